From an optimization exercise on the open Yosys and OpenROAD flow, aimed at small area, a short achievable clock period and few clock cycles; shortcuts taken in it are not production practice. Where RTL was checked, it was by simulation tests only, not by an equivalence proof against the original. Order is by start time. A run may have started before the one above it ended, and the first run may already hold edits. Some runs may be left out. An edit can pass the tests and still lose a function that they never use. Only the layout flow was run in run 2; the RTL was not checked for function there. The clock port is modelled as an ideal driver; clocking choices that lean on that would not hold on a real chip. No activity file was given, so power comes from the tool's default toggle rates.

[run.sh]
#!/bin/bash
# synth_recipe.tcl (not shown) runs the flow's synth.tcl, then flattens the netlist and writes it again
# the make line also repeats each setting of config.mk as NAME=value (left out here)
make -C /OpenROAD-flow-scripts/flow DESIGN_CONFIG=/design/flow/config.mk WORK_HOME=/design/flow/orfs CLKGATE_MAP_FILE= SYNTH_SCRIPT=/design/flow/synth_recipe.tcl finish
[config.mk]
export PLATFORM = sky130hd
export DESIGN_NAME = mnist_conv
export DESIGN_NICKNAME = mnist_conv
export VERILOG_FILES = /design/flow/design.v
export SDC_FILE = /design/flow/constraint.sdc
export NUM_CORES = 4
export LEC_CHECK = 0
export CAP_MARGIN = 20
export CORE_MARGIN = 2
export CORE_UTILIZATION = 40
export SLEW_MARGIN = 20
[constraint.sdc]
create_clock -name core_clock -period 8.0 [get_ports {clk}]
set_input_delay 1.6000 -clock core_clock [delete_from_list [all_inputs] [get_ports {clk}]]
set_output_delay 1.6000 -clock core_clock [all_outputs]
set_load 0.01 [all_outputs]
[design.v]
module signed_mult (clk, a, b, out);
	input      signed  clk;
	output 	signed  [15:0]	out; 
	input 	signed	[15:0] 	a; 
	input 	signed	[15:0] 	b; 
	wire 	signed	[31:0]	mult_out;
	assign out = a * b;
endmodule
module element_process(clk, reset, a, b, out);
    parameter DATA_WIDTH = 16;
    input      signed  clk;
    input      signed  reset;
    input      signed  [DATA_WIDTH-1:0] a;
    input      signed  [DATA_WIDTH-1:0] b;
    output reg signed  [DATA_WIDTH-1:0] out;
    wire signed [DATA_WIDTH-1:0] mulResult;
    signed_mult multiplication (clk, a, b, mulResult);
    always @(posedge clk) begin
        if (reset) begin
            out <= 0;
        end
        else begin
            out <= out + mulResult;
        end
    end
endmodule
module conv_unit(
    input clk,
    input reset,
    input start,
    output reg done,
    input  wire [11:0] sram1_start_address,
    input  wire [11:0] sram2_start_address,
    output reg [11:0] sram_address_1,
    input  wire [15:0] sram_readdata_1,
    output reg [15:0] sram_writedata_1,
    output reg        sram_write_1,
    output reg [11:0] sram_address_2,
    input  wire [15:0] sram_readdata_2,
    output reg [15:0] sram_writedata_2,
    output reg        sram_write_2,
    input  wire [5:0]  src1_row_size,
    input  wire [5:0]  src1_col_size,
    input  wire [5:0]  src2_row_size,
    input  wire [5:0]  src2_col_size,
    input  wire [11:0] dest_start_address,
    output reg [11:0] dest_address,
    output reg [15:0] dest_writedata,
    input  wire [15:0] dest_readdata,
    output reg        dest_write
);
    reg  [2:0]  state;
    reg  [2:0]  internal_state;
    reg [15:0]  imag_data, weight1, weight2, weight3;
    wire [15:0]  operand_output[2:0];
    reg [15:0]  kernel_output[2:0];
    reg  [3:0]  conv_counter;
    reg  [4:0]  kernel_counter;
    reg  [1:0]  store_counter;
    reg  [9:0]  imag_counter;
    reg [15:0]  kernel1 [8:0];
    reg [15:0]  kernel2 [8:0];
    reg [15:0]  kernel3 [8:0];
    reg         internal_reset1, internal_reset2, internal_reset3;
    element_process processUnit1 (clk, internal_reset1, imag_data, weight1, operand_output[0]);
    element_process processUnit2 (clk, internal_reset2, imag_data, weight2, operand_output[1]);
    element_process processUnit3 (clk, internal_reset3, imag_data, weight3, operand_output[2]);
    always @(posedge clk) begin
        if (reset) begin
            internal_state <= 0;
        end
        else if (internal_state == 0 && ( (state == 1 && kernel_counter == (src1_row_size-2)) || (state == 2 || state == 3) ) )begin
            internal_state <= 1;
        end
        else if (internal_state == 1 && conv_counter == 7) begin
            internal_state <= 3;
        end
        else if ( (conv_counter+2) % 3 == 0 && internal_state == 1 ) begin
            internal_state <= 2;
        end
        else if (internal_state == 2 && conv_counter != 7) begin
            internal_state <= 1;
        end
        else if (internal_state == 3) begin
            internal_state <= 4;
        end
        else if (internal_state == 4) begin
            internal_state <= 5;
        end
        else if (internal_state == 5 && store_counter == 2) begin
            internal_state <= 0;
        end
        else begin
            internal_state <= internal_state;
        end
    end
    always @(posedge clk) begin
        if (reset) begin
            state <= 0;
        end
        else if (start) begin
            if (state == 0) begin
                state <= 1;
            end 
        end
        else if (state == 1 && kernel_counter == (src1_row_size-2)) begin
            state <= 2;
        end
        else if (state == 2 && internal_state == 5 && store_counter == 2) begin
            state <= 3;
        end
        else if (state == 3 && imag_counter == (src1_row_size-2)*(src1_row_size-2)-1 && internal_state == 0 && store_counter == 3) begin
            state <= 4;
        end
        else begin
            state <= state;
        end
    end 
    always @(posedge clk) begin
        if (reset) begin
            conv_counter <= 0;
            imag_counter <= 0;
            sram_address_1 <= 0;
            internal_reset1 <= 1;
            internal_reset2 <= 1;
            internal_reset3 <= 1;
            dest_write <= 0;
            store_counter <= 0;
        end
        else begin
            if (internal_state == 0 && state == 1 && kernel_counter == 26) begin
                conv_counter <= conv_counter + 1;
            end
            if ((state == 1 && kernel_counter == 25)) begin
                sram_address_1 <= sram1_start_address;
                internal_reset1 <= 0;
                internal_reset2 <= 0;
                internal_reset3 <= 0;
                dest_write <= 0;
                store_counter <= 0;
            end
            else if ((state == 1 && kernel_counter == 24)) begin
                sram_address_1 <= sram1_start_address;
            end
            else if ((state == 1 && kernel_counter == (src1_row_size-2))) begin
                sram_address_1 <= sram_address_1 + 1;
            end
            else if (state == 2 || state == 3) begin
                case (internal_state)
                    0: begin  
                        dest_write <= 0;
                        store_counter <= 0;
                        sram_address_1 <= sram_address_1 + 1;
                        if (store_counter == 3) begin
                            imag_counter <= imag_counter + 1;
                        end
                        conv_counter <= conv_counter + 1;
                    end
                    1: begin  
                        sram_address_1 <= sram_address_1 + 1;
                        conv_counter <= conv_counter + 1;
                    end
                    2: begin  
                        sram_address_1 <= sram_address_1 + src1_col_size - 2;
                        conv_counter <= conv_counter + 1;
                    end
                    3: begin  
                        if ((imag_counter + 1) % 26 == 0 && imag_counter > 0) begin
                            sram_address_1 <= sram_address_1 - (src1_col_size*2) + 1; 
                        end
                        else begin
                            sram_address_1 <= sram_address_1 - (src1_col_size*2) - 1; 
                        end
                        conv_counter <= conv_counter + 1;
                        internal_reset1 <= 1;
                        internal_reset2 <= 1;
                        internal_reset3 <= 1;
                    end
                    4: begin 
                        conv_counter <= 0;
                        dest_writedata <= operand_output[store_counter];
                        dest_write <= 1;
                        if (state == 2) begin
                            dest_address <= dest_start_address;
                        end
                        else if (state == 3) begin
                            dest_address <= dest_address - 2*(src1_row_size-2)*(src1_row_size-2)+1;
                        end
                        kernel_output[0] <= operand_output[0];
                        kernel_output[1] <= operand_output[1];
                        kernel_output[2] <= operand_output[2];
                        store_counter <= store_counter + 1;
                    end
                    5: begin   
                        dest_writedata <= kernel_output[store_counter];
                        dest_address <= dest_address + (src1_row_size-2)*(src1_row_size-2);
                        store_counter <= store_counter + 1;
                        if (store_counter == 2) begin
                            internal_reset1 <= 0;
                            internal_reset2 <= 0;
                            internal_reset3 <= 0;
                        end
                    end
                endcase
            end
        end
    end
    always @(posedge clk) begin
        if (reset) begin
            kernel_counter <= 0;
				done <= 0;
        end
        case(state)
            0: begin
                sram_address_2 <= sram2_start_address;
            end
            1: begin
                sram_address_2 <= sram_address_2 + 1;
                kernel_counter <= kernel_counter + 1;
                if (kernel_counter < 9) begin 
                    kernel1[kernel_counter] <= sram_readdata_2;
                end
                else if (kernel_counter < 18) begin
                    kernel2[kernel_counter-9] <= sram_readdata_2;
                end
                else begin
                    kernel3[kernel_counter-18] <= sram_readdata_2;
                end
            end
             4: begin
                 done <= 1'd1;
            end
        endcase
    end
    always @(*) begin
        imag_data = sram_readdata_1;
        weight1 = kernel1[conv_counter];
        weight2 = kernel2[conv_counter];
        weight3 = kernel3[conv_counter];
    end
endmodule
module mnist_conv (
    input  wire        clk,
    input  wire        reset,
    input  wire        start,
    output wire        done,
    input  wire [11:0] img_base,
    input  wire [11:0] krn_base,
    input  wire [11:0] dst_base,
    output wire [11:0] img_addr,
    input  wire [15:0] img_rdata,
    output wire [11:0] krn_addr,
    input  wire [15:0] krn_rdata,
    output wire [11:0] dst_addr,
    output wire [15:0] dst_wdata,
    output wire        dst_we
);
    wire [15:0] unused_wd1, unused_wd2;
    wire        unused_w1, unused_w2;
    conv_unit conv_layer (
        .clk(clk),
        .reset(reset),
        .start(start),
        .done(done),
        .sram1_start_address(img_base),
        .sram2_start_address(krn_base),
        .sram_address_1(img_addr),
        .sram_readdata_1(img_rdata),
        .sram_writedata_1(unused_wd1),
        .sram_write_1(unused_w1),
        .sram_address_2(krn_addr),
        .sram_readdata_2(krn_rdata),
        .sram_writedata_2(unused_wd2),
        .sram_write_2(unused_w2),
        .src1_row_size(6'd28),
        .src1_col_size(6'd28),
        .src2_row_size(6'd3),
        .src2_col_size(6'd3),
        .dest_start_address(dst_base),
        .dest_address(dst_addr),
        .dest_writedata(dst_wdata),
        .dest_readdata(16'd0),
        .dest_write(dst_we)
    );
endmodule
==> run summary, run 1 <==
* CP Class: register to register
* DP Worst Slack at 0.596 ns
* Async SR Flop Fraction at 0%
* Final Non-Filler Cells at 5012
* Hold EP: conv_layer.kernel_output[1][2]
* HPWL after DPL at 69.4 mm
* Drt wl/cell at 19.8 µm
* Row cnt at 116
* #FFs+latches synth at 610
* Vias in the first global route at 27200
* Largest vdd supply drop at 197 µV
* Gr usage total at 19.7%
* Total die area at 104000 µm²
* H-tree depth at 3
* Final ANT Viol Nets at 0
* Core area at 100000 µm²
* Effective utilization at floorplan at 40.4%
* Nets at 4241
* Util after Layout at 45.7%
* Critical Path Start Type: register
* Ant. Diodes at 0
* Part of the power in registers at 36.1%
* First-pass GRT wire length at 157 mm
* Internal at 6.70 mW
* Reg2reg start: conv_layer.conv_counter[1]
* Max-Cap Viols at 0
* Path depth of the worst reg2reg path at 25
* Sequential area share after synthesis at 43.2%
* Number of buffers created by CTS at 73
* Fillers at 9233
* Hold buffers post-CTS at 0
* Placed cell count at 4879
* Fin crit share at 88.8%
* Number of warnings issued by yosys at 4
* Status: timing/DRC/antenna clean
* Least-Margin Pin Slew at 1.15 ns
* Combinational power share at 30.0%
* Post-synth cell types at 94
* Final Hold Fails at 0
* RSZ-0062 raised after global routing: no
* CP endpoint kind: register
* PD cells at 213 nW/µm²
* Hold WC Path Type: register to register
* Die Wd at 322 µm
* DR iter-0 viols at 1982
* Top area cells in the synthesized netlist: edfxtp_1 39%, fa_1 14%, ha_1 7.3%
* Min-delay src: conv_layer.processUnit2.out[2]
* R2r setup slk at 0.90 ns
* Gr ovfl total at 0
* Hold slack at 0.466 ns
* Post-CTS setup buffers at 0
* Crit path DAT at 7.61 ns
* P&R area growth vs syn at 13.2%
* Synth Flop Type: edfxtp_1
* Rel. slew slack at 22.9%
* Chip Height at 322 µm
* Commonest non-fill, non-tap cells in the layout: 525 x edfxtp_1, 511 x nand2_1, 423 x inv_1, 279 x fa_1, 235 x ha_1
* Clk root buf: clkbuf_16
* Avg Synthesized Cell Area at 11.4 µm²
* Post-synth EDFFs at 525
* FF-to-FF End: conv_layer.processUnit2.out[15]
* Fin crit period at 7.10 ns
* Clock network power share at 33.9%
* Hold Path Cell Cnt at 0
* Clock-pin slew on the worst setup and hold paths at 0.07 ns
* Synth Cell Area at 40400 µm²
* Via density at 5.25
* Initial antenna violation count at 3
* Pin count of the biggest net entering global routing at 83
* Sw Ratio at 31.2%
* CTS tree: built
* Wire length after detailed routing at 99.5 mm
* Yosys top cell area share at 39.0%
* I/O pin cnt at 125
* Clk latency of the worst-skew pair at 0.68 ns
* Placed Area at 43400 µm²
* Detailed-route DRC error count at 0
* Fraction of final layout cells sized beyond drive strength 1 at 9.72%
* Setup TNS at 0 ns
* PortBufs at 124
* 1st-pass router iterations at 5
* Dominant cell type by area after synthesis: edfxtp_1
* Net Count, Synth at 4120
* Finished Cell Area at 45800 µm²
* Slew Limit Fails at 0
* Via count at 26300
* FMAX at 0.141 GHz
* Clk_skew at 0.0713 ns
* Clk sinks at 610
* WP data required at 8.51 ns
* Setup Viol. Count Final at 0
* Pleak at 18.3 nW
* Clock Path Buffers at 3
* GP Congestion at 0.861
* Power, Total at 9.73 mW
* Post-synthesis cell count at 3535
* Commonest non-fill, non-tap cell in the layout: edfxtp_1
* Final worst slack at 0.898 ns
* Psw at 3.03 mW
* # resized after CTS at 0
* Crit Path Max Fanout at 38
[cell type report]
class                   count  area [µm²]  area share [%]
well taps                1298        1620            3.55
inverters                 425        1600            3.48
clock buffers              85        1880            4.11
clock inverters            48         517            1.13
repair buffers            215        1950            4.25
flip-flops and latches    610       17500            38.2
multi-input cells        2331       20700            45.3
[layer usage]
metal,wire [µm],vias up,GRT usage (%)
met5,33,-,0
met4,2240,6,5.29
met2,47800,678,33.0
li1,-,12300,-
met1,43700,13200,26.4
met3,5680,136,3.40
[state kept, by name (all words and copies together), names as in the netlist, 3 cells and up]
signal                       cells
conv_layer.dest_address         12
conv_layer.conv_counter          4
conv_layer.dest_writedata       16
conv_layer.kernel_counter        5
conv_layer.sram_address_2       12
conv_layer.kernel_output        48
conv_layer.sram_address_1       12
conv_layer.kernel2             144
conv_layer.processUnit1.out     16
conv_layer.imag_counter         10
conv_layer.kernel1             144
conv_layer.processUnit3.out     16
conv_layer.processUnit2.out     16
conv_layer.internal_state        3
conv_layer.state                 3
conv_layer.kernel3             144
[Yosys cell counts, types with 6 or more instances]
cell type and count:
edfxtp_1 525, nand2_1 512, inv_1 423, fa_1 279
ha_1 235, xnor2_1 152, nor2_1 141, clkbuf_1 134
and2_1 122, nor2b_1 103, a21oi_1 99, mux4_2 98
dfxtp_1 85, o21ai_0 70, mux2i_1 45, xor2_1 41
nor3_1 38, a31oi_1 36, nand3_1 35, nand2b_1 31
a221oi_1 23, buf_1 23, and3_1 22, o21bai_1 19
a21o_1 17, o21ai_1 16, o211ai_1 12, o22ai_1 12
a211oi_1 11, nand4_1 11, or3_1 10, nor3b_1 8
o221ai_1 8, buf_2 7, nor4_1 7, o32ai_1 7
or2_2 7, a21boi_0 6, a221o_1 6, a22oi_1 6
o31ai_1 6
[worst max-delay path by stage]
stage,slack (ns),start,cells after the start,endpoint
after global routing,0.50,conv_layer.conv_counter[1],25,conv_layer.processUnit2.out[15]
after global placement,0.64,img_rdata[7],23,conv_layer.processUnit1.out[15]
after CTS,0.90,conv_layer.conv_counter[1],25,conv_layer.processUnit2.out[15]
after detailed placement,0.60,img_rdata[7],23,conv_layer.processUnit3.out[15]
final,0.90,conv_layer.conv_counter[1],25,conv_layer.processUnit2.out[15]
after floorplan,0.08,conv_layer.conv_counter[0],31,conv_layer.processUnit1.out[15]
[power by group through the flow]
stage / clock (mW) / sequential, mW / combinational, mW
floorplan: 0 / 3.57 / 2.34
global placement: 0 / 3.58 / 2.90
detailed placement: 0 / 3.58 / 2.96
CTS: 3.37 / 3.52 / 2.98
global route: 3.49 / 3.52 / 3.40
finish: 3.30 / 3.52 / 2.91
[cells by family (layout without fill, tap and decap cells)]
| family | after synthesis | after routing | share of synthesized area, % |
|---|---|---|---|
| muxes | 147 | 147 | 6.72 |
| DFF | 610 | 610 | 43.2 |
| AOI/OAI and AO/OA | 409 | 409 | 6.73 |
| buffers and inverters | 594 | 773 | 5.59 |
| xor gates and xnor gates | 193 | 193 | 4.18 |
| and+or+nand+nor | 1066 | 1066 | 12.4 |
| adders and majority gates | 516 | 516 | 21.1 |
[worst max-delay path, stage by stage (launching register included)]
cell      delay [ns]
dfxtp_4         0.58
buf_12          0.31
mux4_2          0.23
mux2i_1         0.15
o21ai_1         0.85
nand2_1         0.20
fa_1            0.57
inv_1           0.05
fa_1            0.47
ha_1            0.23
fa_1            0.53
inv_1           0.05
fa_1            0.46
fa_1            0.55
inv_1           0.04
ha_1            0.27
inv_1           0.10
o21bai_1        0.11
a21oi_1         0.16
o21bai_1        0.11
a21oi_1         0.18
o21bai_1        0.12
a21o_1          0.19
a21oi_1         0.20
xnor2_1         0.14
nor2_1          0.05
Testbench counts, summed over its fixed seeds: cycles 195,384.
--- run 2: outline of the changes from run 1 ---
design.v: 285 -> 4063 lines; modules unchanged: 0
  element_process: edited, 18 -> 3888 lines, shown in part
  mnist_conv: edited, 44 -> 175 lines
  removed: signed_mult, conv_unit
==> module element_process, changes in run 2, first 74 of 3906 lines <==
@@ -1,18 +1,3888 @@
-module element_process(clk, reset, a, b, out);
-    parameter DATA_WIDTH = 16;
-    input      signed  clk;
-    input      signed  reset;
-    input      signed  [DATA_WIDTH-1:0] a;
-    input      signed  [DATA_WIDTH-1:0] b;
-    output reg signed  [DATA_WIDTH-1:0] out;
-    wire signed [DATA_WIDTH-1:0] mulResult;
-    signed_mult multiplication (clk, a, b, mulResult);
-    always @(posedge clk) begin
-        if (reset) begin
-            out <= 0;
-        end
-        else begin
-            out <= out + mulResult;
-        end
-    end
+module element_process (
+    input  wire        clk,
+    input  wire [15:0] t0,
+    input  wire [15:0] t1,
+    input  wire [15:0] t2,
+    input  wire [15:0] t3,
+    input  wire [15:0] t4,
+    input  wire [15:0] t5,
+    input  wire [15:0] t6,
+    input  wire [15:0] t7,
+    input  wire [15:0] w0,
+    input  wire [15:0] w1,
+    input  wire [15:0] w2,
+    input  wire [15:0] w3,
+    input  wire [15:0] w4,
+    input  wire [15:0] w5,
+    input  wire [15:0] w6,
+    input  wire [15:0] w7,
+    output reg  [15:0] y
+);
+    reg [170:0] st1_q;
+    reg [39:0] st2_q;
+    wire [15:0] fa_x, fa_y;
+    wire b0_0_one;
+    wire b0_0_two;
+    wire b0_0_neg;
+    wire p0_0_0;
+    wire p0_0_1;
+    wire p0_0_2;
+    wire p0_0_3;
+    wire p0_0_4;
+    wire p0_0_5;
+    wire p0_0_6;
+    wire p0_0_7;
+    wire p0_0_8;
+    wire p0_0_9;
+    wire p0_0_10;
+    wire p0_0_11;
+    wire p0_0_12;
+    wire p0_0_13;
+    wire p0_0_14;
+    wire p0_0_15;
+    wire b0_1_one;
+    wire b0_1_two;
+    wire b0_1_neg;
+    wire p0_1_0;
+    wire p0_1_1;
+    wire p0_1_2;
+    wire p0_1_3;
+    wire p0_1_4;
+    wire p0_1_5;
+    wire p0_1_6;
+    wire p0_1_7;
+    wire p0_1_8;
+    wire p0_1_9;
+    wire p0_1_10;
==> module mnist_conv as of run 2 <==
module mnist_conv (
    input  wire        clk,
    input  wire        reset,
    input  wire        start,
    output wire        done,
    input  wire [11:0] img_base,
    input  wire [11:0] krn_base,
    input  wire [11:0] dst_base,
    output wire [11:0] img_addr,
    input  wire [15:0] img_rdata,
    output wire [11:0] krn_addr,
    input  wire [15:0] krn_rdata,
    output wire [11:0] dst_addr,
    output wire [15:0] dst_wdata,
    output wire        dst_we
);
    localparam PIPE = 3;             
    localparam [11:0] WE_ON  = 12'd26 + PIPE;
    localparam [11:0] WE_OFF = 12'd2054 + PIPE;
    localparam [1:0] MV_R = 2'd0, MV_L = 2'd1, MV_D = 2'd2;
    reg         run, done_r, we_r;
    reg  [11:0] cnt;                 
    reg  [2:0]  ph;                  
    reg  [11:0] ka, ia, da;          
    reg  [15:0] krd_q;               
    reg  [15:0] pix_q, pix_s0, pix_s1;   
    reg         rd_on;               
    assign done     = done_r;
    assign dst_we   = we_r;
    assign krn_addr = ka;
    assign img_addr = ia;
    assign dst_addr = da;
    wire go = start & ~run & ~done_r;    
    always @(posedge clk) begin
        if (reset) begin
            run    <= 1'b0;
            done_r <= 1'b0;
            we_r   <= 1'b0;
            cnt    <= 12'd0;
            ph     <= 3'b001;
            rd_on  <= 1'b0;
        end else begin
            if (go) run <= 1'b1;
            if (go | run) begin
                cnt <= cnt + 12'd1;
                ph  <= {ph[1:0], ph[2]};
            end
            if (run && cnt == 12'd15) rd_on <= 1'b1;
            if (run && cnt == WE_ON) we_r <= 1'b1;
            if (run && cnt == WE_OFF) begin
                we_r   <= 1'b0;
                done_r <= 1'b1;
                run    <= 1'b0;
                rd_on  <= 1'b0;
            end
        end
    end
    always @(posedge clk) begin
        if (!run) ka <= go ? ka + 12'd8 : krn_base;
        else      ka <= ka + (ph[2] ? 12'hfef : 12'd9);    
    end
    always @(posedge clk) krd_q <= krn_rdata;
    reg [15:0] ring0 [0:7], ring1 [0:7], ring2 [0:7];
    wire ld0_direct = run && (cnt == 12'd2 || cnt == 12'd3 || cnt == 12'd4);
    wire ld0_add    = run && (cnt == 12'd5 || cnt == 12'd6 || cnt == 12'd7);
    wire [15:0] ring0_sum = ring2[0] + krd_q;
    genvar j;
    generate
        for (j = 0; j < 8; j = j + 1) begin : g_ring
            always @(posedge clk) begin
                ring1[j] <= ring0[j];
                ring2[j] <= ring1[j];
            end
            if (j == 0) begin : g_r0
                always @(posedge clk)
                    ring0[0] <= ld0_add ? ring0_sum : (ld0_direct ? krd_q : ring2[0]);
            end else begin : g_rj
                wire ld = run && (cnt == 3*j+5 || cnt == 3*j+6 || cnt == 3*j+7);
                always @(posedge clk)
                    ring0[j] <= ld ? krd_q : ring2[j];
            end
        end
    endgenerate
    reg  [4:0] rrow, rpos;
    wire       row0    = (rrow == 5'd0);
    wire       row_end = (rpos == (row0 ? 5'd27 : 5'd25));
    wire [1:0] mv_cur  = row0 ? MV_R : (rpos == 5'd0 ? MV_D : (rrow[0] ? MV_L : MV_R));
    reg [11:0] ia_step;
    always @(*) begin
        if (!ph[0])
            ia_step = (mv_cur == MV_D) ? 12'd1 : 12'd28;
        else if (row_end)
            ia_step = rrow[0] ? 12'd28 : 12'd26;             
        else if (rrow[0])                                    
            ia_step = (mv_cur == MV_D) ? 12'hfc5 : 12'hfc7;  
        else
            ia_step = 12'hfc9;                               
    end
    always @(posedge clk) begin
        if (!rd_on) begin
            ia   <= img_base;
            rrow <= 5'd0;
            rpos <= 5'd0;
        end else begin
            ia <= ia + ia_step;
            if (ph[0]) begin
                if (row_end) begin
                    rrow <= rrow + 5'd1;
                    rpos <= 5'd0;
                end else begin
                    rpos <= rpos + 5'd1;
                end
            end
        end
    end
    always @(posedge clk) begin
        pix_q  <= img_rdata;
        pix_s0 <= pix_q;
        pix_s1 <= pix_s0;
    end
    reg [1:0] mv_d [0:PIPE];
    integer i;
    always @(posedge clk) begin
        mv_d[0] <= (ph[0] & rd_on) ? mv_cur : mv_d[0];
        for (i = 1; i <= PIPE; i = i + 1) mv_d[i] <= mv_d[i-1];
    end
    reg [15:0] win [0:8];
    wire [15:0] nw0 = pix_s1, nw1 = pix_s0, nw2 = pix_q;
    wire [1:0] mv_w = mv_d[0];
    always @(posedge clk) begin
        if (ph[2]) begin
            case (mv_w)
                MV_R: begin
                    win[0] <= win[1]; win[1] <= win[2]; win[2] <= nw0;
                    win[3] <= win[4]; win[4] <= win[5]; win[5] <= nw1;
                    win[6] <= win[7]; win[7] <= win[8]; win[8] <= nw2;
                end
                MV_L: begin
                    win[2] <= win[1]; win[1] <= win[0]; win[0] <= nw0;
                    win[5] <= win[4]; win[4] <= win[3]; win[3] <= nw1;
                    win[8] <= win[7]; win[7] <= win[6]; win[6] <= nw2;
                end
                default: begin
                    win[0] <= win[3]; win[1] <= win[4]; win[2] <= win[5];
                    win[3] <= win[6]; win[4] <= win[7]; win[5] <= win[8];
                    win[6] <= nw0;    win[7] <= nw1;    win[8] <= nw2;
                end
            endcase
        end
    end
    element_process mac (
        .clk(clk),
        .t0(ring0[0]), .t1(ring0[1]), .t2(ring0[2]), .t3(ring0[3]),
        .t4(ring0[4]), .t5(ring0[5]), .t6(ring0[6]), .t7(ring0[7]),
        .w0(win[0]), .w1(win[1]), .w2(win[2]), .w3(win[3]),
        .w4(win[4]), .w5(win[5]), .w6(win[6]), .w7(win[7]),
        .y(dst_wdata)
    );
    wire [1:0] mv_o = mv_d[PIPE];
    reg [11:0] da_step;
    always @(*) begin
        case (mv_o)
            MV_R:    da_step = 12'd2745;    
            MV_L:    da_step = 12'd2743;    
            default: da_step = 12'd2770;    
        endcase
    end
    wire last_ch = (PIPE % 3 == 0) ? ph[2] : ((PIPE % 3 == 1) ? ph[0] : ph[1]);
    always @(posedge clk) begin
        if (!run || cnt <= WE_ON)
            da <= run ? da : dst_base;
        else
            da <= da + (last_ch ? da_step : 12'd676);
    end
endmodule
==> run summary, run 2 <==
* CP endpoint kind: register
* Synth Cell Area at 60000 µm²
* PortBufs at 124
* Avg Synthesized Cell Area at 8.83 µm²
* Net Count, Synth at 7425
* RSZ-0062 raised after global routing: no
* Final Hold Fails at 0
* Detailed-route DRC error count at 0
* Post-synthesis compound-gate area fraction at 16.6%
* Crit path DAT at 5.03 ns
* Adder-cell share of the synthesized area at 19.4%
* Wire length after detailed routing at 215 mm
* Commonest non-fill, non-tap cells in the layout: 888 x nand2_1, 701 x dfxtp_1, 630 x o21ai_0, 493 x fa_1, 487 x a21oi_1
* DP Worst Slack at 3.67 ns
* Total die area at 153000 µm²
* Hold buffers post-CTS at 0
* Status: timing/DRC/antenna clean
* Clk sinks at 892
* Pleak at 25.6 nW
* Clk latency of the worst-skew pair at 0.79 ns
* Count leader, synth: nand2_1
* 1st-pass router iterations at 9
* Placed cell count at 8436
* Fin crit share at 54.4%
* #FFs+latches synth at 892
* Util after Layout at 44.3%
* Via density at 5.66
* Initial antenna violation count at 15
* Via count at 48900
* HPWL after DPL at 160 mm
* Slowest-stage cell, CP: nor4b_1
* Final Non-Filler Cells at 8632
* Post-synth cell types at 70
* Gr ovfl total at 0
* Main combinational cell family by area after synthesis: adder cells
* Clock Path Buffers at 3
* Placed Area at 62300 µm²
* Dominant cell type by area after synthesis: dfxtp_1
* Top Metal Used: met5
* Number of buffers created by CTS at 101
* Number of warnings issued by yosys at 12
* Synth Flop Type: dfxtp_1
* CP peak stage delay at 0.66 ns
* Setup TNS at 0 ns
* Hold WC Path Type: register to register
* Fin crit period at 4.36 ns
* Biggest register: mac.st1_q
* Critical Path Start Type: register
* Fraction of final layout cells sized beyond drive strength 1 at 7.26%
* Xor and xnor fraction of the mapped netlist area at 7.24%
* WP data required at 8.67 ns
* Vias in the first global route at 45100
* Post-synth EDFFs at 161
* H-tree depth at 3
* Routed wl met3 at 22.0 mm
* Row cnt at 142
* Setup Viol. Count Final at 0
* CP Buf/Inv Count at 3
* Flip-flop count of the largest register after layout at 171
* Sequential area share after synthesis at 32.5%
* Pin count of the biggest net entering global routing at 259
* GP Congestion at 1.02
* Crit Path Max Fanout at 8
* Rel. slew slack at 21.9%
* I/O pin cnt at 125
* Clk_skew at 0.130 ns
* Power, Total at 15.0 mW
* CP Class: register to register
* Top area cells in the synthesized netlist: dfxtp_1 24%, fa_1 16%, edfxtp_1 8.1%
* Fillers at 14400
* P&R area growth vs syn at 10.3%
* Least-Margin Pin Slew at 1.17 ns
* # resized after CTS at 0
* Gr usage total at 27.7%
* M1 wire length at 90.4 mm
* Largest vdd supply drop at 221 µV
* FMAX at 0.230 GHz
* First-pass GRT wire length at 310 mm
* WL met2 at 90.5 mm
* Final ANT Viol Nets at 0
* Nets at 7157
* Crit-path leading delay family: simple AND/OR/NAND/NOR gates
* Hold slack at 0.269 ns
* Clock-pin slew on the worst setup and hold paths at 0.06 ns
* Max-Cap Viols at 0
* Regs by FF count: mac.st1_q (171), win (144)
* Proportion of synthesized area in mux cells at 4.81%
* Slew Limit Fails at 0
* Die Wd at 391 µm
* Final worst slack at 3.64 ns
* CTS tree: built
* Worst-path cell chain: inv_1, ha_1, nor4b_1, xnor2_1, nand4_1, or2_2, o21ai_0, inv_1, ha_1, inv_1, fa_1, nor2b_1, o21a_1, o21ai_0, a21oi_1, o21ai_0, a21boi_0, o21ai_0, nand4b_1, o311ai_0
* Most Frequent Cell on Critical Path: o21ai_0
* Drt wl/cell at 24.9 µm
* Core area at 149000 µm²
* Post-synthesis simple-gate area fraction at 12.5%
* Post-synth top cells: 889 x nand2_1, 731 x dfxtp_1, 631 x o21ai_0, 493 x fa_1, 487 x a21oi_1
* Post-CTS setup buffers at 0
* Effective utilization at floorplan at 40.1%
* Clk root buf: clkbuf_16
* Commonest non-fill, non-tap cell in the layout: nand2_1
* DR iter-0 viols at 6503
* Finished Cell Area at 66100 µm²
* Yosys top cell area share at 24.4%
* Chip Height at 391 µm
* Post-synthesis cell count at 6793
* Async SR Flop Fraction at 0%
* PD cells at 227 nW/µm²
## run 2: power breakdown
part | switching [mW] | internal [mW]
Clock | 2.10 | 3.06
Combinational | 2.64 | 1.74
Sequential | 0.449 | 5.03
## run 2: final cells by class
| class | count | area, µm² | share of cell area (%) |
|---|---|---|---|
| Multi-Input combinational cell | 4809 | 36300 | 54.9 |
| Sequential cell | 892 | 19500 | 29.5 |
| Clock buffer | 129 | 2870 | 4.34 |
| Tap cell | 2016 | 2520 | 3.81 |
| Timing Repair Buffer | 248 | 2200 | 3.33 |
| Inverter | 473 | 1780 | 2.68 |
| Clock inverter | 62 | 906 | 1.37 |
| Antenna cell | 3 | 7.51 | 0.0114 |
## run 2: worst paths after layout
kind	start	endpoint	slack, ns	cells past startpoint
max	rrow[0]	ia[10]	3.64	20
min	ring1[3][14]	ring2[3][14]	0.27	0
max reg2reg	rrow[0]	ia[10]	3.64	20
min reg2reg	ring1[3][14]	ring2[3][14]	0.27	0
## run 2: routing by layer
layer  track usage [%]  up-vias
met3              5.90      419
met2              40.8     2442
met5                 0        -
met1              38.4    23800
li1                  -    22200
met4              13.4        4
## run 2: kinds of logic (layout without fill, tap and decap cells)
family | Yosys count | after routing
adders and majority gates | 651 | 651
buffers and inverters | 1092 | 912
xor gates and xnor gates | 496 | 496
and+or+nand+nor | 1705 | 1705
DFF | 892 | 892
muxes | 269 | 269
other | 0 | 3
AOI/OAI and AO/OA | 1688 | 1688
--- run 3: outline of the changes from run 2 ---
design.v: 4063 -> 6171 lines; modules unchanged: 0
  element_process: edited, 3888 -> 5990 lines, shown in part
  mnist_conv: edited, 175 -> 181 lines
==> module element_process, changes in run 3, first 94 of 7652 lines <==
@@ -18,12 +18,9 @@
     input  wire [15:0] w7,
     output reg  [15:0] y
 );
-    reg [170:0] st1_q;
-    reg [39:0] st2_q;
+    reg [179:0] st1_q;
+    reg [40:0] st2_q;
     wire [15:0] fa_x, fa_y;
-    wire b0_0_one;
-    wire b0_0_two;
-    wire b0_0_neg;
     wire p0_0_0;
     wire p0_0_1;
     wire p0_0_2;
@@ -40,9 +37,6 @@
     wire p0_0_13;
     wire p0_0_14;
     wire p0_0_15;
-    wire b0_1_one;
-    wire b0_1_two;
-    wire b0_1_neg;
     wire p0_1_0;
     wire p0_1_1;
     wire p0_1_2;
@@ -57,9 +51,7 @@
     wire p0_1_11;
     wire p0_1_12;
     wire p0_1_13;
-    wire b0_2_one;
-    wire b0_2_two;
-    wire b0_2_neg;
+    wire p0_1_14;
     wire p0_2_0;
     wire p0_2_1;
     wire p0_2_2;
@@ -72,9 +64,8 @@
     wire p0_2_9;
     wire p0_2_10;
     wire p0_2_11;
-    wire b0_3_one;
-    wire b0_3_two;
-    wire b0_3_neg;
+    wire p0_2_12;
+    wire p0_2_13;
     wire p0_3_0;
     wire p0_3_1;
     wire p0_3_2;
@@ -85,9 +76,9 @@
     wire p0_3_7;
     wire p0_3_8;
     wire p0_3_9;
-    wire b0_4_one;
-    wire b0_4_two;
-    wire b0_4_neg;
+    wire p0_3_10;
+    wire p0_3_11;
+    wire p0_3_12;
     wire p0_4_0;
     wire p0_4_1;
     wire p0_4_2;
@@ -96,30 +87,76 @@
     wire p0_4_5;
     wire p0_4_6;
     wire p0_4_7;
-    wire b0_5_one;
-    wire b0_5_two;
-    wire b0_5_neg;
+    wire p0_4_8;
+    wire p0_4_9;
+    wire p0_4_10;
+    wire p0_4_11;
     wire p0_5_0;
     wire p0_5_1;
     wire p0_5_2;
     wire p0_5_3;
     wire p0_5_4;
     wire p0_5_5;
-    wire b0_6_one;
-    wire b0_6_two;
-    wire b0_6_neg;
+    wire p0_5_6;
+    wire p0_5_7;
+    wire p0_5_8;
+    wire p0_5_9;
+    wire p0_5_10;
     wire p0_6_0;
     wire p0_6_1;
     wire p0_6_2;
     wire p0_6_3;
-    wire b0_7_one;
-    wire b0_7_two;
-    wire b0_7_neg;
+    wire p0_6_4;
==> module mnist_conv, changes in run 3 <==
@@ -81,35 +81,41 @@
             end
         end
     endgenerate
-    reg  [4:0] rrow, rpos;
-    wire       row0    = (rrow == 5'd0);
-    wire       row_end = (rpos == (row0 ? 5'd27 : 5'd25));
-    wire [1:0] mv_cur  = row0 ? MV_R : (rpos == 5'd0 ? MV_D : (rrow[0] ? MV_L : MV_R));
-    reg [11:0] ia_step;
+    reg  [4:0]  rrow, rpos;
+    reg  [1:0]  mv_q;
+    reg  [11:0] jmp_q;
+    wire        row0     = (rrow == 5'd0);
+    wire        row_end  = (rpos == (row0 ? 5'd27 : 5'd25));
+    wire [4:0]  n1_row   = row_end ? rrow + 5'd1 : rrow;
+    wire        n1_odd   = row_end ? ~rrow[0] : rrow[0];
+    wire        n1_first = row_end;                        
+    wire        n1_end   = ~row_end & (rpos == (row0 ? 5'd26 : 5'd24));
+    wire [1:0]  n1_mv    = n1_first ? MV_D : (n1_odd ? MV_L : MV_R);
+    reg  [11:0] n1_jmp;
     always @(*) begin
-        if (!ph[0])
-            ia_step = (mv_cur == MV_D) ? 12'd1 : 12'd28;
-        else if (row_end)
-            ia_step = rrow[0] ? 12'd28 : 12'd26;             
-        else if (rrow[0])                                    
-            ia_step = (mv_cur == MV_D) ? 12'hfc5 : 12'hfc7;  
+        if (n1_end)
+            n1_jmp = n1_odd ? 12'd28 : 12'd26;                
+        else if (n1_odd)                                      
+            n1_jmp = n1_first ? 12'hfc5 : 12'hfc7;            
         else
-            ia_step = 12'hfc9;                               
+            n1_jmp = 12'hfc9;                                 
     end
+    wire [1:0]  mv_cur  = mv_q;
+    wire [11:0] ia_step = ph[0] ? jmp_q : (mv_q == MV_D ? 12'd1 : 12'd28);
     always @(posedge clk) begin
         if (!rd_on) begin
-            ia   <= img_base;
-            rrow <= 5'd0;
-            rpos <= 5'd0;
+            ia    <= img_base;
+            rrow  <= 5'd0;
+            rpos  <= 5'd0;
+            mv_q  <= MV_R;
+            jmp_q <= 12'hfc9;
         end else begin
             ia <= ia + ia_step;
             if (ph[0]) begin
-                if (row_end) begin
-                    rrow <= rrow + 5'd1;
-                    rpos <= 5'd0;
-                end else begin
-                    rpos <= rpos + 5'd1;
-                end
+                rrow  <= n1_row;
+                rpos  <= row_end ? 5'd0 : rpos + 5'd1;
+                mv_q  <= n1_mv;
+                jmp_q <= n1_jmp;
             end
         end
     end
==> run summary, run 3 <==
* Core area at 136000 µm²
* Regs by FF count: mac.st1_q (180), win (144)
* Clk root buf: clkbuf_16
* Via count at 38000
* Clock-pin slew on the worst setup and hold paths at 0.07 ns
* Flip-flop count of the largest register after layout at 180
* WP data required at 8.63 ns
* Rel. slew slack at 16.7%
* I/O pin cnt at 125
* Post-synthesis cell count at 5208
* Avg Synthesized Cell Area at 10.5 µm²
* Drt wl/cell at 28.8 µm
* Via density at 5.32
* Pin count of the biggest net entering global routing at 106
* Psw at 4.44 mW
* DR iter-0 viols at 4411
* Top area cells in the synthesized netlist: fa_1 30%, dfxtp_1 27%, edfxtp_1 8.8%
* Net Count, Synth at 6174
* First-pass GRT wire length at 289 mm
* Combinational power share at 24.1%
* Gr ovfl total at 0
* Async SR Flop Fraction at 0%
* Commonest non-fill, non-tap cell in the layout: nand2_1
* Synth Cell Area at 54900 µm²
* Fraction of final layout cells sized beyond drive strength 1 at 8.19%
* Min-delay src: ring1[7][2]
* H-tree depth at 3
* Fin crit period at 3.96 ns
* Worst Setup SP: win[5][6]
* Biggest register: mac.st1_q
* Hold buffers post-CTS at 0
* Clock Path Buffers at 3
* Internal at 9.26 mW
* Initial antenna violation count at 13
* PD cells at 222 nW/µm²
* Pleak at 24.3 nW
* Util after Layout at 45.5%
* Clk_skew at 0.0617 ns
* Row cnt at 135
* HPWL after DPL at 154 mm
* Crit path DAT at 4.59 ns
* Sequential area share after synthesis at 36.1%
* Max-Cap Viols at 0
* Post-CTS setup buffers at 0
* Part of the power in registers at 40.4%
* Number of buffers created by CTS at 97
* Dominant cell type by area after synthesis: fa_1
* Fin crit share at 49.5%
* Status: timing/DRC/antenna clean
* Wire length after detailed routing at 206 mm
* Clock network power share at 35.4%
* Post-synth cell types at 60
* Gr usage total at 29.6%
* Sw Ratio at 32.4%
* RSZ-0062 raised after global routing: no
* Least-Margin Pin Slew at 1.25 ns
* Die Wd at 374 µm
* Final Hold Fails at 0
* Synth Flop Type: dfxtp_1
* Largest vdd supply drop at 180 µV
* Setup TNS at 0 ns
* Post-synth EDFFs at 161
* Critical Path Start Type: register
* Path depth of the worst reg2reg path at 10
* CP Class: register to register
* Hold Path Cell Cnt at 0
* Number of warnings issued by yosys at 12
* FMAX at 0.253 GHz
* Yosys top cell area share at 30.3%
* Clk sinks at 909
* Clk latency of the worst-skew pair at 0.75 ns
* Hold WC Path Type: register to register
* PortBufs at 124
* Commonest non-fill, non-tap cells in the layout: 1141 x nand2_1, 831 x fa_1, 783 x inv_1, 743 x dfxtp_1, 230 x xnor2_1
* Crit Path Max Fanout at 12
* Effective utilization at floorplan at 40.4%
* Slew Limit Fails at 0
* CP endpoint kind: register
* Total die area at 140000 µm²
* Post-synth top cells: 1141 x nand2_1, 831 x fa_1, 783 x inv_1, 748 x dfxtp_1, 230 x xnor2_1
* #FFs+latches synth at 909
* Final ANT Viol Nets at 0
* Setup Viol. Count Final at 0
* Chip Height at 374 µm
* Nets at 6258
* CTS tree: built
* Vias in the first global route at 38900
* P&R area growth vs syn at 12.5%
* # resized after CTS at 0
* Count leader, synth: nand2_1
* Detailed-route DRC error count at 0
* GP Congestion at 1.04
* Reg2reg start: win[5][6]
* 1st-pass router iterations at 6
-- run 3: path summary, 6_finish.rpt --
path / endpoint / slack [ns]
max: mac.st1_q[178] / 4.04
min: ring2[7][2] / 0.32
max reg2reg: mac.st1_q[178] / 4.04
min reg2reg: ring2[7][2] / 0.32
-- run 3: final cells by class --
class	count	area, µm²
fillers	12900	74100
multi-input cells	3265	31100
flip-flops and latches	909	19800
inverters	783	2940
clock buffers	128	2820
well taps	1781	2230
repair buffers	236	2080
clock inverters	54	701
diodes	2	5.00
-- run 3: per-stage QoR --
step	std cells	hold WS (ns)	cell area, µm²	total power, mW	worst slack, ns
global route	7156	0.327	61700	14.4	4.00
detailed placement	6974	0.312	58200	8.91	4.20
global placement	6974	0.310	58200	8.87	3.94
finish	7158	0.320	61700	13.7	4.04
CTS	7156	0.322	61700	13.8	4.20
floorplan	5208	0.310	54900	7.50	1.79
-- run 3: logic make-up after synthesis --
family,Yosys count,synth area share [%]
buffers and inverters,1034,7.17
and+or+nand+nor,1470,11.4
muxes,279,5.46
DFF,909,36.1
adders and majority gates,895,31.8
xor gates and xnor gates,304,4.85
AOI/OAI and AO/OA,317,3.25
-- run 3: power by group through the flow --
stage	clock network [mW]	registers [mW]	logic (mW)
global route	5.14	5.56	3.71
global placement	0	5.62	3.26
detailed placement	0	5.62	3.28
finish	4.86	5.54	3.31
floorplan	0	5.41	2.09
CTS	4.95	5.52	3.30
-- run 3: layer usage --
layer | global-route usage, % | share of wire (%) | vias up
li1 | - | - | 15900
met1 | 39.8 | 40 | 19100
met2 | 42.5 | 41 | 2432
met3 | 9.81 | 12 | 609
met4 | 15.3 | 6.3 | 6
met5 | 0 | 0.052 | -
-- run 3: worst max-delay path, stage by stage, from the launching register on --
cell and delay (ns):
edfxtp_1 1.12, nand2_1 0.18, fa_1 0.57, fa_1 0.55, inv_1 0.05, fa_1 0.46, xnor2_1 0.32, xnor2_1 0.13
xnor2_1 0.20, xnor2_1 0.10, xnor2_1 0.15
Testbench counts for the RTL of run 3, summed over its fixed seeds: cycles 49,392.
==> run 4, diff against run 3 <==
--- a/config.mk
+++ b/config.mk
@@ -8,4 +8,5 @@
 export CAP_MARGIN = 20
 export CORE_MARGIN = 2
 export CORE_UTILIZATION = 40
+export SETUP_SLACK_MARGIN = 5.0
 export SLEW_MARGIN = 20
==> run summary, run 4 <==
* R2r setup slk at 4.69 ns
* GP Congestion at 1.07
* Clock Path Buffers at 3
* Least-Margin Pin Slew at 1.07 ns
* Nets at 6679
* Reg2reg start: win[4][14]
* Finished Cell Area at 67800 µm²
* Largest vdd supply drop at 170 µV
* HPWL after DPL at 153 mm
* Yosys top cell area share at 30.3%
* Fraction of final layout cells sized beyond drive strength 1 at 24.9%
* Clk latency of the worst-skew pair at 0.77 ns
* Power, Total at 13.7 mW
* PD cells at 202 nW/µm²
* Min-delay src: ring1[5][5]
* Pleak at 27.0 nW
* Commonest non-fill, non-tap cells in the layout: 1078 x nand2_1, 673 x inv_1, 651 x dfxtp_1, 580 x fa_1, 328 x buf_4
* Fin crit period at 3.31 ns
* Setup TNS at 0 ns
* Commonest non-fill, non-tap cell in the layout: nand2_1
* Wire length after detailed routing at 213 mm
* Hold Path Cell Cnt at 0
* Top area cells in the synthesized netlist: fa_1 30%, dfxtp_1 27%, edfxtp_1 8.8%
* CTS tree: built
* Clk sinks at 909
* Final ANT Viol Nets at 0
* DP Worst Slack at 3.84 ns
* FF-to-FF End: mac.st1_q[178]
* Synth Flop Type: dfxtp_1
* CP endpoint kind: register
* First-pass GRT wire length at 299 mm
* Clk root buf: clkbuf_16
* Status: timing/DRC/antenna clean
* Total die area at 140000 µm²
* Rel. slew slack at 28.5%
* Vias in the first global route at 41700
* Crit path DAT at 3.98 ns
* Row cnt at 135
* Biggest register: mac.st1_q
* Avg Synthesized Cell Area at 10.5 µm²
* RSZ-0062 raised after global routing: yes
* P&R area growth vs syn at 23.5%
* Hold WC Path Type: register to register
* Initial antenna violation count at 11
* WP data required at 8.67 ns
* Final Hold Fails at 0
* Max-Cap Viols at 0
* Path depth of the worst reg2reg path at 9
* Drt wl/cell at 28.1 µm
* Final worst slack at 4.69 ns
* Gr ovfl total at 0
* Synth Cell Area at 54900 µm²
* PortBufs at 124
* Regs by FF count: mac.st1_q (180), win (144)
* Sequential area share after synthesis at 36.1%
* Detailed-route DRC error count at 0
* Fillers at 12200
* CP Class: register to register
* Dominant cell type by area after synthesis: fa_1
* Async SR Flop Fraction at 0%
* Clk_skew at 0.0777 ns
* Gr usage total at 30.4%
* Via count at 40500
* Setup Viol. Count Final at 0
* I/O pin cnt at 125
* Chip Height at 374 µm
* Core area at 136000 µm²
* Pin count of the biggest net entering global routing at 187
* Post-synth cell types at 60
* DR iter-0 viols at 4708
* Number of warnings issued by yosys at 12
* Crit Path Max Fanout at 5
* H-tree depth at 3
* Number of buffers created by CTS at 95
* Critical Path Start Type: register
* Slew Limit Fails at 0
* Flip-flop count of the largest register after layout at 180
* FMAX at 0.302 GHz
* Placed Area at 58000 µm²
* Hold EP: ring2[5][5]
* #FFs+latches synth at 909
* Post-synthesis cell count at 5208
* Count leader, synth: nand2_1
* Net Count, Synth at 6174
* Via density at 5.35
* Post-synth EDFFs at 161
* Clock-pin slew on the worst setup and hold paths at 0.07 ns
* Post-synth top cells: 1141 x nand2_1, 831 x fa_1, 783 x inv_1, 748 x dfxtp_1, 230 x xnor2_1
* Effective utilization at floorplan at 40.4%
* Fin crit share at 41.4%
* Die Wd at 374 µm
* 1st-pass router iterations at 7
==> run 4: logic make-up after synthesis <==
logic type | after synthesis | share of synthesized area [%]
adder cells (fa/ha/maj) | 895 | 31.8
multiplexers | 279 | 5.46
buffers and inverters | 1034 | 7.17
AO/OA/AOI/OAI | 317 | 3.25
flip-flops | 909 | 36.1
AND/OR/NAND/NOR | 1470 | 11.4
XOR/XNOR | 304 | 4.85
==> run 4: worst max-delay path by stage <==
| stage | startpoint | to | slack (ns) | cells past startpoint |
|---|---|---|---|---|
| floorplan | ph[2] | da[6] | 4.44 | 13 |
| global placement | ring0[7][0] | mac.st1_q[178] | 3.88 | 10 |
| detailed placement | ring0[7][0] | mac.st1_q[178] | 3.84 | 10 |
| CTS | win[5][10] | mac.st1_q[178] | 4.74 | 10 |
| global route | win[5][1] | mac.st1_q[8] | 4.69 | 10 |
| finish | win[4][14] | mac.st1_q[178] | 4.69 | 9 |
==> run 4: metrics by stage <==
| stage | utilization (%) | hold WS, ns | std cells |
|---|---|---|---|
| 2_1_floorplan | - | 0.310 | 5208 |
| 3_3_place_gp | 42.7 | 0.310 | 6938 |
| 3_5_place_dp | 42.7 | 0.312 | 6939 |
| 4_1_cts | 48.6 | 0.315 | 7478 |
| 5_1_grt | 49.9 | 0.325 | 7575 |
| 6_report | 49.9 | 0.309 | 7581 |
==> run 4: worst max-delay path, cell delays in order (launching register included) <==
cell and delay (ns):
edfxtp_1 0.60, nand2_1 0.17, fa_1 0.53, fa_1 0.55
fa_2 0.41, xnor2_4 0.33, xnor2_2 0.16, xnor2_1 0.16
xnor2_1 0.16, xnor2_1 0.16
==> run 4: cell type report <==
cell class,count,area (µm²),share of cell area (%)
multi-input cells,3265,32300,47.6
flip-flops and latches,909,20100,29.6
diodes,10,25.0,0.0369
clock buffers,137,2800,4.13
repair buffers,659,6880,10.2
well taps,1781,2230,3.29
clock inverters,37,504,0.744
inverters,783,2980,4.39
==> run 4: layer usage <==
metal | up-vias | track usage, % | wire [µm]
met4 | 10 | 19.3 | 17900
met5 | - | 1.23 | 323
met2 | 2800 | 41.6 | 83300
met1 | 20000 | 37.3 | 77200
met3 | 904 | 15.7 | 34100
li1 | 16800 | - | -
==> run 4: power by group <==
group	internal, mW	switching (mW)	total (mW)
Combinational	1.56	2.02	3.58
Sequential	5.10	0.382	5.48
Clock	2.66	1.99	4.65
Total	9.32	4.40	13.7
==> run 4: what timing repair did <==
action / 4_1_cts / 5_1_grt
setup endpoints to repair: 263 / 130
cloned: 3 / 6
buffers inserted: 362 / 87
pin swaps: 114 / 211
hold buffers: 0 / 0
resized for setup: 643 / 377
==> run 5, diff against run 4 <==
--- a/design.v
+++ b/design.v
@@ -18,7 +18,7 @@
     input  wire [15:0] w7,
     output reg  [15:0] y
 );
-    reg [179:0] st1_q;
+    reg [279:0] st1_q;
     reg [40:0] st2_q;
     wire [15:0] fa_x, fa_y;
     wire p0_0_0;
@@ -5335,520 +5335,620 @@
     assign s1353 = s1082 ^ s1083 ^ s1084;
     assign s1354 = s1085 ^ s1086 ^ s1087;
     assign s1355 = s1088 ^ s1089 ^ s1090;
-    assign s1356 = s675 ^ s677 ^ s1093;
-    assign c1357 = (s675 & s677) | (s1093 & (s675 ^ s677));
-    assign s1358 = s685 ^ c1094 ^ s1095;
-    assign c1359 = (s685 & c1094) | (s1095 & (s685 ^ c1094));
-    assign s1360 = c1096 ^ s1099 ^ s1101;
-    assign c1361 = (c1096 & s1099) | (s1101 & (c1096 ^ s1099));
-    assign s1362 = s1103 ^ c1098 ^ s1105;
-    assign c1363 = (s1103 & c1098) | (s1105 & (s1103 ^ c1098));
-    assign s1364 = s711 ^ s713 ^ c1100;
-    assign c1365 = (s711 & s713) | (c1100 & (s711 ^ s713));
-    assign s1366 = c1102 ^ c1104 ^ s1107;
-    assign c1367 = (c1102 & c1104) | (s1107 & (c1102 ^ c1104));
-    assign s1368 = s1109 ^ s1111 ^ c1106;
-    assign c1369 = (s1109 & s1111) | (c1106 & (s1109 ^ s1111));
-    assign s1370 = s731 ^ c1108 ^ c1110;
-    assign c1371 = (s731 & c1108) | (c1110 & (s731 ^ c1108));
-    assign s1372 = c1112 ^ s1115 ^ s1117;
-    assign c1373 = (c1112 & s1115) | (s1117 & (c1112 ^ s1115));
-    assign s1374 = s1119 ^ s1121 ^ c1114;
-    assign c1375 = (s1119 & s1121) | (c1114 & (s1119 ^ s1121));
-    assign s1376 = c1116 ^ c1118 ^ c1120;
-    assign c1377 = (c1116 & c1118) | (c1120 & (c1116 ^ c1118));
-    assign s1378 = c1122 ^ s1127 ^ s1129;
-    assign c1379 = (c1122 & s1127) | (s1129 & (c1122 ^ s1127));
-    assign s1380 = s1131 ^ s1133 ^ s1135;
-    assign c1381 = (s1131 & s1133) | (s1135 & (s1131 ^ s1133));
-    assign s1382 = c1124 ^ c1126 ^ s1137;
-    assign c1383 = (c1124 & c1126) | (s1137 & (c1124 ^ c1126));
-    assign s1384 = s779 ^ s781 ^ c1128;
-    assign c1385 = (s779 & s781) | (c1128 & (s779 ^ s781));
-    assign s1386 = c1130 ^ c1132 ^ c1134;
-    assign c1387 = (c1130 & c1132) | (c1134 & (c1130 ^ c1132));
-    assign s1388 = c1136 ^ s1141 ^ s1143;
-    assign c1389 = (c1136 & s1141) | (s1143 & (c1136 ^ s1141));
-    assign s1390 = s1145 ^ s1147 ^ s1149;
-    assign c1391 = (s1145 & s1147) | (s1149 & (s1145 ^ s1147));
-    assign s1392 = s1151 ^ c1138 ^ c1140;
-    assign c1393 = (s1151 & c1138) | (c1140 & (s1151 ^ c1138));
-    assign s1394 = s811 ^ c1142 ^ c1144;
-    assign c1395 = (s811 & c1142) | (c1144 & (s811 ^ c1142));
-    assign s1396 = c1146 ^ c1148 ^ c1150;
-    assign c1397 = (c1146 & c1148) | (c1150 & (c1146 ^ c1148));
-    assign s1398 = c1152 ^ s1157 ^ s1159;
-    assign c1399 = (c1152 & s1157) | (s1159 & (c1152 ^ s1157));
-    assign s1400 = s1161 ^ s1163 ^ s1165;
-    assign c1401 = (s1161 & s1163) | (s1165 & (s1161 ^ s1163));
-    assign s1402 = s1167 ^ c1154 ^ c1156;
-    assign c1403 = (s1167 & c1154) | (c1156 & (s1167 ^ c1154));
-    assign s1404 = s1169 ^ s1171 ^ s1173;
-    assign c1405 = (s1169 & s1171) | (s1173 & (s1169 ^ s1171));
-    assign s1406 = c1158 ^ c1160 ^ c1162;
-    assign c1407 = (c1158 & c1160) | (c1162 & (c1158 ^ c1160));
-    assign s1408 = c1164 ^ c1166 ^ c1168;
-    assign c1409 = (c1164 & c1166) | (c1168 & (c1164 ^ c1166));
-    assign s1410 = s1175 ^ s1177 ^ s1179;
-    assign c1411 = (s1175 & s1177) | (s1179 & (s1175 ^ s1177));
-    assign s1412 = s1181 ^ s1183 ^ s1185;
-    assign c1413 = (s1181 & s1183) | (s1185 & (s1181 ^ s1183));
-    assign s1414 = s1187 ^ s1189 ^ c1170;
-    assign c1415 = (s1187 & s1189) | (c1170 & (s1187 ^ s1189));
-    assign s1416 = c1172 ^ c1174 ^ s1191;
-    assign c1417 = (c1172 & c1174) | (s1191 & (c1172 ^ c1174));
-    assign s1418 = s881 ^ c1176 ^ c1178;
-    assign c1419 = (s881 & c1176) | (c1178 & (s881 ^ c1176));
-    assign s1420 = c1180 ^ c1182 ^ c1184;
-    assign c1421 = (c1180 & c1182) | (c1184 & (c1180 ^ c1182));
-    assign s1422 = c1186 ^ c1188 ^ c1190;
-    assign c1423 = (c1186 & c1188) | (c1190 & (c1186 ^ c1188));
-    assign s1424 = s1197 ^ s1199 ^ s1201;
-    assign c1425 = (s1197 & s1199) | (s1201 & (s1197 ^ s1199));
-    assign s1426 = s1203 ^ s1205 ^ s1207;
-    assign c1427 = (s1203 & s1205) | (s1207 & (s1203 ^ s1205));
-    assign s1428 = s1209 ^ s1211 ^ s1213;
-    assign c1429 = (s1209 & s1211) | (s1213 & (s1209 ^ s1211));
-    assign s1430 = c1192 ^ c1194 ^ c1196;
-    assign c1431 = (c1192 & c1194) | (c1196 & (c1192 ^ c1194));
-    assign s1432 = s1215 ^ s1217 ^ s1219;
-    assign c1433 = (s1215 & s1217) | (s1219 & (s1215 ^ s1217));
-    assign s1434 = c1198 ^ c1200 ^ c1202;
-    assign c1435 = (c1198 & c1200) | (c1202 & (c1198 ^ c1200));
-    assign s1436 = c1204 ^ c1206 ^ c1208;
-    assign c1437 = (c1204 & c1206) | (c1208 & (c1204 ^ c1206));
-    assign s1438 = c1210 ^ c1212 ^ c1214;
-    assign c1439 = (c1210 & c1212) | (c1214 & (c1210 ^ c1212));
-    assign s1440 = s1221 ^ s1223 ^ s1225;
-    assign c1441 = (s1221 & s1223) | (s1225 & (s1221 ^ s1223));
-    assign s1442 = s1227 ^ s1229 ^ s1231;
-    assign c1443 = (s1227 & s1229) | (s1231 & (s1227 ^ s1229));
-    assign s1444 = s1233 ^ s1235 ^ s1237;
-    assign c1445 = (s1233 & s1235) | (s1237 & (s1233 ^ s1235));
-    assign s1446 = c1216 ^ c1218 ^ c1220;
-    assign c1447 = (c1216 & c1218) | (c1220 & (c1216 ^ c1218));
-    assign s1448 = s1239 ^ s1241 ^ s1243;
-    assign c1449 = (s1239 & s1241) | (s1243 & (s1239 ^ s1241));
-    assign s1450 = s963 ^ s965 ^ c1222;
-    assign c1451 = (s963 & s965) | (c1222 & (s963 ^ s965));
-    assign s1452 = c1224 ^ c1226 ^ c1228;
-    assign c1453 = (c1224 & c1226) | (c1228 & (c1224 ^ c1226));
-    assign s1454 = c1230 ^ c1232 ^ c1234;
-    assign c1455 = (c1230 & c1232) | (c1234 & (c1230 ^ c1232));
-    assign s1456 = c1236 ^ c1238 ^ s1247;
-    assign c1457 = (c1236 & c1238) | (s1247 & (c1236 ^ c1238));
-    assign s1458 = s1249 ^ s1251 ^ s1253;
-    assign c1459 = (s1249 & s1251) | (s1253 & (s1249 ^ s1251));
-    assign s1460 = s1255 ^ s1257 ^ s1259;
-    assign c1461 = (s1255 & s1257) | (s1259 & (s1255 ^ s1257));
-    assign s1462 = s1261 ^ s1263 ^ s1265;
-    assign c1463 = (s1261 & s1263) | (s1265 & (s1261 ^ s1263));
-    assign s1464 = s1267 ^ c1240 ^ c1242;
-    assign c1465 = (s1267 & c1240) | (c1242 & (s1267 ^ c1240));
-    assign s1466 = c1244 ^ c1246 ^ s1269;
-    assign c1467 = (c1244 & c1246) | (s1269 & (c1244 ^ c1246));
-    assign s1468 = s999 ^ c1248 ^ c1250;
-    assign c1469 = (s999 & c1248) | (c1250 & (s999 ^ c1248));
-    assign s1470 = c1252 ^ c1254 ^ c1256;
-    assign c1471 = (c1252 & c1254) | (c1256 & (c1252 ^ c1254));
-    assign s1472 = c1258 ^ c1260 ^ c1262;
-    assign c1473 = (c1258 & c1260) | (c1262 & (c1258 ^ c1260));
-    assign s1474 = c1264 ^ c1266 ^ c1268;
-    assign c1475 = (c1264 & c1266) | (c1268 & (c1264 ^ c1266));
-    assign s1476 = s1275 ^ s1277 ^ s1279;
-    assign c1477 = (s1275 & s1277) | (s1279 & (s1275 ^ s1277));
-    assign s1478 = s1281 ^ s1283 ^ s1285;
-    assign c1479 = (s1281 & s1283) | (s1285 & (s1281 ^ s1283));
-    assign s1480 = s1287 ^ s1289 ^ s1291;
-    assign c1481 = (s1287 & s1289) | (s1291 & (s1287 ^ s1289));
-    assign s1482 = s1293 ^ s1295 ^ c1270;
-    assign c1483 = (s1293 & s1295) | (c1270 & (s1293 ^ s1295));
-    assign s1484 = c1272 ^ c1274 ^ s1297;
-    assign c1485 = (c1272 & c1274) | (s1297 & (c1272 ^ c1274));
-    assign s1486 = s1299 ^ s1301 ^ s1303;
-    assign c1487 = (s1299 & s1301) | (s1303 & (s1299 ^ s1301));
-    assign s1488 = c1276 ^ c1278 ^ c1280;
-    assign c1489 = (c1276 & c1278) | (c1280 & (c1276 ^ c1278));
-    assign s1490 = c1282 ^ c1284 ^ c1286;
-    assign c1491 = (c1282 & c1284) | (c1286 & (c1282 ^ c1284));
-    assign s1492 = c1288 ^ c1290 ^ c1292;
-    assign c1493 = (c1288 & c1290) | (c1292 & (c1288 ^ c1290));
-    assign s1494 = c1294 ^ c1296 ^ s1305;
-    assign c1495 = (c1294 & c1296) | (s1305 & (c1294 ^ c1296));
-    assign s1496 = s1307 ^ s1309 ^ s1311;
-    assign c1497 = (s1307 & s1309) | (s1311 & (s1307 ^ s1309));
-    assign s1498 = s1313 ^ s1315 ^ s1317;
-    assign c1499 = (s1313 & s1315) | (s1317 & (s1313 ^ s1315));
-    assign s1500 = s1319 ^ s1321 ^ s1323;
-    assign c1501 = (s1319 & s1321) | (s1323 & (s1319 ^ s1321));
-    assign s1502 = s1325 ^ s1327 ^ c1298;
-    assign c1503 = (s1325 & s1327) | (c1298 & (s1325 ^ s1327));
-    assign s1504 = c1300 ^ c1302 ^ c1304;
-    assign c1505 = (c1300 & c1302) | (c1304 & (c1300 ^ c1302));
-    assign s1506 = s1329 ^ s1331 ^ s1333;
-    assign c1507 = (s1329 & s1331) | (s1333 & (s1329 ^ s1331));
-    assign s1508 = s1091 ^ s1092 ^ c1306;
-    assign s1509 = c1308 ^ c1310 ^ c1312;
-    assign s1510 = c1314 ^ c1316 ^ c1318;
-    assign s1511 = c1320 ^ c1322 ^ c1324;
-    assign s1512 = c1326 ^ c1328 ^ s1339;
-    assign s1513 = s1340 ^ s1341 ^ s1342;
-    assign s1514 = s1343 ^ s1344 ^ s1345;
-    assign s1515 = s1346 ^ s1347 ^ s1348;
-    assign s1516 = s1349 ^ s1350 ^ s1351;
-    assign s1517 = c1330 ^ c1332 ^ c1334;
-    assign s1518 = c1336 ^ c1338 ^ s1352;
-    assign s1519 = s1353 ^ s1354 ^ s1355;
     always @(posedge clk) st1_q[0] <= s3;
     always @(posedge clk) st1_q[1] <= s673;
-    always @(posedge clk) st1_q[2] <= s1356;
-    always @(posedge clk) st1_q[3] <= c1357;
-    always @(posedge clk) st1_q[4] <= s1358;
-    always @(posedge clk) st1_q[5] <= s1097;
-    always @(posedge clk) st1_q[6] <= c1359;
-    always @(posedge clk) st1_q[7] <= s1360;
-    always @(posedge clk) st1_q[8] <= s1362;
-    always @(posedge clk) st1_q[9] <= c1361;
-    always @(posedge clk) st1_q[10] <= c1363;
-    always @(posedge clk) st1_q[11] <= s1364;
-    always @(posedge clk) st1_q[12] <= s1366;
-    always @(posedge clk) st1_q[13] <= s1368;
-    always @(posedge clk) st1_q[14] <= s1113;
-    always @(posedge clk) st1_q[15] <= c1365;
-    always @(posedge clk) st1_q[16] <= c1367;
-    always @(posedge clk) st1_q[17] <= c1369;
-    always @(posedge clk) st1_q[18] <= s1370;
-    always @(posedge clk) st1_q[19] <= s1372;
-    always @(posedge clk) st1_q[20] <= s1374;
-    always @(posedge clk) st1_q[21] <= s1123;
-    always @(posedge clk) st1_q[22] <= s1125;
-    always @(posedge clk) st1_q[23] <= c1371;
-    always @(posedge clk) st1_q[24] <= c1373;
-    always @(posedge clk) st1_q[25] <= c1375;
-    always @(posedge clk) st1_q[26] <= s1376;
-    always @(posedge clk) st1_q[27] <= s1378;
-    always @(posedge clk) st1_q[28] <= s1380;
-    always @(posedge clk) st1_q[29] <= s1382;
-    always @(posedge clk) st1_q[30] <= s1139;
-    always @(posedge clk) st1_q[31] <= c1377;
-    always @(posedge clk) st1_q[32] <= c1379;
-    always @(posedge clk) st1_q[33] <= c1381;
-    always @(posedge clk) st1_q[34] <= c1383;
-    always @(posedge clk) st1_q[35] <= s1384;
-    always @(posedge clk) st1_q[36] <= s1386;
-    always @(posedge clk) st1_q[37] <= s1388;
-    always @(posedge clk) st1_q[38] <= s1390;
-    always @(posedge clk) st1_q[39] <= s1392;
-    always @(posedge clk) st1_q[40] <= s1153;
-    always @(posedge clk) st1_q[41] <= s1155;
-    always @(posedge clk) st1_q[42] <= c1385;
-    always @(posedge clk) st1_q[43] <= c1387;
-    always @(posedge clk) st1_q[44] <= c1389;
-    always @(posedge clk) st1_q[45] <= c1391;
-    always @(posedge clk) st1_q[46] <= c1393;
-    always @(posedge clk) st1_q[47] <= s1394;
-    always @(posedge clk) st1_q[48] <= s1396;
-    always @(posedge clk) st1_q[49] <= s1398;
-    always @(posedge clk) st1_q[50] <= s1400;
-    always @(posedge clk) st1_q[51] <= s1402;
-    always @(posedge clk) st1_q[52] <= s1404;
-    always @(posedge clk) st1_q[53] <= c1395;
-    always @(posedge clk) st1_q[54] <= c1397;
-    always @(posedge clk) st1_q[55] <= c1399;
-    always @(posedge clk) st1_q[56] <= c1401;
-    always @(posedge clk) st1_q[57] <= c1403;
-    always @(posedge clk) st1_q[58] <= c1405;
-    always @(posedge clk) st1_q[59] <= s1406;
-    always @(posedge clk) st1_q[60] <= s1408;
-    always @(posedge clk) st1_q[61] <= s1410;
-    always @(posedge clk) st1_q[62] <= s1412;
-    always @(posedge clk) st1_q[63] <= s1414;
-    always @(posedge clk) st1_q[64] <= s1416;
-    always @(posedge clk) st1_q[65] <= s1193;
-    always @(posedge clk) st1_q[66] <= s1195;
-    always @(posedge clk) st1_q[67] <= c1407;
-    always @(posedge clk) st1_q[68] <= c1409;
-    always @(posedge clk) st1_q[69] <= c1411;
-    always @(posedge clk) st1_q[70] <= c1413;
-    always @(posedge clk) st1_q[71] <= c1415;
-    always @(posedge clk) st1_q[72] <= c1417;
-    always @(posedge clk) st1_q[73] <= s1418;
-    always @(posedge clk) st1_q[74] <= s1420;
-    always @(posedge clk) st1_q[75] <= s1422;
-    always @(posedge clk) st1_q[76] <= s1424;
-    always @(posedge clk) st1_q[77] <= s1426;
-    always @(posedge clk) st1_q[78] <= s1428;
-    always @(posedge clk) st1_q[79] <= s1430;
-    always @(posedge clk) st1_q[80] <= s1432;
-    always @(posedge clk) st1_q[81] <= c1419;
-    always @(posedge clk) st1_q[82] <= c1421;
-    always @(posedge clk) st1_q[83] <= c1423;
-    always @(posedge clk) st1_q[84] <= c1425;
-    always @(posedge clk) st1_q[85] <= c1427;
-    always @(posedge clk) st1_q[86] <= c1429;
-    always @(posedge clk) st1_q[87] <= c1431;
-    always @(posedge clk) st1_q[88] <= c1433;
-    always @(posedge clk) st1_q[89] <= s1434;
-    always @(posedge clk) st1_q[90] <= s1436;
-    always @(posedge clk) st1_q[91] <= s1438;
-    always @(posedge clk) st1_q[92] <= s1440;
-    always @(posedge clk) st1_q[93] <= s1442;
-    always @(posedge clk) st1_q[94] <= s1444;
-    always @(posedge clk) st1_q[95] <= s1446;
-    always @(posedge clk) st1_q[96] <= s1448;
-    always @(posedge clk) st1_q[97] <= s1245;
-    always @(posedge clk) st1_q[98] <= c1435;
-    always @(posedge clk) st1_q[99] <= c1437;
-    always @(posedge clk) st1_q[100] <= c1439;
-    always @(posedge clk) st1_q[101] <= c1441;
-    always @(posedge clk) st1_q[102] <= c1443;
-    always @(posedge clk) st1_q[103] <= c1445;
-    always @(posedge clk) st1_q[104] <= c1447;
-    always @(posedge clk) st1_q[105] <= c1449;
-    always @(posedge clk) st1_q[106] <= s1450;
-    always @(posedge clk) st1_q[107] <= s1452;
-    always @(posedge clk) st1_q[108] <= s1454;
-    always @(posedge clk) st1_q[109] <= s1456;
-    always @(posedge clk) st1_q[110] <= s1458;
-    always @(posedge clk) st1_q[111] <= s1460;
-    always @(posedge clk) st1_q[112] <= s1462;
-    always @(posedge clk) st1_q[113] <= s1464;
-    always @(posedge clk) st1_q[114] <= s1466;
-    always @(posedge clk) st1_q[115] <= s1271;
-    always @(posedge clk) st1_q[116] <= s1273;
-    always @(posedge clk) st1_q[117] <= c1451;
-    always @(posedge clk) st1_q[118] <= c1453;
-    always @(posedge clk) st1_q[119] <= c1455;
-    always @(posedge clk) st1_q[120] <= c1457;
-    always @(posedge clk) st1_q[121] <= c1459;
-    always @(posedge clk) st1_q[122] <= c1461;
-    always @(posedge clk) st1_q[123] <= c1463;
-    always @(posedge clk) st1_q[124] <= c1465;
-    always @(posedge clk) st1_q[125] <= c1467;
-    always @(posedge clk) st1_q[126] <= s1468;
-    always @(posedge clk) st1_q[127] <= s1470;
-    always @(posedge clk) st1_q[128] <= s1472;
-    always @(posedge clk) st1_q[129] <= s1474;
-    always @(posedge clk) st1_q[130] <= s1476;
-    always @(posedge clk) st1_q[131] <= s1478;
-    always @(posedge clk) st1_q[132] <= s1480;
-    always @(posedge clk) st1_q[133] <= s1482;
-    always @(posedge clk) st1_q[134] <= s1484;
-    always @(posedge clk) st1_q[135] <= s1486;
-    always @(posedge clk) st1_q[136] <= c1469;
-    always @(posedge clk) st1_q[137] <= c1471;
-    always @(posedge clk) st1_q[138] <= c1473;
-    always @(posedge clk) st1_q[139] <= c1475;
-    always @(posedge clk) st1_q[140] <= c1477;
-    always @(posedge clk) st1_q[141] <= c1479;
-    always @(posedge clk) st1_q[142] <= c1481;
-    always @(posedge clk) st1_q[143] <= c1483;
-    always @(posedge clk) st1_q[144] <= c1485;
-    always @(posedge clk) st1_q[145] <= c1487;
-    always @(posedge clk) st1_q[146] <= s1488;
-    always @(posedge clk) st1_q[147] <= s1490;
-    always @(posedge clk) st1_q[148] <= s1492;
-    always @(posedge clk) st1_q[149] <= s1494;
-    always @(posedge clk) st1_q[150] <= s1496;
-    always @(posedge clk) st1_q[151] <= s1498;
-    always @(posedge clk) st1_q[152] <= s1500;
-    always @(posedge clk) st1_q[153] <= s1502;
-    always @(posedge clk) st1_q[154] <= s1504;
-    always @(posedge clk) st1_q[155] <= s1506;
-    always @(posedge clk) st1_q[156] <= s1335;
-    always @(posedge clk) st1_q[157] <= s1337;
-    always @(posedge clk) st1_q[158] <= c1489;
-    always @(posedge clk) st1_q[159] <= c1491;
-    always @(posedge clk) st1_q[160] <= c1493;
-    always @(posedge clk) st1_q[161] <= c1495;
-    always @(posedge clk) st1_q[162] <= c1497;
-    always @(posedge clk) st1_q[163] <= c1499;
-    always @(posedge clk) st1_q[164] <= c1501;
-    always @(posedge clk) st1_q[165] <= c1503;
-    always @(posedge clk) st1_q[166] <= c1505;
-    always @(posedge clk) st1_q[167] <= c1507;
-    always @(posedge clk) st1_q[168] <= s1508;
-    always @(posedge clk) st1_q[169] <= s1509;
-    always @(posedge clk) st1_q[170] <= s1510;
-    always @(posedge clk) st1_q[171] <= s1511;
-    always @(posedge clk) st1_q[172] <= s1512;
-    always @(posedge clk) st1_q[173] <= s1513;
-    always @(posedge clk) st1_q[174] <= s1514;
-    always @(posedge clk) st1_q[175] <= s1515;
-    always @(posedge clk) st1_q[176] <= s1516;
-    always @(posedge clk) st1_q[177] <= s1517;
-    always @(posedge clk) st1_q[178] <= s1518;
-    always @(posedge clk) st1_q[179] <= s1519;
-    assign s1520 = st1_q[3] ^ st1_q[4] ^ st1_q[5];
-    assign c1521 = (st1_q[3] & st1_q[4]) | (st1_q[5] & (st1_q[3] ^ st1_q[4]));
-    assign s1522 = st1_q[6] ^ st1_q[7] ^ st1_q[8];
-    assign c1523 = (st1_q[6] & st1_q[7]) | (st1_q[8] & (st1_q[6] ^ st1_q[7]));
-    assign s1524 = st1_q[10] ^ st1_q[11] ^ st1_q[12];
-    assign c1525 = (st1_q[10] & st1_q[11]) | (st1_q[12] & (st1_q[10] ^ st1_q[11]));
-    assign s1526 = st1_q[13] ^ st1_q[14] ^ st1_q[9];
-    assign c1527 = (st1_q[13] & st1_q[14]) | (st1_q[9] & (st1_q[13] ^ st1_q[14]));
-    assign s1528 = st1_q[15] ^ st1_q[16] ^ st1_q[17];
-    assign c1529 = (st1_q[15] & st1_q[16]) | (st1_q[17] & (st1_q[15] ^ st1_q[16]));
-    assign s1530 = st1_q[18] ^ st1_q[19] ^ st1_q[20];
-    assign c1531 = (st1_q[18] & st1_q[19]) | (st1_q[20] & (st1_q[18] ^ st1_q[19]));
-    assign s1532 = st1_q[23] ^ st1_q[24] ^ st1_q[25];
-    assign c1533 = (st1_q[23] & st1_q[24]) | (st1_q[25] & (st1_q[23] ^ st1_q[24]));
-    assign s1534 = st1_q[26] ^ st1_q[27] ^ st1_q[28];
-    assign c1535 = (st1_q[26] & st1_q[27]) | (st1_q[28] & (st1_q[26] ^ st1_q[27]));
-    assign s1536 = st1_q[31] ^ st1_q[32] ^ st1_q[33];
-    assign c1537 = (st1_q[31] & st1_q[32]) | (st1_q[33] & (st1_q[31] ^ st1_q[32]));
-    assign s1538 = st1_q[34] ^ st1_q[35] ^ st1_q[36];
-    assign c1539 = (st1_q[34] & st1_q[35]) | (st1_q[36] & (st1_q[34] ^ st1_q[35]));
-    assign s1540 = st1_q[37] ^ st1_q[38] ^ st1_q[39];
-    assign c1541 = (st1_q[37] & st1_q[38]) | (st1_q[39] & (st1_q[37] ^ st1_q[38]));
-    assign s1542 = st1_q[42] ^ st1_q[43] ^ st1_q[44];
-    assign c1543 = (st1_q[42] & st1_q[43]) | (st1_q[44] & (st1_q[42] ^ st1_q[43]));
-    assign s1544 = st1_q[45] ^ st1_q[46] ^ st1_q[47];
-    assign c1545 = (st1_q[45] & st1_q[46]) | (st1_q[47] & (st1_q[45] ^ st1_q[46]));
-    assign s1546 = st1_q[48] ^ st1_q[49] ^ st1_q[50];
-    assign c1547 = (st1_q[48] & st1_q[49]) | (st1_q[50] & (st1_q[48] ^ st1_q[49]));
-    assign s1548 = st1_q[53] ^ st1_q[54] ^ st1_q[55];
-    assign c1549 = (st1_q[53] & st1_q[54]) | (st1_q[55] & (st1_q[53] ^ st1_q[54]));
-    assign s1550 = st1_q[56] ^ st1_q[57] ^ st1_q[58];
-    assign c1551 = (st1_q[56] & st1_q[57]) | (st1_q[58] & (st1_q[56] ^ st1_q[57]));
-    assign s1552 = st1_q[59] ^ st1_q[60] ^ st1_q[61];
-    assign c1553 = (st1_q[59] & st1_q[60]) | (st1_q[61] & (st1_q[59] ^ st1_q[60]));
-    assign s1554 = st1_q[62] ^ st1_q[63] ^ st1_q[64];
-    assign c1555 = (st1_q[62] & st1_q[63]) | (st1_q[64] & (st1_q[62] ^ st1_q[63]));
-    assign s1556 = st1_q[67] ^ st1_q[68] ^ st1_q[69];
-    assign c1557 = (st1_q[67] & st1_q[68]) | (st1_q[69] & (st1_q[67] ^ st1_q[68]));
-    assign s1558 = st1_q[70] ^ st1_q[71] ^ st1_q[72];
-    assign c1559 = (st1_q[70] & st1_q[71]) | (st1_q[72] & (st1_q[70] ^ st1_q[71]));
-    assign s1560 = st1_q[73] ^ st1_q[74] ^ st1_q[75];
-    assign c1561 = (st1_q[73] & st1_q[74]) | (st1_q[75] & (st1_q[73] ^ st1_q[74]));
-    assign s1562 = st1_q[76] ^ st1_q[77] ^ st1_q[78];
-    assign c1563 = (st1_q[76] & st1_q[77]) | (st1_q[78] & (st1_q[76] ^ st1_q[77]));
-    assign s1564 = st1_q[81] ^ st1_q[82] ^ st1_q[83];
-    assign c1565 = (st1_q[81] & st1_q[82]) | (st1_q[83] & (st1_q[81] ^ st1_q[82]));
-    assign s1566 = st1_q[84] ^ st1_q[85] ^ st1_q[86];
-    assign c1567 = (st1_q[84] & st1_q[85]) | (st1_q[86] & (st1_q[84] ^ st1_q[85]));
-    assign s1568 = st1_q[87] ^ st1_q[88] ^ st1_q[89];
-    assign c1569 = (st1_q[87] & st1_q[88]) | (st1_q[89] & (st1_q[87] ^ st1_q[88]));
-    assign s1570 = st1_q[90] ^ st1_q[91] ^ st1_q[92];
-    assign c1571 = (st1_q[90] & st1_q[91]) | (st1_q[92] & (st1_q[90] ^ st1_q[91]));
-    assign s1572 = st1_q[93] ^ st1_q[94] ^ st1_q[95];
-    assign c1573 = (st1_q[93] & st1_q[94]) | (st1_q[95] & (st1_q[93] ^ st1_q[94]));
-    assign s1574 = st1_q[100] ^ st1_q[101] ^ st1_q[102];
-    assign c1575 = (st1_q[100] & st1_q[101]) | (st1_q[102] & (st1_q[100] ^ st1_q[101]));
-    assign s1576 = st1_q[103] ^ st1_q[104] ^ st1_q[105];
-    assign c1577 = (st1_q[103] & st1_q[104]) | (st1_q[105] & (st1_q[103] ^ st1_q[104]));
-    assign s1578 = st1_q[106] ^ st1_q[107] ^ st1_q[108];
-    assign c1579 = (st1_q[106] & st1_q[107]) | (st1_q[108] & (st1_q[106] ^ st1_q[107]));
-    assign s1580 = st1_q[109] ^ st1_q[110] ^ st1_q[111];
-    assign c1581 = (st1_q[109] & st1_q[110]) | (st1_q[111] & (st1_q[109] ^ st1_q[110]));
-    assign s1582 = st1_q[112] ^ st1_q[113] ^ st1_q[114];
-    assign c1583 = (st1_q[112] & st1_q[113]) | (st1_q[114] & (st1_q[112] ^ st1_q[113]));
-    assign s1584 = st1_q[115] ^ st1_q[116] ^ st1_q[98];
-    assign c1585 = (st1_q[115] & st1_q[116]) | (st1_q[98] & (st1_q[115] ^ st1_q[116]));
-    assign s1586 = st1_q[117] ^ st1_q[118] ^ st1_q[119];
-    assign c1587 = (st1_q[117] & st1_q[118]) | (st1_q[119] & (st1_q[117] ^ st1_q[118]));
-    assign s1588 = st1_q[120] ^ st1_q[121] ^ st1_q[122];
-    assign c1589 = (st1_q[120] & st1_q[121]) | (st1_q[122] & (st1_q[120] ^ st1_q[121]));
-    assign s1590 = st1_q[123] ^ st1_q[124] ^ st1_q[125];
-    assign c1591 = (st1_q[123] & st1_q[124]) | (st1_q[125] & (st1_q[123] ^ st1_q[124]));
-    assign s1592 = st1_q[126] ^ st1_q[127] ^ st1_q[128];
-    assign c1593 = (st1_q[126] & st1_q[127]) | (st1_q[128] & (st1_q[126] ^ st1_q[127]));
-    assign s1594 = st1_q[129] ^ st1_q[130] ^ st1_q[131];
-    assign c1595 = (st1_q[129] & st1_q[130]) | (st1_q[131] & (st1_q[129] ^ st1_q[130]));
-    assign s1596 = st1_q[132] ^ st1_q[133] ^ st1_q[134];
-    assign c1597 = (st1_q[132] & st1_q[133]) | (st1_q[134] & (st1_q[132] ^ st1_q[133]));
-    assign s1598 = st1_q[136] ^ st1_q[137] ^ st1_q[138];
-    assign c1599 = (st1_q[136] & st1_q[137]) | (st1_q[138] & (st1_q[136] ^ st1_q[137]));
-    assign s1600 = st1_q[139] ^ st1_q[140] ^ st1_q[141];
-    assign c1601 = (st1_q[139] & st1_q[140]) | (st1_q[141] & (st1_q[139] ^ st1_q[140]));
-    assign s1602 = st1_q[142] ^ st1_q[143] ^ st1_q[144];
-    assign c1603 = (st1_q[142] & st1_q[143]) | (st1_q[144] & (st1_q[142] ^ st1_q[143]));
-    assign s1604 = st1_q[145] ^ st1_q[146] ^ st1_q[147];
-    assign c1605 = (st1_q[145] & st1_q[146]) | (st1_q[147] & (st1_q[145] ^ st1_q[146]));
-    assign s1606 = st1_q[148] ^ st1_q[149] ^ st1_q[150];
-    assign c1607 = (st1_q[148] & st1_q[149]) | (st1_q[150] & (st1_q[148] ^ st1_q[149]));
-    assign s1608 = st1_q[151] ^ st1_q[152] ^ st1_q[153];
-    assign c1609 = (st1_q[151] & st1_q[152]) | (st1_q[153] & (st1_q[151] ^ st1_q[152]));
-    assign s1610 = st1_q[154] ^ st1_q[155] ^ st1_q[156];
-    assign c1611 = (st1_q[154] & st1_q[155]) | (st1_q[156] & (st1_q[154] ^ st1_q[155]));
-    assign s1612 = st1_q[158] ^ st1_q[159] ^ st1_q[160];
-    assign s1613 = st1_q[161] ^ st1_q[162] ^ st1_q[163];
-    assign s1614 = st1_q[164] ^ st1_q[165] ^ st1_q[166];
-    assign s1615 = st1_q[167] ^ st1_q[168] ^ st1_q[169];
-    assign s1616 = st1_q[170] ^ st1_q[171] ^ st1_q[172];
-    assign s1617 = st1_q[173] ^ st1_q[174] ^ st1_q[175];
-    assign s1618 = st1_q[176] ^ st1_q[177] ^ st1_q[178];
+    always @(posedge clk) st1_q[2] <= s1093;
+    always @(posedge clk) st1_q[3] <= s675;
+    always @(posedge clk) st1_q[4] <= s677;
+    always @(posedge clk) st1_q[5] <= c1094;
+    always @(posedge clk) st1_q[6] <= s1095;
+    always @(posedge clk) st1_q[7] <= s1097;
+    always @(posedge clk) st1_q[8] <= s685;
+    always @(posedge clk) st1_q[9] <= c1096;
+    always @(posedge clk) st1_q[10] <= c1098;
+    always @(posedge clk) st1_q[11] <= s1099;
+    always @(posedge clk) st1_q[12] <= s1101;
+    always @(posedge clk) st1_q[13] <= s1103;
+    always @(posedge clk) st1_q[14] <= s1105;
+    always @(posedge clk) st1_q[15] <= c1100;
+    always @(posedge clk) st1_q[16] <= c1102;
+    always @(posedge clk) st1_q[17] <= c1104;
+    always @(posedge clk) st1_q[18] <= c1106;
+    always @(posedge clk) st1_q[19] <= s1107;
+    always @(posedge clk) st1_q[20] <= s1109;
+    always @(posedge clk) st1_q[21] <= s1111;
+    always @(posedge clk) st1_q[22] <= s1113;
+    always @(posedge clk) st1_q[23] <= s711;
+    always @(posedge clk) st1_q[24] <= s713;
+    always @(posedge clk) st1_q[25] <= c1108;
+    always @(posedge clk) st1_q[26] <= c1110;
+    always @(posedge clk) st1_q[27] <= c1112;
+    always @(posedge clk) st1_q[28] <= c1114;
+    always @(posedge clk) st1_q[29] <= s1115;
+    always @(posedge clk) st1_q[30] <= s1117;
+    always @(posedge clk) st1_q[31] <= s1119;
+    always @(posedge clk) st1_q[32] <= s1121;
+    always @(posedge clk) st1_q[33] <= s1123;
+    always @(posedge clk) st1_q[34] <= s1125;
+    always @(posedge clk) st1_q[35] <= s731;
+    always @(posedge clk) st1_q[36] <= c1116;
+    always @(posedge clk) st1_q[37] <= c1118;
+    always @(posedge clk) st1_q[38] <= c1120;
+    always @(posedge clk) st1_q[39] <= c1122;
+    always @(posedge clk) st1_q[40] <= c1124;
+    always @(posedge clk) st1_q[41] <= c1126;
+    always @(posedge clk) st1_q[42] <= s1127;
+    always @(posedge clk) st1_q[43] <= s1129;
+    always @(posedge clk) st1_q[44] <= s1131;
+    always @(posedge clk) st1_q[45] <= s1133;
+    always @(posedge clk) st1_q[46] <= s1135;
+    always @(posedge clk) st1_q[47] <= s1137;
+    always @(posedge clk) st1_q[48] <= s1139;
+    always @(posedge clk) st1_q[49] <= c1128;
+    always @(posedge clk) st1_q[50] <= c1130;
+    always @(posedge clk) st1_q[51] <= c1132;
+    always @(posedge clk) st1_q[52] <= c1134;
+    always @(posedge clk) st1_q[53] <= c1136;
+    always @(posedge clk) st1_q[54] <= c1138;
+    always @(posedge clk) st1_q[55] <= c1140;
+    always @(posedge clk) st1_q[56] <= s1141;
+    always @(posedge clk) st1_q[57] <= s1143;
+    always @(posedge clk) st1_q[58] <= s1145;
+    always @(posedge clk) st1_q[59] <= s1147;
+    always @(posedge clk) st1_q[60] <= s1149;
+    always @(posedge clk) st1_q[61] <= s1151;
+    always @(posedge clk) st1_q[62] <= s1153;
+    always @(posedge clk) st1_q[63] <= s1155;
+    always @(posedge clk) st1_q[64] <= s779;
+    always @(posedge clk) st1_q[65] <= s781;
+    always @(posedge clk) st1_q[66] <= c1142;
+    always @(posedge clk) st1_q[67] <= c1144;
+    always @(posedge clk) st1_q[68] <= c1146;
+    always @(posedge clk) st1_q[69] <= c1148;
+    always @(posedge clk) st1_q[70] <= c1150;
+    always @(posedge clk) st1_q[71] <= c1152;
+    always @(posedge clk) st1_q[72] <= c1154;
+    always @(posedge clk) st1_q[73] <= c1156;
+    always @(posedge clk) st1_q[74] <= s1157;
+    always @(posedge clk) st1_q[75] <= s1159;
+    always @(posedge clk) st1_q[76] <= s1161;
+    always @(posedge clk) st1_q[77] <= s1163;
+    always @(posedge clk) st1_q[78] <= s1165;
+    always @(posedge clk) st1_q[79] <= s1167;
+    always @(posedge clk) st1_q[80] <= s1169;
+    always @(posedge clk) st1_q[81] <= s1171;
+    always @(posedge clk) st1_q[82] <= s1173;
+    always @(posedge clk) st1_q[83] <= s811;
+    always @(posedge clk) st1_q[84] <= c1158;
+    always @(posedge clk) st1_q[85] <= c1160;
+    always @(posedge clk) st1_q[86] <= c1162;
+    always @(posedge clk) st1_q[87] <= c1164;
+    always @(posedge clk) st1_q[88] <= c1166;
+    always @(posedge clk) st1_q[89] <= c1168;
+    always @(posedge clk) st1_q[90] <= c1170;
+    always @(posedge clk) st1_q[91] <= c1172;
+    always @(posedge clk) st1_q[92] <= c1174;
+    always @(posedge clk) st1_q[93] <= s1175;
+    always @(posedge clk) st1_q[94] <= s1177;
+    always @(posedge clk) st1_q[95] <= s1179;
+    always @(posedge clk) st1_q[96] <= s1181;
+    always @(posedge clk) st1_q[97] <= s1183;
+    always @(posedge clk) st1_q[98] <= s1185;
+    always @(posedge clk) st1_q[99] <= s1187;
+    always @(posedge clk) st1_q[100] <= s1189;
+    always @(posedge clk) st1_q[101] <= s1191;
+    always @(posedge clk) st1_q[102] <= s1193;
+    always @(posedge clk) st1_q[103] <= s1195;
+    always @(posedge clk) st1_q[104] <= c1176;
+    always @(posedge clk) st1_q[105] <= c1178;
+    always @(posedge clk) st1_q[106] <= c1180;
+    always @(posedge clk) st1_q[107] <= c1182;
+    always @(posedge clk) st1_q[108] <= c1184;
+    always @(posedge clk) st1_q[109] <= c1186;
+    always @(posedge clk) st1_q[110] <= c1188;
+    always @(posedge clk) st1_q[111] <= c1190;
+    always @(posedge clk) st1_q[112] <= c1192;
+    always @(posedge clk) st1_q[113] <= c1194;
+    always @(posedge clk) st1_q[114] <= c1196;
+    always @(posedge clk) st1_q[115] <= s1197;
+    always @(posedge clk) st1_q[116] <= s1199;
+    always @(posedge clk) st1_q[117] <= s1201;
+    always @(posedge clk) st1_q[118] <= s1203;
+    always @(posedge clk) st1_q[119] <= s1205;
+    always @(posedge clk) st1_q[120] <= s1207;
+    always @(posedge clk) st1_q[121] <= s1209;
+    always @(posedge clk) st1_q[122] <= s1211;
+    always @(posedge clk) st1_q[123] <= s1213;
+    always @(posedge clk) st1_q[124] <= s1215;
+    always @(posedge clk) st1_q[125] <= s1217;
+    always @(posedge clk) st1_q[126] <= s1219;
+    always @(posedge clk) st1_q[127] <= s881;
+    always @(posedge clk) st1_q[128] <= c1198;
+    always @(posedge clk) st1_q[129] <= c1200;
+    always @(posedge clk) st1_q[130] <= c1202;
+    always @(posedge clk) st1_q[131] <= c1204;
+    always @(posedge clk) st1_q[132] <= c1206;
+    always @(posedge clk) st1_q[133] <= c1208;
+    always @(posedge clk) st1_q[134] <= c1210;
+    always @(posedge clk) st1_q[135] <= c1212;
+    always @(posedge clk) st1_q[136] <= c1214;
+    always @(posedge clk) st1_q[137] <= c1216;
+    always @(posedge clk) st1_q[138] <= c1218;
+    always @(posedge clk) st1_q[139] <= c1220;
+    always @(posedge clk) st1_q[140] <= s1221;
+    always @(posedge clk) st1_q[141] <= s1223;
+    always @(posedge clk) st1_q[142] <= s1225;
+    always @(posedge clk) st1_q[143] <= s1227;
+    always @(posedge clk) st1_q[144] <= s1229;
+    always @(posedge clk) st1_q[145] <= s1231;
+    always @(posedge clk) st1_q[146] <= s1233;
+    always @(posedge clk) st1_q[147] <= s1235;
+    always @(posedge clk) st1_q[148] <= s1237;
+    always @(posedge clk) st1_q[149] <= s1239;
+    always @(posedge clk) st1_q[150] <= s1241;
+    always @(posedge clk) st1_q[151] <= s1243;
+    always @(posedge clk) st1_q[152] <= s1245;
+    always @(posedge clk) st1_q[153] <= c1222;
+    always @(posedge clk) st1_q[154] <= c1224;
+    always @(posedge clk) st1_q[155] <= c1226;
+    always @(posedge clk) st1_q[156] <= c1228;
+    always @(posedge clk) st1_q[157] <= c1230;
+    always @(posedge clk) st1_q[158] <= c1232;
+    always @(posedge clk) st1_q[159] <= c1234;
+    always @(posedge clk) st1_q[160] <= c1236;
+    always @(posedge clk) st1_q[161] <= c1238;
+    always @(posedge clk) st1_q[162] <= c1240;
+    always @(posedge clk) st1_q[163] <= c1242;
+    always @(posedge clk) st1_q[164] <= c1244;
+    always @(posedge clk) st1_q[165] <= c1246;
+    always @(posedge clk) st1_q[166] <= s1247;
+    always @(posedge clk) st1_q[167] <= s1249;
+    always @(posedge clk) st1_q[168] <= s1251;
+    always @(posedge clk) st1_q[169] <= s1253;
+    always @(posedge clk) st1_q[170] <= s1255;
+    always @(posedge clk) st1_q[171] <= s1257;
+    always @(posedge clk) st1_q[172] <= s1259;
+    always @(posedge clk) st1_q[173] <= s1261;
+    always @(posedge clk) st1_q[174] <= s1263;
+    always @(posedge clk) st1_q[175] <= s1265;
+    always @(posedge clk) st1_q[176] <= s1267;
+    always @(posedge clk) st1_q[177] <= s1269;
+    always @(posedge clk) st1_q[178] <= s1271;
+    always @(posedge clk) st1_q[179] <= s1273;
+    always @(posedge clk) st1_q[180] <= s963;
+    always @(posedge clk) st1_q[181] <= s965;
+    always @(posedge clk) st1_q[182] <= c1248;
+    always @(posedge clk) st1_q[183] <= c1250;
+    always @(posedge clk) st1_q[184] <= c1252;
+    always @(posedge clk) st1_q[185] <= c1254;
+    always @(posedge clk) st1_q[186] <= c1256;
+    always @(posedge clk) st1_q[187] <= c1258;
+    always @(posedge clk) st1_q[188] <= c1260;
+    always @(posedge clk) st1_q[189] <= c1262;
+    always @(posedge clk) st1_q[190] <= c1264;
+    always @(posedge clk) st1_q[191] <= c1266;
+    always @(posedge clk) st1_q[192] <= c1268;
+    always @(posedge clk) st1_q[193] <= c1270;
+    always @(posedge clk) st1_q[194] <= c1272;
+    always @(posedge clk) st1_q[195] <= c1274;
+    always @(posedge clk) st1_q[196] <= s1275;
+    always @(posedge clk) st1_q[197] <= s1277;
+    always @(posedge clk) st1_q[198] <= s1279;
+    always @(posedge clk) st1_q[199] <= s1281;
+    always @(posedge clk) st1_q[200] <= s1283;
+    always @(posedge clk) st1_q[201] <= s1285;
+    always @(posedge clk) st1_q[202] <= s1287;
+    always @(posedge clk) st1_q[203] <= s1289;
+    always @(posedge clk) st1_q[204] <= s1291;
+    always @(posedge clk) st1_q[205] <= s1293;
+    always @(posedge clk) st1_q[206] <= s1295;
+    always @(posedge clk) st1_q[207] <= s1297;
+    always @(posedge clk) st1_q[208] <= s1299;
+    always @(posedge clk) st1_q[209] <= s1301;
+    always @(posedge clk) st1_q[210] <= s1303;
+    always @(posedge clk) st1_q[211] <= s999;
+    always @(posedge clk) st1_q[212] <= c1276;
+    always @(posedge clk) st1_q[213] <= c1278;
+    always @(posedge clk) st1_q[214] <= c1280;
+    always @(posedge clk) st1_q[215] <= c1282;
+    always @(posedge clk) st1_q[216] <= c1284;
+    always @(posedge clk) st1_q[217] <= c1286;
+    always @(posedge clk) st1_q[218] <= c1288;
+    always @(posedge clk) st1_q[219] <= c1290;
+    always @(posedge clk) st1_q[220] <= c1292;
+    always @(posedge clk) st1_q[221] <= c1294;
+    always @(posedge clk) st1_q[222] <= c1296;
+    always @(posedge clk) st1_q[223] <= c1298;
+    always @(posedge clk) st1_q[224] <= c1300;
+    always @(posedge clk) st1_q[225] <= c1302;
+    always @(posedge clk) st1_q[226] <= c1304;
+    always @(posedge clk) st1_q[227] <= s1305;
+    always @(posedge clk) st1_q[228] <= s1307;
+    always @(posedge clk) st1_q[229] <= s1309;
+    always @(posedge clk) st1_q[230] <= s1311;
+    always @(posedge clk) st1_q[231] <= s1313;
+    always @(posedge clk) st1_q[232] <= s1315;
+    always @(posedge clk) st1_q[233] <= s1317;
+    always @(posedge clk) st1_q[234] <= s1319;
+    always @(posedge clk) st1_q[235] <= s1321;
+    always @(posedge clk) st1_q[236] <= s1323;
+    always @(posedge clk) st1_q[237] <= s1325;
+    always @(posedge clk) st1_q[238] <= s1327;
+    always @(posedge clk) st1_q[239] <= s1329;
+    always @(posedge clk) st1_q[240] <= s1331;
+    always @(posedge clk) st1_q[241] <= s1333;
+    always @(posedge clk) st1_q[242] <= s1335;
+    always @(posedge clk) st1_q[243] <= s1337;
+    always @(posedge clk) st1_q[244] <= c1306;
+    always @(posedge clk) st1_q[245] <= c1308;
+    always @(posedge clk) st1_q[246] <= c1310;
+    always @(posedge clk) st1_q[247] <= c1312;
+    always @(posedge clk) st1_q[248] <= c1314;
+    always @(posedge clk) st1_q[249] <= c1316;
+    always @(posedge clk) st1_q[250] <= c1318;
+    always @(posedge clk) st1_q[251] <= c1320;
+    always @(posedge clk) st1_q[252] <= c1322;
+    always @(posedge clk) st1_q[253] <= c1324;
+    always @(posedge clk) st1_q[254] <= c1326;
+    always @(posedge clk) st1_q[255] <= c1328;
+    always @(posedge clk) st1_q[256] <= c1330;
+    always @(posedge clk) st1_q[257] <= c1332;
+    always @(posedge clk) st1_q[258] <= c1334;
+    always @(posedge clk) st1_q[259] <= c1336;
+    always @(posedge clk) st1_q[260] <= c1338;
+    always @(posedge clk) st1_q[261] <= s1339;
+    always @(posedge clk) st1_q[262] <= s1340;
+    always @(posedge clk) st1_q[263] <= s1341;
+    always @(posedge clk) st1_q[264] <= s1342;
+    always @(posedge clk) st1_q[265] <= s1343;
+    always @(posedge clk) st1_q[266] <= s1344;
+    always @(posedge clk) st1_q[267] <= s1345;
+    always @(posedge clk) st1_q[268] <= s1346;
+    always @(posedge clk) st1_q[269] <= s1347;
+    always @(posedge clk) st1_q[270] <= s1348;
+    always @(posedge clk) st1_q[271] <= s1349;
+    always @(posedge clk) st1_q[272] <= s1350;
+    always @(posedge clk) st1_q[273] <= s1351;
+    always @(posedge clk) st1_q[274] <= s1352;
+    always @(posedge clk) st1_q[275] <= s1353;
+    always @(posedge clk) st1_q[276] <= s1354;
+    always @(posedge clk) st1_q[277] <= s1355;
+    always @(posedge clk) st1_q[278] <= s1091;
+    always @(posedge clk) st1_q[279] <= s1092;
+    assign s1356 = st1_q[2] ^ st1_q[3] ^ st1_q[4];
+    assign c1357 = (st1_q[2] & st1_q[3]) | (st1_q[4] & (st1_q[2] ^ st1_q[3]));
+    assign s1358 = st1_q[5] ^ st1_q[6] ^ st1_q[7];
+    assign c1359 = (st1_q[5] & st1_q[6]) | (st1_q[7] & (st1_q[5] ^ st1_q[6]));
+    assign s1360 = st1_q[10] ^ st1_q[11] ^ st1_q[12];
+    assign c1361 = (st1_q[10] & st1_q[11]) | (st1_q[12] & (st1_q[10] ^ st1_q[11]));
+    assign s1362 = st1_q[13] ^ st1_q[14] ^ st1_q[9];
+    assign c1363 = (st1_q[13] & st1_q[14]) | (st1_q[9] & (st1_q[13] ^ st1_q[14]));
+    assign s1364 = st1_q[15] ^ st1_q[16] ^ st1_q[17];
+    assign c1365 = (st1_q[15] & st1_q[16]) | (st1_q[17] & (st1_q[15] ^ st1_q[16]));
+    assign s1366 = st1_q[18] ^ st1_q[19] ^ st1_q[20];
+    assign c1367 = (st1_q[18] & st1_q[19]) | (st1_q[20] & (st1_q[18] ^ st1_q[19]));
+    assign s1368 = st1_q[21] ^ st1_q[22] ^ st1_q[23];
+    assign c1369 = (st1_q[21] & st1_q[22]) | (st1_q[23] & (st1_q[21] ^ st1_q[22]));
+    assign s1370 = st1_q[25] ^ st1_q[26] ^ st1_q[27];
+    assign c1371 = (st1_q[25] & st1_q[26]) | (st1_q[27] & (st1_q[25] ^ st1_q[26]));
+    assign s1372 = st1_q[28] ^ st1_q[29] ^ st1_q[30];
+    assign c1373 = (st1_q[28] & st1_q[29]) | (st1_q[30] & (st1_q[28] ^ st1_q[29]));
+    assign s1374 = st1_q[31] ^ st1_q[32] ^ st1_q[33];
+    assign c1375 = (st1_q[31] & st1_q[32]) | (st1_q[33] & (st1_q[31] ^ st1_q[32]));
+    assign s1376 = st1_q[36] ^ st1_q[37] ^ st1_q[38];
+    assign c1377 = (st1_q[36] & st1_q[37]) | (st1_q[38] & (st1_q[36] ^ st1_q[37]));
+    assign s1378 = st1_q[39] ^ st1_q[40] ^ st1_q[41];
+    assign c1379 = (st1_q[39] & st1_q[40]) | (st1_q[41] & (st1_q[39] ^ st1_q[40]));
+    assign s1380 = st1_q[42] ^ st1_q[43] ^ st1_q[44];
+    assign c1381 = (st1_q[42] & st1_q[43]) | (st1_q[44] & (st1_q[42] ^ st1_q[43]));
+    assign s1382 = st1_q[45] ^ st1_q[46] ^ st1_q[47];
+    assign c1383 = (st1_q[45] & st1_q[46]) | (st1_q[47] & (st1_q[45] ^ st1_q[46]));
+    assign s1384 = st1_q[49] ^ st1_q[50] ^ st1_q[51];
+    assign c1385 = (st1_q[49] & st1_q[50]) | (st1_q[51] & (st1_q[49] ^ st1_q[50]));
+    assign s1386 = st1_q[52] ^ st1_q[53] ^ st1_q[54];
+    assign c1387 = (st1_q[52] & st1_q[53]) | (st1_q[54] & (st1_q[52] ^ st1_q[53]));
+    assign s1388 = st1_q[55] ^ st1_q[56] ^ st1_q[57];
+    assign c1389 = (st1_q[55] & st1_q[56]) | (st1_q[57] & (st1_q[55] ^ st1_q[56]));
+    assign s1390 = st1_q[58] ^ st1_q[59] ^ st1_q[60];
+    assign c1391 = (st1_q[58] & st1_q[59]) | (st1_q[60] & (st1_q[58] ^ st1_q[59]));
+    assign s1392 = st1_q[61] ^ st1_q[62] ^ st1_q[63];
+    assign c1393 = (st1_q[61] & st1_q[62]) | (st1_q[63] & (st1_q[61] ^ st1_q[62]));
+    assign s1394 = st1_q[66] ^ st1_q[67] ^ st1_q[68];
+    assign c1395 = (st1_q[66] & st1_q[67]) | (st1_q[68] & (st1_q[66] ^ st1_q[67]));
+    assign s1396 = st1_q[69] ^ st1_q[70] ^ st1_q[71];
+    assign c1397 = (st1_q[69] & st1_q[70]) | (st1_q[71] & (st1_q[69] ^ st1_q[70]));
+    assign s1398 = st1_q[72] ^ st1_q[73] ^ st1_q[74];
+    assign c1399 = (st1_q[72] & st1_q[73]) | (st1_q[74] & (st1_q[72] ^ st1_q[73]));
+    assign s1400 = st1_q[75] ^ st1_q[76] ^ st1_q[77];
+    assign c1401 = (st1_q[75] & st1_q[76]) | (st1_q[77] & (st1_q[75] ^ st1_q[76]));
+    assign s1402 = st1_q[78] ^ st1_q[79] ^ st1_q[80];
+    assign c1403 = (st1_q[78] & st1_q[79]) | (st1_q[80] & (st1_q[78] ^ st1_q[79]));
+    assign s1404 = st1_q[81] ^ st1_q[82] ^ st1_q[83];
+    assign c1405 = (st1_q[81] & st1_q[82]) | (st1_q[83] & (st1_q[81] ^ st1_q[82]));
+    assign s1406 = st1_q[100] ^ st1_q[101] ^ st1_q[102];
+    assign c1407 = (st1_q[100] & st1_q[101]) | (st1_q[102] & (st1_q[100] ^ st1_q[101]));
+    assign s1408 = st1_q[103] ^ st1_q[84] ^ st1_q[85];
+    assign c1409 = (st1_q[103] & st1_q[84]) | (st1_q[85] & (st1_q[103] ^ st1_q[84]));
+    assign s1410 = st1_q[86] ^ st1_q[87] ^ st1_q[88];
+    assign c1411 = (st1_q[86] & st1_q[87]) | (st1_q[88] & (st1_q[86] ^ st1_q[87]));
+    assign s1412 = st1_q[89] ^ st1_q[90] ^ st1_q[91];
+    assign c1413 = (st1_q[89] & st1_q[90]) | (st1_q[91] & (st1_q[89] ^ st1_q[90]));
+    assign s1414 = st1_q[92] ^ st1_q[93] ^ st1_q[94];
+    assign c1415 = (st1_q[92] & st1_q[93]) | (st1_q[94] & (st1_q[92] ^ st1_q[93]));
+    assign s1416 = st1_q[95] ^ st1_q[96] ^ st1_q[97];
+    assign c1417 = (st1_q[95] & st1_q[96]) | (st1_q[97] & (st1_q[95] ^ st1_q[96]));
+    assign s1418 = st1_q[104] ^ st1_q[105] ^ st1_q[106];
+    assign c1419 = (st1_q[104] & st1_q[105]) | (st1_q[106] & (st1_q[104] ^ st1_q[105]));
+    assign s1420 = st1_q[107] ^ st1_q[108] ^ st1_q[109];
+    assign c1421 = (st1_q[107] & st1_q[108]) | (st1_q[109] & (st1_q[107] ^ st1_q[108]));
+    assign s1422 = st1_q[110] ^ st1_q[111] ^ st1_q[112];
+    assign c1423 = (st1_q[110] & st1_q[111]) | (st1_q[112] & (st1_q[110] ^ st1_q[111]));
+    assign s1424 = st1_q[113] ^ st1_q[114] ^ st1_q[115];
+    assign c1425 = (st1_q[113] & st1_q[114]) | (st1_q[115] & (st1_q[113] ^ st1_q[114]));
+    assign s1426 = st1_q[116] ^ st1_q[117] ^ st1_q[118];
+    assign c1427 = (st1_q[116] & st1_q[117]) | (st1_q[118] & (st1_q[116] ^ st1_q[117]));
+    assign s1428 = st1_q[119] ^ st1_q[120] ^ st1_q[121];
+    assign c1429 = (st1_q[119] & st1_q[120]) | (st1_q[121] & (st1_q[119] ^ st1_q[120]));
+    assign s1430 = st1_q[122] ^ st1_q[123] ^ st1_q[124];
+    assign c1431 = (st1_q[122] & st1_q[123]) | (st1_q[124] & (st1_q[122] ^ st1_q[123]));
+    assign s1432 = st1_q[125] ^ st1_q[126] ^ st1_q[127];
+    assign c1433 = (st1_q[125] & st1_q[126]) | (st1_q[127] & (st1_q[125] ^ st1_q[126]));
+    assign s1434 = st1_q[128] ^ st1_q[129] ^ st1_q[130];
+    assign c1435 = (st1_q[128] & st1_q[129]) | (st1_q[130] & (st1_q[128] ^ st1_q[129]));
+    assign s1436 = st1_q[131] ^ st1_q[132] ^ st1_q[133];
+    assign c1437 = (st1_q[131] & st1_q[132]) | (st1_q[133] & (st1_q[131] ^ st1_q[132]));
+    assign s1438 = st1_q[134] ^ st1_q[135] ^ st1_q[136];
+    assign c1439 = (st1_q[134] & st1_q[135]) | (st1_q[136] & (st1_q[134] ^ st1_q[135]));
+    assign s1440 = st1_q[137] ^ st1_q[138] ^ st1_q[139];
+    assign c1441 = (st1_q[137] & st1_q[138]) | (st1_q[139] & (st1_q[137] ^ st1_q[138]));
+    assign s1442 = st1_q[140] ^ st1_q[141] ^ st1_q[142];
+    assign c1443 = (st1_q[140] & st1_q[141]) | (st1_q[142] & (st1_q[140] ^ st1_q[141]));
+    assign s1444 = st1_q[143] ^ st1_q[144] ^ st1_q[145];
+    assign c1445 = (st1_q[143] & st1_q[144]) | (st1_q[145] & (st1_q[143] ^ st1_q[144]));
+    assign s1446 = st1_q[146] ^ st1_q[147] ^ st1_q[148];
+    assign c1447 = (st1_q[146] & st1_q[147]) | (st1_q[148] & (st1_q[146] ^ st1_q[147]));
+    assign s1448 = st1_q[149] ^ st1_q[150] ^ st1_q[151];
+    assign c1449 = (st1_q[149] & st1_q[150]) | (st1_q[151] & (st1_q[149] ^ st1_q[150]));
+    assign s1450 = st1_q[153] ^ st1_q[154] ^ st1_q[155];
+    assign c1451 = (st1_q[153] & st1_q[154]) | (st1_q[155] & (st1_q[153] ^ st1_q[154]));
+    assign s1452 = st1_q[156] ^ st1_q[157] ^ st1_q[158];
+    assign c1453 = (st1_q[156] & st1_q[157]) | (st1_q[158] & (st1_q[156] ^ st1_q[157]));
+    assign s1454 = st1_q[159] ^ st1_q[160] ^ st1_q[161];
+    assign c1455 = (st1_q[159] & st1_q[160]) | (st1_q[161] & (st1_q[159] ^ st1_q[160]));
+    assign s1456 = st1_q[162] ^ st1_q[163] ^ st1_q[164];
+    assign c1457 = (st1_q[162] & st1_q[163]) | (st1_q[164] & (st1_q[162] ^ st1_q[163]));
+    assign s1458 = st1_q[165] ^ st1_q[166] ^ st1_q[167];
+    assign c1459 = (st1_q[165] & st1_q[166]) | (st1_q[167] & (st1_q[165] ^ st1_q[166]));
+    assign s1460 = st1_q[168] ^ st1_q[169] ^ st1_q[170];
+    assign c1461 = (st1_q[168] & st1_q[169]) | (st1_q[170] & (st1_q[168] ^ st1_q[169]));
+    assign s1462 = st1_q[171] ^ st1_q[172] ^ st1_q[173];
+    assign c1463 = (st1_q[171] & st1_q[172]) | (st1_q[173] & (st1_q[171] ^ st1_q[172]));
+    assign s1464 = st1_q[174] ^ st1_q[175] ^ st1_q[176];
+    assign c1465 = (st1_q[174] & st1_q[175]) | (st1_q[176] & (st1_q[174] ^ st1_q[175]));
+    assign s1466 = st1_q[177] ^ st1_q[178] ^ st1_q[179];
+    assign c1467 = (st1_q[177] & st1_q[178]) | (st1_q[179] & (st1_q[177] ^ st1_q[178]));
+    assign s1468 = st1_q[182] ^ st1_q[183] ^ st1_q[184];
+    assign c1469 = (st1_q[182] & st1_q[183]) | (st1_q[184] & (st1_q[182] ^ st1_q[183]));
+    assign s1470 = st1_q[185] ^ st1_q[186] ^ st1_q[187];
+    assign c1471 = (st1_q[185] & st1_q[186]) | (st1_q[187] & (st1_q[185] ^ st1_q[186]));
+    assign s1472 = st1_q[188] ^ st1_q[189] ^ st1_q[190];
+    assign c1473 = (st1_q[188] & st1_q[189]) | (st1_q[190] & (st1_q[188] ^ st1_q[189]));
+    assign s1474 = st1_q[191] ^ st1_q[192] ^ st1_q[193];
+    assign c1475 = (st1_q[191] & st1_q[192]) | (st1_q[193] & (st1_q[191] ^ st1_q[192]));
+    assign s1476 = st1_q[194] ^ st1_q[195] ^ st1_q[196];
+    assign c1477 = (st1_q[194] & st1_q[195]) | (st1_q[196] & (st1_q[194] ^ st1_q[195]));
+    assign s1478 = st1_q[197] ^ st1_q[198] ^ st1_q[199];
+    assign c1479 = (st1_q[197] & st1_q[198]) | (st1_q[199] & (st1_q[197] ^ st1_q[198]));
+    assign s1480 = st1_q[200] ^ st1_q[201] ^ st1_q[202];
+    assign c1481 = (st1_q[200] & st1_q[201]) | (st1_q[202] & (st1_q[200] ^ st1_q[201]));
+    assign s1482 = st1_q[203] ^ st1_q[204] ^ st1_q[205];
+    assign c1483 = (st1_q[203] & st1_q[204]) | (st1_q[205] & (st1_q[203] ^ st1_q[204]));
+    assign s1484 = st1_q[206] ^ st1_q[207] ^ st1_q[208];
+    assign c1485 = (st1_q[206] & st1_q[207]) | (st1_q[208] & (st1_q[206] ^ st1_q[207]));
+    assign s1486 = st1_q[209] ^ st1_q[210] ^ st1_q[211];
+    assign c1487 = (st1_q[209] & st1_q[210]) | (st1_q[211] & (st1_q[209] ^ st1_q[210]));
+    assign s1488 = st1_q[212] ^ st1_q[213] ^ st1_q[214];
+    assign c1489 = (st1_q[212] & st1_q[213]) | (st1_q[214] & (st1_q[212] ^ st1_q[213]));
+    assign s1490 = st1_q[215] ^ st1_q[216] ^ st1_q[217];
+    assign c1491 = (st1_q[215] & st1_q[216]) | (st1_q[217] & (st1_q[215] ^ st1_q[216]));
+    assign s1492 = st1_q[218] ^ st1_q[219] ^ st1_q[220];
+    assign c1493 = (st1_q[218] & st1_q[219]) | (st1_q[220] & (st1_q[218] ^ st1_q[219]));
+    assign s1494 = st1_q[221] ^ st1_q[222] ^ st1_q[223];
+    assign c1495 = (st1_q[221] & st1_q[222]) | (st1_q[223] & (st1_q[221] ^ st1_q[222]));
+    assign s1496 = st1_q[224] ^ st1_q[225] ^ st1_q[226];
+    assign c1497 = (st1_q[224] & st1_q[225]) | (st1_q[226] & (st1_q[224] ^ st1_q[225]));
+    assign s1498 = st1_q[227] ^ st1_q[228] ^ st1_q[229];
+    assign c1499 = (st1_q[227] & st1_q[228]) | (st1_q[229] & (st1_q[227] ^ st1_q[228]));
+    assign s1500 = st1_q[230] ^ st1_q[231] ^ st1_q[232];
+    assign c1501 = (st1_q[230] & st1_q[231]) | (st1_q[232] & (st1_q[230] ^ st1_q[231]));
+    assign s1502 = st1_q[233] ^ st1_q[234] ^ st1_q[235];
+    assign c1503 = (st1_q[233] & st1_q[234]) | (st1_q[235] & (st1_q[233] ^ st1_q[234]));
+    assign s1504 = st1_q[236] ^ st1_q[237] ^ st1_q[238];
+    assign c1505 = (st1_q[236] & st1_q[237]) | (st1_q[238] & (st1_q[236] ^ st1_q[237]));
+    assign s1506 = st1_q[239] ^ st1_q[240] ^ st1_q[241];
+    assign c1507 = (st1_q[239] & st1_q[240]) | (st1_q[241] & (st1_q[239] ^ st1_q[240]));
+    assign s1508 = st1_q[244] ^ st1_q[245] ^ st1_q[246];
+    assign s1509 = st1_q[247] ^ st1_q[248] ^ st1_q[249];
+    assign s1510 = st1_q[250] ^ st1_q[251] ^ st1_q[252];
+    assign s1511 = st1_q[253] ^ st1_q[254] ^ st1_q[255];
+    assign s1512 = st1_q[256] ^ st1_q[257] ^ st1_q[258];
+    assign s1513 = st1_q[259] ^ st1_q[260] ^ st1_q[261];
+    assign s1514 = st1_q[262] ^ st1_q[263] ^ st1_q[264];
+    assign s1515 = st1_q[265] ^ st1_q[266] ^ st1_q[267];
+    assign s1516 = st1_q[268] ^ st1_q[269] ^ st1_q[270];
+    assign s1517 = st1_q[271] ^ st1_q[272] ^ st1_q[273];
+    assign s1518 = st1_q[274] ^ st1_q[275] ^ st1_q[276];
+    assign s1519 = st1_q[277] ^ st1_q[278] ^ st1_q[279];
+    assign s1520 = st1_q[8] ^ c1357 ^ s1358;
+    assign c1521 = (st1_q[8] & c1357) | (s1358 & (st1_q[8] ^ c1357));
+    assign s1522 = c1359 ^ s1360 ^ s1362;
+    assign c1523 = (c1359 & s1360) | (s1362 & (c1359 ^ s1360));
+    assign s1524 = st1_q[24] ^ c1361 ^ c1363;
+    assign c1525 = (st1_q[24] & c1361) | (c1363 & (st1_q[24] ^ c1361));
+    assign s1526 = s1364 ^ s1366 ^ s1368;
+    assign c1527 = (s1364 & s1366) | (s1368 & (s1364 ^ s1366));
+    assign s1528 = st1_q[34] ^ st1_q[35] ^ c1365;
+    assign c1529 = (st1_q[34] & st1_q[35]) | (c1365 & (st1_q[34] ^ st1_q[35]));
+    assign s1530 = c1367 ^ c1369 ^ s1370;
+    assign c1531 = (c1367 & c1369) | (s1370 & (c1367 ^ c1369));
+    assign s1532 = st1_q[48] ^ c1371 ^ c1373;
+    assign c1533 = (st1_q[48] & c1371) | (c1373 & (st1_q[48] ^ c1371));
+    assign s1534 = c1375 ^ s1376 ^ s1378;
+    assign c1535 = (c1375 & s1376) | (s1378 & (c1375 ^ s1376));
+    assign s1536 = st1_q[64] ^ st1_q[65] ^ c1377;
+    assign c1537 = (st1_q[64] & st1_q[65]) | (c1377 & (st1_q[64] ^ st1_q[65]));
+    assign s1538 = c1379 ^ c1381 ^ c1383;
+    assign c1539 = (c1379 & c1381) | (c1383 & (c1379 ^ c1381));
+    assign s1540 = s1384 ^ s1386 ^ s1388;
+    assign c1541 = (s1384 & s1386) | (s1388 & (s1384 ^ s1386));
+    assign s1542 = c1385 ^ c1387 ^ c1389;
+    assign c1543 = (c1385 & c1387) | (c1389 & (c1385 ^ c1387));
+    assign s1544 = c1391 ^ c1393 ^ s1394;
+    assign c1545 = (c1391 & c1393) | (s1394 & (c1391 ^ c1393));
+    assign s1546 = s1396 ^ s1398 ^ s1400;
+    assign c1547 = (s1396 & s1398) | (s1400 & (s1396 ^ s1398));
+    assign s1548 = st1_q[98] ^ st1_q[99] ^ c1395;
+    assign c1549 = (st1_q[98] & st1_q[99]) | (c1395 & (st1_q[98] ^ st1_q[99]));
+    assign s1550 = c1397 ^ c1399 ^ c1401;
+    assign c1551 = (c1397 & c1399) | (c1401 & (c1397 ^ c1399));
+    assign s1552 = c1403 ^ c1405 ^ s1406;
+    assign c1553 = (c1403 & c1405) | (s1406 & (c1403 ^ c1405));
+    assign s1554 = s1408 ^ s1410 ^ s1412;
+    assign c1555 = (s1408 & s1410) | (s1412 & (s1408 ^ s1410));
+    assign s1556 = c1407 ^ c1409 ^ c1411;
+    assign c1557 = (c1407 & c1409) | (c1411 & (c1407 ^ c1409));
+    assign s1558 = c1413 ^ c1415 ^ c1417;
+    assign c1559 = (c1413 & c1415) | (c1417 & (c1413 ^ c1415));
+    assign s1560 = s1418 ^ s1420 ^ s1422;
+    assign c1561 = (s1418 & s1420) | (s1422 & (s1418 ^ s1420));
+    assign s1562 = s1424 ^ s1426 ^ s1428;
+    assign c1563 = (s1424 & s1426) | (s1428 & (s1424 ^ s1426));
+    assign s1564 = st1_q[152] ^ c1419 ^ c1421;
+    assign c1565 = (st1_q[152] & c1419) | (c1421 & (st1_q[152] ^ c1419));
+    assign s1566 = c1423 ^ c1425 ^ c1427;
+    assign c1567 = (c1423 & c1425) | (c1427 & (c1423 ^ c1425));
+    assign s1568 = c1429 ^ c1431 ^ c1433;
+    assign c1569 = (c1429 & c1431) | (c1433 & (c1429 ^ c1431));
+    assign s1570 = s1434 ^ s1436 ^ s1438;
+    assign c1571 = (s1434 & s1436) | (s1438 & (s1434 ^ s1436));
+    assign s1572 = s1440 ^ s1442 ^ s1444;
+    assign c1573 = (s1440 & s1442) | (s1444 & (s1440 ^ s1442));
+    assign s1574 = st1_q[180] ^ st1_q[181] ^ c1435;
+    assign c1575 = (st1_q[180] & st1_q[181]) | (c1435 & (st1_q[180] ^ st1_q[181]));
+    assign s1576 = c1437 ^ c1439 ^ c1441;
+    assign c1577 = (c1437 & c1439) | (c1441 & (c1437 ^ c1439));
+    assign s1578 = c1443 ^ c1445 ^ c1447;
+    assign c1579 = (c1443 & c1445) | (c1447 & (c1443 ^ c1445));
+    assign s1580 = c1449 ^ s1450 ^ s1452;
+    assign c1581 = (c1449 & s1450) | (s1452 & (c1449 ^ s1450));
+    assign s1582 = s1454 ^ s1456 ^ s1458;
+    assign c1583 = (s1454 & s1456) | (s1458 & (s1454 ^ s1456));
+    assign s1584 = s1460 ^ s1462 ^ s1464;
+    assign c1585 = (s1460 & s1462) | (s1464 & (s1460 ^ s1462));
+    assign s1586 = c1451 ^ c1453 ^ c1455;
+    assign c1587 = (c1451 & c1453) | (c1455 & (c1451 ^ c1453));
+    assign s1588 = c1457 ^ c1459 ^ c1461;
+    assign c1589 = (c1457 & c1459) | (c1461 & (c1457 ^ c1459));
+    assign s1590 = c1463 ^ c1465 ^ c1467;
+    assign c1591 = (c1463 & c1465) | (c1467 & (c1463 ^ c1465));
+    assign s1592 = s1468 ^ s1470 ^ s1472;
+    assign c1593 = (s1468 & s1470) | (s1472 & (s1468 ^ s1470));
+    assign s1594 = s1474 ^ s1476 ^ s1478;
+    assign c1595 = (s1474 & s1476) | (s1478 & (s1474 ^ s1476));
+    assign s1596 = s1480 ^ s1482 ^ s1484;
+    assign c1597 = (s1480 & s1482) | (s1484 & (s1480 ^ s1482));
+    assign s1598 = st1_q[242] ^ st1_q[243] ^ c1469;
+    assign c1599 = (st1_q[242] & st1_q[243]) | (c1469 & (st1_q[242] ^ st1_q[243]));
+    assign s1600 = c1471 ^ c1473 ^ c1475;
+    assign c1601 = (c1471 & c1473) | (c1475 & (c1471 ^ c1473));
+    assign s1602 = c1477 ^ c1479 ^ c1481;
+    assign c1603 = (c1477 & c1479) | (c1481 & (c1477 ^ c1479));
+    assign s1604 = c1483 ^ c1485 ^ c1487;
+    assign c1605 = (c1483 & c1485) | (c1487 & (c1483 ^ c1485));
+    assign s1606 = s1488 ^ s1490 ^ s1492;
+    assign c1607 = (s1488 & s1490) | (s1492 & (s1488 ^ s1490));
+    assign s1608 = s1494 ^ s1496 ^ s1498;
+    assign c1609 = (s1494 & s1496) | (s1498 & (s1494 ^ s1496));
+    assign s1610 = s1500 ^ s1502 ^ s1504;
+    assign c1611 = (s1500 & s1502) | (s1504 & (s1500 ^ s1502));
+    assign s1612 = c1489 ^ c1491 ^ c1493;
+    assign s1613 = c1495 ^ c1497 ^ c1499;
+    assign s1614 = c1501 ^ c1503 ^ c1505;
+    assign s1615 = c1507 ^ s1508 ^ s1509;
+    assign s1616 = s1510 ^ s1511 ^ s1512;
+    assign s1617 = s1513 ^ s1514 ^ s1515;
+    assign s1618 = s1516 ^ s1517 ^ s1518;
     assign s1619 = c1523 ^ s1524 ^ s1526;
     assign c1620 = (c1523 & s1524) | (s1526 & (c1523 ^ s1524));
-    assign s1621 = st1_q[21] ^ st1_q[22] ^ c1525;
-    assign c1622 = (st1_q[21] & st1_q[22]) | (c1525 & (st1_q[21] ^ st1_q[22]));
+    assign s1621 = s1372 ^ s1374 ^ c1525;
+    assign c1622 = (s1372 & s1374) | (c1525 & (s1372 ^ s1374));
     assign s1623 = c1527 ^ s1528 ^ s1530;
     assign c1624 = (c1527 & s1528) | (s1530 & (c1527 ^ s1528));
-    assign s1625 = st1_q[29] ^ st1_q[30] ^ c1529;
-    assign c1626 = (st1_q[29] & st1_q[30]) | (c1529 & (st1_q[29] ^ st1_q[30]));
+    assign s1625 = s1380 ^ s1382 ^ c1529;
+    assign c1626 = (s1380 & s1382) | (c1529 & (s1380 ^ s1382));
     assign s1627 = c1531 ^ s1532 ^ s1534;
     assign c1628 = (c1531 & s1532) | (s1534 & (c1531 ^ s1532));
-    assign s1629 = st1_q[40] ^ st1_q[41] ^ c1533;
-    assign c1630 = (st1_q[40] & st1_q[41]) | (c1533 & (st1_q[40] ^ st1_q[41]));
+    assign s1629 = s1390 ^ s1392 ^ c1533;
+    assign c1630 = (s1390 & s1392) | (c1533 & (s1390 ^ s1392));
     assign s1631 = c1535 ^ s1536 ^ s1538;
     assign c1632 = (c1535 & s1536) | (s1538 & (c1535 ^ s1536));
-    assign s1633 = st1_q[51] ^ st1_q[52] ^ c1537;
-    assign c1634 = (st1_q[51] & st1_q[52]) | (c1537 & (st1_q[51] ^ st1_q[52]));
+    assign s1633 = s1402 ^ s1404 ^ c1537;
+    assign c1634 = (s1402 & s1404) | (c1537 & (s1402 ^ s1404));
     assign s1635 = c1539 ^ c1541 ^ s1542;
     assign c1636 = (c1539 & c1541) | (s1542 & (c1539 ^ c1541));
-    assign s1637 = st1_q[65] ^ st1_q[66] ^ c1543;
-    assign c1638 = (st1_q[65] & st1_q[66]) | (c1543 & (st1_q[65] ^ st1_q[66]));
+    assign s1637 = s1414 ^ s1416 ^ c1543;
+    assign c1638 = (s1414 & s1416) | (c1543 & (s1414 ^ s1416));
     assign s1639 = c1545 ^ c1547 ^ s1548;
     assign c1640 = (c1545 & c1547) | (s1548 & (c1545 ^ c1547));
     assign s1641 = s1550 ^ s1552 ^ s1554;
     assign c1642 = (s1550 & s1552) | (s1554 & (s1550 ^ s1552));
-    assign s1643 = st1_q[79] ^ st1_q[80] ^ c1549;
-    assign c1644 = (st1_q[79] & st1_q[80]) | (c1549 & (st1_q[79] ^ st1_q[80]));
+    assign s1643 = s1430 ^ s1432 ^ c1549;
+    assign c1644 = (s1430 & s1432) | (c1549 & (s1430 ^ s1432));
     assign s1645 = c1551 ^ c1553 ^ c1555;
     assign c1646 = (c1551 & c1553) | (c1555 & (c1551 ^ c1553));
     assign s1647 = s1556 ^ s1558 ^ s1560;
     assign c1648 = (s1556 & s1558) | (s1560 & (s1556 ^ s1558));
-    assign s1649 = st1_q[96] ^ st1_q[97] ^ c1557;
-    assign c1650 = (st1_q[96] & st1_q[97]) | (c1557 & (st1_q[96] ^ st1_q[97]));
+    assign s1649 = s1446 ^ s1448 ^ c1557;
+    assign c1650 = (s1446 & s1448) | (c1557 & (s1446 ^ s1448));
     assign s1651 = c1559 ^ c1561 ^ c1563;
     assign c1652 = (c1559 & c1561) | (c1563 & (c1559 ^ c1561));
     assign s1653 = s1564 ^ s1566 ^ s1568;
     assign c1654 = (s1564 & s1566) | (s1568 & (s1564 ^ s1566));
-    assign s1655 = st1_q[99] ^ c1565 ^ c1567;
-    assign c1656 = (st1_q[99] & c1565) | (c1567 & (st1_q[99] ^ c1565));
+    assign s1655 = s1466 ^ c1565 ^ c1567;
+    assign c1656 = (s1466 & c1565) | (c1567 & (s1466 ^ c1565));
     assign s1657 = c1569 ^ c1571 ^ c1573;
     assign c1658 = (c1569 & c1571) | (c1573 & (c1569 ^ c1571));
     assign s1659 = s1574 ^ s1576 ^ s1578;
     assign c1660 = (s1574 & s1576) | (s1578 & (s1574 ^ s1576));
     assign s1661 = s1580 ^ s1582 ^ s1584;
     assign c1662 = (s1580 & s1582) | (s1584 & (s1580 ^ s1582));
-    assign s1663 = st1_q[135] ^ c1575 ^ c1577;
-    assign c1664 = (st1_q[135] & c1575) | (c1577 & (st1_q[135] ^ c1575));
+    assign s1663 = s1486 ^ c1575 ^ c1577;
+    assign c1664 = (s1486 & c1575) | (c1577 & (s1486 ^ c1575));
     assign s1665 = c1579 ^ c1581 ^ c1583;
     assign c1666 = (c1579 & c1581) | (c1583 & (c1579 ^ c1581));
     assign s1667 = c1585 ^ s1586 ^ s1588;
     assign c1668 = (c1585 & s1586) | (s1588 & (c1585 ^ s1586));
     assign s1669 = s1590 ^ s1592 ^ s1594;
     assign c1670 = (s1590 & s1592) | (s1594 & (s1590 ^ s1592));
-    assign s1671 = st1_q[157] ^ c1587 ^ c1589;
-    assign c1672 = (st1_q[157] & c1587) | (c1589 & (st1_q[157] ^ c1587));
+    assign s1671 = s1506 ^ c1587 ^ c1589;
+    assign c1672 = (s1506 & c1587) | (c1589 & (s1506 ^ c1587));
     assign s1673 = c1591 ^ c1593 ^ c1595;
     assign c1674 = (c1591 & c1593) | (c1595 & (c1591 ^ c1593));
     assign s1675 = c1597 ^ s1598 ^ s1600;
     assign c1676 = (c1597 & s1598) | (s1600 & (c1597 ^ s1598));
     assign s1677 = s1602 ^ s1604 ^ s1606;
     assign c1678 = (s1602 & s1604) | (s1606 & (s1602 ^ s1604));
-    assign s1679 = st1_q[179] ^ c1599 ^ c1601;
+    assign s1679 = s1519 ^ c1599 ^ c1601;
     assign s1680 = c1603 ^ c1605 ^ c1607;
     assign s1681 = c1609 ^ c1611 ^ s1612;
     assign s1682 = s1613 ^ s1614 ^ s1615;
     assign s1683 = s1616 ^ s1617 ^ s1618;
-    assign s1684 = c1620 ^ s1621 ^ s1623;
-    assign c1685 = (c1620 & s1621) | (s1623 & (c1620 ^ s1621));
-    assign s1686 = c1622 ^ c1624 ^ s1625;
-    assign c1687 = (c1622 & c1624) | (s1625 & (c1622 ^ c1624));
-    assign s1688 = s1540 ^ c1626 ^ c1628;
-    assign c1689 = (s1540 & c1626) | (c1628 & (s1540 ^ c1626));
+    assign s1684 = s1621 ^ c1620 ^ s1623;
+    assign c1685 = (s1621 & c1620) | (s1623 & (s1621 ^ c1620));
+    assign s1686 = c1622 ^ s1625 ^ c1624;
+    assign c1687 = (c1622 & s1625) | (c1624 & (c1622 ^ s1625));
+    assign s1688 = s1540 ^ c1626 ^ s1629;
+    assign c1689 = (s1540 & c1626) | (s1629 & (s1540 ^ c1626));
     assign s1690 = s1544 ^ s1546 ^ c1630;
     assign c1691 = (s1544 & s1546) | (c1630 & (s1544 ^ s1546));
     assign s1692 = c1632 ^ s1633 ^ s1635;
@@ -5857,35 +5957,35 @@
     assign c1695 = (c1634 & c1636) | (s1637 & (c1634 ^ c1636));
     assign s1696 = s1562 ^ c1638 ^ c1640;
     assign c1697 = (s1562 & c1638) | (c1640 & (s1562 ^ c1638));
-    assign s1698 = c1642 ^ s1643 ^ s1645;
-    assign c1699 = (c1642 & s1643) | (s1645 & (c1642 ^ s1643));
+    assign s1698 = s1643 ^ c1642 ^ s1645;
+    assign c1699 = (s1643 & c1642) | (s1645 & (s1643 ^ c1642));
     assign s1700 = s1570 ^ s1572 ^ c1644;
     assign c1701 = (s1570 & s1572) | (c1644 & (s1570 ^ s1572));
-    assign s1702 = c1646 ^ c1648 ^ s1649;
-    assign c1703 = (c1646 & c1648) | (s1649 & (c1646 ^ c1648));
+    assign s1702 = c1646 ^ s1649 ^ c1648;
+    assign c1703 = (c1646 & s1649) | (c1648 & (c1646 ^ s1649));
     assign s1704 = c1650 ^ c1652 ^ c1654;
     assign c1705 = (c1650 & c1652) | (c1654 & (c1650 ^ c1652));
     assign s1706 = s1655 ^ s1657 ^ s1659;
     assign c1707 = (s1655 & s1657) | (s1659 & (s1655 ^ s1657));
     assign s1708 = s1596 ^ c1656 ^ c1658;
     assign c1709 = (s1596 & c1656) | (c1658 & (s1596 ^ c1656));
-    assign s1710 = c1660 ^ c1662 ^ s1663;
-    assign c1711 = (c1660 & c1662) | (s1663 & (c1660 ^ c1662));
+    assign s1710 = c1660 ^ s1663 ^ c1662;
+    assign c1711 = (c1660 & s1663) | (c1662 & (c1660 ^ s1663));
     assign s1712 = s1665 ^ s1667 ^ s1669;
     assign c1713 = (s1665 & s1667) | (s1669 & (s1665 ^ s1667));
     assign s1714 = s1608 ^ s1610 ^ c1664;
     assign c1715 = (s1608 & s1610) | (c1664 & (s1608 ^ s1610));
-    assign s1716 = c1666 ^ c1668 ^ c1670;
-    assign c1717 = (c1666 & c1668) | (c1670 & (c1666 ^ c1668));
-    assign s1718 = s1671 ^ s1673 ^ s1675;
-    assign c1719 = (s1671 & s1673) | (s1675 & (s1671 ^ s1673));
+    assign s1716 = c1666 ^ c1668 ^ s1671;
+    assign c1717 = (c1666 & c1668) | (s1671 & (c1666 ^ c1668));
+    assign s1718 = c1670 ^ s1673 ^ s1675;
+    assign c1719 = (c1670 & s1673) | (s1675 & (c1670 ^ s1673));
     assign s1720 = c1672 ^ c1674 ^ c1676;
-    assign s1721 = c1678 ^ s1679 ^ s1680;
+    assign s1721 = s1679 ^ c1678 ^ s1680;
     assign s1722 = s1681 ^ s1682 ^ s1683;
     assign s1723 = s1627 ^ c1685 ^ s1686;
     assign c1724 = (s1627 & c1685) | (s1686 & (s1627 ^ c1685));
-    assign s1725 = s1629 ^ s1631 ^ c1687;
-    assign c1726 = (s1629 & s1631) | (c1687 & (s1629 ^ s1631));
+    assign s1725 = c1628 ^ s1631 ^ c1687;
+    assign c1726 = (c1628 & s1631) | (c1687 & (c1628 ^ s1631));
     assign s1727 = c1689 ^ s1690 ^ s1692;
     assign c1728 = (c1689 & s1690) | (s1692 & (c1689 ^ s1690));
     assign s1729 = s1639 ^ s1641 ^ c1691;
@@ -5894,21 +5994,21 @@
     assign c1732 = (s1647 & c1695) | (s1696 & (s1647 ^ c1695));
     assign s1733 = s1651 ^ s1653 ^ c1697;
     assign c1734 = (s1651 & s1653) | (c1697 & (s1651 ^ s1653));
-    assign s1735 = c1699 ^ s1700 ^ s1702;
-    assign c1736 = (c1699 & s1700) | (s1702 & (c1699 ^ s1700));
+    assign s1735 = s1700 ^ c1699 ^ s1702;
+    assign c1736 = (s1700 & c1699) | (s1702 & (s1700 ^ c1699));
     assign s1737 = s1661 ^ c1701 ^ c1703;
     assign c1738 = (s1661 & c1701) | (c1703 & (s1661 ^ c1701));
-    assign s1739 = c1705 ^ s1708 ^ c1707;
-    assign c1740 = (c1705 & s1708) | (c1707 & (c1705 ^ s1708));
-    assign s1741 = s1677 ^ c1709 ^ c1711;
-    assign c1742 = (s1677 & c1709) | (c1711 & (s1677 ^ c1709));
-    assign s1743 = s1714 ^ c1713 ^ s1716;
-    assign c1744 = (s1714 & c1713) | (s1716 & (s1714 ^ c1713));
+    assign s1739 = c1705 ^ c1707 ^ s1708;
+    assign c1740 = (c1705 & c1707) | (s1708 & (c1705 ^ c1707));
+    assign s1741 = s1677 ^ c1709 ^ s1714;
+    assign c1742 = (s1677 & c1709) | (s1714 & (s1677 ^ c1709));
+    assign s1743 = c1711 ^ s1716 ^ c1713;
+    assign c1744 = (c1711 & s1716) | (c1713 & (c1711 ^ s1716));
     assign s1745 = c1715 ^ c1717 ^ c1719;
     assign s1746 = s1720 ^ s1721 ^ s1722;
     always @(posedge clk) st2_q[0] <= st1_q[0];
     always @(posedge clk) st2_q[1] <= st1_q[1];
-    always @(posedge clk) st2_q[2] <= st1_q[2];
+    always @(posedge clk) st2_q[2] <= s1356;
     always @(posedge clk) st2_q[3] <= s1520;
     always @(posedge clk) st2_q[4] <= c1521;
     always @(posedge clk) st2_q[5] <= s1522;
@@ -6031,9 +6131,12 @@
             rd_on  <= 1'b0;
         end else begin
             if (go) run <= 1'b1;
-            if (go | run) begin
+            if (run) begin
                 cnt <= cnt + 12'd1;
                 ph  <= {ph[1:0], ph[2]};
+            end else begin
+                cnt <= {11'd0, go};
+                ph  <= go ? 3'b010 : 3'b001;
             end
             if (run && cnt == 12'd15) rd_on <= 1'b1;
             if (run && cnt == WE_ON) we_r <= 1'b1;
@@ -6042,21 +6145,35 @@
                 done_r <= 1'b1;
                 run    <= 1'b0;
                 rd_on  <= 1'b0;
+                cnt    <= 12'd0;
+                ph     <= 3'b001;
             end
         end
     end
+    reg kstream;
     always @(posedge clk) begin
-        if (!run) ka <= go ? ka + 12'd8 : krn_base;
-        else      ka <= ka + (ph[2] ? 12'hfef : 12'd9);    
+        if (!run) begin
+            ka      <= go ? ka + 12'd8 : krn_base;
+            kstream <= 1'b0;
+        end else if (!kstream) begin
+            if (cnt == 12'd23) begin
+                ka      <= ka + 12'd1;                     
+                kstream <= 1'b1;
+            end else begin
+                ka      <= ka + (ph[2] ? 12'hfef : 12'd9);  
+            end
+        end else begin
+            ka <= ka + (ph[0] ? 12'hfee : 12'd9);           
+        end
     end
     always @(posedge clk) krd_q <= krn_rdata;
-    reg [15:0] ring0 [0:7], ring1 [0:7], ring2 [0:7];
+    reg [15:0] ring0 [0:6], ring1 [0:6], ring2 [0:6];
     wire ld0_direct = run && (cnt == 12'd2 || cnt == 12'd3 || cnt == 12'd4);
     wire ld0_add    = run && (cnt == 12'd5 || cnt == 12'd6 || cnt == 12'd7);
     wire [15:0] ring0_sum = ring2[0] + krd_q;
     genvar j;
     generate
-        for (j = 0; j < 8; j = j + 1) begin : g_ring
+        for (j = 0; j < 7; j = j + 1) begin : g_ring
             always @(posedge clk) begin
                 ring1[j] <= ring0[j];
                 ring2[j] <= ring1[j];
@@ -6147,7 +6264,7 @@
     element_process mac (
         .clk(clk),
         .t0(ring0[0]), .t1(ring0[1]), .t2(ring0[2]), .t3(ring0[3]),
-        .t4(ring0[4]), .t5(ring0[5]), .t6(ring0[6]), .t7(ring0[7]),
+        .t4(ring0[4]), .t5(ring0[5]), .t6(ring0[6]), .t7(krd_q),
         .w0(win[0]), .w1(win[1]), .w2(win[2]), .w3(win[3]),
         .w4(win[4]), .w5(win[5]), .w6(win[6]), .w7(win[7]),
         .y(dst_wdata)
==> flow/run.sh (new file) <==
#!/bin/bash
# The standard layout (standard.sh), except that synthesis skips the early
# "abc -fast" pass inside Yosys's synth command (synth -noabc).  That pass
# restructures the full-adder trees before extract_fa runs and leaves many
# inverters between adder cells; without it extract_fa maps the trees
# cleanly.  Registers (names, count and cell types) are the same as the
# standard synthesis: the final abc mapping and dfflibmap are unchanged.
set -euo pipefail
here=$(pwd)
sed 's/yosys synth -nofsm -noshare {\*}\$args/yosys synth -nofsm -noshare -noabc {*}$args/' \
    synth_recipe.tcl > noabc_synth.tcl
grep -q -- '-noshare -noabc' noabc_synth.tcl
sed "s|SYNTH_SCRIPT=[^ ]*|SYNTH_SCRIPT=$here/noabc_synth.tcl|" standard.sh > standard_noabc.sh
grep -q "SYNTH_SCRIPT=$here/noabc_synth.tcl" standard_noabc.sh
bash standard_noabc.sh > flow_make.log 2>&1
==> standard.sh (new file) <==
#!/bin/bash
# synth_recipe.tcl (not shown) runs the flow's synth.tcl, then flattens the netlist and writes it again
# the make line also repeats each setting of config.mk as NAME=value (left out here)
make -C /OpenROAD-flow-scripts/flow DESIGN_CONFIG=/design/flow/config.mk WORK_HOME=/design/flow/orfs CLKGATE_MAP_FILE= SYNTH_SCRIPT=/design/flow/synth_recipe.tcl "${@:-finish}"
--- a/config.mk
+++ b/config.mk
@@ -5,6 +5,7 @@
 export SDC_FILE = /design/flow/constraint.sdc
 export NUM_CORES = 4
 export LEC_CHECK = 0
+export ABC_CLOCK_PERIOD_IN_PS = 3000
 export CAP_MARGIN = 20
 export CORE_MARGIN = 2
 export CORE_UTILIZATION = 40
removed: run.sh
==> run summary, run 5 <==
* Commonest non-fill, non-tap cells in the layout: 972 x and2_1, 819 x fa_1, 767 x dfxtp_1, 321 x nand2_1, 240 x xnor2_1
* Chip Height at 374 µm
* DR iter-0 viols at 3578
* Sequential area share after synthesis at 38.0%
* Path depth of the worst reg2reg path at 4
* Drt wl/cell at 29.3 µm
* Clock Path Buffers at 3
* Number of warnings issued by yosys at 12
* Post-synth cell types at 68
* PortBufs at 124
* Max-Cap Viols at 0
* Nets at 5547
* RSZ-0062 raised after global routing: yes
* Main combinational cell family by area after synthesis: adder cells
* Proportion of synthesized area in mux cells at 5.28%
* Post-synthesis simple-gate area fraction at 15.1%
* Min-delay src: ring1[5][6]
* Regs by FF count: mac.st1_q (280), win (144)
* Finished Cell Area at 62300 µm²
* Fin crit period at 3.03 ns
* Clk root buf: clkbuf_16
* GP Congestion at 1.00
* Fin crit share at 37.9%
* Setup TNS at 0 ns
* Number of buffers created by CTS at 104
* Core area at 136000 µm²
* 1st-pass router iterations at 6
* Final Hold Fails at 0
* HPWL after DPL at 136 mm
* FMAX at 0.330 GHz
* #FFs+latches synth at 962
* Hold EP: ring2[5][6]
* Gr usage total at 27.3%
* Reg2reg start: ring0[4][3]
* Commonest non-fill, non-tap cell in the layout: and2_1
* Crit path DAT at 3.68 ns
* Die Wd at 374 µm
* Pleak at 27.6 nW
* Final ANT Viol Nets at 0
* Vias in the first global route at 36900
* Placed Area at 58100 µm²
* Via count at 35000
* Net Count, Synth at 5414
* Dominant cell type by area after synthesis: fa_1
* Clock network power share at 37.9%
* Pin count of the biggest net entering global routing at 259
* Initial antenna violation count at 24
* CP endpoint kind: register
* Yosys top cell area share at 30.3%
* WP data required at 8.64 ns
* Clock-pin slew on the worst setup and hold paths at 0.07 ns
* Hold Path Cell Cnt at 0
* Part of the power in registers at 42.5%
* H-tree depth at 3
* Wire length after detailed routing at 190 mm
* Clk latency of the worst-skew pair at 0.77 ns
* Hold WC Path Type: register to register
* Post-synthesis cell count at 4447
* Total die area at 140000 µm²
* Status: timing/DRC/antenna clean
* Util after Layout at 45.9%
* Fraction of final layout cells sized beyond drive strength 1 at 11.2%
* PD cells at 210 nW/µm²
* Post-synth EDFFs at 161
* Least-Margin Pin Slew at 1.22 ns
* R2r setup slk at 4.97 ns
* P&R area growth vs syn at 13.5%
* Post-synth top cells: 972 x and2_1, 831 x fa_1, 801 x dfxtp_1, 321 x nand2_1, 240 x xnor2_1
* Rel. slew slack at 18.8%
* Xor and xnor fraction of the mapped netlist area at 4.98%
* Synth Cell Area at 54900 µm²
* Biggest register: mac.st1_q
* Clk sinks at 962
* Critical Path Start Type: register
* I/O pin cnt at 125
* Count leader, synth: and2_1
* Slew Limit Fails at 0
* Setup Viol. Count Final at 0
* Hold buffers post-CTS at 0
* Async SR Flop Fraction at 0%
* Sw Ratio at 28.8%
* Crit Path Max Fanout at 15
* Combinational power share at 19.6%
* Detailed-route DRC error count at 0
* Synth Flop Type: dfxtp_1
* Clk_skew at 0.0664 ns
* FF-to-FF End: mac.st1_q[179]
* Row cnt at 135
* Effective utilization at floorplan at 40.4%
* Adder-cell share of the synthesized area at 31.8%
* CTS tree: built
* Internal at 9.33 mW
* Top area cells in the synthesized netlist: fa_1 30%, dfxtp_1 29%, and2_1 11%
* CP Class: register to register
* Via density at 5.42
* Post-synthesis compound-gate area fraction at 3.23%
* Flip-flop count of the largest register after layout at 280
* Avg Synthesized Cell Area at 12.3 µm²
* First-pass GRT wire length at 269 mm
* Psw at 3.77 mW
* Gr ovfl total at 0
* Largest vdd supply drop at 174 µV
-- run 5: cell count changes in the layout (fill, tap and decap cells not counted), moves of 48 or more --
| cell | change |
|---|---|
| nand2_1 | -757 |
| fa_1 | +239 |
| dfxtp_1 | +116 |
| buf_4 | -237 |
| and2_1 | +827 |
| buf_12 | -79 |
| inv_1 | -651 |
| buf_6 | -87 |
| inv_2 | -98 |
| fa_2 | -239 |
| dfxtp_4 | -48 |
-- run 5: worst max-delay path by stage --
stage / from / to / slack [ns] / depth (start not counted)
after global routing: mac.st1_q[188] / mac.st2_q[40] / 4.94 / 9
after floorplan: ph[2] / ka[11] / 4.74 / 10
final: ring0[4][3] / mac.st1_q[179] / 4.97 / 4
after detailed placement: ph[0] / ia[8] / 4.44 / 12
after CTS: ka[11] / krn_addr[11] / 5.00 / 1
after global placement: ph[0] / ia[8] / 4.46 / 12
-- run 5: critical path, stage by stage, from the launching register on --
cell	delay, ns
dfxtp_1	1.12
and2_1	0.27
fa_1	0.45
fa_1	0.62
fa_1	0.43
-- run 5: power by group through the flow --
stage	clock (mW)	combinational (mW)	sequential [mW]
after CTS	5.04	2.55	5.57
after global routing	5.24	2.84	5.60
after global placement	0	2.46	5.67
after detailed placement	0	2.51	5.68
after floorplan	0	1.59	5.57
final	4.96	2.57	5.57
-- run 5: area by class of cell --
class / instances / area, µm²
clock inverter: 47 / 479
fill: 12400 / 73500
multi-input combinational: 3257 / 33300
antenna: 17 / 42.5
timing repair buffer: 232 / 2130
sequential: 962 / 20900
inverter: 23 / 87.6
tap: 1781 / 2230
clock buffer: 149 / 3060
-- run 5: cell families (layout without fill, tap and decap cells) --
family,after synthesis,count (layout)
buffers and inverters,228,451
flip-flops,962,962
multiplexers,274,274
adder cells (fa/ha/maj),896,896
XOR/XNOR,312,312
AND/OR/NAND/NOR,1466,1466
other,0,17
AO/OA/AOI/OAI,309,309
-- run 5: per-layer routing --
metal  up-vias  GRT usage (%)  part of all wire, %
li1      14600              -                    -
met1     18100           35.2                   40
met2      1859           41.5                   44
met3       481           7.75                   10
met4         8           14.4                  5.9
met5         -              0                0.029
-- run 5: metrics by stage --
stage               std cells  setup slack, ns  power [mW]  hold WS, ns
floorplan                4447             4.74        7.16        0.310
global placement         6209             4.46        8.14        0.310
detailed placement       6209             4.44        8.20        0.312
CTS                      6445             5.00        13.2        0.306
global route             6452             4.94        13.7        0.307
finish                   6468             4.97        13.1        0.304
-- run 5: timing repair --
item,CTS,global route
cloned,0,0
gates resized for setup,215,38
setup endpoints to repair,95,46
pin swaps,7,17
setup buffers,40,6
Testbench counts for the RTL of run 5, summed over its fixed seeds: cycles 49,392.
==> run 6, diff against run 5 <==
--- a/config.mk
+++ b/config.mk
@@ -8,6 +8,6 @@
 export ABC_CLOCK_PERIOD_IN_PS = 3000
 export CAP_MARGIN = 20
 export CORE_MARGIN = 2
-export CORE_UTILIZATION = 40
+export CORE_UTILIZATION = 55
 export SETUP_SLACK_MARGIN = 5.0
 export SLEW_MARGIN = 20
==> run summary, run 6 <==
* Slew Limit Fails at 0
* Effective utilization at floorplan at 55.7%
* Clk_skew at 0.0330 ns
* Fin crit share at 38.4%
* Avg Synthesized Cell Area at 12.3 µm²
* Internal at 9.52 mW
* CP endpoint kind: register
* Gr ovfl total at 0
* Psw at 3.73 mW
* Part of the power in registers at 42.1%
* Adder-cell share of the synthesized area at 31.8%
* 1st-pass router iterations at 5
* Synth Cell Area at 54900 µm²
* Commonest non-fill, non-tap cells in the layout: 972 x and2_1, 813 x fa_1, 766 x dfxtp_1, 321 x nand2_1, 239 x xnor2_1
* Status: timing/DRC/antenna clean
* Chip Height at 320 µm
* Net Count, Synth at 5414
* Row cnt at 115
* Nets at 5543
* Via density at 5.96
* Post-synthesis simple-gate area fraction at 15.1%
* Hold WC Path Type: register to register
* Max-Cap Viols at 0
* Dominant cell type by area after synthesis: fa_1
* Total die area at 102000 µm²
* RSZ-0062 raised after global routing: yes
* Setup Viol. Count Final at 0
* Async SR Flop Fraction at 0%
* Gr usage total at 37.9%
* Clk sinks at 962
* Rel. slew slack at 19.6%
* GP Congestion at 0.989
* CP Class: register to register
* Pleak at 27.7 nW
* Power, Total at 13.2 mW
* P&R area growth vs syn at 12.7%
* Drt wl/cell at 31.8 µm
* Fraction of final layout cells sized beyond drive strength 1 at 11.0%
* PD cells at 214 nW/µm²
* Crit path DAT at 3.66 ns
* HPWL after DPL at 137 mm
* Die Wd at 320 µm
* Initial antenna violation count at 30
* Clk latency of the worst-skew pair at 0.71 ns
* Pin count of the biggest net entering global routing at 208
* Hold buffers post-CTS at 0
* Wire length after detailed routing at 191 mm
* Flip-flop count of the largest register after layout at 280
* DR iter-0 viols at 3770
* WP data required at 8.58 ns
* Final Hold Fails at 0
* Sequential area share after synthesis at 38.0%
* Crit Path Max Fanout at 16
* Top area cells in the synthesized netlist: fa_1 30%, dfxtp_1 29%, and2_1 11%
* Yosys top cell area share at 30.3%
* Post-synthesis compound-gate area fraction at 3.23%
* Synth Flop Type: dfxtp_1
* Least-Margin Pin Slew at 1.20 ns
* CTS tree: built
* Largest vdd supply drop at 246 µV
* Combinational power share at 19.2%
* Xor and xnor fraction of the mapped netlist area at 4.98%
* #FFs+latches synth at 962
* H-tree depth at 3
* Fin crit period at 3.07 ns
* Post-synth cell types at 68
* Via count at 35700
* Proportion of synthesized area in mux cells at 5.28%
* I/O pin cnt at 125
* First-pass GRT wire length at 269 mm
* Sw Ratio at 28.2%
* Setup TNS at 0 ns
* Main combinational cell family by area after synthesis: adder cells
* Number of buffers created by CTS at 102
* Critical Path Start Type: register
* Post-synth top cells: 972 x and2_1, 831 x fa_1, 801 x dfxtp_1, 321 x nand2_1, 240 x xnor2_1
* FMAX at 0.325 GHz
* Count leader, synth: and2_1
* Post-synth EDFFs at 161
* Post-synthesis cell count at 4447
* Core area at 98600 µm²
* Detailed-route DRC error count at 0
* Clock-pin slew on the worst setup and hold paths at 0.07 ns
* Clock Path Buffers at 3
* Clock network power share at 38.7%
* Number of warnings issued by yosys at 12
* Regs by FF count: mac.st1_q (280), win (144)
* PortBufs at 124
* Clk root buf: clkbuf_16
* Biggest register: mac.st1_q
* Commonest non-fill, non-tap cell in the layout: and2_1
* Final ANT Viol Nets at 0
* Vias in the first global route at 36700
## run 6: worst paths after layout
| check | start | cells after the start | end | slack, ns |
|---|---|---|---|---|
| setup reg to reg | win[0][1] | 4 | mac.st1_q[239] | 4.93 |
| hold / removal | ring1[3][7] | 0 | ring2[3][7] | 0.31 |
| setup / recovery | win[0][1] | 4 | mac.st1_q[239] | 4.93 |
| hold reg to reg | ring1[3][7] | 0 | ring2[3][7] | 0.31 |
## run 6: repair_timing
item / CTS / global route
setup endpoints to repair: 105 / 49
resized for setup: 141 / 49
pin swaps: 2 / 25
buffers inserted: 20 / 17
## run 6: metal layers
metal | global-route usage, % | up-vias | share of wire (%)
li1 | - | 14600 | -
met1 | 48.9 | 18400 | 38
met2 | 58.6 | 2105 | 45
met3 | 10.0 | 555 | 11
met4 | 20.7 | 0 | 5.8
met5 | 0 | - | 0
## run 6: cells by family after synthesis
logic type                 Yosys count
xor gates and xnor gates           312
AOI/OAI and AO/OA                  309
DFF                                962
buffers and inverters              228
muxes                              274
adders and majority gates          896
and+or+nand+nor                   1466
## run 6: layout make-up
cell class,instances,area (µm²)
fillers,7839,36800
clock inverters,56,728
diodes,34,85.1
inverters,23,87.6
clock buffers,135,2940
multi-input cells,3257,33300
well taps,1287,1610
flip-flops and latches,962,20900
repair buffers,230,2070
## run 6: through the flow
step	cells	setup WS, ns	util, %	hold slack (ns)	area (µm²)
2_1_floorplan	4447	4.74	-	0.310	54900
3_3_place_gp	5722	4.47	58.4	0.310	57500
3_5_place_dp	5722	4.43	58.4	0.312	57500
4_1_cts	5933	5.00	62.4	0.322	61500
5_1_grt	5950	4.97	62.6	0.326	61700
6_report	5984	4.93	62.7	0.310	61800
## run 6: critical path: stages, from the launching register on
cell and delay (ns):
edfxtp_1 0.99, and2_1 0.26, fa_1 0.54, fa_1 0.73
fa_1 0.43
## run 6: power by group through the flow
| stage | clock network [mW] | logic, mW | registers [mW] |
|---|---|---|---|
| 2_1_floorplan | 0 | 1.59 | 5.57 |
| 5_1_grt | 5.38 | 2.78 | 5.60 |
| 3_3_place_gp | 0 | 2.42 | 5.68 |
| 3_5_place_dp | 0 | 2.45 | 5.68 |
| 4_1_cts | 5.18 | 2.49 | 5.58 |
| 6_report | 5.13 | 2.54 | 5.58 |
## Run 7: large edit since run 6, in outline
design.v: 6288 -> 6288 lines; modules unchanged: 1
  element_process: edited, 6090 -> 6090 lines, shown in part
==> module element_process, changes in run 7, first 50 of 2215 lines <==
@@ -2892,1094 +2892,1094 @@
     wire s1781;
     wire c1782;
     wire s1783;
-    assign p0_0_0 = t0[0] & w0[0];
-    assign p0_0_1 = t0[0] & w0[1];
-    assign p0_0_2 = t0[0] & w0[2];
-    assign p0_0_3 = t0[0] & w0[3];
-    assign p0_0_4 = t0[0] & w0[4];
-    assign p0_0_5 = t0[0] & w0[5];
-    assign p0_0_6 = t0[0] & w0[6];
-    assign p0_0_7 = t0[0] & w0[7];
-    assign p0_0_8 = t0[0] & w0[8];
-    assign p0_0_9 = t0[0] & w0[9];
-    assign p0_0_10 = t0[0] & w0[10];
-    assign p0_0_11 = t0[0] & w0[11];
-    assign p0_0_12 = t0[0] & w0[12];
-    assign p0_0_13 = t0[0] & w0[13];
-    assign p0_0_14 = t0[0] & w0[14];
-    assign p0_0_15 = t0[0] & w0[15];
-    assign p0_1_0 = t0[1] & w0[0];
-    assign p0_1_1 = t0[1] & w0[1];
-    assign p0_1_2 = t0[1] & w0[2];
-    assign p0_1_3 = t0[1] & w0[3];
-    assign p0_1_4 = t0[1] & w0[4];
-    assign p0_1_5 = t0[1] & w0[5];
-    assign p0_1_6 = t0[1] & w0[6];
-    assign p0_1_7 = t0[1] & w0[7];
-    assign p0_1_8 = t0[1] & w0[8];
-    assign p0_1_9 = t0[1] & w0[9];
-    assign p0_1_10 = t0[1] & w0[10];
-    assign p0_1_11 = t0[1] & w0[11];
-    assign p0_1_12 = t0[1] & w0[12];
-    assign p0_1_13 = t0[1] & w0[13];
-    assign p0_1_14 = t0[1] & w0[14];
-    assign p0_2_0 = t0[2] & w0[0];
-    assign p0_2_1 = t0[2] & w0[1];
-    assign p0_2_2 = t0[2] & w0[2];
-    assign p0_2_3 = t0[2] & w0[3];
-    assign p0_2_4 = t0[2] & w0[4];
-    assign p0_2_5 = t0[2] & w0[5];
-    assign p0_2_6 = t0[2] & w0[6];
-    assign p0_2_7 = t0[2] & w0[7];
-    assign p0_2_8 = t0[2] & w0[8];
-    assign p0_2_9 = t0[2] & w0[9];
-    assign p0_2_10 = t0[2] & w0[10];
-    assign p0_2_11 = t0[2] & w0[11];
-    assign p0_2_12 = t0[2] & w0[12];
-    assign p0_2_13 = t0[2] & w0[13];
-    assign p0_3_0 = t0[3] & w0[0];
--- a/config.mk
+++ b/config.mk
@@ -8,6 +8,6 @@
 export ABC_CLOCK_PERIOD_IN_PS = 3000
 export CAP_MARGIN = 20
 export CORE_MARGIN = 2
-export CORE_UTILIZATION = 55
+export CORE_UTILIZATION = 40
 export SETUP_SLACK_MARGIN = 5.0
 export SLEW_MARGIN = 20
==> run summary, run 7 <==
* CP Depth at 12
* Total die area at 135000 µm²
* Regs by FF count: mac.st1_q (280), win (144)
* Net Count, Synth at 5501
* Chip Height at 367 µm
* Initial antenna violation count at 6
* PD cells at 222 nW/µm²
* GP Congestion at 0.980
* Final Hold Fails at 0
* CP peak stage delay at 0.39 ns
* Gr ovfl total at 0
* Post-synthesis cell count at 4534
* Placed cell count at 6208
* HPWL after DPL at 129 mm
* DR iter-0 viols at 4112
* Detailed-route DRC error count at 0
* Crit-path leading delay family: compound AO/OA/AOI/OAI gates
* RSZ-0062 raised after global routing: yes
* Fillers at 11900
* Clk_skew at 0.0361 ns
* M1 wire length at 68.7 mm
* CP Buf/Inv Count at 0
* Clock Path Buffers at 3
* First-pass GRT wire length at 260 mm
* Xor and xnor fraction of the mapped netlist area at 5.25%
* Biggest register: mac.st1_q
* Most Frequent Cell on Critical Path: nor4_4
* Post-synthesis compound-gate area fraction at 3.49%
* Multi-input logic area at 30800 µm²
* Critical Path Start Type: register
* Post-synthesis simple-gate area fraction at 10.9%
* #FFs+latches synth at 962
* Gr usage total at 27.0%
* Via density at 5.48
* Slowest-stage cell, CP: a2111o_1
* Dominant cell type by area after synthesis: fa_1
* Die Wd at 367 µm
* Number of warnings issued by yosys at 12
* Sequential area share after synthesis at 39.5%
* Hold WC Path Type: register to register
* Synth Flop Type: dfxtp_1
* Status: timing/DRC/antenna clean
* WL met2 at 78.4 mm
* Max-Cap Viols at 0
* Drt wl/cell at 27.9 µm
* CP endpoint kind: register
* Pleak at 17.4 nW
* Clk root buf: clkbuf_16
* Vias in the first global route at 37200
* Worst-path cell chain: nor4_4, nand2_2, nor4_4, o31ai_4, fa_2, a21o_1, a21oi_2, o21bai_1, a2111o_1, a31oi_2, xor2_1, mux2i_1
* Avg Synthesized Cell Area at 11.6 µm²
* Pin count of the biggest net entering global routing at 122
* H-tree depth at 3
* Proportion of synthesized area in mux cells at 5.35%
* Post-synth cell types at 70
* Slew Limit Fails at 0
* Nets at 5594
* CP Class: register to register
* Routed wl met3 at 20.2 mm
* Fin crit period at 3.07 ns
* I/O pin cnt at 125
* Adder-cell share of the synthesized area at 33.1%
* Clk sinks at 962
* Hold Path Cell Cnt at 0
* Via count at 35500
* Final ANT Viol Nets at 0
* Row cnt at 133
* CTS tree: built
* PortBufs at 124
* Synth Cell Area at 52800 µm²
* Number of buffers created by CTS at 103
* Main combinational cell family by area after synthesis: adder cells
* Flip-flop count of the largest register after layout at 280
* Fin crit share at 38.4%
* WP data required at 8.61 ns
* Setup Viol. Count Final at 0
* Commonest non-fill, non-tap cells in the layout: 1276 x nand2_1, 821 x fa_1, 765 x dfxtp_1, 232 x xnor2_1, 165 x o21ai_0
* Commonest non-fill, non-tap cell in the layout: nand2_1
* Wire length after detailed routing at 180 mm
* Post-synth top cells: 1276 x nand2_1, 831 x fa_1, 801 x dfxtp_1, 251 x clkbuf_1, 234 x xnor2_1
* Core area at 131000 µm²
* Setup TNS at 0 ns
* Final Non-Filler Cells at 6475
* Yosys top cell area share at 31.5%
* 1st-pass router iterations at 6
* Crit Path Max Fanout at 3
* Path depth of the worst reg2reg path at 12
* Largest vdd supply drop at 212 µV
* Crit path DAT at 3.68 ns
* Fraction of final layout cells sized beyond drive strength 1 at 11.3%
* Least-Margin Pin Slew at 1.10 ns
* Clock-pin slew on the worst setup and hold paths at 0.07 ns
* Post-synth EDFFs at 161
* Clk latency of the worst-skew pair at 0.75 ns
* P&R area growth vs syn at 14.1%
* Async SR Flop Fraction at 0%
* Register area at 20900 µm²
* Effective utilization at floorplan at 40.2%
* Count leader, synth: nand2_1
* Top Metal Used: met5
* Rel. slew slack at 26.8%
* Top area cells in the synthesized netlist: fa_1 32%, dfxtp_1 30%, edfxtp_1 9.2%
* FMAX at 0.325 GHz
==> run 7: cell count changes after synthesis, sizes merged, moves of 6 or more <==
cell / change
and3: -8
xor2: +8
nand2: +956
inv: +29
xnor2: -6
and2: -961
a211oi: +9
mux2i: -11
a21oi: +11
clkbuf: +61
buf: +10
==> run 7: logic make-up (layout without fill, tap and decap cells) <==
family	Yosys count	count (layout)
compound gates	317	317
flops	962	962
mux	263	263
buf+inv	327	509
fa+ha+maj	896	896
other cells	0	4
simple gates	1454	1454
xor+xnor	315	315
==> run 7: cell type report <==
cell class / count / share of cell area (%)
repair buffers: 264 / 4.08
well taps: 1755 / 3.65
multi-input cells: 3245 / 51.2
clock inverters: 52 / 1.08
diodes: 4 / 0.0166
flip-flops and latches: 962 / 34.8
clock buffers: 142 / 4.88
inverters: 51 / 0.328
==> run 7: worst paths after layout <==
kind / startpoint / end / slack, ns
hold / removal: ring1[5][6] / ring2[5][6] / 0.31
hold reg to reg: ring1[5][6] / ring2[5][6] / 0.31
setup reg to reg: cnt[10] / ka[10] / 4.93
setup / recovery: cnt[10] / ka[10] / 4.93
==> run 7: stage by stage <==
step | setup slack (ns) | hold slack (ns) | cell area, µm² | utilization, % | power (mW)
after floorplan | 4.46 | 0.310 | 52900 | - | 7.37
after global placement | 4.22 | 0.310 | 55800 | 42.5 | 8.29
after detailed placement | 4.15 | 0.312 | 55800 | 42.5 | 8.32
after CTS | 4.79 | 0.313 | 59700 | 45.5 | 13.4
after global routing | 4.73 | 0.319 | 60200 | 45.9 | 14.0
final | 4.93 | 0.311 | 60200 | 45.9 | 13.4
==> run 7: per-layer routing <==
metal | global-route usage [%] | up-vias
li1 | - | 14600
met1 | 34.9 | 18000
met2 | 40.8 | 2252
met3 | 6.80 | 622
met4 | 16.3 | 4
met5 | 0 | -
==> run 7: where the power goes <==
| group | internal [mW] | switching (mW) | total, mW |
|---|---|---|---|
| registers | 5.28 | 0.282 | 5.57 |
| clock network | 2.98 | 2.12 | 5.10 |
| logic | 1.29 | 1.44 | 2.72 |
==> run 7: what timing repair did <==
item,CTS,global route
buffers inserted,35,32
hold buffers,0,0
setup endpoints to repair,90,75
gates resized for setup,172,33
pin swaps,11,19
cloned,0,0
Testbench counts for the RTL of run 7, summed over its fixed seeds: cycles 49,392.
==> run 8, diff against run 7 <==
--- a/design.v
+++ b/design.v
@@ -6150,20 +6150,32 @@
             end
         end
     end
-    reg kstream;
+    localparam [1:0] KD_P9 = 2'd0, KD_M17 = 2'd1, KD_P1 = 2'd2, KD_M18 = 2'd3;
+    reg       kstream;
+    reg [1:0] kd;
+    reg [11:0] kstep;
+    always @(*) begin
+        case (kd)
+            KD_P9:   kstep = 12'd9;
+            KD_M17:  kstep = 12'hfef;
+            KD_P1:   kstep = 12'd1;
+            default: kstep = 12'hfee;
+        endcase
+    end
     always @(posedge clk) begin
         if (!run) begin
             ka      <= go ? ka + 12'd8 : krn_base;
             kstream <= 1'b0;
-        end else if (!kstream) begin
-            if (cnt == 12'd23) begin
-                ka      <= ka + 12'd1;                     
-                kstream <= 1'b1;
-            end else begin
-                ka      <= ka + (ph[2] ? 12'hfef : 12'd9);  
-            end
+            kd      <= KD_P9;                               
         end else begin
-            ka <= ka + (ph[0] ? 12'hfee : 12'd9);           
+            ka <= ka + kstep;
+            if (cnt == 12'd23) kstream <= 1'b1;
+            if (cnt == 12'd22)
+                kd <= KD_P1;                                
+            else if (kstream || cnt == 12'd23)
+                kd <= ph[2] ? KD_M18 : KD_P9;               
+            else
+                kd <= ph[1] ? KD_M17 : KD_P9;               
         end
     end
     always @(posedge clk) krd_q <= krn_rdata;
@@ -6280,9 +6292,9 @@
     end
     wire last_ch = (PIPE % 3 == 0) ? ph[2] : ((PIPE % 3 == 1) ? ph[0] : ph[1]);
     always @(posedge clk) begin
-        if (!run || cnt <= WE_ON)
-            da <= run ? da : dst_base;
-        else
+        if (we_r)
             da <= da + (last_ch ? da_step : 12'd676);
+        else
+            da <= dst_base;
     end
 endmodule
==> flow/run.sh (replaced) <==
#!/bin/bash
set -euo pipefail
SETUP_MARGIN=5.15
here=$(pwd)
sed 's/yosys synth -nofsm -noshare {\*}\$args/yosys synth -nofsm -noshare -noabc {*}$args/' \
    synth_recipe.tcl > noabc_synth.tcl
grep -q -- '-noshare -noabc' noabc_synth.tcl
sed -e "s|SYNTH_SCRIPT=[^ ]*|SYNTH_SCRIPT=$here/noabc_synth.tcl SETUP_SLACK_MARGIN=$SETUP_MARGIN|" \
    standard.sh > standard_noabc.sh
grep -q "SYNTH_SCRIPT=$here/noabc_synth.tcl SETUP_SLACK_MARGIN=$SETUP_MARGIN" standard_noabc.sh
bash standard_noabc.sh > flow_make.log 2>&1
--- a/config.mk
+++ b/config.mk
@@ -8,6 +8,5 @@
 export ABC_CLOCK_PERIOD_IN_PS = 3000
 export CAP_MARGIN = 20
 export CORE_MARGIN = 2
-export CORE_UTILIZATION = 40
-export SETUP_SLACK_MARGIN = 5.0
+export CORE_UTILIZATION = 55
 export SLEW_MARGIN = 20
==> run summary, run 8 <==
* CP peak stage delay at 0.49 ns
* I/O pin cnt at 125
* Final ANT Viol Nets at 0
* #FFs+latches synth at 964
* Power, Total at 13.9 mW
* Critical Path Start Type: register
* Sequential area share after synthesis at 39.5%
* WP data required at 8.62 ns
* Clk latency of the worst-skew pair at 0.71 ns
* Async SR Flop Fraction at 0%
* Setup TNS at 0 ns
* Clk_skew at 0.0283 ns
* Nets at 5639
* Die Wd at 313 µm
* DR iter-0 viols at 3697
* PD cells at 230 nW/µm²
* Synth Cell Area at 52700 µm²
* Initial antenna violation count at 8
* Crit-path leading delay family: adder cells
* Drt wl/cell at 30.1 µm
* Detailed-route DRC error count at 0
* Largest vdd supply drop at 270 µV
* Post-synthesis cell count at 4536
* Via density at 5.89
* Hold buffers post-CTS at 0
* Gr ovfl total at 0
* Most Frequent Cell on Critical Path: fa_2
* Regs by FF count: mac.st1_q (280), win (144)
* Hold WC Path Type: register to register
* Fraction of final layout cells sized beyond drive strength 1 at 15.2%
* Biggest register: mac.st1_q
* H-tree depth at 3
* Dominant cell type by area after synthesis: fa_1
* CP endpoint kind: register
* Placed cell count at 5716
* Post-synth EDFFs at 149
* First-pass GRT wire length at 259 mm
* Number of buffers created by CTS at 103
* Slew Limit Fails at 0
* Synth Flop Type: dfxtp_1
* Post-synth cell types at 58
* Rel. slew slack at 36.1%
* Wire length after detailed routing at 182 mm
* GP Congestion at 1.02
* Total die area at 98200 µm²
* Fin crit share at 37.0%
* CP Class: register to register
* Least-Margin Pin Slew at 0.957 ns
* Number of warnings issued by yosys at 12
* 1st-pass router iterations at 5
* Status: timing/DRC/antenna clean
* Crit path DAT at 3.57 ns
* Flip-flop count of the largest register after layout at 280
* Gr usage total at 37.7%
* Commonest non-fill, non-tap cell in the layout: nand2_1
* Top area cells in the synthesized netlist: fa_1 32%, dfxtp_1 31%, nand2_1 9.2%
* RSZ-0062 raised after global routing: yes
* Clock Path Buffers at 3
* Count leader, synth: nand2_1
* CP Buf/Inv Count at 0
* Effective utilization at floorplan at 55.5%
* Clock-pin slew on the worst setup and hold paths at 0.06 ns
* Avg Synthesized Cell Area at 11.6 µm²
* Row cnt at 113
* Via count at 35500
* P&R area growth vs syn at 14.4%
* HPWL after DPL at 129 mm
* Worst-path cell chain: fa_2, fa_2, fa_2, o31a_1, o21a_1, or4_1, o311ai_2, xor2_1
* Fin crit period at 2.96 ns
* Chip Height at 313 µm
* Post-synth top cells: 1287 x nand2_1, 831 x fa_1, 815 x dfxtp_1, 255 x clkbuf_1, 237 x xnor2_1
* Pleak at 19.4 nW
* Util after Layout at 63.5%
* Yosys top cell area share at 31.6%
* Commonest non-fill, non-tap cells in the layout: 1286 x nand2_1, 764 x fa_1, 742 x dfxtp_1, 234 x xnor2_1, 167 x o21ai_0
* Pin count of the biggest net entering global routing at 170
* FMAX at 0.338 GHz
* Crit Path Max Fanout at 3
* Max-Cap Viols at 0
* PortBufs at 124
* Setup Viol. Count Final at 0
* Slowest-stage cell, CP: fa_2
* Vias in the first global route at 37000
* Final Non-Filler Cells at 6026
* CTS tree: built
* Net Count, Synth at 5505
* Core area at 94900 µm²
* Clk sinks at 964
* Clk root buf: clkbuf_16
* Final Hold Fails at 0
run 8: cell count changes in the layout (fill, tap and decap cells not counted), sizes merged, moves of 9 or more:
cell and delta:
clkinv -10, nand3 -9, edfxtp -12, clkdlybuf4s15 -20, buf +76, nand2 +10, dlygate4sd2 -17, dfxtp +14
nor3 -11
run 8: per-stage QoR:
step,hold slack (ns),worst slack (ns),cell area (µm²)
finish,0.317,5.04,60200
global route,0.324,4.98,60200
CTS,0.314,4.97,59500
detailed placement,0.312,4.68,55000
global placement,0.310,4.72,55000
floorplan,0.310,4.74,52700
run 8: cells by family after synthesis:
logic type                 count (synthesis)  share of synthesized area [%]
and+or+nand+nor                         1445                           10.8
DFF                                      964                           39.5
adders and majority gates                898                           33.2
buffers and inverters                    325                           2.34
xor gates and xnor gates                 319                           5.31
AOI/OAI and AO/OA                        312                           3.40
muxes                                    273                           5.49
run 8: worst paths after layout:
check	cells past startpoint	end	from	slack [ns]
max reg2reg	8	mac.y[14]	mac.st2_q[9]	5.04
min reg2reg	0	mv_d[2][1]	mv_d[1][1]	0.32
max	8	mac.y[14]	mac.st2_q[9]	5.04
min	0	mv_d[2][1]	mv_d[1][1]	0.32
run 8: layer usage:
metal	global-route usage, %	wire length (µm)
met5	0	13
met2	56.7	79500
met1	48.3	67200
met4	21.9	12900
met3	11.8	22000
run 8: report_power, final:
| part | internal [mW] | total (mW) | switching [mW] | leakage [nW] |
|---|---|---|---|---|
| Sequential | 5.29 | 5.57 | 0.282 | 8.03 |
| Combinational | 1.44 | 3.10 | 1.66 | 9.55 |
| Clock | 3.12 | 5.19 | 2.07 | 1.83 |
| Total | 9.85 | 13.9 | 4.01 | 19.4 |
run 8: what timing repair did:
action | in CTS | in global routing
pin swaps | 37 | 54
cloned | 1 | 0
gates resized for setup | 330 | 84
setup buffers | 65 | 47
setup endpoints to repair | 264 | 179
run 8: area by class of cell:
| cell class | instances | area [µm²] |
|---|---|---|
| clock buffer | 150 | 3150 |
| inverter | 49 | 184 |
| clock inverter | 44 | 576 |
| sequential | 964 | 20900 |
| antenna | 2 | 5.00 |
| timing repair buffer | 305 | 2750 |
| fill | 7584 | 34600 |
| tap | 1265 | 1580 |
| multi-input combinational | 3247 | 31100 |
run 8: worst reg2reg max path, stage by stage (launching register included):
cell      delay, ns
dfxtp_2        0.33
fa_2           0.39
fa_2           0.38
fa_2           0.49
o31a_1         0.40
o21a_1         0.22
or4_1          0.42
o311ai_2       0.10
xor2_1         0.16
Testbench counts for the RTL of run 8, summed over its fixed seeds: cycles 49,392.
==> run 9, diff against run 8 <==
--- a/design.v
+++ b/design.v
@@ -19,7 +19,8 @@
     output reg  [15:0] y
 );
     reg [279:0] st1_q;
-    reg [40:0] st2_q;
+    reg [55:0] st2_q;
+    reg [31:0] st3_q;
     wire [15:0] fa_x, fa_y;
     wire p0_0_0;
     wire p0_0_1;
@@ -5982,30 +5983,6 @@
     assign s1720 = c1672 ^ c1674 ^ c1676;
     assign s1721 = s1679 ^ c1678 ^ s1680;
     assign s1722 = s1681 ^ s1682 ^ s1683;
-    assign s1723 = s1627 ^ c1685 ^ s1686;
-    assign c1724 = (s1627 & c1685) | (s1686 & (s1627 ^ c1685));
-    assign s1725 = c1628 ^ s1631 ^ c1687;
-    assign c1726 = (c1628 & s1631) | (c1687 & (c1628 ^ s1631));
-    assign s1727 = c1689 ^ s1690 ^ s1692;
-    assign c1728 = (c1689 & s1690) | (s1692 & (c1689 ^ s1690));
-    assign s1729 = s1639 ^ s1641 ^ c1691;
-    assign c1730 = (s1639 & s1641) | (c1691 & (s1639 ^ s1641));
-    assign s1731 = s1647 ^ c1695 ^ s1696;
-    assign c1732 = (s1647 & c1695) | (s1696 & (s1647 ^ c1695));
-    assign s1733 = s1651 ^ s1653 ^ c1697;
-    assign c1734 = (s1651 & s1653) | (c1697 & (s1651 ^ s1653));
-    assign s1735 = s1700 ^ c1699 ^ s1702;
-    assign c1736 = (s1700 & c1699) | (s1702 & (s1700 ^ c1699));
-    assign s1737 = s1661 ^ c1701 ^ c1703;
-    assign c1738 = (s1661 & c1701) | (c1703 & (s1661 ^ c1701));
-    assign s1739 = c1705 ^ c1707 ^ s1708;
-    assign c1740 = (c1705 & c1707) | (s1708 & (c1705 ^ c1707));
-    assign s1741 = s1677 ^ c1709 ^ s1714;
-    assign c1742 = (s1677 & c1709) | (s1714 & (s1677 ^ c1709));
-    assign s1743 = c1711 ^ s1716 ^ c1713;
-    assign c1744 = (c1711 & s1716) | (c1713 & (c1711 ^ s1716));
-    assign s1745 = c1715 ^ c1717 ^ c1719;
-    assign s1746 = s1720 ^ s1721 ^ s1722;
     always @(posedge clk) st2_q[0] <= st1_q[0];
     always @(posedge clk) st2_q[1] <= st1_q[1];
     always @(posedge clk) st2_q[2] <= s1356;
@@ -6014,78 +5991,149 @@
     always @(posedge clk) st2_q[5] <= s1522;
     always @(posedge clk) st2_q[6] <= s1619;
     always @(posedge clk) st2_q[7] <= s1684;
-    always @(posedge clk) st2_q[8] <= s1723;
-    always @(posedge clk) st2_q[9] <= c1724;
-    always @(posedge clk) st2_q[10] <= s1725;
-    always @(posedge clk) st2_q[11] <= s1688;
-    always @(posedge clk) st2_q[12] <= c1726;
-    always @(posedge clk) st2_q[13] <= s1727;
-    always @(posedge clk) st2_q[14] <= c1728;
-    always @(posedge clk) st2_q[15] <= s1729;
-    always @(posedge clk) st2_q[16] <= c1693;
-    always @(posedge clk) st2_q[17] <= s1694;
-    always @(posedge clk) st2_q[18] <= c1730;
-    always @(posedge clk) st2_q[19] <= s1731;
-    always @(posedge clk) st2_q[20] <= s1698;
-    always @(posedge clk) st2_q[21] <= c1732;
-    always @(posedge clk) st2_q[22] <= s1733;
-    always @(posedge clk) st2_q[23] <= s1735;
-    always @(posedge clk) st2_q[24] <= c1734;
-    always @(posedge clk) st2_q[25] <= c1736;
-    always @(posedge clk) st2_q[26] <= s1737;
-    always @(posedge clk) st2_q[27] <= s1704;
-    always @(posedge clk) st2_q[28] <= s1706;
-    always @(posedge clk) st2_q[29] <= c1738;
-    always @(posedge clk) st2_q[30] <= s1739;
-    always @(posedge clk) st2_q[31] <= s1710;
-    always @(posedge clk) st2_q[32] <= s1712;
-    always @(posedge clk) st2_q[33] <= c1740;
-    always @(posedge clk) st2_q[34] <= s1741;
-    always @(posedge clk) st2_q[35] <= s1743;
-    always @(posedge clk) st2_q[36] <= s1718;
-    always @(posedge clk) st2_q[37] <= c1742;
-    always @(posedge clk) st2_q[38] <= c1744;
-    always @(posedge clk) st2_q[39] <= s1745;
-    always @(posedge clk) st2_q[40] <= s1746;
-    assign s1747 = st2_q[10] ^ st2_q[11] ^ st2_q[9];
-    assign c1748 = (st2_q[10] & st2_q[11]) | (st2_q[9] & (st2_q[10] ^ st2_q[11]));
-    assign s1749 = st2_q[14] ^ st2_q[15] ^ st2_q[16];
-    assign c1750 = (st2_q[14] & st2_q[15]) | (st2_q[16] & (st2_q[14] ^ st2_q[15]));
-    assign s1751 = st2_q[18] ^ st2_q[19] ^ st2_q[20];
-    assign c1752 = (st2_q[18] & st2_q[19]) | (st2_q[20] & (st2_q[18] ^ st2_q[19]));
-    assign s1753 = st2_q[21] ^ st2_q[22] ^ st2_q[23];
-    assign c1754 = (st2_q[21] & st2_q[22]) | (st2_q[23] & (st2_q[21] ^ st2_q[22]));
-    assign s1755 = st2_q[24] ^ st2_q[25] ^ st2_q[26];
-    assign c1756 = (st2_q[24] & st2_q[25]) | (st2_q[26] & (st2_q[24] ^ st2_q[25]));
-    assign s1757 = st2_q[29] ^ st2_q[30] ^ st2_q[31];
-    assign c1758 = (st2_q[29] & st2_q[30]) | (st2_q[31] & (st2_q[29] ^ st2_q[30]));
-    assign s1759 = st2_q[33] ^ st2_q[34] ^ st2_q[35];
-    assign c1760 = (st2_q[33] & st2_q[34]) | (st2_q[35] & (st2_q[33] ^ st2_q[34]));
-    assign s1761 = st2_q[37] ^ st2_q[38] ^ st2_q[39];
-    assign s1762 = st2_q[12] ^ st2_q[13] ^ c1748;
-    assign c1763 = (st2_q[12] & st2_q[13]) | (c1748 & (st2_q[12] ^ st2_q[13]));
-    assign s1764 = st2_q[27] ^ st2_q[28] ^ c1754;
-    assign c1765 = (st2_q[27] & st2_q[28]) | (c1754 & (st2_q[27] ^ st2_q[28]));
-    assign s1766 = st2_q[32] ^ c1756 ^ s1757;
-    assign c1767 = (st2_q[32] & c1756) | (s1757 & (st2_q[32] ^ c1756));
-    assign s1768 = st2_q[36] ^ c1758 ^ s1759;
-    assign c1769 = (st2_q[36] & c1758) | (s1759 & (st2_q[36] ^ c1758));
-    assign s1770 = st2_q[40] ^ c1760 ^ s1761;
-    assign s1771 = st2_q[17] ^ s1749 ^ c1763;
-    assign c1772 = (st2_q[17] & s1749) | (c1763 & (st2_q[17] ^ s1749));
-    assign s1773 = ~(c1750 ^ s1751);
-    assign c1774 = c1750 | s1751;
-    assign s1775 = ~(c1752 ^ s1753);
-    assign c1776 = c1752 | s1753;
-    assign s1777 = ~(s1755 ^ s1764);
-    assign c1778 = s1755 | s1764;
+    always @(posedge clk) st2_q[8] <= c1685;
+    always @(posedge clk) st2_q[9] <= s1686;
+    always @(posedge clk) st2_q[10] <= s1627;
+    always @(posedge clk) st2_q[11] <= c1687;
+    always @(posedge clk) st2_q[12] <= s1688;
+    always @(posedge clk) st2_q[13] <= c1628;
+    always @(posedge clk) st2_q[14] <= s1631;
+    always @(posedge clk) st2_q[15] <= c1689;
+    always @(posedge clk) st2_q[16] <= s1690;
+    always @(posedge clk) st2_q[17] <= s1692;
+    always @(posedge clk) st2_q[18] <= c1691;
+    always @(posedge clk) st2_q[19] <= c1693;
+    always @(posedge clk) st2_q[20] <= s1694;
+    always @(posedge clk) st2_q[21] <= s1639;
+    always @(posedge clk) st2_q[22] <= s1641;
+    always @(posedge clk) st2_q[23] <= c1695;
+    always @(posedge clk) st2_q[24] <= s1696;
+    always @(posedge clk) st2_q[25] <= s1698;
+    always @(posedge clk) st2_q[26] <= s1647;
+    always @(posedge clk) st2_q[27] <= c1697;
+    always @(posedge clk) st2_q[28] <= c1699;
+    always @(posedge clk) st2_q[29] <= s1700;
+    always @(posedge clk) st2_q[30] <= s1702;
+    always @(posedge clk) st2_q[31] <= s1651;
+    always @(posedge clk) st2_q[32] <= s1653;
+    always @(posedge clk) st2_q[33] <= c1701;
+    always @(posedge clk) st2_q[34] <= c1703;
+    always @(posedge clk) st2_q[35] <= s1704;
+    always @(posedge clk) st2_q[36] <= s1706;
+    always @(posedge clk) st2_q[37] <= s1661;
+    always @(posedge clk) st2_q[38] <= c1705;
+    always @(posedge clk) st2_q[39] <= c1707;
+    always @(posedge clk) st2_q[40] <= s1708;
+    always @(posedge clk) st2_q[41] <= s1710;
+    always @(posedge clk) st2_q[42] <= s1712;
+    always @(posedge clk) st2_q[43] <= c1709;
+    always @(posedge clk) st2_q[44] <= c1711;
+    always @(posedge clk) st2_q[45] <= c1713;
+    always @(posedge clk) st2_q[46] <= s1714;
+    always @(posedge clk) st2_q[47] <= s1716;
+    always @(posedge clk) st2_q[48] <= s1718;
+    always @(posedge clk) st2_q[49] <= s1677;
+    always @(posedge clk) st2_q[50] <= c1715;
+    always @(posedge clk) st2_q[51] <= c1717;
+    always @(posedge clk) st2_q[52] <= c1719;
+    always @(posedge clk) st2_q[53] <= s1720;
+    always @(posedge clk) st2_q[54] <= s1721;
+    always @(posedge clk) st2_q[55] <= s1722;
+    assign s1723 = st2_q[10] ^ st2_q[8] ^ st2_q[9];
+    assign c1724 = (st2_q[10] & st2_q[8]) | (st2_q[9] & (st2_q[10] ^ st2_q[8]));
+    assign s1725 = st2_q[11] ^ st2_q[12] ^ st2_q[13];
+    assign c1726 = (st2_q[11] & st2_q[12]) | (st2_q[13] & (st2_q[11] ^ st2_q[12]));
+    assign s1727 = st2_q[15] ^ st2_q[16] ^ st2_q[17];
+    assign c1728 = (st2_q[15] & st2_q[16]) | (st2_q[17] & (st2_q[15] ^ st2_q[16]));
+    assign s1729 = st2_q[18] ^ st2_q[19] ^ st2_q[20];
+    assign c1730 = (st2_q[18] & st2_q[19]) | (st2_q[20] & (st2_q[18] ^ st2_q[19]));
+    assign s1731 = st2_q[23] ^ st2_q[24] ^ st2_q[25];
+    assign c1732 = (st2_q[23] & st2_q[24]) | (st2_q[25] & (st2_q[23] ^ st2_q[24]));
+    assign s1733 = st2_q[27] ^ st2_q[28] ^ st2_q[29];
+    assign c1734 = (st2_q[27] & st2_q[28]) | (st2_q[29] & (st2_q[27] ^ st2_q[28]));
+    assign s1735 = st2_q[30] ^ st2_q[31] ^ st2_q[32];
+    assign c1736 = (st2_q[30] & st2_q[31]) | (st2_q[32] & (st2_q[30] ^ st2_q[31]));
+    assign s1737 = st2_q[33] ^ st2_q[34] ^ st2_q[35];
+    assign c1738 = (st2_q[33] & st2_q[34]) | (st2_q[35] & (st2_q[33] ^ st2_q[34]));
+    assign s1739 = st2_q[38] ^ st2_q[39] ^ st2_q[40];
+    assign c1740 = (st2_q[38] & st2_q[39]) | (st2_q[40] & (st2_q[38] ^ st2_q[39]));
+    assign s1741 = st2_q[43] ^ st2_q[44] ^ st2_q[45];
+    assign c1742 = (st2_q[43] & st2_q[44]) | (st2_q[45] & (st2_q[43] ^ st2_q[44]));
+    assign s1743 = st2_q[46] ^ st2_q[47] ^ st2_q[48];
+    assign c1744 = (st2_q[46] & st2_q[47]) | (st2_q[48] & (st2_q[46] ^ st2_q[47]));
+    assign s1745 = st2_q[50] ^ st2_q[51] ^ st2_q[52];
+    assign s1746 = st2_q[53] ^ st2_q[54] ^ st2_q[55];
+    assign s1747 = st2_q[14] ^ c1724 ^ s1725;
+    assign c1748 = (st2_q[14] & c1724) | (s1725 & (st2_q[14] ^ c1724));
+    assign s1749 = st2_q[21] ^ st2_q[22] ^ c1728;
+    assign c1750 = (st2_q[21] & st2_q[22]) | (c1728 & (st2_q[21] ^ st2_q[22]));
+    assign s1751 = st2_q[26] ^ c1730 ^ s1731;
+    assign c1752 = (st2_q[26] & c1730) | (s1731 & (st2_q[26] ^ c1730));
+    assign s1753 = c1732 ^ s1733 ^ s1735;
+    assign c1754 = (c1732 & s1733) | (s1735 & (c1732 ^ s1733));
+    assign s1755 = st2_q[36] ^ st2_q[37] ^ c1734;
+    assign c1756 = (st2_q[36] & st2_q[37]) | (c1734 & (st2_q[36] ^ st2_q[37]));
+    assign s1757 = st2_q[41] ^ st2_q[42] ^ c1738;
+    assign c1758 = (st2_q[41] & st2_q[42]) | (c1738 & (st2_q[41] ^ st2_q[42]));
+    assign s1759 = st2_q[49] ^ c1740 ^ s1741;
+    assign c1760 = (st2_q[49] & c1740) | (s1741 & (st2_q[49] ^ c1740));
+    assign s1761 = c1742 ^ c1744 ^ s1745;
+    always @(posedge clk) st3_q[0] <= st2_q[0];
+    always @(posedge clk) st3_q[1] <= st2_q[1];
+    always @(posedge clk) st3_q[2] <= st2_q[2];
+    always @(posedge clk) st3_q[3] <= st2_q[3];
+    always @(posedge clk) st3_q[4] <= st2_q[4];
+    always @(posedge clk) st3_q[5] <= st2_q[5];
+    always @(posedge clk) st3_q[6] <= st2_q[6];
+    always @(posedge clk) st3_q[7] <= st2_q[7];
+    always @(posedge clk) st3_q[8] <= s1723;
+    always @(posedge clk) st3_q[9] <= s1747;
+    always @(posedge clk) st3_q[10] <= c1748;
+    always @(posedge clk) st3_q[11] <= c1726;
+    always @(posedge clk) st3_q[12] <= s1727;
+    always @(posedge clk) st3_q[13] <= s1749;
+    always @(posedge clk) st3_q[14] <= s1729;
+    always @(posedge clk) st3_q[15] <= c1750;
+    always @(posedge clk) st3_q[16] <= s1751;
+    always @(posedge clk) st3_q[17] <= c1752;
+    always @(posedge clk) st3_q[18] <= s1753;
+    always @(posedge clk) st3_q[19] <= c1754;
+    always @(posedge clk) st3_q[20] <= s1755;
+    always @(posedge clk) st3_q[21] <= c1736;
+    always @(posedge clk) st3_q[22] <= s1737;
+    always @(posedge clk) st3_q[23] <= c1756;
+    always @(posedge clk) st3_q[24] <= s1757;
+    always @(posedge clk) st3_q[25] <= s1739;
+    always @(posedge clk) st3_q[26] <= c1758;
+    always @(posedge clk) st3_q[27] <= s1759;
+    always @(posedge clk) st3_q[28] <= s1743;
+    always @(posedge clk) st3_q[29] <= c1760;
+    always @(posedge clk) st3_q[30] <= s1761;
+    always @(posedge clk) st3_q[31] <= s1746;
+    assign s1762 = st3_q[10] ^ st3_q[11] ^ st3_q[12];
+    assign c1763 = (st3_q[10] & st3_q[11]) | (st3_q[12] & (st3_q[10] ^ st3_q[11]));
+    assign s1764 = st3_q[19] ^ st3_q[20] ^ st3_q[21];
+    assign c1765 = (st3_q[19] & st3_q[20]) | (st3_q[21] & (st3_q[19] ^ st3_q[20]));
+    assign s1766 = st3_q[23] ^ st3_q[24] ^ st3_q[25];
+    assign c1767 = (st3_q[23] & st3_q[24]) | (st3_q[25] & (st3_q[23] ^ st3_q[24]));
+    assign s1768 = st3_q[26] ^ st3_q[27] ^ st3_q[28];
+    assign c1769 = (st3_q[26] & st3_q[27]) | (st3_q[28] & (st3_q[26] ^ st3_q[27]));
+    assign s1770 = st3_q[29] ^ st3_q[30] ^ st3_q[31];
+    assign s1771 = st3_q[13] ^ st3_q[14] ^ c1763;
+    assign c1772 = (st3_q[13] & st3_q[14]) | (c1763 & (st3_q[13] ^ st3_q[14]));
+    assign s1773 = ~(st3_q[15] ^ st3_q[16]);
+    assign c1774 = st3_q[15] | st3_q[16];
+    assign s1775 = ~(st3_q[17] ^ st3_q[18]);
+    assign c1776 = st3_q[17] | st3_q[18];
+    assign s1777 = ~(st3_q[22] ^ s1764);
+    assign c1778 = st3_q[22] | s1764;
     assign s1779 = ~(c1765 ^ s1766);
     assign c1780 = c1765 | s1766;
     assign s1781 = ~(c1767 ^ s1768);
     assign c1782 = c1767 | s1768;
     assign s1783 = ~(c1769 ^ s1770);
-    assign fa_x = {c1782, c1780, c1778, c1776, c1774, c1772, s1771, s1762, s1747, st2_q[8], st2_q[7], st2_q[6], st2_q[4], st2_q[3], st2_q[2], st2_q[0]};
-    assign fa_y = {s1783, s1781, s1779, s1777, s1775, s1773, 1'b1, 1'b1, 1'b1, 1'b1, 1'b1, 1'b1, st2_q[5], 1'b1, 1'b1, st2_q[1]};
+    assign fa_x = {c1782, c1780, c1778, c1776, c1774, c1772, s1771, s1762, st3_q[9], st3_q[8], st3_q[7], st3_q[6], st3_q[4], st3_q[3], st3_q[2], st3_q[0]};
+    assign fa_y = {s1783, s1781, s1779, s1777, s1775, s1773, 1'b1, 1'b1, 1'b1, 1'b1, 1'b1, 1'b1, st3_q[5], 1'b1, 1'b1, st3_q[1]};
     always @(posedge clk) y <= ~(fa_x + fa_y + 16'd1);
 endmodule
 module mnist_conv (
@@ -6104,7 +6152,7 @@
     output wire [15:0] dst_wdata,
     output wire        dst_we
 );
-    localparam PIPE = 3;             
+    localparam PIPE = 4;             
     localparam [11:0] WE_ON  = 12'd26 + PIPE;
     localparam [11:0] WE_OFF = 12'd2054 + PIPE;
     localparam [1:0] MV_R = 2'd0, MV_L = 2'd1, MV_D = 2'd2;
==> run summary, run 9 <==
* Clock-pin slew on the worst setup and hold paths at 0.07 ns
* Crit-path leading delay family: flip-flops
* H-tree depth at 3
* I/O pin cnt at 125
* Setup TNS at 0 ns
* Detailed-route DRC error count at 0
* HPWL after DPL at 127 mm
* Clk sinks at 1013
* Hold EP: ring2[6][14]
* Hold Path Cell Cnt at 0
* Via count at 35800
* Net Count, Synth at 5552
* CP endpoint kind: output pin
* Status: timing/DRC/antenna clean
* Fin crit share at 35.8%
* Hold WC Path Type: register to register
* Gr usage total at 37.2%
* Via density at 5.89
* Hold buffers post-CTS at 0
* Least-Margin Pin Slew at 1.06 ns
* CTS tree: built
* Clk latency of the worst-skew pair at 0.72 ns
* Synth Cell Area at 53600 µm²
* Fillers at 7744
* #FFs+latches synth at 1013
* Final Hold Fails at 0
* PD cells at 222 nW/µm²
* Placed cell count at 5776
* Synth Flop Type: dfxtp_1
* Post-synth EDFFs at 149
* Nets at 5669
* Final worst slack at 5.14 ns
* Drt wl/cell at 29.8 µm
* Number of buffers created by CTS at 106
* Wire length after detailed routing at 181 mm
* Reg2reg start: win[3][6]
* Vias in the first global route at 37100
* Final Non-Filler Cells at 6070
* Chip Height at 316 µm
* Die Wd at 316 µm
* Pleak at 18.7 nW
* Rel. slew slack at 29.3%
* Post-synth cell types at 67
* Gr ovfl total at 0
* Crit Path Max Fanout at 2
* Post-synth top cells: 1275 x nand2_1, 864 x dfxtp_1, 831 x fa_1, 255 x clkbuf_1, 238 x xnor2_1
* Count leader, synth: nand2_1
* Post-synthesis cell count at 4583
* Avg Synthesized Cell Area at 11.7 µm²
* Core area at 96700 µm²
* CP peak stage delay at 0.40 ns
* Slowest-stage cell, CP: edfxtp_1
* CP Class: register to output pin
* FF-to-FF End: mac.st1_q[151]
* Clk root buf: clkbuf_16
* GP Congestion at 1.04
* Final ANT Viol Nets at 0
* WP data required at 6.40 ns
* Effective utilization at floorplan at 55.5%
* Biggest register: mac.st1_q
* Sequential area share after synthesis at 40.6%
* Flip-flop count of the largest register after layout at 280
* 1st-pass router iterations at 7
* Row cnt at 114
* Critical Path Start Type: register
* PortBufs at 124
* Clk_skew at 0.0357 ns
* Total die area at 100000 µm²
* Commonest non-fill, non-tap cells in the layout: 1272 x nand2_1, 829 x fa_1, 797 x dfxtp_1, 237 x xnor2_1, 166 x o21ai_0
* DP Worst Slack at 4.70 ns
* Fin crit period at 2.86 ns
* Largest vdd supply drop at 195 µV
* Clock Path Buffers at 3
* Async SR Flop Fraction at 0%
* Multi-input logic area at 30800 µm²
* Max-Cap Viols at 0
* Initial antenna violation count at 8
* First-pass GRT wire length at 259 mm
* Dominant cell type by area after synthesis: dfxtp_1
* Register area at 21900 µm²
* Setup Viol. Count Final at 0
* Number of warnings issued by yosys at 12
* DR iter-0 viols at 3833
* Pin count of the biggest net entering global routing at 119
* CP Depth at 1
* R2r setup slk at 5.15 ns
* Regs by FF count: mac.st1_q (280), win (144)
* Worst-path cell chain: buf_2
* Top area cells in the synthesized netlist: dfxtp_1 32%, fa_1 31%, nand2_1 8.9%
* Min-delay src: ring1[6][14]
* CP Buf/Inv Count at 1
* Yosys top cell area share at 32.2%
* FMAX at 0.350 GHz
* Path depth of the worst reg2reg path at 4
* RSZ-0062 raised after global routing: yes
* P&R area growth vs syn at 13.4%
* Fraction of final layout cells sized beyond drive strength 1 at 13.3%
* Commonest non-fill, non-tap cell in the layout: nand2_1
* Slew Limit Fails at 0
* Crit path DAT at 1.26 ns
run 9: cell types whose count changed in the layout (fill, tap and decap cells not counted), sizes merged, moves of 5 or more:
cell	previous run	this run
xor2	82	75
dfxtp	815	864
nand2	1287	1275
mux2	125	131
buf	231	209
a21o	20	15
a21oi	63	51
o31ai	7	0
inv	55	74
nor3	7	15
run 9: area by class of cell:
type / count / share of cell area (%)
Antenna cell: 3 / 0.0123
Inverter: 63 / 0.401
Clock inverter: 50 / 1.14
Sequential cell: 1013 / 36.0
Tap cell: 1276 / 2.62
Multi-Input combinational cell: 3231 / 50.6
Timing Repair Buffer: 285 / 4.18
Clock buffer: 149 / 5.10
run 9: timing repair:
item	in CTS	in global routing
pin swaps	4	15
setup endpoints to repair	276	104
resized for setup	282	64
gates cloned	0	1
buffers inserted	64	27
run 9: how the worst max path moves through the flow:
| stage | end | startpoint |
|---|---|---|
| 3_3_place_gp | ia[10] | ph[0] |
| 3_5_place_dp | ia[10] | ph[0] |
| 6_report | krn_addr[1] | ka[1] |
| 4_1_cts | dst_we | we_r |
| 5_1_grt | krn_addr[1] | ka[1] |
| 2_1_floorplan | ia[9] | ph[0] |
run 9: logic make-up after synthesis:
group / after synthesis / share of synthesized area [%]
and+or+nand+nor: 1438 / 10.5
DFF: 1013 / 40.6
adders and majority gates: 898 / 32.6
buffers and inverters: 339 / 2.39
xor gates and xnor gates: 313 / 5.11
AOI/OAI and AO/OA: 303 / 3.29
muxes: 279 / 5.51
run 9: stage by stage:
step / instance area (µm²) / utilization [%] / hold slack, ns / total power [mW]
floorplan: 53600 / - / 0.310 / 7.38
global placement: 56000 / 57.9 / 0.309 / 8.24
detailed placement: 56000 / 57.9 / 0.312 / 8.27
CTS: 60400 / 62.4 / 0.322 / 13.6
global route: 60800 / 62.9 / 0.326 / 14.1
finish: 60800 / 62.9 / 0.318 / 13.5
run 9: report_power, final:
part / total, mW / switching, mW / leakage (nW) / internal [mW]
Combinational: 2.30 / 1.23 / 8.43 / 1.07
Clock: 5.30 / 2.16 / 1.86 / 3.14
Sequential: 5.93 / 0.321 / 8.46 / 5.61
run 9: routing by layer:
metal	part of all wire [%]	track usage (%)	vias to the layer above
met5	0.022	0	-
met4	8.0	23.4	6
met3	12	11.6	749
met2	42	54.7	2363
met1	37	48.1	17900
li1	-	-	14800
Testbench counts for the RTL of run 9, summed over its fixed seeds: cycles 49,416.
==> run 10, diff against run 9 <==
--- a/flow/run.sh
+++ b/flow/run.sh
@@ -1,6 +1,6 @@
 #!/bin/bash
 set -euo pipefail
-SETUP_MARGIN=5.15
+SETUP_MARGIN=5.3
 here=$(pwd)
 sed 's/yosys synth -nofsm -noshare {\*}\$args/yosys synth -nofsm -noshare -noabc {*}$args/' \
     synth_recipe.tcl > noabc_synth.tcl
--- a/config.mk
+++ b/config.mk
@@ -9,4 +9,6 @@
 export CAP_MARGIN = 20
 export CORE_MARGIN = 2
 export CORE_UTILIZATION = 55
+export CTS_CLUSTER_DIAMETER = 100
+export CTS_CLUSTER_SIZE = 20
 export SLEW_MARGIN = 20
==> run summary, run 10 <==
* Status: timing/DRC/antenna clean
* CP peak stage delay at 0.41 ns
* Min-delay src: ring1[4][2]
* GP Congestion at 0.990
* Worst-path cell chain: buf_2
* Gr usage total at 38.5%
* Synth Flop Type: dfxtp_1
* Drt wl/cell at 31.2 µm
* Post-synth cell types at 67
* Post-synth top cells: 1275 x nand2_1, 864 x dfxtp_1, 831 x fa_1, 255 x clkbuf_1, 238 x xnor2_1
* CP Buf/Inv Count at 1
* Setup TNS at 0 ns
* First-pass GRT wire length at 267 mm
* Via count at 36100
* Crit path DAT at 1.27 ns
* H-tree depth at 2
* Clk root buf: clkbuf_16
* WP data required at 6.40 ns
* Die Wd at 316 µm
* Hold WC Path Type: register to register
* Total die area at 100000 µm²
* Post-synth EDFFs at 149
* Slowest-stage cell, CP: edfxtp_1
* Via density at 5.97
* Clk_skew at 0.0677 ns
* Clk sinks at 1013
* Clock Path Buffers at 3
* Final worst slack at 5.13 ns
* CTS tree: built
* Crit-path leading delay family: flip-flops
* R2r setup slk at 5.25 ns
* Yosys top cell area share at 32.2%
* Worst Setup SP: ka[2]
* Hold buffers post-CTS at 0
* Rel. slew slack at 28.3%
* Core area at 96700 µm²
* Row cnt at 114
* Wire length after detailed routing at 189 mm
* Regs by FF count: mac.st1_q (280), win (144)
* Crit Path Max Fanout at 2
* Detailed-route DRC error count at 0
* Net Count, Synth at 5552
* Util after Layout at 62.1%
* Number of buffers created by CTS at 57
* PortBufs at 124
* RSZ-0062 raised after global routing: yes
* Slew Limit Fails at 0
* Commonest non-fill, non-tap cells in the layout: 1274 x nand2_1, 823 x fa_1, 761 x dfxtp_1, 233 x xnor2_1, 180 x buf_4
* Flip-flop count of the largest register after layout at 280
* Post-synthesis cell count at 4583
* Clock-pin slew on the worst setup and hold paths at 0.09 ns
* CP Class: register to output pin
* Vias in the first global route at 37000
* HPWL after DPL at 132 mm
* Initial antenna violation count at 9
* I/O pin cnt at 125
* Pleak at 18.3 nW
* Top area cells in the synthesized netlist: dfxtp_1 32%, fa_1 31%, nand2_1 8.9%
* Setup Viol. Count Final at 0
* Avg Synthesized Cell Area at 11.7 µm²
* Chip Height at 316 µm
* Largest vdd supply drop at 201 µV
* CP endpoint kind: output pin
* Fraction of final layout cells sized beyond drive strength 1 at 13.9%
* #FFs+latches synth at 1013
* Max-Cap Viols at 0
* Async SR Flop Fraction at 0%
* Count leader, synth: nand2_1
* PD cells at 191 nW/µm²
* Nets at 5705
* Pin count of the biggest net entering global routing at 126
* Biggest register: mac.st1_q
* Number of warnings issued by yosys at 12
* Fin crit share at 35.8%
* Least-Margin Pin Slew at 1.08 ns
* Synth Cell Area at 53600 µm²
* DR iter-0 viols at 4145
* Dominant cell type by area after synthesis: dfxtp_1
* FMAX at 0.349 GHz
* P&R area growth vs syn at 12.0%
* 1st-pass router iterations at 6
* Effective utilization at floorplan at 55.5%
* DP Worst Slack at 4.81 ns
* Final Hold Fails at 0
* Reg2reg start: ring0[4][5]
* Sequential area share after synthesis at 40.6%
* Critical Path Start Type: register
* Final ANT Viol Nets at 0
* Gr ovfl total at 0
* Clk latency of the worst-skew pair at 0.74 ns
* Commonest non-fill, non-tap cell in the layout: nand2_1
* Fin crit period at 2.87 ns
## run 10: cell counts after synthesis
No cell type changed its count.
## run 10: worst paths after layout
path                   endpoint  cells past startpoint
setup / recovery    krn_addr[2]                      1
hold / removal      ring2[4][2]                      0
setup reg to reg  mac.st1_q[82]                      4
hold reg to reg     ring2[4][2]                      0
## run 10: timing repair
item                                    4_1_cts  5_1_grt
pin swaps                                    19       51
setup buffers                               136       35
gates resized for setup                     388       85
endpoints found under the setup margin      332      188
gates cloned                                  1        1
## run 10: report_power, final
part	internal [mW]	switching (mW)	total, mW
clock network	1.36	1.75	3.11
logic	1.15	1.27	2.42
registers	5.61	0.328	5.93
## run 10: through the flow
stage / std cells / total power, mW / hold WS, ns / area [µm²]
final: 6046 / 11.5 / 0.327 / 60100
after global routing: 6042 / 12.0 / 0.329 / 60100
after CTS: 6006 / 11.5 / 0.328 / 59400
after detailed placement: 5780 / 8.29 / 0.312 / 56000
after global placement: 5780 / 8.24 / 0.310 / 56000
after floorplan: 4583 / 7.38 / 0.310 / 53700
## run 10: cells by family (layout without fill, tap and decap cells)
logic type	count (synthesis)	count (layout)	share of synthesized area, %
simple gates	1438	1438	10.5
buf+inv	339	522	2.39
compound gates	303	303	3.29
mux	279	279	5.51
flops	1013	1013	40.6
other cells	0	4	0
xor+xnor	313	313	5.11
fa+ha+maj	898	898	32.6
## run 10: routing by layer
layer / part of all wire, % / GRT usage (%) / vias to the layer above
met5: 0.022 / 0.237 / -
met4: 7.8 / 23.5 / 4
met3: 12 / 11.8 / 729
met2: 43 / 57.6 / 2351
met1: 37 / 49.4 / 18200
li1: - / - / 14800
## run 10: final cells by class
cell class / instances / area [µm²]
antenna: 4 / 10.0
clock buffer: 84 / 1560
clock inverter: 5 / 68.8
fill: 7822 / 36600
inverter: 63 / 249
multi-input combinational: 3231 / 30900
sequential: 1013 / 21900
tap: 1276 / 1600
timing repair buffer: 370 / 3780
==> run 11, diff against run 10 <==
--- a/flow/run.sh
+++ b/flow/run.sh
@@ -1,6 +1,6 @@
 #!/bin/bash
 set -euo pipefail
-SETUP_MARGIN=5.3
+SETUP_MARGIN=5.15
 here=$(pwd)
 sed 's/yosys synth -nofsm -noshare {\*}\$args/yosys synth -nofsm -noshare -noabc {*}$args/' \
     synth_recipe.tcl > noabc_synth.tcl
==> run summary, run 11 <==
* Status: timing/DRC/antenna clean
* Via count at 35600
* Final ANT Viol Nets at 0
* RSZ-0062 raised after global routing: yes
* DR iter-0 viols at 3696
* Proportion of synthesized area in mux cells at 5.51%
* Critical Path Start Type: register
* Clk latency of the worst-skew pair at 0.73 ns
* Crit path DAT at 1.28 ns
* Slew Limit Fails at 0
* Synth Flop Type: dfxtp_1
* Net Count, Synth at 5552
* Via density at 5.97
* Gr usage total at 36.8%
* Pleak at 17.7 nW
* Rel. slew slack at 28.8%
* First-pass GRT wire length at 256 mm
* Commonest non-fill, non-tap cells in the layout: 1273 x nand2_1, 828 x fa_1, 794 x dfxtp_1, 237 x xnor2_1, 166 x o21ai_0
* H-tree depth at 2
* M1 wire length at 67.1 mm
* CP peak stage delay at 0.41 ns
* Post-synthesis cell count at 4583
* Top area cells in the synthesized netlist: dfxtp_1 32%, fa_1 31%, nand2_1 8.9%
* Fin crit share at 36.0%
* Number of buffers created by CTS at 58
* Hold WC Path Type: register to register
* Post-synthesis compound-gate area fraction at 3.29%
* Row cnt at 114
* Setup Viol. Count Final at 0
* Clock Path Buffers at 3
* Count leader, synth: nand2_1
* PD cells at 194 nW/µm²
* Wire length after detailed routing at 180 mm
* Chip Height at 316 µm
* Clock-pin slew on the worst setup and hold paths at 0.09 ns
* Effective utilization at floorplan at 55.5%
* Adder-cell share of the synthesized area at 32.6%
* Clk sinks at 1013
* CP Buf/Inv Count at 1
* Async SR Flop Fraction at 0%
* Hold slack at 0.327 ns
* Slowest-stage cell, CP: edfxtp_1
* Path depth of the worst reg2reg path at 4
* Detailed-route DRC error count at 0
* Routed wl met3 at 22.0 mm
* 1st-pass router iterations at 6
* CTS tree: built
* Sequential area share after synthesis at 40.6%
* HPWL after DPL at 127 mm
* FMAX at 0.347 GHz
* Post-synth top cells: 1275 x nand2_1, 864 x dfxtp_1, 831 x fa_1, 255 x clkbuf_1, 238 x xnor2_1
* Hold buffers post-CTS at 0
* Initial antenna violation count at 6
* Gr ovfl total at 0
* Clk_skew at 0.0365 ns
* Max-Cap Viols at 0
* Worst-path cell chain: buf_2
* WL met2 at 76.1 mm
* Number of warnings issued by yosys at 12
* Pin count of the biggest net entering global routing at 119
* I/O pin cnt at 125
* Avg Synthesized Cell Area at 11.7 µm²
* CP endpoint kind: output pin
* Post-synthesis simple-gate area fraction at 10.5%
* P&R area growth vs syn at 9.48%
* Dominant cell type by area after synthesis: dfxtp_1
* Post-synth EDFFs at 149
* Fin crit period at 2.88 ns
* Clk root buf: clkbuf_16
* Final Hold Fails at 0
* Xor and xnor fraction of the mapped netlist area at 5.11%
* Yosys top cell area share at 32.2%
* Main combinational cell family by area after synthesis: adder cells
* GP Congestion at 1.04
* Commonest non-fill, non-tap cell in the layout: nand2_1
* Core area at 96700 µm²
* Top Metal Used: met5
* Crit Path Max Fanout at 2
* WP data required at 6.40 ns
* Flip-flop count of the largest register after layout at 280
* Vias in the first global route at 36500
* Nets at 5622
* Drt wl/cell at 30.1 µm
* #FFs+latches synth at 1013
* Fraction of final layout cells sized beyond drive strength 1 at 11.3%
* CP Class: register to output pin
* Crit-path leading delay family: flip-flops
* Synth Cell Area at 53600 µm²
* Regs by FF count: mac.st1_q (280), win (144)
* Total die area at 100000 µm²
* Die Wd at 316 µm
* Largest vdd supply drop at 175 µV
* Hold Path Cell Cnt at 0
* Post-synth cell types at 67
* PortBufs at 124
* Biggest register: mac.st1_q
* Least-Margin Pin Slew at 1.07 ns
* CP Depth at 1
* Setup TNS at 0 ns
## run 11: cell count changes in the layout (fill, tap and decap cells not counted), sizes merged
cell      before  now
buf          297  213
clkinv         3    2
clkinvlp       0    1
clkbuf        86   88
bufbuf         1    0
inv           65   67
## run 11: logic make-up (layout without fill, tap and decap cells)
| family | count (synthesis) | count (layout) |
|---|---|---|
| AO/OA/AOI/OAI | 303 | 303 |
| XOR/XNOR | 313 | 313 |
| adder cells (fa/ha/maj) | 898 | 898 |
| buffers and inverters | 339 | 441 |
| flip-flops | 1013 | 1013 |
| multiplexers | 279 | 279 |
| other | 0 | 4 |
| AND/OR/NAND/NOR | 1438 | 1438 |
## run 11: path summary, 6_finish.rpt
check,start,end,slack (ns)
worst min register to register,ring1[4][12],ring2[4][12],0.33
worst max-delay path,ka[1],krn_addr[1],5.12
worst min-delay path,ring1[4][12],ring2[4][12],0.33
worst max register to register,win[5][9],mac.st1_q[242],5.14
## run 11: cell type report
cell class              count  area [µm²]
well taps                1276        1600
diodes                      4        10.0
clock inverters             7         108
repair buffers            286        2530
fillers                  7978       38000
multi-input cells        3231       30800
inverters                  63         241
flip-flops and latches   1013       21900
clock buffers              85        1580
## run 11: per-layer routing
layer  track usage (%)  up-vias
li1                  -    14600
met1              47.5    17900
met2              53.9     2408
met3              11.9      713
met4              23.6        2
met5                 0        -
## run 11: per-stage QoR
step / std cells / setup WS [ns] / power [mW] / instance area (µm²) / utilization (%)
detailed placement: 5776 / 4.70 / 8.27 / 56000 / 57.9
finish: 5965 / 5.12 / 11.4 / 58700 / 60.7
global route: 5961 / 5.06 / 12.0 / 58700 / 60.7
global placement: 5776 / 4.69 / 8.24 / 56000 / 57.9
floorplan: 4583 / 5.17 / 7.38 / 53600 / -
CTS: 5937 / 5.07 / 11.4 / 58300 / 60.3
## run 11: power by group
| part | internal [mW] | switching (mW) |
|---|---|---|
| combinational | 1.07 | 1.24 |
| sequential | 5.60 | 0.316 |
| clock | 1.39 | 1.76 |
## run 11: timing repair
item / CTS / global route
gates cloned: 0 / 1
gates resized for setup: 303 / 47
endpoints found under the setup margin: 285 / 100
pin swaps: 4 / 17
setup buffers: 69 / 22
endpoints found under the hold margin: 0 / 0
==> run 12, diff against run 11 <==
--- a/design.v
+++ b/design.v
@@ -6212,7 +6212,7 @@
     end
     always @(posedge clk) begin
         if (!run) begin
-            ka      <= go ? ka + 12'd8 : krn_base;
+            ka      <= go ? krn_base + 12'd8 : krn_base;
             kstream <= 1'b0;
             kd      <= KD_P9;                               
         end else begin
@@ -6228,8 +6228,15 @@
     end
     always @(posedge clk) krd_q <= krn_rdata;
     reg [15:0] ring0 [0:6], ring1 [0:6], ring2 [0:6];
-    wire ld0_direct = run && (cnt == 12'd2 || cnt == 12'd3 || cnt == 12'd4);
-    wire ld0_add    = run && (cnt == 12'd5 || cnt == 12'd6 || cnt == 12'd7);
+    reg       ld0_direct, ld0_add;
+    reg [6:1] ld_q;
+    integer m;
+    always @(posedge clk) begin
+        ld0_direct <= run && (cnt == 12'd1 || cnt == 12'd2 || cnt == 12'd3);
+        ld0_add    <= run && (cnt == 12'd4 || cnt == 12'd5 || cnt == 12'd6);
+        for (m = 1; m < 7; m = m + 1)
+            ld_q[m] <= run && (cnt == 3*m+4 || cnt == 3*m+5 || cnt == 3*m+6);
+    end
     wire [15:0] ring0_sum = ring2[0] + krd_q;
     genvar j;
     generate
@@ -6242,9 +6249,8 @@
                 always @(posedge clk)
                     ring0[0] <= ld0_add ? ring0_sum : (ld0_direct ? krd_q : ring2[0]);
             end else begin : g_rj
-                wire ld = run && (cnt == 3*j+5 || cnt == 3*j+6 || cnt == 3*j+7);
                 always @(posedge clk)
-                    ring0[j] <= ld ? krd_q : ring2[j];
+                    ring0[j] <= ld_q[j] ? krd_q : ring2[j];
             end
         end
     endgenerate
==> run summary, run 12 <==
* Net Count, Synth at 5574
* Final ANT Viol Nets at 0
* Post-synth top cells: 1275 x nand2_1, 875 x dfxtp_1, 831 x fa_1, 260 x clkbuf_1, 232 x xnor2_1
* RSZ-0062 raised after global routing: yes
* Top area cells in the synthesized netlist: dfxtp_1 33%, fa_1 31%, nand2_1 8.9%
* Async SR Flop Fraction at 0%
* H-tree depth at 2
* Setup Viol. Count Final at 0
* CP peak stage delay at 0.95 ns
* P&R area growth vs syn at 9.52%
* CTS tree: built
* Flip-flop count of the largest register after layout at 280
* Util after Layout at 60.8%
* Die Wd at 317 µm
* Clock Path Buffers at 3
* Clk root buf: clkbuf_16
* FMAX at 0.349 GHz
* Rel. slew slack at 28.6%
* Commonest non-fill, non-tap cell in the layout: nand2_1
* Drt wl/cell at 30.4 µm
* Worst-path cell chain: nand2_1, fa_1, fa_1, fa_1
* Crit Path Max Fanout at 10
* Number of warnings issued by yosys at 12
* Clk latency of the worst-skew pair at 0.71 ns
* PD cells at 214 nW/µm²
* Sequential area share after synthesis at 40.7%
* GP Congestion at 1.01
* Ant. Diodes at 0
* WP data required at 8.55 ns
* Effective utilization at floorplan at 55.5%
* Clk sinks at 1021
* Row cnt at 114
* Post-synthesis cell count at 4605
* First-pass GRT wire length at 260 mm
* Clock-pin slew on the worst setup and hold paths at 0.10 ns
* Initial antenna violation count at 8
* Max-Cap Viols at 0
* Fillers at 7946
* Via count at 35500
* Fin crit share at 35.8%
* Total die area at 100000 µm²
* 1st-pass router iterations at 5
* CP endpoint kind: register
* Commonest non-fill, non-tap cells in the layout: 1275 x nand2_1, 831 x fa_1, 803 x dfxtp_1, 232 x xnor2_1, 164 x o21ai_0
* Core area at 96900 µm²
* Crit path DAT at 3.41 ns
* Chip Height at 317 µm
* Status: timing/DRC/antenna clean
* Setup TNS at 0 ns
* Fin crit period at 2.86 ns
* Via density at 5.94
* Vias in the first global route at 36700
* Yosys top cell area share at 32.6%
* Detailed-route DRC error count at 0
* Synth Cell Area at 53800 µm²
* Post-synth EDFFs at 146
* Pleak at 18.9 nW
* Clk_skew at 0.0388 ns
* Pin count of the biggest net entering global routing at 257
* Wire length after detailed routing at 182 mm
* Gr ovfl total at 0
* HPWL after DPL at 130 mm
* Most Frequent Cell on Critical Path: fa_1
* Regs by FF count: mac.st1_q (280), win (144)
* Nets at 5648
* Number of buffers created by CTS at 58
* Dominant cell type by area after synthesis: dfxtp_1
* Post-synth cell types at 60
* Fraction of final layout cells sized beyond drive strength 1 at 10.7%
* Least-Margin Pin Slew at 1.07 ns
* Synth Flop Type: dfxtp_1
* I/O pin cnt at 125
* Gr usage total at 37.4%
* Hold buffers post-CTS at 0
* PortBufs at 124
* Hold slack at 0.324 ns
* Count leader, synth: nand2_1
* Biggest register: mac.st1_q
* Final Hold Fails at 0
* Largest vdd supply drop at 183 µV
* DR iter-0 viols at 3797
* Critical Path Start Type: register
* Slowest-stage cell, CP: edfxtp_1
* #FFs+latches synth at 1021
* Slew Limit Fails at 0
* Avg Synthesized Cell Area at 11.7 µm²
* CP Class: register to register
* Hold WC Path Type: register to register
[run 12: cell types whose count changed in the layout (fill, tap and decap cells not counted), sizes merged, moves of 7 or more]
cell,previous run,this run
dfxtp,864,875
inv,67,57
mux2i,148,139
nor4,3,12
a21oi,51,59
nor3,15,22
[run 12: area by class of cell]
cell class / count / area, µm² / share of cell area (%)
clock buffer: 89 / 1660 / 2.82
clock inverter: 3 / 38.8 / 0.0659
inverter: 57 / 215 / 0.365
multi-input combinational: 3248 / 30700 / 52.1
sequential: 1021 / 22000 / 37.4
tap: 1276 / 1600 / 2.71
timing repair buffer: 293 / 2700 / 4.59
[run 12: path summary, 6_finish.rpt]
check | cells past startpoint | from | slack [ns] | endpoint
setup / recovery | 4 | win[4][9] | 5.14 | mac.st1_q[102]
hold / removal | 0 | ring1[3][8] | 0.32 | ring2[3][8]
setup reg to reg | 4 | win[4][9] | 5.14 | mac.st1_q[102]
hold reg to reg | 0 | ring1[3][8] | 0.32 | ring2[3][8]
[run 12: stage by stage]
stage / cells / worst slack, ns / power (mW) / instance area, µm²
global route: 5987 / 5.04 / 13.3 / 58900
global placement: 5797 / 4.40 / 9.50 / 56100
CTS: 5972 / 5.02 / 12.7 / 58700
floorplan: 4605 / 5.31 / 8.22 / 53800
finish: 5987 / 5.14 / 12.6 / 58900
detailed placement: 5797 / 4.36 / 9.57 / 56100
[run 12: where the power goes]
| part | switching [mW] | internal, mW | total, mW |
|---|---|---|---|
| sequential | 0.414 | 5.77 | 6.18 |
| combinational | 1.80 | 1.46 | 3.26 |
| clock | 1.73 | 1.44 | 3.17 |
| total | 3.95 | 8.67 | 12.6 |
[run 12: timing repair]
| item | CTS | global route |
|---|---|---|
| pin swaps | 0 | 3 |
| setup endpoints to repair | 283 | 64 |
| resized for setup | 276 | 26 |
| setup buffers | 83 | 15 |
| endpoints found under the hold margin | 0 | 0 |
[run 12: routing by layer]
metal,track usage (%),part of all wire [%],vias to the layer above
met5,0,0.013,-
met3,9.70,11,532
li1,-,-,14700
met4,20.5,6.7,4
met2,55.7,43,2241
met1,50.2,39,18000
[run 12: cells by family (layout without fill, tap and decap cells)]
logic type / count (synthesis) / count (layout) / share of synthesized area, %
AOI/OAI and AO/OA: 314 / 314 / 3.41
adders and majority gates: 898 / 898 / 32.5
muxes: 267 / 267 / 5.27
DFF: 1021 / 1021 / 40.7
and+or+nand+nor: 1459 / 1459 / 10.7
buffers and inverters: 336 / 442 / 2.35
xor gates and xnor gates: 310 / 310 / 5.05
[run 12: critical path: cells and delay by family (launching register included)]
family	cells	cell delay [ns]
AND/OR/NAND/NOR	1	0.18
flip-flops	1	0.95
adder cells (fa/ha/maj)	3	1.57
Testbench counts for the RTL of run 12, summed over its fixed seeds: cycles 49,416.
==> run 13, diff against run 12 <==
--- a/config.mk
+++ b/config.mk
@@ -8,7 +8,7 @@
 export ABC_CLOCK_PERIOD_IN_PS = 3000
 export CAP_MARGIN = 20
 export CORE_MARGIN = 2
-export CORE_UTILIZATION = 55
+export CORE_UTILIZATION = 65
 export CTS_CLUSTER_DIAMETER = 100
 export CTS_CLUSTER_SIZE = 20
 export SLEW_MARGIN = 20
==> run summary, run 13 <==
* Clock Path Buffers at 3
* FMAX at 0.345 GHz
* Hold buffers post-CTS at 0
* Row cnt at 105
* PD cells at 216 nW/µm²
* Biggest register: mac.st1_q
* Post-synth cell types at 60
* Yosys top cell area share at 32.6%
* Status: timing/DRC/antenna clean
* Die Wd at 292 µm
* Total die area at 85000 µm²
* CP Class: register to register
* Slew Limit Fails at 0
* Count leader, synth: nand2_1
* Clk sinks at 1021
* I/O pin cnt at 125
* Synth Flop Type: dfxtp_1
* RSZ-0062 raised after global routing: yes
* Setup Viol. Count Final at 0
* Vias in the first global route at 37400
* Top Metal Used: met5
* First-pass GRT wire length at 256 mm
* Number of warnings issued by yosys at 12
* Pin count of the biggest net entering global routing at 97
* Gr usage total at 42.7%
* Critical Path Start Type: register
* Post-synthesis cell count at 4605
* Clk root buf: clkbuf_16
* #FFs+latches synth at 1021
* Setup TNS at 0 ns
* DP Worst Slack at 4.43 ns
* Gr ovfl total at 0
* Commonest non-fill, non-tap cell in the layout: nand2_1
* Clock-pin slew on the worst setup and hold paths at 0.09 ns
* Commonest non-fill, non-tap cells in the layout: 1275 x nand2_1, 831 x fa_1, 803 x dfxtp_1, 231 x xnor2_1, 165 x o21ai_0
* R2r setup slk at 5.10 ns
* Nets at 5630
* Clk latency of the worst-skew pair at 0.68 ns
* Max-Cap Viols at 0
* Crit Path Max Fanout at 12
* Core area at 82000 µm²
* Effective utilization at floorplan at 65.6%
* Detailed-route DRC error count at 0
* PortBufs at 124
* P&R area growth vs syn at 8.91%
* CP endpoint kind: register
* HPWL after DPL at 126 mm
* Via density at 6.31
* Sequential area share after synthesis at 40.7%
* Async SR Flop Fraction at 0%
* Top area cells in the synthesized netlist: dfxtp_1 33%, fa_1 31%, nand2_1 8.9%
* Drt wl/cell at 30.9 µm
* Regs by FF count: mac.st1_q (280), win (144)
* Final worst slack at 5.10 ns
* Wire length after detailed routing at 178 mm
* Initial antenna violation count at 4
* Largest vdd supply drop at 238 µV
* WP data required at 8.54 ns
* Post-synth top cells: 1275 x nand2_1, 875 x dfxtp_1, 831 x fa_1, 260 x clkbuf_1, 232 x xnor2_1
* 1st-pass router iterations at 8
* Post-synth EDFFs at 146
* Fin crit period at 2.90 ns
* Net Count, Synth at 5574
* Util after Layout at 71.4%
* Dominant cell type by area after synthesis: dfxtp_1
* Synth Cell Area at 53800 µm²
* Finished Cell Area at 58600 µm²
* Rel. slew slack at 27.1%
* WL met2 at 74.3 mm
* H-tree depth at 2
* Fin crit share at 36.2%
* M1 wire length at 63.1 mm
* Final ANT Viol Nets at 0
* Fillers at 5908
* Least-Margin Pin Slew at 1.09 ns
* Hold WC Path Type: register to register
* Chip Height at 292 µm
* DR iter-0 viols at 4097
* Routed wl met3 at 25.5 mm
* Flip-flop count of the largest register after layout at 280
* Avg Synthesized Cell Area at 11.7 µm²
* GP Congestion at 1.02
* Clk_skew at 0.0359 ns
* Crit path DAT at 3.43 ns
* CTS tree: built
* Final Hold Fails at 0
* Pleak at 18.8 nW
* Placed Area at 55800 µm²
* Number of buffers created by CTS at 58
* Fraction of final layout cells sized beyond drive strength 1 at 10.2%
* Via count at 36400
run 13: cell counts after synthesis:
No cell type changed its count.
run 13: final timing paths:
path / from / depth (start not counted) / to
min: ring1[3][1] / 0 / ring2[3][1]
max: win[3][6] / 4 / mac.st1_q[81]
min reg2reg: ring1[3][1] / 0 / ring2[3][1]
max reg2reg: win[3][6] / 4 / mac.st1_q[81]
run 13: where the power goes:
group / switching (mW) / leakage (nW) / internal [mW]
sequential: 0.427 / 8.51 / 5.77
combinational: 1.84 / 9.47 / 1.49
clock: 1.72 / 0.794 / 1.37
run 13: area by class of cell:
| type | instances | area, µm² | area share (%) |
|---|---|---|---|
| repair buffers | 275 | 2650 | 4.53 |
| inverters | 57 | 216 | 0.370 |
| flip-flops and latches | 1021 | 22000 | 37.6 |
| well taps | 1070 | 1340 | 2.29 |
| diodes | 4 | 10.0 | 0.0171 |
| clock inverters | 6 | 77.6 | 0.132 |
| clock buffers | 89 | 1580 | 2.69 |
| multi-input cells | 3248 | 30700 | 52.4 |
run 13: through the flow:
step	cells	total power, mW	hold WS, ns
6_report	5770	12.6	0.312
5_1_grt	5766	13.2	0.314
4_1_cts	5740	12.6	0.312
3_5_place_dp	5590	9.57	0.312
3_3_place_gp	5590	9.49	0.310
2_1_floorplan	4605	8.22	0.310
run 13: cell families after synthesis:
group	after synthesis	share of synthesized area (%)
AO/OA/AOI/OAI	314	3.41
XOR/XNOR	310	5.05
adder cells (fa/ha/maj)	898	32.5
buffers and inverters	336	2.35
flip-flops	1021	40.7
multiplexers	267	5.27
AND/OR/NAND/NOR	1459	10.7
run 13: worst max-delay path, stage by stage, from the launching register on:
cell and delay [ns]:
edfxtp_1 1.00, nand2_1 0.19, fa_1 0.60, fa_1 0.44, fa_1 0.52
run 13: routing by layer:
metal	up-vias	GRT usage, %
li1	14700	-
met1	18000	55.1
met2	2804	61.2
met3	870	15.6
met4	8	27.7
met5	-	0
run 13: what timing repair did:
| action | 4_1_cts | 5_1_grt |
|---|---|---|
| resized for setup | 219 | 45 |
| setup buffers | 55 | 26 |
| pin swaps | 0 | 4 |
| hold endpoints to repair | 0 | 0 |
| cloned | 0 | 0 |
| endpoints found under the setup margin | 251 | 178 |
==> run 14, diff against run 13 <==
--- a/design.v
+++ b/design.v
@@ -2878,8 +2878,8 @@
     wire s1766;
     wire c1767;
     wire s1768;
-    wire c1769;
-    wire s1770;
+    wire s1769;
+    wire c1770;
     wire s1771;
     wire c1772;
     wire s1773;
@@ -6110,30 +6110,30 @@
     always @(posedge clk) st3_q[29] <= c1760;
     always @(posedge clk) st3_q[30] <= s1761;
     always @(posedge clk) st3_q[31] <= s1746;
-    assign s1762 = st3_q[10] ^ st3_q[11] ^ st3_q[12];
-    assign c1763 = (st3_q[10] & st3_q[11]) | (st3_q[12] & (st3_q[10] ^ st3_q[11]));
-    assign s1764 = st3_q[19] ^ st3_q[20] ^ st3_q[21];
-    assign c1765 = (st3_q[19] & st3_q[20]) | (st3_q[21] & (st3_q[19] ^ st3_q[20]));
-    assign s1766 = st3_q[23] ^ st3_q[24] ^ st3_q[25];
-    assign c1767 = (st3_q[23] & st3_q[24]) | (st3_q[25] & (st3_q[23] ^ st3_q[24]));
-    assign s1768 = st3_q[26] ^ st3_q[27] ^ st3_q[28];
-    assign c1769 = (st3_q[26] & st3_q[27]) | (st3_q[28] & (st3_q[26] ^ st3_q[27]));
-    assign s1770 = st3_q[29] ^ st3_q[30] ^ st3_q[31];
-    assign s1771 = st3_q[13] ^ st3_q[14] ^ c1763;
-    assign c1772 = (st3_q[13] & st3_q[14]) | (c1763 & (st3_q[13] ^ st3_q[14]));
+    assign s1762 = ~(st3_q[19] ^ st3_q[20]);
+    assign c1763 = st3_q[19] | st3_q[20];
+    assign s1764 = ~(st3_q[23] ^ st3_q[24]);
+    assign c1765 = st3_q[23] | st3_q[24];
+    assign s1766 = ~(st3_q[26] ^ st3_q[27]);
+    assign c1767 = st3_q[26] | st3_q[27];
+    assign s1768 = ~(st3_q[29] ^ st3_q[30]);
+    assign s1769 = ~(st3_q[10] ^ st3_q[11]);
+    assign c1770 = st3_q[10] | st3_q[11];
+    assign s1771 = ~(st3_q[13] ^ st3_q[14]);
+    assign c1772 = st3_q[13] | st3_q[14];
     assign s1773 = ~(st3_q[15] ^ st3_q[16]);
     assign c1774 = st3_q[15] | st3_q[16];
     assign s1775 = ~(st3_q[17] ^ st3_q[18]);
     assign c1776 = st3_q[17] | st3_q[18];
-    assign s1777 = ~(st3_q[22] ^ s1764);
-    assign c1778 = st3_q[22] | s1764;
-    assign s1779 = ~(c1765 ^ s1766);
-    assign c1780 = c1765 | s1766;
-    assign s1781 = ~(c1767 ^ s1768);
-    assign c1782 = c1767 | s1768;
-    assign s1783 = ~(c1769 ^ s1770);
-    assign fa_x = {c1782, c1780, c1778, c1776, c1774, c1772, s1771, s1762, st3_q[9], st3_q[8], st3_q[7], st3_q[6], st3_q[4], st3_q[3], st3_q[2], st3_q[0]};
-    assign fa_y = {s1783, s1781, s1779, s1777, s1775, s1773, 1'b1, 1'b1, 1'b1, 1'b1, 1'b1, 1'b1, st3_q[5], 1'b1, 1'b1, st3_q[1]};
+    assign s1777 = st3_q[21] ^ st3_q[22] ^ s1762;
+    assign c1778 = (st3_q[21] & st3_q[22]) | (s1762 & (st3_q[21] ^ st3_q[22]));
+    assign s1779 = st3_q[25] ^ c1763 ^ s1764;
+    assign c1780 = (st3_q[25] & c1763) | (s1764 & (st3_q[25] ^ c1763));
+    assign s1781 = st3_q[28] ^ c1765 ^ s1766;
+    assign c1782 = (st3_q[28] & c1765) | (s1766 & (st3_q[28] ^ c1765));
+    assign s1783 = st3_q[31] ^ c1767 ^ s1768;
+    assign fa_x = {c1782, c1780, c1778, c1776, c1774, c1772, c1770, s1769, st3_q[9], st3_q[8], st3_q[7], st3_q[6], st3_q[4], st3_q[3], st3_q[2], st3_q[0]};
+    assign fa_y = {s1783, s1781, s1779, s1777, s1775, s1773, s1771, st3_q[12], 1'b1, 1'b1, 1'b1, 1'b1, st3_q[5], 1'b1, 1'b1, st3_q[1]};
     always @(posedge clk) y <= ~(fa_x + fa_y + 16'd1);
 endmodule
 module mnist_conv (
==> flow/run.sh (replaced) <==
#!/bin/bash
# The standard layout (standard.sh) with these changes:
#  * synthesis skips the early "abc -fast" pass inside Yosys's synth command
#    (synth -noabc).  That pass restructures the full-adder trees before
#    extract_fa runs and leaves many inverters between adder cells; without
#    it extract_fa maps the trees cleanly.  Registers (names, count and cell
#    types) are the same as the standard synthesis: the final abc mapping
#    and dfflibmap are unchanged.
set -euo pipefail
SETUP_MARGIN=5.15
here=$(pwd)
sed 's/yosys synth -nofsm -noshare {\*}\$args/yosys synth -nofsm -noshare -noabc {*}$args/' \
    synth_recipe.tcl > noabc_synth.tcl
grep -q -- '-noshare -noabc' noabc_synth.tcl
sed -e "s|SYNTH_SCRIPT=[^ ]*|SYNTH_SCRIPT=$here/noabc_synth.tcl SETUP_SLACK_MARGIN=$SETUP_MARGIN POST_RESIZE_TCL=$here/flow/post_resize.tcl|" \
    standard.sh > standard_noabc.sh
grep -q "POST_RESIZE_TCL=$here/flow/post_resize.tcl" standard_noabc.sh
bash standard_noabc.sh > flow_make.log 2>&1
==> flow/post_resize.tcl (new file) <==
# Flip-flops whose output drives many loads: upsize plain flip-flops to
# dfxtp_4, and give enable flip-flops (edfxtp exists only in size 1) a
# buffer.  Only drive strengths and buffers change.
set hook_db [ord::get_db]
set hook_block [ord::get_db_block]
set hook_ff4 [$hook_db findMaster sky130_fd_sc_hd__dfxtp_4]
set hook_up 0
set hook_buf 0
set hook_nets {}
foreach inst [$hook_block getInsts] {
  set master [[$inst getMaster] getName]
  if {$master ne "sky130_fd_sc_hd__dfxtp_1" && $master ne "sky130_fd_sc_hd__edfxtp_1"} { continue }
  set q [$inst findITerm Q]
  if {$q eq "NULL"} { continue }
  set net [$q getNet]
  if {$net eq "NULL"} { continue }
  set fo [expr {[llength [$net getITerms]] - 1}]
  if {$fo < 8} { continue }
  if {$master eq "sky130_fd_sc_hd__dfxtp_1"} {
    $inst swapMaster $hook_ff4
    incr hook_up
  } else {
    lappend hook_nets [$net getName]
    incr hook_buf
  }
}
foreach n $hook_nets { insert_buffer -buffer_cell sky130_fd_sc_hd__buf_4 -net [get_nets $n] }
puts "post_resize hook: $hook_up flip-flops upsized, $hook_buf buffered"
--- a/config.mk
+++ b/config.mk
@@ -8,7 +8,7 @@
 export ABC_CLOCK_PERIOD_IN_PS = 3000
 export CAP_MARGIN = 20
 export CORE_MARGIN = 2
-export CORE_UTILIZATION = 65
+export CORE_UTILIZATION = 55
 export CTS_CLUSTER_DIAMETER = 100
 export CTS_CLUSTER_SIZE = 20
 export SLEW_MARGIN = 20
==> run summary, run 14 <==
* Gr ovfl total at 0
* Crit Path Max Fanout at 19
* FMAX at 0.347 GHz
* Slew Limit Fails at 0
* Fin crit share at 36.0%
* Setup TNS at 0 ns
* Synth Flop Type: dfxtp_1
* Initial antenna violation count at 7
* Crit path DAT at 3.47 ns
* Top area cells in the synthesized netlist: dfxtp_1 33%, fa_1 31%, nand2_1 8.9%
* Biggest register: mac.st1_q
* Psw at 4.09 mW
* CP Class: register to register
* Clk latency of the worst-skew pair at 0.72 ns
* Util after Layout at 60.5%
* Hold slack at 0.310 ns
* Critical Path Start Type: register
* Combinational power share at 26.8%
* DR iter-0 viols at 3825
* Via count at 35200
* Power, Total at 12.8 mW
* I/O pin cnt at 125
* Hold WC Path Type: register to register
* Regs by FF count: mac.st1_q (280), win (144)
* Largest vdd supply drop at 223 µV
* Nets at 5624
* Drt wl/cell at 30.3 µm
* CP peak stage delay at 0.93 ns
* Vias in the first global route at 36400
* Clock network power share at 24.9%
* Sequential area share after synthesis at 40.7%
* Clk_skew at 0.0389 ns
* Effective utilization at floorplan at 55.5%
* Pleak at 18.9 nW
* HPWL after DPL at 131 mm
* Detailed-route DRC error count at 0
* Least-Margin Pin Slew at 0.959 ns
* Post-synth cell types at 59
* Commonest non-fill, non-tap cell in the layout: nand2_1
* Number of warnings issued by yosys at 12
* Clk sinks at 1021
* P&R area growth vs syn at 8.99%
* Worst-path cell chain: nand2_1, fa_1, fa_1, fa_1
* Fin crit period at 2.88 ns
* Pin count of the biggest net entering global routing at 87
* Part of the power in registers at 48.3%
* Count leader, synth: nand2_1
* RSZ-0062 raised after global routing: yes
* Net Count, Synth at 5561
* Post-synth EDFFs at 146
* Yosys top cell area share at 32.6%
* Avg Synthesized Cell Area at 11.7 µm²
* Slowest-stage cell, CP: dfxtp_2
* Internal at 8.72 mW
* CTS tree: built
* Clk root buf: clkbuf_16
* Commonest non-fill, non-tap cells in the layout: 1272 x nand2_1, 828 x fa_1, 767 x dfxtp_1, 245 x xnor2_1, 161 x o21ai_0
* Flip-flop count of the largest register after layout at 280
* Core area at 96900 µm²
* Wire length after detailed routing at 181 mm
* Final Hold Fails at 0
* Post-synth top cells: 1272 x nand2_1, 875 x dfxtp_1, 829 x fa_1, 251 x clkbuf_1, 245 x xnor2_1
* GP Congestion at 1.00
* Max-Cap Viols at 0
* Die Wd at 317 µm
* Chip Height at 317 µm
* Crit-path leading delay family: adder cells
* Ant. Diodes at 0
* Gr usage total at 37.1%
* 1st-pass router iterations at 5
* First-pass GRT wire length at 259 mm
* WP data required at 8.60 ns
* Most Frequent Cell on Critical Path: fa_1
* Dominant cell type by area after synthesis: dfxtp_1
* Status: timing/DRC/antenna clean
* PortBufs at 124
* Sw Ratio at 31.9%
* CP Buf/Inv Count at 0
* Post-synthesis cell count at 4590
* Clock Path Buffers at 3
* Setup Viol. Count Final at 0
* Async SR Flop Fraction at 0%
* Fraction of final layout cells sized beyond drive strength 1 at 11.7%
* #FFs+latches synth at 1021
* Clock-pin slew on the worst setup and hold paths at 0.10 ns
* Via density at 5.90
* Synth Cell Area at 53800 µm²
* Rel. slew slack at 36.0%
* Number of buffers created by CTS at 58
* H-tree depth at 2
* CP endpoint kind: register
* Total die area at 100000 µm²
* PD cells at 219 nW/µm²
* Final ANT Viol Nets at 0
* Row cnt at 114
[run 14: cell types whose count changed in the layout (fill, tap and decap cells not counted), sizes merged, moves of 6 or more]
cell | before | now
buf | 170 | 210
o21ai | 166 | 175
nor2 | 68 | 58
a211oi | 14 | 4
nor3 | 22 | 11
nor4 | 12 | 3
mux2 | 128 | 135
clkdlybuf4s15 | 30 | 0
a21boi | 0 | 6
o21bai | 8 | 2
and2 | 4 | 11
xnor2 | 232 | 245
mux2i | 139 | 145
[run 14: repair_timing]
| item | CTS | global route |
|---|---|---|
| cloned | 0 | 0 |
| setup endpoints to repair | 87 | 44 |
| pin swaps | 0 | 3 |
| gates resized for setup | 255 | 22 |
| hold buffers | 0 | 0 |
| buffers inserted | 24 | 2 |
[run 14: logic make-up after synthesis]
| logic type | synth area share [%] |
|---|---|
| muxes | 5.52 |
| adders and majority gates | 32.5 |
| DFF | 40.7 |
| AOI/OAI and AO/OA | 3.20 |
| and+or+nand+nor | 10.4 |
| xor gates and xnor gates | 5.24 |
| buffers and inverters | 2.36 |
[run 14: routing by layer]
layer / share of wire, % / vias up / GRT usage, %
met2: 44 / 2190 / 56.5
met5: 0.0094 / - / 0
met1: 38 / 17900 / 48.5
met4: 6.2 / 2 / 18.9
li1: - / 14600 / -
met3: 12 / 533 / 10.9
[run 14: worst paths after layout]
kind	end	cells past startpoint	from	slack, ns
worst max register to register	mac.st1_q[239]	4	krd_q[5]	5.12
worst min-delay path	ring2[3][9]	0	ring1[3][9]	0.31
worst min register to register	ring2[3][9]	0	ring1[3][9]	0.31
worst max-delay path	mac.st1_q[239]	4	krd_q[5]	5.12
[run 14: per-stage QoR]
step / setup WS (ns) / instances / area, µm²
3_3_place_gp: 4.49 / 5780 / 56100
5_1_grt: 5.11 / 5968 / 58600
4_1_cts: 5.04 / 5966 / 58600
6_report: 5.12 / 5968 / 58600
3_5_place_dp: 4.49 / 5843 / 56800
2_1_floorplan: 5.17 / 4590 / 53800
[run 14: area by class of cell]
cell class | count | area (µm²)
flip-flops and latches | 1021 | 22200
fillers | 8059 | 38200
well taps | 1276 | 1600
multi-input cells | 3231 | 30700
inverters | 60 | 225
clock inverters | 3 | 33.8
clock buffers | 96 | 1690
repair buffers | 281 | 2170
[run 14: power groups by stage]
stage / sequential (mW) / clock (mW) / combinational, mW
floorplan: 6.14 / 0 / 2.17
global placement: 6.35 / 0 / 3.38
detailed placement: 6.31 / 0 / 3.47
CTS: 6.19 / 3.25 / 3.47
global route: 6.24 / 3.42 / 3.78
finish: 6.19 / 3.19 / 3.43
Testbench counts for the RTL of run 14, summed over its fixed seeds: cycles 49,416.
==> run 15, diff against run 14 <==
--- a/design.v
+++ b/design.v
@@ -6274,16 +6274,23 @@
             n1_jmp = 12'hfc9;                                 
     end
     wire [1:0]  mv_cur  = mv_q;
-    wire [11:0] ia_step = ph[0] ? jmp_q : (mv_q == MV_D ? 12'd1 : 12'd28);
+    reg  [11:0] ia_step;
     always @(posedge clk) begin
         if (!rd_on) begin
-            ia    <= img_base;
-            rrow  <= 5'd0;
-            rpos  <= 5'd0;
-            mv_q  <= MV_R;
-            jmp_q <= 12'hfc9;
+            ia      <= img_base;
+            rrow    <= 5'd0;
+            rpos    <= 5'd0;
+            mv_q    <= MV_R;
+            jmp_q   <= 12'hfc9;
+            ia_step <= 12'd28;                                
         end else begin
             ia <= ia + ia_step;
+            if (ph[0])
+                ia_step <= (n1_mv == MV_D) ? 12'd1 : 12'd28;
+            else if (ph[1])
+                ia_step <= (mv_q == MV_D) ? 12'd1 : 12'd28;
+            else
+                ia_step <= jmp_q;
             if (ph[0]) begin
                 rrow  <= n1_row;
                 rpos  <= row_end ? 5'd0 : rpos + 5'd1;
--- a/flow/run.sh
+++ b/flow/run.sh
@@ -7,7 +7,7 @@
 #    types) are the same as the standard synthesis: the final abc mapping
 #    and dfflibmap are unchanged.
 set -euo pipefail
-SETUP_MARGIN=5.15
+SETUP_MARGIN=5.3
 here=$(pwd)
 sed 's/yosys synth -nofsm -noshare {\*}\$args/yosys synth -nofsm -noshare -noabc {*}$args/' \
     synth_recipe.tcl > noabc_synth.tcl
==> run summary, run 15 <==
* HPWL after DPL at 132 mm
* Reg2reg start: win[5][1]
* Post-synthesis cell count at 4650
* Final Non-Filler Cells at 6052
* Clk latency of the worst-skew pair at 0.72 ns
* Gr ovfl total at 0
* Initial antenna violation count at 4
* Row cnt at 115
* Number of warnings issued by yosys at 12
* Synth Flop Type: dfxtp_1
* Least-Margin Pin Slew at 1.11 ns
* Pin count of the biggest net entering global routing at 108
* Net Count, Synth at 5621
* Nets at 5698
* Core area at 98000 µm²
* GP Congestion at 1.02
* Hold slack at 0.319 ns
* CP Class: register to output pin
* Sequential area share after synthesis at 40.6%
* Gr usage total at 36.6%
* Fraction of final layout cells sized beyond drive strength 1 at 12.1%
* Via density at 5.92
* Count leader, synth: nand2_1
* Worst-path cell chain: buf_6
* PortBufs at 124
* Placed cell count at 5913
* Dominant cell type by area after synthesis: dfxtp_1
* Clk root buf: clkbuf_16
* CP Buf/Inv Count at 1
* Chip Height at 318 µm
* Clk sinks at 1027
* Effective utilization at floorplan at 55.3%
* Status: timing/DRC/antenna clean
* Power, Total at 12.9 mW
* Via count at 35800
* Rel. slew slack at 25.9%
* Clk_skew at 0.0434 ns
* Fin crit period at 2.78 ns
* Regs by FF count: mac.st1_q (280), win (144)
* Commonest non-fill, non-tap cell in the layout: nand2_1
* Slowest-stage cell, CP: dfxtp_4
* Yosys top cell area share at 32.6%
* Crit path DAT at 1.18 ns
* Async SR Flop Fraction at 0%
* FMAX at 0.359 GHz
* I/O pin cnt at 125
* Hold WC Path Type: register to register
* DR iter-0 viols at 3910
* Clock Path Buffers at 3
* 1st-pass router iterations at 5
* Setup TNS at 0 ns
* Detailed-route DRC error count at 0
* Critical Path Start Type: register
* Placed Area at 57200 µm²
* Post-synth top cells: 1267 x nand2_1, 881 x dfxtp_1, 829 x fa_1, 263 x clkbuf_1, 229 x xnor2_1
* CTS tree: built
* Final Hold Fails at 0
* Commonest non-fill, non-tap cells in the layout: 1267 x nand2_1, 826 x fa_1, 758 x dfxtp_1, 229 x xnor2_1, 171 x o21ai_0
* Crit-path leading delay family: flip-flops
* Finished Cell Area at 59500 µm²
* Synth Cell Area at 54200 µm²
* Die Wd at 318 µm
* H-tree depth at 2
* CP peak stage delay at 0.37 ns
* Clock-pin slew on the worst setup and hold paths at 0.09 ns
* DP Worst Slack at 4.70 ns
* First-pass GRT wire length at 261 mm
* CP endpoint kind: output pin
* Setup Viol. Count Final at 0
* Top area cells in the synthesized netlist: dfxtp_1 33%, fa_1 31%, nand2_1 8.8%
* Post-synth cell types at 72
* Pleak at 19.1 nW
* Crit Path Max Fanout at 4
* Wire length after detailed routing at 182 mm
* Final ANT Viol Nets at 0
* Max-Cap Viols at 0
* P&R area growth vs syn at 9.85%
* Drt wl/cell at 30.1 µm
* Final worst slack at 5.22 ns
* Slew Limit Fails at 0
* Biggest register: mac.st1_q
* Min-delay src: ring1[1][14]
* Fin crit share at 34.8%
* Total die area at 101000 µm²
* WP data required at 6.40 ns
* Flip-flop count of the largest register after layout at 280
* Largest vdd supply drop at 206 µV
* Number of buffers created by CTS at 59
* RSZ-0062 raised after global routing: yes
* Avg Synthesized Cell Area at 11.7 µm²
* PD cells at 217 nW/µm²
* Util after Layout at 60.7%
* Worst Setup SP: done_r
* Vias in the first global route at 37500
* #FFs+latches synth at 1027
* Post-synth EDFFs at 146
-- run 15: cell count changes after synthesis, sizes merged, moves of 7 or more --
cell and change:
nand3 +13, a211oi +12, buf -9, clkbuf +12, mux2 -9, xnor2 -16, nor2 +7, nor3 +22
a21oi -9, and2 -7
-- run 15: final cells by class --
class                           instances  area, µm²
Timing Repair Buffer                  297       2650
Clock buffer                           91       1620
Antenna cell                            2       5.00
Fill cell                            7992      38500
Sequential cell                      1027      22400
Clock inverter                          6       67.6
Inverter                               65        251
Multi-Input combinational cell       3277      30900
Tap cell                             1287       1610
-- run 15: what timing repair did --
item	CTS	global route
pin swaps	1	7
setup buffers	29	11
endpoints found under the setup margin	241	171
resized for setup	328	43
hold buffers	0	0
-- run 15: logic make-up after synthesis --
logic type	after synthesis	share of synthesized area, %
XOR/XNOR	304	4.91
multiplexers	269	5.26
buffers and inverters	346	2.41
adder cells (fa/ha/maj)	900	32.3
AND/OR/NAND/NOR	1471	10.8
AO/OA/AOI/OAI	333	3.72
flip-flops	1027	40.6
-- run 15: routing by layer --
layer	vias up	routed length (µm)	track usage (%)	share of wire (%)
met3	581	21200	10.2	12
met2	2155	77500	54.2	43
met4	0	12900	21.7	7.1
li1	14900	-	-	-
met5	-	0	0	0
met1	18100	70600	48.4	39
-- run 15: worst paths after layout --
check	end	slack [ns]	cells after the start
worst max-delay path	done	5.22	1
worst max register to register	mac.st1_q[179]	5.33	6
worst min register to register	ring2[1][14]	0.32	0
worst min-delay path	ring2[1][14]	0.32	0
-- run 15: power breakdown --
part	total, mW	switching (mW)	internal, mW
registers	6.23	0.441	5.79
logic	3.52	1.93	1.60
clock network	3.17	1.77	1.40
Testbench counts for the RTL of run 15, summed over its fixed seeds: cycles 49,416.
==> run 16, diff against run 15 <==
--- a/flow/run.sh
+++ b/flow/run.sh
@@ -12,7 +12,7 @@
 sed 's/yosys synth -nofsm -noshare {\*}\$args/yosys synth -nofsm -noshare -noabc {*}$args/' \
     synth_recipe.tcl > noabc_synth.tcl
 grep -q -- '-noshare -noabc' noabc_synth.tcl
-sed -e "s|SYNTH_SCRIPT=[^ ]*|SYNTH_SCRIPT=$here/noabc_synth.tcl SETUP_SLACK_MARGIN=$SETUP_MARGIN POST_RESIZE_TCL=$here/flow/post_resize.tcl|" \
+sed -e "s|SYNTH_SCRIPT=[^ ]*|SYNTH_SCRIPT=$here/noabc_synth.tcl SETUP_SLACK_MARGIN=$SETUP_MARGIN POST_RESIZE_TCL=$here/flow/post_resize.tcl POST_CTS_TCL=$here/flow/post_cts.tcl|" \
     standard.sh > standard_noabc.sh
-grep -q "POST_RESIZE_TCL=$here/flow/post_resize.tcl" standard_noabc.sh
+grep -q "POST_CTS_TCL=$here/flow/post_cts.tcl" standard_noabc.sh
 bash standard_noabc.sh > flow_make.log 2>&1
==> flow/ff_drive.tcl (new file) <==
# Flip-flops whose output reaches many loads (counted through buffers):
# upsize plain flip-flops to dfxtp_4, and give enable flip-flops (edfxtp
# exists only in size 1) a buffer.  Only drive strengths and buffers change.
proc ffd_loads {net depth} {
  set n 0
  foreach it [$net getITerms] {
    if {[$it isOutputSignal]} { continue }
    set inst [$it getInst]
    set m [[$inst getMaster] getName]
    if {$depth < 4 && [regexp {__(buf|clkbuf)_[0-9]+$} $m]} {
      set o [$inst findITerm X]
      if {$o ne "NULL" && [$o getNet] ne "NULL"} {
        incr n [ffd_loads [$o getNet] [expr {$depth + 1}]]
        continue
      }
    }
    incr n
  }
  return $n
}
proc ffd_fix {min_loads} {
  set db [ord::get_db]
  set ff4 [$db findMaster sky130_fd_sc_hd__dfxtp_4]
  set up 0
  set nets {}
  foreach inst [[ord::get_db_block] getInsts] {
    set m [[$inst getMaster] getName]
    if {$m ne "sky130_fd_sc_hd__dfxtp_1" && $m ne "sky130_fd_sc_hd__dfxtp_2" && $m ne "sky130_fd_sc_hd__edfxtp_1"} { continue }
    set q [$inst findITerm Q]
    if {$q eq "NULL" || [$q getNet] eq "NULL"} { continue }
    set net [$q getNet]
    if {[ffd_loads $net 0] < $min_loads} { continue }
    if {$m eq "sky130_fd_sc_hd__edfxtp_1"} {
      if {[llength [$net getITerms]] - 1 >= $min_loads} { lappend nets [$net getName] }
    } else {
      $inst swapMaster $ff4
      incr up
    }
  }
  foreach n $nets { insert_buffer -buffer_cell sky130_fd_sc_hd__buf_4 -net [get_nets $n] }
  puts "ff_drive: $up flip-flops upsized, [llength $nets] outputs buffered"
}
==> flow/post_cts.tcl (new file) <==
source [file join [file dirname [info script]] ff_drive.tcl]
ffd_fix 8
detailed_placement
==> flow/post_resize.tcl (replaced) <==
source [file join [file dirname [info script]] ff_drive.tcl]
ffd_fix 8
==> run summary, run 16 <==
* Clk_skew at 0.0544 ns
* Sequential area share after synthesis at 40.6%
* Flip-flop count of the largest register after layout at 280
* #FFs+latches synth at 1027
* Setup Viol. Count Final at 0
* 1st-pass router iterations at 6
* Die Wd at 318 µm
* Pin count of the biggest net entering global routing at 108
* Yosys top cell area share at 32.6%
* Fin crit period at 2.79 ns
* Clock network power share at 24.6%
* GP Congestion at 1.02
* Psw at 4.10 mW
* Rel. slew slack at 32.8%
* Sw Ratio at 31.8%
* Slowest-stage cell, CP: dfxtp_4
* Top area cells in the synthesized netlist: dfxtp_1 33%, fa_1 31%, nand2_1 8.8%
* Effective utilization at floorplan at 55.3%
* Core area at 98000 µm²
* Biggest register: mac.st1_q
* PD cells at 216 nW/µm²
* CP peak stage delay at 0.37 ns
* Largest vdd supply drop at 171 µV
* FMAX at 0.358 GHz
* Combinational power share at 27.2%
* Slew Limit Fails at 0
* Total die area at 101000 µm²
* Util after Layout at 60.8%
* Wire length after detailed routing at 182 mm
* P&R area growth vs syn at 10.0%
* Part of the power in registers at 48.2%
* Post-synthesis cell count at 4650
* Clock-pin slew on the worst setup and hold paths at 0.09 ns
* Synth Cell Area at 54200 µm²
* Fraction of final layout cells sized beyond drive strength 1 at 12.4%
* Hold WC Path Type: register to register
* Synth Flop Type: dfxtp_1
* Internal at 8.79 mW
* Async SR Flop Fraction at 0%
* Setup TNS at 0 ns
* Dominant cell type by area after synthesis: dfxtp_1
* WP data required at 6.40 ns
* Max-Cap Viols at 0
* Chip Height at 318 µm
* Detailed-route DRC error count at 0
* Status: timing/DRC/antenna clean
* Post-synth EDFFs at 146
* Critical Path Start Type: register
* Final Hold Fails at 0
* Number of warnings issued by yosys at 12
* Nets at 5697
* R2r setup slk at 5.33 ns
* Gr usage total at 36.8%
* Post-synth cell types at 72
* Avg Synthesized Cell Area at 11.7 µm²
* Crit-path leading delay family: flip-flops
* HPWL after DPL at 132 mm
* Gr ovfl total at 0
* Count leader, synth: nand2_1
* Commonest non-fill, non-tap cell in the layout: nand2_1
* CP endpoint kind: output pin
* Crit Path Max Fanout at 2
* Row cnt at 115
* CTS tree: built
* DR iter-0 viols at 3667
* Fillers at 8012
* Crit path DAT at 1.19 ns
* Commonest non-fill, non-tap cells in the layout: 1267 x nand2_1, 827 x fa_1, 734 x dfxtp_1, 229 x xnor2_1, 171 x o21ai_0
* Placed cell count at 5913
* Drt wl/cell at 30.1 µm
* Hold slack at 0.321 ns
* RSZ-0062 raised after global routing: yes
* Via density at 5.89
* Regs by FF count: mac.st1_q (280), win (144)
* Via count at 35700
* Least-Margin Pin Slew at 1.01 ns
* Vias in the first global route at 37600
* Final ANT Viol Nets at 0
* Final Non-Filler Cells at 6054
* Net Count, Synth at 5621
* CP Class: register to output pin
* Initial antenna violation count at 8
* CP Buf/Inv Count at 1
* Worst-path cell chain: buf_6
* First-pass GRT wire length at 263 mm
* Pleak at 19.1 nW
* Clk latency of the worst-skew pair at 0.72 ns
* Fin crit share at 34.9%
* I/O pin cnt at 125
* Post-synth top cells: 1267 x nand2_1, 881 x dfxtp_1, 829 x fa_1, 263 x clkbuf_1, 229 x xnor2_1
* Clk sinks at 1027
* PortBufs at 124
## run 16: worst paths after layout
kind          startpoint            end  cells after the start
min reg2reg  ring1[3][3]    ring2[3][3]                      0
max reg2reg    win[5][0]  mac.st1_q[82]                      6
max                ka[3]    krn_addr[3]                      1
min          ring1[3][3]    ring2[3][3]                      0
## run 16: cell type report, without the clock buffers
| class | count | area (µm²) | share of cell area (%) |
|---|---|---|---|
| Antenna cell | 2 | 5.00 | 0.00840 |
| Clock inverter | 5 | 68.8 | 0.115 |
| Inverter | 65 | 251 | 0.422 |
| Multi-Input combinational cell | 3277 | 30900 | 51.9 |
| Sequential cell | 1027 | 22500 | 37.7 |
| Tap cell | 1287 | 1610 | 2.70 |
| Timing Repair Buffer | 297 | 2670 | 4.48 |
## run 16: layer usage
metal / wire length, µm / vias to the layer above / part of all wire [%] / GRT usage [%]
met2: 78600 / 2099 / 43 / 54.9
li1: - / 14900 / - / -
met5: 40 / - / 0.022 / 0.189
met4: 12200 / 6 / 6.7 / 20.3
met1: 70400 / 18100 / 39 / 48.9
met3: 21300 / 571 / 12 / 10.1
## run 16: power groups by stage
stage          registers, mW  logic (mW)  clock network [mW]
6_report                6.22        3.50                3.18
5_1_grt                 6.27        3.91                3.42
3_5_place_dp            6.33        3.43                   0
3_3_place_gp            6.37        3.33                   0
2_1_floorplan           6.16        2.23                   0
## run 16: cells by family (layout without fill, tap and decap cells)
logic type      after synthesis  count (layout)  share of synthesized area [%]
simple gates               1471            1471                           10.8
fa+ha+maj                   900             900                           32.3
compound gates              333             333                           3.72
buf+inv                     346             461                           2.41
other cells                   0               2                              0
flops                      1027            1027                           40.6
mux                         269             269                           5.26
xor+xnor                    304             304                           4.91
## run 16: stage by stage
| step | area, µm² | power, mW | setup WS [ns] |
|---|---|---|---|
| 2_1_floorplan | 54200 | 8.39 | 5.33 |
| 3_3_place_gp | 56500 | 9.71 | 4.66 |
| 3_5_place_dp | 57400 | 9.76 | 4.72 |
| 5_1_grt | 59600 | 13.6 | 5.18 |
| 6_report | 59600 | 12.9 | 5.21 |
==> run 17, diff against run 16 <==
--- a/flow/run.sh
+++ b/flow/run.sh
@@ -7,7 +7,7 @@
 #    types) are the same as the standard synthesis: the final abc mapping
 #    and dfflibmap are unchanged.
 set -euo pipefail
-SETUP_MARGIN=5.3
+SETUP_MARGIN=5.25
 here=$(pwd)
 sed 's/yosys synth -nofsm -noshare {\*}\$args/yosys synth -nofsm -noshare -noabc {*}$args/' \
     synth_recipe.tcl > noabc_synth.tcl
==> run summary, run 17 <==
* Status: timing/DRC/antenna clean
* Effective utilization at floorplan at 55.3%
* RSZ-0062 raised after global routing: yes
* Fin crit share at 34.9%
* Fillers at 8019
* CTS tree: built
* Gr ovfl total at 0
* Wire length after detailed routing at 183 mm
* CP peak stage delay at 0.37 ns
* Net Count, Synth at 5621
* Crit-path leading delay family: flip-flops
* CP Class: register to output pin
* Hold Path Cell Cnt at 0
* Least-Margin Pin Slew at 1.00 ns
* Pleak at 19.1 nW
* Initial antenna violation count at 7
* Clk sinks at 1027
* Path depth of the worst reg2reg path at 5
* Fraction of final layout cells sized beyond drive strength 1 at 12.4%
* P&R area growth vs syn at 9.98%
* #FFs+latches synth at 1027
* Pin count of the biggest net entering global routing at 108
* Multi-input logic area at 30900 µm²
* Slowest-stage cell, CP: dfxtp_4
* 1st-pass router iterations at 6
* Sequential area share after synthesis at 40.6%
* PD cells at 216 nW/µm²
* Via count at 36100
* Top area cells in the synthesized netlist: dfxtp_1 33%, fa_1 31%, nand2_1 8.8%
* Max-Cap Viols at 0
* Yosys top cell area share at 32.6%
* DP Worst Slack at 4.72 ns
* First-pass GRT wire length at 262 mm
* Clock-pin slew on the worst setup and hold paths at 0.10 ns
* WP data required at 6.40 ns
* Core area at 98000 µm²
* Critical Path Start Type: register
* GP Congestion at 1.02
* HPWL after DPL at 132 mm
* Avg Synthesized Cell Area at 11.7 µm²
* FF-to-FF End: mac.st1_q[82]
* Biggest register: mac.st1_q
* Setup Viol. Count Final at 0
* Rel. slew slack at 33.0%
* Worst-path cell chain: buf_6
* Count leader, synth: nand2_1
* Vias in the first global route at 37500
* Crit path DAT at 1.19 ns
* I/O pin cnt at 125
* Drt wl/cell at 30.2 µm
* CP Buf/Inv Count at 1
* Synth Cell Area at 54200 µm²
* Post-synth EDFFs at 146
* Row cnt at 115
* Commonest non-fill, non-tap cells in the layout: 1267 x nand2_1, 827 x fa_1, 734 x dfxtp_1, 229 x xnor2_1, 171 x o21ai_0
* Slew Limit Fails at 0
* Clk latency of the worst-skew pair at 0.72 ns
* PortBufs at 124
* Register area at 22500 µm²
* Synth Flop Type: dfxtp_1
* Gr usage total at 36.8%
* Power, Total at 12.9 mW
* Via density at 5.96
* CP endpoint kind: output pin
* Min-delay src: ring1[4][15]
* Fin crit period at 2.79 ns
* Flip-flop count of the largest register after layout at 280
* Hold WC Path Type: register to register
* R2r setup slk at 5.25 ns
* FMAX at 0.358 GHz
* Hold EP: ring2[4][15]
* Clk_skew at 0.0558 ns
* Post-synthesis cell count at 4650
* Reg2reg start: win[6][0]
* Total die area at 101000 µm²
* Detailed-route DRC error count at 0
* Post-synth top cells: 1267 x nand2_1, 881 x dfxtp_1, 829 x fa_1, 263 x clkbuf_1, 229 x xnor2_1
* Die Wd at 318 µm
* Nets at 5697
* Post-synth cell types at 72
* Dominant cell type by area after synthesis: dfxtp_1
* Async SR Flop Fraction at 0%
* Largest vdd supply drop at 172 µV
* Final ANT Viol Nets at 0
* Setup TNS at 0 ns
* Hold slack at 0.319 ns
* Chip Height at 318 µm
* Final worst slack at 5.21 ns
* Crit Path Max Fanout at 2
* Regs by FF count: mac.st1_q (280), win (144)
* Final Hold Fails at 0
* Commonest non-fill, non-tap cell in the layout: nand2_1
* DR iter-0 viols at 3982
* Number of warnings issued by yosys at 12
==> run 17: worst max-delay path by stage <==
stage,cells past startpoint,from,end
after floorplan,5,krn_base[5],ka[8]
after global placement,6,krn_base[5],ka[8]
after global routing,1,ka[3],krn_addr[3]
final,1,ka[3],krn_addr[3]
after detailed placement,6,krn_base[5],ka[8]
==> run 17: final cells by class, without the clock buffers <==
type / instances / share of cell area [%]
multi-input combinational: 3277 / 51.9
sequential: 1027 / 37.7
timing repair buffer: 297 / 4.42
tap: 1287 / 2.70
inverter: 65 / 0.422
clock inverter: 5 / 0.115
antenna: 5 / 0.0210
==> run 17: cell families (layout without fill, tap and decap cells) <==
| group | after synthesis | in the layout | synth area share, % |
|---|---|---|---|
| other cells | 0 | 5 | 0 |
| xor+xnor | 304 | 304 | 4.91 |
| flops | 1027 | 1027 | 40.6 |
| fa+ha+maj | 900 | 900 | 32.3 |
| buf+inv | 346 | 461 | 2.41 |
| mux | 269 | 269 | 5.26 |
| simple gates | 1471 | 1471 | 10.8 |
| compound gates | 333 | 333 | 3.72 |
==> run 17: through the flow <==
stage | utilization, % | cell area [µm²] | cells
finish | 60.8 | 59600 | 6057
global route | 60.8 | 59600 | 6052
detailed placement | 58.5 | 57400 | 5913
global placement | 57.7 | 56500 | 5850
floorplan | - | 54200 | 4650
==> run 17: layer usage <==
metal	track usage [%]	share of wire, %
met1	48.9	39
met2	54.8	43
met3	10.1	11
met4	20.5	6.8
met5	0.189	0.015
==> run 17: where the power goes <==
group,internal (mW),switching (mW)
Clock,1.42,1.75
Sequential,5.78,0.433
Combinational,1.58,1.92
Total,8.78,4.10
==> run 18, diff against run 17 <==
--- a/flow/ff_drive.tcl
+++ b/flow/ff_drive.tcl
@@ -40,3 +40,16 @@
   foreach n $nets { insert_buffer -buffer_cell sky130_fd_sc_hd__buf_4 -net [get_nets $n] }
   puts "ff_drive: $up flip-flops upsized, [llength $nets] outputs buffered"
 }
+# Port buffers that the placement step left as delay cells
+# (clkdlybuf4s50_1): swap them for buf_2, a plain buffer of half the area.
+proc ffd_port_bufs {} {
+  set b2 [[ord::get_db] findMaster sky130_fd_sc_hd__buf_2]
+  set n 0
+  foreach inst [[ord::get_db_block] getInsts] {
+    if {[[$inst getMaster] getName] ne "sky130_fd_sc_hd__clkdlybuf4s50_1"} { continue }
+    if {![string match "input*" [$inst getName]] && ![string match "output*" [$inst getName]]} { continue }
+    $inst swapMaster $b2
+    incr n
+  }
+  puts "ff_drive: $n port buffers swapped to buf_2"
+}
==> flow/post_resize.tcl (replaced) <==
source [file join [file dirname [info script]] ff_drive.tcl]
ffd_fix 8
ffd_port_bufs
==> run summary, run 18 <==
* DR iter-0 viols at 4027
* Rel. slew slack at 32.2%
* HPWL after DPL at 132 mm
* Final Hold Fails at 0
* Nets at 5695
* Reg2reg start: win[6][0]
* Clk sinks at 1027
* Dominant cell type by area after synthesis: dfxtp_1
* Psw at 4.11 mW
* RSZ-0062 raised after global routing: yes
* Fin crit share at 34.8%
* Number of warnings issued by yosys at 12
* Internal at 8.73 mW
* Combinational power share at 27.1%
* Hold EP: ring2[3][3]
* Fraction of final layout cells sized beyond drive strength 1 at 13.8%
* Sw Ratio at 32.0%
* CTS tree: built
* Worst Setup SP: done_r
* Hold Path Cell Cnt at 0
* CP Class: register to output pin
* Power, Total at 12.8 mW
* Final ANT Viol Nets at 0
* Gr usage total at 36.7%
* Clk_skew at 0.0675 ns
* Setup TNS at 0 ns
* Max-Cap Viols at 0
* Regs by FF count: mac.st1_q (280), win (144)
* Crit Path Max Fanout at 4
* FF-to-FF End: mac.st1_q[82]
* Worst-path cell chain: buf_6
* Core area at 98000 µm²
* Gr ovfl total at 0
* Pin count of the biggest net entering global routing at 108
* Slowest-stage cell, CP: dfxtp_4
* Total die area at 101000 µm²
* PD cells at 217 nW/µm²
* Vias in the first global route at 37500
* Part of the power in registers at 48.4%
* Setup Viol. Count Final at 0
* Clock network power share at 24.5%
* Via count at 35800
* Net Count, Synth at 5621
* Largest vdd supply drop at 207 µV
* First-pass GRT wire length at 262 mm
* Flip-flop count of the largest register after layout at 280
* CP Depth at 1
* Count leader, synth: nand2_1
* Top area cells in the synthesized netlist: dfxtp_1 33%, fa_1 31%, nand2_1 8.8%
* Pleak at 19.1 nW
* Status: timing/DRC/antenna clean
* P&R area growth vs syn at 9.22%
* WP data required at 6.40 ns
* Post-synth top cells: 1267 x nand2_1, 881 x dfxtp_1, 829 x fa_1, 263 x clkbuf_1, 229 x xnor2_1
* #FFs+latches synth at 1027
* CP peak stage delay at 0.37 ns
* Post-synthesis cell count at 4650
* Effective utilization at floorplan at 55.3%
* Via density at 5.91
* Slew Limit Fails at 0
* Crit-path leading delay family: flip-flops
* Crit path DAT at 1.19 ns
* FMAX at 0.359 GHz
* Post-synth EDFFs at 146
* Row cnt at 115
* Commonest non-fill, non-tap cells in the layout: 1267 x nand2_1, 827 x fa_1, 736 x dfxtp_1, 229 x xnor2_1, 171 x o21ai_0
* Avg Synthesized Cell Area at 11.7 µm²
* Clk latency of the worst-skew pair at 0.73 ns
* Initial antenna violation count at 8
* Yosys top cell area share at 32.6%
* Min-delay src: ring1[3][3]
* CP endpoint kind: output pin
* Chip Height at 318 µm
* Synth Flop Type: dfxtp_1
* Drt wl/cell at 30.1 µm
* GP Congestion at 1.02
* Biggest register: mac.st1_q
* Sequential area share after synthesis at 40.6%
* Detailed-route DRC error count at 0
* Fin crit period at 2.79 ns
* Commonest non-fill, non-tap cell in the layout: nand2_1
* Critical Path Start Type: register
* Clock-pin slew on the worst setup and hold paths at 0.09 ns
* 1st-pass router iterations at 6
* Path depth of the worst reg2reg path at 5
* Hold WC Path Type: register to register
* I/O pin cnt at 125
* Least-Margin Pin Slew at 1.02 ns
* Wire length after detailed routing at 182 mm
* Synth Cell Area at 54200 µm²
* R2r setup slk at 5.26 ns
* Post-synth cell types at 72
* PortBufs at 124
* Async SR Flop Fraction at 0%
* CP Buf/Inv Count at 1
* Die Wd at 318 µm
-- run 18: cell counts after synthesis --
No cell type changed its count.
-- run 18: worst max path at each step --
stage	endpoint	slack, ns
6_report	done	5.21
5_1_grt	done	5.18
3_5_place_dp	win[0][10]	4.87
3_3_place_gp	ka[8]	4.66
2_1_floorplan	ka[8]	5.33
-- run 18: cells by family after synthesis --
family | Yosys count | synth area share, %
multiplexers | 269 | 5.26
AO/OA/AOI/OAI | 333 | 3.72
AND/OR/NAND/NOR | 1471 | 10.8
adder cells (fa/ha/maj) | 900 | 32.3
XOR/XNOR | 304 | 4.91
buffers and inverters | 346 | 2.41
flip-flops | 1027 | 40.6
-- run 18: power groups by stage --
stage	sequential, mW	clock [mW]	combinational (mW)
floorplan	6.16	0	2.23
global placement	6.37	0	3.33
detailed placement	6.32	0	3.36
global route	6.26	3.39	3.89
finish	6.21	3.15	3.48
-- run 18: layout make-up, without the clock buffers --
cell class,count,area [µm²]
tap,1287,1610
fill,8108,38800
inverter,65,251
timing repair buffer,295,2260
sequential,1027,22500
antenna,3,7.51
clock inverter,5,50.0
multi-input combinational,3277,30900
-- run 18: metrics by stage --
step | instance area, µm² | utilization (%) | hold slack [ns] | setup WS, ns | cells
global placement | 56500 | 57.7 | 0.310 | 4.66 | 5850
global route | 59200 | 60.4 | 0.326 | 5.18 | 6049
floorplan | 54200 | - | 0.310 | 5.33 | 4650
detailed placement | 56700 | 57.9 | 0.312 | 4.87 | 5913
finish | 59200 | 60.4 | 0.317 | 5.21 | 6052
-- run 18: per-layer routing --
layer | vias up | GRT usage, % | routed length (µm)
li1 | 14900 | - | -
met1 | 18100 | 48.8 | 70400
met2 | 2182 | 54.9 | 78300
met3 | 569 | 9.97 | 21300
met4 | 4 | 20.1 | 12200
met5 | - | 0.142 | 21
==> run 19, diff against run 18 <==
--- a/flow/run.sh
+++ b/flow/run.sh
@@ -7,7 +7,7 @@
 #    types) are the same as the standard synthesis: the final abc mapping
 #    and dfflibmap are unchanged.
 set -euo pipefail
-SETUP_MARGIN=5.25
+SETUP_MARGIN=5.3
 here=$(pwd)
 sed 's/yosys synth -nofsm -noshare {\*}\$args/yosys synth -nofsm -noshare -noabc {*}$args/' \
     synth_recipe.tcl > noabc_synth.tcl
--- a/config.mk
+++ b/config.mk
@@ -11,4 +11,5 @@
 export CORE_UTILIZATION = 55
 export CTS_CLUSTER_DIAMETER = 100
 export CTS_CLUSTER_SIZE = 20
+export PLACE_DENSITY = 0.7
 export SLEW_MARGIN = 20
==> run summary, run 19 <==
* GP Congestion at 1.03
* Crit-path leading delay family: flip-flops
* Max-Cap Viols at 0
* Fin crit share at 34.9%
* Total die area at 101000 µm²
* Yosys top cell area share at 32.6%
* Clock-pin slew on the worst setup and hold paths at 0.10 ns
* Setup TNS at 0 ns
* FMAX at 0.358 GHz
* Core area at 98000 µm²
* Status: timing/DRC/antenna clean
* Slowest-stage cell, CP: dfxtp_2
* Post-synthesis cell count at 4650
* Pleak at 19.1 nW
* Power, Total at 12.9 mW
* Top area cells in the synthesized netlist: dfxtp_1 33%, fa_1 31%, nand2_1 8.8%
* Util after Layout at 60.4%
* 1st-pass router iterations at 7
* Drt wl/cell at 29.6 µm
* Dominant cell type by area after synthesis: dfxtp_1
* Count leader, synth: nand2_1
* Synth Cell Area at 54200 µm²
* Chip Height at 318 µm
* Post-synth top cells: 1267 x nand2_1, 881 x dfxtp_1, 829 x fa_1, 263 x clkbuf_1, 229 x xnor2_1
* Pin count of the biggest net entering global routing at 259
* RSZ-0062 raised after global routing: yes
* Die Wd at 318 µm
* Async SR Flop Fraction at 0%
* Final Hold Fails at 0
* Number of warnings issued by yosys at 12
* Gr ovfl total at 0
* Initial antenna violation count at 6
* WP data required at 6.40 ns
* CP Buf/Inv Count at 1
* CTS tree: built
* Flip-flop count of the largest register after layout at 280
* Largest vdd supply drop at 246 µV
* Worst-path cell chain: buf_6
* Critical Path Start Type: register
* Slew Limit Fails at 0
* Synth Flop Type: dfxtp_1
* Row cnt at 115
* Gr usage total at 35.8%
* CP Class: register to output pin
* Fraction of final layout cells sized beyond drive strength 1 at 13.9%
* Clk_skew at 0.0328 ns
* Via count at 36500
* Nets at 5689
* #FFs+latches synth at 1027
* Detailed-route DRC error count at 0
* Setup Viol. Count Final at 0
* Clk sinks at 1027
* Regs by FF count: mac.st1_q (280), win (144)
* I/O pin cnt at 125
* Vias in the first global route at 37800
* Commonest non-fill, non-tap cells in the layout: 1267 x nand2_1, 828 x fa_1, 733 x dfxtp_1, 226 x xnor2_1, 171 x o21ai_0
* Hold WC Path Type: register to register
* Final worst slack at 5.21 ns
* DR iter-0 viols at 4013
* First-pass GRT wire length at 258 mm
* Via density at 6.03
* Final ANT Viol Nets at 0
* Commonest non-fill, non-tap cell in the layout: nand2_1
* Crit Path Max Fanout at 2
* CP endpoint kind: output pin
* Avg Synthesized Cell Area at 11.7 µm²
* HPWL after DPL at 127 mm
* PortBufs at 124
* Rel. slew slack at 29.4%
* Crit path DAT at 1.19 ns
* Post-synth cell types at 72
* PD cells at 217 nW/µm²
* Clk latency of the worst-skew pair at 0.72 ns
* Post-synth EDFFs at 146
* Fillers at 7847
* Biggest register: mac.st1_q
* DP Worst Slack at 5.02 ns
* Fin crit period at 2.79 ns
* Effective utilization at floorplan at 55.3%
* Sequential area share after synthesis at 40.6%
* Least-Margin Pin Slew at 1.06 ns
* Net Count, Synth at 5621
* P&R area growth vs syn at 9.28%
* Wire length after detailed routing at 179 mm
* CP peak stage delay at 0.37 ns
-- run 19: cell count changes in the layout (fill, tap and decap cells not counted), sizes merged --
cell      previous run  this run
inv                 64        67
diode                3         2
clkinv               3         6
clkinvlp             3         2
buf                295       288
-- run 19: cell type report, without the clock buffers --
cell class	count	area [µm²]	share of cell area (%)
inverter	65	248	0.418
tap	1287	1610	2.72
clock inverter	10	125	0.211
multi-input combinational	3277	30900	52.2
sequential	1027	22500	38.0
timing repair buffer	288	2210	3.73
antenna	2	5.00	0.00845
-- run 19: per-layer routing --
metal	up-vias	track usage, %	wire length [µm]
li1	14900	-	-
met1	18000	44.9	63100
met2	2706	53.4	76400
met3	815	12.1	24800
met4	4	23.0	14500
met5	-	0.615	67
-- run 19: metrics by stage --
step                instances  cell area, µm²  hold slack (ns)
finish                   6049           59200            0.317
global placement         5842           56500            0.310
detailed placement       5908           56700            0.312
global route             6047           59200            0.334
floorplan                4650           54200            0.310
-- run 19: power breakdown --
group          internal [mW]  switching (mW)  total [mW]
clock network           1.40            1.79        3.19
logic                   1.53            1.94        3.47
registers               5.78           0.420        6.20
-- run 19: path summary, 6_finish.rpt --
path / endpoint / slack, ns / start / cells past startpoint
max: dst_addr[2] / 5.21 / da[2] / 1
min: ring2[1][10] / 0.32 / ring1[1][10] / 0
max reg2reg: mac.st1_q[152] / 5.30 / win[5][2] / 6
min reg2reg: ring2[1][10] / 0.32 / ring1[1][10] / 0
-- run 19: logic make-up (layout without fill, tap and decap cells) --
family / count (synthesis) / count (layout) / share of synthesized area [%]
AO/OA/AOI/OAI: 333 / 333 / 3.72
XOR/XNOR: 304 / 304 / 4.91
adder cells (fa/ha/maj): 900 / 900 / 32.3
buffers and inverters: 346 / 456 / 2.41
flip-flops: 1027 / 1027 / 40.6
multiplexers: 269 / 269 / 5.26
other: 0 / 2 / 0
AND/OR/NAND/NOR: 1471 / 1471 / 10.8
==> run 20, diff against run 19 <==
--- a/flow/run.sh
+++ b/flow/run.sh
@@ -7,7 +7,7 @@
 #    types) are the same as the standard synthesis: the final abc mapping
 #    and dfflibmap are unchanged.
 set -euo pipefail
-SETUP_MARGIN=5.3
+SETUP_MARGIN=5.25
 here=$(pwd)
 sed 's/yosys synth -nofsm -noshare {\*}\$args/yosys synth -nofsm -noshare -noabc {*}$args/' \
     synth_recipe.tcl > noabc_synth.tcl
--- a/config.mk
+++ b/config.mk
@@ -11,5 +11,5 @@
 export CORE_UTILIZATION = 55
 export CTS_CLUSTER_DIAMETER = 100
 export CTS_CLUSTER_SIZE = 20
-export PLACE_DENSITY = 0.7
+export GPL_ROUTABILITY_DRIVEN = 0
 export SLEW_MARGIN = 20
==> run summary, run 20 <==
* CP Class: register to output pin
* Regs by FF count: mac.st1_q (280), win (144)
* Status: timing/DRC/antenna clean
* Biggest register: mac.st1_q
* Crit path DAT at 1.20 ns
* Synth Cell Area at 54200 µm²
* Wire length after detailed routing at 180 mm
* Yosys top cell area share at 32.6%
* Chip Height at 318 µm
* PD cells at 217 nW/µm²
* Final Non-Filler Cells at 6052
* Number of warnings issued by yosys at 12
* Multi-input logic area at 30900 µm²
* Post-synthesis cell count at 4650
* Least-Margin Pin Slew at 1.05 ns
* Row cnt at 115
* Fin crit share at 35.0%
* Net Count, Synth at 5621
* Post-synth cell types at 72
* Hold EP: ring2[2][5]
* Crit Path Max Fanout at 2
* Largest vdd supply drop at 233 µV
* Nets at 5696
* Reg2reg start: win[7][0]
* Gr usage total at 36.2%
* Detailed-route DRC error count at 0
* Fillers at 8074
* Fin crit period at 2.80 ns
* DR iter-0 viols at 3845
* Setup Viol. Count Final at 0
* RSZ-0062 raised after global routing: yes
* Commonest non-fill, non-tap cell in the layout: nand2_1
* FMAX at 0.357 GHz
* Ant. Diodes at 0
* Critical Path Start Type: register
* Commonest non-fill, non-tap cells in the layout: 1267 x nand2_1, 828 x fa_1, 735 x dfxtp_1, 228 x xnor2_1, 171 x o21ai_0
* Rel. slew slack at 30.3%
* Flip-flop count of the largest register after layout at 280
* Placed cell count at 5914
* HPWL after DPL at 130 mm
* Worst-path cell chain: buf_6
* Sequential area share after synthesis at 40.6%
* Drt wl/cell at 29.8 µm
* Die Wd at 318 µm
* Register area at 22500 µm²
* #FFs+latches synth at 1027
* Pleak at 19.1 nW
* WP data required at 6.40 ns
* Clk latency of the worst-skew pair at 0.72 ns
* Clock-pin slew on the worst setup and hold paths at 0.09 ns
* CP peak stage delay at 0.36 ns
* Slowest-stage cell, CP: dfxtp_4
* Core area at 98000 µm²
* Async SR Flop Fraction at 0%
* Avg Synthesized Cell Area at 11.7 µm²
* CTS tree: built
* P&R area growth vs syn at 9.24%
* Max-Cap Viols at 0
* DP Worst Slack at 5.07 ns
* Slew Limit Fails at 0
* PortBufs at 124
* FF-to-FF End: mac.st1_q[34]
* Via count at 35900
* Count leader, synth: nand2_1
* Clk_skew at 0.0226 ns
* First-pass GRT wire length at 258 mm
* Effective utilization at floorplan at 55.3%
* Path depth of the worst reg2reg path at 5
* Dominant cell type by area after synthesis: dfxtp_1
* 1st-pass router iterations at 6
* Top area cells in the synthesized netlist: dfxtp_1 33%, fa_1 31%, nand2_1 8.8%
* Vias in the first global route at 37500
* CP endpoint kind: output pin
* Hold Path Cell Cnt at 0
* Final worst slack at 5.20 ns
* Setup TNS at 0 ns
* Clk sinks at 1027
* Final Hold Fails at 0
* Via density at 5.94
* Hold WC Path Type: register to register
* I/O pin cnt at 125
* Total die area at 101000 µm²
* Crit-path leading delay family: flip-flops
* Post-synth top cells: 1267 x nand2_1, 881 x dfxtp_1, 829 x fa_1, 263 x clkbuf_1, 229 x xnor2_1
* Pin count of the biggest net entering global routing at 98
* Final ANT Viol Nets at 0
* Gr ovfl total at 0
* Synth Flop Type: dfxtp_1
* R2r setup slk at 5.29 ns
* Min-delay src: ring1[2][5]
* Post-synth EDFFs at 146
* Initial antenna violation count at 3
* CP Buf/Inv Count at 1
* Fraction of final layout cells sized beyond drive strength 1 at 13.9%
## run 20: cell counts after synthesis
Identical to the previous run, type by type.
## run 20: worst max path at each step
| stage | startpoint | end | depth (start not counted) |
|---|---|---|---|
| floorplan | krn_base[5] | ka[8] | 5 |
| global placement | krn_base[5] | ka[10] | 7 |
| global route | ka[3] | krn_addr[3] | 1 |
| finish | we_r | dst_we | 1 |
| detailed placement | kd[1] | ka[8] | 10 |
## run 20: area by class of cell, without the clock buffers
type	count	area share [%]
Clock inverter	5	0.110
Inverter	65	0.425
Multi-Input combinational cell	3277	52.2
Sequential cell	1027	38.0
Tap cell	1287	2.72
Timing Repair Buffer	296	3.77
## run 20: cell families (layout without fill, tap and decap cells)
logic type	Yosys count	after routing	share of synthesized area, %
flops	1027	1027	40.6
compound gates	333	333	3.72
buf+inv	346	461	2.41
simple gates	1471	1471	10.8
xor+xnor	304	304	4.91
fa+ha+maj	900	900	32.3
mux	269	269	5.26
## run 20: metrics by stage
| stage | total power [mW] | hold WS (ns) | util (%) | cell area [µm²] |
|---|---|---|---|---|
| finish | 12.9 | 0.320 | 60.4 | 59200 |
| global placement | 9.69 | 0.310 | 57.7 | 56500 |
| floorplan | 8.39 | 0.310 | - | 54200 |
| detailed placement | 9.68 | 0.312 | 57.9 | 56700 |
| global route | 13.5 | 0.328 | 60.4 | 59200 |
## run 20: layer usage
metal	up-vias	share of wire, %	global-route usage (%)
met4	2	7.2	21.1
met2	2216	43	54.1
met1	18100	38	47.3
li1	14900	-	-
met3	666	12	10.3
met5	-	0.0072	0
## run 20: power breakdown
group          total [mW]  internal (mW)  switching [mW]  leakage, nW
clock                3.18           1.41            1.77        0.816
combinational        3.47           1.55            1.92         9.65
sequential           6.21           5.78           0.430         8.62
==> run 21, diff against run 20 <==
--- a/design.v
+++ b/design.v
@@ -6256,7 +6256,9 @@
     endgenerate
     reg  [4:0]  rrow, rpos;
     reg  [1:0]  mv_q;
-    reg  [11:0] jmp_q;
+    localparam [2:0] S_P28 = 3'd0, S_P1 = 3'd1, S_M55 = 3'd2, S_M57 = 3'd3,
+                     S_M59 = 3'd4, S_P26 = 3'd5;
+    reg  [2:0]  jmp_q;
     wire        row0     = (rrow == 5'd0);
     wire        row_end  = (rpos == (row0 ? 5'd27 : 5'd25));
     wire [4:0]  n1_row   = row_end ? rrow + 5'd1 : rrow;
@@ -6264,33 +6266,44 @@
     wire        n1_first = row_end;                        
     wire        n1_end   = ~row_end & (rpos == (row0 ? 5'd26 : 5'd24));
     wire [1:0]  n1_mv    = n1_first ? MV_D : (n1_odd ? MV_L : MV_R);
-    reg  [11:0] n1_jmp;
+    reg  [2:0]  n1_jmp;
     always @(*) begin
         if (n1_end)
-            n1_jmp = n1_odd ? 12'd28 : 12'd26;                
+            n1_jmp = n1_odd ? S_P28 : S_P26;                  
         else if (n1_odd)                                      
-            n1_jmp = n1_first ? 12'hfc5 : 12'hfc7;            
+            n1_jmp = n1_first ? S_M59 : S_M57;
         else
-            n1_jmp = 12'hfc9;                                 
+            n1_jmp = S_M55;                                   
     end
     wire [1:0]  mv_cur  = mv_q;
+    reg  [2:0]  ia_sc;
     reg  [11:0] ia_step;
+    always @(*) begin
+        case (ia_sc)
+            S_P28:   ia_step = 12'd28;
+            S_P1:    ia_step = 12'd1;
+            S_M55:   ia_step = 12'hfc9;
+            S_M57:   ia_step = 12'hfc7;
+            S_M59:   ia_step = 12'hfc5;
+            default: ia_step = 12'd26;
+        endcase
+    end
     always @(posedge clk) begin
         if (!rd_on) begin
             ia      <= img_base;
             rrow    <= 5'd0;
             rpos    <= 5'd0;
             mv_q    <= MV_R;
-            jmp_q   <= 12'hfc9;
-            ia_step <= 12'd28;                                
+            jmp_q   <= S_M55;
+            ia_sc   <= S_P28;                                 
         end else begin
             ia <= ia + ia_step;
             if (ph[0])
-                ia_step <= (n1_mv == MV_D) ? 12'd1 : 12'd28;
+                ia_sc <= (n1_mv == MV_D) ? S_P1 : S_P28;
             else if (ph[1])
-                ia_step <= (mv_q == MV_D) ? 12'd1 : 12'd28;
+                ia_sc <= (mv_q == MV_D) ? S_P1 : S_P28;
             else
-                ia_step <= jmp_q;
+                ia_sc <= jmp_q;
             if (ph[0]) begin
                 rrow  <= n1_row;
                 rpos  <= row_end ? 5'd0 : rpos + 5'd1;
--- a/config.mk
+++ b/config.mk
@@ -11,5 +11,4 @@
 export CORE_UTILIZATION = 55
 export CTS_CLUSTER_DIAMETER = 100
 export CTS_CLUSTER_SIZE = 20
-export GPL_ROUTABILITY_DRIVEN = 0
 export SLEW_MARGIN = 20
==> run summary, run 21 <==
* 1st-pass router iterations at 8
* Clk sinks at 1022
* Worst Setup SP: kd[0]
* Crit Path Max Fanout at 10
* First-pass GRT wire length at 252 mm
* CP Buf/Inv Count at 0
* Avg Synthesized Cell Area at 11.8 µm²
* GP Congestion at 1.01
* CP Class: register to register
* Dominant cell type by area after synthesis: dfxtp_1
* Post-synth top cells: 1259 x nand2_1, 876 x dfxtp_1, 829 x fa_1, 264 x clkbuf_1, 238 x xnor2_1
* Fin crit period at 2.79 ns
* Net Count, Synth at 5549
* HPWL after DPL at 129 mm
* Total die area at 100000 µm²
* Fraction of final layout cells sized beyond drive strength 1 at 14.4%
* Synth Flop Type: dfxtp_1
* Status: timing/DRC/antenna clean
* Via density at 5.86
* Slowest-stage cell, CP: a2111o_1
* FF-to-FF End: ka[10]
* Die Wd at 317 µm
* Initial antenna violation count at 5
* Clk latency of the worst-skew pair at 0.71 ns
* Gr usage total at 36.0%
* Via count at 35000
* Regs by FF count: mac.st1_q (280), win (144)
* Worst-path cell chain: ha_1, or2_4, fa_2, a21o_1, a21oi_4, o21bai_2, a2111o_1, a31oi_1, xor2_1, mux2i_1
* FMAX at 0.358 GHz
* PortBufs at 124
* Yosys top cell area share at 32.6%
* Critical Path Start Type: register
* Final ANT Viol Nets at 0
* Async SR Flop Fraction at 0%
* Core area at 96900 µm²
* Post-synth cell types at 61
* Hold Path Cell Cnt at 0
* DR iter-0 viols at 3740
* Path depth of the worst reg2reg path at 10
* Sequential area share after synthesis at 40.7%
* Synth Cell Area at 53800 µm²
* Number of warnings issued by yosys at 12
* Effective utilization at floorplan at 55.6%
* Flip-flop count of the largest register after layout at 280
* Fillers at 7872
* Post-synth EDFFs at 146
* Reg2reg start: kd[0]
* Fin crit share at 34.9%
* Crit path DAT at 3.37 ns
* Drt wl/cell at 29.5 µm
* #FFs+latches synth at 1022
* Largest vdd supply drop at 203 µV
* Chip Height at 317 µm
* Biggest register: mac.st1_q
* Detailed-route DRC error count at 0
* Power, Total at 12.8 mW
* Rel. slew slack at 43.0%
* Clock-pin slew on the worst setup and hold paths at 0.09 ns
* Setup Viol. Count Final at 0
* Hold WC Path Type: register to register
* I/O pin cnt at 125
* R2r setup slk at 5.21 ns
* CP peak stage delay at 0.42 ns
* Commonest non-fill, non-tap cell in the layout: nand2_1
* Top area cells in the synthesized netlist: dfxtp_1 33%, fa_1 31%, nand2_1 8.8%
* P&R area growth vs syn at 9.49%
* Slew Limit Fails at 0
* CP endpoint kind: register
* Nets at 5628
* Post-synthesis cell count at 4578
* Gr ovfl total at 0
* CTS tree: built
* Least-Margin Pin Slew at 0.855 ns
* Final Hold Fails at 0
* Count leader, synth: nand2_1
* Commonest non-fill, non-tap cells in the layout: 1259 x nand2_1, 827 x fa_1, 728 x dfxtp_1, 237 x xnor2_1, 162 x buf_4
* Wire length after detailed routing at 177 mm
* Pin count of the biggest net entering global routing at 119
* PD cells at 217 nW/µm²
* Max-Cap Viols at 0
* Pleak at 18.3 nW
* WP data required at 8.58 ns
* Setup TNS at 0 ns
* Clk_skew at 0.0362 ns
* CP Depth at 10
* RSZ-0062 raised after global routing: yes
* Vias in the first global route at 35900
* Row cnt at 114
* Crit path to: ka[10]
* Final worst slack at 5.21 ns
* DP Worst Slack at 4.82 ns
* Crit-path leading delay family: compound AO/OA/AOI/OAI gates
==> run 21: kinds of logic after synthesis <==
logic type	count (synthesis)	share of synthesized area, %
XOR/XNOR	322	5.24
flip-flops	1022	40.7
buffers and inverters	335	2.34
multiplexers	280	5.52
adder cells (fa/ha/maj)	901	32.5
AND/OR/NAND/NOR	1426	10.5
AO/OA/AOI/OAI	292	3.18
==> run 21: worst min-delay path by stage <==
stage / startpoint / end / slack [ns]
final: ring1[0][15] / ring2[0][15] / 0.33
after global routing: ring1[5][4] / ring2[5][4] / 0.33
after detailed placement: ring1[1][4] / ring2[1][4] / 0.31
after global placement: ring1[1][8] / ring2[1][8] / 0.31
after floorplan: mac.st1_q[0] / mac.st2_q[0] / 0.31
==> run 21: power breakdown <==
part           leakage (nW)  total (mW)  internal (mW)  switching (mW)
logic                  8.88        3.44           1.54            1.89
registers              8.59        6.18           5.76           0.421
clock network         0.811        3.17           1.41            1.76
==> run 21: through the flow <==
step / hold slack (ns) / cells / utilization, % / cell area [µm²]
after floorplan: 0.310 / 4578 / - / 53800
after global placement: 0.310 / 5763 / 57.9 / 56100
after detailed placement: 0.312 / 5823 / 58.2 / 56300
after global routing: 0.333 / 5974 / 60.8 / 58900
final: 0.327 / 5977 / 60.8 / 58900
==> run 21: area by class of cell, without the clock buffers <==
type | count | area [µm²] | share of cell area (%)
diodes | 3 | 7.51 | 0.0127
clock inverters | 4 | 47.5 | 0.0807
inverters | 55 | 210 | 0.357
multi-input cells | 3221 | 30800 | 52.2
flip-flops and latches | 1022 | 22400 | 38.0
well taps | 1276 | 1600 | 2.71
repair buffers | 299 | 2260 | 3.84
==> run 21: layer usage <==
layer	wire (µm)	GRT usage, %
met1	68300	47.4
met2	78200	54.5
met3	19000	10.7
met4	11000	18.4
met5	13	0
Testbench counts for the RTL of run 21, summed over its fixed seeds: cycles 49,416.
==> run 22, diff against run 21 <==
--- a/design.v
+++ b/design.v
@@ -6161,7 +6161,7 @@
     reg  [2:0]  ph;                  
     reg  [11:0] ka, ia, da;          
     reg  [15:0] krd_q;               
-    reg  [15:0] pix_q, pix_s0, pix_s1;   
+    reg  [15:0] pix_q, pix_s0;       
     reg         rd_on;               
     assign done     = done_r;
     assign dst_we   = we_r;
@@ -6186,7 +6186,7 @@
                 cnt <= {11'd0, go};
                 ph  <= go ? 3'b010 : 3'b001;
             end
-            if (run && cnt == 12'd15) rd_on <= 1'b1;
+            if (run && cnt == 12'd16) rd_on <= 1'b1;
             if (run && cnt == WE_ON) we_r <= 1'b1;
             if (run && cnt == WE_OFF) begin
                 we_r   <= 1'b0;
@@ -6298,13 +6298,13 @@
             ia_sc   <= S_P28;                                 
         end else begin
             ia <= ia + ia_step;
-            if (ph[0])
+            if (ph[1])
                 ia_sc <= (n1_mv == MV_D) ? S_P1 : S_P28;
-            else if (ph[1])
+            else if (ph[2])
                 ia_sc <= (mv_q == MV_D) ? S_P1 : S_P28;
             else
                 ia_sc <= jmp_q;
-            if (ph[0]) begin
+            if (ph[1]) begin
                 rrow  <= n1_row;
                 rpos  <= row_end ? 5'd0 : rpos + 5'd1;
                 mv_q  <= n1_mv;
@@ -6315,16 +6315,15 @@
     always @(posedge clk) begin
         pix_q  <= img_rdata;
         pix_s0 <= pix_q;
-        pix_s1 <= pix_s0;
     end
-    reg [1:0] mv_d [0:PIPE];
+    reg [1:0] mv_d [0:PIPE-1];
     integer i;
     always @(posedge clk) begin
-        mv_d[0] <= (ph[0] & rd_on) ? mv_cur : mv_d[0];
-        for (i = 1; i <= PIPE; i = i + 1) mv_d[i] <= mv_d[i-1];
+        mv_d[0] <= (ph[1] & rd_on) ? mv_cur : mv_d[0];
+        for (i = 1; i <= PIPE - 1; i = i + 1) mv_d[i] <= mv_d[i-1];
     end
     reg [15:0] win [0:8];
-    wire [15:0] nw0 = pix_s1, nw1 = pix_s0, nw2 = pix_q;
+    wire [15:0] nw0 = pix_s0, nw1 = pix_q, nw2 = img_rdata;
     wire [1:0] mv_w = mv_d[0];
     always @(posedge clk) begin
         if (ph[2]) begin
@@ -6355,7 +6354,7 @@
         .w4(win[4]), .w5(win[5]), .w6(win[6]), .w7(win[7]),
         .y(dst_wdata)
     );
-    wire [1:0] mv_o = mv_d[PIPE];
+    wire [1:0] mv_o = mv_d[PIPE-1];
     reg [11:0] da_step;
     always @(*) begin
         case (mv_o)
==> run summary, run 22 <==
* Status: timing/DRC/antenna clean
* Number of warnings issued by yosys at 12
* Setup TNS at 0 ns
* Pin count of the biggest net entering global routing at 99
* Detailed-route DRC error count at 0
* Fraction of final layout cells sized beyond drive strength 1 at 14.8%
* Max-Cap Viols at 0
* Final worst slack at 5.21 ns
* Crit-path leading delay family: flip-flops
* Final ANT Viol Nets at 0
* PD cells at 215 nW/µm²
* DP Worst Slack at 4.95 ns
* Wire length after detailed routing at 181 mm
* Die Wd at 316 µm
* Drt wl/cell at 30.3 µm
* RSZ-0062 raised after global routing: yes
* Internal at 8.56 mW
* GP Congestion at 1.03
* Post-synth EDFFs at 146
* CP peak stage delay at 0.37 ns
* Core area at 96600 µm²
* Crit Path Max Fanout at 2
* FMAX at 0.359 GHz
* Chip Height at 316 µm
* First-pass GRT wire length at 259 mm
* Commonest non-fill, non-tap cells in the layout: 1270 x nand2_1, 827 x fa_1, 703 x dfxtp_1, 241 x xnor2_1, 182 x buf_4
* P&R area growth vs syn at 9.52%
* Placed Area at 56100 µm²
* Via count at 35500
* Flip-flop count of the largest register after layout at 280
* WP data required at 6.40 ns
* Top area cells in the synthesized netlist: dfxtp_1 32%, fa_1 31%, nand2_1 8.9%
* I/O pin cnt at 125
* Vias in the first global route at 36400
* Psw at 4.02 mW
* #FFs+latches synth at 1004
* Nets at 5649
* Clock network power share at 24.7%
* Biggest register: mac.st1_q
* Slew Limit Fails at 0
* Slowest-stage cell, CP: dfxtp_2
* CP Buf/Inv Count at 1
* Gr ovfl total at 0
* Util after Layout at 60.8%
* CTS tree: built
* Effective utilization at floorplan at 55.5%
* Pleak at 18.7 nW
* Rel. slew slack at 33.0%
* Final Hold Fails at 0
* Post-synth cell types at 71
* Avg Synthesized Cell Area at 11.7 µm²
* Worst-path cell chain: buf_6
* Hold WC Path Type: register to register
* Commonest non-fill, non-tap cell in the layout: nand2_1
* Combinational power share at 27.0%
* Fillers at 8000
* Crit path DAT at 1.19 ns
* Critical Path Start Type: register
* Via density at 5.93
* Clock-pin slew on the worst setup and hold paths at 0.10 ns
* Dominant cell type by area after synthesis: dfxtp_1
* CP endpoint kind: output pin
* Largest vdd supply drop at 193 µV
* Regs by FF count: mac.st1_q (280), win (144)
* Fin crit share at 34.8%
* Net Count, Synth at 5560
* Yosys top cell area share at 32.1%
* Synth Cell Area at 53600 µm²
* Async SR Flop Fraction at 0%
* Sequential area share after synthesis at 40.2%
* Row cnt at 114
* Post-synth top cells: 1270 x nand2_1, 858 x dfxtp_1, 829 x fa_1, 264 x clkbuf_1, 243 x xnor2_1
* Part of the power in registers at 48.3%
* Clk latency of the worst-skew pair at 0.73 ns
* Total die area at 99900 µm²
* 1st-pass router iterations at 5
* Count leader, synth: nand2_1
* Fin crit period at 2.79 ns
* Clk sinks at 1004
* Hold slack at 0.322 ns
* PortBufs at 124
* Clk_skew at 0.0530 ns
* Least-Margin Pin Slew at 1.00 ns
* Gr usage total at 37.3%
* HPWL after DPL at 132 mm
* Post-synthesis cell count at 4589
* DR iter-0 viols at 3680
* Setup Viol. Count Final at 0
* CP Class: register to output pin
* Initial antenna violation count at 5
* Synth Flop Type: dfxtp_1
* Finished Cell Area at 58700 µm²
* Sw Ratio at 32.0%
## run 22: worst paths after layout
kind,start,to,slack [ns],cells after the start
worst min register to register,ring1[4][13],ring2[4][13],0.32,0
worst max register to register,krd_q[4],mac.st1_q[103],5.28,5
worst max-delay path,done_r,done,5.21,1
worst min-delay path,ring1[4][13],ring2[4][13],0.32,0
## run 22: cell families after synthesis
logic type | after synthesis | synth area share, %
muxes | 280 | 5.55
AOI/OAI and AO/OA | 284 | 3.11
adders and majority gates | 901 | 32.7
and+or+nand+nor | 1457 | 10.8
xor gates and xnor gates | 320 | 5.26
buffers and inverters | 343 | 2.41
DFF | 1004 | 40.2
## run 22: per-layer routing
| metal | track usage [%] | wire [µm] | up-vias |
|---|---|---|---|
| li1 | - | - | 14700 |
| met1 | 49.0 | 68400 | 18100 |
| met2 | 55.6 | 78500 | 2175 |
| met3 | 10.5 | 21500 | 604 |
| met4 | 22.2 | 12900 | 2 |
| met5 | 0 | 13 | - |
## run 22: final cells by class, without the clock buffers
cell class | count | area [µm²] | area share [%]
multi-input combinational | 3242 | 30800 | 52.5
sequential | 1004 | 22000 | 37.5
timing repair buffer | 311 | 2350 | 4.01
tap | 1276 | 1600 | 2.72
inverter | 62 | 235 | 0.401
clock inverter | 5 | 60.1 | 0.102
antenna | 3 | 7.51 | 0.0128
## run 22: metrics by stage
stage | cells | total power, mW
2_1_floorplan | 4589 | 8.19
6_report | 5994 | 12.6
5_1_grt | 5991 | 13.2
3_5_place_dp | 5843 | 9.49
3_3_place_gp | 5780 | 9.53
## run 22: power groups by stage
stage / registers, mW / clock network, mW / logic, mW
finish: 6.08 / 3.11 / 3.39
global placement: 6.23 / 0 / 3.30
floorplan: 6.05 / 0 / 2.14
global route: 6.14 / 3.33 / 3.76
detailed placement: 6.19 / 0 / 3.31
Testbench counts for the RTL of run 22, summed over its fixed seeds: cycles 49,416.
==> run 23, diff against run 22 <==
--- a/config.mk
+++ b/config.mk
@@ -11,4 +11,5 @@
 export CORE_UTILIZATION = 55
 export CTS_CLUSTER_DIAMETER = 100
 export CTS_CLUSTER_SIZE = 20
+export GPL_ROUTABILITY_DRIVEN = 0
 export SLEW_MARGIN = 20
==> run summary, run 23 <==
* Clk latency of the worst-skew pair at 0.71 ns
* Post-synth cell types at 71
* Rel. slew slack at 36.8%
* Max-Cap Viols at 0
* Commonest non-fill, non-tap cell in the layout: nand2_1
* Synth Flop Type: dfxtp_1
* Clk sinks at 1004
* Nets at 5644
* Crit path DAT at 1.19 ns
* Status: timing/DRC/antenna clean
* Avg Synthesized Cell Area at 11.7 µm²
* Gr ovfl total at 0
* I/O pin cnt at 125
* PortBufs at 124
* Setup Viol. Count Final at 0
* Initial antenna violation count at 6
* Fin crit share at 34.9%
* Crit Path Max Fanout at 2
* Post-synthesis cell count at 4589
* Psw at 4.02 mW
* Chip Height at 316 µm
* Row cnt at 114
* Crit path to: done
* Effective utilization at floorplan at 55.5%
* Fraction of final layout cells sized beyond drive strength 1 at 14.8%
* FF-to-FF End: mac.st1_q[243]
* DR iter-0 viols at 3750
* Clock-pin slew on the worst setup and hold paths at 0.09 ns
* HPWL after DPL at 128 mm
* Worst Setup SP: done_r
* Setup TNS at 0 ns
* Path depth of the worst reg2reg path at 5
* Top area cells in the synthesized netlist: dfxtp_1 32%, fa_1 31%, nand2_1 8.9%
* Dominant cell type by area after synthesis: dfxtp_1
* CP endpoint kind: output pin
* CP Buf/Inv Count at 1
* Vias in the first global route at 36500
* Slew Limit Fails at 0
* Regs by FF count: mac.st1_q (280), win (144)
* Part of the power in registers at 48.1%
* Min-delay src: ring1[5][6]
* Fin crit period at 2.79 ns
* Detailed-route DRC error count at 0
* Final ANT Viol Nets at 0
* Async SR Flop Fraction at 0%
* Via density at 5.91
* CP Depth at 1
* Wire length after detailed routing at 179 mm
* Pleak at 18.7 nW
* Number of warnings issued by yosys at 12
* Total die area at 99900 µm²
* Final Hold Fails at 0
* Synth Cell Area at 53600 µm²
* Biggest register: mac.st1_q
* Largest vdd supply drop at 169 µV
* Flip-flop count of the largest register after layout at 280
* Pin count of the biggest net entering global routing at 111
* #FFs+latches synth at 1004
* Util after Layout at 60.8%
* First-pass GRT wire length at 256 mm
* 1st-pass router iterations at 7
* RSZ-0062 raised after global routing: yes
* CP peak stage delay at 0.36 ns
* Clk_skew at 0.0242 ns
* Post-synth top cells: 1270 x nand2_1, 858 x dfxtp_1, 829 x fa_1, 264 x clkbuf_1, 243 x xnor2_1
* FMAX at 0.358 GHz
* R2r setup slk at 5.29 ns
* Reg2reg start: krd_q[3]
* Slowest-stage cell, CP: dfxtp_2
* Internal at 8.61 mW
* Net Count, Synth at 5560
* WP data required at 6.40 ns
* Clock network power share at 25.3%
* CP Class: register to output pin
* Commonest non-fill, non-tap cells in the layout: 1270 x nand2_1, 827 x fa_1, 703 x dfxtp_1, 242 x xnor2_1, 175 x buf_4
* Via count at 35400
* PD cells at 215 nW/µm²
* Combinational power share at 26.6%
* Critical Path Start Type: register
* CTS tree: built
* Hold WC Path Type: register to register
* Count leader, synth: nand2_1
* Sequential area share after synthesis at 40.2%
* Post-synth EDFFs at 146
* Least-Margin Pin Slew at 0.947 ns
* Yosys top cell area share at 32.1%
* Drt wl/cell at 29.9 µm
* Crit-path leading delay family: flip-flops
* Core area at 96600 µm²
* Die Wd at 316 µm
* Gr usage total at 36.7%
* P&R area growth vs syn at 9.67%
* Hold slack at 0.322 ns
* Worst-path cell chain: buf_6
* Sw Ratio at 31.9%
* Power, Total at 12.6 mW
==> run 23: cell families (layout without fill, tap and decap cells) <==
kind of cell | after synthesis | after routing | share of synthesized area, %
other | 0 | 3 | 0
flip-flops | 1004 | 1004 | 40.2
AO/OA/AOI/OAI | 284 | 284 | 3.11
AND/OR/NAND/NOR | 1457 | 1457 | 10.8
adder cells (fa/ha/maj) | 901 | 901 | 32.7
buffers and inverters | 343 | 467 | 2.41
XOR/XNOR | 320 | 320 | 5.26
multiplexers | 280 | 280 | 5.55
==> run 23: final cells by class, without the clock buffers <==
cell class	count	area, µm²
sequential	1004	22000
clock inverter	5	85.1
antenna	3	7.51
inverter	62	236
timing repair buffer	305	2310
fill	7875	37800
multi-input combinational	3242	30800
tap	1276	1600
==> run 23: metrics by stage <==
step           instance area (µm²)  setup WS (ns)  instances
2_1_floorplan                53600           5.34       4589
3_3_place_gp                 55900           4.73       5777
3_5_place_dp                 56100           4.77       5840
5_1_grt                      58700           5.17       5989
6_report                     58800           5.21       5992
==> run 23: worst min path at each step <==
stage	end	cells past startpoint
after floorplan	mac.st2_q[0]	0
final	ring2[5][6]	0
after global routing	ring2[5][6]	0
after global placement	ring2[3][10]	0
after detailed placement	ring2[1][6]	0
==> run 23: metal layers <==
metal	global-route usage [%]	part of all wire, %	wire length (µm)	vias to the layer above
met4	19.5	6.7	12000	8
met1	46.4	37	65500	17700
met5	0.616	0.052	94	-
met2	55.2	43	77700	2366
met3	13.6	13	24100	645
li1	-	-	-	14700
==> run 23: worst reg2reg max path: cells and delay by family (launching register included) <==
kind	cells	cell delay, ns
adder cells (fa/ha/maj)	3	1.59
AND/OR/NAND/NOR	1	0.25
flip-flops	1	0.34
buffers and inverters	1	0.43
==> run 23: power by group through the flow <==
stage               clock, mW  combinational (mW)  sequential [mW]
global route             3.41                3.75             6.13
detailed placement          0                3.27             6.18
floorplan                   0                2.14             6.05
global placement            0                3.27             6.23
finish                   3.19                3.36             6.08
==> run 24, diff against run 23 <==
--- a/config.mk
+++ b/config.mk
@@ -9,7 +9,7 @@
 export CAP_MARGIN = 20
 export CORE_MARGIN = 2
 export CORE_UTILIZATION = 55
-export CTS_CLUSTER_DIAMETER = 100
-export CTS_CLUSTER_SIZE = 20
+export CTS_CLUSTER_DIAMETER = 120
+export CTS_CLUSTER_SIZE = 24
 export GPL_ROUTABILITY_DRIVEN = 0
 export SLEW_MARGIN = 20
==> run summary, run 24 <==
* Fin crit share at 34.8%
* Rel. slew slack at 30.9%
* Crit path DAT at 1.19 ns
* Sequential area share after synthesis at 40.2%
* Die Wd at 316 µm
* FMAX at 0.359 GHz
* Effective utilization at floorplan at 55.5%
* Async SR Flop Fraction at 0%
* Reg2reg start: krd_q[4]
* Count leader, synth: nand2_1
* Min-delay src: ring1[1][7]
* Nets at 5633
* Sw Ratio at 32.2%
* Worst-path cell chain: buf_6
* Clk_skew at 0.0383 ns
* #FFs+latches synth at 1004
* Yosys top cell area share at 32.1%
* Total die area at 99900 µm²
* Placed cell count at 5840
* Crit-path leading delay family: flip-flops
* I/O pin cnt at 125
* Max-Cap Viols at 0
* Fraction of final layout cells sized beyond drive strength 1 at 14.5%
* CTS tree: built
* Util after Layout at 60.5%
* Dominant cell type by area after synthesis: dfxtp_1
* Synth Flop Type: dfxtp_1
* Via density at 5.91
* Commonest non-fill, non-tap cells in the layout: 1270 x nand2_1, 827 x fa_1, 703 x dfxtp_1, 242 x xnor2_1, 174 x buf_4
* DR iter-0 viols at 3646
* Chip Height at 316 µm
* Clk sinks at 1004
* Drt wl/cell at 30.0 µm
* Slowest-stage cell, CP: dfxtp_2
* Clock-pin slew on the worst setup and hold paths at 0.11 ns
* Biggest register: mac.st1_q
* Fillers at 7928
* P&R area growth vs syn at 8.97%
* First-pass GRT wire length at 255 mm
* Initial antenna violation count at 4
* Final Non-Filler Cells at 5970
* Avg Synthesized Cell Area at 11.7 µm²
* Net Count, Synth at 5560
* Row cnt at 114
* Wire length after detailed routing at 179 mm
* Slew Limit Fails at 0
* Post-synth top cells: 1270 x nand2_1, 858 x dfxtp_1, 829 x fa_1, 264 x clkbuf_1, 243 x xnor2_1
* HPWL after DPL at 128 mm
* Flip-flop count of the largest register after layout at 280
* Number of warnings issued by yosys at 12
* Pleak at 18.6 nW
* 1st-pass router iterations at 8
* Post-synthesis cell count at 4589
* Least-Margin Pin Slew at 1.04 ns
* Synth Cell Area at 53600 µm²
* CP endpoint kind: output pin
* Gr usage total at 36.7%
* Hold Path Cell Cnt at 0
* Commonest non-fill, non-tap cell in the layout: nand2_1
* WP data required at 6.40 ns
* Setup Viol. Count Final at 0
* Clk latency of the worst-skew pair at 0.71 ns
* Core area at 96600 µm²
* CP Class: register to output pin
* Psw at 3.96 mW
* Vias in the first global route at 36400
* PortBufs at 124
* Final Hold Fails at 0
* Largest vdd supply drop at 177 µV
* Worst Setup SP: done_r
* Path depth of the worst reg2reg path at 5
* Part of the power in registers at 49.4%
* Regs by FF count: mac.st1_q (280), win (144)
* CP Buf/Inv Count at 1
* Setup TNS at 0 ns
* PD cells at 211 nW/µm²
* Post-synth EDFFs at 146
* Detailed-route DRC error count at 0
* Hold WC Path Type: register to register
* Combinational power share at 27.3%
* Top area cells in the synthesized netlist: dfxtp_1 32%, fa_1 31%, nand2_1 8.9%
* Power, Total at 12.3 mW
* Final ANT Viol Nets at 0
* Hold slack at 0.321 ns
* CP Depth at 1
* Fin crit period at 2.79 ns
* CP peak stage delay at 0.37 ns
* Clock network power share at 23.3%
* RSZ-0062 raised after global routing: yes
* Gr ovfl total at 0
* Via count at 35300
* Crit Path Max Fanout at 2
* Post-synth cell types at 71
* Pin count of the biggest net entering global routing at 111
* Internal at 8.35 mW
* Critical Path Start Type: register
* Status: timing/DRC/antenna clean
[run 24: power groups by stage]
stage	Sequential, mW	Combinational, mW	Clock [mW]
final	6.08	3.36	2.87
after global routing	6.13	3.74	3.08
after detailed placement	6.18	3.27	0
after global placement	6.23	3.27	0
after floorplan	6.05	2.14	0
[run 24: layout make-up, without the clock buffers]
cell class              count  area, µm²  share of cell area [%]
well taps                1276       1600                    2.73
clock inverters             5       70.1                   0.120
flip-flops and latches   1004      22000                    37.7
inverters                  62        236                   0.405
diodes                      2       5.00                 0.00857
repair buffers            304       2300                    3.95
multi-input cells        3242      30800                    52.8
[run 24: metal layers]
metal / wire [µm] / global-route usage, %
met1: 66500 / 46.7
met2: 77200 / 55.0
met3: 22700 / 13.3
met4: 12500 / 19.8
met5: 0 / 0
[run 24: path summary, 6_finish.rpt]
check / to / slack, ns
max reg2reg: mac.st1_q[103] / 5.26
max: done / 5.21
min reg2reg: ring2[1][7] / 0.32
min: ring2[1][7] / 0.32
[run 24: cell families (layout without fill, tap and decap cells)]
logic type | count (synthesis) | after routing | share of synthesized area (%)
buffers and inverters | 343 | 446 | 2.41
flip-flops | 1004 | 1004 | 40.2
multiplexers | 280 | 280 | 5.55
XOR/XNOR | 320 | 320 | 5.26
other | 0 | 2 | 0
AND/OR/NAND/NOR | 1457 | 1457 | 10.8
adder cells (fa/ha/maj) | 901 | 901 | 32.7
AO/OA/AOI/OAI | 284 | 284 | 3.11
[run 24: through the flow]
stage          area, µm²  worst slack (ns)
2_1_floorplan      53600              5.34
3_3_place_gp       55900              4.73
3_5_place_dp       56100              4.77
5_1_grt            58400              5.19
6_report           58400              5.21
==> run 25, diff against run 24 <==
--- a/config.mk
+++ b/config.mk
@@ -11,5 +11,4 @@
 export CORE_UTILIZATION = 55
 export CTS_CLUSTER_DIAMETER = 120
 export CTS_CLUSTER_SIZE = 24
-export GPL_ROUTABILITY_DRIVEN = 0
 export SLEW_MARGIN = 20
==> run summary, run 25 <==
* Final ANT Viol Nets at 0
* Placed Area at 56100 µm²
* Psw at 3.96 mW
* Least-Margin Pin Slew at 1.01 ns
* Detailed-route DRC error count at 0
* Hold WC Path Type: register to register
* Post-synthesis compound-gate area fraction at 3.11%
* Largest vdd supply drop at 174 µV
* Final Hold Fails at 0
* Total die area at 99900 µm²
* Die Wd at 316 µm
* CP Depth at 1
* P&R area growth vs syn at 9.12%
* RSZ-0062 raised after global routing: yes
* CP Class: register to output pin
* Count leader, synth: nand2_1
* Proportion of synthesized area in mux cells at 5.55%
* Post-synth EDFFs at 146
* Crit Path Max Fanout at 2
* Synth Cell Area at 53600 µm²
* Fraction of final layout cells sized beyond drive strength 1 at 14.7%
* I/O pin cnt at 125
* PortBufs at 124
* Top area cells in the synthesized netlist: dfxtp_1 32%, fa_1 31%, nand2_1 8.9%
* Max-Cap Viols at 0
* Wire length after detailed routing at 181 mm
* Hold Path Cell Cnt at 0
* Crit-path leading delay family: flip-flops
* Hold slack at 0.325 ns
* Fin crit share at 34.8%
* Sequential area share after synthesis at 40.2%
* Clock-pin slew on the worst setup and hold paths at 0.10 ns
* Xor and xnor fraction of the mapped netlist area at 5.26%
* Async SR Flop Fraction at 0%
* Main combinational cell family by area after synthesis: adder cells
* DR iter-0 viols at 3452
* Via count at 35300
* Regs by FF count: mac.st1_q (280), win (144)
* CTS tree: built
* Critical Path Start Type: register
* Status: timing/DRC/antenna clean
* Finished Cell Area at 58500 µm²
* Nets at 5642
* Effective utilization at floorplan at 55.5%
* Power, Total at 12.3 mW
* Post-synthesis simple-gate area fraction at 10.8%
* Flip-flop count of the largest register after layout at 280
* CP peak stage delay at 0.37 ns
* CP endpoint kind: output pin
* Chip Height at 316 µm
* Vias in the first global route at 36400
* #FFs+latches synth at 1004
* Internal at 8.35 mW
* Synth Flop Type: dfxtp_1
* Combinational power share at 27.6%
* Path depth of the worst reg2reg path at 5
* Post-synth cell types at 71
* Final Non-Filler Cells at 5983
* Row cnt at 114
* First-pass GRT wire length at 258 mm
* Slowest-stage cell, CP: dfxtp_2
* Clk sinks at 1004
* Pleak at 18.6 nW
* GP Congestion at 1.03
* Crit path DAT at 1.19 ns
* Commonest non-fill, non-tap cell in the layout: nand2_1
* Gr ovfl total at 0
* Post-synthesis cell count at 4589
* CP Buf/Inv Count at 1
* Setup TNS at 0 ns
* Post-synth top cells: 1270 x nand2_1, 858 x dfxtp_1, 829 x fa_1, 264 x clkbuf_1, 243 x xnor2_1
* Slew Limit Fails at 0
* Drt wl/cell at 30.2 µm
* Fillers at 7997
* Clk_skew at 0.0348 ns
* Yosys top cell area share at 32.1%
* Net Count, Synth at 5560
* Clock network power share at 23.1%
* HPWL after DPL at 132 mm
* Pin count of the biggest net entering global routing at 99
* Worst-path cell chain: buf_6
* Gr usage total at 37.2%
* Via density at 5.90
* 1st-pass router iterations at 6
* Placed cell count at 5843
* Core area at 96600 µm²
* FMAX at 0.359 GHz
* Adder-cell share of the synthesized area at 32.7%
* WP data required at 6.40 ns
* Number of warnings issued by yosys at 12
* Commonest non-fill, non-tap cells in the layout: 1270 x nand2_1, 827 x fa_1, 703 x dfxtp_1, 240 x xnor2_1, 184 x buf_4
* Rel. slew slack at 32.4%
* Part of the power in registers at 49.4%
* Fin crit period at 2.79 ns
* Setup Viol. Count Final at 0
* Avg Synthesized Cell Area at 11.7 µm²
* Biggest register: mac.st1_q
* Dominant cell type by area after synthesis: dfxtp_1
* Initial antenna violation count at 3
* PD cells at 211 nW/µm²
* Clk latency of the worst-skew pair at 0.71 ns
* Sw Ratio at 32.2%
-- run 25: cell counts after synthesis --
No cell type changed its count.
-- run 25: final timing paths --
check	startpoint	to	slack [ns]
worst max-delay path	done_r	done	5.21
worst min-delay path	ring1[0][8]	ring2[0][8]	0.32
worst max register to register	win[5][0]	mac.st1_q[151]	5.28
worst min register to register	ring1[0][8]	ring2[0][8]	0.32
-- run 25: cell families (layout without fill, tap and decap cells) --
| group | Yosys count | count (layout) |
|---|---|---|
| other | 0 | 3 |
| DFF | 1004 | 1004 |
| xor gates and xnor gates | 320 | 320 |
| and+or+nand+nor | 1457 | 1457 |
| buffers and inverters | 343 | 458 |
| adders and majority gates | 901 | 901 |
| muxes | 280 | 280 |
| AOI/OAI and AO/OA | 284 | 284 |
-- run 25: power groups by stage --
stage	Sequential (mW)	Clock [mW]	Combinational (mW)
after floorplan	6.05	0	2.14
after global placement	6.23	0	3.30
after detailed placement	6.19	0	3.31
after global routing	6.14	3.06	3.76
final	6.08	2.84	3.39
-- run 25: through the flow --
stage	util [%]	worst slack (ns)
finish	60.5	5.21
global route	60.5	5.17
detailed placement	58.1	4.95
global placement	57.9	4.72
floorplan	-	5.34
-- run 25: cell type report, without the clock buffers --
cell class | count | area, µm² | share of cell area [%]
antenna | 3 | 7.51 | 0.0128
tap | 1276 | 1600 | 2.73
multi-input combinational | 3242 | 30800 | 52.7
timing repair buffer | 313 | 2370 | 4.05
sequential | 1004 | 22000 | 37.7
inverter | 62 | 235 | 0.402
clock inverter | 5 | 77.6 | 0.133
-- run 25: routing by layer --
metal | global-route usage (%) | vias to the layer above | share of wire, % | wire length [µm]
li1 | - | 14700 | - | -
met1 | 48.6 | 18000 | 38 | 68100
met3 | 10.4 | 596 | 12 | 21200
met2 | 55.6 | 2095 | 43 | 78100
met5 | 0 | - | 0 | 0
met4 | 21.9 | 0 | 7.3 | 13200
==> run 26, diff against run 25 <==
--- a/flow/run.sh
+++ b/flow/run.sh
@@ -7,7 +7,7 @@
 #    types) are the same as the standard synthesis: the final abc mapping
 #    and dfflibmap are unchanged.
 set -euo pipefail
-SETUP_MARGIN=5.25
+SETUP_MARGIN=5.3
 here=$(pwd)
 sed 's/yosys synth -nofsm -noshare {\*}\$args/yosys synth -nofsm -noshare -noabc {*}$args/' \
     synth_recipe.tcl > noabc_synth.tcl
--- a/config.mk
+++ b/config.mk
@@ -11,4 +11,5 @@
 export CORE_UTILIZATION = 55
 export CTS_CLUSTER_DIAMETER = 120
 export CTS_CLUSTER_SIZE = 24
+export GPL_ROUTABILITY_DRIVEN = 0
 export SLEW_MARGIN = 20
==> run summary, run 26 <==
* Status: timing/DRC/antenna clean
* Gr ovfl total at 0
* Initial antenna violation count at 4
* Least-Margin Pin Slew at 1.02 ns
* Row cnt at 114
* Crit Path Max Fanout at 2
* Vias in the first global route at 36400
* Flip-flop count of the largest register after layout at 280
* Min-delay src: ring1[2][11]
* Dominant cell type by area after synthesis: dfxtp_1
* I/O pin cnt at 125
* Biggest register: mac.st1_q
* Nets at 5638
* PortBufs at 124
* Commonest non-fill, non-tap cells in the layout: 1270 x nand2_1, 825 x fa_1, 703 x dfxtp_1, 242 x xnor2_1, 171 x buf_4
* Hold WC Path Type: register to register
* Post-synth top cells: 1270 x nand2_1, 858 x dfxtp_1, 829 x fa_1, 264 x clkbuf_1, 243 x xnor2_1
* Post-synth EDFFs at 146
* Final Non-Filler Cells at 5976
* Largest vdd supply drop at 178 µV
* HPWL after DPL at 128 mm
* Placed cell count at 5840
* Setup TNS at 0 ns
* DP Worst Slack at 4.77 ns
* Async SR Flop Fraction at 0%
* Slowest-stage cell, CP: dfxtp_2
* Via count at 35400
* RSZ-0062 raised after global routing: yes
* Crit-path leading delay family: flip-flops
* Synth Flop Type: dfxtp_1
* Core area at 96600 µm²
* CP endpoint kind: output pin
* 1st-pass router iterations at 6
* Net Count, Synth at 5560
* Final Hold Fails at 0
* Chip Height at 316 µm
* Count leader, synth: nand2_1
* Post-synthesis cell count at 4589
* First-pass GRT wire length at 255 mm
* Fin crit share at 34.9%
* Slew Limit Fails at 0
* Crit path DAT at 1.19 ns
* Synth Cell Area at 53600 µm²
* Final worst slack at 5.21 ns
* Finished Cell Area at 58500 µm²
* Clk sinks at 1004
* Fin crit period at 2.79 ns
* Setup Viol. Count Final at 0
* Sequential area share after synthesis at 40.2%
* Post-synth cell types at 71
* Critical Path Start Type: register
* DR iter-0 viols at 3714
* Clk latency of the worst-skew pair at 0.71 ns
* Worst Setup SP: done_r
* Pleak at 18.6 nW
* Die Wd at 316 µm
* CTS tree: built
* Max-Cap Viols at 0
* Avg Synthesized Cell Area at 11.7 µm²
* CP Class: register to output pin
* Wire length after detailed routing at 179 mm
* FMAX at 0.358 GHz
* P&R area growth vs syn at 9.21%
* Regs by FF count: mac.st1_q (280), win (144)
* Gr usage total at 36.7%
* Reg2reg start: mv_d[0][0]
* Worst-path cell chain: buf_6
* Detailed-route DRC error count at 0
* Final ANT Viol Nets at 0
* Total die area at 99900 µm²
* Via density at 5.92
* #FFs+latches synth at 1004
* Placed Area at 56100 µm²
* Clk_skew at 0.0384 ns
* WP data required at 6.40 ns
* Clock-pin slew on the worst setup and hold paths at 0.10 ns
* Rel. slew slack at 31.8%
* PD cells at 210 nW/µm²
* CP peak stage delay at 0.37 ns
* Effective utilization at floorplan at 55.5%
* Drt wl/cell at 30.0 µm
* Number of warnings issued by yosys at 12
* Yosys top cell area share at 32.1%
* Commonest non-fill, non-tap cell in the layout: nand2_1
* Pin count of the biggest net entering global routing at 111
* CP Buf/Inv Count at 1
* Top area cells in the synthesized netlist: dfxtp_1 32%, fa_1 31%, nand2_1 8.9%
* Fraction of final layout cells sized beyond drive strength 1 at 14.8%
[run 26: logic make-up after synthesis]
| group | after synthesis | share of synthesized area (%) |
|---|---|---|
| multiplexers | 280 | 5.55 |
| XOR/XNOR | 320 | 5.26 |
| buffers and inverters | 343 | 2.41 |
| AO/OA/AOI/OAI | 284 | 3.11 |
| flip-flops | 1004 | 40.2 |
| AND/OR/NAND/NOR | 1457 | 10.8 |
| adder cells (fa/ha/maj) | 901 | 32.7 |
[run 26: layer usage]
metal | global-route usage (%) | part of all wire, % | vias up
met5 | 0 | 0 | -
met4 | 19.9 | 6.7 | 0
met3 | 13.3 | 13 | 611
met2 | 55.0 | 43 | 2341
met1 | 46.7 | 37 | 17800
li1 | - | - | 14600
[run 26: cell type report, without the clock buffers]
type / count / area, µm²
clock inverters: 5 / 70.1
well taps: 1276 / 1600
fillers: 7905 / 38100
flip-flops and latches: 1004 / 22000
diodes: 3 / 7.51
repair buffers: 309 / 2370
multi-input cells: 3242 / 30900
inverters: 62 / 236
[run 26: report_power, final]
part           switching [mW]  leakage, nW  internal (mW)
clock network            1.71        0.668           1.17
logic                    1.85         9.51           1.52
registers               0.403         8.44           5.67
total                    3.96         18.6           8.36
[run 26: path summary, 6_finish.rpt]
kind                            slack, ns  cells past startpoint           end
worst min register to register       0.32                      0  ring2[2][11]
worst min-delay path                 0.32                      0  ring2[2][11]
worst max register to register       5.30                      4     win[4][0]
worst max-delay path                 5.21                      1          done
[run 26: per-stage QoR]
step / hold slack (ns) / total power, mW / utilization, %
floorplan: 0.310 / 8.19 / -
global placement: 0.310 / 9.50 / 57.9
detailed placement: 0.312 / 9.46 / 58.1
global route: 0.328 / 13.0 / 60.6
finish: 0.323 / 12.3 / 60.6
[run 26: worst register-to-register path, cell delays in order, from the launching register on]
cell      delay (ns)
edfxtp_1        0.34
buf_4           0.35
buf_12          0.63
mux2i_1         0.42
o21ai_0         0.65

[separate check: timing with driven ports]
In the flow no input, the clock included, has a driving cell. The finished layouts below were timed again as built, in two steps. Step 1 (the two cells are an assumption about what drives the block):
set clk [get_ports {clk}]
set_driving_cell -lib_cell sky130_fd_sc_hd__clkbuf_16 $clk
set_driving_cell -lib_cell sky130_fd_sc_hd__buf_2 [delete_from_list [all_inputs] $clk]
Step 2 also shifts input and output timing later by t, the mid clock arrival at the registers, as if the neighbouring blocks saw the same clock. a / b / c = ideal ports / drivers / drivers and shift; a / b = the first two.
| run | shift t [ns] | setup WS [ns] | hold slack, ns | worst setup path at the end | worst data-port slew with drivers (ns) |
|---|---|---|---|---|---|
| run 1 | 0.712 | 0.898 / 0.898 / 0.449 | 0.466 / 0.466 / 0.466 | input to register | 0.17 |
| run 2 | 0.806 | 3.645 / 3.645 / 3.645 | 0.269 / 0.269 / 0.269 | register to register | 0.06 |
| run 3 | 0.795 | 4.041 / 4.041 / 4.041 | 0.320 / 0.320 / 0.320 | register to register | 0.06 |
| run 4 | 0.800 | 4.690 / 4.690 / 4.529 | 0.309 / 0.309 / 0.309 | input to register | 0.07 |
| run 5 | 0.809 | 4.965 / 4.965 / 4.676 | 0.304 / 0.304 / 0.304 | input to register | 0.09 |
| run 6 | 0.766 | 4.927 / 4.927 / 4.651 | 0.310 / 0.310 / 0.310 | input to register | 0.07 |
| run 7 | 0.811 | 4.928 / 4.928 / 4.899 | 0.311 / 0.311 / 0.311 | input to register | 0.09 |
| run 8 | 0.774 | 5.043 / 5.043 / 4.934 | 0.317 / 0.317 / 0.317 | input to register | 0.06 |
| run 9 | 0.772 | 5.140 / 5.070 / 4.711 | 0.318 / 0.318 / 0.318 | input to register | 0.08 |
| run 10 | 0.788 | 5.132 / 5.054 / 4.767 | 0.327 / 0.327 / 0.327 | input to register | 0.07 |
| run 11 | 0.785 | 5.117 / 5.047 / 4.707 | 0.327 / 0.327 / 0.327 | input to register | 0.08 |
| run 12 | 0.760 | 5.138 / 5.126 / 4.738 | 0.324 / 0.324 / 0.324 | input to register | 0.09 |
| run 13 | 0.729 | 5.103 / 5.103 / 4.690 | 0.312 / 0.312 / 0.312 | input to register | 0.08 |
| run 14 | 0.774 | 5.121 / 5.119 / 4.618 | 0.310 / 0.310 / 0.310 | input to register | 0.06 |
| run 15 | 0.774 | 5.218 / 5.141 / 4.682 | 0.319 / 0.319 / 0.319 | input to register | 0.07 |
| run 16 | 0.768 | 5.210 / 5.135 / 4.725 | 0.321 / 0.321 / 0.321 | input to register | 0.07 |
| run 17 | 0.768 | 5.210 / 5.134 / 4.723 | 0.319 / 0.319 / 0.319 | input to register | 0.07 |
| run 18 | 0.774 | 5.214 / 5.137 / 5.106 | 0.317 / 0.317 / 0.317 | input to register | 0.07 |
| run 19 | 0.786 | 5.205 / 5.128 / 5.120 | 0.317 / 0.317 / 0.317 | input to register | 0.05 |
| run 20 | 0.782 | 5.203 / 5.127 / 5.061 | 0.320 / 0.320 / 0.320 | input to register | 0.06 |
| run 21 | 0.767 | 5.208 / 5.153 / 4.876 | 0.327 / 0.327 / 0.327 | input to register | 0.07 |
| run 22 | 0.778 | 5.212 / 5.142 / 5.064 | 0.322 / 0.322 / 0.322 | input to register | 0.06 |
| run 23 | 0.778 | 5.210 / 5.134 / 5.085 | 0.322 / 0.322 / 0.322 | input to register | 0.07 |
| run 24 | 0.767 | 5.212 / 5.136 / 5.085 | 0.321 / 0.321 / 0.321 | input to register | 0.07 |
| run 25 | 0.758 | 5.212 / 5.142 / 5.078 | 0.325 / 0.325 / 0.325 | input to register | 0.06 |
| run 26 | 0.766 | 5.209 / 5.133 / 5.089 | 0.323 / 0.323 / 0.323 | input to register | 0.07 |
After both steps every run listed still meets setup and hold. For run 15, which loses most, drivers alone change the setup slack by -0.077 ns; drivers and shift together by -0.536 ns.
